From an optimization exercise on the open Yosys and OpenROAD flow, aimed at small area, a short achievable clock period and few clock cycles; shortcuts taken in it are not production practice.
RTL that was checked went through simulation tests only; none was proved equivalent to the original.
Order is by start time. A run may have started before the one above it ended, and the first run may already hold edits.
Some runs may be left out. An edit can pass the tests and still lose a function that they never use.
The RTL of runs 2 to 10, 12 to 15, 18, 19 and 22 was laid out without a check of its function.
Power is estimated from default activity; no workload was simulated.

[flow/design.v]
module single_cycle (
    input  wire  [7:0] A,
    input  wire  [7:0] B,
    input  wire        clk,
    input  wire  [2:0] op,
    input  wire        reset_n,
    input  wire        start,
    output wire        done_aax,
    output reg  [15:0] result_aax
);
  reg done_aax_int;
  always @(posedge clk) begin
    if (reset_n == 1'b0) begin
      result_aax <= 16'h0000;
    end else begin
      if (start == 1'b1) begin
        case (op)
          3'b001: result_aax <= {8'h00, A} + {8'h00, B};
          3'b010: result_aax <= {8'h00, A} & {8'h00, B};
          3'b011: result_aax <= {8'h00, A} ^ {8'h00, B};
          default: ;
        endcase
      end
    end
  end
  always @(posedge clk or negedge reset_n) begin
    if (reset_n == 1'b0) begin
      done_aax_int <= 1'b0;
    end else begin
      if ((start == 1'b1) && (op != 3'b000) && (done_aax_int == 1'b0) && (reset_n == 1'b1))
        done_aax_int <= 1'b1;
      else
        done_aax_int <= 1'b0;
    end
  end
  assign done_aax = done_aax_int;
endmodule
module three_cycle (
    input  wire  [7:0] A,
    input  wire  [7:0] B,
    input  wire        clk,
    input  wire        reset_n,
    input  wire        start,
    output wire        done_mult,
    output reg  [15:0] result_mult
);
  reg [7:0]  a_int, b_int;     
  reg [15:0] mult1, mult2;     
  reg        done3, done2, done1, done_mult_int;   
  always @(posedge clk or negedge reset_n) begin
    if (reset_n == 1'b0) begin   
      done_mult_int <= 1'b0;
      done3         <= 1'b0;
      done2         <= 1'b0;
      done1         <= 1'b0;
      a_int         <= 8'h00;
      b_int         <= 8'h00;
      mult1         <= 16'h0000;
      mult2         <= 16'h0000;
      result_mult   <= 16'h0000;
    end else begin
      a_int         <= A;
      b_int         <= B;
      mult1         <= a_int * b_int;
      mult2         <= mult1;
      result_mult   <= mult2;
      done3         <= start & (~done_mult_int);
      done2         <= done3 & (~done_mult_int);
      done1         <= done2 & (~done_mult_int);
      done_mult_int <= done1 & (~done_mult_int);
    end
  end
  assign done_mult = done_mult_int;
endmodule
module tinyalu (
    input  wire  [7:0] A,
    input  wire  [7:0] B,
    input  wire        clk,
    input  wire  [2:0] op,
    input  wire        reset_n,
    input  wire        start,
    output wire        done,
    output wire [15:0] result
);
  wire        done_aax;
  wire        done_mult;
  wire [15:0] result_aax;
  wire [15:0] result_mult;
  wire        start_single;   
  wire        start_mult;     
  assign start_single = op[2] ? 1'b0  : start;
  assign start_mult   = op[2] ? start : 1'b0;
  assign result = op[2] ? result_mult : result_aax;
  assign done = op[2] ? done_mult : done_aax;
  single_cycle add_and_xor (
      .A          (A),
      .B          (B),
      .clk        (clk),
      .op         (op),
      .reset_n    (reset_n),
      .start      (start_single),
      .done_aax   (done_aax),
      .result_aax (result_aax)
  );
  three_cycle mult (
      .A           (A),
      .B           (B),
      .clk         (clk),
      .reset_n     (reset_n),
      .start       (start_mult),
      .done_mult   (done_mult),
      .result_mult (result_mult)
  );
endmodule
[flow/run.sh]
#!/bin/bash
# synth_recipe.tcl (not shown) runs the flow's synth.tcl, then flattens the netlist and writes it again
# the make line also repeats each setting of config.mk as NAME=value (left out here)
make -C /OpenROAD-flow-scripts/flow DESIGN_CONFIG=/design/flow/config.mk WORK_HOME=/design/flow/orfs CLKGATE_MAP_FILE= SYNTH_SCRIPT=/design/flow/synth_recipe.tcl finish
[flow/config.mk]
export PLATFORM = sky130hd
export DESIGN_NAME = tinyalu
export DESIGN_NICKNAME = tinyalu
export VERILOG_FILES = /design/flow/design.v
export SDC_FILE = /design/flow/constraint.sdc
export NUM_CORES = 4
export LEC_CHECK = 0
export CAP_MARGIN = 20
export CORE_MARGIN = 2
export CORE_UTILIZATION = 40
export PLACE_DENSITY = 0.6
export SLEW_MARGIN = 20
[flow/constraint.sdc]
create_clock -name core_clock -period 5.0 [get_ports {clk}]
set_input_delay 1.0000 -clock core_clock [delete_from_list [all_inputs] [get_ports {clk}]]
set_output_delay 1.0000 -clock core_clock [all_outputs]
set_load 0.01 [all_outputs]
==> impl_metrics.env, run 1 <==
export IMPL_status="no timing/DRC/antenna violations"
export IMPL_start_util_pct=40.6
export IMPL_drt_total_wl_um=9250
export IMPL_skew_ns=0.00791
export IMPL_boundaryPins=39
export IMPL_endpoint_kind="flop"
export IMPL_grtUsageTotal_pct=15.5
export IMPL_gp_congestion=0.809
export IMPL_arrival_ns=4.47
export IMPL_areaGrowthSynthToFinish_pct=17.1
export IMPL_synth_edff_count=0
export IMPL_port_buffers=38
export IMPL_htreeDepth=3
export IMPL_r2r_cells=13
export IMPL_slew_headroom_pct=46.8
export IMPL_cts_resized=0
export IMPL_synth_fp_nets=534
export IMPL_path_cells="and2_1, fa_1, fa_1, fa_1, inv_1, fa_1, inv_1, ha_1, a21oi_1, a21boi_0, a21o_1, a21oi_1, xnor2_1"
export IMPL_finalMaxSlewViolations=0
export IMPL_worstSetupStartpointType="flop"
export IMPL_drt_first_pass_iters=4
export IMPL_grt_pass1_wl_um=15600
export IMPL_cts_buffer_depth=2
export IMPL_clkLatencyLatePin_ns=0.33
export IMPL_cts_setup_buffers=0
export IMPL_num_rows=40
export IMPL_die_w_um=114
export IMPL_drc_errors=0
export IMPL_drt_antenna_violating_nets=0
export IMPL_worst_path_stages=13
export IMPL_cpMaxStageDelayCell="fa_1"
export IMPL_core_um2=11900
export IMPL_fmax_ghz=0.237
export IMPL_cts_tree="done"
export IMPL_synth_main_ff_cell="dfrtp_1"
export IMPL_ir_drop_mv=0.163
export IMPL_antenna_cells=0
export IMPL_dp_slack_ns=0.789
export IMPL_grt_setup_unrepaired="no"
export IMPL_hold_depth=0
export IMPL_globalRouteOverflowTotal=0
export IMPL_synth_warnings=2
export IMPL_viasPerCell=4.96
export IMPL_cts_buffers=9
export IMPL_cts_hold_buf=0
export IMPL_dpl_hpwl_um=7320
export IMPL_grt_max_degree=46
export IMPL_timing_final_crit_period_ns=4.23
export IMPL_worst_path_max_fanout=8
export IMPL_root_buffer="clkbuf_16"
export IMPL_path_delay_family="adder cells"
export IMPL_path_class="reg2reg"
export IMPL_grt_pass1_vias=3117
export IMPL_setup_viol=0
export IMPL_syn_avg_cell_area_um2=11.2
export IMPL_cts_num_sinks=78
export IMPL_finalHoldViolations=0
export IMPL_dieArea_um2=12900
export IMPL_min_period_over_period_pct=84.5
export IMPL_nets=577
export IMPL_ys_seq_area_share_pct=39.6
export IMPL_fin_ws_ns=0.774
export IMPL_antenna_found_initial=0
export IMPL_hold_slack_ns=0.345
export IMPL_drive_above_1_share_pct=7.31
export IMPL_pwr_density_cell_nw_per_um2=408
export IMPL_wl_per_cell_um=14.8
export IMPL_die_h_um=114
export IMPL_syn_area_um2=4820
export IMPL_required_ns=5.25
export IMPL_synthCells=431
export IMPL_path_common_cell="fa_1"
export IMPL_r2r_setup_slack_ns=0.77
export IMPL_tns_ns=0
export IMPL_cts_clk_slew_worst_paths_ns=0.06
export IMPL_synth_async_reset_ratio_pct=88.5
export IMPL_crit_buf_inv=2
export IMPL_total_power_w=0.00230
export IMPL_p_leak_nw=2.71
export IMPL_vias=3106
export IMPL_crit_path_max_incr_delay_ns=0.57
export IMPL_ys_ff_latch=78
export IMPL_cap_violations=0
export IMPL_drt_initial_drc_count=186
export IMPL_worstMarginPinSlew_ns=0.795
export IMPL_ys_types=45
export IMPL_hold_path_class="reg2reg"
## Yosys cell counts (all sizes together) (3+ instances only)
| library cell | number | area, um2 |
|---|---|---|
| a211oi | 3 | 27.5 |
| a21o | 9 | 76.3 |
| a21oi | 18 | 90.1 |
| a31oi | 4 | 25.0 |
| and2 | 56 | 352 |
| buf | 4 | 26.3 |
| clkbuf | 3 | 11.3 |
| dfrtp | 69 | 1730 |
| dfxtp | 9 | 180 |
| fa | 37 | 741 |
| ha | 44 | 551 |
| inv | 55 | 206 |
| mux2 | 10 | 113 |
| nand2 | 30 | 113 |
| nand2b | 4 | 25.0 |
| nand3 | 5 | 25.0 |
| nor2 | 8 | 32.5 |
| nor2b | 6 | 37.5 |
| o211ai | 6 | 45.0 |
| o21a | 4 | 30.0 |
| o21ai | 10 | 50.1 |
| o31ai | 3 | 22.5 |
| xnor2 | 10 | 87.6 |
| xor2 | 3 | 26.3 |
## logic make-up (layout without fill, tap and decap cells)
family | Yosys count | in the layout | share of synthesized area, %
and+or+nand+nor | 112 | 112 | 12.5
adders and majority gates | 81 | 81 | 26.8
DFF | 78 | 78 | 39.6
AOI/OAI and AO/OA | 73 | 73 | 11.0
buffers and inverters | 62 | 110 | 5.06
xor gates and xnor gates | 13 | 13 | 2.36
muxes | 12 | 12 | 2.75
## per-layer routing
layer	part of all wire (%)	track usage, %
met1	44	20.9
met2	51	25.7
met3	3.0	2.98
met4	1.5	4.39
met5	0	0
## stage by stage
step | area, um2 | utilization [%] | std cells
floorplan | 4820 | - | 431
global placement | 5350 | 45.1 | 610
detailed placement | 5350 | 45.1 | 610
CTS | 5640 | 47.6 | 626
global route | 5640 | 47.6 | 626
finish | 5640 | 47.6 | 626
## layout by cell type (no fill, tap or decap), drive strengths merged, types with 4 or more instances in the layout
cell / synthesis / layout
dfxtp: 9 / 9
nand3: 5 / 5
mux2: 10 / 10
dfrtp: 69 / 69
nand2: 30 / 30
a21oi: 18 / 18
nor2b: 6 / 6
ha: 44 / 44
clkdlybuf4s50: 0 / 37
and2: 56 / 56
a31oi: 4 / 4
o21ai: 10 / 10
fa: 37 / 37
o211ai: 6 / 6
nor2: 8 / 8
o21a: 4 / 4
nand2b: 4 / 4
a21o: 9 / 9
inv: 55 / 56
clkbuf: 3 / 10
xnor2: 10 / 10
## final timing paths
kind,to,start
worst min-delay path,mult.result_mult[2],mult.mult2[2]
max in group asynchronous,mult.b_int[3],reset_n
min in group asynchronous,mult.mult2[0],reset_n
worst max-delay path,mult.mult1[12],mult.b_int[4]
worst max register to register,mult.mult1[12],mult.b_int[4]
worst min register to register,mult.result_mult[2],mult.mult2[2]
## power by group
part           internal [W]  leakage (nW)  switching [W]  total, W
clock network      0.000385         0.143       0.000241  0.000627
logic              0.000387          1.66       0.000426  0.000814
registers          0.000802         0.902      0.0000604  0.000863
## sequential cells by signal, summed over array words and instances (netlist names)
register / count
add_and_xor.result_aax: 9
mult.done_mult_int: 1
add_and_xor.done_aax_int: 1
mult.mult1: 16
mult.result_mult: 16
mult.mult2: 16
mult.done1: 1
mult.done3: 1
mult.done2: 1
mult.a_int: 8
mult.b_int: 8
## final cells by class
class                   count  area (um2)
well taps                 147         184
inverters                  55         206
fillers                  1095        6220
multi-input cells         291        2670
repair buffers             39         385
flip-flops and latches     78        1910
clock buffers              10         229
clock inverters             6        61.3
Testbench counts, summed over its fixed seeds: cycles 32,959.
==> run 2, diff against run 1 <==
==> flow/design.v (replaced) <==
module tinyalu (
    input  wire  [7:0] A,
    input  wire  [7:0] B,
    input  wire        clk,
    input  wire  [2:0] op,
    input  wire        reset_n,
    input  wire        start,
    output wire        done,
    output wire [15:0] result
);
  reg [15:0] acc;
  reg [2:0]  cnt;      
  reg        done_r;
  wire idle = (cnt == 3'd0);
  wire [7:0] x = !idle ? acc[15:8] :
                 op[2] ? {1'b0, A[7:1] & {7{B[0]}}} : B;
  wire       m = !idle ? acc[0] : (op[2] ? B[1] : 1'b1);
  wire [8:0] s = {1'b0, x} + {1'b0, A & {8{m}}};
  always @(posedge clk) begin
    if (!idle)
      acc <= {s, acc[7:1]};
    else if (op[2])
      acc <= {s, A[0] & B[0], B[7:2]};
    else if (!op[1])
      acc <= {7'h00, s};
    else if (op[0])
      acc <= {8'h00, A ^ B};
    else
      acc <= {8'h00, A & B};
  end
  always @(posedge clk or negedge reset_n) begin
    if (!reset_n) begin
      cnt    <= 3'd0;
      done_r <= 1'b0;
    end else if (!idle) begin
      cnt    <= cnt - 3'd1;
      done_r <= (cnt == 3'd1);
    end else begin
      cnt    <= (start && op[2] && !done_r) ? 3'd6 : 3'd0;
      done_r <= start && !op[2] && (op[1:0] != 2'b00) && !done_r;
    end
  end
  assign done   = done_r;
  assign result = acc;
endmodule
==> run 2 against run 1 <==
  * Sequential power shrank 67%
  * Setup slack gained 0.43 ns
  * Flip-flop and latch count shrank 58
  * Critical path type is now in2reg
  * Highest routed layer unchanged
  * Still clean on timing, DRC and antenna
==> impl_metrics.env, run 2 <==
export IMPL_cap_violations=0
export IMPL_regMostFlops="acc"
export IMPL_p_int_w=0.000657
export IMPL_pwr_share_seq_pct=25.0
export IMPL_switching_share_pct=43.2
export IMPL_worst_path_max_fanout=8
export IMPL_pwr_density_cell_nw_per_um2=567
export IMPL_dp_slack_ns=0.964
export IMPL_arrival_ns=3.94
export IMPL_final_area_um2=2040
export IMPL_yosys_top_cells_area="dfxtp_1, ha_1, dfrtp_1"
export IMPL_reg_top3="acc (16), cnt (3), done_r (1)"
export IMPL_p_switching_w=0.000499
export IMPL_htreeDepth=1
export IMPL_core_um2=3740
export IMPL_multi_input_area_um2=1090
export IMPL_fin_ws_ns=1.20
export IMPL_filler_cell_count=376
export IMPL_endpoint_kind="flop"
export IMPL_syn_area_um2=1590
export IMPL_synth_main_ff_cell="dfxtp_1"
export IMPL_finalHoldViolations=0
export IMPL_synth_warnings=1
export IMPL_cts_buffer_depth=2
export IMPL_drt_initial_drc_count=122
export IMPL_finalMaxSlewViolations=0
export IMPL_status="no timing/DRC/antenna violations"
export IMPL_synth_most_common_cell="o21ai_0"
export IMPL_wl_per_cell_um=15.7
export IMPL_grt_pass1_vias=1449
export IMPL_drc_errors=0
export IMPL_start_util_pct=42.3
export IMPL_layout_commonest_cell="clkdlybuf4s50_1"
export IMPL_dpl_hpwl_um=3230
export IMPL_regArea_um2=420
export IMPL_drt_antenna_violating_nets=0
export IMPL_nets=270
export IMPL_grt_max_degree=36
export IMPL_synthCells=193
export IMPL_cts_clk_slew_worst_paths_ns=0.08
export IMPL_fmax_ghz=0.263
export IMPL_setup_viol=0
export IMPL_drt_total_wl_um=4320
export IMPL_num_rows=22
export IMPL_port_buffers=38
export IMPL_timing_final_crit_period_ns=3.80
export IMPL_slew_headroom_pct=45.5
export IMPL_cts_num_sinks=20
export IMPL_synth_top_area_cell="dfxtp_1"
export IMPL_globalRouteOverflowTotal=0
export IMPL_root_buffer="clkbuf_8"
export IMPL_cts_hold_buf=0
export IMPL_cts_tree="done"
export IMPL_skew_ns=0.00229
export IMPL_placed_area_um2=2000
export IMPL_path_class="in2reg"
export IMPL_gp_congestion=0.881
export IMPL_hold_path_class="reg2reg"
export IMPL_syn_avg_cell_area_um2=8.21
export IMPL_worstSetupStartpointType="input pin"
export IMPL_grt_pass1_wl_um=7050
export IMPL_drive_above_1_share_pct=4.85
export IMPL_cts_resized=0
export IMPL_r2r_setup_slack_ns=1.74
export IMPL_ys_ff_latch=20
export IMPL_synth_async_reset_ratio_pct=20.0
export IMPL_die_h_um=67.0
export IMPL_antenna_found_initial=0
export IMPL_p_leak_nw=0.911
export IMPL_boundaryPins=39
export IMPL_areaGrowthSynthToFinish_pct=28.7
export IMPL_grt_setup_unrepaired="no"
export IMPL_ir_drop_mv=0.268
export IMPL_startpoint="op[2]"
export IMPL_clock_power_share_pct=9.8
export IMPL_drt_first_pass_iters=4
export IMPL_grtUsageTotal_pct=20.9
export IMPL_antenna_cells=0
export IMPL_ys_types=39
export IMPL_reg2reg_to="acc[7]"
export IMPL_clkLatencyLatePin_ns=0.26
export IMPL_dieArea_um2=4480
export IMPL_final_cell_mix="clkdlybuf4s50_1, o21ai_0, nand2_1, ha_1"
export IMPL_synth_top_area_share_pct=20.2
export IMPL_ys_seq_area_share_pct=26.5
export IMPL_min_period_over_period_pct=76.0
export IMPL_endpoint="acc[7]"
export IMPL_tns_ns=0
export IMPL_synthTopCellsByCount="o21ai_0, ha_1, nand2_1, a21oi_1, dfxtp_1"
export IMPL_cts_setup_buffers=0
export IMPL_largest_reg_flops=16
export IMPL_die_w_um=67.0
export IMPL_r2r_cells=13
export IMPL_synth_edff_count=0
export IMPL_vias=1511
export IMPL_synth_fp_nets=235
export IMPL_combPwrFrac_pct=65.3
export IMPL_cts_buffers=3
export IMPL_rr_startpoint="cnt[0]"
export IMPL_viasPerCell=5.49
export IMPL_worstMarginPinSlew_ns=0.815
export IMPL_required_ns=5.14
run 2: changes by cell type in the layout (fill, tap and decap cells not counted), sizes merged, moves of 6 or more:
cell    before  now
fa          37    1
xnor2       10    2
o21ai       10   20
inv         56    7
mux2        10    4
nand2       30   19
dfxtp        9   16
clkbuf      10    4
ha          44   19
dfrtp       69    4
and2        56    2
run 2: area by class of cell:
type / count / share of cell area, %
Multi-Input combinational cell: 155 / 53.4
Sequential cell: 20 / 20.6
Timing Repair Buffer: 40 / 19.4
Tap cell: 48 / 2.94
Clock buffer: 4 / 2.21
Inverter: 8 / 1.47
run 2: routing by layer:
layer,wire (um),vias up,track usage [%]
met4,36,0,6.38
met2,1990,54,33.8
met3,286,4,2.53
met5,0,-,0
li1,-,752,-
met1,2010,701,29.0
run 2: power by group through the flow:
stage / combinational [W] / sequential [W] / clock (W)
2_1_floorplan: 0.000464 / 0.000315 / 0
3_3_place_gp: 0.000743 / 0.000289 / 0
3_5_place_dp: 0.000748 / 0.000293 / 0
4_1_cts: 0.000753 / 0.000290 / 0.000116
5_1_grt: 0.000840 / 0.000301 / 0.000123
6_report: 0.000755 / 0.000289 / 0.000113
run 2: logic make-up (layout without fill, tap and decap cells):
kind of cell / Yosys count / count (layout) / share of synthesized area, %
xor+xnor: 6 / 6 / 3.31
compound gates: 60 / 60 / 24.1
fa+ha+maj: 20 / 20 / 16.3
simple gates: 59 / 59 / 18.5
buf+inv: 18 / 52 / 4.74
mux: 10 / 10 / 6.63
flops: 20 / 20 / 26.5
run 2: stage by stage:
stage | hold WS, ns | instances | util [%] | total power [W]
final | 0.462 | 275 | 54.5 | 0.00116
after global routing | 0.491 | 275 | 54.5 | 0.00126
after CTS | 0.473 | 275 | 54.5 | 0.00116
after detailed placement | 0.447 | 271 | 53.3 | 0.00104
after global placement | 0.437 | 271 | 53.3 | 0.00103
after floorplan | 0.436 | 193 | - | 0.000779
run 2: critical path, stage by stage:
cell	delay (ns)
clkdlybuf4s50_1	0.63
a21oi_1	0.10
a21oi_1	0.54
nand2b_1	0.24
inv_1	0.06
ha_1	0.27
a21o_1	0.19
o21a_2	0.23
o41ai_4	0.36
mux2i_1	0.23
nand3_1	0.08
run 2: how the worst min path moves through the flow:
stage | cells after the start | to | from
4_1_cts | 2 | acc[1] | acc[2]
3_3_place_gp | 2 | acc[1] | acc[2]
3_5_place_dp | 2 | acc[1] | acc[2]
6_report | 1 | acc[2] | acc[3]
5_1_grt | 1 | acc[2] | acc[3]
2_1_floorplan | 1 | done_r | cnt[2]
==> run 3, diff against run 2 <==
--- a/flow/config.mk
+++ b/flow/config.mk
@@ -9,4 +9,5 @@
 export CORE_MARGIN = 2
 export CORE_UTILIZATION = 40
 export PLACE_DENSITY = 0.6
+export SETUP_SLACK_MARGIN = 2.5
 export SLEW_MARGIN = 20
==> run 3 against run 2 <==
  * Non-clock buffer count increased by 21
  * Sequential share of layout area decreased by 3.1 points
  * Die area unchanged
  * Register-to-register slack better by 0.65 ns
  * Critical path type unchanged
  * Critical endpoint unchanged
==> impl_metrics.env, run 3 <==
export IMPL_status="no timing/DRC/antenna violations"
export IMPL_clock_power_share_pct=7.7
export IMPL_required_ns=5.15
export IMPL_cts_buffers=3
export IMPL_viasPerCell=5.73
export IMPL_tns_ns=0
export IMPL_r2r_cells=16
export IMPL_dieArea_um2=4480
export IMPL_reg_top3="acc (16), cnt (3), done_r (1)"
export IMPL_htreeDepth=1
export IMPL_use_met2_pct=39.6
export IMPL_dp_cells=270
export IMPL_grt_max_degree=21
export IMPL_p_leak_nw=1.09
export IMPL_slew_headroom_pct=42.8
export IMPL_grtUsageTotal_pct=24.2
export IMPL_endpoint_kind="flop"
export IMPL_crit_buf_inv=2
export IMPL_synth_main_ff_cell="dfxtp_1"
export IMPL_syn_avg_cell_area_um2=8.21
export IMPL_grt_pass1_wl_um=8130
export IMPL_drt_antenna_violating_nets=0
export IMPL_cap_violations=0
export IMPL_min_period_over_period_pct=54.8
export IMPL_skew_ns=0.00506
export IMPL_ys_types=39
export IMPL_switching_share_pct=42.5
export IMPL_arrival_ns=2.89
export IMPL_die_w_um=67.0
export IMPL_worst_path_max_fanout=5
export IMPL_cts_tree="done"
export IMPL_port_buffers=38
export IMPL_combPwrFrac_pct=72.2
export IMPL_drt_initial_drc_count=76
export IMPL_synth_top_area_share_pct=20.2
export IMPL_hold_path_class="reg2reg"
export IMPL_synthTopCellsByCount="o21ai_0, ha_1, nand2_1, a21oi_1, dfxtp_1"
export IMPL_nets=293
export IMPL_largest_reg_flops=16
export IMPL_num_rows=22
export IMPL_path_cells="buf_12, and2_4, buf_6, a22oi_2, o21ai_1, ha_1, a21o_4, o41ai_4, mux2i_1, nand3_1"
export IMPL_worstMarginPinSlew_ns=0.855
export IMPL_cts_num_sinks=20
export IMPL_reg2reg_to="acc[2]"
export IMPL_path_delay_family="compound AO/OA/AOI/OAI gates"
export IMPL_areaGrowthSynthToFinish_pct=51.7
export IMPL_globalRouteOverflowTotal=0
export IMPL_regMostFlops="acc"
export IMPL_grtUsageMet1_pct=31.9
export IMPL_r2r_setup_slack_ns=2.39
export IMPL_grt_pass1_vias=1663
export IMPL_synth_async_reset_ratio_pct=20.0
export IMPL_root_buffer="clkbuf_8"
export IMPL_yosys_top_cells_area="dfxtp_1, ha_1, dfrtp_1"
export IMPL_pwr_share_seq_pct=20.1
export IMPL_synth_warnings=1
export IMPL_pwr_density_cell_nw_per_um2=610
export IMPL_wl_per_cell_um=17.3
export IMPL_drt_total_wl_um=5150
export IMPL_drt_first_pass_iters=4
export IMPL_cts_hold_buf=0
export IMPL_ir_drop_mv=0.259
export IMPL_cpMaxStageDelayCell="ha_1"
export IMPL_cts_buffer_depth=2
export IMPL_hold_depth=1
export IMPL_layout_commonest_cell="clkdlybuf4s50_1"
export IMPL_boundaryPins=39
export IMPL_final_cells=298
export IMPL_antenna_found_initial=0
export IMPL_synth_most_common_cell="o21ai_0"
export IMPL_drc_errors=0
export IMPL_dpl_hpwl_um=3220
export IMPL_synth_edff_count=0
export IMPL_synthCells=193
export IMPL_setup_viol=0
export IMPL_gp_congestion=0.823
export IMPL_rr_startpoint="cnt[0]"
export IMPL_ys_seq_area_share_pct=26.5
export IMPL_hold_end="acc[2]"
export IMPL_worstHoldStart="acc[3]"
export IMPL_worstSetupStartpointType="input pin"
export IMPL_cts_clk_slew_worst_paths_ns=0.08
export IMPL_syn_area_um2=1590
export IMPL_clkLatencyLatePin_ns=0.27
export IMPL_die_h_um=67.0
export IMPL_grt_busiest_layer="met2"
export IMPL_synth_top_area_cell="dfxtp_1"
export IMPL_crit_path_max_incr_delay_ns=0.35
export IMPL_p_switching_w=0.000624
export IMPL_use_met3_pct=3.38
export IMPL_start_util_pct=42.3
export IMPL_core_um2=3740
export IMPL_ys_ff_latch=20
export IMPL_path_class="in2reg"
export IMPL_timing_final_crit_period_ns=2.74
export IMPL_finalMaxSlewViolations=0
export IMPL_drive_above_1_share_pct=26.8
export IMPL_vias=1708
export IMPL_final_cell_mix="clkdlybuf4s50_1, buf_4, nand2_1, ha_1, dfxtp_1"
export IMPL_fmax_ghz=0.365
export IMPL_finalHoldViolations=0
export IMPL_grt_setup_unrepaired="yes"
export IMPL_synth_fp_nets=235
export IMPL_p_int_w=0.000843
export IMPL_antenna_cells=0
[run 3: cell count changes in the layout (fill, tap and decap cells not counted), moves of 3 or more]
| cell | delta |
|---|---|
| o21ai_1 | +8 |
| buf_4 | +19 |
| inv_2 | +3 |
| clkdlybuf4s50_1 | -15 |
| nor2b_1 | -3 |
| inv_1 | -4 |
| o21ai_0 | -10 |
| dlygate4sd2_1 | +10 |
[run 3: how the worst max path moves through the flow]
stage | to | depth (start not counted) | slack, ns | from
after global routing | acc[8] | 11 | 2.20 | op[2]
after CTS | acc[7] | 11 | 2.27 | op[2]
after floorplan | acc[7] | 11 | 2.06 | op[2]
final | acc[7] | 10 | 2.26 | op[2]
after detailed placement | acc[7] | 11 | 1.15 | op[2]
after global placement | acc[7] | 11 | 1.22 | op[2]
[run 3: final cells by class]
cell class,count,area [um2]
fill,337,1340
multi-input combinational,157,1260
timing repair buffer,61,564
sequential,20,420
tap,48,60.1
inverter,8,50.0
clock buffer,4,45.0
[run 3: cells by family after synthesis]
group	synth area share (%)
xor gates and xnor gates	3.31
muxes	6.63
AOI/OAI and AO/OA	24.1
DFF	26.5
buffers and inverters	4.74
and+or+nand+nor	18.5
adders and majority gates	16.3
[run 3: stage by stage]
| stage | setup WS [ns] | hold slack (ns) | power [W] | util (%) | instance area (um2) |
|---|---|---|---|---|---|
| 2_1_floorplan | 2.06 | 0.444 | 0.000827 | - | 1670 |
| 3_3_place_gp | 1.22 | 0.436 | 0.00107 | 54.7 | 2050 |
| 3_5_place_dp | 1.15 | 0.439 | 0.00108 | 54.7 | 2050 |
| 4_1_cts | 2.27 | 0.460 | 0.00138 | 62.1 | 2320 |
| 5_1_grt | 2.20 | 0.483 | 0.00158 | 64.2 | 2400 |
| 6_report | 2.26 | 0.457 | 0.00147 | 64.2 | 2400 |
[run 3: worst reg2reg max path, stage by stage (launching register included)]
cell	delay, ns
dfrtp_1	0.39
inv_2	0.09
ha_4	0.14
nand2b_4	0.13
a21oi_4	0.17
a21oi_4	0.05
buf_6	0.13
nor2b_4	0.11
ha_4	0.15
inv_2	0.04
fa_2	0.39
buf_4	0.16
xor2_2	0.15
mux2i_1	0.09
nand2_1	0.08
a21oi_1	0.06
a21o_1	0.17
[run 3: metal layers]
metal	vias up	wire length, um	share of wire [%]
met3	11	312	6.1
met5	-	0	0
met4	0	117	2.3
li1	804	-	-
met1	827	2240	44
met2	66	2470	48
[run 3: timing repair]
item,in CTS,in global routing
hold endpoints to repair,0,0
pin swaps,22,10
setup buffers,17,5
resized for setup,51,15
cloned,2,0
setup endpoints to repair,16,13
[run 3: power groups by stage]
stage | sequential (W) | clock [W] | combinational, W
5_1_grt | 0.000305 | 0.000124 | 0.00115
6_report | 0.000295 | 0.000113 | 0.00106
3_5_place_dp | 0.000294 | 0 | 0.000789
3_3_place_gp | 0.000290 | 0 | 0.000783
4_1_cts | 0.000294 | 0.000117 | 0.000970
2_1_floorplan | 0.000318 | 0 | 0.000510
==> run 4, diff against run 3 <==
==> flow/design.v (replaced) <==
module tinyalu (
    input  wire  [7:0] A,
    input  wire  [7:0] B,
    input  wire        clk,
    input  wire  [2:0] op,
    input  wire        reset_n,
    input  wire        start,
    output wire        done,
    output wire [15:0] result
);
  reg [15:0] acc;
  reg [1:0]  cnt;      
  reg        done_r;
  wire idle = (cnt == 2'd0);
  wire [7:0] h  = idle ? (op[2] ? 8'h00 : B) : acc[15:8];
  wire [1:0] mb = idle ? (op[2] ? B[1:0] : 2'b01) : acc[1:0];
  wire [9:0] s  = {2'b00, h} + {2'b00, A & {8{mb[0]}}} + {1'b0, A & {8{mb[1]}}, 1'b0};
  wire [5:0] lo = idle ? B[7:2] : acc[7:2];
  always @(posedge clk) begin
    if (!idle || op[2])
      acc <= {s, lo};
    else if (!op[1])
      acc <= {7'h00, s[8:0]};
    else if (op[0])
      acc <= {8'h00, A ^ B};
    else
      acc <= {8'h00, A & B};
  end
  always @(posedge clk or negedge reset_n) begin
    if (!reset_n) begin
      cnt    <= 2'd0;
      done_r <= 1'b0;
    end else if (!idle) begin
      cnt    <= cnt - 2'd1;
      done_r <= (cnt == 2'd1);
    end else begin
      cnt    <= (start && op[2] && !done_r) ? 2'd3 : 2'd0;
      done_r <= start && !op[2] && (op[1:0] != 2'b00) && !done_r;
    end
  end
  assign done   = done_r;
  assign result = acc;
endmodule
==> run 4 against run 3 <==
  * First-iteration DRC count is 41% higher
  * Clock skew fell by 0.0035 ns
  * Die area grew 5.7%
  * Synthesized area is 6.1% higher
  * Cell count is 3.4% higher
  * Flip-flop and latch count fell by 1
  * Hold slack worse by 0.0081 ns
  * Routed wire length increased by 4.1%
  * Setup slack got worse by 0.66 ns
  * Largest cell class unchanged
==> impl_metrics.env, run 4 <==
export IMPL_largest_reg_flops=16
export IMPL_dieArea_um2=4740
export IMPL_cts_hold_buf=0
export IMPL_vias=1720
export IMPL_synth_xor_area_share_pct=1.56
export IMPL_final_core_util_pct=66.2
export IMPL_grtUsageTotal_pct=24.0
export IMPL_grt_pass1_wl_um=8310
export IMPL_final_area_um2=2670
export IMPL_synth_most_common_cell="nand2_1"
export IMPL_areaGrowthSynthToFinish_pct=58.7
export IMPL_viasPerCell=5.58
export IMPL_synth_mux_area_share_pct=6.03
export IMPL_synth_top_family_by_area="adder cells"
export IMPL_min_period_over_period_pct=68.0
export IMPL_ys_seq_area_share_pct=23.5
export IMPL_fmax_ghz=0.294
export IMPL_globalRouteOverflowTotal=0
export IMPL_yosys_area_share_simple_pct=19.0
export IMPL_worst_path_max_fanout=6
export IMPL_slew_headroom_pct=46.0
export IMPL_finalMaxSlewViolations=0
export IMPL_regMostFlops="acc"
export IMPL_antenna_cells=0
export IMPL_skew_ns=0.00152
export IMPL_grt_pass1_vias=1736
export IMPL_synthTopCellsByCount="nand2_1, a21oi_1, nor2_1, ha_1, dfxtp_1"
export IMPL_port_buffers=38
export IMPL_synth_top_area_cell="dfxtp_1"
export IMPL_reg2reg_to="acc[7]"
export IMPL_cts_buffers=3
export IMPL_setup_viol=0
export IMPL_rr_startpoint="cnt[1]"
export IMPL_r2r_cells=12
export IMPL_startpoint="op[2]"
export IMPL_status="no timing/DRC/antenna violations"
export IMPL_worstSetupStartpointType="input pin"
export IMPL_synth_compound_gate_area_share_pct=21.8
export IMPL_drt_antenna_violating_nets=0
export IMPL_synthCells=204
export IMPL_start_util_pct=41.7
export IMPL_reg_top3="acc (16), cnt (2), done_r (1)"
export IMPL_synth_fp_nets=251
export IMPL_filler_cell_count=319
export IMPL_finalHoldViolations=0
export IMPL_drc_errors=0
export IMPL_drive_above_1_share_pct=33.7
export IMPL_tns_ns=0
export IMPL_ys_ff_latch=19
export IMPL_timing_final_crit_period_ns=3.40
export IMPL_hold_path_class="reg2reg"
export IMPL_grt_setup_unrepaired="yes"
export IMPL_core_um2=4030
export IMPL_dpl_hpwl_um=3710
export IMPL_path_class="in2reg"
export IMPL_grt_max_degree=23
export IMPL_endpoint_kind="flop"
export IMPL_layout_commonest_cell="clkdlybuf4s50_1"
export IMPL_nets=306
export IMPL_antenna_found_initial=0
export IMPL_root_buffer="clkbuf_8"
export IMPL_yosys_top_cells_area="dfxtp_1, ha_1, fa_1"
export IMPL_r2r_setup_slack_ns=1.64
export IMPL_required_ns=5.21
export IMPL_cts_clk_slew_worst_paths_ns=0.08
export IMPL_gp_congestion=0.825
export IMPL_ys_types=40
export IMPL_drt_first_pass_iters=4
export IMPL_synth_top_area_share_pct=19.0
export IMPL_cap_violations=0
export IMPL_synth_adder_area_share_pct=22.2
export IMPL_worstHoldStart="acc[3]"
export IMPL_synth_main_ff_cell="dfxtp_1"
export IMPL_cts_num_sinks=19
export IMPL_syn_avg_cell_area_um2=8.24
export IMPL_synth_async_reset_ratio_pct=15.8
export IMPL_cts_tree="done"
export IMPL_endpoint="acc[7]"
export IMPL_num_rows=23
export IMPL_placed_area_um2=2210
export IMPL_synth_edff_count=0
export IMPL_die_w_um=68.8
export IMPL_hold_depth=2
export IMPL_clkLatencyLatePin_ns=0.26
export IMPL_cts_buffer_depth=2
export IMPL_syn_area_um2=1680
export IMPL_arrival_ns=3.61
export IMPL_drt_initial_drc_count=107
export IMPL_final_cell_mix="clkdlybuf4s50_1, nand2_1, nor2_1, dfxtp_1, buf_4"
export IMPL_boundaryPins=39
export IMPL_drt_total_wl_um=5360
export IMPL_die_h_um=68.8
export IMPL_worstMarginPinSlew_ns=0.808
export IMPL_synth_warnings=1
export IMPL_htreeDepth=1
export IMPL_wl_per_cell_um=17.4
[run 4: changes by cell type after synthesis, sizes merged, moves of 4 or more]
cell / change
nand2: +8
nor2b: -8
fa: +7
o21ai: -7
inv: +6
nor2: +6
a211oi: +4
a22oi: -4
nand2b: -4
nor3b: +4
o211ai: +4
[run 4: timing repair]
item                       in CTS  in global routing
resized for setup              70                 18
setup endpoints to repair      16                 15
pin swaps                      33                 23
buffers inserted               15                  5
[run 4: final cells by class]
class | count | area, um2 | share of cell area (%)
well taps | 50 | 62.6 | 2.34
clock buffers | 3 | 41.3 | 1.55
clock inverters | 1 | 5.00 | 0.188
inverters | 13 | 48.8 | 1.83
multi-input cells | 162 | 1540 | 57.5
repair buffers | 60 | 581 | 21.8
flip-flops and latches | 19 | 395 | 14.8
[run 4: worst min path at each step]
stage / to
floorplan: cnt[0]
global placement: acc[0]
detailed placement: acc[1]
CTS: acc[1]
global route: acc[1]
finish: acc[1]
[run 4: metrics by stage]
stage / setup slack (ns) / hold WS (ns) / instances
after floorplan: 1.60 / 0.451 / 204
after global placement: 0.864 / 0.434 / 284
after detailed placement: 0.804 / 0.440 / 284
after CTS: 1.56 / 0.453 / 303
after global routing: 1.55 / 0.482 / 308
final: 1.60 / 0.449 / 308
[run 4: kinds of logic (layout without fill, tap and decap cells)]
group / Yosys count / after routing
simple gates: 68 / 68
compound gates: 56 / 56
fa+ha+maj: 25 / 25
buf+inv: 23 / 77
flops: 19 / 19
mux: 10 / 10
xor+xnor: 3 / 3
[run 4: worst max-delay path: stages]
cell	delay [ns]
buf_8	0.08
buf_6	0.09
nand2_4	0.04
o21ai_4	0.16
buf_4	0.18
nand2_1	0.10
fa_1	0.54
inv_2	0.05
ha_4	0.28
a211oi_4	0.07
buf_4	0.14
or4b_4	0.52
a21oi_2	0.17
o22a_2	0.17
[run 4: metal layers]
metal	vias to the layer above	global-route usage (%)	share of wire (%)	wire [um]
li1	818	-	-	-
met1	826	29.3	40	2150
met2	66	43.8	52	2780
met3	10	3.25	6.4	342
met4	0	7.11	1.6	85
met5	-	0	0	0
Power of run 4 is not shown: the default activity estimate is doubtful for this run.
==> run 5, diff against run 4 <==
--- a/flow/design.v
+++ b/flow/design.v
@@ -12,13 +12,16 @@
   reg [1:0]  cnt;      
   reg        done_r;
   wire idle = (cnt == 2'd0);
-  wire [7:0] h  = idle ? (op[2] ? 8'h00 : B) : acc[15:8];
-  wire [1:0] mb = idle ? (op[2] ? B[1:0] : 2'b01) : acc[1:0];
-  wire [9:0] s  = {2'b00, h} + {2'b00, A & {8{mb[0]}}} + {1'b0, A & {8{mb[1]}}, 1'b0};
-  wire [5:0] lo = idle ? B[7:2] : acc[7:2];
+  wire [1:0]  m   = idle ? (op[2] ? B[1:0] : 2'b01) : acc[1:0];
+  wire [9:0]  p01 = {2'b00, A & {8{m[0]}}} + {1'b0, A & {8{m[1]}}, 1'b0};
+  wire [9:0]  p23 = {2'b00, A & {8{B[2]}}} + {1'b0, A & {8{B[3]}}, 1'b0};
+  wire [11:0] x   = idle ? (op[2] ? {p23, 2'b00} : {4'h0, B}) : {4'h0, acc[15:8]};
+  wire [11:0] s   = x + {2'b00, p01};
   always @(posedge clk) begin
-    if (!idle || op[2])
-      acc <= {s, lo};
+    if (!idle)
+      acc <= {s[9:0], acc[7:2]};
+    else if (op[2])
+      acc <= {s, B[7:4]};
     else if (!op[1])
       acc <= {7'h00, s[8:0]};
     else if (op[0])
@@ -34,7 +37,7 @@
       cnt    <= cnt - 2'd1;
       done_r <= (cnt == 2'd1);
     end else begin
-      cnt    <= (start && op[2] && !done_r) ? 2'd3 : 2'd0;
+      cnt    <= (start && op[2] && !done_r) ? 2'd2 : 2'd0;
       done_r <= start && !op[2] && (op[1:0] != 2'b00) && !done_r;
     end
   end
==> run 5 against run 4 <==
  * Cell count grew 35%
  * Hold slack gained 0.00087 ns
  * Critical path depth grew 6
  * Sequential share of layout area shrank 3.1 points
  * Largest cell class unchanged
==> impl_metrics.env, run 5 <==
export IMPL_fmax_ghz=0.239
export IMPL_crit_buf_inv=3
export IMPL_cts_hold_buf=0
export IMPL_synthCells=277
export IMPL_required_ns=5.20
export IMPL_drt_antenna_violating_nets=0
export IMPL_syn_area_um2=2180
export IMPL_synthTopCellsByCount="nand2_1, a21oi_1, ha_1, nor2_1, inv_1"
export IMPL_viasPerCell=5.48
export IMPL_clkLatencyLatePin_ns=0.26
export IMPL_dp_cells=382
export IMPL_pwr_density_cell_nw_per_um2=468
export IMPL_globalRouteOverflowTotal=0
export IMPL_placed_area_um2=2790
export IMPL_drt_initial_drc_count=180
export IMPL_num_rows=26
export IMPL_cts_tree="done"
export IMPL_syn_avg_cell_area_um2=7.86
export IMPL_ys_seq_area_share_pct=18.2
export IMPL_arrival_ns=4.40
export IMPL_setup_viol=0
export IMPL_synth_warnings=1
export IMPL_finalHoldViolations=0
export IMPL_cts_buffer_depth=2
export IMPL_path_cells="buf_8, and2_4, ha_4, fa_2, a21o_4, a21oi_4, xnor2_1, mux2i_1, nor2_1, a21oi_2, fa_1, inv_2, ha_4, buf_4, nor2_1, a21oi_2, nand2_2, xor2_4, o31a_1, a21oi_2"
export IMPL_hold_path_class="reg2reg"
export IMPL_synth_most_common_cell="nand2_1"
export IMPL_cap_violations=0
export IMPL_final_core_util_pct=65.5
export IMPL_drive_above_1_share_pct=35.0
export IMPL_largest_reg_flops=16
export IMPL_p_leak_nw=1.44
export IMPL_root_buffer="clkbuf_8"
export IMPL_min_period_over_period_pct=83.8
export IMPL_dpl_hpwl_um=5070
export IMPL_synth_main_ff_cell="dfxtp_1"
export IMPL_htreeDepth=1
export IMPL_path_class="in2reg"
export IMPL_gp_congestion=0.882
export IMPL_drc_errors=0
export IMPL_wl_per_cell_um=17.5
export IMPL_yosys_top_cells_area="ha_1, dfxtp_1, fa_1"
export IMPL_worstMarginPinSlew_ns=0.591
export IMPL_grtUsageTotal_pct=24.1
export IMPL_ys_ff_latch=19
export IMPL_drt_total_wl_um=7270
export IMPL_worstSetupStartpointType="input pin"
export IMPL_synth_top_area_share_pct=14.9
export IMPL_port_buffers=38
export IMPL_layout_commonest_cell="buf_4"
export IMPL_skew_ns=0.0103
export IMPL_grt_setup_unrepaired="yes"
export IMPL_final_area_um2=3390
export IMPL_ys_types=44
export IMPL_synth_async_reset_ratio_pct=15.8
export IMPL_start_util_pct=42.1
export IMPL_antenna_cells=0
export IMPL_cpMaxStageDelayCell="fa_1"
export IMPL_cts_clk_slew_worst_paths_ns=0.08
export IMPL_antenna_found_initial=0
export IMPL_grt_pass1_vias=2317
export IMPL_finalMaxSlewViolations=0
export IMPL_core_um2=5170
export IMPL_nets=404
export IMPL_timing_final_crit_period_ns=4.19
export IMPL_fin_ws_ns=0.808
export IMPL_final_cell_mix="buf_4, clkdlybuf4s50_1, nand2_1, nor2_1"
export IMPL_cts_num_sinks=19
export IMPL_regMostFlops="acc"
export IMPL_boundaryPins=39
export IMPL_grt_pass1_wl_um=11400
export IMPL_dieArea_um2=6050
export IMPL_drt_first_pass_iters=4
export IMPL_synth_edff_count=0
export IMPL_path_delay_family="adder cells"
export IMPL_synth_fp_nets=334
export IMPL_vias=2281
export IMPL_cts_buffers=3
export IMPL_endpoint_kind="flop"
export IMPL_die_w_um=77.8
export IMPL_ir_drop_mv=0.421
export IMPL_total_power_w=0.00158
export IMPL_final_cells=416
export IMPL_die_h_um=77.8
export IMPL_synth_top_area_cell="ha_1"
export IMPL_worst_path_max_fanout=3
export IMPL_areaGrowthSynthToFinish_pct=55.5
export IMPL_grt_max_degree=19
export IMPL_reg_top3="acc (16), cnt (2), done_r (1)"
export IMPL_path_common_cell="a21oi_2"
export IMPL_status="no timing/DRC/antenna violations"
export IMPL_slew_headroom_pct=60.5
export IMPL_dp_slack_ns=-0.106
export IMPL_crit_path_max_incr_delay_ns=0.50
run 5: cell types whose count changed after synthesis, sizes merged, moves of 6 or more:
cell	change
a21oi	+11
inv	+7
o21a	+6
ha	+9
and2	+11
xnor2	+6
run 5: tightest hold or removal path, cell delays in order (launching register included):
cell and delay (ns):
dfxtp_1 0.32, nand2_1 0.05, o21ai_1 0.05
run 5: worst paths after layout:
check | cells past startpoint | slack (ns) | from | endpoint
max reg2reg | 16 | 1.49 | cnt[0] | acc[7]
min | 2 | 0.45 | acc[5] | acc[3]
min reg2reg | 2 | 0.45 | acc[5] | acc[3]
max in group asynchronous | 1 | 3.93 | reset_n | cnt[0]
max | 20 | 0.81 | A[0] | acc[8]
min in group asynchronous | 1 | 0.91 | reset_n | done_r
run 5: area by class of cell:
type / count / area [um2]
clock buffers: 3 / 41.3
clock inverters: 1 / 5.00
fillers: 412 / 1780
inverters: 20 / 90.1
multi-input cells: 229 / 2070
flip-flops and latches: 19 / 397
well taps: 70 / 87.6
repair buffers: 74 / 693
run 5: power by group:
group | total (W) | switching, W | internal (W)
combinational | 0.00122 | 0.000596 | 0.000624
sequential | 0.000253 | 0.0000391 | 0.000214
clock | 0.000111 | 0.0000560 | 0.0000555
total | 0.00158 | 0.000691 | 0.000893
run 5: logic make-up after synthesis:
family	count (synthesis)	synth area share (%)
buffers and inverters	30	5.17
AO/OA/AOI/OAI	87	25.7
adder cells (fa/ha/maj)	35	23.2
XOR/XNOR	11	4.42
multiplexers	11	5.17
flip-flops	19	18.2
AND/OR/NAND/NOR	84	18.2
run 5: timing repair:
| action | 4_1_cts | 5_1_grt |
|---|---|---|
| resized for setup | 88 | 30 |
| buffers inserted | 17 | 12 |
| setup endpoints to repair | 16 | 15 |
| pin swaps | 39 | 28 |
| cloned | 1 | 0 |
run 5: stage by stage:
| stage | hold WS [ns] | setup TNS (ns) |
|---|---|---|
| after floorplan | 0.452 | 0 |
| after global routing | 0.487 | 0 |
| after detailed placement | 0.447 | -0.141 |
| after CTS | 0.455 | 0 |
| after global placement | 0.442 | -0.133 |
| final | 0.450 | 0 |
run 5: layer usage:
| metal | global-route usage, % | vias up | routed length [um] |
|---|---|---|---|
| met1 | 34.0 | 1093 | 3480 |
| met3 | 2.91 | 8 | 337 |
| met2 | 39.0 | 65 | 3350 |
| li1 | - | 1115 | - |
| met4 | 6.07 | 0 | 93 |
| met5 | 0 | - | 0 |
==> run 6, diff against run 5 <==
==> flow/design.v (replaced) <==
module tinyalu (
    input  wire  [7:0] A,
    input  wire  [7:0] B,
    input  wire        clk,
    input  wire  [2:0] op,
    input  wire        reset_n,
    input  wire        start,
    output wire        done,
    output wire [15:0] result
);
  reg [15:0] acc;
  reg [2:0]  cnt;      
  reg        done_r;
  wire idle = (cnt == 3'd0);
  wire [7:0] x = !idle ? acc[15:8] :
                 op[2] ? {1'b0, A[7:1] & {7{B[0]}}} : B;
  wire       m = !idle ? acc[0] : (op[2] ? B[1] : 1'b1);
  wire [8:0] s = {1'b0, x} + {1'b0, A & {8{m}}};
  always @(posedge clk) begin
    if (!idle)
      acc <= {s, acc[7:1]};
    else if (op[2])
      acc <= {s, A[0] & B[0], B[7:2]};
    else if (!op[1])
      acc <= {7'h00, s};
    else if (op[0])
      acc <= {8'h00, A ^ B};
    else
      acc <= {8'h00, A & B};
  end
  always @(posedge clk or negedge reset_n) begin
    if (!reset_n) begin
      cnt    <= 3'd0;
      done_r <= 1'b0;
    end else if (!idle) begin
      cnt    <= cnt - 3'd1;
      done_r <= (cnt == 3'd1);
    end else begin
      cnt    <= (start && op[2] && !done_r) ? 3'd6 : 3'd0;
      done_r <= start && !op[2] && (op[1:0] != 2'b00) && !done_r;
    end
  end
  assign done   = done_r;
  assign result = acc;
endmodule
==> flow/flow/run.sh (new file) <==
#!/bin/bash
# Layout flow: the standard ORFS flow, with plain buffers on the ports
# instead of the delay cells buffer_ports picks by default.
set -euo pipefail
export BUFFER_PORTS_ARGS="-buffer_cell sky130_fd_sc_hd__buf_1"
bash standard.sh finish > run_standard.log 2>&1
==> flow/standard.sh (new file) <==
#!/bin/bash
# synth_recipe.tcl (not shown) runs the flow's synth.tcl, then flattens the netlist and writes it again
# the make line also repeats each setting of config.mk as NAME=value (left out here)
make -C /OpenROAD-flow-scripts/flow DESIGN_CONFIG=/design/flow/config.mk WORK_HOME=/design/flow/orfs CLKGATE_MAP_FILE= SYNTH_SCRIPT=/design/flow/synth_recipe.tcl "${@:-finish}"
removed: flow/run.sh
==> run 6 against run 5 <==
  * Setup slack gained 1.4 ns
  * Global-route usage shrank 2.1 points
  * Non-clock buffer count shrank 21
  * Design area shrank 38%
  * Clock power grew 51%
  * Highest routed layer unchanged
==> impl_metrics.env, run 6 <==
export IMPL_cts_clk_slew_worst_paths_ns=0.09
export IMPL_clkLatencyLatePin_ns=0.27
export IMPL_synth_fp_nets=235
export IMPL_synth_compound_gate_area_share_pct=24.1
export IMPL_syn_avg_cell_area_um2=8.21
export IMPL_drc_errors=0
export IMPL_slew_headroom_pct=46.0
export IMPL_synth_edff_count=0
export IMPL_worstHoldStart="acc[2]"
export IMPL_ir_drop_mv=0.289
export IMPL_skew_ns=0.00820
export IMPL_dieArea_um2=4480
export IMPL_synth_mux_area_share_pct=6.63
export IMPL_hold_path_class="reg2reg"
export IMPL_min_period_over_period_pct=55.3
export IMPL_grt_max_degree=21
export IMPL_final_cell_mix="buf_1, nand2_1, ha_1, dfxtp_1, a21oi_1"
export IMPL_worstSetupStartpointType="input pin"
export IMPL_port_buffers=38
export IMPL_root_buffer="clkbuf_8"
export IMPL_tns_ns=0
export IMPL_synth_most_common_cell="o21ai_0"
export IMPL_nets=285
export IMPL_rr_startpoint="cnt[0]"
export IMPL_grt_setup_unrepaired="yes"
export IMPL_synth_async_reset_ratio_pct=20.0
export IMPL_finalHoldViolations=0
export IMPL_yosys_area_share_simple_pct=18.5
export IMPL_arrival_ns=2.91
export IMPL_endpoint_kind="flop"
export IMPL_cts_buffers=3
export IMPL_crit_path_max_incr_delay_ns=0.27
export IMPL_timing_final_crit_period_ns=2.77
export IMPL_synth_top_family_by_area="compound AO/OA/AOI/OAI gates"
export IMPL_wl_per_cell_um=16.1
export IMPL_die_h_um=67.0
export IMPL_drt_first_pass_iters=4
export IMPL_setup_viol=0
export IMPL_hold_depth=2
export IMPL_cts_buffer_depth=2
export IMPL_syn_area_um2=1590
export IMPL_ys_types=39
export IMPL_synth_xor_area_share_pct=3.31
export IMPL_boundaryPins=39
export IMPL_drt_antenna_violating_nets=0
export IMPL_required_ns=5.14
export IMPL_drive_above_1_share_pct=20.2
export IMPL_finalMaxSlewViolations=0
export IMPL_pwr_density_cell_nw_per_um2=621
export IMPL_vias=1592
export IMPL_path_cells="buf_6, buf_8, and2_4, a22oi_2, o21a_1, inv_1, ha_1, a21o_1, o21a_2, o41ai_4, mux2i_1, nand3_1"
export IMPL_globalRouteOverflowTotal=0
export IMPL_reg_top3="acc (16), cnt (3), done_r (1)"
export IMPL_hold_slack_ns=0.453
export IMPL_synthCells=193
export IMPL_ys_seq_area_share_pct=26.5
export IMPL_cap_violations=0
export IMPL_grt_pass1_vias=1506
export IMPL_core_um2=3740
export IMPL_ys_ff_latch=20
export IMPL_grtUsageTotal_pct=22.0
export IMPL_synth_top_area_share_pct=20.2
export IMPL_drt_initial_drc_count=75
export IMPL_num_rows=22
export IMPL_antenna_found_initial=0
export IMPL_synth_adder_area_share_pct=16.3
export IMPL_die_w_um=67.0
export IMPL_r2r_cells=13
export IMPL_synth_main_ff_cell="dfxtp_1"
export IMPL_path_class="in2reg"
export IMPL_reg2reg_to="acc[7]"
export IMPL_areaGrowthSynthToFinish_pct=32.4
export IMPL_synthTopCellsByCount="o21ai_0, ha_1, nand2_1, a21oi_1, dfxtp_1"
export IMPL_largest_reg_flops=16
export IMPL_worstMarginPinSlew_ns=0.807
export IMPL_cts_num_sinks=20
export IMPL_viasPerCell=5.49
export IMPL_hold_end="acc[1]"
export IMPL_p_leak_nw=0.947
export IMPL_yosys_top_cells_area="dfxtp_1, ha_1, dfrtp_1"
export IMPL_cpMaxStageDelayCell="o41ai_4"
export IMPL_gp_congestion=0.852
export IMPL_layout_commonest_cell="buf_1"
export IMPL_fmax_ghz=0.362
export IMPL_worst_path_max_fanout=5
export IMPL_regMostFlops="acc"
export IMPL_drt_total_wl_um=4660
export IMPL_start_util_pct=42.3
export IMPL_grt_pass1_wl_um=7380
export IMPL_status="no timing/DRC/antenna violations"
export IMPL_htreeDepth=1
export IMPL_cts_tree="done"
export IMPL_synth_warnings=1
export IMPL_r2r_setup_slack_ns=2.35
export IMPL_synth_top_area_cell="dfxtp_1"
export IMPL_antenna_cells=0
export IMPL_dpl_hpwl_um=3110
[run 6: kinds of logic (layout without fill, tap and decap cells)]
logic type	after synthesis	after routing
DFF	20	20
AOI/OAI and AO/OA	60	60
adders and majority gates	20	20
and+or+nand+nor	59	61
muxes	10	10
buffers and inverters	18	65
xor gates and xnor gates	6	6
[run 6: how the worst max path moves through the flow]
stage / depth (start not counted) / slack, ns / end / startpoint
global route: 12 / 2.12 / acc[7] / op[2]
detailed placement: 12 / 1.65 / acc[7] / op[2]
floorplan: 11 / 2.06 / acc[7] / op[2]
global placement: 12 / 1.70 / acc[7] / op[2]
CTS: 12 / 2.15 / acc[7] / op[2]
finish: 12 / 2.23 / acc[7] / op[2]
[run 6: through the flow]
stage / setup slack, ns / area [um2] / cells / util [%] / total power [W]
after global routing: 2.12 / 2100 / 290 / 56.1 / 0.00142
after floorplan: 2.06 / 1670 / 193 / - / 0.000827
after CTS: 2.15 / 2020 / 283 / 53.8 / 0.00125
final: 2.23 / 2100 / 290 / 56.1 / 0.00130
after detailed placement: 1.65 / 1810 / 270 / 48.3 / 0.000986
after global placement: 1.70 / 1810 / 270 / 48.3 / 0.000987
[run 6: area by class of cell]
cell class,instances,area [um2]
clock buffers,3,41.3
clock inverters,1,30.0
fillers,382,1640
inverters,8,50.0
multi-input cells,157,1220
flip-flops and latches,20,420
well taps,48,60.1
repair buffers,53,274
[run 6: where the power goes]
group / switching (W) / total [W] / internal (W) / leakage, nW
Sequential: 0.0000451 / 0.000290 / 0.000245 / 0.182
Combinational: 0.000467 / 0.000846 / 0.000378 / 0.729
Clock: 0.0000606 / 0.000168 / 0.000107 / 0.0357
Total: 0.000573 / 0.00130 / 0.000731 / 0.947
[run 6: timing repair]
| action | CTS | global route |
|---|---|---|
| endpoints found under the setup margin | 15 | 14 |
| setup buffers | 6 | 7 |
| cloned | 3 | 0 |
| hold buffers | 0 | 0 |
| pin swaps | 13 | 7 |
| gates resized for setup | 15 | 6 |
[run 6: layer usage]
| layer | track usage [%] | vias to the layer above | routed length (um) |
|---|---|---|---|
| li1 | - | 786 | - |
| met1 | 30.9 | 742 | 2180 |
| met2 | 34.5 | 60 | 2100 |
| met3 | 5.07 | 4 | 337 |
| met4 | 3.57 | 0 | 39 |
| met5 | 0 | - | 0 |
[run 6: critical path, delay by kind of cell]
family / cells / cell delay (ns)
AO/OA/AOI/OAI: 5 / 0.92
buffers and inverters: 3 / 0.28
adder cells (fa/ha/maj): 1 / 0.26
AND/OR/NAND/NOR: 2 / 0.24
multiplexers: 1 / 0.22
==> run 7, diff against run 6 <==
--- a/flow/config.mk
+++ b/flow/config.mk
@@ -9,5 +9,4 @@
 export CORE_MARGIN = 2
 export CORE_UTILIZATION = 40
 export PLACE_DENSITY = 0.6
-export SETUP_SLACK_MARGIN = 2.5
 export SLEW_MARGIN = 20
==> run 7 against run 6 <==
  * Design area fell by 13%
  * Routed wire length fell by 12%
  * Via count fell by 6.0%
  * Core utilization fell by 7.2 points
  * Clock-buffer cell count did not move
  * Synthesized area did not move
  * Clock power barely moved
  * Sequential power barely moved
  * Critical path depth rose by 2
  * Total power fell by 15%
  * Cell count fell by 5.2%
==> impl_metrics.env, run 7 <==
export IMPL_drt_antenna_violating_nets=0
export IMPL_port_buffers=38
export IMPL_status="no timing/DRC/antenna violations"
export IMPL_largest_reg_flops=16
export IMPL_final_core_util_pct=48.9
export IMPL_use_met2_pct=28.2
export IMPL_nets=270
export IMPL_synth_top_area_share_pct=20.2
export IMPL_ys_ff_latch=20
export IMPL_endpoint_kind="flop"
export IMPL_grt_busiest_layer="met1"
export IMPL_syn_avg_cell_area_um2=8.21
export IMPL_pwr_density_cell_nw_per_um2=606
export IMPL_dpl_hpwl_um=3090
export IMPL_root_buffer="clkbuf_8"
export IMPL_dieArea_um2=4480
export IMPL_finalMaxSlewViolations=0
export IMPL_worstMarginPinSlew_ns=0.853
export IMPL_synth_async_reset_ratio_pct=20.0
export IMPL_drive_above_1_share_pct=5.29
export IMPL_min_period_over_period_pct=68.5
export IMPL_grt_setup_unrepaired="no"
export IMPL_synthCells=193
export IMPL_grtUsageTotal_pct=19.7
export IMPL_ys_seq_area_share_pct=26.5
export IMPL_globalRouteOverflowTotal=0
export IMPL_synth_top_area_cell="dfxtp_1"
export IMPL_use_met3_pct=2.53
export IMPL_p_leak_nw=0.823
export IMPL_boundaryPins=39
export IMPL_setup_viol=0
export IMPL_vias=1496
export IMPL_cap_violations=0
export IMPL_grt_max_degree=41
export IMPL_multi_input_area_um2=1090
export IMPL_filler_cell_count=411
export IMPL_drt_initial_drc_count=97
export IMPL_cts_clk_slew_worst_paths_ns=0.09
export IMPL_finalHoldViolations=0
export IMPL_cts_setup_buffers=0
export IMPL_cts_tree="done"
export IMPL_synth_fp_nets=235
export IMPL_synth_most_common_cell="o21ai_0"
export IMPL_wl_per_cell_um=14.9
export IMPL_ir_drop_mv=0.238
export IMPL_synth_edff_count=0
export IMPL_regMostFlops="acc"
export IMPL_cts_buffer_depth=2
export IMPL_yosys_top_cells_area="dfxtp_1, ha_1, dfrtp_1"
export IMPL_num_rows=22
export IMPL_htreeDepth=1
export IMPL_cts_buffers=3
export IMPL_synthTopCellsByCount="o21ai_0, ha_1, nand2_1, a21oi_1, dfxtp_1"
export IMPL_worstSetupStartpointType="flop"
export IMPL_ys_types=39
export IMPL_start_util_pct=42.3
export IMPL_die_h_um=67.0
export IMPL_regArea_um2=420
export IMPL_drt_first_pass_iters=4
export IMPL_grtUsageMet1_pct=30.3
export IMPL_gp_congestion=0.886
export IMPL_areaGrowthSynthToFinish_pct=15.4
export IMPL_syn_area_um2=1590
export IMPL_synth_main_ff_cell="dfxtp_1"
export IMPL_slew_headroom_pct=42.9
export IMPL_required_ns=5.15
export IMPL_clkLatencyLatePin_ns=0.26
export IMPL_layout_commonest_cell="buf_1"
export IMPL_final_cell_mix="buf_1, o21ai_0, nand2_1, ha_1"
export IMPL_cts_num_sinks=20
export IMPL_drt_total_wl_um=4090
export IMPL_core_um2=3740
export IMPL_die_w_um=67.0
export IMPL_cts_resized=0
export IMPL_synth_warnings=1
export IMPL_grt_pass1_wl_um=6710
export IMPL_hold_path_class="reg2reg"
export IMPL_antenna_cells=0
export IMPL_path_class="reg2reg"
export IMPL_reg_top3="acc (16), cnt (3), done_r (1)"
export IMPL_arrival_ns=3.57
export IMPL_cts_hold_buf=0
export IMPL_drc_errors=0
export IMPL_viasPerCell=5.44
export IMPL_antenna_found_initial=0
export IMPL_tns_ns=0
export IMPL_fmax_ghz=0.292
export IMPL_timing_final_crit_period_ns=3.43
export IMPL_grt_pass1_vias=1411
export IMPL_skew_ns=0.00627
export IMPL_worst_path_max_fanout=40
-- run 7: cell count changes in the layout (fill, tap and decap cells not counted), moves of 3 or more --
cell     previous run  this run
buf_1              35        38
buf_4              12         2
o21ai_0            12        20
buf_2               3         0
o21ai_1             7         0
-- run 7: metrics by stage --
stage | instance area (um2) | std cells | power (W) | setup WS [ns] | hold WS (ns)
5_1_grt | 1830 | 275 | 0.00121 | 1.27 | 0.483
2_1_floorplan | 1590 | 193 | 0.000779 | 1.85 | 0.436
3_3_place_gp | 1760 | 271 | 0.000947 | 1.42 | 0.436
4_1_cts | 1830 | 275 | 0.00111 | 1.57 | 0.462
3_5_place_dp | 1760 | 271 | 0.000941 | 1.38 | 0.438
6_report | 1830 | 275 | 0.00111 | 1.57 | 0.460
-- run 7: logic make-up after synthesis --
kind of cell    count (synthesis)  share of synthesized area (%)
compound gates                 60                           24.1
simple gates                   59                           18.5
fa+ha+maj                      20                           16.3
flops                          20                           26.5
buf+inv                        18                           4.74
mux                            10                           6.63
xor+xnor                        6                           3.31
-- run 7: path summary, 6_finish.rpt --
check	startpoint	endpoint	slack (ns)	cells after the start
worst max register to register	cnt[0]	acc[7]	1.57	14
max in group asynchronous	reset_n	cnt[1]	4.26	1
min in group asynchronous	reset_n	done_r	0.55	1
worst min register to register	acc[3]	acc[2]	0.46	1
worst max-delay path	cnt[0]	acc[7]	1.57	14
worst min-delay path	acc[3]	acc[2]	0.46	1
-- run 7: cell type report --
| type | count | share of cell area, % |
|---|---|---|
| Timing Repair Buffer | 40 | 8.62 |
| Clock inverter | 1 | 1.64 |
| Tap cell | 48 | 3.28 |
| Clock buffer | 3 | 2.26 |
| Multi-Input combinational cell | 155 | 59.6 |
| Sequential cell | 20 | 23.0 |
| Inverter | 8 | 1.64 |
-- run 7: power by group --
group          switching (W)  total, W  internal [W]
registers          0.0000424  0.000288      0.000245
clock network      0.0000604  0.000167      0.000107
logic               0.000388  0.000654      0.000266
-- run 7: layer usage --
metal / vias up / routed length, um
li1: 756 / -
met1: 694 / 2140
met2: 42 / 1700
met3: 4 / 221
met4: 0 / 31
met5: - / 0
-- run 7: critical path, stage by stage (launching register included) --
cell and delay [ns]:
dfrtp_1 0.36, inv_1 0.07, ha_1 0.25, nand2b_1 0.08, buf_4 0.34, a21oi_1 0.07
a21oi_1 0.51, nand2b_1 0.23, inv_1 0.06, ha_1 0.26, a21o_1 0.19, o21a_2 0.23
o41ai_4 0.34, mux2i_1 0.23, nand3_1 0.08
==> run 8, diff against run 7 <==
==> flow/flow/run.sh (replaced) <==
#!/bin/bash
# Layout flow: the standard ORFS flow, with plain buffers on the ports
# instead of the delay cells buffer_ports picks by default, and without the
# half/full adder cells, so that ABC maps the adders as ordinary logic.
set -euo pipefail
export BUFFER_PORTS_ARGS="-buffer_cell sky130_fd_sc_hd__buf_1"
export DONT_USE_CELLS="sky130_fd_sc_hd__ha_1 sky130_fd_sc_hd__ha_2 sky130_fd_sc_hd__ha_4 sky130_fd_sc_hd__fa_1 sky130_fd_sc_hd__fa_2 sky130_fd_sc_hd__fa_4"
bash standard.sh finish > run_standard.log 2>&1
--- a/flow/config.mk
+++ b/flow/config.mk
@@ -9,4 +9,5 @@
 export CORE_MARGIN = 2
 export CORE_UTILIZATION = 40
 export PLACE_DENSITY = 0.6
+export SETUP_SLACK_MARGIN = 2.5
 export SLEW_MARGIN = 20
==> run 8 against run 7 <==
  * Still clean on timing, DRC and antenna
  * Critical path type is now in2reg
  * Design area increased by 15%
  * Combinational power increased by 29%
  * Clock skew increased by 0.0019 ns
  * Clock power about the same
  * Die area unchanged
==> impl_metrics.env, run 8 <==
export IMPL_path_cells="buf_6, buf_8, and2_4, a22oi_2, o21a_1, inv_1, ha_1, a21o_1, o21a_2, o41ai_4, mux2i_1, nand3_1"
export IMPL_largest_reg_flops=16
export IMPL_boundaryPins=39
export IMPL_use_met3_pct=5.07
export IMPL_num_rows=22
export IMPL_drt_antenna_violating_nets=0
export IMPL_synth_top_area_share_pct=20.2
export IMPL_grt_busiest_layer="met2"
export IMPL_required_ns=5.14
export IMPL_drive_above_1_share_pct=20.2
export IMPL_path_class="in2reg"
export IMPL_tns_ns=0
export IMPL_globalRouteOverflowTotal=0
export IMPL_reg2reg_to="acc[7]"
export IMPL_filler_cell_count=382
export IMPL_htreeDepth=1
export IMPL_areaGrowthSynthToFinish_pct=32.4
export IMPL_pwr_share_seq_pct=22.3
export IMPL_startpoint="op[2]"
export IMPL_cap_violations=0
export IMPL_regMostFlops="acc"
export IMPL_hold_slack_ns=0.453
export IMPL_p_switching_w=0.000573
export IMPL_layout_commonest_cell="buf_1"
export IMPL_die_w_um=67.0
export IMPL_grtUsageMet1_pct=30.9
export IMPL_timing_final_crit_period_ns=2.77
export IMPL_antenna_cells=0
export IMPL_core_um2=3740
export IMPL_drc_errors=0
export IMPL_viasPerCell=5.49
export IMPL_grtUsageTotal_pct=22.0
export IMPL_r2r_setup_slack_ns=2.35
export IMPL_finalHoldViolations=0
export IMPL_cts_hold_buf=0
export IMPL_cts_tree="done"
export IMPL_drt_first_pass_iters=4
export IMPL_start_util_pct=42.3
export IMPL_clock_power_share_pct=12.9
export IMPL_cts_buffer_depth=2
export IMPL_synthCells=193
export IMPL_synth_async_reset_ratio_pct=20.0
export IMPL_ir_drop_mv=0.289
export IMPL_cts_clk_slew_worst_paths_ns=0.09
export IMPL_crit_path_max_incr_delay_ns=0.27
export IMPL_synth_edff_count=0
export IMPL_cts_num_sinks=20
export IMPL_grt_max_degree=21
export IMPL_final_cell_mix="buf_1, nand2_1, ha_1, dfxtp_1, a21oi_1"
export IMPL_vias=1592
export IMPL_grt_pass1_wl_um=7380
export IMPL_syn_area_um2=1590
export IMPL_fmax_ghz=0.362
export IMPL_use_met2_pct=34.5
export IMPL_root_buffer="clkbuf_8"
export IMPL_ys_ff_latch=20
export IMPL_worstMarginPinSlew_ns=0.807
export IMPL_synth_fp_nets=235
export IMPL_rr_startpoint="cnt[0]"
export IMPL_reg_top3="acc (16), cnt (3), done_r (1)"
export IMPL_drt_initial_drc_count=75
export IMPL_drt_total_wl_um=4660
export IMPL_synth_top_area_cell="dfxtp_1"
export IMPL_combPwrFrac_pct=64.9
export IMPL_grt_setup_unrepaired="yes"
export IMPL_dpl_hpwl_um=3110
export IMPL_worstSetupStartpointType="input pin"
export IMPL_synth_warnings=1
export IMPL_cpMaxStageDelayCell="o41ai_4"
export IMPL_skew_ns=0.00820
export IMPL_status="no timing/DRC/antenna violations"
export IMPL_ys_seq_area_share_pct=26.5
export IMPL_yosys_top_cells_area="dfxtp_1, ha_1, dfrtp_1"
export IMPL_setup_viol=0
export IMPL_hold_path_class="reg2reg"
export IMPL_wl_per_cell_um=16.1
export IMPL_gp_congestion=0.852
export IMPL_nets=285
export IMPL_antenna_found_initial=0
export IMPL_grt_pass1_vias=1506
export IMPL_syn_avg_cell_area_um2=8.21
export IMPL_clkLatencyLatePin_ns=0.27
export IMPL_endpoint_kind="flop"
export IMPL_ys_types=39
export IMPL_dp_cells=270
export IMPL_die_h_um=67.0
export IMPL_arrival_ns=2.91
export IMPL_worst_path_max_fanout=5
export IMPL_p_leak_nw=0.947
export IMPL_min_period_over_period_pct=55.3
export IMPL_p_int_w=0.000731
export IMPL_synth_main_ff_cell="dfxtp_1"
export IMPL_endpoint="acc[7]"
export IMPL_synthTopCellsByCount="o21ai_0, ha_1, nand2_1, a21oi_1, dfxtp_1"
export IMPL_r2r_cells=13
export IMPL_final_cells=290
export IMPL_pwr_density_cell_nw_per_um2=621
export IMPL_cts_buffers=3
export IMPL_switching_share_pct=44.0
export IMPL_finalMaxSlewViolations=0
export IMPL_dieArea_um2=4480
export IMPL_port_buffers=38
export IMPL_slew_headroom_pct=46.0
export IMPL_synth_most_common_cell="o21ai_0"
==> run 8: cell count changes in the layout (fill, tap and decap cells not counted), moves of 3 or more <==
cell     before  now
buf_2         0    3
buf_4         2   12
buf_1        38   35
o21ai_1       0    7
o21ai_0      20   12
==> run 8: worst min path at each step <==
stage                     startpoint  endpoint  slack (ns)  cells after the start
after global routing          acc[2]    acc[1]        0.47                      2
after floorplan               cnt[2]    done_r        0.44                      1
after CTS                     acc[2]    acc[1]        0.46                      2
after global placement        acc[2]    acc[1]        0.44                      2
after detailed placement      acc[3]    acc[2]        0.44                      1
final                         acc[2]    acc[1]        0.45                      2
==> run 8: worst max-delay path, delay by kind of cell <==
family / cells / cell delay (ns)
adder cells (fa/ha/maj): 1 / 0.26
AND/OR/NAND/NOR: 2 / 0.24
AO/OA/AOI/OAI: 5 / 0.92
buffers and inverters: 3 / 0.28
multiplexers: 1 / 0.22
==> run 8: power by group through the flow <==
stage	logic, W	registers [W]	clock network (W)
after floorplan	0.000510	0.000318	0
after global placement	0.000696	0.000291	0
after detailed placement	0.000695	0.000291	0
after CTS	0.000787	0.000291	0.000172
after global routing	0.000940	0.000301	0.000180
final	0.000846	0.000290	0.000168
==> run 8: final cells by class <==
cell class | count | area, um2 | share of cell area [%]
Multi-Input combinational cell | 157 | 1220 | 58.3
Inverter | 8 | 50.0 | 2.38
Timing Repair Buffer | 53 | 274 | 13.1
Clock inverter | 1 | 30.0 | 1.43
Clock buffer | 3 | 41.3 | 1.97
Sequential cell | 20 | 420 | 20.0
Tap cell | 48 | 60.1 | 2.86
==> run 8: layer usage <==
layer | share of wire (%) | up-vias
met5 | 0 | -
met4 | 0.84 | 0
met3 | 7.2 | 4
met2 | 45 | 60
met1 | 47 | 742
li1 | - | 786
==> run 8: logic make-up after synthesis <==
| group | after synthesis | share of synthesized area [%] |
|---|---|---|
| buf+inv | 18 | 4.74 |
| fa+ha+maj | 20 | 16.3 |
| simple gates | 59 | 18.5 |
| mux | 10 | 6.63 |
| compound gates | 60 | 24.1 |
| flops | 20 | 26.5 |
| xor+xnor | 6 | 3.31 |
==> run 8: timing repair <==
action	in CTS	in global routing
cloned	3	0
setup endpoints to repair	15	14
resized for setup	15	6
hold endpoints to repair	0	0
setup buffers	6	7
pin swaps	13	7
==> run 8: per-stage QoR <==
step                      util [%]  setup slack (ns)  cell area (um2)  power, W
after global placement        48.3              1.70             1810  0.000987
after detailed placement      48.3              1.65             1810  0.000986
after global routing          56.1              2.12             2100   0.00142
after CTS                     53.8              2.15             2020   0.00125
after floorplan                  -              2.06             1670  0.000827
final                         56.1              2.23             2100   0.00130
==> run 9, diff against run 8 <==
==> flow/flow/run.sh (replaced) <==
#!/bin/bash
# Layout flow: the standard ORFS flow, with plain buffers on the ports
# instead of the delay cells buffer_ports picks by default.
set -euo pipefail
export BUFFER_PORTS_ARGS="-buffer_cell sky130_fd_sc_hd__buf_1"
bash standard.sh finish > run_standard.log 2>&1
--- a/flow/config.mk
+++ b/flow/config.mk
@@ -5,6 +5,7 @@
 export SDC_FILE = /design/flow/constraint.sdc
 export NUM_CORES = 4
 export LEC_CHECK = 0
+export ABC_CLOCK_PERIOD_IN_PS = 1500
 export CAP_MARGIN = 20
 export CORE_MARGIN = 2
 export CORE_UTILIZATION = 40
==> run 9 against run 8 <==
  * Maximum frequency unchanged
  * Clock-buffer cell count unchanged
  * Highest routed layer unchanged
  * Hold slack unchanged
  * Clock skew unchanged
  * Setup slack unchanged
  * Via count unchanged
  * Critical endpoint unchanged
  * Sequential power about the same
  * Non-clock buffer count unchanged
  * Combinational power about the same
  * Still clean on timing, DRC and antenna
==> impl_metrics.env, run 9 <==
export IMPL_status="no timing/DRC/antenna violations"
export IMPL_cts_buffer_depth=2
export IMPL_cts_buffers=3
export IMPL_reg2reg_to="acc[7]"
export IMPL_path_cells="buf_6, buf_8, and2_4, a22oi_2, o21a_1, inv_1, ha_1, a21o_1, o21a_2, o41ai_4, mux2i_1, nand3_1"
export IMPL_endpoint="acc[7]"
export IMPL_multi_input_area_um2=1220
export IMPL_vias=1592
export IMPL_path_class="in2reg"
export IMPL_setup_viol=0
export IMPL_crit_buf_inv=3
export IMPL_grt_max_degree=21
export IMPL_path_delay_family="compound AO/OA/AOI/OAI gates"
export IMPL_crit_path_max_incr_delay_ns=0.27
export IMPL_rr_startpoint="cnt[0]"
export IMPL_timing_final_crit_period_ns=2.77
export IMPL_viasPerCell=5.49
export IMPL_grt_pass1_vias=1506
export IMPL_antenna_found_initial=0
export IMPL_worstHoldStart="acc[2]"
export IMPL_synth_top_area_cell="dfxtp_1"
export IMPL_total_power_w=0.00130
export IMPL_fin_ws_ns=2.23
export IMPL_root_buffer="clkbuf_8"
export IMPL_die_w_um=67.0
export IMPL_hold_path_class="reg2reg"
export IMPL_reg_top3="acc (16), cnt (3), done_r (1)"
export IMPL_ys_ff_latch=20
export IMPL_synth_async_reset_ratio_pct=20.0
export IMPL_gp_congestion=0.852
export IMPL_synthCells=193
export IMPL_syn_avg_cell_area_um2=8.21
export IMPL_regMostFlops="acc"
export IMPL_boundaryPins=39
export IMPL_drive_above_1_share_pct=20.2
export IMPL_grt_setup_unrepaired="yes"
export IMPL_cts_num_sinks=20
export IMPL_drt_total_wl_um=4660
export IMPL_drt_antenna_violating_nets=0
export IMPL_startpoint="op[2]"
export IMPL_cap_violations=0
export IMPL_dieArea_um2=4480
export IMPL_pwr_density_cell_nw_per_um2=621
export IMPL_synth_warnings=1
export IMPL_antenna_cells=0
export IMPL_synth_edff_count=0
export IMPL_start_util_pct=42.3
export IMPL_synth_top_area_share_pct=20.2
export IMPL_endpoint_kind="flop"
export IMPL_htreeDepth=1
export IMPL_grtUsageTotal_pct=22.0
export IMPL_synth_fp_nets=235
export IMPL_worstSetupStartpointType="input pin"
export IMPL_p_leak_nw=0.947
export IMPL_r2r_cells=13
export IMPL_num_rows=22
export IMPL_arrival_ns=2.91
export IMPL_skew_ns=0.00820
export IMPL_r2r_setup_slack_ns=2.35
export IMPL_filler_cell_count=382
export IMPL_dpl_hpwl_um=3110
export IMPL_drc_errors=0
export IMPL_required_ns=5.14
export IMPL_tns_ns=0
export IMPL_ir_drop_mv=0.289
export IMPL_syn_area_um2=1590
export IMPL_finalHoldViolations=0
export IMPL_worstMarginPinSlew_ns=0.807
export IMPL_use_met2_pct=34.5
export IMPL_layout_commonest_cell="buf_1"
export IMPL_wl_per_cell_um=16.1
export IMPL_grtUsageMet1_pct=30.9
export IMPL_die_h_um=67.0
export IMPL_drt_initial_drc_count=75
export IMPL_slew_headroom_pct=46.0
export IMPL_final_area_um2=2100
export IMPL_clkLatencyLatePin_ns=0.27
export IMPL_ys_types=39
export IMPL_dp_slack_ns=1.65
export IMPL_cpMaxStageDelayCell="o41ai_4"
export IMPL_areaGrowthSynthToFinish_pct=32.4
export IMPL_use_met3_pct=5.07
export IMPL_grt_pass1_wl_um=7380
export IMPL_regArea_um2=420
export IMPL_cts_hold_buf=0
export IMPL_worst_path_stages=12
export IMPL_finalMaxSlewViolations=0
export IMPL_worst_path_max_fanout=5
export IMPL_min_period_over_period_pct=55.3
export IMPL_synth_most_common_cell="o21ai_0"
export IMPL_cts_clk_slew_worst_paths_ns=0.09
export IMPL_largest_reg_flops=16
export IMPL_hold_slack_ns=0.453
export IMPL_drt_first_pass_iters=4
export IMPL_synth_main_ff_cell="dfxtp_1"
export IMPL_nets=285
export IMPL_cts_tree="done"
export IMPL_placed_area_um2=1810
export IMPL_grt_busiest_layer="met2"
export IMPL_globalRouteOverflowTotal=0
export IMPL_core_um2=3740
export IMPL_fmax_ghz=0.362
export IMPL_port_buffers=38
export IMPL_ys_seq_area_share_pct=26.5
export IMPL_yosys_top_cells_area="dfxtp_1, ha_1, dfrtp_1"
export IMPL_synthTopCellsByCount="o21ai_0, ha_1, nand2_1, a21oi_1, dfxtp_1"
export IMPL_final_cell_mix="buf_1, nand2_1, ha_1, dfxtp_1, a21oi_1"
## run 9: cell counts after synthesis
No cell type changed its count.
## run 9: final cells by class
| type | instances | share of cell area [%] |
|---|---|---|
| clock inverter | 1 | 1.43 |
| inverter | 8 | 2.38 |
| timing repair buffer | 53 | 13.1 |
| sequential | 20 | 20.0 |
| tap | 48 | 2.86 |
| clock buffer | 3 | 1.97 |
| multi-input combinational | 157 | 58.3 |
## run 9: power breakdown
part / switching, W / internal [W]
Clock: 0.0000606 / 0.000107
Combinational: 0.000467 / 0.000378
Sequential: 0.0000451 / 0.000245
## run 9: repair_timing
item	in CTS	in global routing
resized for setup	15	6
endpoints found under the setup margin	15	14
pin swaps	13	7
setup buffers	6	7
gates cloned	3	0
## run 9: how the worst min path moves through the flow
stage	slack (ns)	endpoint	depth (start not counted)
6_report	0.45	acc[1]	2
4_1_cts	0.46	acc[1]	2
2_1_floorplan	0.44	done_r	1
3_5_place_dp	0.44	acc[2]	1
3_3_place_gp	0.44	acc[1]	2
5_1_grt	0.47	acc[1]	2
## run 9: cells by family after synthesis
group / Yosys count / share of synthesized area, %
and+or+nand+nor: 59 / 18.5
xor gates and xnor gates: 6 / 3.31
muxes: 10 / 6.63
DFF: 20 / 26.5
buffers and inverters: 18 / 4.74
adders and majority gates: 20 / 16.3
AOI/OAI and AO/OA: 60 / 24.1
## run 9: per-stage QoR
step | util, % | cells
after floorplan | - | 193
after global placement | 48.3 | 270
after global routing | 56.1 | 290
after detailed placement | 48.3 | 270
final | 56.1 | 290
after CTS | 53.8 | 283
## run 9: routing by layer
layer / part of all wire [%] / up-vias
met5: 0 / -
met4: 0.84 / 0
li1: - / 786
met2: 45 / 60
met1: 47 / 742
met3: 7.2 / 4
## run 9: worst reg2reg max path, cell delays in order, from the launching register on
cell and delay, ns:
dfrtp_1 0.39, inv_1 0.13, ha_4 0.19, nand2b_4 0.13, a21oi_4 0.16, a21oi_4 0.06
buf_4 0.14, nor2b_1 0.11, ha_1 0.29, o211a_1 0.22, o21a_2 0.13, o41ai_4 0.27
mux2i_1 0.22, nand3_1 0.08
==> run 10, diff against run 9 <==
==> flow/design.v (replaced) <==
module tinyalu (
    input  wire  [7:0] A,
    input  wire  [7:0] B,
    input  wire        clk,
    input  wire  [2:0] op,
    input  wire        reset_n,
    input  wire        start,
    output wire        done,
    output wire [15:0] result
);
  reg [15:0] acc;
  reg [1:0]  cnt;      
  reg        done_r;
  wire idle = (cnt == 2'd0);
  wire [7:0] h  = idle ? (op[2] ? 8'h00 : B) : acc[15:8];
  wire [1:0] mb = idle ? (op[2] ? B[1:0] : 2'b01) : acc[1:0];
  wire [9:0] s  = {2'b00, h} + {2'b00, A & {8{mb[0]}}} + {1'b0, A & {8{mb[1]}}, 1'b0};
  wire [5:0] lo = idle ? B[7:2] : acc[7:2];
  always @(posedge clk) begin
    if (!idle || op[2])
      acc <= {s, lo};
    else if (!op[1])
      acc <= {7'h00, s[8:0]};
    else if (op[0])
      acc <= {8'h00, A ^ B};
    else
      acc <= {8'h00, A & B};
  end
  always @(posedge clk or negedge reset_n) begin
    if (!reset_n) begin
      cnt    <= 2'd0;
      done_r <= 1'b0;
    end else if (!idle) begin
      cnt    <= cnt - 2'd1;
      done_r <= (cnt == 2'd1);
    end else begin
      cnt    <= (start && op[2] && !done_r) ? 2'd3 : 2'd0;
      done_r <= start && !op[2] && (op[1:0] != 2'b00) && !done_r;
    end
  end
  assign done   = done_r;
  assign result = acc;
endmodule
==> flow/flow/run.sh (replaced) <==
#!/bin/bash
# Layout flow: the standard ORFS flow (standard.sh, which runs the
# standard synthesis script) with two changes:
#  - the ports get plain buf_1 buffers instead of the delay cells that
#    buffer_ports picks by default;
#  - the half/full adder cells are added to the platform's don't-use list,
#    so that ABC maps the adders as ordinary gates.
# ORFS's own logs go to orfs/logs/; make's output goes to run_standard.log.
set -euo pipefail
export BUFFER_PORTS_ARGS="-buffer_cell sky130_fd_sc_hd__buf_1"
PLATFORM_DONT_USE="sky130_fd_sc_hd__probe_p_8 sky130_fd_sc_hd__probec_p_8 sky130_fd_sc_hd__lpflow_bleeder_1 sky130_fd_sc_hd__lpflow_clkbufkapwr_1 sky130_fd_sc_hd__lpflow_clkbufkapwr_16 sky130_fd_sc_hd__lpflow_clkbufkapwr_2 sky130_fd_sc_hd__lpflow_clkbufkapwr_4 sky130_fd_sc_hd__lpflow_clkbufkapwr_8 sky130_fd_sc_hd__lpflow_clkinvkapwr_1 sky130_fd_sc_hd__lpflow_clkinvkapwr_16 sky130_fd_sc_hd__lpflow_clkinvkapwr_2 sky130_fd_sc_hd__lpflow_clkinvkapwr_4 sky130_fd_sc_hd__lpflow_clkinvkapwr_8 sky130_fd_sc_hd__lpflow_decapkapwr_12 sky130_fd_sc_hd__lpflow_decapkapwr_3 sky130_fd_sc_hd__lpflow_decapkapwr_4 sky130_fd_sc_hd__lpflow_decapkapwr_6 sky130_fd_sc_hd__lpflow_decapkapwr_8 sky130_fd_sc_hd__lpflow_inputiso0n_1 sky130_fd_sc_hd__lpflow_inputiso0p_1 sky130_fd_sc_hd__lpflow_inputiso1n_1 sky130_fd_sc_hd__lpflow_inputiso1p_1 sky130_fd_sc_hd__lpflow_inputisolatch_1 sky130_fd_sc_hd__lpflow_isobufsrc_1 sky130_fd_sc_hd__lpflow_isobufsrc_16 sky130_fd_sc_hd__lpflow_isobufsrc_2 sky130_fd_sc_hd__lpflow_isobufsrc_4 sky130_fd_sc_hd__lpflow_isobufsrc_8 sky130_fd_sc_hd__lpflow_isobufsrckapwr_16 sky130_fd_sc_hd__lpflow_lsbuf_lh_hl_isowell_tap_1 sky130_fd_sc_hd__lpflow_lsbuf_lh_hl_isowell_tap_2 sky130_fd_sc_hd__lpflow_lsbuf_lh_hl_isowell_tap_4 sky130_fd_sc_hd__lpflow_lsbuf_lh_isowell_4 sky130_fd_sc_hd__lpflow_lsbuf_lh_isowell_tap_1 sky130_fd_sc_hd__lpflow_lsbuf_lh_isowell_tap_2 sky130_fd_sc_hd__lpflow_lsbuf_lh_isowell_tap_4 "
ADDERS="sky130_fd_sc_hd__ha_1 sky130_fd_sc_hd__ha_2 sky130_fd_sc_hd__ha_4 sky130_fd_sc_hd__fa_1 sky130_fd_sc_hd__fa_2 sky130_fd_sc_hd__fa_4"
bash standard.sh "DONT_USE_CELLS=$PLATFORM_DONT_USE $ADDERS" finish > run_standard.log 2>&1
--- a/flow/config.mk
+++ b/flow/config.mk
@@ -5,7 +5,7 @@
 export SDC_FILE = /design/flow/constraint.sdc
 export NUM_CORES = 4
 export LEC_CHECK = 0
-export ABC_CLOCK_PERIOD_IN_PS = 1500
+export ABC_AREA = 1
 export CAP_MARGIN = 20
 export CORE_MARGIN = 2
 export CORE_UTILIZATION = 40
==> run 10 against run 9 <==
  * Maximum frequency is 15% higher
  * Non-clock buffer count is 3 lower
  * Clock-buffer cell count stayed put
  * Clock skew hardly changed
  * Global-route usage is 1.3 points higher
  * Via count is 51% higher
  * Register-to-register slack better by 0.31 ns
  * Still clean on timing, DRC and antenna
  * Design area is 32% higher
  * Highest routed layer unchanged
  * Synthesized cell count is 76% higher
  * Flip-flop and latch count is 1 lower
==> impl_metrics.env, run 10 <==
export IMPL_syn_avg_cell_area_um2=5.77
export IMPL_cpMaxStageDelayCell="nand2_8"
export IMPL_drt_total_wl_um=6580
export IMPL_synthCells=340
export IMPL_synthTopCellsByCount="nand2_1, inv_1, nand3_1, nor2_1, o21ai_0"
export IMPL_finalHoldViolations=0
export IMPL_min_period_over_period_pct=48.1
export IMPL_grt_pass1_wl_um=9870
export IMPL_cap_violations=0
export IMPL_vias=2403
export IMPL_path_common_cell="nand2_2"
export IMPL_antenna_cells=0
export IMPL_dpl_hpwl_um=4650
export IMPL_worst_path_max_fanout=7
export IMPL_cts_buffers=3
export IMPL_die_h_um=74.0
export IMPL_synth_top_area_share_pct=20.9
export IMPL_reg_top3="acc (16), cnt (2), done_r (1)"
export IMPL_num_rows=25
export IMPL_cts_tree="done"
export IMPL_synth_top_area_cell="nand2_1"
export IMPL_wl_per_cell_um=14.4
export IMPL_largest_reg_flops=16
export IMPL_port_buffers=38
export IMPL_drive_above_1_share_pct=33.2
export IMPL_worstSetupStartpointType="input pin"
export IMPL_htreeDepth=1
export IMPL_cts_buffer_depth=2
export IMPL_synth_warnings=1
export IMPL_status="no timing/DRC/antenna violations"
export IMPL_die_w_um=74.0
export IMPL_cts_num_sinks=19
export IMPL_grt_setup_unrepaired="no"
export IMPL_drt_initial_drc_count=121
export IMPL_crit_path_max_incr_delay_ns=0.14
export IMPL_areaGrowthSynthToFinish_pct=40.8
export IMPL_yosys_top_cells_area="nand2_1, dfxtp_1, nand3_1"
export IMPL_ys_seq_area_share_pct=20.2
export IMPL_regMostFlops="acc"
export IMPL_timing_final_crit_period_ns=2.40
export IMPL_path_class="in2reg"
export IMPL_dieArea_um2=5480
export IMPL_path_cells="buf_8, inv_6, nand2_4, nand2_8, nand2_8, nand2_2, nand2_4, nand2_1, nand2_2, nand2_2, nand2_2, nand3_4, nand2_4, nand2_4, o21ai_2, nand2_2, nand2_1, nor2_1"
export IMPL_synth_main_ff_cell="dfxtp_1"
export IMPL_endpoint_kind="flop"
export IMPL_boundaryPins=39
export IMPL_ys_types=33
export IMPL_crit_buf_inv=2
export IMPL_skew_ns=0.00816
export IMPL_drt_first_pass_iters=5
export IMPL_hold_path_class="reg2reg"
export IMPL_cts_hold_buf=0
export IMPL_drc_errors=0
export IMPL_root_buffer="clkbuf_8"
export IMPL_viasPerCell=5.27
export IMPL_slew_headroom_pct=59.8
export IMPL_core_um2=4720
export IMPL_globalRouteOverflowTotal=0
export IMPL_synth_edff_count=0
export IMPL_antenna_found_initial=0
export IMPL_fmax_ghz=0.416
export IMPL_synth_fp_nets=362
export IMPL_worstMarginPinSlew_ns=0.601
export IMPL_synth_most_common_cell="nand2_1"
export IMPL_start_util_pct=41.5
export IMPL_path_delay_family="simple AND/OR/NAND/NOR gates"
export IMPL_cts_clk_slew_worst_paths_ns=0.09
export IMPL_layout_commonest_cell="nand2_1"
export IMPL_grt_max_degree=19
export IMPL_drt_antenna_violating_nets=0
export IMPL_arrival_ns=2.55
export IMPL_finalMaxSlewViolations=0
export IMPL_filler_cell_count=461
export IMPL_syn_area_um2=1960
export IMPL_clkLatencyLatePin_ns=0.27
export IMPL_grtUsageTotal_pct=23.3
export IMPL_required_ns=5.14
export IMPL_gp_congestion=0.888
export IMPL_nets=412
export IMPL_setup_viol=0
export IMPL_tns_ns=0
export IMPL_ys_ff_latch=19
export IMPL_final_cell_mix="nand2_1, inv_1, nand2_2, buf_1, nand3_1"
export IMPL_synth_async_reset_ratio_pct=15.8
export IMPL_grt_pass1_vias=2063
-- run 10: final timing paths --
check,start,end,slack [ns],cells past startpoint
max,B[0],acc[12],2.60,18
min,acc[3],acc[1],0.50,2
max reg2reg,cnt[1],acc[12],2.66,14
min in group asynchronous,reset_n,done_r,0.52,1
min reg2reg,acc[3],acc[1],0.50,2
max in group asynchronous,reset_n,cnt[0],4.33,1
-- run 10: worst register-to-register path, delay by kind of cell (launching register included) --
family	cells	cell delay, ns
simple gates	11	0.99
compound gates	2	0.63
flops	1	0.45
buf+inv	1	0.16
-- run 10: cell type report --
| class | instances | area [um2] | share of cell area (%) |
|---|---|---|---|
| repair buffers | 50 | 297 | 10.7 |
| well taps | 67 | 83.8 | 3.04 |
| flip-flops and latches | 19 | 395 | 14.3 |
| inverters | 53 | 216 | 7.84 |
| clock inverters | 1 | 5.00 | 0.181 |
| clock buffers | 3 | 41.3 | 1.50 |
| multi-input cells | 263 | 1720 | 62.4 |
-- run 10: stage by stage --
step                      std cells  cell area (um2)  hold slack (ns)  setup WS [ns]  util [%]
after floorplan                 340             1960            0.489           2.52         -
after global placement          439             2140            0.469           2.05      45.4
after detailed placement        439             2140            0.486           2.05      45.4
after CTS                       444             2270            0.496           2.50      48.0
after global routing            456             2760            0.528           2.43      58.5
final                           456             2760            0.504           2.60      58.5
-- run 10: logic make-up (layout without fill, tap and decap cells) --
logic type / count (synthesis) / after routing / synth area share, %
and+or+nand+nor: 201 / 202 / 47.1
buffers and inverters: 59 / 107 / 12.4
AOI/OAI and AO/OA: 56 / 56 / 18.0
DFF: 19 / 19 / 20.2
xor gates and xnor gates: 4 / 4 / 1.79
adders and majority gates: 1 / 1 / 0.510
-- run 10: what timing repair did --
action	CTS	global route
pin swaps	4	36
gates resized for setup	21	108
setup endpoints to repair	13	13
cloned	1	0
setup buffers	0	12
-- run 10: layer usage --
layer | global-route usage (%) | up-vias | part of all wire, %
met5 | 0 | - | 0
met4 | 5.86 | 0 | 2.1
met3 | 2.03 | 13 | 5.4
met2 | 39.1 | 96 | 48
met1 | 32.2 | 1094 | 44
li1 | - | 1200 | -
Power of run 10 is not shown: the default activity estimate is doubtful for this run.
==> run 11, diff against run 10 <==
==> flow/design.v (replaced) <==
module tinyalu (
    input  wire  [7:0] A,
    input  wire  [7:0] B,
    input  wire        clk,
    input  wire  [2:0] op,
    input  wire        reset_n,
    input  wire        start,
    output wire        done,
    output wire [15:0] result
);
  reg [15:0] acc;
  reg        busy;     
  reg [2:0]  step;     
  reg        done_r;
  wire last = step[2] & ~step[1];    
  wire [7:0] x = busy  ? acc[15:8] :
                 op[2] ? {1'b0, A[7:1] & {7{B[0]}}} : B;
  wire       m = busy  ? acc[0] : (op[2] ? B[1] : 1'b1);
  wire [8:0] s = {1'b0, x} + {1'b0, A & {8{m}}};
  always @(posedge clk) begin
    if (busy)
      acc <= {s, acc[7:1]};
    else if (op[2])
      acc <= {s, A[0] & B[0], B[7:2]};
    else if (!op[1])
      acc <= {7'h00, s};
    else if (op[0])
      acc <= {8'h00, A ^ B};
    else
      acc <= {8'h00, A & B};
  end
  always @(posedge clk or negedge reset_n) begin
    if (!reset_n) begin
      busy   <= 1'b0;
      step   <= 3'b000;
      done_r <= 1'b0;
    end else if (busy) begin
      busy   <= ~last;
      step   <= {step[1:0], ~step[2]};
      done_r <= last;
    end else begin
      busy   <= start && op[2] && !done_r;
      done_r <= start && !op[2] && (op[1:0] != 2'b00) && !done_r;
    end
  end
  assign done   = done_r;
  assign result = acc;
endmodule
==> run 11 against run 10 <==
  * Critical endpoint is now acc[4]
  * Clock-buffer cell count is the same
  * Synthesized area is 11% lower
  * Flip-flop and latch count is 2 higher
  * Clock skew shrank 0.0063 ns
==> impl_metrics.env, run 11 <==
export IMPL_finalHoldViolations=0
export IMPL_filler_cell_count=469
export IMPL_port_buffers=38
export IMPL_path_common_cell="nand2_1"
export IMPL_synth_top_area_share_pct=19.4
export IMPL_reg_top3="acc (16), step (3)"
export IMPL_status="no timing/DRC/antenna violations"
export IMPL_hold_path_class="reg2reg"
export IMPL_drc_errors=0
export IMPL_endpoint_kind="flop"
export IMPL_syn_avg_cell_area_um2=6.04
export IMPL_required_ns=5.22
export IMPL_num_rows=24
export IMPL_boundaryPins=39
export IMPL_die_h_um=70.0
export IMPL_syn_area_um2=1740
export IMPL_grt_setup_unrepaired="no"
export IMPL_timing_final_crit_period_ns=2.35
export IMPL_worstMarginPinSlew_ns=0.531
export IMPL_final_cell_mix="nand2_1, buf_1, nand3_1, inv_1, nor2_1"
export IMPL_reg2reg_to="acc[4]"
export IMPL_cpMaxStageDelayCell="buf_4"
export IMPL_globalRouteOverflowTotal=0
export IMPL_fin_ws_ns=2.65
export IMPL_min_period_over_period_pct=47.1
export IMPL_layout_commonest_cell="nand2_1"
export IMPL_synthCells=289
export IMPL_setup_viol=0
export IMPL_yosys_top_cells_area="nand2_1, dfxtp_1, nand3_1"
export IMPL_htreeDepth=1
export IMPL_ir_drop_mv=0.178
export IMPL_dpl_hpwl_um=3910
export IMPL_dp_slack_ns=1.98
export IMPL_synth_most_common_cell="nand2_1"
export IMPL_fmax_ghz=0.425
export IMPL_grtUsageTotal_pct=20.8
export IMPL_drive_above_1_share_pct=15.6
export IMPL_tns_ns=0
export IMPL_grt_pass1_wl_um=8220
export IMPL_synth_async_reset_ratio_pct=23.8
export IMPL_rr_startpoint="busy"
export IMPL_wl_per_cell_um=13.3
export IMPL_drt_antenna_violating_nets=0
export IMPL_vias=1998
export IMPL_ys_seq_area_share_pct=25.5
export IMPL_pwr_density_cell_nw_per_um2=577
export IMPL_hold_depth=2
export IMPL_die_w_um=70.0
export IMPL_r2r_setup_slack_ns=2.69
export IMPL_hold_end="acc[3]"
export IMPL_antenna_found_initial=0
export IMPL_cts_tree="done"
export IMPL_worst_path_max_fanout=14
export IMPL_synth_edff_count=0
export IMPL_largest_reg_flops=16
export IMPL_finalMaxSlewViolations=0
export IMPL_regMostFlops="acc"
export IMPL_gp_congestion=0.871
export IMPL_viasPerCell=5.18
export IMPL_drt_total_wl_um=5120
export IMPL_path_cells="buf_4, nor2_4, buf_4, nand2_1, nand2_1, nand3b_1, nand2_1, nor2_1, nand2_2, nand2_2, nand2_1, nand2_1, o21ai_1, nand2_1, nand2_1"
export IMPL_antenna_cells=0
export IMPL_ys_types=35
export IMPL_final_core_util_pct=48.2
export IMPL_cts_clk_slew_worst_paths_ns=0.09
export IMPL_synth_fp_nets=311
export IMPL_cap_violations=0
export IMPL_r2r_cells=16
export IMPL_cts_buffer_depth=2
export IMPL_dieArea_um2=4900
export IMPL_skew_ns=0.00187
export IMPL_grt_pass1_vias=1728
export IMPL_cts_buffers=3
export IMPL_p_leak_nw=1.06
export IMPL_path_class="in2reg"
export IMPL_crit_path_max_incr_delay_ns=0.20
export IMPL_hold_slack_ns=0.455
export IMPL_drt_initial_drc_count=253
export IMPL_worstHoldStart="acc[4]"
export IMPL_worstSetupStartpointType="input pin"
export IMPL_clkLatencyLatePin_ns=0.27
export IMPL_root_buffer="clkbuf_8"
export IMPL_nets=357
export IMPL_areaGrowthSynthToFinish_pct=17.9
export IMPL_synth_main_ff_cell="dfxtp_1"
export IMPL_start_util_pct=40.9
export IMPL_arrival_ns=2.57
export IMPL_synth_warnings=1
export IMPL_grt_max_degree=30
export IMPL_core_um2=4260
export IMPL_synthTopCellsByCount="nand2_1, nand3_1, inv_1, nor2_1"
export IMPL_slew_headroom_pct=64.6
export IMPL_drt_first_pass_iters=6
export IMPL_synth_top_area_cell="nand2_1"
export IMPL_cts_num_sinks=21
export IMPL_ys_ff_latch=21
## run 11: cell count changes in the layout (fill, tap and decap cells not counted), moves of 4 or more
cell | previous run | this run
nand2_4 | 11 | 1
a211oi_1 | 4 | 0
inv_1 | 42 | 28
inv_2 | 9 | 5
nand3_4 | 5 | 0
nand3_1 | 23 | 31
nand3_2 | 14 | 3
nand2_1 | 76 | 90
nor2_4 | 12 | 3
nor2_1 | 14 | 24
a221oi_1 | 6 | 0
nand2_2 | 32 | 12
a31oi_1 | 0 | 5
a21oi_1 | 7 | 11
## run 11: kinds of logic (layout without fill, tap and decap cells)
| family | count (synthesis) | after routing | synth area share [%] |
|---|---|---|---|
| fa+ha+maj | 3 | 3 | 1.72 |
| simple gates | 177 | 177 | 47.0 |
| flops | 21 | 21 | 25.5 |
| buf+inv | 43 | 88 | 10.4 |
| compound gates | 41 | 41 | 13.3 |
| xor+xnor | 4 | 4 | 2.01 |
## run 11: cell type report
cell class	instances	area [um2]	area share (%)
tap	52	65.1	3.16
timing repair buffer	50	243	11.8
multi-input combinational	225	1120	54.7
sequential	21	445	21.7
clock inverter	1	5.00	0.243
inverter	34	131	6.39
clock buffer	3	41.3	2.01
## run 11: what timing repair did
item,in CTS,in global routing
setup buffers,4,7
resized for setup,1,8
endpoints found under the setup margin,15,12
hold endpoints to repair,0,0
pin swaps,1,1
hold buffers,0,0
## run 11: per-layer routing
metal,track usage (%),share of wire (%),vias up
met2,34.2,46,62
met1,28.9,47,905
met4,3.85,1.7,0
met5,0,0,-
li1,-,-,1019
met3,3.32,5.5,12
## run 11: report_power, final
group,internal [W],switching (W)
Clock,0.0000558,0.0000640
Combinational,0.000279,0.000493
Sequential,0.000255,0.0000396
## run 11: how the worst max path moves through the flow
stage | start | end | slack [ns] | cells past startpoint
after floorplan | B[0] | acc[6] | 2.77 | 14
after global placement | op[2] | acc[5] | 1.94 | 14
after detailed placement | op[2] | acc[5] | 1.98 | 14
after CTS | busy | acc[4] | 2.53 | 16
after global routing | busy | acc[4] | 2.47 | 16
final | op[2] | acc[4] | 2.65 | 15
## run 11: metrics by stage
| stage | std cells | power, W | instance area (um2) |
|---|---|---|---|
| floorplan | 289 | 0.000838 | 1740 |
| global route | 386 | 0.00131 | 2060 |
| global placement | 371 | 0.00101 | 1910 |
| CTS | 379 | 0.00114 | 1980 |
| detailed placement | 371 | 0.00100 | 1910 |
| finish | 386 | 0.00119 | 2060 |
## run 11: worst max-delay path, delay by kind of cell
| family | cells | cell delay [ns] |
|---|---|---|
| buffers and inverters | 2 | 0.36 |
| AOI/OAI and AO/OA | 1 | 0.18 |
| and+or+nand+nor | 12 | 1.03 |
Testbench counts for the RTL of run 11, summed over its fixed seeds: cycles 41,926.
==> run 12, diff against run 11 <==
==> flow/design.v (replaced) <==
module tinyalu (
    input  wire  [7:0] A,
    input  wire  [7:0] B,
    input  wire        clk,
    input  wire  [2:0] op,
    input  wire        reset_n,
    input  wire        start,
    output wire        done,
    output wire [15:0] result
);
  reg [15:0] acc;
  reg [2:0]  cnt;      
  reg        done_r;
  wire idle = (cnt == 3'd0);
  wire [7:0] x = idle ? B : acc[15:8];
  wire       m = idle | acc[0];
  wire [8:0] s = {1'b0, x} + {1'b0, A & {8{m}}};
  always @(posedge clk) begin
    if (!idle)
      acc <= {s, acc[7:1]};
    else if (op[2])
      acc <= {1'b0, A & {8{B[0]}}, B[7:1]};
    else if (!op[1])
      acc <= {7'h00, s};
    else if (op[0])
      acc <= {8'h00, A ^ B};
    else
      acc <= {8'h00, A & B};
  end
  always @(posedge clk or negedge reset_n) begin
    if (!reset_n) begin
      cnt    <= 3'd0;
      done_r <= 1'b0;
    end else if (!idle) begin
      cnt    <= cnt - 3'd1;
      done_r <= (cnt == 3'd1);
    end else begin
      cnt    <= (start && op[2] && !done_r) ? 3'd7 : 3'd0;
      done_r <= start && !op[2] && (op[1:0] != 2'b00) && !done_r;
    end
  end
  assign done   = done_r;
  assign result = acc;
endmodule
==> run 12 against run 11 <==
  * Still clean
  * Non-clock buffer count down 8
  * Synthesized area up 1.3%
  * Flip-flop and latch count is 1 lower
  * Clock-buffer cell count rose by 1
  * Die area increased by 1.2%
  * Sequential share of layout area fell by 0.67 points
  * Cell count down 3.6%
  * First-iteration DRC count fell by 64%
  * Routed wire length down 2.7%
==> impl_metrics.env, run 12 <==
export IMPL_areaGrowthSynthToFinish_pct=13.3
export IMPL_grtUsageTotal_pct=21.1
export IMPL_start_util_pct=41.1
export IMPL_final_cell_mix="nand2_1, buf_1, inv_1, nor2_1, nand3_1"
export IMPL_drt_initial_drc_count=90
export IMPL_grt_pass1_wl_um=8410
export IMPL_synth_most_common_cell="nand2_1"
export IMPL_cts_resized=0
export IMPL_skew_ns=0.00295
export IMPL_synth_top_area_cell="nand2_1"
export IMPL_path_common_cell="inv_1"
export IMPL_synth_mux_area_share_pct=0
export IMPL_final_core_util_pct=46.6
export IMPL_antenna_cells=0
export IMPL_synth_xor_area_share_pct=3.97
export IMPL_endpoint_kind="flop"
export IMPL_hold_path_class="reg2reg"
export IMPL_synth_top_family_by_area="simple AND/OR/NAND/NOR gates"
export IMPL_synth_edff_count=0
export IMPL_cts_setup_buffers=0
export IMPL_crit_path_max_incr_delay_ns=0.46
export IMPL_synth_compound_gate_area_share_pct=18.5
export IMPL_worstMarginPinSlew_ns=0.556
export IMPL_worstSetupStartpointType="input pin"
export IMPL_synth_fp_nets=304
export IMPL_regArea_um2=420
export IMPL_layout_commonest_cell="nand2_1"
export IMPL_yosys_area_share_simple_pct=43.8
export IMPL_finalHoldViolations=0
export IMPL_cts_buffers=3
export IMPL_cap_violations=0
export IMPL_cts_clk_slew_worst_paths_ns=0.08
export IMPL_final_area_um2=2000
export IMPL_drt_total_wl_um=4980
export IMPL_drt_first_pass_iters=4
export IMPL_ys_seq_area_share_pct=23.8
export IMPL_ys_ff_latch=20
export IMPL_reg_top3="acc (16), cnt (3), done_r (1)"
export IMPL_path_cells="buf_1, inv_1, nor2_1, inv_1, o21ai_0"
export IMPL_cts_tree="done"
export IMPL_grt_setup_unrepaired="no"
export IMPL_regMostFlops="acc"
export IMPL_tns_ns=0
export IMPL_slew_headroom_pct=62.9
export IMPL_dieArea_um2=4960
export IMPL_placed_area_um2=1920
export IMPL_fmax_ghz=0.454
export IMPL_globalRouteOverflowTotal=0
export IMPL_use_met2_pct=34.7
export IMPL_core_um2=4290
export IMPL_grt_max_degree=37
export IMPL_cts_hold_buf=0
export IMPL_cts_num_sinks=20
export IMPL_worst_path_max_fanout=13
export IMPL_arrival_ns=2.40
export IMPL_synth_async_reset_ratio_pct=20.0
export IMPL_hold_slack_ns=0.478
export IMPL_required_ns=5.20
export IMPL_num_rows=24
export IMPL_die_h_um=70.5
export IMPL_die_w_um=70.5
export IMPL_nets=343
export IMPL_wl_per_cell_um=13.4
export IMPL_drc_errors=0
export IMPL_grt_pass1_vias=1831
export IMPL_synth_adder_area_share_pct=0.567
export IMPL_synth_main_ff_cell="dfxtp_1"
export IMPL_dpl_hpwl_um=3870
export IMPL_synth_warnings=1
export IMPL_min_period_over_period_pct=44.1
export IMPL_largest_reg_flops=16
export IMPL_filler_cell_count=496
export IMPL_syn_area_um2=1770
export IMPL_viasPerCell=5.19
export IMPL_synth_top_area_share_pct=19.1
export IMPL_grt_busiest_layer="met2"
export IMPL_synthTopCellsByCount="nand2_1, inv_1, nor2_1, nand3_1, dfxtp_1"
export IMPL_clkLatencyLatePin_ns=0.27
export IMPL_setup_viol=0
export IMPL_ys_types=37
export IMPL_cpMaxStageDelayCell="nor2_1"
export IMPL_antenna_found_initial=0
export IMPL_htreeDepth=1
export IMPL_root_buffer="clkbuf_8"
export IMPL_synthCells=282
export IMPL_finalMaxSlewViolations=0
export IMPL_grtUsageMet1_pct=28.5
export IMPL_use_met3_pct=4.04
export IMPL_drt_antenna_violating_nets=0
export IMPL_boundaryPins=39
export IMPL_vias=1932
export IMPL_port_buffers=38
export IMPL_cts_buffer_depth=2
export IMPL_gp_congestion=0.883
export IMPL_drive_above_1_share_pct=12.8
export IMPL_yosys_top_cells_area="nand2_1, dfxtp_1, dfrtp_1"
export IMPL_path_class="in2reg"
export IMPL_multi_input_area_um2=1180
export IMPL_status="no timing/DRC/antenna violations"
export IMPL_timing_final_crit_period_ns=2.20
export IMPL_syn_avg_cell_area_um2=6.26
run 12: changes by cell type in the layout (fill, tap and decap cells not counted), moves of 4 or more:
cell,change
nand3_1,-11
nor3_1,+5
buf_4,-8
a31oi_1,-4
a21oi_2,+5
run 12: final cells by class:
type / count / share of cell area, %
multi-input combinational: 225 / 58.9
sequential: 20 / 21.0
timing repair buffer: 42 / 8.63
inverter: 29 / 5.44
tap: 52 / 3.25
clock buffer: 4 / 2.75
run 12: worst paths after layout:
kind	startpoint	to	slack, ns	cells past startpoint
worst max-delay path	op[2]	acc[13]	2.80	5
worst max register to register	cnt[0]	acc[7]	2.80	13
min in group asynchronous	reset_n	cnt[2]	0.56	1
worst min-delay path	acc[2]	acc[1]	0.48	2
worst min register to register	acc[2]	acc[1]	0.48	2
max in group asynchronous	reset_n	done_r	4.24	1
run 12: routing by layer:
layer	vias up	part of all wire (%)	routed length, um
met3	5	5.6	277
met4	0	0.62	31
li1	991	-	-
met1	887	48	2390
met5	-	0	0
met2	49	46	2280
run 12: worst max-delay path, delay by kind of cell:
| kind | cells | cell delay [ns] |
|---|---|---|
| simple gates | 1 | 0.46 |
| buf+inv | 3 | 0.79 |
| compound gates | 1 | 0.15 |
run 12: cell families after synthesis:
group	count (synthesis)
AO/OA/AOI/OAI	50
XOR/XNOR	8
adder cells (fa/ha/maj)	1
buffers and inverters	37
flip-flops	20
AND/OR/NAND/NOR	166
run 12: through the flow:
step,setup WS (ns),cells
6_report,2.80,372
5_1_grt,2.52,372
4_1_cts,2.65,369
3_5_place_dp,2.56,365
3_3_place_gp,2.54,365
2_1_floorplan,3.07,282
Power of run 12 is not shown: the default activity estimate is doubtful for this run.
==> run 13, diff against run 12 <==
--- a/flow/config.mk
+++ b/flow/config.mk
@@ -10,5 +10,5 @@
 export CORE_MARGIN = 2
 export CORE_UTILIZATION = 40
 export PLACE_DENSITY = 0.6
-export SETUP_SLACK_MARGIN = 2.5
+export SETUP_SLACK_MARGIN = 3.0
 export SLEW_MARGIN = 20
==> run 13 against run 12 <==
  * Sequential share of layout area is 2.9 points lower
  * Hold slack better by 0.0029 ns
  * Design area is 17% higher
  * Global-route usage is 0.99 points higher
  * Register-to-register slack better by 0.20 ns
  * Via count is 5.5% higher
  * Routed wire length is 13% higher
  * Cell count is 4.8% higher
  * Synthesized area stayed put
  * Maximum frequency is 10% higher
  * First-iteration DRC count is 1.1% higher
  * Non-clock buffer count is 16 higher
  * Largest cell class unchanged
==> impl_metrics.env, run 13 <==
export IMPL_status="no timing/DRC/antenna violations"
export IMPL_dp_cells=365
export IMPL_finalHoldViolations=0
export IMPL_clkLatencyLatePin_ns=0.27
export IMPL_timing_final_crit_period_ns=2.00
export IMPL_layout_commonest_cell="nand2_1"
export IMPL_synth_main_ff_cell="dfxtp_1"
export IMPL_path_class="in2reg"
export IMPL_antenna_cells=0
export IMPL_synth_edff_count=0
export IMPL_start_util_pct=41.1
export IMPL_skew_ns=0.00349
export IMPL_finalMaxSlewViolations=0
export IMPL_worst_path_max_fanout=3
export IMPL_cts_clk_slew_worst_paths_ns=0.08
export IMPL_drt_antenna_violating_nets=0
export IMPL_syn_area_um2=1770
export IMPL_min_period_over_period_pct=40.1
export IMPL_largest_reg_flops=16
export IMPL_cts_num_sinks=20
export IMPL_dpl_hpwl_um=3870
export IMPL_dieArea_um2=4960
export IMPL_vias=2038
export IMPL_hold_path_class="reg2reg"
export IMPL_endpoint_kind="flop"
export IMPL_root_buffer="clkbuf_8"
export IMPL_filler_cell_count=462
export IMPL_gp_congestion=0.883
export IMPL_drive_above_1_share_pct=27.8
export IMPL_die_h_um=70.5
export IMPL_grt_max_degree=19
export IMPL_port_buffers=38
export IMPL_setup_viol=0
export IMPL_ys_ff_latch=20
export IMPL_drt_initial_drc_count=91
export IMPL_synth_most_common_cell="nand2_1"
export IMPL_cts_buffer_depth=2
export IMPL_areaGrowthSynthToFinish_pct=32.2
export IMPL_regArea_um2=422
export IMPL_cts_tree="done"
export IMPL_synth_fp_nets=304
export IMPL_synth_top_area_cell="nand2_1"
export IMPL_globalRouteOverflowTotal=0
export IMPL_cts_buffers=3
export IMPL_slew_headroom_pct=62.1
export IMPL_htreeDepth=1
export IMPL_wl_per_cell_um=14.4
export IMPL_nets=361
export IMPL_ys_types=37
export IMPL_cap_violations=0
export IMPL_final_core_util_pct=54.4
export IMPL_fmax_ghz=0.499
export IMPL_grt_pass1_wl_um=8740
export IMPL_drc_errors=0
export IMPL_tns_ns=0
export IMPL_worstMarginPinSlew_ns=0.566
export IMPL_final_cells=390
export IMPL_multi_input_area_um2=1290
export IMPL_synth_warnings=1
export IMPL_die_w_um=70.5
export IMPL_required_ns=5.19
export IMPL_arrival_ns=2.20
export IMPL_hold_slack_ns=0.481
export IMPL_ys_seq_area_share_pct=23.8
export IMPL_final_cell_mix="nand2_1, inv_1, buf_1, nand2_2"
export IMPL_regMostFlops="acc"
export IMPL_viasPerCell=5.23
export IMPL_yosys_top_cells_area="nand2_1, dfxtp_1, dfrtp_1"
export IMPL_grtUsageTotal_pct=22.1
export IMPL_num_rows=24
export IMPL_synth_async_reset_ratio_pct=20.0
export IMPL_synthTopCellsByCount="nand2_1, inv_1, nor2_1, nand3_1, dfxtp_1"
export IMPL_synth_top_area_share_pct=19.1
export IMPL_boundaryPins=39
export IMPL_grt_pass1_vias=1885
export IMPL_synthCells=282
export IMPL_drt_first_pass_iters=4
export IMPL_reg_top3="acc (16), cnt (3), done_r (1)"
export IMPL_worstSetupStartpointType="input pin"
export IMPL_core_um2=4290
export IMPL_drt_total_wl_um=5610
export IMPL_antenna_found_initial=0
export IMPL_grt_setup_unrepaired="yes"
export IMPL_syn_avg_cell_area_um2=6.26
## run 13: layout make-up
cell class	count	share of cell area, %
multi-input combinational	227	55.3
sequential	20	18.1
timing repair buffer	58	16.6
inverter	29	4.93
tap	52	2.79
clock buffer	4	2.36
## run 13: cell families after synthesis
logic type / count (synthesis) / synth area share [%]
simple gates: 166 / 43.8
compound gates: 50 / 18.5
buf+inv: 37 / 9.42
flops: 20 / 23.8
xor+xnor: 8 / 3.97
fa+ha+maj: 1 / 0.567
## run 13: through the flow
step / cell area, um2 / setup slack (ns)
6_report: 2330 / 3.00
5_1_grt: 2330 / 2.88
4_1_cts: 2120 / 2.98
3_5_place_dp: 1920 / 2.56
3_3_place_gp: 1920 / 2.54
2_1_floorplan: 1770 / 3.07
## run 13: metal layers
metal,track usage (%),up-vias,routed length [um]
li1,-,1033,-
met1,29.5,930,2620
met2,36.8,67,2560
met3,4.18,8,355
met4,4.91,0,79
met5,0,-,0
## run 13: worst paths after layout
path / startpoint / to / slack, ns / cells past startpoint
setup reg to reg: cnt[1] / acc[2] / 3.00 / 10
hold / removal: acc[2] / acc[1] / 0.48 / 2
min in group asynchronous: reset_n / cnt[2] / 0.56 / 1
setup / recovery: B[0] / acc[2] / 3.00 / 8
hold reg to reg: acc[2] / acc[1] / 0.48 / 2
max in group asynchronous: reset_n / cnt[0] / 4.23 / 1
## run 13: critical path: stages
cell and delay [ns]:
clkbuf_2 0.11, nand3_2 0.10, nand2_2 0.11, nand3_2 0.11, o21ai_2 0.22, xor2_1 0.24, nand2_1 0.11, a21oi_2 0.20
## run 13: timing repair
action | 4_1_cts | 5_1_grt
setup endpoints to repair | 16 | 14
pin swaps | 3 | 14
gates cloned | 1 | 2
hold buffers | 0 | 0
resized for setup | 13 | 35
hold endpoints to repair | 0 | 0
setup buffers | 9 | 9
Power of run 13 is not shown: the default activity estimate is doubtful for this run.
==> run 14, diff against run 13 <==
==> flow/design.v (replaced) <==
module tinyalu (
    input  wire  [7:0] A,
    input  wire  [7:0] B,
    input  wire        clk,
    input  wire  [2:0] op,
    input  wire        reset_n,
    input  wire        start,
    output wire        done,
    output wire [15:0] result
);
  reg [15:0] acc;
  reg [1:0]  cnt;      
  reg        done_r;
  wire idle = (cnt == 2'd0);
  wire [7:0] h  = idle ? (op[2] ? 8'h00 : B) : acc[15:8];
  wire [1:0] mb = idle ? (op[2] ? B[1:0] : 2'b01) : acc[1:0];
  wire [9:0] s  = {2'b00, h} + {2'b00, A & {8{mb[0]}}} + {1'b0, A & {8{mb[1]}}, 1'b0};
  wire [5:0] lo = idle ? B[7:2] : acc[7:2];
  always @(posedge clk) begin
    if (!idle || op[2])
      acc <= {s, lo};
    else if (!op[1])
      acc <= {7'h00, s[8:0]};
    else if (op[0])
      acc <= {8'h00, A ^ B};
    else
      acc <= {8'h00, A & B};
  end
  always @(posedge clk or negedge reset_n) begin
    if (!reset_n) begin
      cnt    <= 2'd0;
      done_r <= 1'b0;
    end else if (!idle) begin
      cnt    <= cnt - 2'd1;
      done_r <= (cnt == 2'd1);
    end else begin
      cnt    <= (start && op[2] && !done_r) ? 2'd3 : 2'd0;
      done_r <= start && !op[2] && (op[1:0] != 2'b00) && !done_r;
    end
  end
  assign done   = done_r;
  assign result = acc;
endmodule
--- a/flow/config.mk
+++ b/flow/config.mk
@@ -10,5 +10,5 @@
 export CORE_MARGIN = 2
 export CORE_UTILIZATION = 40
 export PLACE_DENSITY = 0.6
-export SETUP_SLACK_MARGIN = 3.0
+export SETUP_SLACK_MARGIN = 2.0
 export SLEW_MARGIN = 20
==> run 14 against run 13 <==
  * Global-route usage increased by 0.31 points
  * Flip-flop and latch count down 1
  * Cell count increased by 14%
  * Clock-buffer cell count fell by 1
  * Die area increased by 10%
  * Clock skew is 0.0010 ns higher
  * Maximum frequency down 26%
  * Via count grew 11%
  * Register-to-register slack worse by 0.52 ns
  * Core utilization fell by 8.0 points
==> impl_metrics.env, run 14 <==
export IMPL_cts_hold_buf=0
export IMPL_clkLatencyLatePin_ns=0.26
export IMPL_path_class="in2reg"
export IMPL_synth_top_area_cell="nand2_1"
export IMPL_drive_above_1_share_pct=9.84
export IMPL_areaGrowthSynthToFinish_pct=11.6
export IMPL_synth_main_ff_cell="dfxtp_1"
export IMPL_cts_tree="done"
export IMPL_dpl_hpwl_um=4650
export IMPL_arrival_ns=2.84
export IMPL_crit_path_max_incr_delay_ns=0.34
export IMPL_synthCells=340
export IMPL_syn_avg_cell_area_um2=5.77
export IMPL_drt_initial_drc_count=140
export IMPL_grt_pass1_vias=2036
export IMPL_grt_max_degree=19
export IMPL_cts_clk_slew_worst_paths_ns=0.08
export IMPL_synth_async_reset_ratio_pct=15.8
export IMPL_worst_path_max_fanout=13
export IMPL_gp_congestion=0.888
export IMPL_cts_num_sinks=19
export IMPL_vias=2254
export IMPL_start_util_pct=41.5
export IMPL_regMostFlops="acc"
export IMPL_path_cells="buf_1, nand2_2, nand2_4, nand2_4, nand3_1, a21boi_0, nor2_1, nor2_1, nand2_1, nand2_1, xor2_1, o21ai_1"
export IMPL_nets=399
export IMPL_cts_buffers=3
export IMPL_synthTopCellsByCount="nand2_1, inv_1, nand3_1, nor2_1, o21ai_0"
export IMPL_reg_top3="acc (16), cnt (2), done_r (1)"
export IMPL_drt_first_pass_iters=5
export IMPL_largest_reg_flops=16
export IMPL_die_w_um=74.0
export IMPL_drc_errors=0
export IMPL_fmax_ghz=0.372
export IMPL_cts_setup_buffers=0
export IMPL_htreeDepth=1
export IMPL_grt_setup_unrepaired="no"
export IMPL_skew_ns=0.00450
export IMPL_ys_types=33
export IMPL_globalRouteOverflowTotal=0
export IMPL_core_um2=4720
export IMPL_antenna_cells=0
export IMPL_boundaryPins=39
export IMPL_cts_buffer_depth=2
export IMPL_synth_edff_count=0
export IMPL_cpMaxStageDelayCell="a21boi_0"
export IMPL_synth_top_area_share_pct=20.9
export IMPL_syn_area_um2=1960
export IMPL_synth_warnings=1
export IMPL_cts_resized=0
export IMPL_layout_commonest_cell="nand2_1"
export IMPL_required_ns=5.15
export IMPL_endpoint_kind="flop"
export IMPL_die_h_um=74.0
export IMPL_grtUsageTotal_pct=22.4
export IMPL_tns_ns=0
export IMPL_dieArea_um2=5480
export IMPL_ys_seq_area_share_pct=20.2
export IMPL_synth_fp_nets=362
export IMPL_yosys_top_cells_area="nand2_1, dfxtp_1, nand3_1"
export IMPL_path_delay_family="simple AND/OR/NAND/NOR gates"
export IMPL_hold_path_class="reg2reg"
export IMPL_viasPerCell=5.09
export IMPL_timing_final_crit_period_ns=2.69
export IMPL_final_cell_mix="nand2_1, inv_1, buf_1, nand3_1, nor2_1"
export IMPL_status="no timing/DRC/antenna violations"
export IMPL_wl_per_cell_um=13.0
export IMPL_synth_most_common_cell="nand2_1"
export IMPL_port_buffers=38
export IMPL_crit_buf_inv=1
export IMPL_finalMaxSlewViolations=0
export IMPL_worstSetupStartpointType="input pin"
export IMPL_finalHoldViolations=0
export IMPL_cap_violations=0
export IMPL_grt_pass1_wl_um=9560
export IMPL_num_rows=25
export IMPL_ys_ff_latch=19
export IMPL_antenna_found_initial=0
export IMPL_worstMarginPinSlew_ns=0.564
export IMPL_root_buffer="clkbuf_8"
export IMPL_drt_antenna_violating_nets=0
export IMPL_setup_viol=0
export IMPL_min_period_over_period_pct=53.8
export IMPL_filler_cell_count=517
export IMPL_slew_headroom_pct=62.4
export IMPL_drt_total_wl_um=5740
[run 14: layer usage]
metal  vias up  GRT usage [%]  wire length (um)
met3         9           2.98               318
li1       1177              -                 -
met1       991           30.0              2710
met4         0           5.45               119
met5         -              0                 0
met2        77           38.2              2590
[run 14: worst min-delay path, stage by stage (launching register included)]
cell and delay (ns):
dfxtp_1 0.33, a221oi_1 0.07, o21ai_0 0.07
[run 14: kinds of logic (layout without fill, tap and decap cells)]
| kind of cell | after synthesis | in the layout | synth area share (%) |
|---|---|---|---|
| xor+xnor | 4 | 4 | 1.79 |
| flops | 19 | 19 | 20.2 |
| buf+inv | 59 | 95 | 12.4 |
| compound gates | 56 | 56 | 18.0 |
| simple gates | 201 | 201 | 47.1 |
| fa+ha+maj | 1 | 1 | 0.510 |
[run 14: path summary, 6_finish.rpt]
check,start,endpoint,slack (ns),depth (start not counted)
worst max-delay path,op[2],acc[4],2.31,12
min in group asynchronous,reset_n,done_r,0.52,1
worst min register to register,acc[3],acc[1],0.50,2
worst max register to register,cnt[1],acc[4],2.48,11
max in group asynchronous,reset_n,cnt[0],4.32,1
worst min-delay path,acc[3],acc[1],0.50,2
[run 14: through the flow]
step / instance area [um2] / hold WS (ns) / cells / utilization [%] / setup slack, ns
finish: 2190 / 0.499 / 443 / 46.4 / 2.31
global route: 2190 / 0.528 / 443 / 46.4 / 2.03
CTS: 2190 / 0.496 / 443 / 46.4 / 2.32
detailed placement: 2140 / 0.486 / 439 / 45.4 / 2.05
global placement: 2140 / 0.469 / 439 / 45.4 / 2.05
floorplan: 1960 / 0.489 / 340 / - / 2.52
[run 14: area by class of cell]
| type | count | area, um2 | share of cell area, % |
|---|---|---|---|
| Tap cell | 67 | 83.8 | 3.83 |
| Sequential cell | 19 | 395 | 18.1 |
| Timing Repair Buffer | 38 | 143 | 6.51 |
| Clock buffer | 3 | 41.3 | 1.89 |
| Multi-Input combinational cell | 262 | 1320 | 60.4 |
| Clock inverter | 1 | 5.00 | 0.229 |
| Inverter | 53 | 199 | 9.09 |
Power of run 14 is not shown: the default activity estimate is doubtful for this run.
==> run 15, diff against run 14 <==
==> flow/flow/run.sh (replaced) <==
#!/bin/bash
# Layout flow: the standard ORFS flow (standard.sh) with these changes:
#  - synthesis is synth_recipe.tcl (the standard synthesis script) with ABC
#    run on flow/abc.script, an area-oriented mapping (amap);
#  - the ports get plain buf_1 buffers instead of the delay cells that
#    buffer_ports picks by default;
#  - the half/full adder cells are added to the platform's don't-use list,
#    so that ABC maps the adders as ordinary gates.
# ORFS's own logs go to orfs/logs/; make's output goes to run_standard.log.
set -euo pipefail
HERE=$(pwd)
export FLOW_ABC_SCRIPT="$HERE/flow/abc.script"
export BUFFER_PORTS_ARGS="-buffer_cell sky130_fd_sc_hd__buf_1"
{ head -n 1 synth_recipe.tcl; cat flow/abc_override.tcl; tail -n +2 synth_recipe.tcl; } > synth_custom.tcl
PLATFORM_DONT_USE="sky130_fd_sc_hd__probe_p_8 sky130_fd_sc_hd__probec_p_8 sky130_fd_sc_hd__lpflow_bleeder_1 sky130_fd_sc_hd__lpflow_clkbufkapwr_1 sky130_fd_sc_hd__lpflow_clkbufkapwr_16 sky130_fd_sc_hd__lpflow_clkbufkapwr_2 sky130_fd_sc_hd__lpflow_clkbufkapwr_4 sky130_fd_sc_hd__lpflow_clkbufkapwr_8 sky130_fd_sc_hd__lpflow_clkinvkapwr_1 sky130_fd_sc_hd__lpflow_clkinvkapwr_16 sky130_fd_sc_hd__lpflow_clkinvkapwr_2 sky130_fd_sc_hd__lpflow_clkinvkapwr_4 sky130_fd_sc_hd__lpflow_clkinvkapwr_8 sky130_fd_sc_hd__lpflow_decapkapwr_12 sky130_fd_sc_hd__lpflow_decapkapwr_3 sky130_fd_sc_hd__lpflow_decapkapwr_4 sky130_fd_sc_hd__lpflow_decapkapwr_6 sky130_fd_sc_hd__lpflow_decapkapwr_8 sky130_fd_sc_hd__lpflow_inputiso0n_1 sky130_fd_sc_hd__lpflow_inputiso0p_1 sky130_fd_sc_hd__lpflow_inputiso1n_1 sky130_fd_sc_hd__lpflow_inputiso1p_1 sky130_fd_sc_hd__lpflow_inputisolatch_1 sky130_fd_sc_hd__lpflow_isobufsrc_1 sky130_fd_sc_hd__lpflow_isobufsrc_16 sky130_fd_sc_hd__lpflow_isobufsrc_2 sky130_fd_sc_hd__lpflow_isobufsrc_4 sky130_fd_sc_hd__lpflow_isobufsrc_8 sky130_fd_sc_hd__lpflow_isobufsrckapwr_16 sky130_fd_sc_hd__lpflow_lsbuf_lh_hl_isowell_tap_1 sky130_fd_sc_hd__lpflow_lsbuf_lh_hl_isowell_tap_2 sky130_fd_sc_hd__lpflow_lsbuf_lh_hl_isowell_tap_4 sky130_fd_sc_hd__lpflow_lsbuf_lh_isowell_4 sky130_fd_sc_hd__lpflow_lsbuf_lh_isowell_tap_1 sky130_fd_sc_hd__lpflow_lsbuf_lh_isowell_tap_2 sky130_fd_sc_hd__lpflow_lsbuf_lh_isowell_tap_4 "
ADDERS="sky130_fd_sc_hd__ha_1 sky130_fd_sc_hd__ha_2 sky130_fd_sc_hd__ha_4 sky130_fd_sc_hd__fa_1 sky130_fd_sc_hd__fa_2 sky130_fd_sc_hd__fa_4"
bash standard.sh "DONT_USE_CELLS=$PLATFORM_DONT_USE $ADDERS" "SYNTH_SCRIPT=$HERE/synth_custom.tcl" finish > run_standard.log 2>&1
==> flow/flow/abc.script (new file) <==
strash
dch
amap
topo
stime -c
buffer -c
upsize -c
dnsize -c
==> flow/flow/abc_override.tcl (new file) <==
# Run ABC with flow/abc.script instead of ORFS's abc_area/abc_speed script.
proc abc {args} {
  set i [lsearch -exact $args -script]
  if {$i >= 0} {
    set args [lreplace $args [expr {$i + 1}] [expr {$i + 1}] $::env(FLOW_ABC_SCRIPT)]
  }
  yosys abc {*}$args
}
--- a/flow/config.mk
+++ b/flow/config.mk
@@ -5,10 +5,9 @@
 export SDC_FILE = /design/flow/constraint.sdc
 export NUM_CORES = 4
 export LEC_CHECK = 0
-export ABC_AREA = 1
 export CAP_MARGIN = 20
 export CORE_MARGIN = 2
 export CORE_UTILIZATION = 40
 export PLACE_DENSITY = 0.6
-export SETUP_SLACK_MARGIN = 2.0
+export SETUP_SLACK_MARGIN = 2.5
 export SLEW_MARGIN = 20
==> run 15 against run 14 <==
  * Still clean on timing, DRC and antenna
  * Hold slack lost 0.018 ns
  * Design area shrank 3.7%
  * Global-route usage grew 0.78 points
  * Via count shrank 20%
  * First-iteration DRC count shrank 13%
  * Sequential share of layout area grew 0.69 points
  * Critical path depth grew 7
  * Flip-flop and latch count is the same
  * Maximum frequency shrank 20%
  * Non-clock buffer count grew 21
  * Register-to-register slack lost 0.72 ns
  * Cell count shrank 25%
  * Critical endpoint is now acc[7]
  * Largest cell class unchanged
==> impl_metrics.env, run 15 <==
export IMPL_synth_edff_count=0
export IMPL_die_h_um=65.7
export IMPL_slew_headroom_pct=67.2
export IMPL_path_common_cell="nand2_1"
export IMPL_final_cell_mix="buf_1, nor2_1, nand2_1, inv_1, buf_4"
export IMPL_worstSetupStartpointType="input pin"
export IMPL_ys_ff_latch=19
export IMPL_layout_commonest_cell="buf_1"
export IMPL_synth_top_area_share_pct=21.1
export IMPL_path_class="in2reg"
export IMPL_cts_buffer_depth=2
export IMPL_syn_avg_cell_area_um2=6.73
export IMPL_fmax_ghz=0.298
export IMPL_reg_top3="acc (16), cnt (2), done_r (1)"
export IMPL_antenna_found_initial=0
export IMPL_ys_types=38
export IMPL_cts_buffers=3
export IMPL_globalRouteOverflowTotal=0
export IMPL_drt_initial_drc_count=122
export IMPL_p_leak_nw=0.874
export IMPL_drt_total_wl_um=4990
export IMPL_root_buffer="clkbuf_8"
export IMPL_endpoint_kind="flop"
export IMPL_areaGrowthSynthToFinish_pct=38.7
export IMPL_grt_pass1_wl_um=7760
export IMPL_boundaryPins=39
export IMPL_path_delay_family="compound AO/OA/AOI/OAI gates"
export IMPL_skew_ns=0.00847
export IMPL_htreeDepth=1
export IMPL_pwr_density_cell_nw_per_um2=759
export IMPL_timing_final_crit_period_ns=3.35
export IMPL_synth_main_ff_cell="dfxtp_1"
export IMPL_grt_setup_unrepaired="yes"
export IMPL_grt_pass1_vias=1645
export IMPL_finalMaxSlewViolations=0
export IMPL_grt_max_degree=18
export IMPL_vias=1814
export IMPL_core_um2=3660
export IMPL_crit_buf_inv=3
export IMPL_arrival_ns=3.49
export IMPL_port_buffers=38
export IMPL_drive_above_1_share_pct=25.6
export IMPL_start_util_pct=41.6
export IMPL_placed_area_um2=1720
export IMPL_min_period_over_period_pct=67.0
export IMPL_cts_hold_buf=0
export IMPL_synthTopCellsByCount="nor2_1, nand2_1, inv_1, o21ai_0, dfxtp_1"
export IMPL_cts_clk_slew_worst_paths_ns=0.08
export IMPL_grtUsageTotal_pct=23.2
export IMPL_synth_async_reset_ratio_pct=15.8
export IMPL_cap_violations=0
export IMPL_drt_antenna_violating_nets=0
export IMPL_crit_path_max_incr_delay_ns=0.31
export IMPL_synth_warnings=1
export IMPL_viasPerCell=5.45
export IMPL_cpMaxStageDelayCell="o311ai_4"
export IMPL_wl_per_cell_um=15.0
export IMPL_synthCells=226
export IMPL_drt_first_pass_iters=4
export IMPL_ir_drop_mv=0.325
export IMPL_hold_slack_ns=0.482
export IMPL_dpl_hpwl_um=3420
export IMPL_drc_errors=0
export IMPL_finalHoldViolations=0
export IMPL_synth_fp_nets=248
export IMPL_cts_tree="done"
export IMPL_dieArea_um2=4310
export IMPL_largest_reg_flops=16
export IMPL_setup_viol=0
export IMPL_synth_most_common_cell="nor2_1"
export IMPL_regMostFlops="acc"
export IMPL_total_power_w=0.00160
export IMPL_antenna_cells=0
export IMPL_cts_num_sinks=19
export IMPL_worst_path_max_fanout=6
export IMPL_final_area_um2=2110
export IMPL_syn_area_um2=1520
export IMPL_tns_ns=0
export IMPL_clkLatencyLatePin_ns=0.26
export IMPL_hold_path_class="reg2reg"
export IMPL_ys_seq_area_share_pct=26.0
export IMPL_nets=308
export IMPL_path_cells="buf_8, o32ai_4, buf_12, nor2_1, nand2_1, o21a_1, nand2_2, o21ai_4, a21oi_4, a31oi_4, inv_2, o311ai_4, nand2_1, nand3_1, o21ai_2, a21oi_2, o22ai_1, nand2_1, o21ai_2"
export IMPL_die_w_um=65.7
export IMPL_worstMarginPinSlew_ns=0.479
export IMPL_gp_congestion=0.862
export IMPL_num_rows=22
export IMPL_yosys_top_cells_area="dfxtp_1, nor2_1, nand2_1"
export IMPL_synth_top_area_cell="dfxtp_1"
export IMPL_final_core_util_pct=57.6
export IMPL_status="no timing/DRC/antenna violations"
export IMPL_required_ns=5.14
run 15: changes by cell type after synthesis, moves of 5 or more:
cell / delta
nand2_1: -73
nand3_1: -36
inv_1: -24
nor2_1: +11
o21a_1: +7
o221ai_1: +7
a221oi_1: -6
o22ai_1: +6
nand2_4: -5
nand3_2: -5
o311ai_0: +5
run 15: final timing paths:
| path | startpoint | to | slack, ns | cells after the start |
|---|---|---|---|---|
| worst max-delay path | B[0] | acc[7] | 1.65 | 19 |
| worst min-delay path | acc[6] | acc[4] | 0.48 | 2 |
| min in group asynchronous | reset_n | cnt[0] | 0.54 | 1 |
| max in group asynchronous | reset_n | done_r | 4.31 | 1 |
| worst max register to register | cnt[0] | acc[7] | 1.76 | 20 |
| worst min register to register | acc[6] | acc[4] | 0.48 | 2 |
run 15: repair_timing:
action                                  4_1_cts  5_1_grt
buffers inserted                             15        6
pin swaps                                    15        2
gates resized for setup                      23       15
endpoints found under the setup margin       15       15
hold endpoints to repair                      0        0
run 15: kinds of logic (layout without fill, tap and decap cells):
kind of cell    count (synthesis)  after routing  synth area share, %
simple gates                   88             88                 25.2
buf+inv                        31             90                 7.89
flops                          19             19                 26.0
compound gates                 88             88                 40.9
run 15: final cells by class:
type                    count  area (um2)
fillers                   368        1550
repair buffers             59         332
inverters                  27         111
well taps                  48        60.1
multi-input cells         176        1170
clock buffers               4        45.0
flip-flops and latches     19         395
run 15: through the flow:
| stage | worst slack, ns | cells |
|---|---|---|
| 2_1_floorplan | 1.80 | 226 |
| 3_3_place_gp | 0.987 | 308 |
| 3_5_place_dp | 0.996 | 308 |
| 4_1_cts | 1.80 | 327 |
| 5_1_grt | 1.48 | 333 |
| 6_report | 1.65 | 333 |
run 15: layer usage:
metal	global-route usage, %	wire length [um]	vias up
li1	-	-	923
met1	30.2	2240	822
met2	40.9	2440	62
met3	3.77	266	7
met4	3.13	45	0
met5	0	0	-
run 15: power breakdown:
group	switching [W]	internal, W
Clock	0.0000524	0.0000568
Combinational	0.000703	0.000508
Sequential	0.0000511	0.000231
run 15: worst min-delay path, cell delays in order, from the launching register on:
cell	delay (ns)
dfxtp_1	0.33
a21oi_1	0.06
o221ai_1	0.06
==> run 16, diff against run 15 <==
==> flow/design.v (replaced) <==
module tinyalu (
    input  wire  [7:0] A,
    input  wire  [7:0] B,
    input  wire        clk,
    input  wire  [2:0] op,
    input  wire        reset_n,
    input  wire        start,
    output wire        done,
    output wire [15:0] result
);
  reg [15:0] acc;
  reg [2:0]  cnt;      
  reg        done_r;
  wire idle = (cnt == 3'd0);
  wire [7:0] x = idle ? B : acc[15:8];
  wire [7:0] y = A & {8{idle | acc[0]}};
  wire [7:0] p = x ^ y;
  wire [7:0] g = x & y;
  wire [7:0] g1 = {g[7] | (p[7] & g[6]), g[6], g[5] | (p[5] & g[4]), g[4],
                   g[3] | (p[3] & g[2]), g[2], g[1] | (p[1] & g[0]), g[0]};
  wire [7:0] p1 = {p[7] & p[6], p[6], p[5] & p[4], p[4],
                   p[3] & p[2], p[2], p[1] & p[0], p[0]};
  wire [7:0] g2 = {g1[7:6] | (p1[7:6] & {2{g1[5]}}), g1[5:4],
                   g1[3:2] | (p1[3:2] & {2{g1[1]}}), g1[1:0]};
  wire [7:0] p2 = {p1[7:6] & {2{p1[5]}}, p1[5:4],
                   p1[3:2] & {2{p1[1]}}, p1[1:0]};
  wire [7:0] g3 = {g2[7:4] | (p2[7:4] & {4{g2[3]}}), g2[3:0]};
  wire [8:0] c  = {g3, 1'b0};
  wire [8:0] s = {c[8], p ^ c[7:0]};
  always @(posedge clk) begin
    if (!idle)
      acc <= {s, acc[7:1]};
    else if (op[2])
      acc <= {1'b0, A & {8{B[0]}}, B[7:1]};
    else if (!op[1])
      acc <= {7'h00, s};
    else if (op[0])
      acc <= {8'h00, p};
    else
      acc <= {8'h00, g};
  end
  always @(posedge clk or negedge reset_n) begin
    if (!reset_n) begin
      cnt    <= 3'd0;
      done_r <= 1'b0;
    end else if (!idle) begin
      cnt    <= cnt - 3'd1;
      done_r <= (cnt == 3'd1);
    end else begin
      cnt    <= (start && op[2] && !done_r) ? 3'd7 : 3'd0;
      done_r <= start && !op[2] && (op[1:0] != 2'b00) && !done_r;
    end
  end
  assign done   = done_r;
  assign result = acc;
endmodule
==> run 16 against run 15 <==
  * Core utilization shrank 2.2 points
  * Synthesized cell count shrank 27%
  * Sequential share of layout area grew 6.3 points
  * Still clean on timing, DRC and antenna
  * Non-clock buffer count shrank 5
  * Clock skew shrank 0.0065 ns
  * Flip-flop and latch count grew 1
  * Register-to-register slack gained 0.66 ns
==> impl_metrics.env, run 16 <==
export IMPL_status="no timing/DRC/antenna violations"
export IMPL_die_w_um=60.4
export IMPL_cts_tree="done"
export IMPL_path_cells="nor2_4, nand2_8, inv_16, nor2_4, nor2_2, nand2_2, o21ai_2, o21ai_4, a21oi_4, nor3_2, buf_4, o31ai_2, o21ai_0, o2111ai_1, o21a_1"
export IMPL_rr_startpoint="cnt[1]"
export IMPL_cts_hold_buf=0
export IMPL_htreeDepth=1
export IMPL_startpoint="cnt[1]"
export IMPL_antenna_found_initial=0
export IMPL_boundaryPins=39
export IMPL_grt_pass1_vias=1314
export IMPL_num_rows=20
export IMPL_cts_buffer_depth=2
export IMPL_timing_final_crit_period_ns=2.58
export IMPL_vias=1463
export IMPL_required_ns=5.28
export IMPL_drt_total_wl_um=3970
export IMPL_nets=240
export IMPL_root_buffer="clkbuf_4"
export IMPL_antenna_cells=0
export IMPL_wl_per_cell_um=15.2
export IMPL_drive_above_1_share_pct=24.4
export IMPL_reg_top3="acc (16), cnt (3), done_r (1)"
export IMPL_endpoint="acc[7]"
export IMPL_synth_warnings=1
export IMPL_syn_area_um2=1270
export IMPL_viasPerCell=5.61
export IMPL_crit_buf_inv=2
export IMPL_crit_path_max_incr_delay_ns=0.43
export IMPL_core_um2=3030
export IMPL_final_core_util_pct=55.5
export IMPL_cts_clk_slew_worst_paths_ns=0.12
export IMPL_slew_headroom_pct=61.1
export IMPL_ys_ff_latch=20
export IMPL_filler_cell_count=295
export IMPL_final_area_um2=1680
export IMPL_grtUsageTotal_pct=21.2
export IMPL_start_util_pct=42.0
export IMPL_yosys_top_cells_area="dfxtp_1, dfrtp_1, o22ai_1"
export IMPL_grt_max_degree=18
export IMPL_cpMaxStageDelayCell="dfrtp_1"
export IMPL_drt_antenna_violating_nets=0
export IMPL_synth_top_area_share_pct=25.2
export IMPL_setup_viol=0
export IMPL_r2r_setup_slack_ns=2.42
export IMPL_grt_pass1_wl_um=5680
export IMPL_synth_most_common_cell="nand2_1"
export IMPL_ys_seq_area_share_pct=33.0
export IMPL_arrival_ns=2.85
export IMPL_skew_ns=0.00194
export IMPL_endpoint_kind="flop"
export IMPL_synth_edff_count=0
export IMPL_dieArea_um2=3650
export IMPL_synth_async_reset_ratio_pct=20.0
export IMPL_areaGrowthSynthToFinish_pct=32.0
export IMPL_finalHoldViolations=0
export IMPL_gp_congestion=0.871
export IMPL_clkLatencyLatePin_ns=0.32
export IMPL_placed_area_um2=1430
export IMPL_globalRouteOverflowTotal=0
export IMPL_synth_fp_nets=187
export IMPL_die_h_um=60.4
export IMPL_hold_slack_ns=0.482
export IMPL_path_class="reg2reg"
export IMPL_regMostFlops="acc"
export IMPL_syn_avg_cell_area_um2=7.71
export IMPL_drc_errors=0
export IMPL_min_period_over_period_pct=51.5
export IMPL_synthTopCellsByCount="nand2_1, dfxtp_1, nor2_1, o21ai_0"
export IMPL_path_delay_family="compound AO/OA/AOI/OAI gates"
export IMPL_layout_commonest_cell="buf_1"
export IMPL_finalMaxSlewViolations=0
export IMPL_synth_main_ff_cell="dfxtp_1"
export IMPL_drt_first_pass_iters=4
export IMPL_dpl_hpwl_um=2480
export IMPL_r2r_cells=15
export IMPL_cap_violations=0
export IMPL_grt_setup_unrepaired="yes"
export IMPL_worstSetupStartpointType="flop"
export IMPL_cts_num_sinks=20
export IMPL_ys_types=39
export IMPL_worstMarginPinSlew_ns=0.583
export IMPL_largest_reg_flops=16
export IMPL_path_common_cell="nor2_4"
export IMPL_tns_ns=0
export IMPL_reg2reg_to="acc[7]"
export IMPL_worst_path_max_fanout=17
export IMPL_drt_initial_drc_count=76
export IMPL_hold_path_class="in2async"
export IMPL_worst_path_stages=15
export IMPL_synthCells=165
export IMPL_synth_top_area_cell="dfxtp_1"
export IMPL_cts_buffers=3
export IMPL_fmax_ghz=0.388
export IMPL_port_buffers=38
export IMPL_final_cell_mix="buf_1, nand2_1, dfxtp_1, buf_4, o22ai_1"
[run 16: changes by cell type after synthesis, sizes merged, moves of 6 or more]
cell and delta:
o221ai -7, o311ai -6, nand2 -17, nor2 -25
o21ai -10, o22ai +7, inv -13, nand3 +7
o2111ai +6, a21oi -10
[run 16: worst min path at each step]
stage	from	end	slack [ns]	depth (start not counted)
after CTS	cnt[2]	done_r	0.46	1
final	reset_n	cnt[1]	0.48	1
after detailed placement	cnt[2]	done_r	0.44	1
after global placement	cnt[2]	done_r	0.43	1
after global routing	reset_n	cnt[0]	0.49	1
after floorplan	cnt[2]	done_r	0.41	1
[run 16: layer usage]
metal  track usage [%]  share of wire, %  vias up  wire [um]
met3              3.62               7.2        3        284
met4              6.98              0.58        0         23
met1              27.0                44      689       1740
met2              36.3                48       60       1920
li1                  -                 -      711          -
met5                 0                 0        -          0
[run 16: cells by family (layout without fill, tap and decap cells)]
family	count (synthesis)	count (layout)	share of synthesized area [%]
flops	20	20	33.0
simple gates	56	56	22.5
buf+inv	22	74	7.77
compound gates	67	67	36.7
[run 16: layout make-up]
cell class / count / area (um2) / area share (%)
Tap cell: 44 / 55.1 / 3.28
Timing Repair Buffer: 54 / 263 / 15.6
Multi-Input combinational cell: 123 / 823 / 49.0
Sequential cell: 20 / 420 / 25.0
Clock buffer: 4 / 36.3 / 2.16
Timing Repair inverter: 1 / 8.76 / 0.522
Inverter: 15 / 72.6 / 4.32
[run 16: timing repair]
item | 4_1_cts | 5_1_grt
gates cloned | 1 | 0
gates resized for setup | 5 | 21
buffers inserted | 8 | 8
hold endpoints to repair | 0 | 0
setup endpoints to repair | 7 | 10
pin swaps | 3 | 10
[run 16: metrics by stage]
step / setup WS (ns) / std cells
after floorplan: 2.43 / 165
after global placement: 2.17 / 240
after detailed placement: 2.16 / 240
after CTS: 2.43 / 253
after global routing: 2.30 / 261
final: 2.42 / 261
Testbench counts for the RTL of run 16, summed over its fixed seeds: cycles 44,915.
Power of run 16 is not shown: the default activity estimate is doubtful for this run.
==> run 17, diff against run 16 <==
==> flow/flow/run.sh (replaced) <==
#!/bin/bash
# Layout flow: the standard ORFS flow (standard.sh, which runs the
# standard synthesis script) with two changes:
#  - the ports get plain buf_1 buffers instead of the delay cells that
#    buffer_ports picks by default;
#  - the half/full adder cells are added to the platform's don't-use list,
#    so that ABC maps the adders as ordinary gates.
# ORFS's own logs go to orfs/logs/; make's output goes to run_standard.log.
set -euo pipefail
export BUFFER_PORTS_ARGS="-buffer_cell sky130_fd_sc_hd__buf_1"
PLATFORM_DONT_USE="sky130_fd_sc_hd__probe_p_8 sky130_fd_sc_hd__probec_p_8 sky130_fd_sc_hd__lpflow_bleeder_1 sky130_fd_sc_hd__lpflow_clkbufkapwr_1 sky130_fd_sc_hd__lpflow_clkbufkapwr_16 sky130_fd_sc_hd__lpflow_clkbufkapwr_2 sky130_fd_sc_hd__lpflow_clkbufkapwr_4 sky130_fd_sc_hd__lpflow_clkbufkapwr_8 sky130_fd_sc_hd__lpflow_clkinvkapwr_1 sky130_fd_sc_hd__lpflow_clkinvkapwr_16 sky130_fd_sc_hd__lpflow_clkinvkapwr_2 sky130_fd_sc_hd__lpflow_clkinvkapwr_4 sky130_fd_sc_hd__lpflow_clkinvkapwr_8 sky130_fd_sc_hd__lpflow_decapkapwr_12 sky130_fd_sc_hd__lpflow_decapkapwr_3 sky130_fd_sc_hd__lpflow_decapkapwr_4 sky130_fd_sc_hd__lpflow_decapkapwr_6 sky130_fd_sc_hd__lpflow_decapkapwr_8 sky130_fd_sc_hd__lpflow_inputiso0n_1 sky130_fd_sc_hd__lpflow_inputiso0p_1 sky130_fd_sc_hd__lpflow_inputiso1n_1 sky130_fd_sc_hd__lpflow_inputiso1p_1 sky130_fd_sc_hd__lpflow_inputisolatch_1 sky130_fd_sc_hd__lpflow_isobufsrc_1 sky130_fd_sc_hd__lpflow_isobufsrc_16 sky130_fd_sc_hd__lpflow_isobufsrc_2 sky130_fd_sc_hd__lpflow_isobufsrc_4 sky130_fd_sc_hd__lpflow_isobufsrc_8 sky130_fd_sc_hd__lpflow_isobufsrckapwr_16 sky130_fd_sc_hd__lpflow_lsbuf_lh_hl_isowell_tap_1 sky130_fd_sc_hd__lpflow_lsbuf_lh_hl_isowell_tap_2 sky130_fd_sc_hd__lpflow_lsbuf_lh_hl_isowell_tap_4 sky130_fd_sc_hd__lpflow_lsbuf_lh_isowell_4 sky130_fd_sc_hd__lpflow_lsbuf_lh_isowell_tap_1 sky130_fd_sc_hd__lpflow_lsbuf_lh_isowell_tap_2 sky130_fd_sc_hd__lpflow_lsbuf_lh_isowell_tap_4 "
ADDERS="sky130_fd_sc_hd__ha_1 sky130_fd_sc_hd__ha_2 sky130_fd_sc_hd__ha_4 sky130_fd_sc_hd__fa_1 sky130_fd_sc_hd__fa_2 sky130_fd_sc_hd__fa_4"
bash standard.sh "DONT_USE_CELLS=$PLATFORM_DONT_USE $ADDERS" finish > run_standard.log 2>&1
--- a/flow/config.mk
+++ b/flow/config.mk
@@ -5,6 +5,7 @@
 export SDC_FILE = /design/flow/constraint.sdc
 export NUM_CORES = 4
 export LEC_CHECK = 0
+export ABC_AREA = 1
 export CAP_MARGIN = 20
 export CORE_MARGIN = 2
 export CORE_UTILIZATION = 40
removed: flow/flow/abc.script
removed: flow/flow/abc_override.tcl
==> run 17 against run 16 <==
  * Synthesized area rose by 16%
  * First-iteration DRC count rose by 68%
  * Highest routed layer unchanged
  * Synthesized cell count rose by 44%
  * Register-to-register slack improved by 0.34 ns
  * Routed wire length rose by 6.1%
  * Largest cell class unchanged
  * Setup slack improved by 0.17 ns
  * Design area rose by 2.8%
  * Still clean
  * Die area rose by 15%
  * Hold slack improved by 0.012 ns
  * Critical path type is now in2reg
==> impl_metrics.env, run 17 <==
export IMPL_ys_ff_latch=20
export IMPL_finalMaxSlewViolations=0
export IMPL_required_ns=5.21
export IMPL_reg_top3="acc (16), cnt (3), done_r (1)"
export IMPL_cts_tree="done"
export IMPL_ys_types=35
export IMPL_crit_buf_inv=4
export IMPL_setup_viol=0
export IMPL_grt_max_degree=33
export IMPL_filler_cell_count=414
export IMPL_path_cells="buf_1, inv_1, nor3_2, inv_1, o21ai_0, inv_1, nand2_1"
export IMPL_grt_setup_unrepaired="no"
export IMPL_port_buffers=38
export IMPL_largest_reg_flops=16
export IMPL_tns_ns=0
export IMPL_skew_ns=0.00630
export IMPL_drt_first_pass_iters=4
export IMPL_core_um2=3610
export IMPL_synth_warnings=1
export IMPL_synth_top_area_share_pct=21.6
export IMPL_path_common_cell="inv_1"
export IMPL_synth_main_ff_cell="dfxtp_1"
export IMPL_cts_buffer_depth=2
export IMPL_grtUsageTotal_pct=21.2
export IMPL_antenna_cells=0
export IMPL_drt_initial_drc_count=128
export IMPL_synthCells=238
export IMPL_drive_above_1_share_pct=8.73
export IMPL_status="no timing/DRC/antenna violations"
export IMPL_drt_total_wl_um=4210
export IMPL_cpMaxStageDelayCell="nor3_2"
export IMPL_hold_path_class="reg2reg"
export IMPL_cap_violations=0
export IMPL_path_class="in2reg"
export IMPL_finalHoldViolations=0
export IMPL_viasPerCell=5.00
export IMPL_endpoint_kind="flop"
export IMPL_antenna_found_initial=0
export IMPL_synth_fp_nets=260
export IMPL_arrival_ns=2.61
export IMPL_root_buffer="clkbuf_8"
export IMPL_synth_top_area_cell="dfxtp_1"
export IMPL_globalRouteOverflowTotal=0
export IMPL_fmax_ghz=0.416
export IMPL_cts_num_sinks=20
export IMPL_synthTopCellsByCount="nand2_1, inv_1, a21oi_1, nand3_1, dfxtp_1"
export IMPL_die_w_um=64.8
export IMPL_cts_clk_slew_worst_paths_ns=0.08
export IMPL_syn_avg_cell_area_um2=6.22
export IMPL_worst_path_max_fanout=11
export IMPL_nets=298
export IMPL_drc_errors=0
export IMPL_worstSetupStartpointType="input pin"
export IMPL_slew_headroom_pct=63.0
export IMPL_synth_most_common_cell="nand2_1"
export IMPL_vias=1614
export IMPL_wl_per_cell_um=13.0
export IMPL_worstMarginPinSlew_ns=0.553
export IMPL_timing_final_crit_period_ns=2.40
export IMPL_synth_edff_count=0
export IMPL_areaGrowthSynthToFinish_pct=16.6
export IMPL_min_period_over_period_pct=48.0
export IMPL_clkLatencyLatePin_ns=0.26
export IMPL_die_h_um=64.8
export IMPL_drt_antenna_violating_nets=0
export IMPL_path_delay_family="buffers and inverters"
export IMPL_regMostFlops="acc"
export IMPL_crit_path_max_incr_delay_ns=0.45
export IMPL_layout_commonest_cell="nand2_1"
export IMPL_grt_pass1_vias=1445
export IMPL_dieArea_um2=4200
export IMPL_htreeDepth=1
export IMPL_syn_area_um2=1480
export IMPL_gp_congestion=0.859
export IMPL_grt_pass1_wl_um=6820
export IMPL_num_rows=22
export IMPL_boundaryPins=39
export IMPL_start_util_pct=41.0
export IMPL_cts_buffers=3
export IMPL_dpl_hpwl_um=3130
export IMPL_synth_async_reset_ratio_pct=20.0
export IMPL_final_cell_mix="nand2_1, buf_1, inv_1, a21oi_1, nand3_1"
export IMPL_yosys_top_cells_area="dfxtp_1, nand2_1, inv_1"
export IMPL_ys_seq_area_share_pct=28.4
[run 17: layout make-up]
class | count | area, um2 | share of cell area (%)
multi-input combinational | 175 | 903 | 52.4
sequential | 20 | 420 | 24.4
timing repair buffer | 40 | 158 | 9.14
inverter | 36 | 139 | 8.05
tap | 48 | 60.1 | 3.48
clock buffer | 4 | 45.0 | 2.61
[run 17: what timing repair did]
action | 4_1_cts | 5_1_grt
endpoints found under the setup margin | 1 | 10
hold buffers | 0 | 0
setup buffers | 0 | 2
pin swaps | 0 | 1
resized for setup | 1 | 2
[run 17: worst reg2reg max path: cells and delay by family (launching register included)]
family | cells | cell delay [ns]
buffers and inverters | 2 | 0.27
DFF | 1 | 0.37
and+or+nand+nor | 14 | 1.55
[run 17: worst paths after layout]
kind / from / end / slack [ns] / depth (start not counted)
max: op[2] / acc[8] / 2.60 / 7
min: acc[1] / acc[0] / 0.49 / 2
max reg2reg: cnt[2] / acc[8] / 2.76 / 16
min reg2reg: acc[1] / acc[0] / 0.49 / 2
max in group asynchronous: reset_n / cnt[2] / 4.25 / 1
min in group asynchronous: reset_n / done_r / 0.56 / 1
[run 17: per-stage QoR]
step                      area (um2)  hold slack, ns  instances  util, %  setup slack (ns)
after floorplan                 1480           0.508        238        -              2.92
after global placement          1650           0.481        317     45.7              2.31
after detailed placement        1650           0.484        317     45.7              2.18
after CTS                       1700           0.499        321     47.1              2.64
after global routing            1730           0.516        323     47.8              2.51
final                           1730           0.494        323     47.8              2.60
[run 17: cells by family after synthesis]
group / after synthesis / synth area share [%]
buf+inv: 43 / 11.5
simple gates: 119 / 35.5
flops: 20 / 28.4
compound gates: 50 / 20.5
xor+xnor: 6 / 4.06
[run 17: layer usage]
layer / vias up / global-route usage, % / part of all wire (%)
met5: - / 0 / 0
met4: 0 / 5.85 / 0.52
met3: 2 / 2.60 / 4.8
met2: 41 / 33.4 / 46
met1: 722 / 30.3 / 49
li1: 849 / - / -
Power of run 17 is not shown: the default activity estimate is doubtful for this run.
==> run 18, diff against run 17 <==
==> flow/design.v (replaced) <==
module single_cycle #(
    parameter integer W = 8
) (
    input  wire [W-1:0] x,
    input  wire [W-1:0] y,
    output wire [W:0]   sum
);
  localparam integer L = $clog2(W);
  wire [W*(L+1)-1:0] g;
  wire [W*(L+1)-1:0] p;
  assign g[W-1:0] = x & y;
  assign p[W-1:0] = x ^ y;
  genvar k, i;
  generate
    for (k = 0; k < L; k = k + 1) begin : level
      for (i = 0; i < W; i = i + 1) begin : bit_
        if ((i >> k) & 1) begin : merge
          localparam integer J = ((i >> k) << k) - 1;
          assign g[(k+1)*W + i] = g[k*W + i] | (p[k*W + i] & g[k*W + J]);
          assign p[(k+1)*W + i] = p[k*W + i] & p[k*W + J];
        end else begin : pass
          assign g[(k+1)*W + i] = g[k*W + i];
          assign p[(k+1)*W + i] = p[k*W + i];
        end
      end
    end
  endgenerate
  wire [W:0] c = {g[L*W +: W], 1'b0};
  assign sum = {c[W], p[W-1:0] ^ c[W-1:0]};
endmodule
module tinyalu (
    input  wire  [7:0] A,
    input  wire  [7:0] B,
    input  wire        clk,
    input  wire  [2:0] op,
    input  wire        reset_n,
    input  wire        start,
    output wire        done,
    output wire [15:0] result
);
  reg [15:0] acc;
  reg [2:0]  rem;      
  reg        done_r;
  wire idle = (rem == 3'd0);
  wire two  = (rem[2] | rem[1]) & ~(acc[1] & acc[0]);
  wire [7:0] x   = !idle ? acc[15:8] : (op[2] ? A & {8{B[0]}} : B);
  wire       mA  = idle ? ~op[2] : acc[0];
  wire       m2A = idle ? (op[2] & B[1]) : (two & acc[1]);
  wire [8:0] y   = ({1'b0, A} & {9{mA}}) | ({A, 1'b0} & {9{m2A}});
  wire [9:0] s;
  single_cycle #(.W(9)) add (.x({1'b0, x}), .y(y), .sum(s));
  always @(posedge clk) begin
    if (!idle)
      acc <= two ? {s, acc[7:2]} : {s[8:0], acc[7:1]};
    else if (op[2])
      acc <= {s, B[7:2]};
    else if (!op[1])
      acc <= {7'h00, s[8:0]};
    else if (op[0])
      acc <= {8'h00, A ^ B};
    else
      acc <= {8'h00, A & B};
  end
  wire [2:0] rem_next = rem - {1'b0, two, ~two};
  always @(posedge clk or negedge reset_n) begin
    if (!reset_n) begin
      rem    <= 3'd0;
      done_r <= 1'b0;
    end else if (!idle) begin
      rem    <= rem_next;
      done_r <= (rem_next == 3'd0);
    end else begin
      rem    <= (start && op[2] && !done_r) ? 3'd6 : 3'd0;
      done_r <= start && !op[2] && (op[1:0] != 2'b00) && !done_r;
    end
  end
  assign done   = done_r;
  assign result = acc;
endmodule
==> run 18 against run 17 <==
  * Core utilization is 0.63 points higher
  * Clock-buffer cell count is 1 lower
  * Clock skew is 0.0021 ns higher
  * Cell count is 30% higher
  * Largest cell class unchanged
  * Synthesized cell count is 39% higher
  * Design area is 32% higher
  * Register-to-register slack worse by 0.04 ns
  * First-iteration DRC count is 70% higher
  * Sequential share of layout area is 5.9 points lower
  * Critical path type unchanged
  * Still clean
  * Hold slack better by 0.032 ns
  * Non-clock buffer count is 1 lower
==> impl_metrics.env, run 18 <==
export IMPL_fin_ws_ns=2.60
export IMPL_r2r_setup_slack_ns=2.72
export IMPL_regMostFlops="acc"
export IMPL_cts_num_sinks=20
export IMPL_worstMarginPinSlew_ns=0.700
export IMPL_final_cell_mix="nand2_1, nand3_1, buf_1, inv_1, dfxtp_1"
export IMPL_grt_pass1_vias=2036
export IMPL_die_h_um=73.5
export IMPL_grt_busiest_layer="met2"
export IMPL_use_met3_pct=2.33
export IMPL_cts_tree="done"
export IMPL_boundaryPins=39
export IMPL_finalHoldViolations=0
export IMPL_num_rows=25
export IMPL_rr_startpoint="rem[2]"
export IMPL_reg2reg_to="acc[6]"
export IMPL_crit_path_max_incr_delay_ns=0.29
export IMPL_synth_fp_nets=354
export IMPL_synth_top_area_cell="nand2_1"
export IMPL_ys_ff_latch=20
export IMPL_drt_antenna_violating_nets=0
export IMPL_grtUsageMet1_pct=29.3
export IMPL_clkLatencyLatePin_ns=0.27
export IMPL_cts_buffer_depth=2
export IMPL_grt_pass1_wl_um=9250
export IMPL_cts_buffers=3
export IMPL_use_met2_pct=36.2
export IMPL_timing_final_crit_period_ns=2.40
export IMPL_antenna_cells=0
export IMPL_synthCells=332
export IMPL_dp_slack_ns=1.83
export IMPL_startpoint="op[2]"
export IMPL_globalRouteOverflowTotal=0
export IMPL_yosys_top_cells_area="nand2_1, dfxtp_1, nand3_1"
export IMPL_reg_top3="acc (16), rem (3), done_r (1)"
export IMPL_endpoint_kind="flop"
export IMPL_ys_seq_area_share_pct=21.8
export IMPL_root_buffer="clkbuf_8"
export IMPL_synth_edff_count=0
export IMPL_arrival_ns=2.60
export IMPL_antenna_found_initial=0
export IMPL_synth_warnings=1
export IMPL_synthTopCellsByCount="nand2_1, nand3_1, inv_1, dfxtp_1, o21ai_0"
export IMPL_drt_total_wl_um=5670
export IMPL_skew_ns=0.00837
export IMPL_fmax_ghz=0.417
export IMPL_hold_slack_ns=0.526
export IMPL_cts_clk_slew_worst_paths_ns=0.08
export IMPL_dieArea_um2=5400
export IMPL_synth_main_ff_cell="dfxtp_1"
export IMPL_slew_headroom_pct=53.1
export IMPL_setup_viol=0
export IMPL_cpMaxStageDelayCell="or2_2"
export IMPL_die_w_um=73.5
export IMPL_cts_hold_buf=0
export IMPL_status="no timing/DRC/antenna violations"
export IMPL_port_buffers=38
export IMPL_nets=389
export IMPL_finalMaxSlewViolations=0
export IMPL_hold_path_class="reg2reg"
export IMPL_synth_most_common_cell="nand2_1"
export IMPL_drt_first_pass_iters=4
export IMPL_cap_violations=0
export IMPL_drive_above_1_share_pct=14.2
export IMPL_path_class="in2reg"
export IMPL_grtUsageTotal_pct=22.0
export IMPL_htreeDepth=1
export IMPL_ys_types=39
export IMPL_layout_commonest_cell="nand2_1"
export IMPL_tns_ns=0
export IMPL_drt_initial_drc_count=218
export IMPL_viasPerCell=5.44
export IMPL_grt_setup_unrepaired="yes"
export IMPL_drc_errors=0
export IMPL_syn_area_um2=1930
export IMPL_worst_path_max_fanout=15
export IMPL_vias=2286
export IMPL_areaGrowthSynthToFinish_pct=17.8
export IMPL_grt_max_degree=28
export IMPL_largest_reg_flops=16
export IMPL_dpl_hpwl_um=4360
export IMPL_gp_congestion=0.901
export IMPL_syn_avg_cell_area_um2=5.82
export IMPL_synth_async_reset_ratio_pct=20.0
export IMPL_min_period_over_period_pct=48.0
export IMPL_path_cells="buf_8, or2_2, nand2_1, nand2_1, nand2_2, inv_1, nand2_2, nand3_4, nand2_4, nand2_4, nand2_4, nand2_1, nand3_1, nand3_1, a21boi_1"
export IMPL_endpoint="acc[6]"
export IMPL_r2r_cells=15
export IMPL_required_ns=5.20
export IMPL_worstSetupStartpointType="input pin"
export IMPL_core_um2=4690
export IMPL_wl_per_cell_um=13.5
export IMPL_synth_top_area_share_pct=24.9
export IMPL_start_util_pct=41.1
## run 18: changes by cell type after synthesis, moves of 3 or more
cell       previous run  this run
a32oi_1               0         3
nand3_1              17        38
a21oi_1              18        13
nand2_2               4        12
nor2_1               14         7
nand4_1               0         5
o211ai_1              1         6
a21boi_1              0         3
a31oi_1               6         1
inv_1                36        33
o2111ai_1             0         5
nor3_1                6         0
inv_2                 0         6
nand2_1              69       128
## run 18: worst min path at each step
stage                 start     end  cells after the start  slack [ns]
global placement     acc[6]  acc[4]                      2        0.52
global route        reset_n  rem[0]                      1        0.56
detailed placement   acc[6]  acc[4]                      2        0.52
finish               acc[6]  acc[4]                      2        0.53
CTS                  acc[6]  acc[4]                      2        0.53
floorplan            acc[5]  acc[4]                      2        0.53
## run 18: layout make-up
class	instances	area [um2]
multi-input cells	262	1390
flip-flops and latches	20	420
well taps	54	67.6
clock inverters	1	30.0
fillers	509	2420
clock buffers	3	41.3
inverters	41	164
repair buffers	39	164
## run 18: what timing repair did
item                       4_1_cts  5_1_grt
pin swaps                        0        9
resized for setup                3       27
buffers inserted                 0        1
setup endpoints to repair       16       15
gates cloned                     0        0
## run 18: worst max-delay path, delay by kind of cell
family | cells | cell delay [ns]
buffers and inverters | 2 | 0.18
AND/OR/NAND/NOR | 12 | 1.24
AO/OA/AOI/OAI | 1 | 0.17
## run 18: through the flow
stage          util, %  instance area, um2  std cells
2_1_floorplan        -                1930        332
3_3_place_gp      44.5                2090        415
3_5_place_dp      44.5                2090        415
4_1_cts           46.1                2160        419
5_1_grt           48.5                2270        420
6_report          48.5                2270        420
## run 18: routing by layer
| layer | up-vias | routed length, um |
|---|---|---|
| met1 | 1032 | 2530 |
| met3 | 10 | 328 |
| met5 | - | 0 |
| met4 | 0 | 143 |
| met2 | 80 | 2670 |
| li1 | 1164 | - |
## run 18: cell families after synthesis
kind of cell / share of synthesized area, %
muxes: 0.518
buffers and inverters: 11.0
DFF: 21.8
xor gates and xnor gates: 0.907
and+or+nand+nor: 47.2
AOI/OAI and AO/OA: 18.7
Power of run 18 is not shown: the default activity estimate is doubtful for this run.
==> run 19, diff against run 18 <==
--- a/flow/config.mk
+++ b/flow/config.mk
@@ -10,5 +10,5 @@
 export CORE_MARGIN = 2
 export CORE_UTILIZATION = 40
 export PLACE_DENSITY = 0.6
-export SETUP_SLACK_MARGIN = 2.5
+export SETUP_SLACK_MARGIN = 2.0
 export SLEW_MARGIN = 20
==> run 19 against run 18 <==
  * Flip-flop and latch count unchanged
  * Register-to-register slack worse by 0.04 ns
  * Core utilization down 2.5 points
  * Die area unchanged
  * Routed wire length down 1.4%
  * Hold slack worse by 0.0018 ns
  * Clock-buffer cell count unchanged
  * Sequential share of layout area up 1.0 points
==> impl_metrics.env, run 19 <==
export IMPL_status="no timing/DRC/antenna violations"
export IMPL_cts_setup_buffers=0
export IMPL_arrival_ns=2.81
export IMPL_cap_violations=0
export IMPL_hold_end="acc[4]"
export IMPL_slew_headroom_pct=52.4
export IMPL_fmax_ghz=0.378
export IMPL_syn_area_um2=1930
export IMPL_synth_async_reset_ratio_pct=20.0
export IMPL_synth_most_common_cell="nand2_1"
export IMPL_final_core_util_pct=46.0
export IMPL_final_cells=419
export IMPL_synth_top_area_share_pct=24.9
export IMPL_crit_path_max_incr_delay_ns=0.30
export IMPL_ys_types=39
export IMPL_ys_seq_area_share_pct=21.8
export IMPL_drc_errors=0
export IMPL_dpl_hpwl_um=4360
export IMPL_cpMaxStageDelayCell="inv_2"
export IMPL_reg2reg_to="acc[14]"
export IMPL_skew_ns=0.0102
export IMPL_cts_resized=0
export IMPL_finalMaxSlewViolations=0
export IMPL_core_um2=4690
export IMPL_grt_pass1_vias=2046
export IMPL_wl_per_cell_um=13.4
export IMPL_areaGrowthSynthToFinish_pct=11.8
export IMPL_grt_max_degree=28
export IMPL_die_h_um=73.5
export IMPL_vias=2270
export IMPL_hold_path_class="reg2reg"
export IMPL_ys_ff_latch=20
export IMPL_yosys_top_cells_area="nand2_1, dfxtp_1, nand3_1"
export IMPL_synthTopCellsByCount="nand2_1, nand3_1, inv_1, dfxtp_1, o21ai_0"
export IMPL_final_area_um2=2160
export IMPL_regMostFlops="acc"
export IMPL_grt_setup_unrepaired="no"
export IMPL_dr_max_layer_used="met4"
export IMPL_worstMarginPinSlew_ns=0.711
export IMPL_synth_main_ff_cell="dfxtp_1"
export IMPL_start_util_pct=41.1
export IMPL_synth_fp_nets=354
export IMPL_cts_tree="done"
export IMPL_antenna_found_initial=0
export IMPL_met2_length_um=2530
export IMPL_drt_first_pass_iters=5
export IMPL_cts_hold_buf=0
export IMPL_port_buffers=38
export IMPL_synth_warnings=1
export IMPL_worst_path_max_fanout=17
export IMPL_dp_cells=415
export IMPL_die_w_um=73.5
export IMPL_crit_buf_inv=2
export IMPL_syn_avg_cell_area_um2=5.82
export IMPL_htreeDepth=1
export IMPL_cts_buffer_depth=2
export IMPL_placed_area_um2=2090
export IMPL_required_ns=5.17
export IMPL_root_buffer="clkbuf_8"
export IMPL_clkLatencyLatePin_ns=0.27
export IMPL_drt_antenna_violating_nets=0
export IMPL_timing_final_crit_period_ns=2.64
export IMPL_hold_depth=2
export IMPL_grt_pass1_wl_um=9250
export IMPL_min_period_over_period_pct=52.9
export IMPL_endpoint_kind="flop"
export IMPL_worstHoldStart="acc[6]"
export IMPL_worstSetupStartpointType="input pin"
export IMPL_r2r_setup_slack_ns=2.68
export IMPL_viasPerCell=5.42
export IMPL_path_delay_family="simple AND/OR/NAND/NOR gates"
export IMPL_cts_buffers=3
export IMPL_wl_met1_um=2560
export IMPL_grtUsageTotal_pct=22.0
export IMPL_path_class="in2reg"
export IMPL_path_common_cell="nand2_1"
export IMPL_reg_top3="acc (16), rem (3), done_r (1)"
export IMPL_r2r_cells=17
export IMPL_globalRouteOverflowTotal=0
export IMPL_synth_top_area_cell="nand2_1"
export IMPL_drt_total_wl_um=5600
export IMPL_route_met3_wl_um=342
export IMPL_synth_edff_count=0
export IMPL_antenna_cells=0
export IMPL_cts_num_sinks=20
export IMPL_setup_viol=0
export IMPL_dieArea_um2=5400
export IMPL_drt_initial_drc_count=191
export IMPL_largest_reg_flops=16
export IMPL_drive_above_1_share_pct=9.86
export IMPL_nets=388
export IMPL_gp_congestion=0.901
export IMPL_path_cells="clkbuf_2, inv_2, o21a_1, o21ai_1, nor2_1, nand3_2, nand2_2, nand2_2, nand2_2, nand2_1, nand2_1, nand2_1, and2_1, nand2_1, nand2_1"
export IMPL_final_cell_mix="nand2_1, nand3_1, buf_1, inv_1, dfxtp_1"
export IMPL_rr_startpoint="rem[2]"
export IMPL_cts_clk_slew_worst_paths_ns=0.09
export IMPL_layout_commonest_cell="nand2_1"
export IMPL_finalHoldViolations=0
export IMPL_synthCells=332
export IMPL_boundaryPins=39
export IMPL_tns_ns=0
export IMPL_num_rows=25
run 19: cell counts after synthesis:
No cell type changed its count.
run 19: tightest hold or removal path, delay by kind of cell, from the launching register on:
| family | cells | cell delay [ns] |
|---|---|---|
| flip-flops | 1 | 0.32 |
| AO/OA/AOI/OAI | 1 | 0.09 |
| AND/OR/NAND/NOR | 1 | 0.06 |
run 19: cell families (layout without fill, tap and decap cells):
kind of cell	after synthesis	count (layout)	synth area share, %
AND/OR/NAND/NOR	203	203	47.2
AO/OA/AOI/OAI	56	56	18.7
buffers and inverters	50	83	11.0
flip-flops	20	20	21.8
XOR/XNOR	2	2	0.907
multiplexers	1	1	0.518
run 19: worst max-delay path by stage:
stage	start	end	slack, ns	depth (start not counted)
after floorplan	op[2]	acc[13]	2.64	16
after global placement	op[2]	acc[14]	1.84	14
after detailed placement	op[2]	acc[15]	1.83	15
after CTS	op[2]	acc[15]	2.09	15
after global routing	op[2]	acc[14]	2.08	15
final	op[2]	acc[14]	2.36	15
run 19: per-layer routing:
| metal | vias to the layer above | track usage (%) |
|---|---|---|
| li1 | 1164 | - |
| met5 | - | 0 |
| met1 | 1009 | 29.1 |
| met4 | 0 | 8.89 |
| met3 | 12 | 2.33 |
| met2 | 85 | 36.4 |
run 19: area by class of cell:
type | instances | area, um2
fill | 513 | 2530
multi-input combinational | 262 | 1300
sequential | 20 | 420
inverter | 41 | 156
timing repair buffer | 38 | 144
tap | 54 | 67.6
clock buffer | 3 | 41.3
clock inverter | 1 | 30.0
run 19: metrics by stage:
| step | setup slack (ns) | hold WS [ns] |
|---|---|---|
| finish | 2.36 | 0.524 |
| global route | 2.08 | 0.561 |
| CTS | 2.09 | 0.530 |
| detailed placement | 1.83 | 0.518 |
| global placement | 1.84 | 0.520 |
| floorplan | 2.64 | 0.528 |
Power of run 19 is not shown: the default activity estimate is doubtful for this run.
==> run 20, diff against run 19 <==
==> flow/design.v (replaced) <==
module tinyalu (
    input  wire  [7:0] A,
    input  wire  [7:0] B,
    input  wire        clk,
    input  wire  [2:0] op,
    input  wire        reset_n,
    input  wire        start,
    output wire        done,
    output wire [15:0] result
);
  reg [15:0] acc;
  reg [2:0]  cnt;      
  reg        done_r;
  wire idle = (cnt == 3'd0);
  wire [7:0] x = idle ? B : acc[15:8];
  wire [7:0] y = A & {8{idle | acc[0]}};
  wire [7:0] p = x ^ y;
  wire [7:0] g = x & y;
  wire [7:0] g1 = {g[7] | (p[7] & g[6]), g[6], g[5] | (p[5] & g[4]), g[4],
                   g[3] | (p[3] & g[2]), g[2], g[1] | (p[1] & g[0]), g[0]};
  wire [7:0] p1 = {p[7] & p[6], p[6], p[5] & p[4], p[4],
                   p[3] & p[2], p[2], p[1] & p[0], p[0]};
  wire [7:0] g2 = {g1[7:6] | (p1[7:6] & {2{g1[5]}}), g1[5:4],
                   g1[3:2] | (p1[3:2] & {2{g1[1]}}), g1[1:0]};
  wire [7:0] p2 = {p1[7:6] & {2{p1[5]}}, p1[5:4],
                   p1[3:2] & {2{p1[1]}}, p1[1:0]};
  wire [7:0] g3 = {g2[7:4] | (p2[7:4] & {4{g2[3]}}), g2[3:0]};
  wire [8:0] c  = {g3, 1'b0};
  wire [8:0] s = {c[8], p ^ c[7:0]};
  always @(posedge clk) begin
    if (!idle)
      acc <= {s, acc[7:1]};
    else if (op[2])
      acc <= {1'b0, A & {8{B[0]}}, B[7:1]};
    else if (!op[1])
      acc <= {7'h00, s};
    else if (op[0])
      acc <= {8'h00, p};
    else
      acc <= {8'h00, g};
  end
  always @(posedge clk or negedge reset_n) begin
    if (!reset_n) begin
      cnt    <= 3'd0;
      done_r <= 1'b0;
    end else if (!idle) begin
      cnt    <= cnt - 3'd1;
      done_r <= (cnt == 3'd1);
    end else begin
      cnt    <= (start && op[2] && !done_r) ? 3'd7 : 3'd0;
      done_r <= start && !op[2] && (op[1:0] != 2'b00) && !done_r;
    end
  end
  assign done   = done_r;
  assign result = acc;
endmodule
--- a/flow/config.mk
+++ b/flow/config.mk
@@ -8,7 +8,10 @@
 export ABC_AREA = 1
 export CAP_MARGIN = 20
 export CORE_MARGIN = 2
-export CORE_UTILIZATION = 40
-export PLACE_DENSITY = 0.6
-export SETUP_SLACK_MARGIN = 2.0
+export CORE_UTILIZATION = 65
+export CTS_BUF_LIST = sky130_fd_sc_hd__clkbuf_16
+export CTS_CLUSTER_DIAMETER = 100
+export CTS_CLUSTER_SIZE = 30
+export PLACE_DENSITY = 0.8
+export SETUP_SLACK_MARGIN = 2.5
 export SLEW_MARGIN = 20
==> run 20 against run 19 <==
  * Still clean on timing, DRC and antenna
  * Core utilization rose by 33 points
  * Global-route usage rose by 9.3 points
  * Critical path depth fell by 8
  * Clock-buffer cell count did not move
  * Maximum frequency rose by 13%
  * Sequential share of layout area rose by 5.0 points
  * Critical endpoint is now acc[8]
==> impl_metrics.env, run 20 <==
export IMPL_drt_antenna_violating_nets=0
export IMPL_synthTopCellsByCount="nand2_1, inv_1, a21oi_1, nand3_1, dfxtp_1"
export IMPL_drive_above_1_share_pct=7.69
export IMPL_cts_tree="done"
export IMPL_hold_path_class="reg2reg"
export IMPL_slew_headroom_pct=63.1
export IMPL_timing_final_crit_period_ns=2.34
export IMPL_vias=1639
export IMPL_final_core_util_pct=78.5
export IMPL_root_buffer="clkbuf_16"
export IMPL_worst_path_max_fanout=11
export IMPL_antenna_cells=0
export IMPL_min_period_over_period_pct=46.8
export IMPL_path_class="in2reg"
export IMPL_hold_slack_ns=0.483
export IMPL_synth_main_ff_cell="dfxtp_1"
export IMPL_synth_fp_nets=260
export IMPL_fmax_ghz=0.427
export IMPL_die_w_um=51.7
export IMPL_ys_seq_area_share_pct=28.4
export IMPL_setup_viol=0
export IMPL_cts_clk_slew_worst_paths_ns=0.06
export IMPL_worstSetupStartpointType="input pin"
export IMPL_drt_first_pass_iters=5
export IMPL_cts_buffers=3
export IMPL_boundaryPins=39
export IMPL_endpoint="acc[8]"
export IMPL_drt_initial_drc_count=61
export IMPL_yosys_top_cells_area="dfxtp_1, nand2_1, inv_1"
export IMPL_worstMarginPinSlew_ns=0.552
export IMPL_syn_area_um2=1480
export IMPL_grt_max_degree=33
export IMPL_synth_most_common_cell="nand2_1"
export IMPL_grt_setup_unrepaired="no"
export IMPL_finalHoldViolations=0
export IMPL_antenna_found_initial=0
export IMPL_synth_top_area_cell="dfxtp_1"
export IMPL_skew_ns=0.00252
export IMPL_synth_async_reset_ratio_pct=20.0
export IMPL_synth_warnings=1
export IMPL_die_h_um=51.7
export IMPL_core_um2=2190
export IMPL_arrival_ns=2.54
export IMPL_cts_buffer_depth=2
export IMPL_syn_avg_cell_area_um2=6.22
export IMPL_filler_cell_count=187
export IMPL_areaGrowthSynthToFinish_pct=16.2
export IMPL_synth_edff_count=0
export IMPL_r2r_setup_slack_ns=2.81
export IMPL_reg_top3="acc (16), cnt (3), done_r (1)"
export IMPL_reg2reg_to="acc[6]"
export IMPL_htreeDepth=1
export IMPL_cts_hold_buf=0
export IMPL_clkLatencyLatePin_ns=0.25
export IMPL_endpoint_kind="flop"
export IMPL_dieArea_um2=2670
export IMPL_synth_top_area_share_pct=21.6
export IMPL_dpl_hpwl_um=2820
export IMPL_required_ns=5.20
export IMPL_wl_per_cell_um=12.9
export IMPL_globalRouteOverflowTotal=0
export IMPL_grt_pass1_wl_um=6130
export IMPL_final_cell_mix="nand2_1, buf_1, inv_1, a21oi_1, nand3_1"
export IMPL_drc_errors=0
export IMPL_cap_violations=0
export IMPL_grt_pass1_vias=1411
export IMPL_start_util_pct=67.6
export IMPL_status="no timing/DRC/antenna violations"
export IMPL_drt_total_wl_um=3870
export IMPL_largest_reg_flops=16
export IMPL_layout_commonest_cell="nand2_1"
export IMPL_finalMaxSlewViolations=0
export IMPL_rr_startpoint="cnt[0]"
export IMPL_regMostFlops="acc"
export IMPL_ys_ff_latch=20
export IMPL_tns_ns=0
export IMPL_ys_types=35
export IMPL_viasPerCell=5.45
export IMPL_synthCells=238
export IMPL_port_buffers=38
export IMPL_grtUsageTotal_pct=31.3
export IMPL_r2r_cells=15
export IMPL_num_rows=17
export IMPL_startpoint="op[2]"
export IMPL_cts_num_sinks=20
export IMPL_gp_congestion=0.872
export IMPL_nets=296
## run 20: cells by family after synthesis
group / after synthesis / synth area share [%]
XOR/XNOR: 6 / 4.06
AND/OR/NAND/NOR: 119 / 35.5
buffers and inverters: 43 / 11.5
AO/OA/AOI/OAI: 50 / 20.5
flip-flops: 20 / 28.4
## run 20: layout make-up
class / instances / area, um2 / share of cell area [%]
Multi-Input combinational cell: 175 / 908 / 52.8
Sequential cell: 20 / 420 / 24.4
Timing Repair Buffer: 38 / 143 / 8.29
Inverter: 36 / 135 / 7.85
Clock buffer: 3 / 75.1 / 4.36
Tap cell: 28 / 35.0 / 2.04
Clock inverter: 1 / 3.75 / 0.218
## run 20: worst min-delay path by stage
stage	start	endpoint	cells past startpoint
global route	acc[3]	acc[2]	2
CTS	acc[3]	acc[2]	2
global placement	acc[5]	acc[4]	2
finish	acc[3]	acc[2]	2
detailed placement	acc[4]	acc[3]	2
floorplan	acc[2]	acc[1]	2
## run 20: repair_timing
item | 4_1_cts | 5_1_grt
gates resized for setup | 1 | 2
setup buffers | 0 | 0
gates cloned | 0 | 0
endpoints found under the setup margin | 1 | 9
## run 20: metal layers
layer | GRT usage [%] | vias to the layer above | routed length [um]
met3 | 3.45 | 5 | 260
met5 | 0 | - | 0
met2 | 53.4 | 68 | 1870
li1 | - | 836 | -
met1 | 41.0 | 730 | 1700
met4 | 10.5 | 0 | 44
## run 20: critical path: stages
cell and delay, ns:
buf_1 0.35, inv_1 0.29, nor3_2 0.47, inv_1 0.15, o21ai_0 0.17, inv_1 0.06
nand2_1 0.05
## run 20: stage by stage
step | cell area (um2) | setup WS [ns] | instances
after floorplan | 1480 | 2.92 | 238
after global placement | 1620 | 2.33 | 297
after detailed placement | 1620 | 2.21 | 297
after CTS | 1710 | 2.69 | 301
after global routing | 1720 | 2.53 | 301
final | 1720 | 2.66 | 301
Testbench counts for the RTL of run 20, summed over its fixed seeds: cycles 44,915.
Power of run 20 is not shown: the default activity estimate is doubtful for this run.
==> run 21, diff against run 20 <==
--- a/flow/config.mk
+++ b/flow/config.mk
@@ -9,9 +9,7 @@
 export CAP_MARGIN = 20
 export CORE_MARGIN = 2
 export CORE_UTILIZATION = 65
-export CTS_BUF_LIST = sky130_fd_sc_hd__clkbuf_16
-export CTS_CLUSTER_DIAMETER = 100
-export CTS_CLUSTER_SIZE = 30
+export CTS_BUF_LIST = sky130_fd_sc_hd__clkbuf_8
 export PLACE_DENSITY = 0.8
-export SETUP_SLACK_MARGIN = 2.5
+export SETUP_SLACK_MARGIN = 2.9
 export SLEW_MARGIN = 20
==> run 21 against run 20 <==
  * Clock skew up 0.0058 ns
  * Highest routed layer unchanged
  * Clock-buffer cell count unchanged
  * Critical path depth up 4
  * Routed wire length up 51%
  * Synthesized cell count unchanged
  * Critical path type unchanged
  * Still clean on timing, DRC and antenna
  * Non-clock buffer count up 10
==> impl_metrics.env, run 21 <==
export IMPL_status="no timing/DRC/antenna violations"
export IMPL_ys_types=35
export IMPL_areaGrowthSynthToFinish_pct=36.2
export IMPL_r2r_cells=12
export IMPL_multi_input_area_um2=1140
export IMPL_skew_ns=0.00835
export IMPL_rr_startpoint="cnt[2]"
export IMPL_crit_path_max_incr_delay_ns=0.26
export IMPL_regArea_um2=422
export IMPL_synth_adder_area_share_pct=0
export IMPL_grt_setup_unrepaired="yes"
export IMPL_grt_pass1_vias=1430
export IMPL_cap_violations=0
export IMPL_die_w_um=51.7
export IMPL_largest_reg_flops=16
export IMPL_cts_clk_slew_worst_paths_ns=0.08
export IMPL_ys_ff_latch=20
export IMPL_core_um2=2190
export IMPL_viasPerCell=6.48
export IMPL_grt_pass1_wl_um=6280
export IMPL_setup_viol=0
export IMPL_path_class="in2reg"
export IMPL_synth_top_area_cell="dfxtp_1"
export IMPL_cts_buffers=3
export IMPL_vias=2029
export IMPL_dieArea_um2=2670
export IMPL_cts_tree="done"
export IMPL_grtUsageTotal_pct=32.0
export IMPL_wl_met1_um=2020
export IMPL_antenna_found_initial=0
export IMPL_synth_fp_nets=260
export IMPL_hold_end="acc[2]"
export IMPL_route_met3_wl_um=721
export IMPL_worstHoldStart="acc[3]"
export IMPL_yosys_area_share_simple_pct=35.5
export IMPL_worst_path_max_fanout=3
export IMPL_nets=308
export IMPL_ys_seq_area_share_pct=28.4
export IMPL_path_cells="buf_1, nand3_1, nand2_2, nand2_1, inv_1, nor2_1, xor2_1, nand2_1, o21ai_0, inv_1, nand2_1"
export IMPL_reg_top3="acc (16), cnt (3), done_r (1)"
export IMPL_layout_commonest_cell="nand2_1"
export IMPL_cts_buffer_depth=2
export IMPL_endpoint_kind="flop"
export IMPL_gp_congestion=0.872
export IMPL_filler_cell_count=98
export IMPL_cts_num_sinks=20
export IMPL_synth_top_family_by_area="simple AND/OR/NAND/NOR gates"
export IMPL_regMostFlops="acc"
export IMPL_worstSetupStartpointType="input pin"
export IMPL_fmax_ghz=0.464
export IMPL_cpMaxStageDelayCell="xor2_1"
export IMPL_synthTopCellsByCount="nand2_1, inv_1, a21oi_1, nand3_1, dfxtp_1"
export IMPL_slew_headroom_pct=55.4
export IMPL_finalMaxSlewViolations=0
export IMPL_start_util_pct=67.6
export IMPL_tns_ns=0
export IMPL_dr_max_layer_used="met4"
export IMPL_startpoint="B[1]"
export IMPL_drive_above_1_share_pct=27.4
export IMPL_synthCells=238
export IMPL_synth_async_reset_ratio_pct=20.0
export IMPL_finalHoldViolations=0
export IMPL_synth_xor_area_share_pct=4.06
export IMPL_path_common_cell="nand2_1"
export IMPL_final_cell_mix="nand2_1, buf_1, inv_1, nand2_2, dfxtp_1"
export IMPL_drt_initial_drc_count=177
export IMPL_drt_antenna_violating_nets=0
export IMPL_hold_depth=2
export IMPL_synth_top_area_share_pct=21.6
export IMPL_required_ns=5.22
export IMPL_port_buffers=38
export IMPL_root_buffer="clkbuf_8"
export IMPL_globalRouteOverflowTotal=0
export IMPL_htreeDepth=1
export IMPL_timing_final_crit_period_ns=2.16
export IMPL_wl_per_cell_um=18.7
export IMPL_drt_total_wl_um=5840
export IMPL_synth_compound_gate_area_share_pct=20.5
export IMPL_hold_path_class="reg2reg"
export IMPL_antenna_cells=0
export IMPL_min_period_over_period_pct=43.1
export IMPL_clkLatencyLatePin_ns=0.27
export IMPL_boundaryPins=39
export IMPL_synth_mux_area_share_pct=0
export IMPL_synth_most_common_cell="nand2_1"
export IMPL_num_rows=17
export IMPL_synth_edff_count=0
export IMPL_synth_warnings=1
export IMPL_met2_length_um=2780
export IMPL_yosys_top_cells_area="dfxtp_1, nand2_1, inv_1"
export IMPL_worstMarginPinSlew_ns=0.666
export IMPL_drt_first_pass_iters=5
export IMPL_synth_main_ff_cell="dfxtp_1"
export IMPL_syn_area_um2=1480
export IMPL_r2r_setup_slack_ns=2.86
export IMPL_syn_avg_cell_area_um2=6.22
export IMPL_die_h_um=51.7
export IMPL_grt_max_degree=17
export IMPL_reg2reg_to="acc[8]"
export IMPL_dpl_hpwl_um=2820
export IMPL_drc_errors=0
export IMPL_arrival_ns=2.37
-- run 21: changes by cell type in the layout (fill, tap and decap cells not counted), sizes merged --
cell / change
buf: +9
clkinvlp: +1
inv: -1
clkbuf: +1
nand2: +2
-- run 21: cell families (layout without fill, tap and decap cells) --
kind of cell | after synthesis | in the layout
simple gates | 119 | 121
buf+inv | 43 | 88
xor+xnor | 6 | 6
compound gates | 50 | 50
flops | 20 | 20
-- run 21: cell type report --
class | count | area share, %
Inverter | 36 | 6.89
Timing Repair Buffer | 48 | 11.5
Sequential cell | 20 | 20.9
Clock inverter | 1 | 0.186
Multi-Input combinational cell | 177 | 56.7
Clock buffer | 3 | 2.05
Tap cell | 28 | 1.74
-- run 21: repair_timing --
item                                    CTS  global route
endpoints found under the setup margin   14            13
pin swaps                                 2            21
hold buffers                              0             0
buffers inserted                          3             7
cloned                                    1             1
gates resized for setup                   6            54
-- run 21: worst max-delay path by stage --
stage / endpoint / cells past startpoint
floorplan: acc[8] / 7
global placement: acc[8] / 7
finish: acc[8] / 11
detailed placement: acc[8] / 7
CTS: acc[6] / 13
global route: acc[4] / 13
-- run 21: stage by stage --
step           area (um2)  utilization, %  hold WS (ns)  cells  setup slack, ns
5_1_grt              2020            92.0         0.508    313             2.74
2_1_floorplan        1480               -         0.508    238             2.92
4_1_cts              1730            79.0         0.492    305             2.93
6_report             2020            92.0         0.492    313             2.84
3_3_place_gp         1620            74.1         0.478    297             2.33
3_5_place_dp         1620            74.1         0.482    297             2.21
-- run 21: per-layer routing --
metal | GRT usage, % | vias to the layer above
li1 | - | 861
met1 | 41.9 | 909
met2 | 57.9 | 206
met3 | 2.59 | 53
met4 | 5.70 | 0
met5 | 0 | -
-- run 21: critical path: cells and delay by family --
kind	cells	cell delay [ns]
xor+xnor	1	0.26
compound gates	1	0.11
simple gates	6	0.75
buf+inv	3	0.25
Power of run 21 is not shown: the default activity estimate is doubtful for this run.
==> run 22, diff against run 21 <==
==> flow/design.v (replaced) <==
module single_cycle #(
    parameter integer W = 8
) (
    input  wire [W-1:0] x,
    input  wire [W-1:0] y,
    output wire [W:0]   sum
);
  localparam integer L = $clog2(W);
  wire [W*(L+1)-1:0] g;
  wire [W*(L+1)-1:0] p;
  assign g[W-1:0] = x & y;
  assign p[W-1:0] = x ^ y;
  genvar k, i;
  generate
    for (k = 0; k < L; k = k + 1) begin : level
      for (i = 0; i < W; i = i + 1) begin : bit_
        if ((i >> k) & 1) begin : merge
          localparam integer J = ((i >> k) << k) - 1;
          assign g[(k+1)*W + i] = g[k*W + i] | (p[k*W + i] & g[k*W + J]);
          assign p[(k+1)*W + i] = p[k*W + i] & p[k*W + J];
        end else begin : pass
          assign g[(k+1)*W + i] = g[k*W + i];
          assign p[(k+1)*W + i] = p[k*W + i];
        end
      end
    end
  endgenerate
  wire [W:0] c = {g[L*W +: W], 1'b0};
  assign sum = {c[W], p[W-1:0] ^ c[W-1:0]};
endmodule
module tinyalu (
    input  wire  [7:0] A,
    input  wire  [7:0] B,
    input  wire        clk,
    input  wire  [2:0] op,
    input  wire        reset_n,
    input  wire        start,
    output wire        done,
    output wire [15:0] result
);
  reg [15:0] acc;
  reg [2:0]  rem;      
  reg        done_r;
  wire idle = (rem == 3'd0);
  wire two  = (rem[2] | rem[1]) & ~(acc[1] & acc[0]);
  wire [7:0] x   = idle ? B : acc[15:8];
  wire       mA  = idle | acc[0];
  wire       m2A = ~idle & two & acc[1];
  wire [8:0] y   = ({1'b0, A} & {9{mA}}) | ({A, 1'b0} & {9{m2A}});
  wire [9:0] s;
  single_cycle #(.W(9)) add (.x({1'b0, x}), .y(y), .sum(s));
  always @(posedge clk) begin
    if (!idle)
      acc <= two ? {s, acc[7:2]} : {s[8:0], acc[7:1]};
    else if (op[2])
      acc <= {1'b0, A & {8{B[0]}}, B[7:1]};
    else if (!op[1])
      acc <= {7'h00, s[8:0]};
    else if (op[0])
      acc <= {8'h00, A ^ B};
    else
      acc <= {8'h00, A & B};
  end
  wire [2:0] rem_next = rem - {1'b0, two, ~two};
  always @(posedge clk or negedge reset_n) begin
    if (!reset_n) begin
      rem    <= 3'd0;
      done_r <= 1'b0;
    end else if (!idle) begin
      rem    <= rem_next;
      done_r <= (rem_next == 3'd0);
    end else begin
      rem    <= (start && op[2] && !done_r) ? 3'd7 : 3'd0;
      done_r <= start && !op[2] && (op[1:0] != 2'b00) && !done_r;
    end
  end
  assign done   = done_r;
  assign result = acc;
endmodule
--- a/flow/config.mk
+++ b/flow/config.mk
@@ -11,5 +11,5 @@
 export CORE_UTILIZATION = 65
 export CTS_BUF_LIST = sky130_fd_sc_hd__clkbuf_8
 export PLACE_DENSITY = 0.8
-export SETUP_SLACK_MARGIN = 2.9
+export SETUP_SLACK_MARGIN = 2.7
 export SLEW_MARGIN = 20
==> run 22 against run 21 <==
  * Global-route usage increased by 1.6 points
  * Die area increased by 21%
  * Core utilization decreased by 14 points
  * Sequential share of layout area decreased by 0.95 points
  * Register-to-register slack got worse by 0.04 ns
  * Critical path depth increased by 1
  * Synthesized cell count increased by 28%
  * Clock-buffer cell count unchanged
  * Non-clock buffer count decreased by 7
  * First-iteration DRC count decreased by 17%
  * Largest cell class unchanged
==> impl_metrics.env, run 22 <==
export IMPL_wl_per_cell_um=14.4
export IMPL_syn_area_um2=1820
export IMPL_die_h_um=57.0
export IMPL_r2r_setup_slack_ns=2.82
export IMPL_rr_startpoint="rem[1]"
export IMPL_path_class="in2reg"
export IMPL_path_cells="buf_1, inv_1, o21ai_4, nand2_2, o21ai_2, nand2_2, nand2_4, nand2_2, nand2_1, nand2_2, nand3_1, nand3_1"
export IMPL_viasPerCell=5.70
export IMPL_grt_setup_unrepaired="no"
export IMPL_synth_fp_nets=326
export IMPL_worstSetupStartpointType="input pin"
export IMPL_timing_final_crit_period_ns=2.20
export IMPL_grt_max_degree=22
export IMPL_required_ns=5.15
export IMPL_drt_first_pass_iters=5
export IMPL_antenna_found_initial=0
export IMPL_synth_top_area_share_pct=19.5
export IMPL_dp_slack_ns=2.41
export IMPL_boundaryPins=39
export IMPL_r2r_cells=16
export IMPL_antenna_cells=0
export IMPL_final_cells=372
export IMPL_cap_violations=0
export IMPL_gp_congestion=0.933
export IMPL_reg2reg_to="acc[14]"
export IMPL_port_buffers=38
export IMPL_fin_ws_ns=2.80
export IMPL_ys_seq_area_share_pct=23.0
export IMPL_die_w_um=57.0
export IMPL_dp_cells=365
export IMPL_drt_total_wl_um=5350
export IMPL_fmax_ghz=0.454
export IMPL_regMostFlops="acc"
export IMPL_hold_path_class="in2async"
export IMPL_cts_buffer_depth=2
export IMPL_reg_top3="acc (16), rem (3), done_r (1)"
export IMPL_drive_above_1_share_pct=11.7
export IMPL_cts_buffers=3
export IMPL_htreeDepth=1
export IMPL_grt_pass1_vias=1930
export IMPL_synth_async_reset_ratio_pct=20.0
export IMPL_syn_avg_cell_area_um2=6.00
export IMPL_synth_most_common_cell="nand2_1"
export IMPL_dieArea_um2=3250
export IMPL_synth_edff_count=0
export IMPL_grtUsageTotal_pct=33.6
export IMPL_ys_types=38
export IMPL_drt_initial_drc_count=147
export IMPL_synthTopCellsByCount="nand2_1, inv_1, nand3_1, a21oi_1, dfxtp_1"
export IMPL_finalMaxSlewViolations=0
export IMPL_crit_buf_inv=2
export IMPL_cts_clk_slew_worst_paths_ns=0.08
export IMPL_path_common_cell="nand2_2"
export IMPL_drc_errors=0
export IMPL_vias=2120
export IMPL_finalHoldViolations=0
export IMPL_endpoint_kind="flop"
export IMPL_num_rows=19
export IMPL_cts_tree="done"
export IMPL_worst_path_max_fanout=5
export IMPL_core_um2=2710
export IMPL_crit_path_max_incr_delay_ns=0.20
export IMPL_clkLatencyLatePin_ns=0.27
export IMPL_cpMaxStageDelayCell="o21ai_2"
export IMPL_arrival_ns=2.36
export IMPL_drt_antenna_violating_nets=0
export IMPL_yosys_top_cells_area="nand2_1, dfxtp_1, nand3_1"
export IMPL_grt_pass1_wl_um=8540
export IMPL_nets=364
export IMPL_min_period_over_period_pct=44.1
export IMPL_final_cell_mix="nand2_1, inv_1, buf_1, nand3_1, a21oi_1"
export IMPL_root_buffer="clkbuf_8"
export IMPL_layout_commonest_cell="nand2_1"
export IMPL_skew_ns=0.00825
export IMPL_tns_ns=0
export IMPL_worst_path_stages=12
export IMPL_largest_reg_flops=16
export IMPL_start_util_pct=67.3
export IMPL_startpoint="B[0]"
export IMPL_endpoint="acc[14]"
export IMPL_synth_top_area_cell="nand2_1"
export IMPL_worstMarginPinSlew_ns=0.740
export IMPL_dpl_hpwl_um=3750
export IMPL_setup_viol=0
export IMPL_globalRouteOverflowTotal=0
export IMPL_synth_main_ff_cell="dfxtp_1"
export IMPL_areaGrowthSynthToFinish_pct=15.8
export IMPL_synth_warnings=1
export IMPL_status="no timing/DRC/antenna violations"
export IMPL_cts_num_sinks=20
export IMPL_ys_ff_latch=20
export IMPL_synthCells=304
export IMPL_slew_headroom_pct=50.5
export IMPL_path_delay_family="simple AND/OR/NAND/NOR gates"
==> run 22: repair_timing <==
item                       CTS  global route
hold buffers                 0             0
gates resized for setup      1             9
pin swaps                    1             4
setup endpoints to repair   12            14
buffers inserted             1             2
==> run 22: metrics by stage <==
step | utilization, % | hold WS (ns) | instance area, um2
floorplan | - | 0.537 | 1820
global placement | 72.6 | 0.520 | 1970
detailed placement | 72.6 | 0.536 | 1970
CTS | 75.7 | 0.556 | 2050
global route | 77.9 | 0.564 | 2110
finish | 77.9 | 0.555 | 2110
==> run 22: kinds of logic after synthesis <==
logic type,after synthesis,synth area share (%)
simple gates,170,43.9
compound gates,57,19.7
buf+inv,53,11.4
flops,20,23.0
xor+xnor,3,1.44
fa+ha+maj,1,0.549
==> run 22: how the worst min path moves through the flow <==
| stage | start | slack (ns) | to | depth (start not counted) |
|---|---|---|---|---|
| 3_3_place_gp | acc[2] | 0.52 | acc[1] | 2 |
| 6_report | reset_n | 0.56 | rem[2] | 1 |
| 3_5_place_dp | acc[2] | 0.54 | acc[1] | 2 |
| 2_1_floorplan | acc[2] | 0.54 | acc[1] | 2 |
| 4_1_cts | reset_n | 0.56 | done_r | 1 |
| 5_1_grt | reset_n | 0.56 | done_r | 1 |
==> run 22: worst reg2reg max path, delay by kind of cell (launching register included) <==
family,cells,cell delay [ns]
simple gates,13,1.24
buf+inv,3,0.41
flops,1,0.43
==> run 22: cell type report <==
type	count	area (um2)
Clock buffer	3	41.3
Fill cell	235	598
Timing Repair Buffer	41	183
Multi-Input combinational cell	231	1220
Sequential cell	20	422
Tap cell	31	38.8
Inverter	45	173
Clock inverter	1	30.0
==> run 22: layer usage <==
metal	vias up	part of all wire [%]	global-route usage, %	routed length [um]
met5	-	0	0	0
met4	0	2.7	14.0	146
met3	17	7.1	4.99	380
met2	77	48	55.7	2570
met1	942	42	43.7	2250
li1	1084	-	-	-
Power of run 22 is not shown: the default activity estimate is doubtful for this run.
==> run 23, diff against run 22 <==
==> flow/design.v (replaced) <==
module tinyalu (
    input  wire  [7:0] A,
    input  wire  [7:0] B,
    input  wire        clk,
    input  wire  [2:0] op,
    input  wire        reset_n,
    input  wire        start,
    output wire        done,
    output wire [15:0] result
);
  reg [15:0] acc;
  reg [2:0]  cnt;      
  reg        done_r;
  wire idle = (cnt == 3'd0);
  wire [7:0] x = idle ? B : acc[15:8];
  wire [7:0] y = A & {8{idle | acc[0]}};
  wire [7:0] p = x ^ y;
  wire [7:0] g = x & y;
  wire [7:0] g1 = {g[7] | (p[7] & g[6]), g[6], g[5] | (p[5] & g[4]), g[4],
                   g[3] | (p[3] & g[2]), g[2], g[1] | (p[1] & g[0]), g[0]};
  wire [7:0] p1 = {p[7] & p[6], p[6], p[5] & p[4], p[4],
                   p[3] & p[2], p[2], p[1] & p[0], p[0]};
  wire [7:0] g2 = {g1[7:6] | (p1[7:6] & {2{g1[5]}}), g1[5:4],
                   g1[3:2] | (p1[3:2] & {2{g1[1]}}), g1[1:0]};
  wire [7:0] p2 = {p1[7:6] & {2{p1[5]}}, p1[5:4],
                   p1[3:2] & {2{p1[1]}}, p1[1:0]};
  wire [7:0] g3 = {g2[7:4] | (p2[7:4] & {4{g2[3]}}), g2[3:0]};
  wire [8:0] c  = {g3, 1'b0};
  wire [8:0] s = {c[8], p ^ c[7:0]};
  always @(posedge clk) begin
    if (!idle)
      acc <= {s, acc[7:1]};
    else if (op[2])
      acc <= {1'b0, A & {8{B[0]}}, B[7:1]};
    else if (!op[1])
      acc <= {7'h00, s};
    else if (op[0])
      acc <= {8'h00, p};
    else
      acc <= {8'h00, g};
  end
  always @(posedge clk or negedge reset_n) begin
    if (!reset_n) begin
      cnt    <= 3'd0;
      done_r <= 1'b0;
    end else if (!idle) begin
      cnt    <= cnt - 3'd1;
      done_r <= (cnt == 3'd1);
    end else begin
      cnt    <= (start && op[2] && !done_r) ? 3'd7 : 3'd0;
      done_r <= start && !op[2] && (op[1:0] != 2'b00) && !done_r;
    end
  end
  assign done   = done_r;
  assign result = acc;
endmodule
--- a/flow/config.mk
+++ b/flow/config.mk
@@ -11,5 +11,5 @@
 export CORE_UTILIZATION = 65
 export CTS_BUF_LIST = sky130_fd_sc_hd__clkbuf_8
 export PLACE_DENSITY = 0.8
-export SETUP_SLACK_MARGIN = 2.7
+export SETUP_SLACK_MARGIN = 2.8
 export SLEW_MARGIN = 20
==> run 23 against run 22 <==
  * Hold slack worse by 0.068 ns
  * Critical path depth is 1 higher
  * Cell count is 17% lower
  * Core utilization is 3.7 points higher
  * First-iteration DRC count is 46% lower
  * Setup slack better by 0.12 ns
  * Clock-buffer cell count stayed put
  * Design area is 15% lower
  * Die area is 18% lower
  * Via count is 20% lower
  * Maximum frequency is 6.0% higher
  * Highest routed layer unchanged
==> impl_metrics.env, run 23 <==
export IMPL_synth_fp_nets=260
export IMPL_synthTopCellsByCount="nand2_1, inv_1, a21oi_1, nand3_1, dfxtp_1"
export IMPL_start_util_pct=67.6
export IMPL_globalRouteOverflowTotal=0
export IMPL_regMostFlops="acc"
export IMPL_port_buffers=38
export IMPL_drt_initial_drc_count=79
export IMPL_setup_viol=0
export IMPL_worstSetupStartpointType="input pin"
export IMPL_crit_buf_inv=4
export IMPL_num_rows=17
export IMPL_filler_cell_count=168
export IMPL_hold_path_class="reg2reg"
export IMPL_ys_types=35
export IMPL_cts_clk_slew_worst_paths_ns=0.07
export IMPL_cts_tree="done"
export IMPL_min_period_over_period_pct=41.6
export IMPL_nets=303
export IMPL_grtUsageTotal_pct=31.6
export IMPL_largest_reg_flops=16
export IMPL_grt_setup_unrepaired="no"
export IMPL_fin_ws_ns=2.92
export IMPL_synth_warnings=1
export IMPL_worstMarginPinSlew_ns=0.526
export IMPL_multi_input_area_um2=960
export IMPL_dieArea_um2=2670
export IMPL_cap_violations=0
export IMPL_skew_ns=0.00774
export IMPL_gp_congestion=0.872
export IMPL_syn_area_um2=1480
export IMPL_cts_buffers=3
export IMPL_drt_antenna_violating_nets=0
export IMPL_dp_slack_ns=2.21
export IMPL_final_cell_mix="nand2_1, buf_1, inv_1, nand3_1, a21oi_1"
export IMPL_slew_headroom_pct=64.8
export IMPL_regArea_um2=422
export IMPL_crit_path_max_incr_delay_ns=0.20
export IMPL_clkLatencyLatePin_ns=0.26
export IMPL_synth_top_area_cell="dfxtp_1"
export IMPL_finalMaxSlewViolations=0
export IMPL_syn_avg_cell_area_um2=6.22
export IMPL_boundaryPins=39
export IMPL_path_delay_family="simple AND/OR/NAND/NOR gates"
export IMPL_arrival_ns=2.24
export IMPL_synth_most_common_cell="nand2_1"
export IMPL_die_w_um=51.7
export IMPL_worst_path_max_fanout=3
export IMPL_cts_buffer_depth=2
export IMPL_timing_final_crit_period_ns=2.08
export IMPL_die_h_um=51.7
export IMPL_grt_max_degree=17
export IMPL_synth_async_reset_ratio_pct=20.0
export IMPL_dpl_hpwl_um=2820
export IMPL_cpMaxStageDelayCell="xnor2_1"
export IMPL_vias=1687
export IMPL_synth_edff_count=0
export IMPL_path_cells="buf_1, inv_1, nand3_1, nand2_1, inv_2, nand2_2, nand2_2, inv_1, nand2_1, nand2_1, xnor2_1, nand2_1, o21ai_0"
export IMPL_root_buffer="clkbuf_8"
export IMPL_antenna_found_initial=0
export IMPL_ys_ff_latch=20
export IMPL_viasPerCell=5.48
export IMPL_finalHoldViolations=0
export IMPL_core_um2=2190
export IMPL_fmax_ghz=0.481
export IMPL_drt_first_pass_iters=4
export IMPL_yosys_top_cells_area="dfxtp_1, nand2_1, inv_1"
export IMPL_synth_top_area_share_pct=21.6
export IMPL_synth_main_ff_cell="dfxtp_1"
export IMPL_reg_top3="acc (16), cnt (3), done_r (1)"
export IMPL_drt_total_wl_um=4240
export IMPL_tns_ns=0
export IMPL_wl_per_cell_um=13.8
export IMPL_antenna_cells=0
export IMPL_required_ns=5.16
export IMPL_layout_commonest_cell="nand2_1"
export IMPL_endpoint_kind="flop"
export IMPL_path_common_cell="nand2_1"
export IMPL_status="no timing/DRC/antenna violations"
export IMPL_drive_above_1_share_pct=14.3
export IMPL_drc_errors=0
export IMPL_areaGrowthSynthToFinish_pct=20.9
export IMPL_synthCells=238
export IMPL_path_class="in2reg"
export IMPL_htreeDepth=1
export IMPL_grt_pass1_wl_um=6200
export IMPL_grt_pass1_vias=1414
export IMPL_ys_seq_area_share_pct=28.4
export IMPL_cts_num_sinks=20
==> run 23: cell count changes after synthesis, moves of 3 or more <==
| cell | change |
|---|---|
| nand2_2 | -4 |
| nand2_1 | -26 |
| nand4_1 | -4 |
| or2_2 | +3 |
| nand3_1 | -15 |
| nor3_1 | +5 |
| a31oi_1 | +3 |
| o2111ai_1 | -4 |
| nand3b_1 | -6 |
| clkinv_1 | -3 |
| inv_2 | -5 |
| o22ai_1 | -6 |
| nand3_2 | -3 |
==> run 23: what timing repair did <==
action | in CTS | in global routing
pin swaps | 2 | 4
gates cloned | 1 | 0
setup buffers | 1 | 5
setup endpoints to repair | 13 | 14
hold buffers | 0 | 0
resized for setup | 5 | 12
==> run 23: cell type report <==
cell class              instances  share of cell area, %
clock buffers                   3                   2.31
clock inverters                 1                  0.210
inverters                      36                   7.76
multi-input cells             176                   53.6
flip-flops and latches         20                   23.6
well taps                      28                   1.96
repair buffers                 44                   10.6
==> run 23: metrics by stage <==
| step | hold slack, ns | std cells | utilization [%] | area [um2] |
|---|---|---|---|---|
| finish | 0.487 | 308 | 81.7 | 1790 |
| global route | 0.509 | 308 | 81.7 | 1790 |
| CTS | 0.492 | 303 | 78.1 | 1710 |
| detailed placement | 0.482 | 297 | 74.1 | 1620 |
| global placement | 0.478 | 297 | 74.1 | 1620 |
| floorplan | 0.508 | 238 | - | 1480 |
==> run 23: cell families after synthesis <==
| kind of cell | Yosys count | share of synthesized area (%) |
|---|---|---|
| AO/OA/AOI/OAI | 50 | 20.5 |
| XOR/XNOR | 6 | 4.06 |
| AND/OR/NAND/NOR | 119 | 35.5 |
| buffers and inverters | 43 | 11.5 |
| flip-flops | 20 | 28.4 |
==> run 23: worst min-delay path: cells and delay by family, from the launching register on <==
family,cells,cell delay [ns]
flip-flops,1,0.31
AND/OR/NAND/NOR,1,0.09
AO/OA/AOI/OAI,1,0.04
==> run 23: path summary, 6_finish.rpt <==
| check | startpoint | to | slack [ns] | cells past startpoint |
|---|---|---|---|---|
| max reg2reg | cnt[1] | acc[10] | 2.93 | 13 |
| max | B[2] | acc[10] | 2.92 | 13 |
| min reg2reg | acc[3] | acc[2] | 0.49 | 2 |
| min in group asynchronous | reset_n | cnt[1] | 0.56 | 1 |
| max in group asynchronous | reset_n | cnt[0] | 4.24 | 1 |
| min | acc[3] | acc[2] | 0.49 | 2 |
==> run 23: layer usage <==
layer	vias to the layer above	part of all wire (%)	global-route usage, %
met5	-	0	0
met4	0	0.38	6.14
met3	2	6.7	2.59
met2	67	51	55.8
met1	764	42	42.3
li1	854	-	-
Testbench counts for the RTL of run 23, summed over its fixed seeds: cycles 44,915.
Power of run 23 is not shown: the default activity estimate is doubtful for this run.
==> run 24, diff against run 23 <==
==> flow/flow/run.sh: back to that of run 15 <==
==> flow/flow/abc.script (new file) <==
strash
dch
map -D 1300
topo
stime -c
buffer -c
upsize -c -D 1300
dnsize -c -D 1300
==> flow/flow/abc_override.tcl (new file) <==
# Run ABC with flow/abc.script instead of ORFS's abc_area/abc_speed script.
proc abc {args} {
  set i [lsearch -exact $args -script]
  if {$i >= 0} {
    set args [lreplace $args [expr {$i + 1}] [expr {$i + 1}] $::env(FLOW_ABC_SCRIPT)]
  }
  yosys abc {*}$args
}
--- a/flow/config.mk
+++ b/flow/config.mk
@@ -5,11 +5,10 @@
 export SDC_FILE = /design/flow/constraint.sdc
 export NUM_CORES = 4
 export LEC_CHECK = 0
-export ABC_AREA = 1
 export CAP_MARGIN = 20
 export CORE_MARGIN = 2
 export CORE_UTILIZATION = 65
 export CTS_BUF_LIST = sky130_fd_sc_hd__clkbuf_8
 export PLACE_DENSITY = 0.8
-export SETUP_SLACK_MARGIN = 2.8
+export SETUP_SLACK_MARGIN = 2.7
 export SLEW_MARGIN = 20
==> run 24 against run 23 <==
  * The run now fails in global routing (5_1_grt)
  * Synthesized area fell by 3.6%
  * Synthesized cell count fell by 15%
==> impl_metrics.env, run 24 <==
export IMPL_status="aborted with a tool error"
export IMPL_lastStage="global routing (5_1_grt)"
export IMPL_tool_error="[ERROR DPL-0038] Utilization greater than 100%, impossible to legalize"
export IMPL_cts_buffer_depth=2
export IMPL_num_rows=16
export IMPL_ys_ff_latch=20
export IMPL_gp_congestion=0.924
export IMPL_synthTopCellsByCount="inv_1, nor2_1, nand2_1, o21ai_0, a21oi_1"
export IMPL_htreeDepth=1
export IMPL_synth_fp_nets=225
export IMPL_cts_hold_buf=0
export IMPL_syn_avg_cell_area_um2=7.03
export IMPL_synth_top_area_share_pct=22.4
export IMPL_synth_async_reset_ratio_pct=20.0
export IMPL_root_buffer="clkbuf_8"
export IMPL_ys_types=39
export IMPL_ys_seq_area_share_pct=29.4
export IMPL_dpl_hpwl_um=2810
export IMPL_grt_max_degree=17
export IMPL_cts_buffers=3
export IMPL_die_h_um=50.9
export IMPL_dp_slack_ns=2.10
export IMPL_yosys_top_cells_area="dfxtp_1, inv_1, dfrtp_1"
export IMPL_port_buffers=38
export IMPL_syn_area_um2=1430
export IMPL_synth_edff_count=0
export IMPL_synth_top_area_cell="dfxtp_1"
export IMPL_boundaryPins=39
export IMPL_die_w_um=50.9
export IMPL_synth_most_common_cell="inv_1"
export IMPL_start_util_pct=70.6
export IMPL_worstEndpointType="register input"
export IMPL_cts_num_sinks=20
export IMPL_synth_warnings=1
export IMPL_synthCells=203
export IMPL_synth_main_ff_cell="dfxtp_1"
export IMPL_postGrtWorstEndpoint="acc[7]$_DFF_P_/D"
## run 24: changes by cell type after synthesis, moves of 3 or more
| cell | change |
|---|---|
| nor2_2 | +4 |
| nor3_1 | -5 |
| nand3_1 | -6 |
| nor2_1 | +12 |
| inv_1 | -9 |
| o21ai_0 | +6 |
| nand2_1 | -45 |
| nand3_2 | +3 |
| or2_2 | -3 |
## run 24: repair_timing
item | CTS
gates resized for setup | 5
buffers inserted | 9
endpoints found under the setup margin | 15
endpoints found under the hold margin | 0
pin swaps | 2
gates cloned | 1
## run 24: logic make-up after synthesis
logic type,after synthesis,share of synthesized area [%]
buffers and inverters,34,9.99
multiplexers,1,0.701
AND/OR/NAND/NOR,84,29.9
flip-flops,20,29.4
AO/OA/AOI/OAI,59,26.9
XOR/XNOR,5,3.07
## run 24: how the worst max path moves through the flow
stage	startpoint	to	slack, ns	depth (start not counted)
after global placement	cnt[1]	acc[7]	2.20	11
after detailed placement	cnt[1]	acc[7]	2.10	11
after floorplan	B[3]	acc[7]	2.72	12
after CTS	B[1]	acc[8]	2.70	13
## run 24: through the flow
step                      cells  hold WS (ns)  utilization [%]  instance area [um2]
after detailed placement    262         0.484             77.5                 1570
after global placement      262         0.476             77.5                 1570
after floorplan             203         0.482                -                 1430
after CTS                   276         0.493             85.7                 1730
==> run 25, diff against run 24 <==
==> flow/flow/abc.script (replaced) <==
strash
ifraig
scorr
dc2
strash
dch -f
map -B 0.9
topo
stime -c
buffer -c
upsize -c
dnsize -c
==> run 25 against run 24 <==
  * Now clean on timing, DRC and antenna
  * Synthesized cell count rose by 4.9%
  * Synthesized area decreased by 0.88%
==> impl_metrics.env, run 25 <==
export IMPL_final_cell_mix="buf_1, inv_1, nor2_1, nand2_1, dfxtp_1"
export IMPL_core_um2=2000
export IMPL_antenna_found_initial=0
export IMPL_ys_types=32
export IMPL_die_h_um=50.7
export IMPL_drt_antenna_violating_nets=0
export IMPL_skew_ns=0.00250
export IMPL_synth_async_reset_ratio_pct=20.0
export IMPL_dieArea_um2=2570
export IMPL_globalRouteOverflowTotal=0
export IMPL_filler_cell_count=82
export IMPL_grt_pass1_wl_um=6910
export IMPL_cts_buffers=3
export IMPL_final_cells=291
export IMPL_synth_most_common_cell="inv_1"
export IMPL_grt_pass1_vias=1583
export IMPL_drive_above_1_share_pct=25.8
export IMPL_drt_first_pass_iters=7
export IMPL_drc_errors=0
export IMPL_cts_clk_slew_worst_paths_ns=0.08
export IMPL_hold_path_class="reg2reg"
export IMPL_setup_viol=0
export IMPL_synth_warnings=1
export IMPL_port_buffers=38
export IMPL_grtUsageTotal_pct=35.6
export IMPL_ys_ff_latch=20
export IMPL_cts_tree="done"
export IMPL_cts_num_sinks=20
export IMPL_layout_commonest_cell="buf_1"
export IMPL_drt_initial_drc_count=139
export IMPL_syn_avg_cell_area_um2=6.64
export IMPL_gp_congestion=0.872
export IMPL_required_ns=5.16
export IMPL_endpoint_kind="flop"
export IMPL_clkLatencyLatePin_ns=0.26
export IMPL_wl_per_cell_um=16.9
export IMPL_start_util_pct=70.7
export IMPL_grt_setup_unrepaired="yes"
export IMPL_syn_area_um2=1420
export IMPL_synthCells=213
export IMPL_path_class="in2reg"
export IMPL_finalHoldViolations=0
export IMPL_synth_main_ff_cell="dfxtp_1"
export IMPL_die_w_um=50.7
export IMPL_cap_violations=0
export IMPL_synth_top_area_share_pct=22.6
export IMPL_num_rows=16
export IMPL_viasPerCell=6.22
export IMPL_status="no timing/DRC/antenna violations"
export IMPL_timing_final_crit_period_ns=2.41
export IMPL_reg_top3="acc (16), cnt (3), done_r (1)"
export IMPL_cts_buffer_depth=2
export IMPL_boundaryPins=39
export IMPL_dp_cells=273
export IMPL_final_core_util_pct=91.7
export IMPL_cts_hold_buf=0
export IMPL_grt_max_degree=25
export IMPL_min_period_over_period_pct=48.2
export IMPL_ys_seq_area_share_pct=29.7
export IMPL_antenna_cells=0
export IMPL_worstMarginPinSlew_ns=0.652
export IMPL_arrival_ns=2.57
export IMPL_worst_path_max_fanout=5
export IMPL_synth_fp_nets=235
export IMPL_finalMaxSlewViolations=0
export IMPL_regMostFlops="acc"
export IMPL_tns_ns=0
export IMPL_dpl_hpwl_um=2800
export IMPL_areaGrowthSynthToFinish_pct=29.7
export IMPL_nets=287
export IMPL_synth_edff_count=0
export IMPL_htreeDepth=1
export IMPL_fmax_ghz=0.415
export IMPL_synthTopCellsByCount="inv_1, nor2_1, nand2_1, nand3_1, dfxtp_1"
export IMPL_vias=1810
export IMPL_largest_reg_flops=16
export IMPL_root_buffer="clkbuf_8"
export IMPL_slew_headroom_pct=56.4
export IMPL_synth_top_area_cell="dfxtp_1"
export IMPL_drt_total_wl_um=4920
export IMPL_yosys_top_cells_area="dfxtp_1, inv_1, nor2_1"
export IMPL_worstSetupStartpointType="input pin"
==> run 25: cell count changes after synthesis, moves of 3 or more <==
cell / delta
nand2_4: +7
inv_1: +8
nor2_1: +4
nand3_1: +9
o22ai_1: +4
a21oi_1: -3
nand2_1: +5
a31oi_1: -3
o21ai_0: -5
==> run 25: final cells by class <==
| type | instances | area [um2] | area share (%) |
|---|---|---|---|
| inverter | 36 | 139 | 7.57 |
| sequential | 20 | 420 | 22.9 |
| multi-input combinational | 153 | 940 | 51.2 |
| tap | 27 | 33.8 | 1.84 |
| timing repair inverter | 1 | 5.00 | 0.273 |
| clock buffer | 4 | 55.1 | 3.00 |
| timing repair buffer | 50 | 243 | 13.2 |
==> run 25: kinds of logic after synthesis <==
logic type	after synthesis	synth area share, %
compound gates	45	19.0
flops	20	29.7
xor+xnor	3	1.86
simple gates	103	37.2
mux	1	0.707
buf+inv	41	11.5
==> run 25: path summary, 6_finish.rpt <==
kind                         start     end  slack [ns]  depth (start not counted)
setup / recovery              B[0]  acc[6]        2.59                         17
hold / removal              acc[1]  acc[0]        0.49                          2
setup reg to reg            cnt[1]  acc[6]        2.64                         19
hold reg to reg             acc[1]  acc[0]        0.49                          2
max in group asynchronous  reset_n  done_r        4.23                          1
min in group asynchronous  reset_n  cnt[1]        0.57                          1
==> run 25: critical path: stages <==
cell and delay [ns]:
buf_2 0.11, nand3_2 0.11, nand2_2 0.13, nand2_4 0.07, o21ai_2 0.18, nand2_2 0.10
nand2_2 0.11, nand2_4 0.07, nand2_4 0.07, nand2_4 0.06, nand2_4 0.07, nand2_4 0.07
nand2_4 0.07, nand2_4 0.07, buf_4 0.16, nand3_2 0.07, a21oi_2 0.06
==> run 25: layer usage <==
metal	wire [um]	vias to the layer above	track usage (%)	share of wire, %
met5	0	-	0	0
met3	512	49	2.68	10
met4	303	0	15.3	6.2
met2	2360	163	63.6	48
met1	1740	792	43.5	35
li1	-	806	-	-
==> run 25: per-stage QoR <==
stage	setup WS (ns)	instance area, um2	hold slack, ns
2_1_floorplan	2.67	1430	0.435
3_3_place_gp	2.43	1570	0.455
3_5_place_dp	2.31	1570	0.470
4_1_cts	2.69	1710	0.492
5_1_grt	2.47	1840	0.516
6_report	2.59	1840	0.491
==> run 25: what timing repair did <==
item / 4_1_cts / 5_1_grt
setup buffers: 5 / 7
endpoints found under the setup margin: 12 / 7
cloned: 1 / 1
resized for setup: 11 / 17
pin swaps: 6 / 14
endpoints found under the hold margin: 0 / 0
Power of run 25 is not shown: the default activity estimate is doubtful for this run.
==> run 26, diff against run 25 <==
==> flow/flow/run.sh (replaced) <==
#!/bin/bash
# Layout flow: the standard ORFS flow (standard.sh, which runs the
# standard synthesis script) with two changes:
#  - the ports get plain buf_1 buffers instead of the delay cells that
#    buffer_ports picks by default;
#  - the half/full adder cells are added to the platform's don't-use list,
#    so that ABC maps the adders as ordinary gates.
# ORFS's own logs go to orfs/logs/; make's output goes to run_standard.log.
set -euo pipefail
export BUFFER_PORTS_ARGS="-buffer_cell sky130_fd_sc_hd__buf_1"
PLATFORM_DONT_USE="sky130_fd_sc_hd__probe_p_8 sky130_fd_sc_hd__probec_p_8 sky130_fd_sc_hd__lpflow_bleeder_1 sky130_fd_sc_hd__lpflow_clkbufkapwr_1 sky130_fd_sc_hd__lpflow_clkbufkapwr_16 sky130_fd_sc_hd__lpflow_clkbufkapwr_2 sky130_fd_sc_hd__lpflow_clkbufkapwr_4 sky130_fd_sc_hd__lpflow_clkbufkapwr_8 sky130_fd_sc_hd__lpflow_clkinvkapwr_1 sky130_fd_sc_hd__lpflow_clkinvkapwr_16 sky130_fd_sc_hd__lpflow_clkinvkapwr_2 sky130_fd_sc_hd__lpflow_clkinvkapwr_4 sky130_fd_sc_hd__lpflow_clkinvkapwr_8 sky130_fd_sc_hd__lpflow_decapkapwr_12 sky130_fd_sc_hd__lpflow_decapkapwr_3 sky130_fd_sc_hd__lpflow_decapkapwr_4 sky130_fd_sc_hd__lpflow_decapkapwr_6 sky130_fd_sc_hd__lpflow_decapkapwr_8 sky130_fd_sc_hd__lpflow_inputiso0n_1 sky130_fd_sc_hd__lpflow_inputiso0p_1 sky130_fd_sc_hd__lpflow_inputiso1n_1 sky130_fd_sc_hd__lpflow_inputiso1p_1 sky130_fd_sc_hd__lpflow_inputisolatch_1 sky130_fd_sc_hd__lpflow_isobufsrc_1 sky130_fd_sc_hd__lpflow_isobufsrc_16 sky130_fd_sc_hd__lpflow_isobufsrc_2 sky130_fd_sc_hd__lpflow_isobufsrc_4 sky130_fd_sc_hd__lpflow_isobufsrc_8 sky130_fd_sc_hd__lpflow_isobufsrckapwr_16 sky130_fd_sc_hd__lpflow_lsbuf_lh_hl_isowell_tap_1 sky130_fd_sc_hd__lpflow_lsbuf_lh_hl_isowell_tap_2 sky130_fd_sc_hd__lpflow_lsbuf_lh_hl_isowell_tap_4 sky130_fd_sc_hd__lpflow_lsbuf_lh_isowell_4 sky130_fd_sc_hd__lpflow_lsbuf_lh_isowell_tap_1 sky130_fd_sc_hd__lpflow_lsbuf_lh_isowell_tap_2 sky130_fd_sc_hd__lpflow_lsbuf_lh_isowell_tap_4 "
ADDERS="sky130_fd_sc_hd__ha_1 sky130_fd_sc_hd__ha_2 sky130_fd_sc_hd__ha_4 sky130_fd_sc_hd__fa_1 sky130_fd_sc_hd__fa_2 sky130_fd_sc_hd__fa_4"
bash standard.sh "DONT_USE_CELLS=$PLATFORM_DONT_USE $ADDERS" finish > run_standard.log 2>&1
--- a/flow/config.mk
+++ b/flow/config.mk
@@ -5,10 +5,11 @@
 export SDC_FILE = /design/flow/constraint.sdc
 export NUM_CORES = 4
 export LEC_CHECK = 0
+export ABC_AREA = 1
 export CAP_MARGIN = 20
-export CORE_MARGIN = 2
-export CORE_UTILIZATION = 65
+export CORE_AREA = 2 2 62 62
 export CTS_BUF_LIST = sky130_fd_sc_hd__clkbuf_8
+export DIE_AREA = 0 0 64 64
 export PLACE_DENSITY = 0.8
 export SETUP_SLACK_MARGIN = 2.7
 export SLEW_MARGIN = 20
removed: flow/flow/abc.script
removed: flow/flow/abc_override.tcl
==> run 26 against run 25 <==
  * Synthesized area is 4.6% higher
  * Highest routed layer unchanged
  * Hold slack hardly changed
  * Still clean
  * Critical path depth is 5 lower
==> impl_metrics.env, run 26 <==
export IMPL_status="no timing/DRC/antenna violations"
export IMPL_regArea_um2=422
export IMPL_drive_above_1_share_pct=11.7
export IMPL_finalHoldViolations=0
export IMPL_antenna_found_initial=0
export IMPL_crit_path_max_incr_delay_ns=0.21
export IMPL_path_common_cell="nand2_1"
export IMPL_filler_cell_count=340
export IMPL_slew_headroom_pct=64.5
export IMPL_cpMaxStageDelayCell="o21ai_2"
export IMPL_gp_congestion=0.949
export IMPL_dp_cells=315
export IMPL_arrival_ns=2.24
export IMPL_synthTopCellsByCount="nand2_1, inv_1, a21oi_1, nand3_1, dfxtp_1"
export IMPL_crit_buf_inv=1
export IMPL_die_h_um=64
export IMPL_final_cell_mix="nand2_1, buf_1, inv_1, a21oi_1, nand3_1"
export IMPL_grt_max_degree=33
export IMPL_reg_top3="acc (16), cnt (3), done_r (1)"
export IMPL_cts_hold_buf=0
export IMPL_htreeDepth=1
export IMPL_yosys_area_share_simple_pct=35.5
export IMPL_ys_types=35
export IMPL_worst_path_max_fanout=4
export IMPL_synthCells=238
export IMPL_synth_fp_nets=260
export IMPL_cts_tree="done"
export IMPL_syn_avg_cell_area_um2=6.22
export IMPL_synth_xor_area_share_pct=4.06
export IMPL_die_w_um=64
export IMPL_cts_num_sinks=20
export IMPL_final_cells=327
export IMPL_synth_edff_count=0
export IMPL_cap_violations=0
export IMPL_yosys_top_cells_area="dfxtp_1, nand2_1, inv_1"
export IMPL_drt_antenna_violating_nets=0
export IMPL_viasPerCell=5.33
export IMPL_wl_per_cell_um=13.0
export IMPL_root_buffer="clkbuf_8"
export IMPL_num_rows=21
export IMPL_synth_compound_gate_area_share_pct=20.5
export IMPL_multi_input_area_um2=920
export IMPL_synth_top_family_by_area="simple AND/OR/NAND/NOR gates"
export IMPL_path_cells="buf_1, nand3_1, nand2_1, nand2_2, o21ai_2, nand2_1, nand2_2, nand2_1, nand2_1, nand2_1, nand3_1, o21ai_0"
export IMPL_synth_mux_area_share_pct=0
export IMPL_grt_setup_unrepaired="no"
export IMPL_dpl_hpwl_um=3100
export IMPL_grtUsageTotal_pct=19.8
export IMPL_drt_first_pass_iters=6
export IMPL_finalMaxSlewViolations=0
export IMPL_syn_area_um2=1480
export IMPL_largest_reg_flops=16
export IMPL_areaGrowthSynthToFinish_pct=20.9
export IMPL_cts_buffers=3
export IMPL_antenna_cells=0
export IMPL_worstMarginPinSlew_ns=0.530
export IMPL_cts_clk_slew_worst_paths_ns=0.08
export IMPL_ys_seq_area_share_pct=28.4
export IMPL_endpoint_kind="flop"
export IMPL_core_um2=3390
export IMPL_boundaryPins=39
export IMPL_synth_most_common_cell="nand2_1"
export IMPL_required_ns=5.14
export IMPL_synth_top_area_share_pct=21.6
export IMPL_cts_buffer_depth=2
export IMPL_nets=304
export IMPL_skew_ns=0.000588
export IMPL_ys_ff_latch=20
export IMPL_synth_warnings=1
export IMPL_synth_top_area_cell="dfxtp_1"
export IMPL_layout_commonest_cell="nand2_1"
export IMPL_worstSetupStartpointType="input pin"
export IMPL_grt_pass1_vias=1509
export IMPL_grt_pass1_wl_um=6490
export IMPL_start_util_pct=43.7
export IMPL_vias=1743
export IMPL_synth_async_reset_ratio_pct=20.0
export IMPL_timing_final_crit_period_ns=2.11
export IMPL_regMostFlops="acc"
export IMPL_tns_ns=0
export IMPL_synth_adder_area_share_pct=0
export IMPL_fmax_ghz=0.475
export IMPL_globalRouteOverflowTotal=0
export IMPL_setup_viol=0
export IMPL_drt_total_wl_um=4250
export IMPL_synth_main_ff_cell="dfxtp_1"
export IMPL_drt_initial_drc_count=130
export IMPL_min_period_over_period_pct=42.1
export IMPL_port_buffers=38
export IMPL_path_delay_family="simple AND/OR/NAND/NOR gates"
export IMPL_dieArea_um2=4100
export IMPL_clkLatencyLatePin_ns=0.26
export IMPL_drc_errors=0
export IMPL_path_class="in2reg"
export IMPL_hold_path_class="reg2reg"
==> run 26: cell count changes after synthesis, sizes merged, moves of 2 or more <==
cell | before | now
o221ai | 2 | 0
nor3 | 1 | 6
nand3 | 23 | 18
o22ai | 4 | 0
nand4 | 2 | 0
clkbuf | 2 | 4
xnor2 | 0 | 2
a21oi | 16 | 20
a31oi | 4 | 6
nor2 | 33 | 15
or2 | 2 | 5
nand2 | 42 | 74
==> run 26: worst paths after layout <==
path	from	end	slack [ns]	cells after the start
worst max-delay path	B[0]	acc[13]	2.89	12
worst max register to register	cnt[0]	acc[13]	2.93	15
min in group asynchronous	reset_n	cnt[2]	0.55	1
max in group asynchronous	reset_n	cnt[0]	4.26	1
worst min register to register	acc[7]	acc[6]	0.49	2
worst min-delay path	acc[7]	acc[6]	0.49	2
==> run 26: area by class of cell <==
| cell class | instances | share of cell area (%) |
|---|---|---|
| multi-input combinational | 176 | 51.4 |
| timing repair buffer | 45 | 11.0 |
| clock buffer | 4 | 3.08 |
| sequential | 20 | 23.6 |
| inverter | 36 | 7.76 |
| tap | 46 | 3.22 |
==> run 26: logic make-up after synthesis <==
group / after synthesis
compound gates: 50
xor+xnor: 6
buf+inv: 43
flops: 20
simple gates: 119
==> run 26: repair_timing <==
action	CTS	global route
resized for setup	2	4
pin swaps	0	2
gates cloned	0	1
endpoints found under the setup margin	4	14
setup buffers	0	7
==> run 26: stage by stage <==
stage	utilization [%]	hold slack [ns]	cell area (um2)	setup WS [ns]
after detailed placement	48.5	0.480	1650	2.32
final	52.8	0.491	1790	2.89
after CTS	50.6	0.493	1710	2.75
after global placement	48.5	0.477	1650	2.55
after global routing	52.8	0.520	1790	2.70
after floorplan	-	0.508	1480	2.92
==> run 26: worst reg2reg max path, cell delays in order (launching register included) <==
cell and delay [ns]:
dfrtp_2 0.45, nor2_4 0.22, buf_4 0.17, nand3_1 0.06
nand2_1 0.10, inv_1 0.06, nand2_1 0.10, nand2_1 0.10
nor2_1 0.10, nand2_1 0.07, nand2_2 0.11, nand2_1 0.08
nand2_1 0.08, nand2_1 0.07, nand3_1 0.08, o21ai_0 0.11
==> run 26: metal layers <==
layer | vias to the layer above | share of wire [%] | global-route usage [%]
li1 | 852 | - | -
met1 | 770 | 40 | 25.6
met2 | 103 | 48 | 33.1
met3 | 18 | 10 | 4.40
met4 | 0 | 1.7 | 5.43
met5 | - | 0 | 0
Power of run 26 is not shown: the default activity estimate is doubtful for this run.
==> run 27, diff against run 26 <==
--- a/flow/design.v
+++ b/flow/design.v
@@ -9,9 +9,10 @@
     output wire [15:0] result
 );
   reg [15:0] acc;
+  reg        busy;     
   reg [2:0]  cnt;      
   reg        done_r;
-  wire idle = (cnt == 3'd0);
+  wire idle = ~busy;
   wire [7:0] x = idle ? B : acc[15:8];
   wire [7:0] y = A & {8{idle | acc[0]}};
   wire [7:0] p = x ^ y;
@@ -39,15 +40,18 @@
     else
       acc <= {8'h00, g};
   end
+  always @(posedge clk) begin
+    cnt <= busy ? cnt - 3'd1 : 3'd6;
+  end
   always @(posedge clk or negedge reset_n) begin
     if (!reset_n) begin
-      cnt    <= 3'd0;
+      busy   <= 1'b0;
       done_r <= 1'b0;
-    end else if (!idle) begin
-      cnt    <= cnt - 3'd1;
-      done_r <= (cnt == 3'd1);
+    end else if (busy) begin
+      busy   <= (cnt != 3'd0);
+      done_r <= (cnt == 3'd0);
     end else begin
-      cnt    <= (start && op[2] && !done_r) ? 3'd7 : 3'd0;
+      busy   <= start && op[2] && !done_r;
       done_r <= start && !op[2] && (op[1:0] != 2'b00) && !done_r;
     end
   end
==> run 27 against run 26 <==
  * Hold slack worse by 0.050 ns
  * Synthesized cell count is 2.9% lower
  * Maximum frequency is 3.1% lower
  * Cell count is 4.3% lower
  * Design area is 5.0% lower
  * Non-clock buffer count is 6 lower
  * Register-to-register slack worse by 0.10 ns
  * Via count is 7.7% lower
==> impl_metrics.env, run 27 <==
export IMPL_worst_path_max_fanout=33
export IMPL_pwr_density_cell_nw_per_um2=719
export IMPL_dp_cells=309
export IMPL_viasPerCell=5.14
export IMPL_p_switching_w=0.000627
export IMPL_cts_tree="done"
export IMPL_grt_pass1_wl_um=6540
export IMPL_r2r_cells=12
export IMPL_switching_share_pct=51.3
export IMPL_final_cell_mix="nand2_1, buf_1, inv_1, nor2_1, dfxtp_1"
export IMPL_largest_reg_flops=16
export IMPL_clkLatencyLatePin_ns=0.26
export IMPL_synthTopCellsByCount="nand2_1, inv_1, nor2_1, dfxtp_1, o21ai_0"
export IMPL_synth_compound_gate_area_share_pct=24.4
export IMPL_endpoint_kind="flop"
export IMPL_vias=1609
export IMPL_ir_drop_mv=0.223
export IMPL_regMostFlops="acc"
export IMPL_worst_path_stages=12
export IMPL_cts_hold_buf=0
export IMPL_crit_buf_inv=2
export IMPL_slew_headroom_pct=53.5
export IMPL_start_util_pct=43.6
export IMPL_synth_warnings=1
export IMPL_synth_xor_area_share_pct=3.47
export IMPL_areaGrowthSynthToFinish_pct=14.9
export IMPL_timing_final_crit_period_ns=2.17
export IMPL_synth_async_reset_ratio_pct=9.52
export IMPL_synth_most_common_cell="nand2_1"
export IMPL_r2r_setup_slack_ns=2.83
export IMPL_synth_top_area_cell="dfxtp_1"
export IMPL_pwr_share_seq_pct=24.7
export IMPL_drive_above_1_share_pct=12.0
export IMPL_syn_avg_cell_area_um2=6.40
export IMPL_reg2reg_to="acc[4]"
export IMPL_finalMaxSlewViolations=0
export IMPL_port_buffers=38
export IMPL_yosys_top_cells_area="dfxtp_1, nand2_1, inv_1"
export IMPL_grt_pass1_vias=1436
export IMPL_nets=290
export IMPL_startpoint="busy"
export IMPL_dieArea_um2=4100
export IMPL_synth_main_ff_cell="dfxtp_1"
export IMPL_reg_top3="acc (16), cnt (3)"
export IMPL_ys_seq_area_share_pct=29.1
export IMPL_required_ns=5.18
export IMPL_fmax_ghz=0.460
export IMPL_cpMaxStageDelayCell="buf_4"
export IMPL_path_class="reg2reg"
export IMPL_skew_ns=0.00291
export IMPL_worstMarginPinSlew_ns=0.695
export IMPL_syn_area_um2=1480
export IMPL_cts_buffer_depth=2
export IMPL_status="no timing/DRC/antenna violations"
export IMPL_layout_commonest_cell="nand2_1"
export IMPL_final_cells=313
export IMPL_num_rows=21
export IMPL_drt_antenna_violating_nets=0
export IMPL_dp_slack_ns=2.33
export IMPL_filler_cell_count=351
export IMPL_tns_ns=0
export IMPL_dpl_hpwl_um=2960
export IMPL_final_core_util_pct=50.1
export IMPL_min_period_over_period_pct=43.5
export IMPL_rr_startpoint="busy"
export IMPL_drt_initial_drc_count=106
export IMPL_path_delay_family="simple AND/OR/NAND/NOR gates"
export IMPL_fin_ws_ns=2.83
export IMPL_drt_total_wl_um=3930
export IMPL_boundaryPins=39
export IMPL_setup_viol=0
export IMPL_htreeDepth=1
export IMPL_die_w_um=64
export IMPL_drt_first_pass_iters=4
export IMPL_grt_max_degree=34
export IMPL_final_area_um2=1700
export IMPL_wl_per_cell_um=12.6
export IMPL_placed_area_um2=1640
export IMPL_antenna_cells=0
export IMPL_die_h_um=64
export IMPL_synthCells=231
export IMPL_p_leak_nw=0.813
export IMPL_synth_top_area_share_pct=25.7
export IMPL_yosys_area_share_simple_pct=32.5
export IMPL_antenna_found_initial=0
export IMPL_worstSetupStartpointType="flop"
export IMPL_hold_path_class="reg2reg"
export IMPL_crit_path_max_incr_delay_ns=0.36
export IMPL_combPwrFrac_pct=66.2
export IMPL_cts_num_sinks=21
export IMPL_ys_ff_latch=21
export IMPL_synth_fp_nets=253
export IMPL_grtUsageTotal_pct=20.0
export IMPL_core_um2=3390
export IMPL_grt_setup_unrepaired="yes"
export IMPL_cts_buffers=3
export IMPL_arrival_ns=2.36
export IMPL_hold_depth=1
export IMPL_synth_mux_area_share_pct=0
export IMPL_gp_congestion=0.982
export IMPL_globalRouteOverflowTotal=0
export IMPL_finalHoldViolations=0
export IMPL_p_int_w=0.000595
export IMPL_drc_errors=0
export IMPL_ys_types=36
export IMPL_path_cells="buf_4, inv_6, nor2_1, nor2_1, nand2_1, nand2_2, nor2_1, nand2_2, nand2_2, xor2_1, nand2_1, a21oi_1"
export IMPL_cts_clk_slew_worst_paths_ns=0.08
export IMPL_endpoint="acc[4]"
export IMPL_root_buffer="clkbuf_8"
export IMPL_clock_power_share_pct=9.2
export IMPL_synth_adder_area_share_pct=0
export IMPL_synth_top_family_by_area="simple AND/OR/NAND/NOR gates"
export IMPL_cts_setup_buffers=0
export IMPL_cap_violations=0
export IMPL_synth_edff_count=0
run 27: power by group through the flow:
| stage | logic [W] | registers, W | clock network (W) |
|---|---|---|---|
| 5_1_grt | 0.000907 | 0.000313 | 0.000123 |
| 6_report | 0.000809 | 0.000302 | 0.000112 |
| 3_3_place_gp | 0.000785 | 0.000303 | 0 |
| 2_1_floorplan | 0.000593 | 0.000340 | 0 |
| 3_5_place_dp | 0.000792 | 0.000306 | 0 |
| 4_1_cts | 0.000801 | 0.000302 | 0.000113 |
run 27: worst min path at each step:
| stage | slack, ns | to | from |
|---|---|---|---|
| after global routing | 0.48 | cnt[1] | cnt[1] |
| final | 0.44 | cnt[0] | cnt[0] |
| after global placement | 0.43 | cnt[0] | cnt[0] |
| after detailed placement | 0.43 | cnt[0] | cnt[0] |
| after floorplan | 0.41 | cnt[0] | cnt[0] |
| after CTS | 0.44 | cnt[0] | cnt[0] |
run 27: worst reg2reg max path, stage by stage, from the launching register on:
cell and delay (ns):
dfrtp_1 0.33, buf_4 0.36, inv_6 0.17, nor2_1 0.25, nor2_1 0.07, nand2_1 0.08
nand2_2 0.08, nor2_1 0.13, nand2_2 0.07, nand2_2 0.10, xor2_1 0.21, nand2_1 0.08
a21oi_1 0.19
run 27: cell families after synthesis:
family | after synthesis
flops | 21
simple gates | 112
compound gates | 56
xor+xnor | 5
buf+inv | 37
run 27: repair_timing:
action | CTS | global route
gates resized for setup | 2 | 4
endpoints found under the setup margin | 1 | 11
cloned | 0 | 0
run 27: cell type report:
class                      count  area (um2)  area share, %
multi-input combinational    173         895           52.7
sequential                    21         430           25.3
timing repair buffer          39         151           8.91
inverter                      30         119           7.00
tap                           46        57.6           3.39
clock buffer                   3        41.3           2.43
clock inverter                 1        5.00          0.295
run 27: per-layer routing:
metal	GRT usage (%)	vias to the layer above	part of all wire (%)
li1	-	817	-
met1	26.6	732	43
met2	34.2	53	50
met3	1.76	7	5.4
met4	5.71	0	1.5
met5	0	-	0
run 27: metrics by stage:
stage	hold slack, ns	power, W
floorplan	0.413	0.000933
global placement	0.427	0.00109
detailed placement	0.432	0.00110
CTS	0.443	0.00122
global route	0.481	0.00134
finish	0.441	0.00122
Testbench counts for the RTL of run 27, summed over its fixed seeds: cycles 44,915.
==> run 28, diff against run 27 <==
--- a/flow/design.v
+++ b/flow/design.v
@@ -10,9 +10,11 @@
 );
   reg [15:0] acc;
   reg        busy;     
-  reg [2:0]  cnt;      
+  reg [2:0]  rem;      
   reg        done_r;
   wire idle = ~busy;
+  wire two  = (rem[2] | rem[1]) & ~acc[1];
+  wire [2:0] rem_next = rem - {1'b0, two, ~two};
   wire [7:0] x = idle ? B : acc[15:8];
   wire [7:0] y = A & {8{idle | acc[0]}};
   wire [7:0] p = x ^ y;
@@ -30,7 +32,7 @@
   wire [8:0] s = {c[8], p ^ c[7:0]};
   always @(posedge clk) begin
     if (!idle)
-      acc <= {s, acc[7:1]};
+      acc <= two ? {1'b0, s, acc[7:2]} : {s, acc[7:1]};
     else if (op[2])
       acc <= {1'b0, A & {8{B[0]}}, B[7:1]};
     else if (!op[1])
@@ -41,15 +43,15 @@
       acc <= {8'h00, g};
   end
   always @(posedge clk) begin
-    cnt <= busy ? cnt - 3'd1 : 3'd6;
+    rem <= busy ? rem_next : 3'd7;
   end
   always @(posedge clk or negedge reset_n) begin
     if (!reset_n) begin
       busy   <= 1'b0;
       done_r <= 1'b0;
     end else if (busy) begin
-      busy   <= (cnt != 3'd0);
-      done_r <= (cnt == 3'd0);
+      busy   <= (rem_next != 3'd0);
+      done_r <= (rem_next == 3'd0);
     end else begin
       busy   <= start && op[2] && !done_r;
       done_r <= start && !op[2] && (op[1:0] != 2'b00) && !done_r;
==> run 28 against run 27 <==
  * Die area is the same
  * Sequential share of layout area shrank 1.8 points
  * Maximum frequency shrank 2.5%
  * Largest power group unchanged
  * Still clean on timing, DRC and antenna
==> impl_metrics.env, run 28 <==
export IMPL_status="no timing/DRC/antenna violations"
export IMPL_filler_cell_count=347
export IMPL_grt_setup_unrepaired="no"
export IMPL_hold_slack_ns=0.498
export IMPL_cts_num_sinks=21
export IMPL_tns_ns=0
export IMPL_die_h_um=64
export IMPL_wl_per_cell_um=12.5
export IMPL_slew_headroom_pct=61.9
export IMPL_endpoint_kind="flop"
export IMPL_ys_seq_area_share_pct=26.4
export IMPL_drive_above_1_share_pct=8.52
export IMPL_required_ns=5.19
export IMPL_antenna_cells=0
export IMPL_skew_ns=0.00805
export IMPL_grt_pass1_vias=1731
export IMPL_num_rows=21
export IMPL_nets=328
export IMPL_ir_drop_mv=0.279
export IMPL_synth_fp_nets=293
export IMPL_boundaryPins=39
export IMPL_yosys_top_cells_area="dfxtp_1, nand2_1, inv_1"
export IMPL_worst_path_max_fanout=9
export IMPL_drc_errors=0
export IMPL_vias=1889
export IMPL_drt_first_pass_iters=8
export IMPL_ys_types=30
export IMPL_worstMarginPinSlew_ns=0.571
export IMPL_p_leak_nw=0.928
export IMPL_synth_async_reset_ratio_pct=9.52
export IMPL_synthTopCellsByCount="nand2_1, inv_1, nand3_1, dfxtp_1, nor2_1"
export IMPL_syn_avg_cell_area_um2=6.01
export IMPL_setup_viol=0
export IMPL_synthCells=271
export IMPL_grt_max_degree=25
export IMPL_finalHoldViolations=0
export IMPL_gp_congestion=0.950
export IMPL_hold_path_class="in2async"
export IMPL_areaGrowthSynthToFinish_pct=13.4
export IMPL_core_um2=3390
export IMPL_cts_buffers=3
export IMPL_fmax_ghz=0.448
export IMPL_syn_area_um2=1630
export IMPL_drt_initial_drc_count=130
export IMPL_fin_ws_ns=2.77
export IMPL_synth_main_ff_cell="dfxtp_1"
export IMPL_path_class="in2reg"
export IMPL_drt_total_wl_um=4400
export IMPL_clkLatencyLatePin_ns=0.27
export IMPL_drt_antenna_violating_nets=0
export IMPL_pwr_density_cell_nw_per_um2=675
export IMPL_grtUsageTotal_pct=22.8
export IMPL_regMostFlops="acc"
export IMPL_cts_setup_buffers=0
export IMPL_grt_pass1_wl_um=7500
export IMPL_dieArea_um2=4100
export IMPL_synth_top_area_share_pct=23.3
export IMPL_finalMaxSlewViolations=0
export IMPL_cts_tree="done"
export IMPL_port_buffers=38
export IMPL_synth_edff_count=0
export IMPL_root_buffer="clkbuf_8"
export IMPL_start_util_pct=48.1
export IMPL_synth_warnings=1
export IMPL_timing_final_crit_period_ns=2.23
export IMPL_largest_reg_flops=16
export IMPL_die_w_um=64
export IMPL_htreeDepth=1
export IMPL_globalRouteOverflowTotal=0
export IMPL_cap_violations=0
export IMPL_synth_top_area_cell="dfxtp_1"
export IMPL_synth_most_common_cell="nand2_1"
export IMPL_antenna_found_initial=0
export IMPL_layout_commonest_cell="nand2_1"
export IMPL_viasPerCell=5.38
export IMPL_dpl_hpwl_um=3310
export IMPL_ys_ff_latch=21
export IMPL_reg_top3="acc (16), rem (3)"
export IMPL_worstSetupStartpointType="input pin"
export IMPL_final_cell_mix="nand2_1, inv_1, buf_1, nand3_1, dfxtp_1"
export IMPL_cts_buffer_depth=2
export IMPL_arrival_ns=2.42
export IMPL_min_period_over_period_pct=44.6
export IMPL_dp_slack_ns=2.49
export IMPL_cts_clk_slew_worst_paths_ns=0.08
## run 28: changes by cell type after synthesis, moves of 5 or more
| cell | delta |
|---|---|
| inv_1 | +12 |
| a22oi_1 | +5 |
| a31oi_1 | -5 |
| nor2_1 | -11 |
| a32oi_1 | +5 |
| nand2_1 | +27 |
| nand3_1 | +15 |
| o21ai_1 | +5 |
## run 28: per-layer routing
metal	routed length (um)	part of all wire (%)	global-route usage (%)	vias to the layer above
met5	0	0	0	-
met4	54	1.2	8.42	0
met3	346	7.9	3.70	14
met2	1940	44	35.8	100
met1	2060	47	31.4	836
li1	-	-	-	939
## run 28: area by class of cell
| type | instances | area, um2 | share of cell area, % |
|---|---|---|---|
| clock buffer | 3 | 41.3 | 2.24 |
| clock inverter | 1 | 5.00 | 0.271 |
| inverter | 43 | 166 | 9.01 |
| multi-input combinational | 199 | 1000 | 54.1 |
| sequential | 21 | 434 | 23.5 |
| tap | 46 | 57.6 | 3.12 |
| timing repair buffer | 38 | 143 | 7.72 |
## run 28: path summary, 6_finish.rpt
check | depth (start not counted) | from | slack, ns | to
worst max-delay path | 7 | op[0] | 2.77 | acc[1]
worst min-delay path | 1 | reset_n | 0.50 | busy
worst max register to register | 15 | busy | 2.88 | acc[5]
worst min register to register | 2 | rem[2] | 0.52 | rem[2]
max in group asynchronous | 1 | reset_n | 4.36 | busy
min in group core_clock | 2 | rem[2] | 0.52 | rem[2]
## run 28: critical path, stage by stage
cell and delay, ns:
buf_1 0.39, clkinv_1 0.42, nand2_1 0.16, nand3_1 0.08
o21ai_0 0.12, a21oi_1 0.07, o21ai_0 0.19
## run 28: logic make-up (layout without fill, tap and decap cells)
logic type / Yosys count / after routing / synth area share (%)
simple gates: 141 / 141 / 36.6
flops: 21 / 21 / 26.4
xor+xnor: 6 / 6 / 3.23
buf+inv: 51 / 85 / 13.8
compound gates: 52 / 52 / 20.0
## run 28: timing repair
action,CTS,global route
gates resized for setup,1,8
gates cloned,0,0
hold buffers,0,0
pin swaps,0,1
setup endpoints to repair,10,8
## run 28: per-stage QoR
stage          utilization, %  std cells  area [um2]  power, W
2_1_floorplan               -        271        1630  0.000937
3_3_place_gp             52.2        347        1770   0.00108
3_5_place_dp             52.2        347        1770   0.00109
4_1_cts                  53.6        351        1820   0.00121
5_1_grt                  54.5        351        1850   0.00137
6_report                 54.5        351        1850   0.00125
## run 28: power breakdown
part           leakage, nW  internal, W  switching, W
clock network       0.0255    0.0000558     0.0000630
registers            0.182     0.000253     0.0000777
logic                0.721     0.000261      0.000536
Testbench counts for the RTL of run 28, summed over its fixed seeds: cycles 38,683.
==> run 29, diff against run 28 <==
--- a/flow/config.mk
+++ b/flow/config.mk
@@ -11,5 +11,5 @@
 export CTS_BUF_LIST = sky130_fd_sc_hd__clkbuf_8
 export DIE_AREA = 0 0 64 64
 export PLACE_DENSITY = 0.8
-export SETUP_SLACK_MARGIN = 2.7
+export SETUP_SLACK_MARGIN = 2.6
 export SLEW_MARGIN = 20
==> run 29 against run 28 <==
  * Sequential power decreased by 2%
  * Global-route usage unchanged
  * Synthesized area unchanged
  * Maximum frequency fell by 1.6%
  * Combinational power is 3.0% lower
  * Sequential share of layout area rose by 0.27 points
  * Non-clock buffer count unchanged
  * Highest routed layer unchanged
==> impl_metrics.env, run 29 <==
export IMPL_num_rows=21
export IMPL_path_cells="buf_1, inv_1, a21oi_1, nand2_1, o21ai_2, nand2_1, nand2_1, xor2_1, o21ai_0, nand2_1, nand2_1"
export IMPL_grt_pass1_vias=1731
export IMPL_total_power_w=0.00122
export IMPL_layout_commonest_cell="nand2_1"
export IMPL_viasPerCell=5.38
export IMPL_synth_async_reset_ratio_pct=9.52
export IMPL_start_util_pct=48.1
export IMPL_ys_ff_latch=21
export IMPL_boundaryPins=39
export IMPL_hold_path_class="in2async"
export IMPL_synth_top_area_share_pct=23.3
export IMPL_skew_ns=0.00775
export IMPL_cts_buffers=3
export IMPL_dp_cells=347
export IMPL_path_common_cell="nand2_1"
export IMPL_ys_types=30
export IMPL_htreeDepth=1
export IMPL_vias=1887
export IMPL_synth_most_common_cell="nand2_1"
export IMPL_clkLatencyLatePin_ns=0.27
export IMPL_final_cell_mix="nand2_1, inv_1, buf_1, nand3_1, dfxtp_1"
export IMPL_dieArea_um2=4100
export IMPL_endpoint_kind="flop"
export IMPL_root_buffer="clkbuf_8"
export IMPL_dpl_hpwl_um=3310
export IMPL_antenna_cells=0
export IMPL_gp_congestion=0.950
export IMPL_r2r_cells=15
export IMPL_syn_avg_cell_area_um2=6.01
export IMPL_ys_seq_area_share_pct=26.4
export IMPL_drt_total_wl_um=4370
export IMPL_synthTopCellsByCount="nand2_1, inv_1, nand3_1, dfxtp_1, nor2_1"
export IMPL_reg_top3="acc (16), rem (3)"
export IMPL_tns_ns=0
export IMPL_min_period_over_period_pct=45.4
export IMPL_finalMaxSlewViolations=0
export IMPL_drt_initial_drc_count=152
export IMPL_globalRouteOverflowTotal=0
export IMPL_synth_warnings=1
export IMPL_slew_headroom_pct=46.6
export IMPL_grtUsageTotal_pct=22.8
export IMPL_worst_path_max_fanout=3
export IMPL_cts_clk_slew_worst_paths_ns=0.08
export IMPL_timing_final_crit_period_ns=2.27
export IMPL_fmax_ghz=0.441
export IMPL_worstMarginPinSlew_ns=0.799
export IMPL_arrival_ns=2.43
export IMPL_port_buffers=38
export IMPL_areaGrowthSynthToFinish_pct=11.4
export IMPL_placed_area_um2=1770
export IMPL_cts_num_sinks=21
export IMPL_drt_first_pass_iters=4
export IMPL_drive_above_1_share_pct=6.89
export IMPL_cts_buffer_depth=2
export IMPL_drc_errors=0
export IMPL_setup_viol=0
export IMPL_crit_path_max_incr_delay_ns=0.27
export IMPL_cap_violations=0
export IMPL_final_area_um2=1820
export IMPL_syn_area_um2=1630
export IMPL_die_w_um=64
export IMPL_ir_drop_mv=0.282
export IMPL_cts_tree="done"
export IMPL_path_class="in2reg"
export IMPL_die_h_um=64
export IMPL_p_leak_nw=0.926
export IMPL_yosys_top_cells_area="dfxtp_1, nand2_1, inv_1"
export IMPL_synth_top_area_cell="dfxtp_1"
export IMPL_cts_hold_buf=0
export IMPL_synth_main_ff_cell="dfxtp_1"
export IMPL_synthCells=271
export IMPL_grt_setup_unrepaired="yes"
export IMPL_antenna_found_initial=0
export IMPL_wl_per_cell_um=12.5
export IMPL_cpMaxStageDelayCell="xor2_1"
export IMPL_core_um2=3390
export IMPL_largest_reg_flops=16
export IMPL_synth_edff_count=0
export IMPL_pwr_density_cell_nw_per_um2=670
export IMPL_drt_antenna_violating_nets=0
export IMPL_final_cells=351
export IMPL_grt_pass1_wl_um=7500
export IMPL_final_core_util_pct=53.6
export IMPL_required_ns=5.16
export IMPL_grt_max_degree=25
export IMPL_synth_fp_nets=293
export IMPL_cts_setup_buffers=0
export IMPL_nets=328
export IMPL_regMostFlops="acc"
export IMPL_status="no timing/DRC/antenna violations"
export IMPL_worstSetupStartpointType="input pin"
export IMPL_finalHoldViolations=0
## run 29: routing by layer
layer,vias to the layer above,global-route usage (%),wire length (um)
met1,837,31.4,1960
met3,10,3.70,440
met4,0,8.42,78
li1,944,-,-
met2,96,35.8,1890
met5,-,0,0
## run 29: cell families (layout without fill, tap and decap cells)
family / count (synthesis) / in the layout / share of synthesized area [%]
AND/OR/NAND/NOR: 141 / 141 / 36.6
AO/OA/AOI/OAI: 52 / 52 / 20.0
buffers and inverters: 51 / 85 / 13.8
flip-flops: 21 / 21 / 26.4
XOR/XNOR: 6 / 6 / 3.23
## run 29: final timing paths
check / slack [ns] / start / endpoint
max: 2.73 / A[0] / acc[3]
min: 0.50 / reset_n / done_r
max reg2reg: 2.79 / busy / acc[5]
min reg2reg: 0.52 / rem[2] / rem[2]
max in group asynchronous: 4.37 / reset_n / busy
min in group core_clock: 0.52 / rem[2] / rem[2]
## run 29: cell type report
cell class	instances	area, um2
Inverter	43	164
Fill cell	351	1570
Clock inverter	1	5.00
Timing Repair Buffer	38	143
Clock buffer	3	41.3
Tap cell	46	57.6
Sequential cell	21	432
Multi-Input combinational cell	199	973
## run 29: metrics by stage
| stage | hold slack (ns) | worst slack (ns) |
|---|---|---|
| after detailed placement | 0.492 | 2.49 |
| after global placement | 0.494 | 2.52 |
| after global routing | 0.493 | 2.60 |
| after floorplan | 0.468 | 2.81 |
| final | 0.500 | 2.73 |
| after CTS | 0.497 | 2.78 |
## run 29: critical path: cells and delay by family
kind	cells	cell delay, ns
compound gates	3	0.59
buf+inv	2	0.12
simple gates	5	0.45
xor+xnor	1	0.27
## run 29: timing repair
action,4_1_cts,5_1_grt
gates resized for setup,1,0
setup endpoints to repair,7,1
endpoints found under the hold margin,0,0
## run 29: report_power, final
| group | internal (W) | total [W] | switching [W] | leakage (nW) |
|---|---|---|---|---|
| combinational | 0.000253 | 0.000773 | 0.000520 | 0.718 |
| clock | 0.0000557 | 0.000118 | 0.0000623 | 0.0255 |
| sequential | 0.000250 | 0.000325 | 0.0000752 | 0.182 |
==> run 30, diff against run 29 <==
==> flow/flow/run.sh (replaced) <==
#!/bin/bash
# Layout flow: the standard ORFS flow (standard.sh, which runs the
# standard synthesis script) with two changes:
#  - the ports get plain buf_2 buffers instead of the delay cells that
#    buffer_ports picks by default;
#  - the half/full adder cells are added to the platform's don't-use list,
#    so that ABC maps the adders as ordinary gates.
# ORFS's own logs go to orfs/logs/; make's output goes to run_standard.log.
set -euo pipefail
export BUFFER_PORTS_ARGS="-buffer_cell sky130_fd_sc_hd__buf_2"
PLATFORM_DONT_USE="sky130_fd_sc_hd__probe_p_8 sky130_fd_sc_hd__probec_p_8 sky130_fd_sc_hd__lpflow_bleeder_1 sky130_fd_sc_hd__lpflow_clkbufkapwr_1 sky130_fd_sc_hd__lpflow_clkbufkapwr_16 sky130_fd_sc_hd__lpflow_clkbufkapwr_2 sky130_fd_sc_hd__lpflow_clkbufkapwr_4 sky130_fd_sc_hd__lpflow_clkbufkapwr_8 sky130_fd_sc_hd__lpflow_clkinvkapwr_1 sky130_fd_sc_hd__lpflow_clkinvkapwr_16 sky130_fd_sc_hd__lpflow_clkinvkapwr_2 sky130_fd_sc_hd__lpflow_clkinvkapwr_4 sky130_fd_sc_hd__lpflow_clkinvkapwr_8 sky130_fd_sc_hd__lpflow_decapkapwr_12 sky130_fd_sc_hd__lpflow_decapkapwr_3 sky130_fd_sc_hd__lpflow_decapkapwr_4 sky130_fd_sc_hd__lpflow_decapkapwr_6 sky130_fd_sc_hd__lpflow_decapkapwr_8 sky130_fd_sc_hd__lpflow_inputiso0n_1 sky130_fd_sc_hd__lpflow_inputiso0p_1 sky130_fd_sc_hd__lpflow_inputiso1n_1 sky130_fd_sc_hd__lpflow_inputiso1p_1 sky130_fd_sc_hd__lpflow_inputisolatch_1 sky130_fd_sc_hd__lpflow_isobufsrc_1 sky130_fd_sc_hd__lpflow_isobufsrc_16 sky130_fd_sc_hd__lpflow_isobufsrc_2 sky130_fd_sc_hd__lpflow_isobufsrc_4 sky130_fd_sc_hd__lpflow_isobufsrc_8 sky130_fd_sc_hd__lpflow_isobufsrckapwr_16 sky130_fd_sc_hd__lpflow_lsbuf_lh_hl_isowell_tap_1 sky130_fd_sc_hd__lpflow_lsbuf_lh_hl_isowell_tap_2 sky130_fd_sc_hd__lpflow_lsbuf_lh_hl_isowell_tap_4 sky130_fd_sc_hd__lpflow_lsbuf_lh_isowell_4 sky130_fd_sc_hd__lpflow_lsbuf_lh_isowell_tap_1 sky130_fd_sc_hd__lpflow_lsbuf_lh_isowell_tap_2 sky130_fd_sc_hd__lpflow_lsbuf_lh_isowell_tap_4 "
ADDERS="sky130_fd_sc_hd__ha_1 sky130_fd_sc_hd__ha_2 sky130_fd_sc_hd__ha_4 sky130_fd_sc_hd__fa_1 sky130_fd_sc_hd__fa_2 sky130_fd_sc_hd__fa_4"
bash standard.sh "DONT_USE_CELLS=$PLATFORM_DONT_USE $ADDERS" finish > run_standard.log 2>&1
--- a/flow/config.mk
+++ b/flow/config.mk
@@ -11,5 +11,5 @@
 export CTS_BUF_LIST = sky130_fd_sc_hd__clkbuf_8
 export DIE_AREA = 0 0 64 64
 export PLACE_DENSITY = 0.8
-export SETUP_SLACK_MARGIN = 2.6
+export SETUP_SLACK_MARGIN = 2.7
 export SLEW_MARGIN = 20
==> run 30 against run 29 <==
  * Still clean
  * Via count fell by 0.11%
  * Synthesized area did not move
  * Sequential share of layout area shrank 0.67 points
  * Synthesized cell count is the same
  * Hold slack lost 0.0017 ns
  * Design area up 3.5%
  * Largest cell class unchanged
==> impl_metrics.env, run 30 <==
export IMPL_globalRouteOverflowTotal=0
export IMPL_drc_errors=0
export IMPL_core_um2=3390
export IMPL_start_util_pct=48.1
export IMPL_worstSetupStartpointType="input pin"
export IMPL_hold_slack_ns=0.498
export IMPL_cts_tree="done"
export IMPL_p_int_w=0.000586
export IMPL_htreeDepth=1
export IMPL_grt_pass1_wl_um=7320
export IMPL_dpl_hpwl_um=3350
export IMPL_layout_commonest_cell="nand2_1"
export IMPL_worst_path_max_fanout=3
export IMPL_cap_violations=0
export IMPL_required_ns=5.16
export IMPL_synthTopCellsByCount="nand2_1, inv_1, nand3_1, dfxtp_1, nor2_1"
export IMPL_regMostFlops="acc"
export IMPL_status="no timing/DRC/antenna violations"
export IMPL_setup_viol=0
export IMPL_p_leak_nw=1.05
export IMPL_arrival_ns=2.40
export IMPL_hold_path_class="in2async"
export IMPL_crit_path_max_incr_delay_ns=0.27
export IMPL_drive_above_1_share_pct=19.9
export IMPL_p_switching_w=0.000669
export IMPL_cts_buffers=3
export IMPL_ys_seq_area_share_pct=26.4
export IMPL_num_rows=21
export IMPL_min_period_over_period_pct=44.7
export IMPL_cpMaxStageDelayCell="xor2_1"
export IMPL_antenna_cells=0
export IMPL_die_w_um=64
export IMPL_largest_reg_flops=16
export IMPL_timing_final_crit_period_ns=2.23
export IMPL_cts_buffer_depth=2
export IMPL_synth_top_area_cell="dfxtp_1"
export IMPL_grt_max_degree=25
export IMPL_drt_first_pass_iters=8
export IMPL_areaGrowthSynthToFinish_pct=15.4
export IMPL_vias=1885
export IMPL_ys_ff_latch=21
export IMPL_skew_ns=0.00244
export IMPL_ys_types=30
export IMPL_synth_edff_count=0
export IMPL_cts_clk_slew_worst_paths_ns=0.09
export IMPL_drt_initial_drc_count=177
export IMPL_reg_top3="acc (16), rem (3)"
export IMPL_final_cell_mix="nand2_1, inv_1, buf_2, nand3_1, dfxtp_1"
export IMPL_viasPerCell=5.36
export IMPL_path_cells="buf_2, inv_1, a21oi_2, nand2_1, o21ai_2, nand2_1, nand2_1, xor2_1, o21ai_0, nand2_1, nand2_1"
export IMPL_boundaryPins=39
export IMPL_grt_pass1_vias=1663
export IMPL_root_buffer="clkbuf_8"
export IMPL_gp_congestion=0.953
export IMPL_finalHoldViolations=0
export IMPL_ir_drop_mv=0.306
export IMPL_clock_power_share_pct=9.4
export IMPL_pwr_density_cell_nw_per_um2=668
export IMPL_syn_avg_cell_area_um2=6.01
export IMPL_drt_antenna_violating_nets=0
export IMPL_path_common_cell="nand2_1"
export IMPL_antenna_found_initial=0
export IMPL_switching_share_pct=53.3
export IMPL_grtUsageTotal_pct=22.0
export IMPL_synth_fp_nets=293
export IMPL_drt_total_wl_um=4490
export IMPL_finalMaxSlewViolations=0
export IMPL_fmax_ghz=0.448
export IMPL_nets=329
export IMPL_slew_headroom_pct=45.3
export IMPL_port_buffers=38
export IMPL_grt_setup_unrepaired="no"
export IMPL_synth_async_reset_ratio_pct=9.52
export IMPL_synth_most_common_cell="nand2_1"
export IMPL_tns_ns=0
export IMPL_die_h_um=64
export IMPL_dieArea_um2=4100
export IMPL_path_delay_family="compound AO/OA/AOI/OAI gates"
export IMPL_cts_num_sinks=21
export IMPL_endpoint_kind="flop"
export IMPL_wl_per_cell_um=12.8
export IMPL_synthCells=271
export IMPL_syn_area_um2=1630
export IMPL_synth_warnings=1
export IMPL_yosys_top_cells_area="dfxtp_1, nand2_1, inv_1"
export IMPL_worstMarginPinSlew_ns=0.818
export IMPL_crit_buf_inv=2
export IMPL_synth_top_area_share_pct=23.3
export IMPL_synth_main_ff_cell="dfxtp_1"
export IMPL_path_class="in2reg"
export IMPL_combPwrFrac_pct=65.1
export IMPL_clkLatencyLatePin_ns=0.27
export IMPL_pwr_share_seq_pct=25.4
[run 30: cell counts after synthesis]
No cell type changed its count.
[run 30: worst paths after layout]
path,end,slack [ns],start,cells past startpoint
min,busy,0.50,reset_n,1
min in group core_clock,rem[2],0.51,rem[2],2
max in group asynchronous,busy,4.40,reset_n,1
max reg2reg,acc[3],2.86,busy,11
max,acc[3],2.77,A[0],11
min reg2reg,rem[2],0.51,rem[2],2
[run 30: final cells by class]
class | instances | area (um2)
Tap cell | 46 | 57.6
Fill cell | 344 | 1510
Clock buffer | 3 | 41.3
Timing Repair Buffer | 39 | 198
Inverter | 43 | 166
Multi-Input combinational cell | 199 | 977
Clock inverter | 1 | 5.00
Sequential cell | 21 | 434
[run 30: metal layers]
layer  wire, um  up-vias  GRT usage (%)
met5          0        -              0
met4         55        0           6.25
met3        337       10           2.46
met2       2060       94           36.2
met1       2040      838           30.3
li1           -      943              -
[run 30: power by group through the flow]
| stage | Sequential, W | Combinational [W] | Clock (W) |
|---|---|---|---|
| 6_report | 0.000319 | 0.000817 | 0.000119 |
| 4_1_cts | 0.000325 | 0.000782 | 0.000117 |
| 3_3_place_gp | 0.000326 | 0.000771 | 0 |
| 3_5_place_dp | 0.000326 | 0.000778 | 0 |
| 2_1_floorplan | 0.000325 | 0.000612 | 0 |
| 5_1_grt | 0.000331 | 0.000917 | 0.000125 |
[run 30: stage by stage]
step / instance area, um2 / util (%) / setup slack [ns] / instances / total power, W
5_1_grt: 1880 / 55.4 / 2.68 / 352 / 0.00137
3_5_place_dp: 1820 / 53.6 / 2.49 / 347 / 0.00110
4_1_cts: 1860 / 55.0 / 2.77 / 351 / 0.00122
2_1_floorplan: 1630 / - / 2.81 / 271 / 0.000937
6_report: 1880 / 55.4 / 2.77 / 352 / 0.00126
3_3_place_gp: 1820 / 53.6 / 2.51 / 347 / 0.00110
[run 30: kinds of logic (layout without fill, tap and decap cells)]
logic type | Yosys count | after routing | synth area share, %
simple gates | 141 | 141 | 36.6
compound gates | 52 | 52 | 20.0
buf+inv | 51 | 86 | 13.8
flops | 21 | 21 | 26.4
xor+xnor | 6 | 6 | 3.23
[run 30: repair_timing]
item,4_1_cts,5_1_grt
resized for setup,1,3
setup buffers,0,1
setup endpoints to repair,10,8
hold buffers,0,0
gates cloned,0,0
==> run 31, diff against run 30 <==
--- a/flow/design.v
+++ b/flow/design.v
@@ -30,17 +30,19 @@
   wire [7:0] g3 = {g2[7:4] | (p2[7:4] & {4{g2[3]}}), g2[3:0]};
   wire [8:0] c  = {g3, 1'b0};
   wire [8:0] s = {c[8], p ^ c[7:0]};
+  wire sel_sh1 = busy & ~two;
+  wire sel_sh2 = busy & two;
+  wire sel_mul = idle & op[2];
+  wire sel_add = idle & ~op[2] & ~op[1];
+  wire sel_xor = idle & ~op[2] & op[1] & op[0];
+  wire sel_and = idle & ~op[2] & op[1] & ~op[0];
   always @(posedge clk) begin
-    if (!idle)
-      acc <= two ? {1'b0, s, acc[7:2]} : {s, acc[7:1]};
-    else if (op[2])
-      acc <= {1'b0, A & {8{B[0]}}, B[7:1]};
-    else if (!op[1])
-      acc <= {7'h00, s};
-    else if (op[0])
-      acc <= {8'h00, p};
-    else
-      acc <= {8'h00, g};
+    acc <= ({16{sel_sh1}} & {s, acc[7:1]})
+         | ({16{sel_sh2}} & {1'b0, s, acc[7:2]})
+         | ({16{sel_mul}} & {1'b0, A & {8{B[0]}}, B[7:1]})
+         | ({16{sel_add}} & {7'h00, s})
+         | ({16{sel_xor}} & {8'h00, p})
+         | ({16{sel_and}} & {8'h00, g});
   end
   always @(posedge clk) begin
     rem <= busy ? rem_next : 3'd7;
==> flow/flow/run.sh (replaced) <==
#!/bin/bash
# Layout flow: the standard ORFS flow (standard.sh, which runs the
# standard synthesis script) with two changes:
#  - the ports get plain buf_1 buffers instead of the delay cells that
#    buffer_ports picks by default;
#  - the half/full adder cells are added to the platform's don't-use list,
#    so that ABC maps the adders as ordinary gates.
# ORFS's own logs go to orfs/logs/; make's output goes to run_standard.log.
set -euo pipefail
export BUFFER_PORTS_ARGS="-buffer_cell sky130_fd_sc_hd__buf_1"
PLATFORM_DONT_USE="sky130_fd_sc_hd__probe_p_8 sky130_fd_sc_hd__probec_p_8 sky130_fd_sc_hd__lpflow_bleeder_1 sky130_fd_sc_hd__lpflow_clkbufkapwr_1 sky130_fd_sc_hd__lpflow_clkbufkapwr_16 sky130_fd_sc_hd__lpflow_clkbufkapwr_2 sky130_fd_sc_hd__lpflow_clkbufkapwr_4 sky130_fd_sc_hd__lpflow_clkbufkapwr_8 sky130_fd_sc_hd__lpflow_clkinvkapwr_1 sky130_fd_sc_hd__lpflow_clkinvkapwr_16 sky130_fd_sc_hd__lpflow_clkinvkapwr_2 sky130_fd_sc_hd__lpflow_clkinvkapwr_4 sky130_fd_sc_hd__lpflow_clkinvkapwr_8 sky130_fd_sc_hd__lpflow_decapkapwr_12 sky130_fd_sc_hd__lpflow_decapkapwr_3 sky130_fd_sc_hd__lpflow_decapkapwr_4 sky130_fd_sc_hd__lpflow_decapkapwr_6 sky130_fd_sc_hd__lpflow_decapkapwr_8 sky130_fd_sc_hd__lpflow_inputiso0n_1 sky130_fd_sc_hd__lpflow_inputiso0p_1 sky130_fd_sc_hd__lpflow_inputiso1n_1 sky130_fd_sc_hd__lpflow_inputiso1p_1 sky130_fd_sc_hd__lpflow_inputisolatch_1 sky130_fd_sc_hd__lpflow_isobufsrc_1 sky130_fd_sc_hd__lpflow_isobufsrc_16 sky130_fd_sc_hd__lpflow_isobufsrc_2 sky130_fd_sc_hd__lpflow_isobufsrc_4 sky130_fd_sc_hd__lpflow_isobufsrc_8 sky130_fd_sc_hd__lpflow_isobufsrckapwr_16 sky130_fd_sc_hd__lpflow_lsbuf_lh_hl_isowell_tap_1 sky130_fd_sc_hd__lpflow_lsbuf_lh_hl_isowell_tap_2 sky130_fd_sc_hd__lpflow_lsbuf_lh_hl_isowell_tap_4 sky130_fd_sc_hd__lpflow_lsbuf_lh_isowell_4 sky130_fd_sc_hd__lpflow_lsbuf_lh_isowell_tap_1 sky130_fd_sc_hd__lpflow_lsbuf_lh_isowell_tap_2 sky130_fd_sc_hd__lpflow_lsbuf_lh_isowell_tap_4 "
ADDERS="sky130_fd_sc_hd__ha_1 sky130_fd_sc_hd__ha_2 sky130_fd_sc_hd__ha_4 sky130_fd_sc_hd__fa_1 sky130_fd_sc_hd__fa_2 sky130_fd_sc_hd__fa_4"
bash standard.sh "DONT_USE_CELLS=$PLATFORM_DONT_USE $ADDERS" finish > run_standard.log 2>&1
==> run 31 against run 30 <==
  * Critical endpoint is now acc[12]
  * Largest cell class unchanged
  * Die area unchanged
  * Cell count shrank 2.6%
  * Global-route usage grew 0.53 points
==> impl_metrics.env, run 31 <==
export IMPL_wl_met1_um=1810
export IMPL_core_um2=3390
export IMPL_wl_per_cell_um=12.5
export IMPL_nets=320
export IMPL_areaGrowthSynthToFinish_pct=13.9
export IMPL_synth_top_area_cell="dfxtp_1"
export IMPL_grt_max_degree=24
export IMPL_fmax_ghz=0.468
export IMPL_cpMaxStageDelayCell="o21ai_2"
export IMPL_crit_path_max_incr_delay_ns=0.23
export IMPL_vias=1822
export IMPL_tns_ns=0
export IMPL_finalMaxSlewViolations=0
export IMPL_final_area_um2=1790
export IMPL_num_rows=21
export IMPL_path_common_cell="nand2_1"
export IMPL_reg_top3="acc (16), rem (3)"
export IMPL_dr_max_layer_used="met4"
export IMPL_grt_setup_unrepaired="no"
export IMPL_synthTopCellsByCount="nand2_1, inv_1, nand3_1, nor2_1, dfxtp_1"
export IMPL_synth_async_reset_ratio_pct=9.52
export IMPL_port_buffers=38
export IMPL_worstMarginPinSlew_ns=0.994
export IMPL_antenna_cells=0
export IMPL_min_period_over_period_pct=42.8
export IMPL_finalHoldViolations=0
export IMPL_cts_clk_slew_worst_paths_ns=0.08
export IMPL_cap_violations=0
export IMPL_boundaryPins=39
export IMPL_p_leak_nw=0.858
export IMPL_root_buffer="clkbuf_8"
export IMPL_multi_input_area_um2=945
export IMPL_cts_num_sinks=21
export IMPL_hold_path_class="in2async"
export IMPL_synth_main_ff_cell="dfxtp_1"
export IMPL_drt_antenna_violating_nets=0
export IMPL_layout_commonest_cell="nand2_1"
export IMPL_regMostFlops="acc"
export IMPL_synth_most_common_cell="nand2_1"
export IMPL_drive_above_1_share_pct=9.76
export IMPL_synth_warnings=1
export IMPL_cts_buffer_depth=2
export IMPL_drt_initial_drc_count=154
export IMPL_status="no timing/DRC/antenna violations"
export IMPL_required_ns=5.15
export IMPL_dp_slack_ns=2.59
export IMPL_placed_area_um2=1740
export IMPL_cts_tree="done"
export IMPL_skew_ns=0.00688
export IMPL_drc_errors=0
export IMPL_timing_final_crit_period_ns=2.14
export IMPL_cts_buffers=3
export IMPL_syn_avg_cell_area_um2=6.05
export IMPL_total_power_w=0.00125
export IMPL_ys_seq_area_share_pct=27.3
export IMPL_drt_total_wl_um=4290
export IMPL_cts_setup_buffers=0
export IMPL_synthCells=260
export IMPL_synth_edff_count=0
export IMPL_endpoint_kind="flop"
export IMPL_start_util_pct=46.4
export IMPL_gp_congestion=0.922
export IMPL_met2_length_um=2040
export IMPL_yosys_top_cells_area="dfxtp_1, nand2_1, nand3_1"
export IMPL_dieArea_um2=4100
export IMPL_die_h_um=64
export IMPL_grtUsageTotal_pct=22.5
export IMPL_path_class="in2reg"
export IMPL_viasPerCell=5.31
export IMPL_syn_area_um2=1570
export IMPL_synth_top_area_share_pct=24.2
export IMPL_final_cell_mix="nand2_1, buf_1, inv_1, nand3_1, nor2_1"
export IMPL_worstSetupStartpointType="input pin"
export IMPL_globalRouteOverflowTotal=0
export IMPL_setup_viol=0
export IMPL_drt_first_pass_iters=6
export IMPL_ys_types=30
export IMPL_regArea_um2=434
export IMPL_htreeDepth=1
export IMPL_fin_ws_ns=2.86
export IMPL_ir_drop_mv=0.264
export IMPL_route_met3_wl_um=400
export IMPL_largest_reg_flops=16
export IMPL_die_w_um=64
export IMPL_clkLatencyLatePin_ns=0.26
export IMPL_filler_cell_count=351
export IMPL_grt_pass1_wl_um=7370
export IMPL_path_cells="buf_1, inv_1, a21oi_1, nand2_1, o21ai_2, nand2_2, nand2_2, nand2_1, nand2_1, nand2_1, nand3_1, nand3_1"
export IMPL_hold_slack_ns=0.500
export IMPL_dpl_hpwl_um=3300
export IMPL_pwr_density_cell_nw_per_um2=696
export IMPL_worst_path_max_fanout=4
export IMPL_grt_pass1_vias=1684
export IMPL_antenna_found_initial=0
export IMPL_ys_ff_latch=21
export IMPL_slew_headroom_pct=33.5
export IMPL_synth_fp_nets=282
export IMPL_arrival_ns=2.28
run 31: changes by cell type after synthesis, sizes merged, moves of 5 or more:
| cell | previous run | this run |
|---|---|---|
| o21ai | 18 | 12 |
| nor2 | 16 | 22 |
| a221oi | 0 | 5 |
| nand2 | 100 | 91 |
| a22oi | 6 | 1 |
| a32oi | 5 | 0 |
run 31: path summary, 6_finish.rpt:
check                         from  endpoint  slack (ns)  depth (start not counted)
max                           A[0]   acc[12]        2.86                         12
min                        reset_n      busy        0.50                          1
max reg2reg                   busy   acc[12]        2.97                         12
min reg2reg                 rem[2]    rem[2]        0.53                          2
max in group asynchronous  reset_n      busy        4.36                          1
min in group core_clock     rem[2]    rem[2]        0.53                          2
run 31: report_power, final:
part,leakage [nW],switching [W],internal [W]
Sequential,0.182,0.0000831,0.000254
Clock,0.0255,0.0000571,0.0000555
Combinational,0.650,0.000532,0.000267
run 31: layer usage:
layer / vias to the layer above / global-route usage, %
met3: 7 / 3.52
met1: 815 / 29.9
met5: - / 0
met2: 88 / 37.1
met4: 0 / 7.34
li1: 912 / -
run 31: logic make-up (layout without fill, tap and decap cells):
| group | Yosys count | count (layout) | share of synthesized area (%) |
|---|---|---|---|
| AO/OA/AOI/OAI | 38 | 38 | 16.9 |
| buffers and inverters | 49 | 86 | 12.9 |
| XOR/XNOR | 6 | 6 | 3.34 |
| AND/OR/NAND/NOR | 146 | 146 | 39.6 |
| flip-flops | 21 | 21 | 27.3 |
run 31: through the flow:
step | instances | utilization [%]
after global placement | 339 | 51.2
after CTS | 343 | 52.6
after detailed placement | 339 | 51.2
after floorplan | 260 | -
after global routing | 343 | 52.9
final | 343 | 52.9
run 31: final cells by class:
| cell class | instances | share of cell area (%) |
|---|---|---|
| clock buffers | 3 | 2.30 |
| clock inverters | 1 | 0.279 |
| inverters | 44 | 9.35 |
| multi-input cells | 190 | 52.7 |
| flip-flops and latches | 21 | 24.2 |
| well taps | 46 | 3.21 |
| repair buffers | 38 | 7.96 |
run 31: what timing repair did:
item | CTS | global route
endpoints found under the setup margin | 12 | 8
endpoints found under the hold margin | 0 | 0
pin swaps | 0 | 1
gates resized for setup | 1 | 4
hold buffers | 0 | 0
run 31: critical path, delay by kind of cell:
kind | cells | cell delay [ns]
compound gates | 2 | 0.41
buf+inv | 2 | 0.15
simple gates | 8 | 0.72
Testbench counts for the RTL of run 31, summed over its fixed seeds: cycles 38,683.
==> run 32, diff against run 31 <==
--- a/flow/config.mk
+++ b/flow/config.mk
@@ -11,5 +11,5 @@
 export CTS_BUF_LIST = sky130_fd_sc_hd__clkbuf_8
 export DIE_AREA = 0 0 64 64
 export PLACE_DENSITY = 0.8
-export SETUP_SLACK_MARGIN = 2.7
+export SETUP_SLACK_MARGIN = 2.5
 export SLEW_MARGIN = 20
==> run 32 against run 31 <==
  * Critical path depth fell by 8
  * Setup slack lost 0.033 ns
  * Routed wire length is 0.51% lower
  * Combinational power decreased by 0.8%
  * Global-route usage unchanged
  * First-iteration DRC count down 11%
  * Sequential share of layout area about the same
  * Critical path type is now reg2reg
==> impl_metrics.env, run 32 <==
export IMPL_dp_cells=339
export IMPL_synth_async_reset_ratio_pct=9.52
export IMPL_regMostFlops="acc"
export IMPL_fmax_ghz=0.461
export IMPL_rr_startpoint="busy"
export IMPL_vias=1792
export IMPL_port_buffers=38
export IMPL_ir_drop_mv=0.254
export IMPL_synth_warnings=1
export IMPL_final_cell_mix="nand2_1, buf_1, inv_1, nand3_1, nor2_1"
export IMPL_p_leak_nw=0.857
export IMPL_worstMarginPinSlew_ns=1.02
export IMPL_clock_power_share_pct=9.1
export IMPL_cts_tree="done"
export IMPL_htreeDepth=1
export IMPL_p_int_w=0.000572
export IMPL_worst_path_max_fanout=23
export IMPL_antenna_cells=0
export IMPL_pwr_density_cell_nw_per_um2=694
export IMPL_synth_fp_nets=282
export IMPL_required_ns=5.20
export IMPL_dieArea_um2=4100
export IMPL_arrival_ns=2.37
export IMPL_path_class="reg2reg"
export IMPL_cts_setup_buffers=0
export IMPL_drt_initial_drc_count=137
export IMPL_min_period_over_period_pct=43.4
export IMPL_viasPerCell=5.22
export IMPL_drive_above_1_share_pct=9.43
export IMPL_ys_types=30
export IMPL_clkLatencyLatePin_ns=0.26
export IMPL_wl_per_cell_um=12.4
export IMPL_num_rows=21
export IMPL_gp_congestion=0.922
export IMPL_drc_errors=0
export IMPL_combPwrFrac_pct=64.0
export IMPL_grt_pass1_wl_um=7370
export IMPL_cap_violations=0
export IMPL_cts_num_sinks=21
export IMPL_worstSetupStartpointType="flop"
export IMPL_total_power_w=0.00124
export IMPL_tns_ns=0
export IMPL_root_buffer="clkbuf_8"
export IMPL_endpoint_kind="flop"
export IMPL_syn_area_um2=1570
export IMPL_largest_reg_flops=16
export IMPL_hold_path_class="in2async"
export IMPL_antenna_found_initial=0
export IMPL_final_cells=343
export IMPL_nets=320
export IMPL_cts_buffer_depth=2
export IMPL_synth_edff_count=0
export IMPL_ys_seq_area_share_pct=27.3
export IMPL_switching_share_pct=53.8
export IMPL_start_util_pct=46.4
export IMPL_r2r_cells=4
export IMPL_skew_ns=0.00575
export IMPL_dpl_hpwl_um=3300
export IMPL_grtUsageTotal_pct=22.5
export IMPL_grt_pass1_vias=1684
export IMPL_yosys_top_cells_area="dfxtp_1, nand2_1, nand3_1"
export IMPL_synth_most_common_cell="nand2_1"
export IMPL_cts_clk_slew_worst_paths_ns=0.08
export IMPL_pwr_share_seq_pct=26.9
export IMPL_reg_top3="acc (16), rem (3)"
export IMPL_syn_avg_cell_area_um2=6.05
export IMPL_setup_viol=0
export IMPL_boundaryPins=39
export IMPL_synth_top_area_share_pct=24.2
export IMPL_drt_first_pass_iters=4
export IMPL_synthCells=260
export IMPL_die_w_um=64
export IMPL_synth_top_area_cell="dfxtp_1"
export IMPL_finalHoldViolations=0
export IMPL_ys_ff_latch=21
export IMPL_synthTopCellsByCount="nand2_1, inv_1, nand3_1, nor2_1, dfxtp_1"
export IMPL_drt_antenna_violating_nets=0
export IMPL_die_h_um=64
export IMPL_core_um2=3390
export IMPL_hold_slack_ns=0.500
export IMPL_cts_buffers=3
export IMPL_globalRouteOverflowTotal=0
export IMPL_grt_max_degree=24
export IMPL_slew_headroom_pct=31.8
export IMPL_drt_total_wl_um=4270
export IMPL_r2r_setup_slack_ns=2.83
export IMPL_grt_setup_unrepaired="no"
export IMPL_finalMaxSlewViolations=0
export IMPL_timing_final_crit_period_ns=2.17
export IMPL_areaGrowthSynthToFinish_pct=13.4
export IMPL_p_switching_w=0.000667
export IMPL_filler_cell_count=352
export IMPL_status="no timing/DRC/antenna violations"
export IMPL_reg2reg_to="acc[6]"
export IMPL_synth_main_ff_cell="dfxtp_1"
export IMPL_layout_commonest_cell="nand2_1"
export IMPL_placed_area_um2=1740
export IMPL_final_area_um2=1780
==> run 32: changes by cell type in the layout (fill, tap and decap cells not counted) <==
cell / previous run / this run
a21oi_1: 6 / 7
dfrtp_4: 1 / 0
inv_2: 8 / 9
inv_4: 1 / 0
dfrtp_2: 0 / 1
a21oi_2: 2 / 1
==> run 32: area by class of cell <==
| class | count | area [um2] | area share [%] |
|---|---|---|---|
| tap | 46 | 57.6 | 3.23 |
| multi-input combinational | 190 | 941 | 52.7 |
| clock inverter | 1 | 5.00 | 0.281 |
| clock buffer | 3 | 41.3 | 2.31 |
| sequential | 21 | 432 | 24.2 |
| timing repair buffer | 38 | 143 | 7.99 |
| inverter | 44 | 165 | 9.26 |
==> run 32: per-layer routing <==
metal | GRT usage [%] | part of all wire [%]
met3 | 3.52 | 7.6
met5 | 0 | 0
met2 | 37.1 | 47
met4 | 7.34 | 1.1
met1 | 29.9 | 44
==> run 32: worst max-delay path by stage <==
stage                    to  from  slack, ns
floorplan           acc[11]  A[1]       2.96
global route        acc[12]  busy       2.60
CTS                  acc[5]  busy       2.62
finish               acc[6]  busy       2.83
global placement     acc[5]  A[0]       2.67
detailed placement   acc[5]  A[0]       2.59
==> run 32: worst max-delay path, stage by stage, from the launching register on <==
cell      delay (ns)
dfrtp_2         0.65
inv_2           0.23
nor2_1          0.83
a221oi_1        0.24
nand3_1         0.14
==> run 32: power by group through the flow <==
stage	clock network, W	registers (W)	logic, W
after CTS	0.000117	0.000332	0.000785
after global routing	0.000126	0.000346	0.000903
final	0.000113	0.000333	0.000792
after global placement	0	0.000334	0.000768
after floorplan	0	0.000331	0.000616
after detailed placement	0	0.000336	0.000781
==> run 32: timing repair <==
item | CTS | global route
setup endpoints to repair | 0 | 16
endpoints found under the hold margin | 0 | 0
gates resized for setup | 0 | 1
hold buffers | 0 | 0
==> run 32: logic make-up after synthesis <==
family | after synthesis | synth area share [%]
and+or+nand+nor | 146 | 39.6
buffers and inverters | 49 | 12.9
xor gates and xnor gates | 6 | 3.34
DFF | 21 | 27.3
AOI/OAI and AO/OA | 38 | 16.9
==> run 32: metrics by stage <==
| step | setup WS, ns | util [%] |
|---|---|---|
| finish | 2.83 | 52.6 |
| global route | 2.60 | 52.6 |
| CTS | 2.62 | 52.6 |
| detailed placement | 2.59 | 51.2 |
| global placement | 2.67 | 51.2 |
| floorplan | 2.96 | - |
==> run 33, diff against run 32 <==
--- a/flow/config.mk
+++ b/flow/config.mk
@@ -11,5 +11,5 @@
 export CTS_BUF_LIST = sky130_fd_sc_hd__clkbuf_8
 export DIE_AREA = 0 0 64 64
 export PLACE_DENSITY = 0.8
-export SETUP_SLACK_MARGIN = 2.5
+export SETUP_SLACK_MARGIN = 2.9
 export SLEW_MARGIN = 20
==> run 33 against run 32 <==
  * Critical path type is now in2reg
  * Critical path depth is 8 higher
  * Core utilization increased by 3.7 points
  * Design area up 6.9%
  * Die area stayed put
  * Sequential share of layout area is 1.4 points lower
  * Flip-flop and latch count unchanged
  * Register-to-register slack improved by 0.15 ns
  * Setup slack improved by 0.080 ns
==> impl_metrics.env, run 33 <==
export IMPL_status="no timing/DRC/antenna violations"
export IMPL_worst_path_max_fanout=4
export IMPL_tns_ns=0
export IMPL_synth_warnings=1
export IMPL_viasPerCell=5.51
export IMPL_finalMaxSlewViolations=0
export IMPL_cts_tree="done"
export IMPL_worstSetupStartpointType="input pin"
export IMPL_cts_buffer_depth=2
export IMPL_cts_clk_slew_worst_paths_ns=0.08
export IMPL_cts_num_sinks=21
export IMPL_drt_initial_drc_count=170
export IMPL_timing_final_crit_period_ns=2.09
export IMPL_min_period_over_period_pct=41.8
export IMPL_synth_async_reset_ratio_pct=9.52
export IMPL_cap_violations=0
export IMPL_endpoint_kind="flop"
export IMPL_synthCells=260
export IMPL_setup_viol=0
export IMPL_drc_errors=0
export IMPL_die_h_um=64
export IMPL_combPwrFrac_pct=67.3
export IMPL_drt_first_pass_iters=5
export IMPL_root_buffer="clkbuf_8"
export IMPL_finalHoldViolations=0
export IMPL_switching_share_pct=54.4
export IMPL_grt_pass1_vias=1691
export IMPL_syn_avg_cell_area_um2=6.05
export IMPL_clock_power_share_pct=8.4
export IMPL_met2_length_um=2290
export IMPL_hold_path_class="in2async"
export IMPL_grtUsageTotal_pct=22.7
export IMPL_dpl_hpwl_um=3300
export IMPL_vias=1901
export IMPL_synth_fp_nets=282
export IMPL_p_int_w=0.000621
export IMPL_clkLatencyLatePin_ns=0.26
export IMPL_final_cell_mix="nand2_1, buf_1, inv_1, nand3_1, dfxtp_1"
export IMPL_synthTopCellsByCount="nand2_1, inv_1, nand3_1, nor2_1, dfxtp_1"
export IMPL_required_ns=5.15
export IMPL_antenna_cells=0
export IMPL_path_class="in2reg"
export IMPL_reg_top3="acc (16), rem (3)"
export IMPL_hold_slack_ns=0.497
export IMPL_drt_antenna_violating_nets=0
export IMPL_slew_headroom_pct=27.2
export IMPL_ys_seq_area_share_pct=27.3
export IMPL_port_buffers=38
export IMPL_wl_met1_um=1890
export IMPL_p_leak_nw=0.903
export IMPL_synth_most_common_cell="nand2_1"
export IMPL_num_rows=21
export IMPL_boundaryPins=39
export IMPL_largest_reg_flops=16
export IMPL_route_met3_wl_um=452
export IMPL_nets=322
export IMPL_drt_total_wl_um=4720
export IMPL_ys_ff_latch=21
export IMPL_gp_congestion=0.922
export IMPL_dr_max_layer_used="met4"
export IMPL_grt_pass1_wl_um=7420
export IMPL_pwr_share_seq_pct=24.3
export IMPL_layout_commonest_cell="nand2_1"
export IMPL_fin_ws_ns=2.91
export IMPL_core_um2=3390
export IMPL_dp_slack_ns=2.59
export IMPL_die_w_um=64
export IMPL_areaGrowthSynthToFinish_pct=21.2
export IMPL_arrival_ns=2.24
export IMPL_wl_per_cell_um=13.7
export IMPL_pwr_density_cell_nw_per_um2=714
export IMPL_fmax_ghz=0.478
export IMPL_globalRouteOverflowTotal=0
export IMPL_synth_edff_count=0
export IMPL_skew_ns=0.00633
export IMPL_grt_setup_unrepaired="yes"
export IMPL_start_util_pct=46.4
export IMPL_htreeDepth=1
export IMPL_p_switching_w=0.000741
export IMPL_ir_drop_mv=0.276
export IMPL_cts_buffers=3
export IMPL_antenna_found_initial=0
export IMPL_yosys_top_cells_area="dfxtp_1, nand2_1, nand3_1"
export IMPL_dieArea_um2=4100
export IMPL_ys_types=30
export IMPL_worstMarginPinSlew_ns=1.09
export IMPL_syn_area_um2=1570
export IMPL_grt_max_degree=24
export IMPL_synth_top_area_cell="dfxtp_1"
export IMPL_synth_main_ff_cell="dfxtp_1"
export IMPL_synth_top_area_share_pct=24.2
export IMPL_regMostFlops="acc"
export IMPL_drive_above_1_share_pct=17.7
==> run 33: cell counts after synthesis <==
No cell type changed its count.
==> run 33: per-stage QoR <==
step | instances | power (W) | instance area (um2) | utilization, %
6_report | 345 | 0.00136 | 1910 | 56.3
5_1_grt | 345 | 0.00149 | 1910 | 56.3
4_1_cts | 344 | 0.00124 | 1790 | 52.9
3_5_place_dp | 339 | 0.00112 | 1740 | 51.2
3_3_place_gp | 339 | 0.00110 | 1740 | 51.2
2_1_floorplan | 260 | 0.000948 | 1570 | -
==> run 33: worst paths after layout <==
kind	from	endpoint	slack (ns)	cells past startpoint
hold / removal	reset_n	busy	0.50	1
max in group asynchronous	reset_n	busy	4.37	1
hold reg to reg	rem[2]	rem[2]	0.53	2
setup / recovery	A[1]	acc[14]	2.91	12
min in group core_clock	rem[2]	rem[2]	0.53	2
setup reg to reg	busy	acc[14]	2.98	11
==> run 33: critical path, stage by stage <==
cell and delay (ns):
buf_1 0.10, inv_1 0.08, a21oi_2 0.19, nor2_2 0.09
o21ai_4 0.19, nand2_2 0.11, nand2_4 0.09, nand2_1 0.08
nand2_1 0.09, nand2_2 0.08, nand3_1 0.08, nand3_1 0.07
==> run 33: power groups by stage <==
stage | Combinational (W) | Clock [W] | Sequential, W
floorplan | 0.000616 | 0 | 0.000331
detailed placement | 0.000781 | 0 | 0.000336
CTS | 0.000791 | 0.000117 | 0.000334
global placement | 0.000768 | 0 | 0.000334
finish | 0.000916 | 0.000114 | 0.000331
global route | 0.00102 | 0.000126 | 0.000341
==> run 33: logic make-up (layout without fill, tap and decap cells) <==
family / Yosys count / count (layout) / synth area share, %
AO/OA/AOI/OAI: 38 / 38 / 16.9
XOR/XNOR: 6 / 6 / 3.34
buffers and inverters: 49 / 88 / 12.9
flip-flops: 21 / 21 / 27.3
AND/OR/NAND/NOR: 146 / 146 / 39.6
==> run 33: what timing repair did <==
item	4_1_cts	5_1_grt
setup buffers	1	1
pin swaps	1	5
resized for setup	2	28
hold buffers	0	0
setup endpoints to repair	16	16
==> run 33: cell type report <==
cell class / count / area (um2)
clock buffers: 3 / 41.3
flip-flops and latches: 21 / 434
inverters: 44 / 168
well taps: 46 / 57.6
fillers: 338 / 1480
clock inverters: 1 / 5.00
multi-input cells: 190 / 1040
repair buffers: 40 / 159
==> run 33: layer usage <==
| metal | up-vias | GRT usage [%] |
|---|---|---|
| met5 | - | 0 |
| met4 | 0 | 7.88 |
| met3 | 16 | 3.52 |
| met2 | 120 | 37.4 |
| met1 | 848 | 29.9 |
| li1 | 917 | - |
==> run 34, diff against run 33 <==
--- a/flow/flow/run.sh
+++ b/flow/flow/run.sh
@@ -3,11 +3,13 @@
 # standard synthesis script) with two changes:
 #  - the ports get plain buf_1 buffers instead of the delay cells that
 #    buffer_ports picks by default;
+#  - clock tree synthesis without sink clustering or dummy loads;
 #  - the half/full adder cells are added to the platform's don't-use list,
 #    so that ABC maps the adders as ordinary gates.
 # ORFS's own logs go to orfs/logs/; make's output goes to run_standard.log.
 set -euo pipefail
 export BUFFER_PORTS_ARGS="-buffer_cell sky130_fd_sc_hd__buf_1"
+export CTS_ARGS="-buf_list sky130_fd_sc_hd__clkbuf_16 -dont_use_dummy_load -repair_clock_nets"
 PLATFORM_DONT_USE="sky130_fd_sc_hd__probe_p_8 sky130_fd_sc_hd__probec_p_8 sky130_fd_sc_hd__lpflow_bleeder_1 sky130_fd_sc_hd__lpflow_clkbufkapwr_1 sky130_fd_sc_hd__lpflow_clkbufkapwr_16 sky130_fd_sc_hd__lpflow_clkbufkapwr_2 sky130_fd_sc_hd__lpflow_clkbufkapwr_4 sky130_fd_sc_hd__lpflow_clkbufkapwr_8 sky130_fd_sc_hd__lpflow_clkinvkapwr_1 sky130_fd_sc_hd__lpflow_clkinvkapwr_16 sky130_fd_sc_hd__lpflow_clkinvkapwr_2 sky130_fd_sc_hd__lpflow_clkinvkapwr_4 sky130_fd_sc_hd__lpflow_clkinvkapwr_8 sky130_fd_sc_hd__lpflow_decapkapwr_12 sky130_fd_sc_hd__lpflow_decapkapwr_3 sky130_fd_sc_hd__lpflow_decapkapwr_4 sky130_fd_sc_hd__lpflow_decapkapwr_6 sky130_fd_sc_hd__lpflow_decapkapwr_8 sky130_fd_sc_hd__lpflow_inputiso0n_1 sky130_fd_sc_hd__lpflow_inputiso0p_1 sky130_fd_sc_hd__lpflow_inputiso1n_1 sky130_fd_sc_hd__lpflow_inputiso1p_1 sky130_fd_sc_hd__lpflow_inputisolatch_1 sky130_fd_sc_hd__lpflow_isobufsrc_1 sky130_fd_sc_hd__lpflow_isobufsrc_16 sky130_fd_sc_hd__lpflow_isobufsrc_2 sky130_fd_sc_hd__lpflow_isobufsrc_4 sky130_fd_sc_hd__lpflow_isobufsrc_8 sky130_fd_sc_hd__lpflow_isobufsrckapwr_16 sky130_fd_sc_hd__lpflow_lsbuf_lh_hl_isowell_tap_1 sky130_fd_sc_hd__lpflow_lsbuf_lh_hl_isowell_tap_2 sky130_fd_sc_hd__lpflow_lsbuf_lh_hl_isowell_tap_4 sky130_fd_sc_hd__lpflow_lsbuf_lh_isowell_4 sky130_fd_sc_hd__lpflow_lsbuf_lh_isowell_tap_1 sky130_fd_sc_hd__lpflow_lsbuf_lh_isowell_tap_2 sky130_fd_sc_hd__lpflow_lsbuf_lh_isowell_tap_4 "
 ADDERS="sky130_fd_sc_hd__ha_1 sky130_fd_sc_hd__ha_2 sky130_fd_sc_hd__ha_4 sky130_fd_sc_hd__fa_1 sky130_fd_sc_hd__fa_2 sky130_fd_sc_hd__fa_4"
 bash standard.sh "DONT_USE_CELLS=$PLATFORM_DONT_USE $ADDERS" finish > run_standard.log 2>&1
--- a/flow/config.mk
+++ b/flow/config.mk
@@ -11,5 +11,5 @@
 export CTS_BUF_LIST = sky130_fd_sc_hd__clkbuf_8
 export DIE_AREA = 0 0 64 64
 export PLACE_DENSITY = 0.8
-export SETUP_SLACK_MARGIN = 2.9
+export SETUP_SLACK_MARGIN = 2.7
 export SLEW_MARGIN = 20
==> run 34 against run 33 <==
  * Still clean on timing, DRC and antenna
  * Total power fell by 2.4%
  * Non-clock buffer count shrank 2
  * Design area is 3.9% lower
  * Critical path depth rose by 2
  * Clock-buffer cell count unchanged
  * Setup slack got worse by 0.038 ns
  * Sequential power rose by 3%
  * Critical path type unchanged
  * Highest routed layer unchanged
==> impl_metrics.env, run 34 <==
export IMPL_synth_most_common_cell="nand2_1"
export IMPL_timing_final_crit_period_ns=2.13
export IMPL_skew_ns=0.00647
export IMPL_worst_path_max_fanout=4
export IMPL_finalHoldViolations=0
export IMPL_cts_num_sinks=21
export IMPL_viasPerCell=5.42
export IMPL_pwr_density_cell_nw_per_um2=724
export IMPL_ys_types=30
export IMPL_start_util_pct=46.4
export IMPL_wl_per_cell_um=13.2
export IMPL_ys_seq_area_share_pct=27.3
export IMPL_cts_buffer_depth=2
export IMPL_synth_fp_nets=282
export IMPL_p_leak_nw=0.870
export IMPL_drive_above_1_share_pct=10.1
export IMPL_areaGrowthSynthToFinish_pct=16.5
export IMPL_reg_top3="acc (16), rem (3)"
export IMPL_path_class="in2reg"
export IMPL_arrival_ns=2.27
export IMPL_port_buffers=38
export IMPL_endpoint_kind="flop"
export IMPL_grt_pass1_vias=1712
export IMPL_hold_path_class="in2async"
export IMPL_synthCells=260
export IMPL_regMostFlops="acc"
export IMPL_cts_setup_buffers=0
export IMPL_syn_avg_cell_area_um2=6.05
export IMPL_synth_main_ff_cell="dfxtp_1"
export IMPL_grtUsageTotal_pct=23.4
export IMPL_num_rows=21
export IMPL_root_buffer="clkbuf_16"
export IMPL_syn_area_um2=1570
export IMPL_synth_top_area_share_pct=24.2
export IMPL_globalRouteOverflowTotal=0
export IMPL_cts_buffers=3
export IMPL_antenna_found_initial=0
export IMPL_clkLatencyLatePin_ns=0.26
export IMPL_synth_edff_count=0
export IMPL_cap_violations=0
export IMPL_status="no timing/DRC/antenna violations"
export IMPL_die_h_um=64
export IMPL_drt_antenna_violating_nets=0
export IMPL_die_w_um=64
export IMPL_layout_commonest_cell="nand2_1"
export IMPL_required_ns=5.14
export IMPL_dpl_hpwl_um=3300
export IMPL_final_core_util_pct=54.1
export IMPL_vias=1854
export IMPL_fmax_ghz=0.470
export IMPL_drt_initial_drc_count=153
export IMPL_synth_warnings=1
export IMPL_synth_async_reset_ratio_pct=9.52
export IMPL_drt_total_wl_um=4510
export IMPL_drc_errors=0
export IMPL_final_cell_mix="nand2_1, buf_1, inv_1, nand3_1"
export IMPL_antenna_cells=0
export IMPL_largest_reg_flops=16
export IMPL_slew_headroom_pct=31.1
export IMPL_ir_drop_mv=0.279
export IMPL_cts_hold_buf=0
export IMPL_grt_setup_unrepaired="no"
export IMPL_htreeDepth=1
export IMPL_tns_ns=0
export IMPL_min_period_over_period_pct=42.6
export IMPL_cts_tree="done"
export IMPL_total_power_w=0.00133
export IMPL_cts_clk_slew_worst_paths_ns=0.06
export IMPL_grt_pass1_wl_um=7550
export IMPL_dieArea_um2=4100
export IMPL_nets=320
export IMPL_gp_congestion=0.922
export IMPL_worstMarginPinSlew_ns=1.03
export IMPL_core_um2=3390
export IMPL_ys_ff_latch=21
export IMPL_synthTopCellsByCount="nand2_1, inv_1, nand3_1, nor2_1, dfxtp_1"
export IMPL_boundaryPins=39
export IMPL_yosys_top_cells_area="dfxtp_1, nand2_1, nand3_1"
export IMPL_setup_viol=0
export IMPL_drt_first_pass_iters=7
export IMPL_worstSetupStartpointType="input pin"
export IMPL_finalMaxSlewViolations=0
export IMPL_grt_max_degree=24
export IMPL_synth_top_area_cell="dfxtp_1"
[run 34: repair_timing]
action,4_1_cts,5_1_grt
hold endpoints to repair,0,0
resized for setup,1,7
pin swaps,0,1
setup endpoints to repair,13,9
[run 34: cell families (layout without fill, tap and decap cells)]
logic type / Yosys count / count (layout) / synth area share [%]
xor+xnor: 6 / 6 / 3.34
buf+inv: 49 / 85 / 12.9
simple gates: 146 / 146 / 39.6
flops: 21 / 21 / 27.3
compound gates: 38 / 38 / 16.9
[run 34: power breakdown]
part	leakage [nW]	switching (W)	internal (W)	total [W]
Clock	0.0370	0.0000625	0.000106	0.000168
Combinational	0.651	0.000550	0.000271	0.000821
Sequential	0.182	0.0000852	0.000254	0.000340
[run 34: metal layers]
layer  GRT usage [%]  wire length, um
met3            4.40              407
met1            30.1             1890
met5               0                0
met4            8.42               58
met2            38.8             2160
[run 34: layout make-up]
type                    count  area (um2)
flip-flops and latches     21         434
repair buffers             38         143
inverters                  44         168
fillers                   343        1560
well taps                  46        57.6
multi-input cells         190         957
clock buffers               3        75.1
[run 34: final timing paths]
kind                          from      end  slack, ns  cells past startpoint
setup / recovery              B[3]  acc[12]       2.87                     14
hold / removal             reset_n     busy       0.51                      1
setup reg to reg              busy  acc[13]       2.95                     10
hold reg to reg             rem[2]   rem[2]       0.52                      2
max in group asynchronous  reset_n     busy       4.35                      1
min in group core_clock     rem[2]   rem[2]       0.52                      2
[run 34: metrics by stage]
step | instance area [um2] | setup WS [ns] | cells | hold WS [ns]
after global routing | 1830 | 2.68 | 342 | 0.515
after CTS | 1810 | 2.86 | 342 | 0.514
after detailed placement | 1740 | 2.59 | 339 | 0.503
after floorplan | 1570 | 2.96 | 260 | 0.470
final | 1830 | 2.87 | 342 | 0.511
after global placement | 1740 | 2.67 | 339 | 0.502
[run 34: critical path: stages]
cell	delay, ns
buf_1	0.13
inv_1	0.07
nand2_1	0.06
nand2_1	0.04
nand2_1	0.12
nand2_2	0.10
nor2_2	0.15
nand2_2	0.08
nand2_2	0.09
nand2_1	0.10
nand2_1	0.07
nand2_1	0.08
nand3_1	0.09
nand3_1	0.07
==> run 35, diff against run 34 <==
==> flow/flow/run.sh (replaced) <==
#!/bin/bash
# Layout flow: the standard ORFS flow (standard.sh, which runs the
# standard synthesis script) with two changes:
#  - the ports get plain buf_1 buffers instead of the delay cells that
#    buffer_ports picks by default;
#  - the half/full adder cells are added to the platform's don't-use list,
#    so that ABC maps the adders as ordinary gates.
# ORFS's own logs go to orfs/logs/; make's output goes to run_standard.log.
set -euo pipefail
export BUFFER_PORTS_ARGS="-buffer_cell sky130_fd_sc_hd__buf_1"
PLATFORM_DONT_USE="sky130_fd_sc_hd__probe_p_8 sky130_fd_sc_hd__probec_p_8 sky130_fd_sc_hd__lpflow_bleeder_1 sky130_fd_sc_hd__lpflow_clkbufkapwr_1 sky130_fd_sc_hd__lpflow_clkbufkapwr_16 sky130_fd_sc_hd__lpflow_clkbufkapwr_2 sky130_fd_sc_hd__lpflow_clkbufkapwr_4 sky130_fd_sc_hd__lpflow_clkbufkapwr_8 sky130_fd_sc_hd__lpflow_clkinvkapwr_1 sky130_fd_sc_hd__lpflow_clkinvkapwr_16 sky130_fd_sc_hd__lpflow_clkinvkapwr_2 sky130_fd_sc_hd__lpflow_clkinvkapwr_4 sky130_fd_sc_hd__lpflow_clkinvkapwr_8 sky130_fd_sc_hd__lpflow_decapkapwr_12 sky130_fd_sc_hd__lpflow_decapkapwr_3 sky130_fd_sc_hd__lpflow_decapkapwr_4 sky130_fd_sc_hd__lpflow_decapkapwr_6 sky130_fd_sc_hd__lpflow_decapkapwr_8 sky130_fd_sc_hd__lpflow_inputiso0n_1 sky130_fd_sc_hd__lpflow_inputiso0p_1 sky130_fd_sc_hd__lpflow_inputiso1n_1 sky130_fd_sc_hd__lpflow_inputiso1p_1 sky130_fd_sc_hd__lpflow_inputisolatch_1 sky130_fd_sc_hd__lpflow_isobufsrc_1 sky130_fd_sc_hd__lpflow_isobufsrc_16 sky130_fd_sc_hd__lpflow_isobufsrc_2 sky130_fd_sc_hd__lpflow_isobufsrc_4 sky130_fd_sc_hd__lpflow_isobufsrc_8 sky130_fd_sc_hd__lpflow_isobufsrckapwr_16 sky130_fd_sc_hd__lpflow_lsbuf_lh_hl_isowell_tap_1 sky130_fd_sc_hd__lpflow_lsbuf_lh_hl_isowell_tap_2 sky130_fd_sc_hd__lpflow_lsbuf_lh_hl_isowell_tap_4 sky130_fd_sc_hd__lpflow_lsbuf_lh_isowell_4 sky130_fd_sc_hd__lpflow_lsbuf_lh_isowell_tap_1 sky130_fd_sc_hd__lpflow_lsbuf_lh_isowell_tap_2 sky130_fd_sc_hd__lpflow_lsbuf_lh_isowell_tap_4 "
ADDERS="sky130_fd_sc_hd__ha_1 sky130_fd_sc_hd__ha_2 sky130_fd_sc_hd__ha_4 sky130_fd_sc_hd__fa_1 sky130_fd_sc_hd__fa_2 sky130_fd_sc_hd__fa_4"
bash standard.sh "DONT_USE_CELLS=$PLATFORM_DONT_USE $ADDERS" finish > run_standard.log 2>&1
--- a/flow/config.mk
+++ b/flow/config.mk
@@ -10,6 +10,6 @@
 export CORE_AREA = 2 2 62 62
 export CTS_BUF_LIST = sky130_fd_sc_hd__clkbuf_8
 export DIE_AREA = 0 0 64 64
-export PLACE_DENSITY = 0.8
+export PLACE_DENSITY = 0.95
 export SETUP_SLACK_MARGIN = 2.7
 export SLEW_MARGIN = 20
==> run 35 against run 34 <==
  * Clock power shrank 27%
  * Total power shrank 5.4%
  * Sequential power about the same
  * Via count down 2.8%
  * Critical path type unchanged
  * Largest power group unchanged
  * Highest routed layer unchanged
==> impl_metrics.env, run 35 <==
export IMPL_status="no timing/DRC/antenna violations"
export IMPL_regArea_um2=434
export IMPL_regMostFlops="acc"
export IMPL_antenna_found_initial=0
export IMPL_synth_mux_area_share_pct=0
export IMPL_finalMaxSlewViolations=0
export IMPL_vias=1803
export IMPL_yosys_area_share_simple_pct=39.6
export IMPL_crit_path_max_incr_delay_ns=0.22
export IMPL_path_class="in2reg"
export IMPL_start_util_pct=46.4
export IMPL_synth_main_ff_cell="dfxtp_1"
export IMPL_areaGrowthSynthToFinish_pct=13.7
export IMPL_drt_first_pass_iters=6
export IMPL_cts_buffer_depth=2
export IMPL_grt_max_degree=24
export IMPL_filler_cell_count=354
export IMPL_arrival_ns=2.29
export IMPL_antenna_cells=0
export IMPL_boundaryPins=39
export IMPL_viasPerCell=5.26
export IMPL_yosys_top_cells_area="dfxtp_1, nand2_1, nand3_1"
export IMPL_worst_path_max_fanout=4
export IMPL_endpoint_kind="flop"
export IMPL_nets=320
export IMPL_r2r_cells=12
export IMPL_worstMarginPinSlew_ns=0.959
export IMPL_drive_above_1_share_pct=9.43
export IMPL_cts_hold_buf=0
export IMPL_drt_total_wl_um=4370
export IMPL_cts_tree="done"
export IMPL_largest_reg_flops=16
export IMPL_synth_most_common_cell="nand2_1"
export IMPL_ys_types=30
export IMPL_finalHoldViolations=0
export IMPL_p_leak_nw=0.858
export IMPL_synth_fp_nets=282
export IMPL_path_common_cell="nand2_1"
export IMPL_port_buffers=38
export IMPL_grt_pass1_wl_um=7110
export IMPL_timing_final_crit_period_ns=2.12
export IMPL_worstSetupStartpointType="input pin"
export IMPL_htreeDepth=1
export IMPL_r2r_setup_slack_ns=2.96
export IMPL_synth_adder_area_share_pct=0
export IMPL_layout_commonest_cell="nand2_1"
export IMPL_synth_warnings=1
export IMPL_clkLatencyLatePin_ns=0.28
export IMPL_hold_path_class="in2async"
export IMPL_skew_ns=0.00459
export IMPL_cap_violations=0
export IMPL_synth_top_area_share_pct=24.2
export IMPL_synthCells=260
export IMPL_ys_seq_area_share_pct=27.3
export IMPL_reg2reg_to="acc[11]"
export IMPL_cts_clk_slew_worst_paths_ns=0.09
export IMPL_tns_ns=0
export IMPL_core_um2=3390
export IMPL_synth_async_reset_ratio_pct=9.52
export IMPL_path_cells="buf_1, inv_1, a21oi_1, nor2_1, o21ai_2, nand2_2, nand2_2, nand2_1, nand2_1, nand2_1, nand3_1, nand3_1"
export IMPL_cts_buffers=3
export IMPL_fmax_ghz=0.472
export IMPL_dp_cells=339
export IMPL_reg_top3="acc (16), rem (3)"
export IMPL_final_cell_mix="nand2_1, buf_1, inv_1, nand3_1, nor2_1"
export IMPL_cts_setup_buffers=0
export IMPL_rr_startpoint="busy"
export IMPL_synth_top_area_cell="dfxtp_1"
export IMPL_synth_edff_count=0
export IMPL_min_period_over_period_pct=42.3
export IMPL_ys_ff_latch=21
export IMPL_multi_input_area_um2=941
export IMPL_synth_xor_area_share_pct=3.34
export IMPL_grt_pass1_vias=1621
export IMPL_final_cells=343
export IMPL_root_buffer="clkbuf_8"
export IMPL_die_h_um=64
export IMPL_drt_antenna_violating_nets=0
export IMPL_gp_congestion=0.970
export IMPL_grt_setup_unrepaired="no"
export IMPL_synth_compound_gate_area_share_pct=16.9
export IMPL_syn_avg_cell_area_um2=6.05
export IMPL_cpMaxStageDelayCell="o21ai_2"
export IMPL_synthTopCellsByCount="nand2_1, inv_1, nand3_1, nor2_1, dfxtp_1"
export IMPL_syn_area_um2=1570
export IMPL_cts_num_sinks=21
export IMPL_drc_errors=0
export IMPL_wl_per_cell_um=12.7
export IMPL_dieArea_um2=4100
export IMPL_drt_initial_drc_count=128
export IMPL_ir_drop_mv=0.221
export IMPL_slew_headroom_pct=35.8
export IMPL_required_ns=5.17
export IMPL_synth_top_family_by_area="simple AND/OR/NAND/NOR gates"
export IMPL_die_w_um=64
export IMPL_pwr_density_cell_nw_per_um2=703
export IMPL_dpl_hpwl_um=3380
export IMPL_globalRouteOverflowTotal=0
export IMPL_num_rows=21
export IMPL_setup_viol=0
export IMPL_grtUsageTotal_pct=22.0
[run 35: cell types whose count changed in the layout (fill, tap and decap cells not counted), sizes merged]
cell / delta
clkinv: +1
[run 35: how the worst max path moves through the flow]
stage,cells past startpoint,startpoint,endpoint
after floorplan,11,A[1],acc[11]
after CTS,12,busy,acc[11]
final,12,A[1],acc[11]
after global placement,12,A[0],acc[10]
after detailed placement,12,A[0],acc[11]
after global routing,12,A[0],acc[11]
[run 35: report_power, final]
group | total (W) | switching, W | leakage [nW] | internal [W]
Combinational | 0.000796 | 0.000530 | 0.650 | 0.000266
Clock | 0.000122 | 0.0000664 | 0.0255 | 0.0000560
Sequential | 0.000339 | 0.0000847 | 0.182 | 0.000254
[run 35: metal layers]
layer | GRT usage, % | wire length [um] | up-vias | share of wire (%)
met5 | 0 | 0 | - | 0
met4 | 8.42 | 77 | 0 | 1.8
met3 | 4.93 | 397 | 7 | 9.1
met2 | 36.2 | 2040 | 77 | 47
met1 | 27.8 | 1850 | 808 | 42
li1 | - | - | 911 | -
[run 35: cells by family (layout without fill, tap and decap cells)]
group,Yosys count,after routing
compound gates,38,38
xor+xnor,6,6
buf+inv,49,86
flops,21,21
simple gates,146,146
[run 35: worst max-delay path: cells and delay by family]
kind	cells	cell delay (ns)
simple gates	8	0.72
buf+inv	2	0.15
compound gates	2	0.43
[run 35: through the flow]
step                hold WS, ns  cell area (um2)  worst slack, ns  util (%)  total power [W]
detailed placement        0.506             1740             2.60      51.2          0.00112
global route              0.501             1790             2.72      52.8          0.00137
finish                    0.489             1790             2.88      52.8          0.00126
CTS                       0.490             1780             2.90      52.6          0.00124
floorplan                 0.470             1570             2.96         -         0.000948
global placement          0.500             1740             2.69      51.2          0.00109
[run 35: what timing repair did]
item,CTS,global route
endpoints found under the setup margin,11,5
pin swaps,0,0
resized for setup,1,3
endpoints found under the hold margin,0,0
[run 35: layout make-up]
type	count	area share [%]
sequential	21	24.3
timing repair buffer	38	7.97
inverter	44	9.37
clock inverter	1	0.280
clock buffer	3	2.31
multi-input combinational	190	52.6
tap	46	3.22
==> run 36, diff against run 35 <==
--- a/flow/config.mk
+++ b/flow/config.mk
@@ -10,6 +10,6 @@
 export CORE_AREA = 2 2 62 62
 export CTS_BUF_LIST = sky130_fd_sc_hd__clkbuf_8
 export DIE_AREA = 0 0 64 64
-export PLACE_DENSITY = 0.95
+export PLACE_DENSITY = 0.65
 export SETUP_SLACK_MARGIN = 2.7
 export SLEW_MARGIN = 20
==> run 36 against run 35 <==
  * Critical path type is now reg2reg
  * Design area about the same
  * Maximum frequency rose by 1.7%
  * Routed wire length fell by 2.9%
  * Total power fell by 1.6%
  * Clock-buffer cell count unchanged
  * Largest power group unchanged
  * Largest cell class unchanged
  * Cell count unchanged
==> impl_metrics.env, run 36 <==
export IMPL_syn_avg_cell_area_um2=6.05
export IMPL_status="no timing/DRC/antenna violations"
export IMPL_cap_violations=0
export IMPL_regMostFlops="acc"
export IMPL_endpoint_kind="flop"
export IMPL_grtUsageTotal_pct=21.9
export IMPL_tns_ns=0
export IMPL_setup_viol=0
export IMPL_drc_errors=0
export IMPL_synth_top_area_cell="dfxtp_1"
export IMPL_port_buffers=38
export IMPL_drt_initial_drc_count=102
export IMPL_die_h_um=64
export IMPL_synth_warnings=1
export IMPL_viasPerCell=5.01
export IMPL_grt_setup_unrepaired="no"
export IMPL_skew_ns=0.00603
export IMPL_ys_ff_latch=21
export IMPL_p_leak_nw=0.859
export IMPL_min_period_over_period_pct=41.6
export IMPL_clkLatencyLatePin_ns=0.26
export IMPL_cts_clk_slew_worst_paths_ns=0.08
export IMPL_synth_main_ff_cell="dfxtp_1"
export IMPL_boundaryPins=39
export IMPL_synth_fp_nets=282
export IMPL_fmax_ghz=0.480
export IMPL_drt_first_pass_iters=4
export IMPL_worst_path_max_fanout=23
export IMPL_dp_cells=339
export IMPL_regArea_um2=434
export IMPL_synth_top_area_share_pct=24.2
export IMPL_drive_above_1_share_pct=9.43
export IMPL_yosys_top_cells_area="dfxtp_1, nand2_1, nand3_1"
export IMPL_antenna_found_initial=0
export IMPL_cts_buffers=3
export IMPL_worstMarginPinSlew_ns=0.755
export IMPL_grt_pass1_wl_um=7050
export IMPL_pwr_density_cell_nw_per_um2=692
export IMPL_grt_max_degree=24
export IMPL_core_um2=3390
export IMPL_layout_commonest_cell="nand2_1"
export IMPL_cts_hold_buf=0
export IMPL_synthCells=260
export IMPL_total_power_w=0.00124
export IMPL_finalMaxSlewViolations=0
export IMPL_grt_pass1_vias=1581
export IMPL_dpl_hpwl_um=3290
export IMPL_dieArea_um2=4100
export IMPL_die_w_um=64
export IMPL_cts_buffer_depth=2
export IMPL_synthTopCellsByCount="nand2_1, inv_1, nand3_1, nor2_1, dfxtp_1"
export IMPL_finalHoldViolations=0
export IMPL_filler_cell_count=368
export IMPL_ir_drop_mv=0.380
export IMPL_cts_tree="done"
export IMPL_r2r_setup_slack_ns=2.92
export IMPL_synth_edff_count=0
export IMPL_start_util_pct=46.4
export IMPL_syn_area_um2=1570
export IMPL_drt_total_wl_um=4240
export IMPL_r2r_cells=7
export IMPL_rr_startpoint="busy"
export IMPL_antenna_cells=0
export IMPL_required_ns=5.21
export IMPL_drt_antenna_violating_nets=0
export IMPL_areaGrowthSynthToFinish_pct=13.6
export IMPL_final_cells=343
export IMPL_htreeDepth=1
export IMPL_ys_types=30
export IMPL_reg2reg_to="acc[7]"
export IMPL_timing_final_crit_period_ns=2.08
export IMPL_wl_per_cell_um=12.4
export IMPL_worstSetupStartpointType="flop"
export IMPL_hold_path_class="in2async"
export IMPL_gp_congestion=0.859
export IMPL_num_rows=21
export IMPL_largest_reg_flops=16
export IMPL_synth_most_common_cell="nand2_1"
export IMPL_path_class="reg2reg"
export IMPL_startpoint="busy"
export IMPL_cts_num_sinks=21
export IMPL_nets=320
export IMPL_ys_seq_area_share_pct=27.3
export IMPL_arrival_ns=2.29
export IMPL_slew_headroom_pct=49.5
export IMPL_reg_top3="acc (16), rem (3)"
export IMPL_root_buffer="clkbuf_8"
export IMPL_globalRouteOverflowTotal=0
export IMPL_multi_input_area_um2=943
export IMPL_synth_async_reset_ratio_pct=9.52
export IMPL_final_cell_mix="nand2_1, buf_1, inv_1, nand3_1"
export IMPL_vias=1717
run 36: cell count changes in the layout (fill, tap and decap cells not counted):
cell / previous run / this run
clkinv_2: 1 / 0
inv_1: 35 / 36
nor2_1: 20 / 19
nor2_2: 2 / 3
inv_2: 8 / 9
inv_4: 1 / 0
run 36: metal layers:
metal  part of all wire (%)  track usage (%)  vias to the layer above
li1                       -                -                      911
met1                     45             29.5                      749
met2                     47             36.2                       53
met3                    7.2             3.35                        4
met4                   0.73             6.25                        0
met5                      0                0                        -
run 36: worst max-delay path, cell delays in order (launching register included):
cell and delay (ns):
dfrtp_4 0.60, inv_2 0.27, nand2_1 0.11, nor2_1 0.59, nand2_1 0.12, o2111ai_1 0.13
a21oi_1 0.09, nand2_1 0.11
run 36: worst max-delay path by stage:
stage                          to  slack [ns]  cells after the start
after floorplan           acc[11]        2.96                     11
after global placement     acc[7]        2.65                      7
after detailed placement   acc[1]        2.60                      4
after CTS                 acc[12]        2.93                     13
after global routing      acc[12]        2.72                     12
final                      acc[7]        2.92                      7
run 36: area by class of cell:
class,count,share of cell area (%)
repair buffers,38,7.98
flip-flops and latches,21,24.3
clock buffers,3,2.31
well taps,46,3.22
clock inverters,1,0.210
inverters,44,9.24
multi-input cells,190,52.8
run 36: repair_timing:
| action | in CTS | in global routing |
|---|---|---|
| hold endpoints to repair | 0 | 0 |
| buffers inserted | 0 | 0 |
| resized for setup | 2 | 1 |
| endpoints found under the setup margin | 15 | 5 |
run 36: logic make-up (layout without fill, tap and decap cells):
| logic type | Yosys count | in the layout | share of synthesized area, % |
|---|---|---|---|
| and+or+nand+nor | 146 | 146 | 39.6 |
| AOI/OAI and AO/OA | 38 | 38 | 16.9 |
| buffers and inverters | 49 | 86 | 12.9 |
| DFF | 21 | 21 | 27.3 |
| xor gates and xnor gates | 6 | 6 | 3.34 |
run 36: stage by stage:
stage                     hold WS (ns)  setup slack, ns  area, um2  utilization, %
after CTS                        0.499             2.93       1790            52.7
after detailed placement         0.496             2.60       1740            51.2
final                            0.503             2.92       1790            52.8
after global placement           0.504             2.65       1740            51.2
after global routing             0.505             2.72       1790            52.8
after floorplan                  0.470             2.96       1570               -
run 36: where the power goes:
part / switching, W / internal (W) / leakage [nW]
Sequential: 0.0000792 / 0.000254 / 0.182
Combinational: 0.000525 / 0.000266 / 0.650
Clock: 0.0000584 / 0.0000548 / 0.0269
==> run 37, diff against run 36 <==
--- a/flow/config.mk
+++ b/flow/config.mk
@@ -11,5 +11,6 @@
 export CTS_BUF_LIST = sky130_fd_sc_hd__clkbuf_8
 export DIE_AREA = 0 0 64 64
 export PLACE_DENSITY = 0.65
-export SETUP_SLACK_MARGIN = 2.7
+export SETUP_SLACK_MARGIN = 2.9
 export SLEW_MARGIN = 20
+export TNS_END_PERCENT = 5
==> run 37 against run 36 <==
  * Still clean on timing, DRC and antenna
  * Hold slack improved by 0.0025 ns
  * Maximum frequency increased by 3.7%
  * Non-clock buffer count increased by 1
  * Global-route usage unchanged
  * Flip-flop and latch count unchanged
  * Core utilization increased by 2.4 points
  * Via count increased by 0.82%
  * Critical path type is now in2reg
  * Highest routed layer unchanged
==> impl_metrics.env, run 37 <==
export IMPL_worstSetupStartpointType="input pin"
export IMPL_met2_length_um=2100
export IMPL_largest_reg_flops=16
export IMPL_start_util_pct=46.4
export IMPL_grt_setup_unrepaired="no"
export IMPL_tns_ns=0
export IMPL_grt_pass1_wl_um=7050
export IMPL_cap_violations=0
export IMPL_path_delay_family="simple AND/OR/NAND/NOR gates"
export IMPL_worstMarginPinSlew_ns=0.682
export IMPL_status="no timing/DRC/antenna violations"
export IMPL_required_ns=5.16
export IMPL_path_cells="clkbuf_2, inv_1, a21oi_2, nor2_2, o21ai_2, nand2_2, nand2_4, nand2_1, nand2_1, nand2_2, nand3_1, nand3_1"
export IMPL_placed_area_um2=1740
export IMPL_drive_above_1_share_pct=15.4
export IMPL_multi_input_area_um2=1010
export IMPL_synth_most_common_cell="nand2_1"
export IMPL_synth_fp_nets=282
export IMPL_dpl_hpwl_um=3290
export IMPL_wl_per_cell_um=13.0
export IMPL_areaGrowthSynthToFinish_pct=18.8
export IMPL_ys_ff_latch=21
export IMPL_ys_seq_area_share_pct=27.3
export IMPL_timing_final_crit_period_ns=2.01
export IMPL_cts_tree="done"
export IMPL_wl_met1_um=2070
export IMPL_drt_first_pass_iters=4
export IMPL_reg_top3="acc (16), rem (3)"
export IMPL_startpoint="A[1]"
export IMPL_worst_path_max_fanout=4
export IMPL_finalHoldViolations=0
export IMPL_synth_top_area_cell="dfxtp_1"
export IMPL_p_leak_nw=0.888
export IMPL_gp_congestion=0.859
export IMPL_die_w_um=64
export IMPL_ys_types=30
export IMPL_cts_num_sinks=21
export IMPL_grt_max_degree=24
export IMPL_cts_buffer_depth=2
export IMPL_dieArea_um2=4100
export IMPL_synthTopCellsByCount="nand2_1, inv_1, nand3_1, nor2_1, dfxtp_1"
export IMPL_drc_errors=0
export IMPL_antenna_found_initial=0
export IMPL_synth_warnings=1
export IMPL_total_power_w=0.00131
export IMPL_skew_ns=0.0107
export IMPL_hold_path_class="in2async"
export IMPL_endpoint_kind="flop"
export IMPL_final_cell_mix="nand2_1, inv_1, buf_1, nand3_1, dfxtp_1"
export IMPL_viasPerCell=5.03
export IMPL_syn_avg_cell_area_um2=6.05
export IMPL_final_area_um2=1870
export IMPL_route_met3_wl_um=275
export IMPL_vias=1731
export IMPL_setup_viol=0
export IMPL_nets=321
export IMPL_synthCells=260
export IMPL_grt_pass1_vias=1581
export IMPL_antenna_cells=0
export IMPL_regArea_um2=434
export IMPL_num_rows=21
export IMPL_synth_top_area_share_pct=24.2
export IMPL_hold_slack_ns=0.506
export IMPL_drt_initial_drc_count=103
export IMPL_root_buffer="clkbuf_8"
export IMPL_drt_total_wl_um=4460
export IMPL_finalMaxSlewViolations=0
export IMPL_cts_clk_slew_worst_paths_ns=0.09
export IMPL_synth_main_ff_cell="dfxtp_1"
export IMPL_dr_max_layer_used="met4"
export IMPL_drt_antenna_violating_nets=0
export IMPL_clkLatencyLatePin_ns=0.27
export IMPL_layout_commonest_cell="nand2_1"
export IMPL_boundaryPins=39
export IMPL_min_period_over_period_pct=40.2
export IMPL_arrival_ns=2.16
export IMPL_filler_cell_count=364
export IMPL_fmax_ghz=0.498
export IMPL_synth_async_reset_ratio_pct=9.52
export IMPL_port_buffers=38
export IMPL_cts_buffers=3
export IMPL_regMostFlops="acc"
export IMPL_final_core_util_pct=55.2
export IMPL_crit_buf_inv=2
export IMPL_ir_drop_mv=0.384
export IMPL_grtUsageTotal_pct=21.9
export IMPL_yosys_top_cells_area="dfxtp_1, nand2_1, nand3_1"
export IMPL_core_um2=3390
export IMPL_pwr_density_cell_nw_per_um2=701
export IMPL_crit_path_max_incr_delay_ns=0.22
export IMPL_slew_headroom_pct=54.3
export IMPL_rr_startpoint="busy"
export IMPL_synth_edff_count=0
export IMPL_htreeDepth=1
export IMPL_syn_area_um2=1570
export IMPL_path_class="in2reg"
export IMPL_cpMaxStageDelayCell="o21ai_2"
export IMPL_die_h_um=64
export IMPL_globalRouteOverflowTotal=0
-- run 37: final cells by class --
| cell class | instances | share of cell area, % |
|---|---|---|
| Clock buffer | 3 | 2.21 |
| Clock inverter | 1 | 0.201 |
| Inverter | 44 | 8.96 |
| Multi-Input combinational cell | 190 | 54.1 |
| Sequential cell | 21 | 23.2 |
| Tap cell | 46 | 3.08 |
| Timing Repair Buffer | 39 | 8.23 |
-- run 37: metrics by stage --
stage / instances / setup slack [ns]
after global routing: 344 / 2.87
after global placement: 339 / 2.65
after detailed placement: 339 / 2.60
final: 344 / 2.99
after CTS: 343 / 2.93
after floorplan: 260 / 2.96
-- run 37: routing by layer --
metal  vias to the layer above  track usage, %
li1                        913               -
met1                       769            29.5
met2                        47            36.2
met3                         2            3.35
met4                         0            6.25
met5                         -               0
-- run 37: final timing paths --
path,to,slack [ns],cells past startpoint
max,acc[14],2.99,12
min,busy,0.51,1
max reg2reg,acc[14],3.05,12
min reg2reg,rem[2],0.51,2
max in group asynchronous,busy,4.35,1
min in group core_clock,rem[2],0.51,2
-- run 37: where the power goes --
group	total, W	leakage [nW]	internal [W]	switching, W
clock	0.000115	0.0269	0.0000548	0.0000603
combinational	0.000867	0.679	0.000295	0.000573
sequential	0.000330	0.182	0.000254	0.0000756
-- run 37: repair_timing --
action | CTS | global route
resized for setup | 2 | 25
setup endpoints to repair | 16 | 15
pin swaps | 0 | 4
setup buffers | 0 | 1
hold buffers | 0 | 0
-- run 37: logic make-up after synthesis --
logic type / count (synthesis) / synth area share, %
buffers and inverters: 49 / 12.9
xor gates and xnor gates: 6 / 3.34
DFF: 21 / 27.3
and+or+nand+nor: 146 / 39.6
AOI/OAI and AO/OA: 38 / 16.9

what the ideal ports hide:
How much do the figures lean on ideal ports? The routed layouts below were timed once more, with nothing changed but the port constraints. Step 1 sets driving cells, clkbuf_16 on the clock port and buf_2 on the other inputs (assumed; they add their load-dependent delay and slew). Step 2 adds t to the input delays and takes it off the output delays; t is the mean of the earliest and latest rising clock arrival at the registers after step 1. Input paths then give back, and output paths get back, about the clock's delay inside the block. a / b / c = ideal / step 1 / step 2; a / b = the first two.
run	t (ns)	slack for setup (ns)	worst setup path at the end
run 1	0.357	0.774 / 0.774 / 0.774	register to register
run 2	0.286	1.201 / 1.200 / 0.914	input to register
run 3	0.289	2.262 / 2.241 / 1.951	input to register
run 4	0.287	1.602 / 1.574 / 1.287	input to register
run 5	0.285	0.808 / 0.794 / 0.509	input to register
run 6	0.289	2.235 / 2.226 / 1.937	input to register
run 7	0.285	1.574 / 1.574 / 1.364	input to register
run 8	0.289	2.235 / 2.226 / 1.937	input to register
run 9	0.289	2.235 / 2.226 / 1.937	input to register
run 10	0.293	2.597 / 2.570 / 2.277	input to register
run 11	0.290	2.646 / 2.638 / 2.348	input to register
run 12	0.287	2.796 / 2.798 / 2.511	input to register
run 13	0.289	2.997 / 2.999 / 2.709	input to register
run 14	0.288	2.309 / 2.315 / 2.027	input to register
run 15	0.278	1.648 / 1.630 / 1.352	input to register
run 16	0.338	2.424 / 2.424 / 2.098	input to register
run 17	0.280	2.599 / 2.597 / 2.317	input to register
run 18	0.289	2.600 / 2.587 / 2.298	input to register
run 19	0.289	2.357 / 2.362 / 2.073	input to register
run 20	0.280	2.660 / 2.667 / 2.387	input to register
run 21	0.290	2.843 / 2.849 / 2.559	input to register
run 22	0.293	2.796 / 2.791 / 2.498	input to register
run 23	0.277	2.921 / 2.923 / 2.646	input to register
run 25	0.285	2.591 / 2.593 / 2.308	input to register
run 26	0.284	2.894 / 2.892 / 2.608	input to register
run 27	0.286	2.826 / 2.826 / 2.561	input to register
run 28	0.293	2.770 / 2.772 / 2.479	input to register
run 29	0.291	2.732 / 2.728 / 2.437	input to register
run 30	0.289	2.767 / 2.772 / 2.483	input to register
run 31	0.283	2.862 / 2.864 / 2.580	input to register
run 32	0.285	2.829 / 2.829 / 2.562	input to register
run 33	0.289	2.909 / 2.915 / 2.626	input to register
run 34	0.282	2.871 / 2.879 / 2.596	input to register
run 35	0.302	2.883 / 2.888 / 2.586	input to register
run 36	0.287	2.918 / 2.918 / 2.650	input to register
run 37	0.286	2.992 / 2.996 / 2.709	input to register
After both steps setup and hold are still met in every run listed. The setup slack of run 16, which loses most, moves by 0.000 ns with the drivers and by -0.326 ns with both steps.
